Context: an optimization exercise on an open-source flow, tuned for small area, a short achievable clock period and few clock cycles per item. The choices shown serve that exercise and are no tape-out recipe.
RTL that was checked went through simulation tests only; none was proved equivalent to the original.
Runs are listed by start time; runs that overlapped did not see each other's results, and the first one shown may already differ from the original design.
Not every run is shown, and edits may drop behaviour that the tests do not exercise.
Function not checked in runs 6, 14, 16 to 19, 21 to 24, 28 and 32: the RTL went through the layout flow alone.
Power figures rest on the tool's default switching activity, not on a simulated workload.

File: design/flow/run.sh
#!/bin/bash
# synth_recipe.tcl (not shown) runs the flow's synth.tcl, then flattens the netlist and writes it again
# the make line also repeats each setting of config.mk as NAME=value (left out here)
make -C /OpenROAD-flow-scripts/flow DESIGN_CONFIG=/design/flow/config.mk WORK_HOME=/design/flow/orfs CLKGATE_MAP_FILE= SYNTH_SCRIPT=/design/flow/synth_recipe.tcl finish
File: design/flow/constraint.sdc
create_clock -name core_clock -period 4.5 [get_ports {clk}]
set_input_delay 0.9000 -clock core_clock [delete_from_list [all_inputs] [get_ports {clk}]]
set_output_delay 0.9000 -clock core_clock [all_outputs]
set_load 0.01 [all_outputs]
File: design/flow/config.mk
export PLATFORM = sky130hd
export DESIGN_NAME = multiply
export DESIGN_NICKNAME = multiply
export VERILOG_FILES = /design/flow/design.v
export SDC_FILE = /design/flow/constraint.sdc
export NUM_CORES = 4
export LEC_CHECK = 0
export CAP_MARGIN = 20
export CORE_MARGIN = 2
export CORE_UTILIZATION = 40
export SLEW_MARGIN = 20
File: design/flow/design.v
module multiply (clk, prod, fin, mcand, mplier, reset);
	input clk, reset;
	output [63:0] prod;
	output fin;
	input [31:0] mcand, mplier;
	reg [63:0] prod;
	reg [7:0] working;
	reg fin;
	reg carry;
	always @(posedge clk)
		begin
		if (reset == 1)
			begin
			fin = 0;
			prod = 0;
			working = 1;	 
			end
		else
			begin
			if (working == 1)
				begin
				prod[31:0] = mplier;
				working = working + 1;
				end
			else if (working > 1)
				begin
				carry = 0;
				if (prod[0:0] == 1)
					{carry, prod[63:32]} = {1'b0, prod[63:32]} + {1'b0, mcand};
				prod = {carry, prod[63:1]};
				if (working > 32)
					fin = 1;
				working = working + 1;
				end
			end
		end
endmodule
==> summary.txt, run 1 <==
Outcome -> finished clean
Gp weighted congestion -> 0.917
Crit path arrival time -> 3.61 ns
Final Slew Violations -> 0
Leakage -> 2.69 nW
CTS tree -> done
Worst-margin pin slew -> 0.928 ns
Proportion of layout cells with a drive suffix above 1 -> 0.0519
Placed Area -> 6640 sq um
Power density cells -> 687 nW/um^2
HP Class -> reg -> reg
GRT overflow -> 0
Yosys warnings -> 1
Io pins -> 131
Max_slew headroom -> 0.379
Area added between synthesis and finish -> 32.0%
Post-cts repair resize count -> 0
Most frequent cell after synthesis -> nor2_1
Core area -> 12700 sq um
Via density -> 5.78
Initial Util -> 0.414
FF+latch count, synth -> 73
Seq/Total Area, Yosys -> 0.278
Fin. Hold Viols -> 0
Maximum vdd drop -> 398 uV
Postcts setup bufs -> 0
Crit start category -> input port
Nets -> 909
Max clock buf depth -> 2
Count of cell types in the netlist -> 63
Syn avg cell area -> 7.47 sq um
DR iter-0 viols -> 326
Fin Setup TNS -> 0 ns
Clock latency on the worst-skew pair -> 0.35 ns
Final setup viols -> 0
Fmax -> 0.296 GHz
Top cells by area in the synthesized netlist -> dfxtp_1 28%, ha_1 8.6%, nor2_1 7.4%
Synth top cells by count -> 104 x nor2_1, 74 x nand2_1, 73 x dfxtp_1
CP endpoint kind -> register
Synthesized cell area -> 5260 sq um
Port Buffers -> 130
Avg WL per Cell -> 17.1 um
FFs w/ async S/R, synth -> 0
Post-synth EDFFs -> 0
Clk slew on worst S/H paths -> 0.06 ns
Final ANT Viol Nets -> 0
Unrepaired setup endpoints after global routing -> false
Vias after detailed routing -> 5677
Minimum clock period after layout -> 3.38 ns
Post-synth top area cell -> dfxtp_1
Final WL -> 16800 um
First-pass GRT wire length -> 27500 um
CP required -> 4.73 ns
Clock root buffer -> clkbuf_16
TritonRoute pass-1 iters -> 5
# hold bufs at CTS -> 0
Die Wd -> 119 um
Critical path peak fanout -> 6
Die area -> 14100 sq um
Initial antenna violation count -> 0
Synth Instances -> 705
Setup ws final -> 1.12 ns
Final period util -> 0.752
Max-cap violation count -> 0
Clock Skew -> 0.00850 ns
Chip height -> 119 um
Post-route cell area -> 6950 sq um
DRC errors left -> 0
Largest net degree at the start of global routing -> 55
Critical setup path kind -> in -> reg
Vias in the first global route -> 5514
Share of the synthesized area in the top cell type -> 0.278
DP HPWL -> 11800 um
Core Rows -> 41
ANT cells -> 0
GRT Total Usage -> 0.239
CTS Buf Count -> 9
Dpl ws -> 0.824 ns
H-tree levels -> 3
Clock Sinks -> 73
Synth Flop Type -> dfxtp_1
[layout by cell type, fill, tap and decap left out, types with 9 or more instances in the layout]
cell type,netlist,layout
a211oi_1,44,44
a21o_1,9,9
a21oi_1,54,54
buf_4,1,9
clkbuf_16,0,9
clkdlybuf4s50_1,0,129
dfxtp_1,73,73
ha_1,36,36
inv_1,15,15
mux2i_1,13,13
nand2_1,74,74
nand3_1,15,15
nand4_1,15,15
nor2_1,104,104
nor3_1,19,19
o21a_1,12,11
o21ai_0,50,50
o21bai_1,10,10
xnor2_1,12,12
[worst max-delay path: stages]
cell,delay (ns)
clkdlybuf4s50_1,0.40
ha_1,0.21
fa_1,0.42
a21oi_1,0.30
o211ai_2,0.11
a21oi_2,0.38
o211a_1,0.24
o31a_1,0.28
nor4b_1,0.29
nor3_1,0.07
[path summary, 6_finish.rpt]
kind / start / endpoint / slack (ns) / cells past startpoint
worst max-delay path: mcand[0] / prod[59] / 1.12 / 10
worst min-delay path: prod[27] / prod[26] / 0.51 / 2
worst max register to register: working[2] / prod[59] / 1.69 / 8
worst min register to register: prod[27] / prod[26] / 0.51 / 2
[per-layer routing]
metal  vias to the layer above  GRT usage  wire, um
met5                         -          0         0
li1                       2774          -         -
met1                      2682      0.305      7590
met2                       197      0.385      7600
met3                        24     0.0598      1240
met4                         0     0.0960       382
[cell type report]
type / count / area (sq um)
inverter: 16 / 60.1
clock buffer: 11 / 253
multi-input combinational: 567 / 3540
fill: 1252 / 5770
sequential: 73 / 1460
clock inverter: 4 / 51.3
tap: 172 / 215
timing repair buffer: 139 / 1360
[state kept, by name, indices dropped and copies added, names as in the netlist]
register	cells
prod	64
working	8
fin	1
[cell families after synthesis]
| family | after synthesis | share of synthesized area |
|---|---|---|
| muxes | 14 | 0.0269 |
| xor gates and xnor gates | 19 | 0.0316 |
| buffers and inverters | 65 | 0.0494 |
| adders and majority gates | 37 | 0.0894 |
| and+or+nand+nor | 259 | 0.223 |
| DFF | 73 | 0.278 |
| AOI/OAI and AO/OA | 238 | 0.302 |
[report_power, final]
group          switching (W)  leakage [nW]  internal, W  total, W
Sequential          0.000217         0.603     0.000878   0.00110
Combinational        0.00170          1.94      0.00122   0.00292
Clock               0.000297         0.148     0.000458  0.000755
[stage by stage]
stage | hold WS, ns | instances | utilization | power [W]
floorplan | 0.517 | 705 | - | 0.00303
global placement | 0.499 | 967 | 0.522 | 0.00399
detailed placement | 0.505 | 967 | 0.522 | 0.00401
CTS | 0.521 | 982 | 0.546 | 0.00479
global route | 0.543 | 982 | 0.546 | 0.00516
finish | 0.515 | 982 | 0.546 | 0.00477
Testbench counts, summed over its fixed seeds: cycles 108,800, items 3,200.
==> run 2: changes to the inputs <==
==> design/flow/design.v (replaced) <==
module multiply (clk, prod, fin, mcand, mplier, reset);
	input clk, reset;
	output [63:0] prod;
	output fin;
	input [31:0] mcand, mplier;
	reg first;		 
	reg [2:0] cnt;		 
	reg [34:0] S, C;	 
	reg [5:0] lx, ly;	 
	reg cin;		 
	reg bprev;		 
	reg [29:0] sh;	 
	assign fin = (cnt == 6);
	wire [35:0] mpx = {4'd0, mplier};
	wire [5:0] src = first ? mpx[5:0] : sh[5:0];
	wire bm1 = bprev & ~first;
	wire [34:0] a = S & {35{~first}} | {1'b1, 34'd0} & {35{first}};
	wire [34:0] b = C & {35{~first}};
	wire [33:0] m1 = {2'b00, mcand};
	wire [33:0] m2 = {1'b0, mcand, 1'b0};
	wire [2:0] g0 = {src[1], src[0], bm1};
	wire s1_0 = g0[1] ^ g0[0];
	wire s2_0 = (g0 == 3'b100) | (g0 == 3'b011);
	wire ng0 = g0[2];
	wire [33:0] r0 = (({34{s1_0}} & m1) | ({34{s2_0}} & m2)) ^ {34{ng0}};
	wire [2:0] g1 = {src[3], src[2], src[1]};
	wire s1_1 = g1[1] ^ g1[0];
	wire s2_1 = (g1 == 3'b100) | (g1 == 3'b011);
	wire ng1 = g1[2];
	wire [33:0] r1 = (({34{s1_1}} & m1) | ({34{s2_1}} & m2)) ^ {34{ng1}};
	wire [2:0] g2 = {src[5], src[4], src[3]};
	wire s1_2 = g2[1] ^ g2[0];
	wire s2_2 = (g2 == 3'b100) | (g2 == 3'b011);
	wire ng2 = g2[2];
	wire [33:0] r2 = (({34{s1_2}} & m1) | ({34{s2_2}} & m2)) ^ {34{ng2}};
	wire l0_2_0_s = a[2] ^ b[2];
	wire l0_2_0_c = a[2] & b[2];
	wire l0_3_1_s = a[3] ^ b[3];
	wire l0_3_1_c = a[3] & b[3];
	wire l0_4_2_s = a[4] ^ b[4] ^ r0[4];
	wire l0_4_2_c = (a[4] & b[4]) | (a[4] & r0[4]) | (b[4] & r0[4]);
	wire l0_4_3_s = r1[2] ^ r2[0];
	wire l0_4_3_c = r1[2] & r2[0];
	wire l0_5_4_s = a[5] ^ b[5] ^ r0[5];
	wire l0_5_4_c = (a[5] & b[5]) | (a[5] & r0[5]) | (b[5] & r0[5]);
	wire l0_5_5_s = r1[3] ^ r2[1];
	wire l0_5_5_c = r1[3] & r2[1];
	wire l0_6_6_s = a[6] ^ b[6] ^ r0[6];
	wire l0_6_6_c = (a[6] & b[6]) | (a[6] & r0[6]) | (b[6] & r0[6]);
	wire l0_6_7_s = r1[4] ^ r2[2];
	wire l0_6_7_c = r1[4] & r2[2];
	wire l0_7_8_s = a[7] ^ b[7] ^ r0[7];
	wire l0_7_8_c = (a[7] & b[7]) | (a[7] & r0[7]) | (b[7] & r0[7]);
	wire l0_7_9_s = r1[5] ^ r2[3];
	wire l0_7_9_c = r1[5] & r2[3];
	wire l0_8_10_s = a[8] ^ b[8] ^ r0[8];
	wire l0_8_10_c = (a[8] & b[8]) | (a[8] & r0[8]) | (b[8] & r0[8]);
	wire l0_8_11_s = r1[6] ^ r2[4];
	wire l0_8_11_c = r1[6] & r2[4];
	wire l0_9_12_s = a[9] ^ b[9] ^ r0[9];
	wire l0_9_12_c = (a[9] & b[9]) | (a[9] & r0[9]) | (b[9] & r0[9]);
	wire l0_9_13_s = r1[7] ^ r2[5];
	wire l0_9_13_c = r1[7] & r2[5];
	wire l0_10_14_s = a[10] ^ b[10] ^ r0[10];
	wire l0_10_14_c = (a[10] & b[10]) | (a[10] & r0[10]) | (b[10] & r0[10]);
	wire l0_10_15_s = r1[8] ^ r2[6];
	wire l0_10_15_c = r1[8] & r2[6];
	wire l0_11_16_s = a[11] ^ b[11] ^ r0[11];
	wire l0_11_16_c = (a[11] & b[11]) | (a[11] & r0[11]) | (b[11] & r0[11]);
	wire l0_11_17_s = r1[9] ^ r2[7];
	wire l0_11_17_c = r1[9] & r2[7];
	wire l0_12_18_s = a[12] ^ b[12] ^ r0[12];
	wire l0_12_18_c = (a[12] & b[12]) | (a[12] & r0[12]) | (b[12] & r0[12]);
	wire l0_12_19_s = r1[10] ^ r2[8];
	wire l0_12_19_c = r1[10] & r2[8];
	wire l0_13_20_s = a[13] ^ b[13] ^ r0[13];
	wire l0_13_20_c = (a[13] & b[13]) | (a[13] & r0[13]) | (b[13] & r0[13]);
	wire l0_13_21_s = r1[11] ^ r2[9];
	wire l0_13_21_c = r1[11] & r2[9];
	wire l0_14_22_s = a[14] ^ b[14] ^ r0[14];
	wire l0_14_22_c = (a[14] & b[14]) | (a[14] & r0[14]) | (b[14] & r0[14]);
	wire l0_14_23_s = r1[12] ^ r2[10];
	wire l0_14_23_c = r1[12] & r2[10];
	wire l0_15_24_s = a[15] ^ b[15] ^ r0[15];
	wire l0_15_24_c = (a[15] & b[15]) | (a[15] & r0[15]) | (b[15] & r0[15]);
	wire l0_15_25_s = r1[13] ^ r2[11];
	wire l0_15_25_c = r1[13] & r2[11];
	wire l0_16_26_s = a[16] ^ b[16] ^ r0[16];
	wire l0_16_26_c = (a[16] & b[16]) | (a[16] & r0[16]) | (b[16] & r0[16]);
	wire l0_16_27_s = r1[14] ^ r2[12];
	wire l0_16_27_c = r1[14] & r2[12];
	wire l0_17_28_s = a[17] ^ b[17] ^ r0[17];
	wire l0_17_28_c = (a[17] & b[17]) | (a[17] & r0[17]) | (b[17] & r0[17]);
	wire l0_17_29_s = r1[15] ^ r2[13];
	wire l0_17_29_c = r1[15] & r2[13];
	wire l0_18_30_s = a[18] ^ b[18] ^ r0[18];
	wire l0_18_30_c = (a[18] & b[18]) | (a[18] & r0[18]) | (b[18] & r0[18]);
	wire l0_18_31_s = r1[16] ^ r2[14];
	wire l0_18_31_c = r1[16] & r2[14];
	wire l0_19_32_s = a[19] ^ b[19] ^ r0[19];
	wire l0_19_32_c = (a[19] & b[19]) | (a[19] & r0[19]) | (b[19] & r0[19]);
	wire l0_19_33_s = r1[17] ^ r2[15];
	wire l0_19_33_c = r1[17] & r2[15];
	wire l0_20_34_s = a[20] ^ b[20] ^ r0[20];
	wire l0_20_34_c = (a[20] & b[20]) | (a[20] & r0[20]) | (b[20] & r0[20]);
	wire l0_20_35_s = r1[18] ^ r2[16];
	wire l0_20_35_c = r1[18] & r2[16];
	wire l0_21_36_s = a[21] ^ b[21] ^ r0[21];
	wire l0_21_36_c = (a[21] & b[21]) | (a[21] & r0[21]) | (b[21] & r0[21]);
	wire l0_21_37_s = r1[19] ^ r2[17];
	wire l0_21_37_c = r1[19] & r2[17];
	wire l0_22_38_s = a[22] ^ b[22] ^ r0[22];
	wire l0_22_38_c = (a[22] & b[22]) | (a[22] & r0[22]) | (b[22] & r0[22]);
	wire l0_22_39_s = r1[20] ^ r2[18];
	wire l0_22_39_c = r1[20] & r2[18];
	wire l0_23_40_s = a[23] ^ b[23] ^ r0[23];
	wire l0_23_40_c = (a[23] & b[23]) | (a[23] & r0[23]) | (b[23] & r0[23]);
	wire l0_23_41_s = r1[21] ^ r2[19];
	wire l0_23_41_c = r1[21] & r2[19];
	wire l0_24_42_s = a[24] ^ b[24] ^ r0[24];
	wire l0_24_42_c = (a[24] & b[24]) | (a[24] & r0[24]) | (b[24] & r0[24]);
	wire l0_24_43_s = r1[22] ^ r2[20];
	wire l0_24_43_c = r1[22] & r2[20];
	wire l0_25_44_s = a[25] ^ b[25] ^ r0[25];
	wire l0_25_44_c = (a[25] & b[25]) | (a[25] & r0[25]) | (b[25] & r0[25]);
	wire l0_25_45_s = r1[23] ^ r2[21];
	wire l0_25_45_c = r1[23] & r2[21];
	wire l0_26_46_s = a[26] ^ b[26] ^ r0[26];
	wire l0_26_46_c = (a[26] & b[26]) | (a[26] & r0[26]) | (b[26] & r0[26]);
	wire l0_26_47_s = r1[24] ^ r2[22];
	wire l0_26_47_c = r1[24] & r2[22];
	wire l0_27_48_s = a[27] ^ b[27] ^ r0[27];
	wire l0_27_48_c = (a[27] & b[27]) | (a[27] & r0[27]) | (b[27] & r0[27]);
	wire l0_27_49_s = r1[25] ^ r2[23];
	wire l0_27_49_c = r1[25] & r2[23];
	wire l0_28_50_s = a[28] ^ b[28] ^ r0[28];
	wire l0_28_50_c = (a[28] & b[28]) | (a[28] & r0[28]) | (b[28] & r0[28]);
	wire l0_28_51_s = r1[26] ^ r2[24];
	wire l0_28_51_c = r1[26] & r2[24];
	wire l0_29_52_s = a[29] ^ b[29] ^ r0[29];
	wire l0_29_52_c = (a[29] & b[29]) | (a[29] & r0[29]) | (b[29] & r0[29]);
	wire l0_29_53_s = r1[27] ^ r2[25];
	wire l0_29_53_c = r1[27] & r2[25];
	wire l0_30_54_s = a[30] ^ b[30] ^ r0[30];
	wire l0_30_54_c = (a[30] & b[30]) | (a[30] & r0[30]) | (b[30] & r0[30]);
	wire l0_30_55_s = r1[28] ^ r2[26];
	wire l0_30_55_c = r1[28] & r2[26];
	wire l0_31_56_s = a[31] ^ b[31] ^ r0[31];
	wire l0_31_56_c = (a[31] & b[31]) | (a[31] & r0[31]) | (b[31] & r0[31]);
	wire l0_31_57_s = r1[29] ^ r2[27];
	wire l0_31_57_c = r1[29] & r2[27];
	wire l0_32_58_s = a[32] ^ b[32] ^ r0[32];
	wire l0_32_58_c = (a[32] & b[32]) | (a[32] & r0[32]) | (b[32] & r0[32]);
	wire l0_32_59_s = r1[30] ^ r2[28];
	wire l0_32_59_c = r1[30] & r2[28];
	wire l0_33_60_s = a[33] ^ b[33] ^ ~r0[33];
	wire l0_33_60_c = (a[33] & b[33]) | (a[33] & ~r0[33]) | (b[33] & ~r0[33]);
	wire l0_33_61_s = r1[31] ^ r2[29] ^ 1'b1;
	wire l0_33_61_c = (r1[31] & r2[29]) | (r1[31] & 1'b1) | (r2[29] & 1'b1);
	wire l0_34_62_s = a[34] ^ b[34] ^ r1[32];
	wire l0_34_62_c = (a[34] & b[34]) | (a[34] & r1[32]) | (b[34] & r1[32]);
	wire l1_0_63_s = a[0] ^ b[0];
	wire l1_0_63_c = a[0] & b[0];
	wire l1_1_64_s = a[1] ^ b[1];
	wire l1_1_64_c = a[1] & b[1];
	wire l1_2_65_s = l0_2_0_s ^ r0[2] ^ r1[0];
	wire l1_2_65_c = (l0_2_0_s & r0[2]) | (l0_2_0_s & r1[0]) | (r0[2] & r1[0]);
	wire l1_3_66_s = l0_2_0_c ^ l0_3_1_s ^ r0[3];
	wire l1_3_66_c = (l0_2_0_c & l0_3_1_s) | (l0_2_0_c & r0[3]) | (l0_3_1_s & r0[3]);
	wire l1_4_67_s = l0_3_1_c ^ l0_4_2_s ^ l0_4_3_s;
	wire l1_4_67_c = (l0_3_1_c & l0_4_2_s) | (l0_3_1_c & l0_4_3_s) | (l0_4_2_s & l0_4_3_s);
	wire l1_5_68_s = l0_4_2_c ^ l0_4_3_c ^ l0_5_4_s;
	wire l1_5_68_c = (l0_4_2_c & l0_4_3_c) | (l0_4_2_c & l0_5_4_s) | (l0_4_3_c & l0_5_4_s);
	wire l1_6_69_s = l0_5_4_c ^ l0_5_5_c ^ l0_6_6_s;
	wire l1_6_69_c = (l0_5_4_c & l0_5_5_c) | (l0_5_4_c & l0_6_6_s) | (l0_5_5_c & l0_6_6_s);
	wire l1_7_70_s = l0_6_6_c ^ l0_6_7_c ^ l0_7_8_s;
	wire l1_7_70_c = (l0_6_6_c & l0_6_7_c) | (l0_6_6_c & l0_7_8_s) | (l0_6_7_c & l0_7_8_s);
	wire l1_8_71_s = l0_7_8_c ^ l0_7_9_c ^ l0_8_10_s;
	wire l1_8_71_c = (l0_7_8_c & l0_7_9_c) | (l0_7_8_c & l0_8_10_s) | (l0_7_9_c & l0_8_10_s);
	wire l1_9_72_s = l0_8_10_c ^ l0_8_11_c ^ l0_9_12_s;
	wire l1_9_72_c = (l0_8_10_c & l0_8_11_c) | (l0_8_10_c & l0_9_12_s) | (l0_8_11_c & l0_9_12_s);
	wire l1_10_73_s = l0_9_12_c ^ l0_9_13_c ^ l0_10_14_s;
	wire l1_10_73_c = (l0_9_12_c & l0_9_13_c) | (l0_9_12_c & l0_10_14_s) | (l0_9_13_c & l0_10_14_s);
	wire l1_11_74_s = l0_10_14_c ^ l0_10_15_c ^ l0_11_16_s;
	wire l1_11_74_c = (l0_10_14_c & l0_10_15_c) | (l0_10_14_c & l0_11_16_s) | (l0_10_15_c & l0_11_16_s);
	wire l1_12_75_s = l0_11_16_c ^ l0_11_17_c ^ l0_12_18_s;
	wire l1_12_75_c = (l0_11_16_c & l0_11_17_c) | (l0_11_16_c & l0_12_18_s) | (l0_11_17_c & l0_12_18_s);
	wire l1_13_76_s = l0_12_18_c ^ l0_12_19_c ^ l0_13_20_s;
	wire l1_13_76_c = (l0_12_18_c & l0_12_19_c) | (l0_12_18_c & l0_13_20_s) | (l0_12_19_c & l0_13_20_s);
	wire l1_14_77_s = l0_13_20_c ^ l0_13_21_c ^ l0_14_22_s;
	wire l1_14_77_c = (l0_13_20_c & l0_13_21_c) | (l0_13_20_c & l0_14_22_s) | (l0_13_21_c & l0_14_22_s);
	wire l1_15_78_s = l0_14_22_c ^ l0_14_23_c ^ l0_15_24_s;
	wire l1_15_78_c = (l0_14_22_c & l0_14_23_c) | (l0_14_22_c & l0_15_24_s) | (l0_14_23_c & l0_15_24_s);
	wire l1_16_79_s = l0_15_24_c ^ l0_15_25_c ^ l0_16_26_s;
	wire l1_16_79_c = (l0_15_24_c & l0_15_25_c) | (l0_15_24_c & l0_16_26_s) | (l0_15_25_c & l0_16_26_s);
	wire l1_17_80_s = l0_16_26_c ^ l0_16_27_c ^ l0_17_28_s;
	wire l1_17_80_c = (l0_16_26_c & l0_16_27_c) | (l0_16_26_c & l0_17_28_s) | (l0_16_27_c & l0_17_28_s);
	wire l1_18_81_s = l0_17_28_c ^ l0_17_29_c ^ l0_18_30_s;
	wire l1_18_81_c = (l0_17_28_c & l0_17_29_c) | (l0_17_28_c & l0_18_30_s) | (l0_17_29_c & l0_18_30_s);
	wire l1_19_82_s = l0_18_30_c ^ l0_18_31_c ^ l0_19_32_s;
	wire l1_19_82_c = (l0_18_30_c & l0_18_31_c) | (l0_18_30_c & l0_19_32_s) | (l0_18_31_c & l0_19_32_s);
	wire l1_20_83_s = l0_19_32_c ^ l0_19_33_c ^ l0_20_34_s;
	wire l1_20_83_c = (l0_19_32_c & l0_19_33_c) | (l0_19_32_c & l0_20_34_s) | (l0_19_33_c & l0_20_34_s);
	wire l1_21_84_s = l0_20_34_c ^ l0_20_35_c ^ l0_21_36_s;
	wire l1_21_84_c = (l0_20_34_c & l0_20_35_c) | (l0_20_34_c & l0_21_36_s) | (l0_20_35_c & l0_21_36_s);
	wire l1_22_85_s = l0_21_36_c ^ l0_21_37_c ^ l0_22_38_s;
	wire l1_22_85_c = (l0_21_36_c & l0_21_37_c) | (l0_21_36_c & l0_22_38_s) | (l0_21_37_c & l0_22_38_s);
	wire l1_23_86_s = l0_22_38_c ^ l0_22_39_c ^ l0_23_40_s;
	wire l1_23_86_c = (l0_22_38_c & l0_22_39_c) | (l0_22_38_c & l0_23_40_s) | (l0_22_39_c & l0_23_40_s);
	wire l1_24_87_s = l0_23_40_c ^ l0_23_41_c ^ l0_24_42_s;
	wire l1_24_87_c = (l0_23_40_c & l0_23_41_c) | (l0_23_40_c & l0_24_42_s) | (l0_23_41_c & l0_24_42_s);
	wire l1_25_88_s = l0_24_42_c ^ l0_24_43_c ^ l0_25_44_s;
	wire l1_25_88_c = (l0_24_42_c & l0_24_43_c) | (l0_24_42_c & l0_25_44_s) | (l0_24_43_c & l0_25_44_s);
	wire l1_26_89_s = l0_25_44_c ^ l0_25_45_c ^ l0_26_46_s;
	wire l1_26_89_c = (l0_25_44_c & l0_25_45_c) | (l0_25_44_c & l0_26_46_s) | (l0_25_45_c & l0_26_46_s);
	wire l1_27_90_s = l0_26_46_c ^ l0_26_47_c ^ l0_27_48_s;
	wire l1_27_90_c = (l0_26_46_c & l0_26_47_c) | (l0_26_46_c & l0_27_48_s) | (l0_26_47_c & l0_27_48_s);
	wire l1_28_91_s = l0_27_48_c ^ l0_27_49_c ^ l0_28_50_s;
	wire l1_28_91_c = (l0_27_48_c & l0_27_49_c) | (l0_27_48_c & l0_28_50_s) | (l0_27_49_c & l0_28_50_s);
	wire l1_29_92_s = l0_28_50_c ^ l0_28_51_c ^ l0_29_52_s;
	wire l1_29_92_c = (l0_28_50_c & l0_28_51_c) | (l0_28_50_c & l0_29_52_s) | (l0_28_51_c & l0_29_52_s);
	wire l1_30_93_s = l0_29_52_c ^ l0_29_53_c ^ l0_30_54_s;
	wire l1_30_93_c = (l0_29_52_c & l0_29_53_c) | (l0_29_52_c & l0_30_54_s) | (l0_29_53_c & l0_30_54_s);
	wire l1_31_94_s = l0_30_54_c ^ l0_30_55_c ^ l0_31_56_s;
	wire l1_31_94_c = (l0_30_54_c & l0_30_55_c) | (l0_30_54_c & l0_31_56_s) | (l0_30_55_c & l0_31_56_s);
	wire l1_32_95_s = l0_31_56_c ^ l0_31_57_c ^ l0_32_58_s;
	wire l1_32_95_c = (l0_31_56_c & l0_31_57_c) | (l0_31_56_c & l0_32_58_s) | (l0_31_57_c & l0_32_58_s);
	wire l1_33_96_s = l0_32_58_c ^ l0_32_59_c ^ l0_33_60_s;
	wire l1_33_96_c = (l0_32_58_c & l0_32_59_c) | (l0_32_58_c & l0_33_60_s) | (l0_32_59_c & l0_33_60_s);
	wire l1_34_97_s = l0_33_60_c ^ l0_33_61_c ^ l0_34_62_s;
	wire l1_34_97_c = (l0_33_60_c & l0_33_61_c) | (l0_33_60_c & l0_34_62_s) | (l0_33_61_c & l0_34_62_s);
	wire l1_35_98_s = l0_34_62_c ^ ~r1[33];
	wire l1_35_98_c = l0_34_62_c & ~r1[33];
	wire l2_0_99_s = l1_0_63_s ^ r0[0];
	wire l2_0_99_c = l1_0_63_s & r0[0];
	wire l2_1_100_s = l1_0_63_c ^ l1_1_64_s ^ r0[1];
	wire l2_1_100_c = (l1_0_63_c & l1_1_64_s) | (l1_0_63_c & r0[1]) | (l1_1_64_s & r0[1]);
	wire l2_2_101_s = l1_1_64_c ^ l1_2_65_s ^ ng1;
	wire l2_2_101_c = (l1_1_64_c & l1_2_65_s) | (l1_1_64_c & ng1) | (l1_2_65_s & ng1);
	wire l2_3_102_s = l1_2_65_c ^ l1_3_66_s ^ r1[1];
	wire l2_3_102_c = (l1_2_65_c & l1_3_66_s) | (l1_2_65_c & r1[1]) | (l1_3_66_s & r1[1]);
	wire l2_4_103_s = l1_3_66_c ^ l1_4_67_s ^ ng2;
	wire l2_4_103_c = (l1_3_66_c & l1_4_67_s) | (l1_3_66_c & ng2) | (l1_4_67_s & ng2);
	wire l2_5_104_s = l1_4_67_c ^ l1_5_68_s ^ l0_5_5_s;
	wire l2_5_104_c = (l1_4_67_c & l1_5_68_s) | (l1_4_67_c & l0_5_5_s) | (l1_5_68_s & l0_5_5_s);
	wire l2_6_105_s = l1_5_68_c ^ l1_6_69_s ^ l0_6_7_s;
	wire l2_6_105_c = (l1_5_68_c & l1_6_69_s) | (l1_5_68_c & l0_6_7_s) | (l1_6_69_s & l0_6_7_s);
	wire l2_7_106_s = l1_6_69_c ^ l1_7_70_s ^ l0_7_9_s;
	wire l2_7_106_c = (l1_6_69_c & l1_7_70_s) | (l1_6_69_c & l0_7_9_s) | (l1_7_70_s & l0_7_9_s);
	wire l2_8_107_s = l1_7_70_c ^ l1_8_71_s ^ l0_8_11_s;
	wire l2_8_107_c = (l1_7_70_c & l1_8_71_s) | (l1_7_70_c & l0_8_11_s) | (l1_8_71_s & l0_8_11_s);
	wire l2_9_108_s = l1_8_71_c ^ l1_9_72_s ^ l0_9_13_s;
	wire l2_9_108_c = (l1_8_71_c & l1_9_72_s) | (l1_8_71_c & l0_9_13_s) | (l1_9_72_s & l0_9_13_s);
	wire l2_10_109_s = l1_9_72_c ^ l1_10_73_s ^ l0_10_15_s;
	wire l2_10_109_c = (l1_9_72_c & l1_10_73_s) | (l1_9_72_c & l0_10_15_s) | (l1_10_73_s & l0_10_15_s);
	wire l2_11_110_s = l1_10_73_c ^ l1_11_74_s ^ l0_11_17_s;
	wire l2_11_110_c = (l1_10_73_c & l1_11_74_s) | (l1_10_73_c & l0_11_17_s) | (l1_11_74_s & l0_11_17_s);
	wire l2_12_111_s = l1_11_74_c ^ l1_12_75_s ^ l0_12_19_s;
	wire l2_12_111_c = (l1_11_74_c & l1_12_75_s) | (l1_11_74_c & l0_12_19_s) | (l1_12_75_s & l0_12_19_s);
	wire l2_13_112_s = l1_12_75_c ^ l1_13_76_s ^ l0_13_21_s;
	wire l2_13_112_c = (l1_12_75_c & l1_13_76_s) | (l1_12_75_c & l0_13_21_s) | (l1_13_76_s & l0_13_21_s);
	wire l2_14_113_s = l1_13_76_c ^ l1_14_77_s ^ l0_14_23_s;
	wire l2_14_113_c = (l1_13_76_c & l1_14_77_s) | (l1_13_76_c & l0_14_23_s) | (l1_14_77_s & l0_14_23_s);
	wire l2_15_114_s = l1_14_77_c ^ l1_15_78_s ^ l0_15_25_s;
	wire l2_15_114_c = (l1_14_77_c & l1_15_78_s) | (l1_14_77_c & l0_15_25_s) | (l1_15_78_s & l0_15_25_s);
	wire l2_16_115_s = l1_15_78_c ^ l1_16_79_s ^ l0_16_27_s;
	wire l2_16_115_c = (l1_15_78_c & l1_16_79_s) | (l1_15_78_c & l0_16_27_s) | (l1_16_79_s & l0_16_27_s);
	wire l2_17_116_s = l1_16_79_c ^ l1_17_80_s ^ l0_17_29_s;
	wire l2_17_116_c = (l1_16_79_c & l1_17_80_s) | (l1_16_79_c & l0_17_29_s) | (l1_17_80_s & l0_17_29_s);
	wire l2_18_117_s = l1_17_80_c ^ l1_18_81_s ^ l0_18_31_s;
	wire l2_18_117_c = (l1_17_80_c & l1_18_81_s) | (l1_17_80_c & l0_18_31_s) | (l1_18_81_s & l0_18_31_s);
	wire l2_19_118_s = l1_18_81_c ^ l1_19_82_s ^ l0_19_33_s;
	wire l2_19_118_c = (l1_18_81_c & l1_19_82_s) | (l1_18_81_c & l0_19_33_s) | (l1_19_82_s & l0_19_33_s);
	wire l2_20_119_s = l1_19_82_c ^ l1_20_83_s ^ l0_20_35_s;
	wire l2_20_119_c = (l1_19_82_c & l1_20_83_s) | (l1_19_82_c & l0_20_35_s) | (l1_20_83_s & l0_20_35_s);
	wire l2_21_120_s = l1_20_83_c ^ l1_21_84_s ^ l0_21_37_s;
	wire l2_21_120_c = (l1_20_83_c & l1_21_84_s) | (l1_20_83_c & l0_21_37_s) | (l1_21_84_s & l0_21_37_s);
	wire l2_22_121_s = l1_21_84_c ^ l1_22_85_s ^ l0_22_39_s;
	wire l2_22_121_c = (l1_21_84_c & l1_22_85_s) | (l1_21_84_c & l0_22_39_s) | (l1_22_85_s & l0_22_39_s);
	wire l2_23_122_s = l1_22_85_c ^ l1_23_86_s ^ l0_23_41_s;
	wire l2_23_122_c = (l1_22_85_c & l1_23_86_s) | (l1_22_85_c & l0_23_41_s) | (l1_23_86_s & l0_23_41_s);
	wire l2_24_123_s = l1_23_86_c ^ l1_24_87_s ^ l0_24_43_s;
	wire l2_24_123_c = (l1_23_86_c & l1_24_87_s) | (l1_23_86_c & l0_24_43_s) | (l1_24_87_s & l0_24_43_s);
	wire l2_25_124_s = l1_24_87_c ^ l1_25_88_s ^ l0_25_45_s;
	wire l2_25_124_c = (l1_24_87_c & l1_25_88_s) | (l1_24_87_c & l0_25_45_s) | (l1_25_88_s & l0_25_45_s);
	wire l2_26_125_s = l1_25_88_c ^ l1_26_89_s ^ l0_26_47_s;
	wire l2_26_125_c = (l1_25_88_c & l1_26_89_s) | (l1_25_88_c & l0_26_47_s) | (l1_26_89_s & l0_26_47_s);
	wire l2_27_126_s = l1_26_89_c ^ l1_27_90_s ^ l0_27_49_s;
	wire l2_27_126_c = (l1_26_89_c & l1_27_90_s) | (l1_26_89_c & l0_27_49_s) | (l1_27_90_s & l0_27_49_s);
	wire l2_28_127_s = l1_27_90_c ^ l1_28_91_s ^ l0_28_51_s;
	wire l2_28_127_c = (l1_27_90_c & l1_28_91_s) | (l1_27_90_c & l0_28_51_s) | (l1_28_91_s & l0_28_51_s);
	wire l2_29_128_s = l1_28_91_c ^ l1_29_92_s ^ l0_29_53_s;
	wire l2_29_128_c = (l1_28_91_c & l1_29_92_s) | (l1_28_91_c & l0_29_53_s) | (l1_29_92_s & l0_29_53_s);
	wire l2_30_129_s = l1_29_92_c ^ l1_30_93_s ^ l0_30_55_s;
	wire l2_30_129_c = (l1_29_92_c & l1_30_93_s) | (l1_29_92_c & l0_30_55_s) | (l1_30_93_s & l0_30_55_s);
	wire l2_31_130_s = l1_30_93_c ^ l1_31_94_s ^ l0_31_57_s;
	wire l2_31_130_c = (l1_30_93_c & l1_31_94_s) | (l1_30_93_c & l0_31_57_s) | (l1_31_94_s & l0_31_57_s);
	wire l2_32_131_s = l1_31_94_c ^ l1_32_95_s ^ l0_32_59_s;
	wire l2_32_131_c = (l1_31_94_c & l1_32_95_s) | (l1_31_94_c & l0_32_59_s) | (l1_32_95_s & l0_32_59_s);
	wire l2_33_132_s = l1_32_95_c ^ l1_33_96_s ^ l0_33_61_s;
	wire l2_33_132_c = (l1_32_95_c & l1_33_96_s) | (l1_32_95_c & l0_33_61_s) | (l1_33_96_s & l0_33_61_s);
	wire l2_34_133_s = l1_33_96_c ^ l1_34_97_s ^ r2[30];
	wire l2_34_133_c = (l1_33_96_c & l1_34_97_s) | (l1_33_96_c & r2[30]) | (l1_34_97_s & r2[30]);
	wire l2_35_134_s = l1_34_97_c ^ l1_35_98_s ^ r2[31];
	wire l2_35_134_c = (l1_34_97_c & l1_35_98_s) | (l1_34_97_c & r2[31]) | (l1_35_98_s & r2[31]);
	wire l2_36_135_s = l1_35_98_c ^ r2[32] ^ 1'b1;
	wire l2_36_135_c = (l1_35_98_c & r2[32]) | (l1_35_98_c & 1'b1) | (r2[32] & 1'b1);
	wire [40:0] x = {1'b0, 1'b1, 1'b1, l2_36_135_c, l2_35_134_c, l2_34_133_c, l2_33_132_c, l2_32_131_c, l2_31_130_c, l2_30_129_c, l2_29_128_c, l2_28_127_c, l2_27_126_c, l2_26_125_c, l2_25_124_c, l2_24_123_c, l2_23_122_c, l2_22_121_c, l2_21_120_c, l2_20_119_c, l2_19_118_c, l2_18_117_c, l2_17_116_c, l2_16_115_c, l2_15_114_c, l2_14_113_c, l2_13_112_c, l2_12_111_c, l2_11_110_c, l2_10_109_c, l2_9_108_c, l2_8_107_c, l2_7_106_c, l2_6_105_c, l2_5_104_c, l2_4_103_c, l2_3_102_c, l2_2_101_c, l2_1_100_c, l2_0_99_c, l2_0_99_s};
	wire [40:0] y = {1'b0, 1'b0, 1'b0, ~r2[33], l2_36_135_s, l2_35_134_s, l2_34_133_s, l2_33_132_s, l2_32_131_s, l2_31_130_s, l2_30_129_s, l2_29_128_s, l2_28_127_s, l2_27_126_s, l2_26_125_s, l2_25_124_s, l2_24_123_s, l2_23_122_s, l2_22_121_s, l2_21_120_s, l2_20_119_s, l2_19_118_s, l2_18_117_s, l2_17_116_s, l2_16_115_s, l2_15_114_s, l2_14_113_s, l2_13_112_s, l2_12_111_s, l2_11_110_s, l2_10_109_s, l2_9_108_s, l2_8_107_s, l2_7_106_s, l2_6_105_s, l2_5_104_s, l2_4_103_s, l2_3_102_s, l2_2_101_s, l2_1_100_s, ng0};
	wire [6:0] low = lx + ly + cin;	 
	always @(posedge clk) begin
		first <= reset;
		if (reset)
			cnt <= 0;
		else if (cnt != 6)
			cnt <= cnt + 1'b1;
		S <= x[40:6];
		C <= y[40:6];
		lx <= x[5:0];
		ly <= y[5:0];
		cin <= low[6] & ~first;
		bprev <= src[5];
		sh <= first ? mpx[35:6] : {low[5:0], sh[29:6]};
	end
	wire [33:0] hi = {S, lx} + {C, ly} + cin;
	assign prod = {hi, sh};
endmodule
==> summary.txt, run 2 <==
Outcome -> finished clean (unchanged)
Die area -> 25000 sq um (was 14100 sq um)
Most frequent cell after synthesis -> xnor2_1 (was nor2_1)
Most frequent cells in the layout -> 130 x clkdlybuf4s50_1, 118 x xnor2_1, 111 x dfxtp_1, 98 x fa_1, 93 x a22oi_1 (was 129 x clkdlybuf4s50_1, 104 x nor2_1, 74 x nand2_1, 73 x dfxtp_1, 54 x a21oi_1)
Syn avg cell area -> 10.4 sq um (was 7.47 sq um)
Clock root buffer -> clkbuf_16 (unchanged)
Synthesized cell area -> 9510 sq um (was 5260 sq um)
TritonRoute pass-1 iters -> 5 (unchanged)
Yosys warnings -> 1 (unchanged)
ANT cells -> 0 (unchanged)
Critical setup path kind -> reg -> out (was in -> reg)
H-tree levels -> 3 (unchanged)
Gp weighted congestion -> 0.867 (was 0.917)
Synth top cells by count -> 118 x xnor2_1, 112 x dfxtp_1, 98 x fa_1 (was 104 x nor2_1, 74 x nand2_1, 73 x dfxtp_1)
Avg WL per Cell -> 18.8 um (was 17.1 um)
Worst Reg-to-Reg Cells -> 11 (was 8)
Share of the synthesized area in the top cell type -> 0.236 (was 0.278)
Max_slew headroom -> 0.554 (was 0.379)
Fmax -> 0.228 GHz (was 0.296 GHz)
Crit path buf inv count -> 1 (unchanged)
Largest family of logic cells by synthesized area -> adder cells (was compound AO/OA/AOI/OAI gates)
# hold bufs at CTS -> 0 (unchanged)
Core Rows -> 56 (was 41)
Count of cell types in the netlist -> 61 (was 63)
Crit path capture -> prod[63] (was prod[59])
GRT overflow -> 0 (unchanged)
DP HPWL -> 20300 um (was 11800 um)
Post-synth top area cell -> dfxtp_1 (unchanged)
Clock Skew -> 0.0132 ns (was 0.00850 ns)
HP Class -> reg -> reg (unchanged)
Worst-margin pin slew -> 0.668 ns (was 0.928 ns)
CP endpoint kind -> output pin (was register)
Chip height -> 158 um (was 119 um)
Final Slew Violations -> 0 (unchanged)
Final WL -> 25400 um (was 16800 um)
Via density -> 5.33 (was 5.78)
Top delay family on crit path -> compound AO/OA/AOI/OAI gates (unchanged)
Area added between synthesis and finish -> 20.6% (was 32.0%)
Seq/Total Area, Yosys -> 0.236 (was 0.278)
Clock Sinks -> 112 (was 73)
Max-cap violation count -> 0 (unchanged)
Postcts setup bufs -> 0 (unchanged)
Fin Setup TNS -> 0 ns (unchanged)
CP Cell Sequence -> ha_1, a21oi_1, o21ai_0, a311oi_1, o41ai_2, a31oi_1, xnor2_1, clkdlybuf4s50_1 (was clkdlybuf4s50_1, ha_1, fa_1, a21oi_1, o211ai_2, a21oi_2, o211a_1, o31a_1, nor4b_1, nor3_1)
Core area -> 23400 sq um (was 12700 sq um)
Vias in the first global route -> 7273 (was 5514)
Top cells by area in the synthesized netlist -> dfxtp_1 24%, fa_1 21%, xnor2_1 11% (was dfxtp_1 28%, ha_1 8.6%, nor2_1 7.4%)
Io pins -> 131 (unchanged)
Post-Synth Simple-Gate Area -> 0.0947 (was 0.223)
Adder-Cell Fraction of Synth Area -> 0.309 (was 0.0894)
Unrepaired setup endpoints after global routing -> false (unchanged)
Minimum clock period after layout -> 4.39 ns (was 3.38 ns)
Die Wd -> 158 um (was 119 um)
Final setup viols -> 0 (unchanged)
CP required -> 3.60 ns (was 4.73 ns)
Proportion of layout cells with a drive suffix above 1 -> 0.0861 (was 0.0519)
Clock latency on the worst-skew pair -> 0.37 ns (was 0.35 ns)
Multiplexer share of the synthesized area -> 0.0433 (was 0.0269)
Crit start category -> register (was input port)
FFs w/ async S/R, synth -> 0 (unchanged)
Critical path peak fanout -> 6 (unchanged)
Worst reg2reg endpoint -> C[17] (was prod[59])
Worst Hold Depth -> 1 (was 2)
XOR/XNOR share of the synthesized area -> 0.117 (was 0.0316)
Source of the worst register-to-register timing path -> first (was working[2])
CTS Buf Count -> 9 (unchanged)
Post-synth EDFFs -> 0 (unchanged)
Vias after detailed routing -> 7213 (was 5677)
Largest net degree at the start of global routing -> 50 (was 55)
CP max-delay cell -> clkdlybuf4s50_1 (was fa_1)
GRT Total Usage -> 0.211 (was 0.239)
Clk slew on worst S/H paths -> 0.09 ns (was 0.06 ns)
Leading cell type in the layout, fill and taps excluded -> clkdlybuf4s50_1 (unchanged)
Synth Instances -> 917 (was 705)
Crit. path cell count -> 8 (was 10)
Flop-to-flop setup slack -> 0.78 ns (was 1.69 ns)
Initial Util -> 0.406 (was 0.414)
CTS tree -> done (unchanged)
Max clock buf depth -> 2 (unchanged)
Nets -> 1271 (was 909)
FF+latch count, synth -> 112 (was 73)
Crit path arrival time -> 3.49 ns (was 3.61 ns)
Initial antenna violation count -> 0 (unchanged)
Final ANT Viol Nets -> 0 (unchanged)
Synth Flop Type -> dfxtp_1 (unchanged)
Final period util -> 0.976 (was 0.752)
First-pass GRT wire length -> 40300 um (was 27500 um)
CP max stage delay -> 0.57 ns (was 0.42 ns)
Complex-gate fraction of the synthesized area -> 0.163 (was 0.302)
Worst setup path start -> C[4] (was mcand[0])
Fin. Hold Viols -> 0 (unchanged)
Port Buffers -> 130 (unchanged)
DRC errors left -> 0 (unchanged)
DR iter-0 viols -> 505 (was 326)
## run 2: how the worst min path moves through the flow
stage,endpoint,from,slack (ns)
floorplan,cnt[2],cnt[2],0.48
global route,sh[10],sh[16],0.50
finish,sh[15],sh[21],0.49
CTS,sh[2],sh[8],0.49
detailed placement,sh[2],sh[8],0.47
global placement,sh[17],sh[23],0.47
## run 2: final cells by class
cell class / instances / area (sq um)
Tap cell: 319 / 399
Timing Repair Buffer: 150 / 1450
Inverter: 34 / 128
Fill cell: 2249 / 11900
Clock inverter: 7 / 98.8
Multi-Input combinational cell: 722 / 6920
Clock buffer: 9 / 225
Sequential cell: 112 / 2250
## run 2: per-layer routing
| metal | global-route usage | share of wire | up-vias |
|---|---|---|---|
| met3 | 0.0435 | 0.056 | 29 |
| met5 | 0 | 0 | - |
| met4 | 0.0656 | 0.022 | 0 |
| met1 | 0.296 | 0.47 | 3532 |
| met2 | 0.327 | 0.46 | 206 |
| li1 | - | - | 3446 |
## run 2: worst reg2reg max path, delay by kind of cell (launching register included)
kind,cells,cell delay (ns)
compound gates,1,0.21
xor+xnor,1,0.17
fa+ha+maj,4,1.60
buf+inv,3,0.54
flops,1,0.50
mux,1,0.43
simple gates,1,0.14
## run 2: logic make-up after synthesis
group	after synthesis
AO/OA/AOI/OAI	216
XOR/XNOR	127
adder cells (fa/ha/maj)	176
buffers and inverters	83
flip-flops	112
multiplexers	35
AND/OR/NAND/NOR	168
## run 2: per-stage QoR
step                      hold slack [ns]  std cells  area, sq um   util  setup slack (ns)
after floorplan                     0.481        917         9510      -             0.421
after global placement              0.467       1337        11100  0.476             0.161
after detailed placement            0.468       1337        11100  0.476            0.0847
after CTS                           0.495       1353        11500  0.490            0.0893
after global routing                0.505       1353        11500  0.490            0.0122
final                               0.490       1353        11500  0.490             0.106
## run 2: timing repair
action | in CTS | in global routing
pin swaps | 0 | 0
setup endpoints to repair | 2 | 2
resized for setup | 1 | 2
Testbench counts for the RTL of run 2, summed over its fixed seeds: cycles 22,400, items 3,200.
Power of run 2 is not shown: the default activity estimate is doubtful for this run.
==> run 3: changes to the inputs <==
==> design/flow/flow/run.sh (new file) <==
#!/bin/bash
# Standard layout, but with plain buffers on the ports instead of delay cells.
export BUFFER_PORTS_ARGS="-buffer_cell sky130_fd_sc_hd__buf_2"
bash standard.sh > standard.log 2>&1
==> design/flow/standard.sh (new file) <==
#!/bin/bash
# synth_recipe.tcl (not shown) runs the flow's synth.tcl, then flattens the netlist and writes it again
# the make line also repeats each setting of config.mk as NAME=value (left out here)
make -C /OpenROAD-flow-scripts/flow DESIGN_CONFIG=/design/flow/config.mk WORK_HOME=/design/flow/orfs CLKGATE_MAP_FILE= SYNTH_SCRIPT=/design/flow/synth_recipe.tcl "${@:-finish}"
--- a/design/flow/config.mk
+++ b/design/flow/config.mk
@@ -8,4 +8,5 @@
 export CAP_MARGIN = 20
 export CORE_MARGIN = 2
 export CORE_UTILIZATION = 40
+export SETUP_SLACK_MARGIN = 0.5
 export SLEW_MARGIN = 20
removed: design/flow/run.sh
==> summary.txt, run 3 <==
Clock Sinks -> 112 (unchanged)
Vias after detailed routing -> 7188 (was 7213)
Fin. Hold Viols -> 0 (unchanged)
CTS Buf Count -> 9 (unchanged)
TritonRoute pass-1 iters -> 6 (was 5)
Max clock buf depth -> 2 (unchanged)
Post-synth top area cell -> dfxtp_1 (unchanged)
Postcts setup bufs -> 0 (unchanged)
Outcome -> finished clean (unchanged)
Worst Hold End -> sh[15] (unchanged)
Worst setup path start -> cin (was C[4])
FF+latch count, synth -> 112 (unchanged)
DR iter-0 viols -> 406 (was 505)
Gp weighted congestion -> 0.884 (was 0.867)
Max_slew headroom -> 0.547 (was 0.554)
Unrepaired setup endpoints after global routing -> true (was false)
Synth Flop Type -> dfxtp_1 (unchanged)
Final setup viols -> 0 (unchanged)
CP Cell Sequence -> fa_1, inv_1, fa_1, nand2b_1, a21oi_2, o21ai_2, a21oi_2, a2111oi_0, a311oi_1, buf_2 (was ha_1, a21oi_1, o21ai_0, a311oi_1, o41ai_2, a31oi_1, xnor2_1, clkdlybuf4s50_1)
Chip height -> 158 um (unchanged)
CTS tree -> done (unchanged)
Most frequent cell after synthesis -> xnor2_1 (unchanged)
Via density -> 5.31 (was 5.33)
Count of cell types in the netlist -> 61 (unchanged)
Vias in the first global route -> 7260 (was 7273)
Worst-margin pin slew -> 0.679 ns (was 0.668 ns)
Most frequent cells in the layout -> 130 x buf_2, 118 x xnor2_1, 111 x dfxtp_1, 98 x fa_1, 93 x a22oi_1 (was 130 x clkdlybuf4s50_1, 118 x xnor2_1, 111 x dfxtp_1, 98 x fa_1, 93 x a22oi_1)
Initial antenna violation count -> 2 (was 0)
Top delay family on crit path -> compound AO/OA/AOI/OAI gates (unchanged)
Initial Util -> 0.406 (unchanged)
Final WL -> 24800 um (was 25400 um)
Synthesized cell area -> 9510 sq um (unchanged)
Clk slew on worst S/H paths -> 0.09 ns (about the same)
Leading cell type in the layout, fill and taps excluded -> buf_2 (was clkdlybuf4s50_1)
Critical path peak fanout -> 4 (was 6)
Synth Instances -> 917 (unchanged)
Final std cells w/o fill -> 1353 (unchanged)
Final Slew Violations -> 0 (unchanged)
Die Wd -> 158 um (unchanged)
Clock Skew -> 0.0142 ns (was 0.0132 ns)
CP endpoint kind -> output pin (unchanged)
Fmax -> 0.258 GHz (was 0.228 GHz)
CP max stage delay -> 0.39 ns (was 0.57 ns)
Source of the worst register-to-register timing path -> first (unchanged)
Clock latency on the worst-skew pair -> 0.38 ns (was 0.37 ns)
Post-synth EDFFs -> 0 (unchanged)
Share of the synthesized area in the top cell type -> 0.236 (unchanged)
Clock root buffer -> clkbuf_16 (unchanged)
Core area -> 23400 sq um (unchanged)
Worst Reg-to-Reg Cells -> 11 (unchanged)
Synth top cells by count -> 118 x xnor2_1, 112 x dfxtp_1, 98 x fa_1 (unchanged)
Crit start category -> register (unchanged)
Worst Hold Depth -> 1 (unchanged)
CP max-delay cell -> fa_1 (was clkdlybuf4s50_1)
Seq/Total Area, Yosys -> 0.236 (unchanged)
Flop-to-flop setup slack -> 0.85 ns (was 0.78 ns)
Max-cap violation count -> 0 (unchanged)
Crit path buf inv count -> 2 (was 1)
H-tree levels -> 3 (unchanged)
Port Buffers -> 130 (unchanged)
Hold_sp -> sh[21] (unchanged)
Nets -> 1269 (was 1271)
Yosys warnings -> 1 (unchanged)
First-pass GRT wire length -> 39400 um (was 40300 um)
Placed Instances -> 1335 (was 1337)
FFs w/ async S/R, synth -> 0 (unchanged)
Minimum clock period after layout -> 3.87 ns (was 4.39 ns)
Die area -> 25000 sq um (unchanged)
Top cells by area in the synthesized netlist -> dfxtp_1 24%, fa_1 21%, xnor2_1 11% (unchanged)
Worst reg2reg endpoint -> C[16] (was C[17])
DRC errors left -> 0 (unchanged)
# hold bufs at CTS -> 0 (unchanged)
Largest net degree at the start of global routing -> 65 (was 50)
Final period util -> 0.861 (was 0.976)
Core Rows -> 56 (unchanged)
GRT Total Usage -> 0.205 (was 0.211)
Fin Setup TNS -> 0 ns (unchanged)
GRT overflow -> 0 (unchanged)
Crit path arrival time -> 2.97 ns (was 3.49 ns)
CP required -> 3.60 ns (about the same)
Critical setup path kind -> reg -> out (unchanged)
Final ANT Viol Nets -> 0 (unchanged)
Proportion of layout cells with a drive suffix above 1 -> 0.217 (was 0.0861)
DP HPWL -> 19900 um (was 20300 um)
Area added between synthesis and finish -> 14.2% (was 20.6%)
Io pins -> 131 (unchanged)
Avg WL per Cell -> 18.4 um (was 18.8 um)
HP Class -> reg -> reg (unchanged)
Syn avg cell area -> 10.4 sq um (unchanged)
[run 3: cell count changes in the layout (fill, tap and decap cells not counted), moves of 2 or more]
cell             change
buf_2              +130
clkdlybuf4s50_1    -130
a31oi_2              +2
clkinv_8             -3
a31oi_1              -2
diode_2              +2
inv_12               +2
buf_4                -3
[run 3: cells by family after synthesis]
| family | count (synthesis) | synth area share |
|---|---|---|
| AO/OA/AOI/OAI | 216 | 0.163 |
| adder cells (fa/ha/maj) | 176 | 0.309 |
| AND/OR/NAND/NOR | 168 | 0.0947 |
| XOR/XNOR | 127 | 0.117 |
| flip-flops | 112 | 0.236 |
| buffers and inverters | 83 | 0.0375 |
| multiplexers | 35 | 0.0433 |
[run 3: layout make-up]
cell class,instances,area [sq um]
sequential,112,2250
inverter,34,128
multi-input combinational,722,6970
timing repair buffer,148,798
clock inverter,7,93.8
antenna,2,5.00
tap,319,399
fill,2266,12500
clock buffer,9,225
[run 3: how the worst max path moves through the flow]
stage	to	slack, ns	cells after the start
final	prod[58]	0.63	10
after global routing	prod[63]	0.43	8
after CTS	prod[58]	0.47	10
after detailed placement	ly[4]	0.47	13
after global placement	ly[4]	0.54	13
after floorplan	ly[4]	0.51	13
[run 3: layer usage]
metal	vias up	GRT usage	wire length, um
met5	-	0	0
met4	0	0.0729	561
met3	39	0.0356	1250
met2	208	0.323	11400
met1	3494	0.283	11600
li1	3447	-	-
[run 3: metrics by stage]
step                      area, sq um  hold WS (ns)  worst slack [ns]  utilization
final                           10900         0.488             0.626        0.464
after global routing            10900         0.509             0.431        0.464
after CTS                       10800         0.490             0.468        0.463
after detailed placement        10500         0.466             0.474        0.448
after global placement          10500         0.465             0.541        0.448
after floorplan                  9510         0.481             0.508            -
[run 3: timing repair]
action                     CTS  global route
pin swaps                    0             0
hold endpoints to repair     0             0
setup endpoints to repair    6            10
resized for setup            6             5
Power of run 3 is not shown: the default activity estimate is doubtful for this run.
==> run 4: changes to the inputs <==
--- a/design/flow/config.mk
+++ b/design/flow/config.mk
@@ -5,8 +5,8 @@
 export SDC_FILE = /design/flow/constraint.sdc
 export NUM_CORES = 4
 export LEC_CHECK = 0
+export ABC_CLOCK_PERIOD_IN_PS = 3000
 export CAP_MARGIN = 20
 export CORE_MARGIN = 2
 export CORE_UTILIZATION = 40
-export SETUP_SLACK_MARGIN = 0.5
 export SLEW_MARGIN = 20
==> summary.txt, run 4 <==
Outcome -> finished clean (unchanged)
Worst Reg-to-Reg Cells -> 9 (was 11)
First-pass GRT wire length -> 40000 um (was 39400 um)
Vias after detailed routing -> 7146 (was 7188)
Max_slew headroom -> 0.513 (was 0.547)
Die Wd -> 158 um (unchanged)
CP Cell Sequence -> fa_1, inv_1, fa_1, nand2b_1, a21oi_1, o21ai_0, a21oi_1, a2111oi_0, a311oi_1, buf_2 (was fa_1, inv_1, fa_1, nand2b_1, a21oi_2, o21ai_2, a21oi_2, a2111oi_0, a311oi_1, buf_2)
Proportion of layout cells with a drive suffix above 1 -> 0.206 (was 0.217)
Via density -> 5.30 (was 5.31)
Fin Setup TNS -> 0 ns (unchanged)
Worst reg2reg endpoint -> C[10] (was C[16])
Worst-margin pin slew -> 0.722 ns (was 0.679 ns)
Multi-input logic area -> 6910 sq um (was 6970 sq um)
DP HPWL -> 19700 um (was 19900 um)
Post-synth top area cell -> dfxtp_1 (unchanged)
Worst Hold Depth -> 1 (unchanged)
DRC errors left -> 0 (unchanged)
Routed wl met3 -> 1450 um (was 1250 um)
Core Rows -> 56 (unchanged)
Post-synth EDFFs -> 0 (unchanged)
CTS tree -> done (unchanged)
CP max-delay cell -> o21ai_0 (was fa_1)
Complex-gate fraction of the synthesized area -> 0.163 (unchanged)
Largest family of logic cells by synthesized area -> adder cells (unchanged)
FFs w/ async S/R, synth -> 0 (unchanged)
Final ANT Viol Nets -> 0 (unchanged)
GRT overflow -> 0 (unchanged)
TritonRoute pass-1 iters -> 5 (was 6)
CP endpoint kind -> output pin (unchanged)
Yosys warnings -> 1 (unchanged)
HP Class -> reg -> reg (unchanged)
H-tree levels -> 3 (unchanged)
Chip height -> 158 um (unchanged)
Top cells by area in the synthesized netlist -> dfxtp_1 24%, fa_1 21%, xnor2_1 11% (unchanged)
Post-Synth Simple-Gate Area -> 0.0947 (unchanged)
Vias in the first global route -> 7386 (was 7260)
Critical path peak fanout -> 4 (unchanged)
Final std cells w/o fill -> 1348 (was 1353)
Crit start category -> register (unchanged)
CP required -> 3.60 ns (about the same)
Top sig layer -> met4 (unchanged)
Final Slew Violations -> 0 (unchanged)
Placed Instances -> 1332 (was 1335)
Initial Util -> 0.406 (unchanged)
Post-cts repair resize count -> 0 (was 6)
Synth top cells by count -> 118 x xnor2_1, 112 x dfxtp_1, 98 x fa_1 (unchanged)
Final setup viols -> 0 (unchanged)
# hold bufs at CTS -> 0 (unchanged)
Flop-to-flop setup slack -> 0.57 ns (was 0.85 ns)
Initial antenna violation count -> 0 (was 2)
Clock root buffer -> clkbuf_16 (unchanged)
DR iter-0 viols -> 410 (was 406)
Critical setup path kind -> reg -> out (unchanged)
# fillers -> 2266 (unchanged)
Worst Hold End -> sh[2] (was sh[15])
Fin. Hold Viols -> 0 (unchanged)
Clock latency on the worst-skew pair -> 0.36 ns (was 0.38 ns)
Fmax -> 0.236 GHz (was 0.258 GHz)
Most frequent cells in the layout -> 130 x buf_2, 118 x xnor2_1, 111 x dfxtp_1, 98 x fa_1, 93 x a22oi_1 (unchanged)
Source of the worst register-to-register timing path -> first (unchanged)
Max-cap violation count -> 0 (unchanged)
Register area -> 2250 sq um (unchanged)
Clock Skew -> 0.00937 ns (was 0.0142 ns)
Port Buffers -> 130 (unchanged)
GRT Total Usage -> 0.206 (was 0.205)
WL met2 -> 11100 um (was 11400 um)
Synth Flop Type -> dfxtp_1 (unchanged)
Synthesized cell area -> 9510 sq um (unchanged)
XOR/XNOR share of the synthesized area -> 0.117 (unchanged)
Crit path arrival time -> 3.34 ns (was 2.97 ns)
Io pins -> 131 (unchanged)
Largest net degree at the start of global routing -> 60 (was 65)
Clock Sinks -> 112 (unchanged)
Final WL -> 24700 um (was 24800 um)
FF+latch count, synth -> 112 (unchanged)
Minimum clock period after layout -> 4.24 ns (was 3.87 ns)
Unrepaired setup endpoints after global routing -> false (was true)
CP max stage delay -> 0.62 ns (was 0.39 ns)
Gp weighted congestion -> 0.874 (was 0.884)
Leading cell type in the layout, fill and taps excluded -> buf_2 (unchanged)
Nets -> 1266 (was 1269)
Most frequent cell after synthesis -> xnor2_1 (unchanged)
Syn avg cell area -> 10.4 sq um (unchanged)
M1 wire length -> 11600 um (about the same)
ANT cells -> 0 (was 2)
Area added between synthesis and finish -> 13.1% (was 14.2%)
Count of cell types in the netlist -> 61 (unchanged)
Clk slew on worst S/H paths -> 0.09 ns (about the same)
Avg WL per Cell -> 18.3 um (was 18.4 um)
Core area -> 23400 sq um (unchanged)
Synth Instances -> 917 (unchanged)
Max clock buf depth -> 2 (unchanged)
Share of the synthesized area in the top cell type -> 0.236 (unchanged)
Postcts setup bufs -> 0 (unchanged)
Die area -> 25000 sq um (unchanged)
Adder-Cell Fraction of Synth Area -> 0.309 (unchanged)
CTS Buf Count -> 9 (unchanged)
Multiplexer share of the synthesized area -> 0.0433 (unchanged)
Hold_sp -> sh[8] (was sh[21])
Final period util -> 0.942 (was 0.861)
Seq/Total Area, Yosys -> 0.236 (unchanged)
run 4: cell counts after synthesis:
No cell type changed its count.
run 4: worst max-delay path by stage:
stage	depth (start not counted)	to	slack, ns	start
after CTS	10	prod[58]	0.26	lx[0]
after global routing	10	prod[58]	0.09	lx[0]
after detailed placement	9	C[10]	0.32	mplier[0]
final	10	prod[58]	0.26	lx[0]
after global placement	9	C[7]	0.40	mplier[0]
after floorplan	13	ly[4]	0.42	mplier[1]
run 4: kinds of logic after synthesis:
family / count (synthesis)
flops: 112
compound gates: 216
mux: 35
fa+ha+maj: 176
xor+xnor: 127
buf+inv: 83
simple gates: 168
run 4: stage by stage:
stage | setup WS [ns] | hold WS [ns] | utilization | cell area, sq um
after global routing | 0.0932 | 0.504 | 0.460 | 10800
final | 0.261 | 0.482 | 0.460 | 10800
after CTS | 0.257 | 0.486 | 0.460 | 10800
after detailed placement | 0.320 | 0.466 | 0.447 | 10500
after global placement | 0.397 | 0.464 | 0.447 | 10500
after floorplan | 0.421 | 0.481 | - | 9510
run 4: cell type report:
cell class,instances,area share
multi-input combinational,722,0.643
sequential,112,0.209
timing repair buffer,145,0.0710
tap,319,0.0371
clock buffer,9,0.0209
inverter,34,0.0119
clock inverter,7,0.00756
run 4: per-layer routing:
layer / vias up / GRT usage
li1: 3432 / -
met2: 206 / 0.315
met4: 0 / 0.0661
met3: 34 / 0.0463
met5: - / 0
met1: 3474 / 0.291
run 4: critical path, delay by kind of cell (launching register included):
family | cells | cell delay, ns
AOI/OAI and AO/OA | 5 | 1.57
adders and majority gates | 2 | 0.67
buffers and inverters | 2 | 0.25
DFF | 1 | 0.33
and+or+nand+nor | 1 | 0.14
Power of run 4 is not shown: the default activity estimate is doubtful for this run.
==> run 5: changes to the inputs <==
==> design/flow/flow/run.sh (replaced) <==
#!/bin/bash
# Standard layout (standard.sh, unchanged synthesis), but the ports get
# plain buf_2 buffers instead of the clkdlybuf4s50 delay cells that
# buffer_ports picks by default.  ORFS writes each step's log under orfs/logs.
export BUFFER_PORTS_ARGS="-buffer_cell sky130_fd_sc_hd__buf_2"
bash standard.sh > standard.log 2>&1
--- a/design/flow/config.mk
+++ b/design/flow/config.mk
@@ -5,7 +5,6 @@
 export SDC_FILE = /design/flow/constraint.sdc
 export NUM_CORES = 4
 export LEC_CHECK = 0
-export ABC_CLOCK_PERIOD_IN_PS = 3000
 export CAP_MARGIN = 20
 export CORE_MARGIN = 2
 export CORE_UTILIZATION = 40
==> summary.txt, run 5 <==
Nets -> 1266 (unchanged)
# hold bufs at CTS -> 0 (unchanged)
XOR/XNOR share of the synthesized area -> 0.117 (unchanged)
Fin Setup TNS -> 0 ns (unchanged)
Via density -> 5.30 (unchanged)
FFs w/ async S/R, synth -> 0 (unchanged)
Leading cell type in the layout, fill and taps excluded -> buf_2 (unchanged)
Dpl ws -> 0.320 ns (unchanged)
Share of the synthesized area in the top cell type -> 0.236 (unchanged)
GRT Total Usage -> 0.206 (unchanged)
Clock Sinks -> 112 (unchanged)
Minimum clock period after layout -> 4.24 ns (unchanged)
Crit start category -> register (unchanged)
CP required -> 3.60 ns (about the same)
Clk slew on worst S/H paths -> 0.09 ns (about the same)
DP HPWL -> 19700 um (unchanged)
FF+latch count, synth -> 112 (unchanged)
Post-synth EDFFs -> 0 (unchanged)
Vias after detailed routing -> 7146 (unchanged)
DR iter-0 viols -> 410 (unchanged)
Most frequent cells in the layout -> 130 x buf_2, 118 x xnor2_1, 111 x dfxtp_1, 98 x fa_1, 93 x a22oi_1 (unchanged)
Max_slew headroom -> 0.513 (unchanged)
Largest net degree at the start of global routing -> 60 (unchanged)
Synth Instances -> 917 (unchanged)
Synth Flop Type -> dfxtp_1 (unchanged)
Post-Synth Simple-Gate Area -> 0.0947 (unchanged)
Complex-gate fraction of the synthesized area -> 0.163 (unchanged)
Placed Instances -> 1332 (unchanged)
Post-synth top area cell -> dfxtp_1 (unchanged)
GRT overflow -> 0 (unchanged)
Max-cap violation count -> 0 (unchanged)
HP Class -> reg -> reg (unchanged)
# fillers -> 2266 (unchanged)
Area added between synthesis and finish -> 13.1% (unchanged)
Top cells by area in the synthesized netlist -> dfxtp_1 24%, fa_1 21%, xnor2_1 11% (unchanged)
CP endpoint kind -> output pin (unchanged)
Setup ws final -> 0.261 ns (unchanged)
Critical path peak fanout -> 4 (unchanged)
CP Cell Sequence -> fa_1, inv_1, fa_1, nand2b_1, a21oi_1, o21ai_0, a21oi_1, a2111oi_0, a311oi_1, buf_2 (unchanged)
Fin. Hold Viols -> 0 (unchanged)
Clock root buffer -> clkbuf_16 (unchanged)
Initial antenna violation count -> 0 (unchanged)
Proportion of layout cells with a drive suffix above 1 -> 0.206 (unchanged)
Avg WL per Cell -> 18.3 um (unchanged)
Gp weighted congestion -> 0.874 (unchanged)
Multiplexer share of the synthesized area -> 0.0433 (unchanged)
DRC errors left -> 0 (unchanged)
First-pass GRT wire length -> 40000 um (unchanged)
Max clock buf depth -> 2 (unchanged)
Post-cts repair resize count -> 0 (unchanged)
Vias in the first global route -> 7386 (unchanged)
Worst-margin pin slew -> 0.722 ns (unchanged)
Yosys warnings -> 1 (unchanged)
Largest family of logic cells by synthesized area -> adder cells (unchanged)
Core area -> 23400 sq um (unchanged)
Die Wd -> 158 um (unchanged)
Synth top cells by count -> 118 x xnor2_1, 112 x dfxtp_1, 98 x fa_1 (unchanged)
Synthesized cell area -> 9510 sq um (unchanged)
Io pins -> 131 (unchanged)
Final std cells w/o fill -> 1348 (unchanged)
Crit path buf inv count -> 2 (unchanged)
Adder-Cell Fraction of Synth Area -> 0.309 (unchanged)
Postcts setup bufs -> 0 (unchanged)
Clock latency on the worst-skew pair -> 0.36 ns (about the same)
TritonRoute pass-1 iters -> 5 (unchanged)
Final Slew Violations -> 0 (unchanged)
Fmax -> 0.236 GHz (unchanged)
Most frequent cell after synthesis -> xnor2_1 (unchanged)
CP max stage delay -> 0.62 ns (about the same)
Die area -> 25000 sq um (unchanged)
Post-route cell area -> 10800 sq um (unchanged)
Chip height -> 158 um (unchanged)
Final ANT Viol Nets -> 0 (unchanged)
Critical setup path kind -> reg -> out (unchanged)
Core Rows -> 56 (unchanged)
Initial Util -> 0.406 (unchanged)
Unrepaired setup endpoints after global routing -> false (unchanged)
Final setup viols -> 0 (unchanged)
CTS Buf Count -> 9 (unchanged)
Seq/Total Area, Yosys -> 0.236 (unchanged)
Top delay family on crit path -> compound AO/OA/AOI/OAI gates (unchanged)
CP max-delay cell -> o21ai_0 (unchanged)
CTS tree -> done (unchanged)
Crit path arrival time -> 3.34 ns (about the same)
Placed Area -> 10500 sq um (unchanged)
Clock Skew -> 0.00937 ns (unchanged)
Final period util -> 0.942 (unchanged)
Port Buffers -> 130 (unchanged)
Count of cell types in the netlist -> 61 (unchanged)
Outcome -> finished clean (unchanged)
Syn avg cell area -> 10.4 sq um (unchanged)
ANT cells -> 0 (unchanged)
Final WL -> 24700 um (unchanged)
H-tree levels -> 3 (unchanged)
-- run 5: cell counts after synthesis --
No cell type changed its count.
-- run 5: cells by family (layout without fill, tap and decap cells) --
| kind of cell | count (synthesis) | count (layout) |
|---|---|---|
| buffers and inverters | 83 | 195 |
| muxes | 35 | 35 |
| xor gates and xnor gates | 127 | 127 |
| AOI/OAI and AO/OA | 216 | 216 |
| and+or+nand+nor | 168 | 168 |
| DFF | 112 | 112 |
| adders and majority gates | 176 | 176 |
-- run 5: path summary, 6_finish.rpt --
| path | start | to | slack [ns] | cells after the start |
|---|---|---|---|---|
| setup / recovery | lx[0] | prod[58] | 0.26 | 10 |
| hold reg to reg | sh[8] | sh[2] | 0.48 | 1 |
| hold / removal | sh[8] | sh[2] | 0.48 | 1 |
| setup reg to reg | first | C[10] | 0.57 | 9 |
-- run 5: area by class of cell --
| class | count | area [sq um] | area share |
|---|---|---|---|
| clock buffer | 9 | 225 | 0.0209 |
| clock inverter | 7 | 81.3 | 0.00756 |
| inverter | 34 | 128 | 0.0119 |
| multi-input combinational | 722 | 6910 | 0.643 |
| sequential | 112 | 2250 | 0.209 |
| tap | 319 | 399 | 0.0371 |
| timing repair buffer | 145 | 763 | 0.0710 |
-- run 5: through the flow --
stage / hold WS [ns] / util
global route: 0.504 / 0.460
detailed placement: 0.466 / 0.447
finish: 0.482 / 0.460
floorplan: 0.481 / -
CTS: 0.486 / 0.460
global placement: 0.464 / 0.447
-- run 5: layer usage --
layer | wire length (um) | up-vias | GRT usage
li1 | - | 3432 | -
met1 | 11600 | 3474 | 0.291
met2 | 11100 | 206 | 0.315
met3 | 1450 | 34 | 0.0463
met4 | 531 | 0 | 0.0661
met5 | 0 | - | 0
Power of run 5 is not shown: the default activity estimate is doubtful for this run.
==> run 6: changes to the inputs <==
==> design/flow/design.v (replaced) <==
module multiply (clk, prod, fin, mcand, mplier, reset);
	input clk, reset;
	output [63:0] prod;
	output fin;
	input [31:0] mcand, mplier;
	reg first;		 
	reg [1:0] cnt;		 
	reg [32:0] S, C;	 
	reg [11:0] lx, ly;	 
	reg cin;		 
	reg [5:0] e1, e2, en;	 
	reg [23:0] sh;	 
	assign fin = (cnt == 3);
	wire [35:0] mpx = {4'd0, mplier};
	wire [12:0] nxt = first ? mpx[23:11] : sh[23:11];	 
	wire [32:0] a = S & {33{~first}} | {1'b1, 32'd0} & {33{first}};
	wire [32:0] b = C & {33{~first}};
	wire [33:0] m1 = {2'b00, mcand};
	wire [33:0] m2 = {1'b0, mcand, 1'b0};
	wire [2:0] f0 = {mplier[1], mplier[0], 1'b0};
	wire [2:0] q0 = nxt[2:0];
	wire s1_0 = e1[0] | first & (f0[1] ^ f0[0]);
	wire s2_0 = e2[0] | first & ((f0 == 3'b100) | (f0 == 3'b011));
	wire ng0 = en[0] | first & f0[2];
	wire [33:0] r0 = (({34{s1_0}} & m1) | ({34{s2_0}} & m2)) ^ {34{ng0}};
	wire [2:0] f1 = {mplier[3], mplier[2], mplier[1]};
	wire [2:0] q1 = nxt[4:2];
	wire s1_1 = e1[1] | first & (f1[1] ^ f1[0]);
	wire s2_1 = e2[1] | first & ((f1 == 3'b100) | (f1 == 3'b011));
	wire ng1 = en[1] | first & f1[2];
	wire [33:0] r1 = (({34{s1_1}} & m1) | ({34{s2_1}} & m2)) ^ {34{ng1}};
	wire [2:0] f2 = {mplier[5], mplier[4], mplier[3]};
	wire [2:0] q2 = nxt[6:4];
	wire s1_2 = e1[2] | first & (f2[1] ^ f2[0]);
	wire s2_2 = e2[2] | first & ((f2 == 3'b100) | (f2 == 3'b011));
	wire ng2 = en[2] | first & f2[2];
	wire [33:0] r2 = (({34{s1_2}} & m1) | ({34{s2_2}} & m2)) ^ {34{ng2}};
	wire [2:0] f3 = {mplier[7], mplier[6], mplier[5]};
	wire [2:0] q3 = nxt[8:6];
	wire s1_3 = e1[3] | first & (f3[1] ^ f3[0]);
	wire s2_3 = e2[3] | first & ((f3 == 3'b100) | (f3 == 3'b011));
	wire ng3 = en[3] | first & f3[2];
	wire [33:0] r3 = (({34{s1_3}} & m1) | ({34{s2_3}} & m2)) ^ {34{ng3}};
	wire [2:0] f4 = {mplier[9], mplier[8], mplier[7]};
	wire [2:0] q4 = nxt[10:8];
	wire s1_4 = e1[4] | first & (f4[1] ^ f4[0]);
	wire s2_4 = e2[4] | first & ((f4 == 3'b100) | (f4 == 3'b011));
	wire ng4 = en[4] | first & f4[2];
	wire [33:0] r4 = (({34{s1_4}} & m1) | ({34{s2_4}} & m2)) ^ {34{ng4}};
	wire [2:0] f5 = {mplier[11], mplier[10], mplier[9]};
	wire [2:0] q5 = nxt[12:10];
	wire s1_5 = e1[5] | first & (f5[1] ^ f5[0]);
	wire s2_5 = e2[5] | first & ((f5 == 3'b100) | (f5 == 3'b011));
	wire ng5 = en[5] | first & f5[2];
	wire [33:0] r5 = (({34{s1_5}} & m1) | ({34{s2_5}} & m2)) ^ {34{ng5}};
	wire l0_6_0_s = a[6] ^ b[6];
	wire l0_6_0_c = a[6] & b[6];
	wire l0_7_1_s = a[7] ^ b[7];
	wire l0_7_1_c = a[7] & b[7];
	wire l0_8_2_s = a[8] ^ b[8] ^ r0[8];
	wire l0_8_2_c = (a[8] & b[8]) | (a[8] & r0[8]) | (b[8] & r0[8]);
	wire l0_8_3_s = r1[6] ^ r2[4];
	wire l0_8_3_c = r1[6] & r2[4];
	wire l0_9_4_s = a[9] ^ b[9] ^ r0[9];
	wire l0_9_4_c = (a[9] & b[9]) | (a[9] & r0[9]) | (b[9] & r0[9]);
	wire l0_9_5_s = r1[7] ^ r2[5];
	wire l0_9_5_c = r1[7] & r2[5];
	wire l0_10_6_s = a[10] ^ b[10] ^ r0[10];
	wire l0_10_6_c = (a[10] & b[10]) | (a[10] & r0[10]) | (b[10] & r0[10]);
	wire l0_10_7_s = r1[8] ^ r2[6] ^ r3[4];
	wire l0_10_7_c = (r1[8] & r2[6]) | (r1[8] & r3[4]) | (r2[6] & r3[4]);
	wire l0_10_8_s = r4[2] ^ r5[0];
	wire l0_10_8_c = r4[2] & r5[0];
	wire l0_11_9_s = a[11] ^ b[11] ^ r0[11];
	wire l0_11_9_c = (a[11] & b[11]) | (a[11] & r0[11]) | (b[11] & r0[11]);
	wire l0_11_10_s = r1[9] ^ r2[7] ^ r3[5];
	wire l0_11_10_c = (r1[9] & r2[7]) | (r1[9] & r3[5]) | (r2[7] & r3[5]);
	wire l0_11_11_s = r4[3] ^ r5[1];
	wire l0_11_11_c = r4[3] & r5[1];
	wire l0_12_12_s = a[12] ^ b[12] ^ r0[12];
	wire l0_12_12_c = (a[12] & b[12]) | (a[12] & r0[12]) | (b[12] & r0[12]);
	wire l0_12_13_s = r1[10] ^ r2[8] ^ r3[6];
	wire l0_12_13_c = (r1[10] & r2[8]) | (r1[10] & r3[6]) | (r2[8] & r3[6]);
	wire l0_12_14_s = r4[4] ^ r5[2];
	wire l0_12_14_c = r4[4] & r5[2];
	wire l0_13_15_s = a[13] ^ b[13] ^ r0[13];
	wire l0_13_15_c = (a[13] & b[13]) | (a[13] & r0[13]) | (b[13] & r0[13]);
	wire l0_13_16_s = r1[11] ^ r2[9] ^ r3[7];
	wire l0_13_16_c = (r1[11] & r2[9]) | (r1[11] & r3[7]) | (r2[9] & r3[7]);
	wire l0_13_17_s = r4[5] ^ r5[3];
	wire l0_13_17_c = r4[5] & r5[3];
	wire l0_14_18_s = a[14] ^ b[14] ^ r0[14];
	wire l0_14_18_c = (a[14] & b[14]) | (a[14] & r0[14]) | (b[14] & r0[14]);
	wire l0_14_19_s = r1[12] ^ r2[10] ^ r3[8];
	wire l0_14_19_c = (r1[12] & r2[10]) | (r1[12] & r3[8]) | (r2[10] & r3[8]);
	wire l0_14_20_s = r4[6] ^ r5[4];
	wire l0_14_20_c = r4[6] & r5[4];
	wire l0_15_21_s = a[15] ^ b[15] ^ r0[15];
	wire l0_15_21_c = (a[15] & b[15]) | (a[15] & r0[15]) | (b[15] & r0[15]);
	wire l0_15_22_s = r1[13] ^ r2[11] ^ r3[9];
	wire l0_15_22_c = (r1[13] & r2[11]) | (r1[13] & r3[9]) | (r2[11] & r3[9]);
	wire l0_15_23_s = r4[7] ^ r5[5];
	wire l0_15_23_c = r4[7] & r5[5];
	wire l0_16_24_s = a[16] ^ b[16] ^ r0[16];
	wire l0_16_24_c = (a[16] & b[16]) | (a[16] & r0[16]) | (b[16] & r0[16]);
	wire l0_16_25_s = r1[14] ^ r2[12] ^ r3[10];
	wire l0_16_25_c = (r1[14] & r2[12]) | (r1[14] & r3[10]) | (r2[12] & r3[10]);
	wire l0_16_26_s = r4[8] ^ r5[6];
	wire l0_16_26_c = r4[8] & r5[6];
	wire l0_17_27_s = a[17] ^ b[17] ^ r0[17];
	wire l0_17_27_c = (a[17] & b[17]) | (a[17] & r0[17]) | (b[17] & r0[17]);
	wire l0_17_28_s = r1[15] ^ r2[13] ^ r3[11];
	wire l0_17_28_c = (r1[15] & r2[13]) | (r1[15] & r3[11]) | (r2[13] & r3[11]);
	wire l0_17_29_s = r4[9] ^ r5[7];
	wire l0_17_29_c = r4[9] & r5[7];
	wire l0_18_30_s = a[18] ^ b[18] ^ r0[18];
	wire l0_18_30_c = (a[18] & b[18]) | (a[18] & r0[18]) | (b[18] & r0[18]);
	wire l0_18_31_s = r1[16] ^ r2[14] ^ r3[12];
	wire l0_18_31_c = (r1[16] & r2[14]) | (r1[16] & r3[12]) | (r2[14] & r3[12]);
	wire l0_18_32_s = r4[10] ^ r5[8];
	wire l0_18_32_c = r4[10] & r5[8];
	wire l0_19_33_s = a[19] ^ b[19] ^ r0[19];
	wire l0_19_33_c = (a[19] & b[19]) | (a[19] & r0[19]) | (b[19] & r0[19]);
	wire l0_19_34_s = r1[17] ^ r2[15] ^ r3[13];
	wire l0_19_34_c = (r1[17] & r2[15]) | (r1[17] & r3[13]) | (r2[15] & r3[13]);
	wire l0_19_35_s = r4[11] ^ r5[9];
	wire l0_19_35_c = r4[11] & r5[9];
	wire l0_20_36_s = a[20] ^ b[20] ^ r0[20];
	wire l0_20_36_c = (a[20] & b[20]) | (a[20] & r0[20]) | (b[20] & r0[20]);
	wire l0_20_37_s = r1[18] ^ r2[16] ^ r3[14];
	wire l0_20_37_c = (r1[18] & r2[16]) | (r1[18] & r3[14]) | (r2[16] & r3[14]);
	wire l0_20_38_s = r4[12] ^ r5[10];
	wire l0_20_38_c = r4[12] & r5[10];
	wire l0_21_39_s = a[21] ^ b[21] ^ r0[21];
	wire l0_21_39_c = (a[21] & b[21]) | (a[21] & r0[21]) | (b[21] & r0[21]);
	wire l0_21_40_s = r1[19] ^ r2[17] ^ r3[15];
	wire l0_21_40_c = (r1[19] & r2[17]) | (r1[19] & r3[15]) | (r2[17] & r3[15]);
	wire l0_21_41_s = r4[13] ^ r5[11];
	wire l0_21_41_c = r4[13] & r5[11];
	wire l0_22_42_s = a[22] ^ b[22] ^ r0[22];
	wire l0_22_42_c = (a[22] & b[22]) | (a[22] & r0[22]) | (b[22] & r0[22]);
	wire l0_22_43_s = r1[20] ^ r2[18] ^ r3[16];
	wire l0_22_43_c = (r1[20] & r2[18]) | (r1[20] & r3[16]) | (r2[18] & r3[16]);
	wire l0_22_44_s = r4[14] ^ r5[12];
	wire l0_22_44_c = r4[14] & r5[12];
	wire l0_23_45_s = a[23] ^ b[23] ^ r0[23];
	wire l0_23_45_c = (a[23] & b[23]) | (a[23] & r0[23]) | (b[23] & r0[23]);
	wire l0_23_46_s = r1[21] ^ r2[19] ^ r3[17];
	wire l0_23_46_c = (r1[21] & r2[19]) | (r1[21] & r3[17]) | (r2[19] & r3[17]);
	wire l0_23_47_s = r4[15] ^ r5[13];
	wire l0_23_47_c = r4[15] & r5[13];
	wire l0_24_48_s = a[24] ^ b[24] ^ r0[24];
	wire l0_24_48_c = (a[24] & b[24]) | (a[24] & r0[24]) | (b[24] & r0[24]);
	wire l0_24_49_s = r1[22] ^ r2[20] ^ r3[18];
	wire l0_24_49_c = (r1[22] & r2[20]) | (r1[22] & r3[18]) | (r2[20] & r3[18]);
	wire l0_24_50_s = r4[16] ^ r5[14];
	wire l0_24_50_c = r4[16] & r5[14];
	wire l0_25_51_s = a[25] ^ b[25] ^ r0[25];
	wire l0_25_51_c = (a[25] & b[25]) | (a[25] & r0[25]) | (b[25] & r0[25]);
	wire l0_25_52_s = r1[23] ^ r2[21] ^ r3[19];
	wire l0_25_52_c = (r1[23] & r2[21]) | (r1[23] & r3[19]) | (r2[21] & r3[19]);
	wire l0_25_53_s = r4[17] ^ r5[15];
	wire l0_25_53_c = r4[17] & r5[15];
	wire l0_26_54_s = a[26] ^ b[26] ^ r0[26];
	wire l0_26_54_c = (a[26] & b[26]) | (a[26] & r0[26]) | (b[26] & r0[26]);
	wire l0_26_55_s = r1[24] ^ r2[22] ^ r3[20];
	wire l0_26_55_c = (r1[24] & r2[22]) | (r1[24] & r3[20]) | (r2[22] & r3[20]);
	wire l0_26_56_s = r4[18] ^ r5[16];
	wire l0_26_56_c = r4[18] & r5[16];
	wire l0_27_57_s = a[27] ^ b[27] ^ r0[27];
	wire l0_27_57_c = (a[27] & b[27]) | (a[27] & r0[27]) | (b[27] & r0[27]);
	wire l0_27_58_s = r1[25] ^ r2[23] ^ r3[21];
	wire l0_27_58_c = (r1[25] & r2[23]) | (r1[25] & r3[21]) | (r2[23] & r3[21]);
	wire l0_27_59_s = r4[19] ^ r5[17];
	wire l0_27_59_c = r4[19] & r5[17];
	wire l0_28_60_s = a[28] ^ b[28] ^ r0[28];
	wire l0_28_60_c = (a[28] & b[28]) | (a[28] & r0[28]) | (b[28] & r0[28]);
	wire l0_28_61_s = r1[26] ^ r2[24] ^ r3[22];
	wire l0_28_61_c = (r1[26] & r2[24]) | (r1[26] & r3[22]) | (r2[24] & r3[22]);
	wire l0_28_62_s = r4[20] ^ r5[18];
	wire l0_28_62_c = r4[20] & r5[18];
	wire l0_29_63_s = a[29] ^ b[29] ^ r0[29];
	wire l0_29_63_c = (a[29] & b[29]) | (a[29] & r0[29]) | (b[29] & r0[29]);
	wire l0_29_64_s = r1[27] ^ r2[25] ^ r3[23];
	wire l0_29_64_c = (r1[27] & r2[25]) | (r1[27] & r3[23]) | (r2[25] & r3[23]);
	wire l0_29_65_s = r4[21] ^ r5[19];
	wire l0_29_65_c = r4[21] & r5[19];
	wire l0_30_66_s = a[30] ^ b[30] ^ r0[30];
	wire l0_30_66_c = (a[30] & b[30]) | (a[30] & r0[30]) | (b[30] & r0[30]);
	wire l0_30_67_s = r1[28] ^ r2[26] ^ r3[24];
	wire l0_30_67_c = (r1[28] & r2[26]) | (r1[28] & r3[24]) | (r2[26] & r3[24]);
	wire l0_30_68_s = r4[22] ^ r5[20];
	wire l0_30_68_c = r4[22] & r5[20];
	wire l0_31_69_s = a[31] ^ b[31] ^ r0[31];
	wire l0_31_69_c = (a[31] & b[31]) | (a[31] & r0[31]) | (b[31] & r0[31]);
	wire l0_31_70_s = r1[29] ^ r2[27] ^ r3[25];
	wire l0_31_70_c = (r1[29] & r2[27]) | (r1[29] & r3[25]) | (r2[27] & r3[25]);
	wire l0_31_71_s = r4[23] ^ r5[21];
	wire l0_31_71_c = r4[23] & r5[21];
	wire l0_32_72_s = a[32] ^ b[32] ^ r0[32];
	wire l0_32_72_c = (a[32] & b[32]) | (a[32] & r0[32]) | (b[32] & r0[32]);
	wire l0_32_73_s = r1[30] ^ r2[28] ^ r3[26];
	wire l0_32_73_c = (r1[30] & r2[28]) | (r1[30] & r3[26]) | (r2[28] & r3[26]);
	wire l0_32_74_s = r4[24] ^ r5[22] ^ 1'b1;
	wire l0_32_74_c = (r4[24] & r5[22]) | (r4[24] & 1'b1) | (r5[22] & 1'b1);
	wire l0_33_75_s = ~r0[33] ^ r1[31] ^ r2[29];
	wire l0_33_75_c = (~r0[33] & r1[31]) | (~r0[33] & r2[29]) | (r1[31] & r2[29]);
	wire l0_33_76_s = r3[27] ^ r4[25];
	wire l0_33_76_c = r3[27] & r4[25];
	wire l0_34_77_s = r1[32] ^ r2[30] ^ r3[28];
	wire l0_34_77_c = (r1[32] & r2[30]) | (r1[32] & r3[28]) | (r2[30] & r3[28]);
	wire l1_2_78_s = a[2] ^ b[2];
	wire l1_2_78_c = a[2] & b[2];
	wire l1_3_79_s = a[3] ^ b[3];
	wire l1_3_79_c = a[3] & b[3];
	wire l1_4_80_s = a[4] ^ b[4] ^ r0[4];
	wire l1_4_80_c = (a[4] & b[4]) | (a[4] & r0[4]) | (b[4] & r0[4]);
	wire l1_4_81_s = r1[2] ^ r2[0];
	wire l1_4_81_c = r1[2] & r2[0];
	wire l1_5_82_s = a[5] ^ b[5] ^ r0[5];
	wire l1_5_82_c = (a[5] & b[5]) | (a[5] & r0[5]) | (b[5] & r0[5]);
	wire l1_5_83_s = r1[3] ^ r2[1];
	wire l1_5_83_c = r1[3] & r2[1];
	wire l1_6_84_s = l0_6_0_s ^ r0[6] ^ r1[4];
	wire l1_6_84_c = (l0_6_0_s & r0[6]) | (l0_6_0_s & r1[4]) | (r0[6] & r1[4]);
	wire l1_6_85_s = r2[2] ^ r3[0] ^ ng3;
	wire l1_6_85_c = (r2[2] & r3[0]) | (r2[2] & ng3) | (r3[0] & ng3);
	wire l1_7_86_s = l0_6_0_c ^ l0_7_1_s ^ r0[7];
	wire l1_7_86_c = (l0_6_0_c & l0_7_1_s) | (l0_6_0_c & r0[7]) | (l0_7_1_s & r0[7]);
	wire l1_7_87_s = r1[5] ^ r2[3] ^ r3[1];
	wire l1_7_87_c = (r1[5] & r2[3]) | (r1[5] & r3[1]) | (r2[3] & r3[1]);
	wire l1_8_88_s = l0_7_1_c ^ l0_8_2_s ^ l0_8_3_s;
	wire l1_8_88_c = (l0_7_1_c & l0_8_2_s) | (l0_7_1_c & l0_8_3_s) | (l0_8_2_s & l0_8_3_s);
	wire l1_8_89_s = r3[2] ^ r4[0] ^ ng4;
	wire l1_8_89_c = (r3[2] & r4[0]) | (r3[2] & ng4) | (r4[0] & ng4);
	wire l1_9_90_s = l0_8_2_c ^ l0_8_3_c ^ l0_9_4_s;
	wire l1_9_90_c = (l0_8_2_c & l0_8_3_c) | (l0_8_2_c & l0_9_4_s) | (l0_8_3_c & l0_9_4_s);
	wire l1_9_91_s = l0_9_5_s ^ r3[3] ^ r4[1];
	wire l1_9_91_c = (l0_9_5_s & r3[3]) | (l0_9_5_s & r4[1]) | (r3[3] & r4[1]);
	wire l1_10_92_s = l0_9_4_c ^ l0_9_5_c ^ l0_10_6_s;
	wire l1_10_92_c = (l0_9_4_c & l0_9_5_c) | (l0_9_4_c & l0_10_6_s) | (l0_9_5_c & l0_10_6_s);
	wire l1_10_93_s = l0_10_7_s ^ l0_10_8_s ^ ng5;
	wire l1_10_93_c = (l0_10_7_s & l0_10_8_s) | (l0_10_7_s & ng5) | (l0_10_8_s & ng5);
	wire l1_11_94_s = l0_10_6_c ^ l0_10_7_c ^ l0_10_8_c;
	wire l1_11_94_c = (l0_10_6_c & l0_10_7_c) | (l0_10_6_c & l0_10_8_c) | (l0_10_7_c & l0_10_8_c);
	wire l1_11_95_s = l0_11_9_s ^ l0_11_10_s ^ l0_11_11_s;
	wire l1_11_95_c = (l0_11_9_s & l0_11_10_s) | (l0_11_9_s & l0_11_11_s) | (l0_11_10_s & l0_11_11_s);
	wire l1_12_96_s = l0_11_9_c ^ l0_11_10_c ^ l0_11_11_c;
	wire l1_12_96_c = (l0_11_9_c & l0_11_10_c) | (l0_11_9_c & l0_11_11_c) | (l0_11_10_c & l0_11_11_c);
	wire l1_12_97_s = l0_12_12_s ^ l0_12_13_s ^ l0_12_14_s;
	wire l1_12_97_c = (l0_12_12_s & l0_12_13_s) | (l0_12_12_s & l0_12_14_s) | (l0_12_13_s & l0_12_14_s);
	wire l1_13_98_s = l0_12_12_c ^ l0_12_13_c ^ l0_12_14_c;
	wire l1_13_98_c = (l0_12_12_c & l0_12_13_c) | (l0_12_12_c & l0_12_14_c) | (l0_12_13_c & l0_12_14_c);
	wire l1_13_99_s = l0_13_15_s ^ l0_13_16_s ^ l0_13_17_s;
	wire l1_13_99_c = (l0_13_15_s & l0_13_16_s) | (l0_13_15_s & l0_13_17_s) | (l0_13_16_s & l0_13_17_s);
	wire l1_14_100_s = l0_13_15_c ^ l0_13_16_c ^ l0_13_17_c;
	wire l1_14_100_c = (l0_13_15_c & l0_13_16_c) | (l0_13_15_c & l0_13_17_c) | (l0_13_16_c & l0_13_17_c);
	wire l1_14_101_s = l0_14_18_s ^ l0_14_19_s ^ l0_14_20_s;
	wire l1_14_101_c = (l0_14_18_s & l0_14_19_s) | (l0_14_18_s & l0_14_20_s) | (l0_14_19_s & l0_14_20_s);
	wire l1_15_102_s = l0_14_18_c ^ l0_14_19_c ^ l0_14_20_c;
	wire l1_15_102_c = (l0_14_18_c & l0_14_19_c) | (l0_14_18_c & l0_14_20_c) | (l0_14_19_c & l0_14_20_c);
	wire l1_15_103_s = l0_15_21_s ^ l0_15_22_s ^ l0_15_23_s;
	wire l1_15_103_c = (l0_15_21_s & l0_15_22_s) | (l0_15_21_s & l0_15_23_s) | (l0_15_22_s & l0_15_23_s);
	wire l1_16_104_s = l0_15_21_c ^ l0_15_22_c ^ l0_15_23_c;
	wire l1_16_104_c = (l0_15_21_c & l0_15_22_c) | (l0_15_21_c & l0_15_23_c) | (l0_15_22_c & l0_15_23_c);
	wire l1_16_105_s = l0_16_24_s ^ l0_16_25_s ^ l0_16_26_s;
	wire l1_16_105_c = (l0_16_24_s & l0_16_25_s) | (l0_16_24_s & l0_16_26_s) | (l0_16_25_s & l0_16_26_s);
	wire l1_17_106_s = l0_16_24_c ^ l0_16_25_c ^ l0_16_26_c;
	wire l1_17_106_c = (l0_16_24_c & l0_16_25_c) | (l0_16_24_c & l0_16_26_c) | (l0_16_25_c & l0_16_26_c);
	wire l1_17_107_s = l0_17_27_s ^ l0_17_28_s ^ l0_17_29_s;
	wire l1_17_107_c = (l0_17_27_s & l0_17_28_s) | (l0_17_27_s & l0_17_29_s) | (l0_17_28_s & l0_17_29_s);
	wire l1_18_108_s = l0_17_27_c ^ l0_17_28_c ^ l0_17_29_c;
	wire l1_18_108_c = (l0_17_27_c & l0_17_28_c) | (l0_17_27_c & l0_17_29_c) | (l0_17_28_c & l0_17_29_c);
	wire l1_18_109_s = l0_18_30_s ^ l0_18_31_s ^ l0_18_32_s;
	wire l1_18_109_c = (l0_18_30_s & l0_18_31_s) | (l0_18_30_s & l0_18_32_s) | (l0_18_31_s & l0_18_32_s);
	wire l1_19_110_s = l0_18_30_c ^ l0_18_31_c ^ l0_18_32_c;
	wire l1_19_110_c = (l0_18_30_c & l0_18_31_c) | (l0_18_30_c & l0_18_32_c) | (l0_18_31_c & l0_18_32_c);
	wire l1_19_111_s = l0_19_33_s ^ l0_19_34_s ^ l0_19_35_s;
	wire l1_19_111_c = (l0_19_33_s & l0_19_34_s) | (l0_19_33_s & l0_19_35_s) | (l0_19_34_s & l0_19_35_s);
	wire l1_20_112_s = l0_19_33_c ^ l0_19_34_c ^ l0_19_35_c;
	wire l1_20_112_c = (l0_19_33_c & l0_19_34_c) | (l0_19_33_c & l0_19_35_c) | (l0_19_34_c & l0_19_35_c);
	wire l1_20_113_s = l0_20_36_s ^ l0_20_37_s ^ l0_20_38_s;
	wire l1_20_113_c = (l0_20_36_s & l0_20_37_s) | (l0_20_36_s & l0_20_38_s) | (l0_20_37_s & l0_20_38_s);
	wire l1_21_114_s = l0_20_36_c ^ l0_20_37_c ^ l0_20_38_c;
	wire l1_21_114_c = (l0_20_36_c & l0_20_37_c) | (l0_20_36_c & l0_20_38_c) | (l0_20_37_c & l0_20_38_c);
	wire l1_21_115_s = l0_21_39_s ^ l0_21_40_s ^ l0_21_41_s;
	wire l1_21_115_c = (l0_21_39_s & l0_21_40_s) | (l0_21_39_s & l0_21_41_s) | (l0_21_40_s & l0_21_41_s);
	wire l1_22_116_s = l0_21_39_c ^ l0_21_40_c ^ l0_21_41_c;
	wire l1_22_116_c = (l0_21_39_c & l0_21_40_c) | (l0_21_39_c & l0_21_41_c) | (l0_21_40_c & l0_21_41_c);
	wire l1_22_117_s = l0_22_42_s ^ l0_22_43_s ^ l0_22_44_s;
	wire l1_22_117_c = (l0_22_42_s & l0_22_43_s) | (l0_22_42_s & l0_22_44_s) | (l0_22_43_s & l0_22_44_s);
	wire l1_23_118_s = l0_22_42_c ^ l0_22_43_c ^ l0_22_44_c;
	wire l1_23_118_c = (l0_22_42_c & l0_22_43_c) | (l0_22_42_c & l0_22_44_c) | (l0_22_43_c & l0_22_44_c);
	wire l1_23_119_s = l0_23_45_s ^ l0_23_46_s ^ l0_23_47_s;
	wire l1_23_119_c = (l0_23_45_s & l0_23_46_s) | (l0_23_45_s & l0_23_47_s) | (l0_23_46_s & l0_23_47_s);
	wire l1_24_120_s = l0_23_45_c ^ l0_23_46_c ^ l0_23_47_c;
	wire l1_24_120_c = (l0_23_45_c & l0_23_46_c) | (l0_23_45_c & l0_23_47_c) | (l0_23_46_c & l0_23_47_c);
	wire l1_24_121_s = l0_24_48_s ^ l0_24_49_s ^ l0_24_50_s;
	wire l1_24_121_c = (l0_24_48_s & l0_24_49_s) | (l0_24_48_s & l0_24_50_s) | (l0_24_49_s & l0_24_50_s);
	wire l1_25_122_s = l0_24_48_c ^ l0_24_49_c ^ l0_24_50_c;
	wire l1_25_122_c = (l0_24_48_c & l0_24_49_c) | (l0_24_48_c & l0_24_50_c) | (l0_24_49_c & l0_24_50_c);
	wire l1_25_123_s = l0_25_51_s ^ l0_25_52_s ^ l0_25_53_s;
	wire l1_25_123_c = (l0_25_51_s & l0_25_52_s) | (l0_25_51_s & l0_25_53_s) | (l0_25_52_s & l0_25_53_s);
	wire l1_26_124_s = l0_25_51_c ^ l0_25_52_c ^ l0_25_53_c;
	wire l1_26_124_c = (l0_25_51_c & l0_25_52_c) | (l0_25_51_c & l0_25_53_c) | (l0_25_52_c & l0_25_53_c);
	wire l1_26_125_s = l0_26_54_s ^ l0_26_55_s ^ l0_26_56_s;
	wire l1_26_125_c = (l0_26_54_s & l0_26_55_s) | (l0_26_54_s & l0_26_56_s) | (l0_26_55_s & l0_26_56_s);
	wire l1_27_126_s = l0_26_54_c ^ l0_26_55_c ^ l0_26_56_c;
	wire l1_27_126_c = (l0_26_54_c & l0_26_55_c) | (l0_26_54_c & l0_26_56_c) | (l0_26_55_c & l0_26_56_c);
	wire l1_27_127_s = l0_27_57_s ^ l0_27_58_s ^ l0_27_59_s;
	wire l1_27_127_c = (l0_27_57_s & l0_27_58_s) | (l0_27_57_s & l0_27_59_s) | (l0_27_58_s & l0_27_59_s);
	wire l1_28_128_s = l0_27_57_c ^ l0_27_58_c ^ l0_27_59_c;
	wire l1_28_128_c = (l0_27_57_c & l0_27_58_c) | (l0_27_57_c & l0_27_59_c) | (l0_27_58_c & l0_27_59_c);
	wire l1_28_129_s = l0_28_60_s ^ l0_28_61_s ^ l0_28_62_s;
	wire l1_28_129_c = (l0_28_60_s & l0_28_61_s) | (l0_28_60_s & l0_28_62_s) | (l0_28_61_s & l0_28_62_s);
	wire l1_29_130_s = l0_28_60_c ^ l0_28_61_c ^ l0_28_62_c;
	wire l1_29_130_c = (l0_28_60_c & l0_28_61_c) | (l0_28_60_c & l0_28_62_c) | (l0_28_61_c & l0_28_62_c);
	wire l1_29_131_s = l0_29_63_s ^ l0_29_64_s ^ l0_29_65_s;
	wire l1_29_131_c = (l0_29_63_s & l0_29_64_s) | (l0_29_63_s & l0_29_65_s) | (l0_29_64_s & l0_29_65_s);
	wire l1_30_132_s = l0_29_63_c ^ l0_29_64_c ^ l0_29_65_c;
	wire l1_30_132_c = (l0_29_63_c & l0_29_64_c) | (l0_29_63_c & l0_29_65_c) | (l0_29_64_c & l0_29_65_c);
	wire l1_30_133_s = l0_30_66_s ^ l0_30_67_s ^ l0_30_68_s;
	wire l1_30_133_c = (l0_30_66_s & l0_30_67_s) | (l0_30_66_s & l0_30_68_s) | (l0_30_67_s & l0_30_68_s);
	wire l1_31_134_s = l0_30_66_c ^ l0_30_67_c ^ l0_30_68_c;
	wire l1_31_134_c = (l0_30_66_c & l0_30_67_c) | (l0_30_66_c & l0_30_68_c) | (l0_30_67_c & l0_30_68_c);
	wire l1_31_135_s = l0_31_69_s ^ l0_31_70_s ^ l0_31_71_s;
	wire l1_31_135_c = (l0_31_69_s & l0_31_70_s) | (l0_31_69_s & l0_31_71_s) | (l0_31_70_s & l0_31_71_s);
	wire l1_32_136_s = l0_31_69_c ^ l0_31_70_c ^ l0_31_71_c;
	wire l1_32_136_c = (l0_31_69_c & l0_31_70_c) | (l0_31_69_c & l0_31_71_c) | (l0_31_70_c & l0_31_71_c);
	wire l1_32_137_s = l0_32_72_s ^ l0_32_73_s ^ l0_32_74_s;
	wire l1_32_137_c = (l0_32_72_s & l0_32_73_s) | (l0_32_72_s & l0_32_74_s) | (l0_32_73_s & l0_32_74_s);
	wire l1_33_138_s = l0_32_72_c ^ l0_32_73_c ^ l0_32_74_c;
	wire l1_33_138_c = (l0_32_72_c & l0_32_73_c) | (l0_32_72_c & l0_32_74_c) | (l0_32_73_c & l0_32_74_c);
	wire l1_33_139_s = l0_33_75_s ^ l0_33_76_s ^ r5[23];
	wire l1_33_139_c = (l0_33_75_s & l0_33_76_s) | (l0_33_75_s & r5[23]) | (l0_33_76_s & r5[23]);
	wire l1_34_140_s = l0_33_75_c ^ l0_33_76_c ^ l0_34_77_s;
	wire l1_34_140_c = (l0_33_75_c & l0_33_76_c) | (l0_33_75_c & l0_34_77_s) | (l0_33_76_c & l0_34_77_s);
	wire l1_34_141_s = r4[26] ^ r5[24] ^ 1'b1;
	wire l1_34_141_c = (r4[26] & r5[24]) | (r4[26] & 1'b1) | (r5[24] & 1'b1);
	wire l1_35_142_s = l0_34_77_c ^ ~r1[33] ^ r2[31];
	wire l1_35_142_c = (l0_34_77_c & ~r1[33]) | (l0_34_77_c & r2[31]) | (~r1[33] & r2[31]);
	wire l1_35_143_s = r3[29] ^ r4[27] ^ r5[25];
	wire l1_35_143_c = (r3[29] & r4[27]) | (r3[29] & r5[25]) | (r4[27] & r5[25]);
	wire l1_36_144_s = r2[32] ^ r3[30] ^ r4[28];
	wire l1_36_144_c = (r2[32] & r3[30]) | (r2[32] & r4[28]) | (r3[30] & r4[28]);
	wire l1_36_145_s = r5[26] ^ 1'b1;
	wire l1_36_145_c = r5[26] & 1'b1;
	wire l1_37_146_s = ~r2[33] ^ r3[31] ^ r4[29];
	wire l1_37_146_c = (~r2[33] & r3[31]) | (~r2[33] & r4[29]) | (r3[31] & r4[29]);
	wire l1_38_147_s = r3[32] ^ r4[30];
	wire l1_38_147_c = r3[32] & r4[30];
	wire l2_0_148_s = a[0] ^ b[0];
	wire l2_0_148_c = a[0] & b[0];
	wire l2_1_149_s = a[1] ^ b[1];
	wire l2_1_149_c = a[1] & b[1];
	wire l2_2_150_s = l1_2_78_s ^ r0[2] ^ r1[0];
	wire l2_2_150_c = (l1_2_78_s & r0[2]) | (l1_2_78_s & r1[0]) | (r0[2] & r1[0]);
	wire l2_3_151_s = l1_2_78_c ^ l1_3_79_s ^ r0[3];
	wire l2_3_151_c = (l1_2_78_c & l1_3_79_s) | (l1_2_78_c & r0[3]) | (l1_3_79_s & r0[3]);
	wire l2_4_152_s = l1_3_79_c ^ l1_4_80_s ^ l1_4_81_s;
	wire l2_4_152_c = (l1_3_79_c & l1_4_80_s) | (l1_3_79_c & l1_4_81_s) | (l1_4_80_s & l1_4_81_s);
	wire l2_5_153_s = l1_4_80_c ^ l1_4_81_c ^ l1_5_82_s;
	wire l2_5_153_c = (l1_4_80_c & l1_4_81_c) | (l1_4_80_c & l1_5_82_s) | (l1_4_81_c & l1_5_82_s);
	wire l2_6_154_s = l1_5_82_c ^ l1_5_83_c ^ l1_6_84_s;
	wire l2_6_154_c = (l1_5_82_c & l1_5_83_c) | (l1_5_82_c & l1_6_84_s) | (l1_5_83_c & l1_6_84_s);
	wire l2_7_155_s = l1_6_84_c ^ l1_6_85_c ^ l1_7_86_s;
	wire l2_7_155_c = (l1_6_84_c & l1_6_85_c) | (l1_6_84_c & l1_7_86_s) | (l1_6_85_c & l1_7_86_s);
	wire l2_8_156_s = l1_7_86_c ^ l1_7_87_c ^ l1_8_88_s;
	wire l2_8_156_c = (l1_7_86_c & l1_7_87_c) | (l1_7_86_c & l1_8_88_s) | (l1_7_87_c & l1_8_88_s);
	wire l2_9_157_s = l1_8_88_c ^ l1_8_89_c ^ l1_9_90_s;
	wire l2_9_157_c = (l1_8_88_c & l1_8_89_c) | (l1_8_88_c & l1_9_90_s) | (l1_8_89_c & l1_9_90_s);
	wire l2_10_158_s = l1_9_90_c ^ l1_9_91_c ^ l1_10_92_s;
	wire l2_10_158_c = (l1_9_90_c & l1_9_91_c) | (l1_9_90_c & l1_10_92_s) | (l1_9_91_c & l1_10_92_s);
	wire l2_11_159_s = l1_10_92_c ^ l1_10_93_c ^ l1_11_94_s;
	wire l2_11_159_c = (l1_10_92_c & l1_10_93_c) | (l1_10_92_c & l1_11_94_s) | (l1_10_93_c & l1_11_94_s);
	wire l2_12_160_s = l1_11_94_c ^ l1_11_95_c ^ l1_12_96_s;
	wire l2_12_160_c = (l1_11_94_c & l1_11_95_c) | (l1_11_94_c & l1_12_96_s) | (l1_11_95_c & l1_12_96_s);
	wire l2_13_161_s = l1_12_96_c ^ l1_12_97_c ^ l1_13_98_s;
	wire l2_13_161_c = (l1_12_96_c & l1_12_97_c) | (l1_12_96_c & l1_13_98_s) | (l1_12_97_c & l1_13_98_s);
	wire l2_14_162_s = l1_13_98_c ^ l1_13_99_c ^ l1_14_100_s;
	wire l2_14_162_c = (l1_13_98_c & l1_13_99_c) | (l1_13_98_c & l1_14_100_s) | (l1_13_99_c & l1_14_100_s);
	wire l2_15_163_s = l1_14_100_c ^ l1_14_101_c ^ l1_15_102_s;
	wire l2_15_163_c = (l1_14_100_c & l1_14_101_c) | (l1_14_100_c & l1_15_102_s) | (l1_14_101_c & l1_15_102_s);
	wire l2_16_164_s = l1_15_102_c ^ l1_15_103_c ^ l1_16_104_s;
	wire l2_16_164_c = (l1_15_102_c & l1_15_103_c) | (l1_15_102_c & l1_16_104_s) | (l1_15_103_c & l1_16_104_s);
	wire l2_17_165_s = l1_16_104_c ^ l1_16_105_c ^ l1_17_106_s;
	wire l2_17_165_c = (l1_16_104_c & l1_16_105_c) | (l1_16_104_c & l1_17_106_s) | (l1_16_105_c & l1_17_106_s);
	wire l2_18_166_s = l1_17_106_c ^ l1_17_107_c ^ l1_18_108_s;
	wire l2_18_166_c = (l1_17_106_c & l1_17_107_c) | (l1_17_106_c & l1_18_108_s) | (l1_17_107_c & l1_18_108_s);
	wire l2_19_167_s = l1_18_108_c ^ l1_18_109_c ^ l1_19_110_s;
	wire l2_19_167_c = (l1_18_108_c & l1_18_109_c) | (l1_18_108_c & l1_19_110_s) | (l1_18_109_c & l1_19_110_s);
	wire l2_20_168_s = l1_19_110_c ^ l1_19_111_c ^ l1_20_112_s;
	wire l2_20_168_c = (l1_19_110_c & l1_19_111_c) | (l1_19_110_c & l1_20_112_s) | (l1_19_111_c & l1_20_112_s);
	wire l2_21_169_s = l1_20_112_c ^ l1_20_113_c ^ l1_21_114_s;
	wire l2_21_169_c = (l1_20_112_c & l1_20_113_c) | (l1_20_112_c & l1_21_114_s) | (l1_20_113_c & l1_21_114_s);
	wire l2_22_170_s = l1_21_114_c ^ l1_21_115_c ^ l1_22_116_s;
	wire l2_22_170_c = (l1_21_114_c & l1_21_115_c) | (l1_21_114_c & l1_22_116_s) | (l1_21_115_c & l1_22_116_s);
	wire l2_23_171_s = l1_22_116_c ^ l1_22_117_c ^ l1_23_118_s;
	wire l2_23_171_c = (l1_22_116_c & l1_22_117_c) | (l1_22_116_c & l1_23_118_s) | (l1_22_117_c & l1_23_118_s);
	wire l2_24_172_s = l1_23_118_c ^ l1_23_119_c ^ l1_24_120_s;
	wire l2_24_172_c = (l1_23_118_c & l1_23_119_c) | (l1_23_118_c & l1_24_120_s) | (l1_23_119_c & l1_24_120_s);
	wire l2_25_173_s = l1_24_120_c ^ l1_24_121_c ^ l1_25_122_s;
	wire l2_25_173_c = (l1_24_120_c & l1_24_121_c) | (l1_24_120_c & l1_25_122_s) | (l1_24_121_c & l1_25_122_s);
	wire l2_26_174_s = l1_25_122_c ^ l1_25_123_c ^ l1_26_124_s;
	wire l2_26_174_c = (l1_25_122_c & l1_25_123_c) | (l1_25_122_c & l1_26_124_s) | (l1_25_123_c & l1_26_124_s);
	wire l2_27_175_s = l1_26_124_c ^ l1_26_125_c ^ l1_27_126_s;
	wire l2_27_175_c = (l1_26_124_c & l1_26_125_c) | (l1_26_124_c & l1_27_126_s) | (l1_26_125_c & l1_27_126_s);
	wire l2_28_176_s = l1_27_126_c ^ l1_27_127_c ^ l1_28_128_s;
	wire l2_28_176_c = (l1_27_126_c & l1_27_127_c) | (l1_27_126_c & l1_28_128_s) | (l1_27_127_c & l1_28_128_s);
	wire l2_29_177_s = l1_28_128_c ^ l1_28_129_c ^ l1_29_130_s;
	wire l2_29_177_c = (l1_28_128_c & l1_28_129_c) | (l1_28_128_c & l1_29_130_s) | (l1_28_129_c & l1_29_130_s);
	wire l2_30_178_s = l1_29_130_c ^ l1_29_131_c ^ l1_30_132_s;
	wire l2_30_178_c = (l1_29_130_c & l1_29_131_c) | (l1_29_130_c & l1_30_132_s) | (l1_29_131_c & l1_30_132_s);
	wire l2_31_179_s = l1_30_132_c ^ l1_30_133_c ^ l1_31_134_s;
	wire l2_31_179_c = (l1_30_132_c & l1_30_133_c) | (l1_30_132_c & l1_31_134_s) | (l1_30_133_c & l1_31_134_s);
	wire l2_32_180_s = l1_31_134_c ^ l1_31_135_c ^ l1_32_136_s;
	wire l2_32_180_c = (l1_31_134_c & l1_31_135_c) | (l1_31_134_c & l1_32_136_s) | (l1_31_135_c & l1_32_136_s);
	wire l2_33_181_s = l1_32_136_c ^ l1_32_137_c ^ l1_33_138_s;
	wire l2_33_181_c = (l1_32_136_c & l1_32_137_c) | (l1_32_136_c & l1_33_138_s) | (l1_32_137_c & l1_33_138_s);
	wire l2_34_182_s = l1_33_138_c ^ l1_33_139_c ^ l1_34_140_s;
	wire l2_34_182_c = (l1_33_138_c & l1_33_139_c) | (l1_33_138_c & l1_34_140_s) | (l1_33_139_c & l1_34_140_s);
	wire l2_35_183_s = l1_34_140_c ^ l1_34_141_c ^ l1_35_142_s;
	wire l2_35_183_c = (l1_34_140_c & l1_34_141_c) | (l1_34_140_c & l1_35_142_s) | (l1_34_141_c & l1_35_142_s);
	wire l2_36_184_s = l1_35_142_c ^ l1_35_143_c ^ l1_36_144_s;
	wire l2_36_184_c = (l1_35_142_c & l1_35_143_c) | (l1_35_142_c & l1_36_144_s) | (l1_35_143_c & l1_36_144_s);
	wire l2_37_185_s = l1_36_144_c ^ l1_36_145_c ^ l1_37_146_s;
	wire l2_37_185_c = (l1_36_144_c & l1_36_145_c) | (l1_36_144_c & l1_37_146_s) | (l1_36_145_c & l1_37_146_s);
	wire l2_38_186_s = l1_37_146_c ^ l1_38_147_s ^ r5[28];
	wire l2_38_186_c = (l1_37_146_c & l1_38_147_s) | (l1_37_146_c & r5[28]) | (l1_38_147_s & r5[28]);
	wire l2_39_187_s = l1_38_147_c ^ ~r3[33] ^ r4[31];
	wire l2_39_187_c = (l1_38_147_c & ~r3[33]) | (l1_38_147_c & r4[31]) | (~r3[33] & r4[31]);
	wire l2_40_188_s = r4[32] ^ r5[30];
	wire l2_40_188_c = r4[32] & r5[30];
	wire l3_0_189_s = l2_0_148_s ^ r0[0];
	wire l3_0_189_c = l2_0_148_s & r0[0];
	wire l3_1_190_s = l2_0_148_c ^ l2_1_149_s ^ r0[1];
	wire l3_1_190_c = (l2_0_148_c & l2_1_149_s) | (l2_0_148_c & r0[1]) | (l2_1_149_s & r0[1]);
	wire l3_2_191_s = l2_1_149_c ^ l2_2_150_s ^ ng1;
	wire l3_2_191_c = (l2_1_149_c & l2_2_150_s) | (l2_1_149_c & ng1) | (l2_2_150_s & ng1);
	wire l3_3_192_s = l2_2_150_c ^ l2_3_151_s ^ r1[1];
	wire l3_3_192_c = (l2_2_150_c & l2_3_151_s) | (l2_2_150_c & r1[1]) | (l2_3_151_s & r1[1]);
	wire l3_4_193_s = l2_3_151_c ^ l2_4_152_s ^ ng2;
	wire l3_4_193_c = (l2_3_151_c & l2_4_152_s) | (l2_3_151_c & ng2) | (l2_4_152_s & ng2);
	wire l3_5_194_s = l2_4_152_c ^ l2_5_153_s ^ l1_5_83_s;
	wire l3_5_194_c = (l2_4_152_c & l2_5_153_s) | (l2_4_152_c & l1_5_83_s) | (l2_5_153_s & l1_5_83_s);
	wire l3_6_195_s = l2_5_153_c ^ l2_6_154_s ^ l1_6_85_s;
	wire l3_6_195_c = (l2_5_153_c & l2_6_154_s) | (l2_5_153_c & l1_6_85_s) | (l2_6_154_s & l1_6_85_s);
	wire l3_7_196_s = l2_6_154_c ^ l2_7_155_s ^ l1_7_87_s;
	wire l3_7_196_c = (l2_6_154_c & l2_7_155_s) | (l2_6_154_c & l1_7_87_s) | (l2_7_155_s & l1_7_87_s);
	wire l3_8_197_s = l2_7_155_c ^ l2_8_156_s ^ l1_8_89_s;
	wire l3_8_197_c = (l2_7_155_c & l2_8_156_s) | (l2_7_155_c & l1_8_89_s) | (l2_8_156_s & l1_8_89_s);
	wire l3_9_198_s = l2_8_156_c ^ l2_9_157_s ^ l1_9_91_s;
	wire l3_9_198_c = (l2_8_156_c & l2_9_157_s) | (l2_8_156_c & l1_9_91_s) | (l2_9_157_s & l1_9_91_s);
	wire l3_10_199_s = l2_9_157_c ^ l2_10_158_s ^ l1_10_93_s;
	wire l3_10_199_c = (l2_9_157_c & l2_10_158_s) | (l2_9_157_c & l1_10_93_s) | (l2_10_158_s & l1_10_93_s);
	wire l3_11_200_s = l2_10_158_c ^ l2_11_159_s ^ l1_11_95_s;
	wire l3_11_200_c = (l2_10_158_c & l2_11_159_s) | (l2_10_158_c & l1_11_95_s) | (l2_11_159_s & l1_11_95_s);
	wire l3_12_201_s = l2_11_159_c ^ l2_12_160_s ^ l1_12_97_s;
	wire l3_12_201_c = (l2_11_159_c & l2_12_160_s) | (l2_11_159_c & l1_12_97_s) | (l2_12_160_s & l1_12_97_s);
	wire l3_13_202_s = l2_12_160_c ^ l2_13_161_s ^ l1_13_99_s;
	wire l3_13_202_c = (l2_12_160_c & l2_13_161_s) | (l2_12_160_c & l1_13_99_s) | (l2_13_161_s & l1_13_99_s);
	wire l3_14_203_s = l2_13_161_c ^ l2_14_162_s ^ l1_14_101_s;
	wire l3_14_203_c = (l2_13_161_c & l2_14_162_s) | (l2_13_161_c & l1_14_101_s) | (l2_14_162_s & l1_14_101_s);
	wire l3_15_204_s = l2_14_162_c ^ l2_15_163_s ^ l1_15_103_s;
	wire l3_15_204_c = (l2_14_162_c & l2_15_163_s) | (l2_14_162_c & l1_15_103_s) | (l2_15_163_s & l1_15_103_s);
	wire l3_16_205_s = l2_15_163_c ^ l2_16_164_s ^ l1_16_105_s;
	wire l3_16_205_c = (l2_15_163_c & l2_16_164_s) | (l2_15_163_c & l1_16_105_s) | (l2_16_164_s & l1_16_105_s);
	wire l3_17_206_s = l2_16_164_c ^ l2_17_165_s ^ l1_17_107_s;
	wire l3_17_206_c = (l2_16_164_c & l2_17_165_s) | (l2_16_164_c & l1_17_107_s) | (l2_17_165_s & l1_17_107_s);
	wire l3_18_207_s = l2_17_165_c ^ l2_18_166_s ^ l1_18_109_s;
	wire l3_18_207_c = (l2_17_165_c & l2_18_166_s) | (l2_17_165_c & l1_18_109_s) | (l2_18_166_s & l1_18_109_s);
	wire l3_19_208_s = l2_18_166_c ^ l2_19_167_s ^ l1_19_111_s;
	wire l3_19_208_c = (l2_18_166_c & l2_19_167_s) | (l2_18_166_c & l1_19_111_s) | (l2_19_167_s & l1_19_111_s);
	wire l3_20_209_s = l2_19_167_c ^ l2_20_168_s ^ l1_20_113_s;
	wire l3_20_209_c = (l2_19_167_c & l2_20_168_s) | (l2_19_167_c & l1_20_113_s) | (l2_20_168_s & l1_20_113_s);
	wire l3_21_210_s = l2_20_168_c ^ l2_21_169_s ^ l1_21_115_s;
	wire l3_21_210_c = (l2_20_168_c & l2_21_169_s) | (l2_20_168_c & l1_21_115_s) | (l2_21_169_s & l1_21_115_s);
	wire l3_22_211_s = l2_21_169_c ^ l2_22_170_s ^ l1_22_117_s;
	wire l3_22_211_c = (l2_21_169_c & l2_22_170_s) | (l2_21_169_c & l1_22_117_s) | (l2_22_170_s & l1_22_117_s);
	wire l3_23_212_s = l2_22_170_c ^ l2_23_171_s ^ l1_23_119_s;
	wire l3_23_212_c = (l2_22_170_c & l2_23_171_s) | (l2_22_170_c & l1_23_119_s) | (l2_23_171_s & l1_23_119_s);
	wire l3_24_213_s = l2_23_171_c ^ l2_24_172_s ^ l1_24_121_s;
	wire l3_24_213_c = (l2_23_171_c & l2_24_172_s) | (l2_23_171_c & l1_24_121_s) | (l2_24_172_s & l1_24_121_s);
	wire l3_25_214_s = l2_24_172_c ^ l2_25_173_s ^ l1_25_123_s;
	wire l3_25_214_c = (l2_24_172_c & l2_25_173_s) | (l2_24_172_c & l1_25_123_s) | (l2_25_173_s & l1_25_123_s);
	wire l3_26_215_s = l2_25_173_c ^ l2_26_174_s ^ l1_26_125_s;
	wire l3_26_215_c = (l2_25_173_c & l2_26_174_s) | (l2_25_173_c & l1_26_125_s) | (l2_26_174_s & l1_26_125_s);
	wire l3_27_216_s = l2_26_174_c ^ l2_27_175_s ^ l1_27_127_s;
	wire l3_27_216_c = (l2_26_174_c & l2_27_175_s) | (l2_26_174_c & l1_27_127_s) | (l2_27_175_s & l1_27_127_s);
	wire l3_28_217_s = l2_27_175_c ^ l2_28_176_s ^ l1_28_129_s;
	wire l3_28_217_c = (l2_27_175_c & l2_28_176_s) | (l2_27_175_c & l1_28_129_s) | (l2_28_176_s & l1_28_129_s);
	wire l3_29_218_s = l2_28_176_c ^ l2_29_177_s ^ l1_29_131_s;
	wire l3_29_218_c = (l2_28_176_c & l2_29_177_s) | (l2_28_176_c & l1_29_131_s) | (l2_29_177_s & l1_29_131_s);
	wire l3_30_219_s = l2_29_177_c ^ l2_30_178_s ^ l1_30_133_s;
	wire l3_30_219_c = (l2_29_177_c & l2_30_178_s) | (l2_29_177_c & l1_30_133_s) | (l2_30_178_s & l1_30_133_s);
	wire l3_31_220_s = l2_30_178_c ^ l2_31_179_s ^ l1_31_135_s;
	wire l3_31_220_c = (l2_30_178_c & l2_31_179_s) | (l2_30_178_c & l1_31_135_s) | (l2_31_179_s & l1_31_135_s);
	wire l3_32_221_s = l2_31_179_c ^ l2_32_180_s ^ l1_32_137_s;
	wire l3_32_221_c = (l2_31_179_c & l2_32_180_s) | (l2_31_179_c & l1_32_137_s) | (l2_32_180_s & l1_32_137_s);
	wire l3_33_222_s = l2_32_180_c ^ l2_33_181_s ^ l1_33_139_s;
	wire l3_33_222_c = (l2_32_180_c & l2_33_181_s) | (l2_32_180_c & l1_33_139_s) | (l2_33_181_s & l1_33_139_s);
	wire l3_34_223_s = l2_33_181_c ^ l2_34_182_s ^ l1_34_141_s;
	wire l3_34_223_c = (l2_33_181_c & l2_34_182_s) | (l2_33_181_c & l1_34_141_s) | (l2_34_182_s & l1_34_141_s);
	wire l3_35_224_s = l2_34_182_c ^ l2_35_183_s ^ l1_35_143_s;
	wire l3_35_224_c = (l2_34_182_c & l2_35_183_s) | (l2_34_182_c & l1_35_143_s) | (l2_35_183_s & l1_35_143_s);
	wire l3_36_225_s = l2_35_183_c ^ l2_36_184_s ^ l1_36_145_s;
	wire l3_36_225_c = (l2_35_183_c & l2_36_184_s) | (l2_35_183_c & l1_36_145_s) | (l2_36_184_s & l1_36_145_s);
	wire l3_37_226_s = l2_36_184_c ^ l2_37_185_s ^ r5[27];
	wire l3_37_226_c = (l2_36_184_c & l2_37_185_s) | (l2_36_184_c & r5[27]) | (l2_37_185_s & r5[27]);
	wire l3_38_227_s = l2_37_185_c ^ l2_38_186_s ^ 1'b1;
	wire l3_38_227_c = (l2_37_185_c & l2_38_186_s) | (l2_37_185_c & 1'b1) | (l2_38_186_s & 1'b1);
	wire l3_39_228_s = l2_38_186_c ^ l2_39_187_s ^ r5[29];
	wire l3_39_228_c = (l2_38_186_c & l2_39_187_s) | (l2_38_186_c & r5[29]) | (l2_39_187_s & r5[29]);
	wire l3_40_229_s = l2_39_187_c ^ l2_40_188_s ^ 1'b1;
	wire l3_40_229_c = (l2_39_187_c & l2_40_188_s) | (l2_39_187_c & 1'b1) | (l2_40_188_s & 1'b1);
	wire l3_41_230_s = l2_40_188_c ^ ~r4[33] ^ r5[31];
	wire l3_41_230_c = (l2_40_188_c & ~r4[33]) | (l2_40_188_c & r5[31]) | (~r4[33] & r5[31]);
	wire l3_42_231_s = r5[32] ^ 1'b1;
	wire l3_42_231_c = r5[32] & 1'b1;
	wire [44:0] x = {1'b0, l3_42_231_c, l3_41_230_c, l3_40_229_c, l3_39_228_c, l3_38_227_c, l3_37_226_c, l3_36_225_c, l3_35_224_c, l3_34_223_c, l3_33_222_c, l3_32_221_c, l3_31_220_c, l3_30_219_c, l3_29_218_c, l3_28_217_c, l3_27_216_c, l3_26_215_c, l3_25_214_c, l3_24_213_c, l3_23_212_c, l3_22_211_c, l3_21_210_c, l3_20_209_c, l3_19_208_c, l3_18_207_c, l3_17_206_c, l3_16_205_c, l3_15_204_c, l3_14_203_c, l3_13_202_c, l3_12_201_c, l3_11_200_c, l3_10_199_c, l3_9_198_c, l3_8_197_c, l3_7_196_c, l3_6_195_c, l3_5_194_c, l3_4_193_c, l3_3_192_c, l3_2_191_c, l3_1_190_c, l3_0_189_c, l3_0_189_s};
	wire [44:0] y = {1'b0, ~r5[33], l3_42_231_s, l3_41_230_s, l3_40_229_s, l3_39_228_s, l3_38_227_s, l3_37_226_s, l3_36_225_s, l3_35_224_s, l3_34_223_s, l3_33_222_s, l3_32_221_s, l3_31_220_s, l3_30_219_s, l3_29_218_s, l3_28_217_s, l3_27_216_s, l3_26_215_s, l3_25_214_s, l3_24_213_s, l3_23_212_s, l3_22_211_s, l3_21_210_s, l3_20_209_s, l3_19_208_s, l3_18_207_s, l3_17_206_s, l3_16_205_s, l3_15_204_s, l3_14_203_s, l3_13_202_s, l3_12_201_s, l3_11_200_s, l3_10_199_s, l3_9_198_s, l3_8_197_s, l3_7_196_s, l3_6_195_s, l3_5_194_s, l3_4_193_s, l3_3_192_s, l3_2_191_s, l3_1_190_s, ng0};
	wire [12:0] low = lx + ly + cin;	 
	always @(posedge clk) begin
		first <= reset;
		if (reset)
			cnt <= 0;
		else if (cnt != 3)
			cnt <= cnt + 1'b1;
		S <= x[44:12];
		C <= y[44:12];
		lx <= x[11:0];
		ly <= y[11:0];
		cin <= low[12] & ~first;
		e1 <= reset ? 6'd0 : {q5[1] ^ q5[0], q4[1] ^ q4[0], q3[1] ^ q3[0], q2[1] ^ q2[0], q1[1] ^ q1[0], q0[1] ^ q0[0]};
		e2 <= reset ? 6'd0 : {(q5 == 3'b100) | (q5 == 3'b011), (q4 == 3'b100) | (q4 == 3'b011), (q3 == 3'b100) | (q3 == 3'b011), (q2 == 3'b100) | (q2 == 3'b011), (q1 == 3'b100) | (q1 == 3'b011), (q0 == 3'b100) | (q0 == 3'b011)};
		en <= reset ? 6'd0 : {q5[2], q4[2], q3[2], q2[2], q1[2], q0[2]};
		sh <= first ? mpx[35:12] : {low[11:0], sh[23:12]};
	end
	wire [39:0] hi = {S, lx} + {C, ly} + cin;
	assign prod = {hi, sh};
endmodule
==> design/flow/flow/run.sh (replaced) <==
#!/bin/bash
# Standard layout, but with plain buffers on the ports instead of delay cells.
export BUFFER_PORTS_ARGS="-buffer_cell sky130_fd_sc_hd__buf_2"
bash standard.sh > standard.log 2>&1
--- a/design/flow/config.mk
+++ b/design/flow/config.mk
@@ -8,4 +8,5 @@
 export CAP_MARGIN = 20
 export CORE_MARGIN = 2
 export CORE_UTILIZATION = 40
+export SETUP_SLACK_MARGIN = 1.0
 export SLEW_MARGIN = 20
==> summary.txt, run 6 <==
Outcome -> finished clean (unchanged)
Avg WL per Cell -> 21.6 um (was 18.3 um)
Die area -> 38700 sq um (was 25000 sq um)
Synth top cells by count -> 253 x inv_1, 187 x fa_1, 186 x a22oi_1 (was 118 x xnor2_1, 112 x dfxtp_1, 98 x fa_1)
Minimum clock period after layout -> 4.15 ns (was 4.24 ns)
Register area -> 2690 sq um (was 2250 sq um)
CTS tree -> done (unchanged)
DR iter-0 viols -> 885 (was 410)
Dpl ws -> 0.0845 ns (was 0.320 ns)
Syn avg cell area -> 9.40 sq um (was 10.4 sq um)
WHS -> 0.514 ns (was 0.482 ns)
Share of the synthesized area in the top cell type -> 0.252 (was 0.236)
Max clock buf depth -> 2 (unchanged)
Clock root buffer -> clkbuf_16 (unchanged)
Post-synth EDFFs -> 0 (unchanged)
Worst-margin pin slew -> 0.703 ns (was 0.722 ns)
Unrepaired setup endpoints after global routing -> true (was false)
Nets -> 2081 (was 1266)
Yosys warnings -> 1 (unchanged)
Complex-gate fraction of the synthesized area -> 0.158 (was 0.163)
CP required -> 3.60 ns (about the same)
Final ANT Viol Nets -> 0 (unchanged)
Top cells by area in the synthesized netlist -> fa_1 25%, dfxtp_1 18%, xnor2_1 9.8% (was dfxtp_1 24%, fa_1 21%, xnor2_1 11%)
Seq/Total Area, Yosys -> 0.180 (was 0.236)
Final setup viols -> 0 (unchanged)
Setup ws final -> 0.348 ns (was 0.261 ns)
Final Slew Violations -> 0 (unchanged)
Most frequent cell after synthesis -> inv_1 (was xnor2_1)
Max-cap violation count -> 0 (unchanged)
Proportion of layout cells with a drive suffix above 1 -> 0.374 (was 0.206)
Core Rows -> 70 (was 56)
Largest family of logic cells by synthesized area -> adder cells (unchanged)
Max_slew headroom -> 0.518 (was 0.513)
CTS Buf Count -> 17 (was 9)
Core area -> 36600 sq um (was 23400 sq um)
Fin Setup TNS -> 0 ns (unchanged)
Synthesized cell area -> 14900 sq um (was 9510 sq um)
Vias in the first global route -> 12500 (was 7386)
Port Buffers -> 130 (unchanged)
H-tree levels -> 4 (was 3)
Via density -> 5.43 (was 5.30)
Multi-input logic area -> 12500 sq um (was 6910 sq um)
Largest net degree at the start of global routing -> 42 (was 60)
# fillers -> 3195 (was 2266)
Adder-Cell Fraction of Synth Area -> 0.338 (was 0.309)
TritonRoute pass-1 iters -> 5 (unchanged)
Vias after detailed routing -> 12000 (was 7146)
Initial antenna violation count -> 2 (was 0)
XOR/XNOR share of the synthesized area -> 0.140 (was 0.117)
Final WL -> 47700 um (was 24700 um)
Initial Util -> 0.406 (about the same)
Fmax -> 0.241 GHz (was 0.236 GHz)
Critical path peak fanout -> 4 (unchanged)
Final period util -> 0.923 (was 0.942)
Clock latency on the worst-skew pair -> 0.45 ns (was 0.36 ns)
Die Wd -> 197 um (was 158 um)
HP Class -> reg -> reg (unchanged)
Fin. Hold Viols -> 0 (unchanged)
Chip height -> 197 um (was 158 um)
Synth Flop Type -> dfxtp_1 (unchanged)
Leading cell type in the layout, fill and taps excluded -> inv_1 (was buf_2)
Count of cell types in the netlist -> 55 (was 61)
Clock Sinks -> 134 (was 112)
Clock Skew -> 0.00975 ns (was 0.00937 ns)
Post-synth top area cell -> fa_1 (was dfxtp_1)
Io pins -> 131 (unchanged)
Crit path arrival time -> 3.25 ns (was 3.34 ns)
Gp weighted congestion -> 0.872 (was 0.874)
FF+latch count, synth -> 134 (was 112)
FFs w/ async S/R, synth -> 0 (unchanged)
Most frequent cells in the layout -> 206 x inv_1, 131 x dfxtp_1, 119 x buf_2, 118 x xnor2_1 (was 130 x buf_2, 118 x xnor2_1, 111 x dfxtp_1, 98 x fa_1, 93 x a22oi_1)
Crit start category -> register (unchanged)
First-pass GRT wire length -> 73600 um (was 40000 um)
Multiplexer share of the synthesized area -> 0.0240 (was 0.0433)
Critical setup path kind -> reg -> out (unchanged)
Post-Synth Simple-Gate Area -> 0.0667 (was 0.0947)
Synth Instances -> 1581 (was 917)
DP HPWL -> 33500 um (was 19700 um)
Area added between synthesis and finish -> 31.0% (was 13.1%)
DRC errors left -> 0 (unchanged)
CP endpoint kind -> output pin (unchanged)
Clk slew on worst S/H paths -> 0.06 ns (was 0.09 ns)
GRT Total Usage -> 0.253 (was 0.206)
GRT overflow -> 0 (unchanged)
-- run 6: cell count changes after synthesis, moves of 24 or more --
cell / change
xor2_1: +61
a22oi_1: +93
clkbuf_1: +62
xnor2_1: +49
fa_1: +89
inv_1: +222
ha_1: +24
-- run 6: repair_timing --
item / CTS / global route
pin swaps: 183 / 113
cloned: 9 / 1
hold buffers: 0 / 0
setup buffers: 40 / 21
resized for setup: 200 / 83
endpoints found under the setup margin: 93 / 93
-- run 6: area by class of cell --
type	instances	area share
Sequential cell	134	0.138
Timing Repair Buffer	233	0.109
Clock inverter	12	0.00765
Inverter	257	0.0524
Tap cell	468	0.0301
Clock buffer	20	0.0235
Antenna cell	2	0.000257
Multi-Input combinational cell	1083	0.640
-- run 6: worst paths after layout --
| check | startpoint | to | slack, ns | cells after the start |
|---|---|---|---|---|
| worst max-delay path | cin | prod[60] | 0.35 | 14 |
| worst min-delay path | cnt[1] | cnt[1] | 0.51 | 2 |
| worst max register to register | first | C[22] | 0.87 | 13 |
| worst min register to register | cnt[1] | cnt[1] | 0.51 | 2 |
-- run 6: layer usage --
| metal | global-route usage | vias up | wire length, um |
|---|---|---|---|
| met3 | 0.0464 | 95 | 2800 |
| met2 | 0.416 | 413 | 22900 |
| met5 | 0 | - | 0 |
| met4 | 0.113 | 0 | 2020 |
| li1 | - | 5438 | - |
| met1 | 0.326 | 6050 | 19900 |
-- run 6: worst max-delay path, cell delays in order (launching register included) --
cell,delay [ns]
dfxtp_2,0.32
inv_2,0.06
fa_2,0.23
inv_2,0.04
fa_2,0.34
a21oi_2,0.16
o211ai_1,0.18
a41oi_1,0.22
a21boi_4,0.23
a21o_4,0.20
o21ai_4,0.09
buf_6,0.13
a31o_2,0.20
a311oi_2,0.24
buf_2,0.16
-- run 6: stage by stage --
stage	instances	util	cell area, sq um
after global placement	2104	0.462	16900
after detailed placement	2104	0.462	16900
after CTS	2185	0.518	18900
final	2209	0.532	19500
after floorplan	1581	-	15700
after global routing	2207	0.532	19500
-- run 6: cells by family after synthesis --
logic type,after synthesis
fa+ha+maj,290
xor+xnor,237
flops,134
simple gates,191
compound gates,331
mux,34
buf+inv,364
Power of run 6 is left out: the tool's default activity adds up to more than one toggle a clock period on the data nets, which glitch-free logic cannot reach.
==> run 7: changes to the inputs <==
--- a/design/flow/design.v
+++ b/design/flow/design.v
@@ -519,7 +519,8 @@
 	wire l3_42_231_c = r5[32] & 1'b1;
 	wire [44:0] x = {1'b0, l3_42_231_c, l3_41_230_c, l3_40_229_c, l3_39_228_c, l3_38_227_c, l3_37_226_c, l3_36_225_c, l3_35_224_c, l3_34_223_c, l3_33_222_c, l3_32_221_c, l3_31_220_c, l3_30_219_c, l3_29_218_c, l3_28_217_c, l3_27_216_c, l3_26_215_c, l3_25_214_c, l3_24_213_c, l3_23_212_c, l3_22_211_c, l3_21_210_c, l3_20_209_c, l3_19_208_c, l3_18_207_c, l3_17_206_c, l3_16_205_c, l3_15_204_c, l3_14_203_c, l3_13_202_c, l3_12_201_c, l3_11_200_c, l3_10_199_c, l3_9_198_c, l3_8_197_c, l3_7_196_c, l3_6_195_c, l3_5_194_c, l3_4_193_c, l3_3_192_c, l3_2_191_c, l3_1_190_c, l3_0_189_c, l3_0_189_s};
 	wire [44:0] y = {1'b0, ~r5[33], l3_42_231_s, l3_41_230_s, l3_40_229_s, l3_39_228_s, l3_38_227_s, l3_37_226_s, l3_36_225_s, l3_35_224_s, l3_34_223_s, l3_33_222_s, l3_32_221_s, l3_31_220_s, l3_30_219_s, l3_29_218_s, l3_28_217_s, l3_27_216_s, l3_26_215_s, l3_25_214_s, l3_24_213_s, l3_23_212_s, l3_22_211_s, l3_21_210_s, l3_20_209_s, l3_19_208_s, l3_18_207_s, l3_17_206_s, l3_16_205_s, l3_15_204_s, l3_14_203_s, l3_13_202_s, l3_12_201_s, l3_11_200_s, l3_10_199_s, l3_9_198_s, l3_8_197_s, l3_7_196_s, l3_6_195_s, l3_5_194_s, l3_4_193_s, l3_3_192_s, l3_2_191_s, l3_1_190_s, ng0};
-	wire [12:0] low = lx + ly + cin;	 
+	wire [13:0] lows = {1'b0, lx, cin} + {1'b0, ly, cin};
+	wire [12:0] low = lows[13:1];	 
 	always @(posedge clk) begin
 		first <= reset;
 		if (reset)
@@ -536,6 +537,7 @@
 		en <= reset ? 6'd0 : {q5[2], q4[2], q3[2], q2[2], q1[2], q0[2]};
 		sh <= first ? mpx[35:12] : {low[11:0], sh[23:12]};
 	end
-	wire [39:0] hi = {S, lx} + {C, ly} + cin;
+	wire [40:0] his = {S, lx, cin} + {C, ly, cin};
+	wire [39:0] hi = his[40:1];
 	assign prod = {hi, sh};
 endmodule
--- a/design/flow/config.mk
+++ b/design/flow/config.mk
@@ -8,5 +8,5 @@
 export CAP_MARGIN = 20
 export CORE_MARGIN = 2
 export CORE_UTILIZATION = 40
-export SETUP_SLACK_MARGIN = 1.0
+export SETUP_SLACK_MARGIN = 0.5
 export SLEW_MARGIN = 20
==> summary.txt, run 7 <==
Outcome -> finished clean (unchanged)
Final ANT Viol Nets -> 0 (unchanged)
CP endpoint kind -> output pin (unchanged)
Largest net degree at the start of global routing -> 44 (was 42)
Via density -> 5.45 (was 5.43)
Fmax -> 0.250 GHz (was 0.241 GHz)
HP Class -> reg -> reg (unchanged)
Vias after detailed routing -> 11800 (was 12000)
Clock Sinks -> 134 (unchanged)
CP max-delay cell -> a311o_2 (was fa_2)
Io pins -> 131 (unchanged)
Clock Skew -> 0.0101 ns (was 0.00975 ns)
Final Slew Violations -> 0 (unchanged)
GRT overflow -> 0 (unchanged)
H-tree levels -> 4 (unchanged)
Critical setup path kind -> reg -> out (unchanged)
Fin Setup TNS -> 0 ns (unchanged)
Clock latency on the worst-skew pair -> 0.45 ns (about the same)
GRT busiest layer -> met2 (unchanged)
Top cells by area in the synthesized netlist -> fa_1 25%, dfxtp_1 18%, xnor2_1 9.7% (was fa_1 25%, dfxtp_1 18%, xnor2_1 9.8%)
Worst-margin pin slew -> 0.704 ns (was 0.703 ns)
CP Cell Sequence -> ha_4, a21o_2, o311a_4, a311o_2, a31oi_4, o311ai_4, a31o_1, xor2_1, buf_2 (was inv_2, fa_2, inv_2, fa_2, a21oi_2, o211ai_1, a41oi_1, a21boi_4, a21o_4, o21ai_4, buf_6, a31o_2, a311oi_2, buf_2)
CP required -> 3.60 ns (about the same)
Post-synth EDFFs -> 0 (unchanged)
Clk slew on worst S/H paths -> 0.06 ns (about the same)
Die area -> 39100 sq um (was 38700 sq um)
Synth top cells by count -> 249 x inv_1, 187 x a22oi_1, 186 x fa_1 (was 253 x inv_1, 187 x fa_1, 186 x a22oi_1)
Avg WL per Cell -> 20.7 um (was 21.6 um)
CP max stage delay -> 0.44 ns (was 0.34 ns)
Critical path peak fanout -> 5 (was 4)
CTS Buf Count -> 17 (unchanged)
Post-synth top area cell -> fa_1 (unchanged)
Leading cell type in the layout, fill and taps excluded -> inv_1 (unchanged)
Synth Instances -> 1594 (was 1581)
Gp weighted congestion -> 0.920 (was 0.872)
Share of the synthesized area in the top cell type -> 0.248 (was 0.252)
Synth Flop Type -> dfxtp_1 (unchanged)
Syn avg cell area -> 9.41 sq um (was 9.40 sq um)
Max_slew headroom -> 0.529 (was 0.518)
Unrepaired setup endpoints after global routing -> true (unchanged)
FF+latch count, synth -> 134 (unchanged)
Clock root buffer -> clkbuf_16 (unchanged)
Initial antenna violation count -> 2 (unchanged)
Proportion of layout cells with a drive suffix above 1 -> 0.231 (was 0.374)
ANT cells -> 0 (was 2)
Initial Util -> 0.408 (was 0.406)
Core Rows -> 70 (unchanged)
Die Wd -> 198 um (was 197 um)
Most frequent cells in the layout -> 249 x inv_1, 163 x xnor2_1, 139 x fa_1, 137 x a22oi_1, 130 x buf_2 (was 206 x inv_1, 131 x dfxtp_1, 119 x buf_2, 118 x xnor2_1)
Port Buffers -> 130 (unchanged)
Core area -> 36800 sq um (was 36600 sq um)
First-pass GRT wire length -> 70000 um (was 73600 um)
Crit path arrival time -> 3.10 ns (was 3.25 ns)
Final setup viols -> 0 (unchanged)
DP HPWL -> 34100 um (was 33500 um)
Final period util -> 0.889 (was 0.923)
Fin. Hold Viols -> 0 (unchanged)
Crit path buf inv count -> 1 (was 4)
Crit. path cell count -> 9 (was 14)
Minimum clock period after layout -> 4.00 ns (was 4.15 ns)
Nets -> 2033 (was 2081)
Worst Hold Depth -> 2 (unchanged)
Area added between synthesis and finish -> 17.7% (was 31.0%)
Max-cap violation count -> 0 (unchanged)
Most frequent cell after synthesis -> inv_1 (unchanged)
Seq/Total Area, Yosys -> 0.179 (was 0.180)
FFs w/ async S/R, synth -> 0 (unchanged)
Met2 Track Usage GR -> 0.389 (was 0.416)
Count of cell types in the netlist -> 67 (was 55)
DRC errors left -> 0 (unchanged)
Chip height -> 198 um (was 197 um)
# fillers -> 3449 (was 3195)
Crit start category -> register (unchanged)
Worst Reg-to-Reg Cells -> 11 (was 13)
Top delay family on crit path -> compound AO/OA/AOI/OAI gates (unchanged)
TritonRoute pass-1 iters -> 7 (was 5)
CTS tree -> done (unchanged)
Final WL -> 44800 um (was 47700 um)
DR iter-0 viols -> 1063 (was 885)
Max clock buf depth -> 2 (unchanged)
GRT Total Usage -> 0.238 (was 0.253)
Yosys warnings -> 1 (unchanged)
Vias in the first global route -> 12200 (was 12500)
GRT met3 Usage -> 0.0458 (was 0.0464)
GR Layer Usage met1 -> 0.312 (was 0.326)
Synthesized cell area -> 15000 sq um (was 14900 sq um)
## run 7: per-layer routing
metal,up-vias,share of wire
li1,5371,-
met1,5901,0.43
met2,430,0.48
met3,71,0.063
met4,4,0.032
met5,-,0.00056
## run 7: per-stage QoR
stage / cell area, sq um / util / hold WS [ns] / cells / setup slack [ns]
global route: 17700 / 0.480 / 0.531 / 2159 / 0.401
CTS: 17400 / 0.474 / 0.507 / 2156 / 0.494
detailed placement: 16600 / 0.450 / 0.493 / 2115 / 0.0907
floorplan: 15400 / - / 0.468 / 1594 / 0.460
finish: 17700 / 0.480 / 0.509 / 2159 / 0.499
global placement: 16600 / 0.450 / 0.479 / 2115 / 0.117
## run 7: cell families after synthesis
kind of cell | Yosys count | share of synthesized area
buffers and inverters | 362 | 0.0943
AOI/OAI and AO/OA | 334 | 0.160
adders and majority gates | 290 | 0.335
xor gates and xnor gates | 237 | 0.138
and+or+nand+nor | 206 | 0.0724
DFF | 134 | 0.179
muxes | 31 | 0.0216
## run 7: area by class of cell
| class | instances | area, sq um | area share |
|---|---|---|---|
| multi-input combinational | 1098 | 11700 | 0.660 |
| sequential | 134 | 2700 | 0.153 |
| timing repair buffer | 174 | 1180 | 0.0666 |
| inverter | 253 | 950 | 0.0538 |
| tap | 468 | 586 | 0.0332 |
| clock buffer | 17 | 425 | 0.0241 |
| clock inverter | 15 | 168 | 0.00950 |
## run 7: timing repair
item	4_1_cts	5_1_grt
hold buffers	0	0
resized for setup	32	44
pin swaps	13	18
gates cloned	0	0
setup buffers	9	3
setup endpoints to repair	30	23
## run 7: worst min-delay path: stages, from the launching register on
cell	delay [ns]
dfxtp_1	0.33
mux2i_1	0.07
nor2_1	0.08
## run 7: final timing paths
check               from  slack [ns]        to
hold reg to reg   cnt[1]        0.51    cnt[1]
setup reg to reg   first        0.68      C[4]
setup / recovery   lx[6]        0.50  prod[57]
hold / removal    cnt[1]        0.51    cnt[1]
Testbench counts for the RTL of run 7, summed over its fixed seeds: cycles 12,800, items 3,200.
Power of run 7 is left out for the same reason.
==> run 8: changes to the inputs <==
==> design/flow/flow/run.sh (replaced) <==
#!/bin/bash
# Standard layout (standard.sh, unchanged synthesis), but the ports get
# plain buf_2 buffers instead of the clkdlybuf4s50 delay cells that
# buffer_ports picks by default.  ORFS writes each step's log under orfs/logs.
export BUFFER_PORTS_ARGS="-buffer_cell sky130_fd_sc_hd__buf_2"
bash standard.sh > standard.log 2>&1
==> summary.txt, run 8 <==
CTS tree -> done (unchanged)
CP required -> 3.60 ns (about the same)
Vias in the first global route -> 12200 (unchanged)
Max-cap violation count -> 0 (unchanged)
Avg WL per Cell -> 20.7 um (unchanged)
Clock latency on the worst-skew pair -> 0.45 ns (about the same)
Adder-Cell Fraction of Synth Area -> 0.335 (unchanged)
TritonRoute pass-1 iters -> 7 (unchanged)
Outcome -> finished clean (unchanged)
Initial Util -> 0.408 (unchanged)
Area added between synthesis and finish -> 17.7% (unchanged)
Core Rows -> 70 (unchanged)
Core area -> 36800 sq um (unchanged)
HP Class -> reg -> reg (unchanged)
# fillers -> 3449 (unchanged)
Post-route cell area -> 17700 sq um (unchanged)
Clock Sinks -> 134 (unchanged)
H-tree levels -> 4 (unchanged)
Synth top cells by count -> 249 x inv_1, 187 x a22oi_1, 186 x fa_1 (unchanged)
Dpl ws -> 0.0907 ns (unchanged)
Crit start category -> register (unchanged)
Leading cell type in the layout, fill and taps excluded -> inv_1 (unchanged)
GRT Total Usage -> 0.238 (unchanged)
Final Slew Violations -> 0 (unchanged)
Flop-to-flop setup slack -> 0.68 ns (about the same)
Count of cell types in the netlist -> 67 (unchanged)
Largest net degree at the start of global routing -> 44 (unchanged)
Post-Synth Simple-Gate Area -> 0.0724 (unchanged)
Complex-gate fraction of the synthesized area -> 0.160 (unchanged)
Initial antenna violation count -> 2 (unchanged)
Placed Area -> 16600 sq um (unchanged)
GRT overflow -> 0 (unchanged)
Synthesized cell area -> 15000 sq um (unchanged)
CTS Buf Count -> 17 (unchanged)
Fin. Hold Viols -> 0 (unchanged)
Setup ws final -> 0.499 ns (unchanged)
Final WL -> 44800 um (unchanged)
Post-synth top area cell -> fa_1 (unchanged)
Minimum clock period after layout -> 4.00 ns (unchanged)
Max_slew headroom -> 0.529 (unchanged)
Die area -> 39100 sq um (unchanged)
Top cells by area in the synthesized netlist -> fa_1 25%, dfxtp_1 18%, xnor2_1 9.7% (unchanged)
Io pins -> 131 (unchanged)
Nets -> 2033 (unchanged)
DRC errors left -> 0 (unchanged)
FF+latch count, synth -> 134 (unchanged)
ANT cells -> 0 (unchanged)
Multiplexer share of the synthesized area -> 0.0216 (unchanged)
Clock root buffer -> clkbuf_16 (unchanged)
Largest family of logic cells by synthesized area -> adder cells (unchanged)
Die Wd -> 198 um (unchanged)
Syn avg cell area -> 9.41 sq um (unchanged)
Via density -> 5.45 (unchanged)
Crit path arrival time -> 3.10 ns (about the same)
Final period util -> 0.889 (unchanged)
DP HPWL -> 34100 um (unchanged)
Vias after detailed routing -> 11800 (unchanged)
Chip height -> 198 um (unchanged)
CP endpoint kind -> output pin (unchanged)
FFs w/ async S/R, synth -> 0 (unchanged)
Seq/Total Area, Yosys -> 0.179 (unchanged)
Unrepaired setup endpoints after global routing -> true (unchanged)
# hold bufs at CTS -> 0 (unchanged)
Gp weighted congestion -> 0.920 (unchanged)
XOR/XNOR share of the synthesized area -> 0.138 (unchanged)
First-pass GRT wire length -> 70000 um (unchanged)
Critical path peak fanout -> 5 (unchanged)
Final ANT Viol Nets -> 0 (unchanged)
Proportion of layout cells with a drive suffix above 1 -> 0.231 (unchanged)
Most frequent cells in the layout -> 249 x inv_1, 163 x xnor2_1, 139 x fa_1, 137 x a22oi_1, 130 x buf_2 (unchanged)
DR iter-0 viols -> 1063 (unchanged)
Fin Setup TNS -> 0 ns (unchanged)
Clock Skew -> 0.0101 ns (unchanged)
Share of the synthesized area in the top cell type -> 0.248 (unchanged)
Final setup viols -> 0 (unchanged)
Most frequent cell after synthesis -> inv_1 (unchanged)
Worst-margin pin slew -> 0.704 ns (unchanged)
Port Buffers -> 130 (unchanged)
Yosys warnings -> 1 (unchanged)
Fmax -> 0.250 GHz (unchanged)
Critical setup path kind -> reg -> out (unchanged)
Max clock buf depth -> 2 (unchanged)
Clk slew on worst S/H paths -> 0.06 ns (about the same)
Synth Instances -> 1594 (unchanged)
Synth Flop Type -> dfxtp_1 (unchanged)
Post-synth EDFFs -> 0 (unchanged)
==> run 8: cell counts in the layout (fill, tap and decap cells not counted) <==
No cell type changed its count.
==> run 8: routing by layer <==
metal / vias up / track usage / share of wire
li1: 5371 / - / -
met1: 5901 / 0.312 / 0.43
met2: 430 / 0.389 / 0.48
met3: 71 / 0.0458 / 0.063
met4: 4 / 0.0902 / 0.032
met5: - / 0 / 0.00056
==> run 8: final timing paths <==
path,cells after the start,endpoint,from
worst min register to register,2,cnt[1],cnt[1]
worst max register to register,11,C[4],first
worst min-delay path,2,cnt[1],cnt[1]
worst max-delay path,9,prod[57],lx[6]
==> run 8: area by class of cell <==
| class | count | area (sq um) | area share |
|---|---|---|---|
| Inverter | 253 | 950 | 0.0538 |
| Multi-Input combinational cell | 1098 | 11700 | 0.660 |
| Sequential cell | 134 | 2700 | 0.153 |
| Timing Repair Buffer | 174 | 1180 | 0.0666 |
| Tap cell | 468 | 586 | 0.0332 |
| Clock buffer | 17 | 425 | 0.0241 |
| Clock inverter | 15 | 168 | 0.00950 |
==> run 8: logic make-up (layout without fill, tap and decap cells) <==
group / count (synthesis) / after routing
adders and majority gates: 290 / 290
AOI/OAI and AO/OA: 334 / 334
muxes: 31 / 31
buffers and inverters: 362 / 459
DFF: 134 / 134
xor gates and xnor gates: 237 / 237
and+or+nand+nor: 206 / 206
==> run 8: metrics by stage <==
step / util / hold slack (ns) / instances
floorplan: - / 0.468 / 1594
global placement: 0.450 / 0.479 / 2115
detailed placement: 0.450 / 0.493 / 2115
CTS: 0.474 / 0.507 / 2156
global route: 0.480 / 0.531 / 2159
finish: 0.480 / 0.509 / 2159
==> run 8: worst max-delay path, stage by stage, from the launching register on <==
cell	delay [ns]
dfxtp_2	0.33
ha_4	0.26
a21o_2	0.19
o311a_4	0.39
a311o_2	0.44
a31oi_4	0.29
o311ai_4	0.17
a31o_1	0.28
xor2_1	0.14
buf_2	0.15
==> run 8: timing repair <==
item / 4_1_cts / 5_1_grt
resized for setup: 32 / 44
buffers inserted: 9 / 3
endpoints found under the setup margin: 30 / 23
pin swaps: 13 / 18
Power of run 8 is left out for the same reason.
==> run 9: changes to the inputs <==
==> design/flow/flow/run.sh (replaced) <==
#!/bin/bash
# Standard layout, but with plain buffers on the ports instead of delay cells.
export BUFFER_PORTS_ARGS="-buffer_cell sky130_fd_sc_hd__buf_2"
bash standard.sh > standard.log 2>&1
--- a/design/flow/config.mk
+++ b/design/flow/config.mk
@@ -8,5 +8,7 @@
 export CAP_MARGIN = 20
 export CORE_MARGIN = 2
 export CORE_UTILIZATION = 40
+export CTS_BUF_LIST = sky130_fd_sc_hd__clkbuf_8
+export CTS_CLUSTER_SIZE = 30
 export SETUP_SLACK_MARGIN = 0.5
 export SLEW_MARGIN = 20
==> summary.txt, run 9 <==
Core area -> 36800 sq um (unchanged)
Clock Skew -> 0.0187 ns (was 0.0101 ns)
Largest net degree at the start of global routing -> 44 (unchanged)
Syn avg cell area -> 9.41 sq um (unchanged)
Synth top cells by count -> 249 x inv_1, 187 x a22oi_1, 186 x fa_1 (unchanged)
Max-cap violation count -> 0 (unchanged)
Avg WL per Cell -> 20.6 um (was 20.7 um)
Max clock buf depth -> 2 (unchanged)
Nets -> 2040 (was 2033)
Final Slew Violations -> 0 (unchanged)
FFs w/ async S/R, synth -> 0 (unchanged)
Source of the worst register-to-register timing path -> first (unchanged)
HP Class -> reg -> reg (unchanged)
Post-synth EDFFs -> 0 (unchanged)
Initial Util -> 0.408 (unchanged)
CP max stage delay -> 0.44 ns (about the same)
Fin. Hold Viols -> 0 (unchanged)
Final setup viols -> 0 (unchanged)
Clock latency on the worst-skew pair -> 0.51 ns (was 0.45 ns)
Critical path peak fanout -> 3 (was 5)
Port Buffers -> 130 (unchanged)
Clock Sinks -> 134 (unchanged)
CTS Buf Count -> 17 (unchanged)
Fmax -> 0.249 GHz (was 0.250 GHz)
Share of the synthesized area in the top cell type -> 0.248 (unchanged)
Top delay family on crit path -> compound AO/OA/AOI/OAI gates (unchanged)
Final ANT Viol Nets -> 0 (unchanged)
Unrepaired setup endpoints after global routing -> true (unchanged)
Crit path buf inv count -> 2 (was 1)
CP Cell Sequence -> inv_2, fa_2, nand2b_4, a21oi_4, o311a_4, a311o_2, a31oi_4, o311ai_4, a31o_1, xor2_1, buf_2 (was ha_4, a21o_2, o311a_4, a311o_2, a31oi_4, o311ai_4, a31o_1, xor2_1, buf_2)
Synth Flop Type -> dfxtp_1 (unchanged)
Seq/Total Area, Yosys -> 0.179 (unchanged)
CP endpoint kind -> output pin (unchanged)
CP required -> 3.60 ns (about the same)
CTS tree -> done (unchanged)
Yosys warnings -> 1 (unchanged)
Chip height -> 198 um (unchanged)
FF+latch count, synth -> 134 (unchanged)
Critical setup path kind -> reg -> out (unchanged)
DR iter-0 viols -> 984 (was 1063)
Most frequent cell after synthesis -> inv_1 (unchanged)
Die area -> 39100 sq um (unchanged)
Clk slew on worst S/H paths -> 0.09 ns (was 0.06 ns)
Vias after detailed routing -> 11800 (about the same)
DP HPWL -> 34100 um (unchanged)
Die Wd -> 198 um (unchanged)
Synth Instances -> 1594 (unchanged)
Top cells by area in the synthesized netlist -> fa_1 25%, dfxtp_1 18%, xnor2_1 9.7% (unchanged)
Gp weighted congestion -> 0.920 (unchanged)
Crit. path cell count -> 11 (was 9)
Fin Setup TNS -> 0 ns (unchanged)
Worst-margin pin slew -> 0.761 ns (was 0.704 ns)
ANT cells -> 0 (unchanged)
Worst Reg-to-Reg Cells -> 11 (unchanged)
Final period util -> 0.893 (was 0.889)
Crit path capture -> prod[57] (unchanged)
Vias in the first global route -> 12300 (was 12200)
GRT overflow -> 0 (unchanged)
GRT Total Usage -> 0.237 (was 0.238)
Leading cell type in the layout, fill and taps excluded -> inv_1 (unchanged)
Minimum clock period after layout -> 4.02 ns (was 4.00 ns)
Worst Hold Depth -> 2 (unchanged)
First-pass GRT wire length -> 69900 um (was 70000 um)
Area added between synthesis and finish -> 16.5% (was 17.7%)
Via density -> 5.44 (was 5.45)
Clock root buffer -> clkbuf_8 (was clkbuf_16)
TritonRoute pass-1 iters -> 6 (was 7)
Io pins -> 131 (unchanged)
Initial antenna violation count -> 2 (unchanged)
Flop-to-flop setup slack -> 0.71 ns (was 0.68 ns)
DRC errors left -> 0 (unchanged)
Crit start category -> register (unchanged)
Final WL -> 44700 um (was 44800 um)
Worst setup path start -> cin (was lx[6])
Worst reg2reg endpoint -> S[12] (was C[4])
Max_slew headroom -> 0.491 (was 0.529)
Synthesized cell area -> 15000 sq um (unchanged)
Core Rows -> 70 (unchanged)
H-tree levels -> 4 (unchanged)
Post-synth top area cell -> fa_1 (unchanged)
Count of cell types in the netlist -> 67 (unchanged)
CP max-delay cell -> o311ai_4 (was a311o_2)
Outcome -> finished clean (unchanged)
Proportion of layout cells with a drive suffix above 1 -> 0.231 (about the same)
# hold bufs at CTS -> 0 (unchanged)
Most frequent cells in the layout -> 248 x inv_1, 164 x xnor2_1, 149 x a22oi_1, 140 x fa_1, 130 x buf_2 (was 249 x inv_1, 163 x xnor2_1, 139 x fa_1, 137 x a22oi_1, 130 x buf_2)
Crit path arrival time -> 3.12 ns (was 3.10 ns)
==> run 9: cell count changes in the layout (fill, tap and decap cells not counted), moves of 2 or more <==
cell and delta:
a31oi_4 +2, ha_4 -2, clkbuf_8 +17, clkbuf_16 -17, ha_2 +3, a22oi_2 -12, dfxtp_2 +5, a22oi_1 +12
dfxtp_1 -5, buf_4 +7
==> run 9: cells by family after synthesis <==
| family | count (synthesis) | share of synthesized area |
|---|---|---|
| xor+xnor | 237 | 0.138 |
| compound gates | 334 | 0.160 |
| simple gates | 206 | 0.0724 |
| mux | 31 | 0.0216 |
| flops | 134 | 0.179 |
| fa+ha+maj | 290 | 0.335 |
| buf+inv | 362 | 0.0943 |
==> run 9: through the flow <==
stage | hold WS (ns) | util | instances | area, sq um | worst slack, ns
floorplan | 0.468 | - | 1594 | 15400 | 0.460
CTS | 0.513 | 0.471 | 2163 | 17300 | 0.441
finish | 0.514 | 0.475 | 2166 | 17500 | 0.482
detailed placement | 0.493 | 0.450 | 2115 | 16600 | 0.0907
global route | 0.537 | 0.475 | 2166 | 17500 | 0.343
global placement | 0.479 | 0.450 | 2115 | 16600 | 0.117
==> run 9: worst min-delay path by stage <==
stage	from	end
after floorplan	cnt[1]	cnt[1]
after global routing	cnt[1]	cnt[1]
after detailed placement	cnt[1]	cnt[1]
after global placement	cnt[1]	cnt[1]
after CTS	cnt[1]	cnt[1]
final	cnt[1]	cnt[1]
==> run 9: repair_timing <==
action                                  CTS  global route
setup buffers                            16             3
endpoints found under the setup margin   33            18
pin swaps                                21            21
resized for setup                        47            30
==> run 9: tightest hold or removal path, stage by stage, from the launching register on <==
cell,delay (ns)
dfxtp_1,0.34
mux2i_1,0.07
nor2_1,0.08
==> run 9: cell type report <==
class | instances | area [sq um]
fill | 3466 | 19300
multi-input combinational | 1098 | 11600
sequential | 134 | 2700
timing repair buffer | 181 | 1230
inverter | 253 | 950
tap | 468 | 586
clock buffer | 17 | 234
clock inverter | 15 | 168
==> run 9: per-layer routing <==
metal	track usage	share of wire	vias to the layer above
li1	-	-	5390
met5	0	0.00056	-
met4	0.0964	0.034	4
met2	0.388	0.47	407
met1	0.310	0.43	5913
met3	0.0427	0.057	70
Power of run 9 is left out for the same reason.
==> run 10: changes to the inputs <==
--- a/design/flow/config.mk
+++ b/design/flow/config.mk
@@ -7,7 +7,7 @@
 export LEC_CHECK = 0
 export CAP_MARGIN = 20
 export CORE_MARGIN = 2
-export CORE_UTILIZATION = 40
+export CORE_UTILIZATION = 60
 export CTS_BUF_LIST = sky130_fd_sc_hd__clkbuf_8
 export CTS_CLUSTER_SIZE = 30
 export SETUP_SLACK_MARGIN = 0.5
==> summary.txt, run 10 <==
Io pins -> 131 (unchanged)
DRC errors left -> 0 (unchanged)
Fmax -> 0.246 GHz (was 0.249 GHz)
CP endpoint kind -> output pin (unchanged)
WL met2 -> 20200 um (was 21200 um)
Critical path peak fanout -> 4 (was 3)
Synth Instances -> 1594 (unchanged)
Setup ws final -> 0.439 ns (was 0.482 ns)
Crit path arrival time -> 3.16 ns (was 3.12 ns)
Top sig layer -> met5 (unchanged)
GRT overflow -> 0 (unchanged)
Leading cell type in the layout, fill and taps excluded -> inv_1 (unchanged)
Fin. Hold Viols -> 0 (unchanged)
TritonRoute pass-1 iters -> 5 (was 6)
CTS tree -> done (unchanged)
Proportion of layout cells with a drive suffix above 1 -> 0.227 (was 0.231)
Nets -> 2033 (was 2040)
H-tree levels -> 4 (unchanged)
Syn avg cell area -> 9.41 sq um (unchanged)
Dpl ws -> 0.0936 ns (was 0.0907 ns)
Critical setup path kind -> reg -> out (unchanged)
Post-synth EDFFs -> 0 (unchanged)
Max clock buf depth -> 2 (unchanged)
Initial Util -> 0.613 (was 0.408)
Area added between synthesis and finish -> 14.5% (was 16.5%)
Synth Flop Type -> dfxtp_1 (unchanged)
DR iter-0 viols -> 1032 (was 984)
Top cells by area in the synthesized netlist -> fa_1 25%, dfxtp_1 18%, xnor2_1 9.7% (unchanged)
Port Buffers -> 130 (unchanged)
Fin Setup TNS -> 0 ns (unchanged)
Chip height -> 162 um (was 198 um)
Die area -> 26300 sq um (was 39100 sq um)
M1 wire length -> 18200 um (was 19400 um)
Clk slew on worst S/H paths -> 0.09 ns (about the same)
Post-synth top area cell -> fa_1 (unchanged)
Final period util -> 0.902 (was 0.893)
Seq/Total Area, Yosys -> 0.179 (unchanged)
Most frequent cells in the layout -> 246 x inv_1, 165 x xnor2_1, 141 x a22oi_1, 140 x fa_1, 129 x buf_2 (was 248 x inv_1, 164 x xnor2_1, 149 x a22oi_1, 140 x fa_1, 130 x buf_2)
Avg WL per Cell -> 21.3 um (was 20.6 um)
Clock latency on the worst-skew pair -> 0.48 ns (was 0.51 ns)
Via density -> 5.86 (was 5.44)
Minimum clock period after layout -> 4.06 ns (was 4.02 ns)
Largest net degree at the start of global routing -> 40 (was 44)
Yosys warnings -> 1 (unchanged)
Most frequent cell after synthesis -> inv_1 (unchanged)
Die Wd -> 162 um (was 198 um)
Synth top cells by count -> 249 x inv_1, 187 x a22oi_1, 186 x fa_1 (unchanged)
Unrepaired setup endpoints after global routing -> true (unchanged)
FF+latch count, synth -> 134 (unchanged)
Synthesized cell area -> 15000 sq um (unchanged)
Routed wl met3 -> 3550 um (was 2550 um)
GRT Total Usage -> 0.336 (was 0.237)
# hold bufs at CTS -> 0 (unchanged)
First-pass GRT wire length -> 67100 um (was 69900 um)
Clock Skew -> 0.0239 ns (was 0.0187 ns)
Max_slew headroom -> 0.532 (was 0.491)
CTS Buf Count -> 17 (unchanged)
HP Class -> reg -> reg (unchanged)
Core Rows -> 57 (was 70)
Initial antenna violation count -> 4 (was 2)
Vias in the first global route -> 12000 (was 12300)
Share of the synthesized area in the top cell type -> 0.248 (unchanged)
Core area -> 24500 sq um (was 36800 sq um)
Max-cap violation count -> 0 (unchanged)
Final setup viols -> 0 (unchanged)
FFs w/ async S/R, synth -> 0 (unchanged)
Outcome -> finished clean (unchanged)
Clock root buffer -> clkbuf_8 (unchanged)
Clock Sinks -> 134 (unchanged)
Count of cell types in the netlist -> 67 (unchanged)
Final WL -> 43000 um (was 44700 um)
Worst-margin pin slew -> 0.699 ns (was 0.761 ns)
DP HPWL -> 32100 um (was 34100 um)
Final Slew Violations -> 0 (unchanged)
Gp weighted congestion -> 0.917 (was 0.920)
Final ANT Viol Nets -> 0 (unchanged)
Vias after detailed routing -> 11800 (about the same)
Crit start category -> register (unchanged)
CP required -> 3.60 ns (about the same)
-- run 10: path summary, 6_finish.rpt --
path	depth (start not counted)	slack (ns)	end	from
max	9	0.44	prod[57]	ly[4]
min	2	0.51	cnt[1]	cnt[1]
max reg2reg	11	0.85	ly[9]	first
min reg2reg	2	0.51	cnt[1]	cnt[1]
-- run 10: per-layer routing --
| metal | vias up | track usage |
|---|---|---|
| li1 | 5381 | - |
| met1 | 5868 | 0.461 |
| met2 | 505 | 0.542 |
| met3 | 67 | 0.0730 |
| met4 | 2 | 0.0933 |
| met5 | - | 0 |
-- run 10: logic make-up (layout without fill, tap and decap cells) --
group | Yosys count | after routing | synth area share
xor gates and xnor gates | 237 | 237 | 0.138
adders and majority gates | 290 | 290 | 0.335
DFF | 134 | 134 | 0.179
muxes | 31 | 31 | 0.0216
buffers and inverters | 362 | 459 | 0.0943
other | 0 | 3 | 0
AOI/OAI and AO/OA | 334 | 334 | 0.160
and+or+nand+nor | 206 | 206 | 0.0724
-- run 10: cell type report --
type	instances	area (sq um)
Sequential cell	134	2700
Antenna cell	3	7.51
Fill cell	1970	7290
Tap cell	324	405
Multi-Input combinational cell	1098	11600
Clock inverter	14	134
Clock buffer	18	248
Inverter	253	950
Timing Repair Buffer	174	1170
-- run 10: metrics by stage --
| stage | util | instances | hold slack [ns] | cell area, sq um |
|---|---|---|---|---|
| 3_5_place_dp | 0.668 | 1970 | 0.501 | 16400 |
| 6_report | 0.702 | 2018 | 0.514 | 17200 |
| 3_3_place_gp | 0.668 | 1970 | 0.479 | 16400 |
| 5_1_grt | 0.702 | 2016 | 0.582 | 17200 |
| 4_1_cts | 0.694 | 2010 | 0.525 | 17000 |
| 2_1_floorplan | - | 1594 | 0.468 | 15400 |
-- run 10: critical path: stages (launching register included) --
cell,delay [ns]
dfxtp_2,0.35
ha_4,0.26
a21o_4,0.22
o311a_4,0.36
a311o_2,0.46
a31oi_4,0.31
o311ai_4,0.16
a31o_1,0.28
xor2_1,0.14
buf_2,0.15
-- run 10: timing repair --
action	in CTS	in global routing
gates resized for setup	36	34
endpoints found under the setup margin	17	22
buffers inserted	8	4
cloned	0	1
pin swaps	14	18
Power of run 10 is left out for the same reason.
==> run 11: changes to the inputs <==
==> design/flow/design.v (replaced) <==
module multiply (clk, prod, fin, mcand, mplier, reset);
	input clk, reset;
	output [63:0] prod;
	output fin;
	input [31:0] mcand, mplier;
	reg first;		 
	reg [1:0] cnt;		 
	reg [32:0] S, C;	 
	reg [11:0] lx, ly;	 
	reg cin;		 
	reg [5:0] e1, e2, en;	 
	reg [23:0] sh;	 
	assign fin = (cnt == 3);
	wire [35:0] mpx = {4'd0, mplier};
	wire [12:0] nxt = first ? mpx[23:11] : sh[23:11];	 
	wire [32:0] a = S & {33{~first}} | {1'b1, 32'd0} & {33{first}};
	wire [32:0] b = C & {33{~first}};
	wire [33:0] m1 = {2'b00, mcand};
	wire [33:0] m2 = {1'b0, mcand, 1'b0};
	wire [2:0] f0 = {mplier[1], mplier[0], 1'b0};
	wire [2:0] q0 = nxt[2:0];
	wire s1_0 = e1[0] | first & (f0[1] ^ f0[0]);
	wire s2_0 = e2[0] | first & ((f0 == 3'b100) | (f0 == 3'b011));
	wire ng0 = en[0] | first & f0[2];
	wire [33:0] r0 = (({34{s1_0}} & m1) | ({34{s2_0}} & m2)) ^ {34{ng0}};
	wire [2:0] f1 = {mplier[3], mplier[2], mplier[1]};
	wire [2:0] q1 = nxt[4:2];
	wire s1_1 = e1[1] | first & (f1[1] ^ f1[0]);
	wire s2_1 = e2[1] | first & ((f1 == 3'b100) | (f1 == 3'b011));
	wire ng1 = en[1] | first & f1[2];
	wire [33:0] r1 = (({34{s1_1}} & m1) | ({34{s2_1}} & m2)) ^ {34{ng1}};
	wire [2:0] f2 = {mplier[5], mplier[4], mplier[3]};
	wire [2:0] q2 = nxt[6:4];
	wire s1_2 = e1[2] | first & (f2[1] ^ f2[0]);
	wire s2_2 = e2[2] | first & ((f2 == 3'b100) | (f2 == 3'b011));
	wire ng2 = en[2] | first & f2[2];
	wire [33:0] r2 = (({34{s1_2}} & m1) | ({34{s2_2}} & m2)) ^ {34{ng2}};
	wire [2:0] f3 = {mplier[7], mplier[6], mplier[5]};
	wire [2:0] q3 = nxt[8:6];
	wire s1_3 = e1[3] | first & (f3[1] ^ f3[0]);
	wire s2_3 = e2[3] | first & ((f3 == 3'b100) | (f3 == 3'b011));
	wire ng3 = en[3] | first & f3[2];
	wire [33:0] r3 = (({34{s1_3}} & m1) | ({34{s2_3}} & m2)) ^ {34{ng3}};
	wire [2:0] f4 = {mplier[9], mplier[8], mplier[7]};
	wire [2:0] q4 = nxt[10:8];
	wire s1_4 = e1[4] | first & (f4[1] ^ f4[0]);
	wire s2_4 = e2[4] | first & ((f4 == 3'b100) | (f4 == 3'b011));
	wire ng4 = en[4] | first & f4[2];
	wire [33:0] r4 = (({34{s1_4}} & m1) | ({34{s2_4}} & m2)) ^ {34{ng4}};
	wire [2:0] f5 = {mplier[11], mplier[10], mplier[9]};
	wire [2:0] q5 = nxt[12:10];
	wire s1_5 = e1[5] | first & (f5[1] ^ f5[0]);
	wire s2_5 = e2[5] | first & ((f5 == 3'b100) | (f5 == 3'b011));
	wire ng5 = en[5] | first & f5[2];
	wire [33:0] r5 = (({34{s1_5}} & m1) | ({34{s2_5}} & m2)) ^ {34{ng5}};
	wire l0_6_0_s, l0_6_0_c;
	ha ul0_6_0 (a[6], b[6], l0_6_0_s, l0_6_0_c);
	wire l0_7_1_s, l0_7_1_c;
	ha ul0_7_1 (a[7], b[7], l0_7_1_s, l0_7_1_c);
	wire l0_8_2_s, l0_8_2_c;
	fa ul0_8_2 (a[8], b[8], r0[8], l0_8_2_s, l0_8_2_c);
	wire l0_8_3_s, l0_8_3_c;
	ha ul0_8_3 (r1[6], r2[4], l0_8_3_s, l0_8_3_c);
	wire l0_9_4_s, l0_9_4_c;
	fa ul0_9_4 (a[9], b[9], r0[9], l0_9_4_s, l0_9_4_c);
	wire l0_9_5_s, l0_9_5_c;
	ha ul0_9_5 (r1[7], r2[5], l0_9_5_s, l0_9_5_c);
	wire l0_10_6_s, l0_10_6_c;
	fa ul0_10_6 (a[10], b[10], r0[10], l0_10_6_s, l0_10_6_c);
	wire l0_10_7_s, l0_10_7_c;
	fa ul0_10_7 (r1[8], r2[6], r3[4], l0_10_7_s, l0_10_7_c);
	wire l0_10_8_s, l0_10_8_c;
	ha ul0_10_8 (r4[2], r5[0], l0_10_8_s, l0_10_8_c);
	wire l0_11_9_s, l0_11_9_c;
	fa ul0_11_9 (a[11], b[11], r0[11], l0_11_9_s, l0_11_9_c);
	wire l0_11_10_s, l0_11_10_c;
	fa ul0_11_10 (r1[9], r2[7], r3[5], l0_11_10_s, l0_11_10_c);
	wire l0_11_11_s, l0_11_11_c;
	ha ul0_11_11 (r4[3], r5[1], l0_11_11_s, l0_11_11_c);
	wire l0_12_12_s, l0_12_12_c;
	fa ul0_12_12 (a[12], b[12], r0[12], l0_12_12_s, l0_12_12_c);
	wire l0_12_13_s, l0_12_13_c;
	fa ul0_12_13 (r1[10], r2[8], r3[6], l0_12_13_s, l0_12_13_c);
	wire l0_12_14_s, l0_12_14_c;
	ha ul0_12_14 (r4[4], r5[2], l0_12_14_s, l0_12_14_c);
	wire l0_13_15_s, l0_13_15_c;
	fa ul0_13_15 (a[13], b[13], r0[13], l0_13_15_s, l0_13_15_c);
	wire l0_13_16_s, l0_13_16_c;
	fa ul0_13_16 (r1[11], r2[9], r3[7], l0_13_16_s, l0_13_16_c);
	wire l0_13_17_s, l0_13_17_c;
	ha ul0_13_17 (r4[5], r5[3], l0_13_17_s, l0_13_17_c);
	wire l0_14_18_s, l0_14_18_c;
	fa ul0_14_18 (a[14], b[14], r0[14], l0_14_18_s, l0_14_18_c);
	wire l0_14_19_s, l0_14_19_c;
	fa ul0_14_19 (r1[12], r2[10], r3[8], l0_14_19_s, l0_14_19_c);
	wire l0_14_20_s, l0_14_20_c;
	ha ul0_14_20 (r4[6], r5[4], l0_14_20_s, l0_14_20_c);
	wire l0_15_21_s, l0_15_21_c;
	fa ul0_15_21 (a[15], b[15], r0[15], l0_15_21_s, l0_15_21_c);
	wire l0_15_22_s, l0_15_22_c;
	fa ul0_15_22 (r1[13], r2[11], r3[9], l0_15_22_s, l0_15_22_c);
	wire l0_15_23_s, l0_15_23_c;
	ha ul0_15_23 (r4[7], r5[5], l0_15_23_s, l0_15_23_c);
	wire l0_16_24_s, l0_16_24_c;
	fa ul0_16_24 (a[16], b[16], r0[16], l0_16_24_s, l0_16_24_c);
	wire l0_16_25_s, l0_16_25_c;
	fa ul0_16_25 (r1[14], r2[12], r3[10], l0_16_25_s, l0_16_25_c);
	wire l0_16_26_s, l0_16_26_c;
	ha ul0_16_26 (r4[8], r5[6], l0_16_26_s, l0_16_26_c);
	wire l0_17_27_s, l0_17_27_c;
	fa ul0_17_27 (a[17], b[17], r0[17], l0_17_27_s, l0_17_27_c);
	wire l0_17_28_s, l0_17_28_c;
	fa ul0_17_28 (r1[15], r2[13], r3[11], l0_17_28_s, l0_17_28_c);
	wire l0_17_29_s, l0_17_29_c;
	ha ul0_17_29 (r4[9], r5[7], l0_17_29_s, l0_17_29_c);
	wire l0_18_30_s, l0_18_30_c;
	fa ul0_18_30 (a[18], b[18], r0[18], l0_18_30_s, l0_18_30_c);
	wire l0_18_31_s, l0_18_31_c;
	fa ul0_18_31 (r1[16], r2[14], r3[12], l0_18_31_s, l0_18_31_c);
	wire l0_18_32_s, l0_18_32_c;
	ha ul0_18_32 (r4[10], r5[8], l0_18_32_s, l0_18_32_c);
	wire l0_19_33_s, l0_19_33_c;
	fa ul0_19_33 (a[19], b[19], r0[19], l0_19_33_s, l0_19_33_c);
	wire l0_19_34_s, l0_19_34_c;
	fa ul0_19_34 (r1[17], r2[15], r3[13], l0_19_34_s, l0_19_34_c);
	wire l0_19_35_s, l0_19_35_c;
	ha ul0_19_35 (r4[11], r5[9], l0_19_35_s, l0_19_35_c);
	wire l0_20_36_s, l0_20_36_c;
	fa ul0_20_36 (a[20], b[20], r0[20], l0_20_36_s, l0_20_36_c);
	wire l0_20_37_s, l0_20_37_c;
	fa ul0_20_37 (r1[18], r2[16], r3[14], l0_20_37_s, l0_20_37_c);
	wire l0_20_38_s, l0_20_38_c;
	ha ul0_20_38 (r4[12], r5[10], l0_20_38_s, l0_20_38_c);
	wire l0_21_39_s, l0_21_39_c;
	fa ul0_21_39 (a[21], b[21], r0[21], l0_21_39_s, l0_21_39_c);
	wire l0_21_40_s, l0_21_40_c;
	fa ul0_21_40 (r1[19], r2[17], r3[15], l0_21_40_s, l0_21_40_c);
	wire l0_21_41_s, l0_21_41_c;
	ha ul0_21_41 (r4[13], r5[11], l0_21_41_s, l0_21_41_c);
	wire l0_22_42_s, l0_22_42_c;
	fa ul0_22_42 (a[22], b[22], r0[22], l0_22_42_s, l0_22_42_c);
	wire l0_22_43_s, l0_22_43_c;
	fa ul0_22_43 (r1[20], r2[18], r3[16], l0_22_43_s, l0_22_43_c);
	wire l0_22_44_s, l0_22_44_c;
	ha ul0_22_44 (r4[14], r5[12], l0_22_44_s, l0_22_44_c);
	wire l0_23_45_s, l0_23_45_c;
	fa ul0_23_45 (a[23], b[23], r0[23], l0_23_45_s, l0_23_45_c);
	wire l0_23_46_s, l0_23_46_c;
	fa ul0_23_46 (r1[21], r2[19], r3[17], l0_23_46_s, l0_23_46_c);
	wire l0_23_47_s, l0_23_47_c;
	ha ul0_23_47 (r4[15], r5[13], l0_23_47_s, l0_23_47_c);
	wire l0_24_48_s, l0_24_48_c;
	fa ul0_24_48 (a[24], b[24], r0[24], l0_24_48_s, l0_24_48_c);
	wire l0_24_49_s, l0_24_49_c;
	fa ul0_24_49 (r1[22], r2[20], r3[18], l0_24_49_s, l0_24_49_c);
	wire l0_24_50_s, l0_24_50_c;
	ha ul0_24_50 (r4[16], r5[14], l0_24_50_s, l0_24_50_c);
	wire l0_25_51_s, l0_25_51_c;
	fa ul0_25_51 (a[25], b[25], r0[25], l0_25_51_s, l0_25_51_c);
	wire l0_25_52_s, l0_25_52_c;
	fa ul0_25_52 (r1[23], r2[21], r3[19], l0_25_52_s, l0_25_52_c);
	wire l0_25_53_s, l0_25_53_c;
	ha ul0_25_53 (r4[17], r5[15], l0_25_53_s, l0_25_53_c);
	wire l0_26_54_s, l0_26_54_c;
	fa ul0_26_54 (a[26], b[26], r0[26], l0_26_54_s, l0_26_54_c);
	wire l0_26_55_s, l0_26_55_c;
	fa ul0_26_55 (r1[24], r2[22], r3[20], l0_26_55_s, l0_26_55_c);
	wire l0_26_56_s, l0_26_56_c;
	ha ul0_26_56 (r4[18], r5[16], l0_26_56_s, l0_26_56_c);
	wire l0_27_57_s, l0_27_57_c;
	fa ul0_27_57 (a[27], b[27], r0[27], l0_27_57_s, l0_27_57_c);
	wire l0_27_58_s, l0_27_58_c;
	fa ul0_27_58 (r1[25], r2[23], r3[21], l0_27_58_s, l0_27_58_c);
	wire l0_27_59_s, l0_27_59_c;
	ha ul0_27_59 (r4[19], r5[17], l0_27_59_s, l0_27_59_c);
	wire l0_28_60_s, l0_28_60_c;
	fa ul0_28_60 (a[28], b[28], r0[28], l0_28_60_s, l0_28_60_c);
	wire l0_28_61_s, l0_28_61_c;
	fa ul0_28_61 (r1[26], r2[24], r3[22], l0_28_61_s, l0_28_61_c);
	wire l0_28_62_s, l0_28_62_c;
	ha ul0_28_62 (r4[20], r5[18], l0_28_62_s, l0_28_62_c);
	wire l0_29_63_s, l0_29_63_c;
	fa ul0_29_63 (a[29], b[29], r0[29], l0_29_63_s, l0_29_63_c);
	wire l0_29_64_s, l0_29_64_c;
	fa ul0_29_64 (r1[27], r2[25], r3[23], l0_29_64_s, l0_29_64_c);
	wire l0_29_65_s, l0_29_65_c;
	ha ul0_29_65 (r4[21], r5[19], l0_29_65_s, l0_29_65_c);
	wire l0_30_66_s, l0_30_66_c;
	fa ul0_30_66 (a[30], b[30], r0[30], l0_30_66_s, l0_30_66_c);
	wire l0_30_67_s, l0_30_67_c;
	fa ul0_30_67 (r1[28], r2[26], r3[24], l0_30_67_s, l0_30_67_c);
	wire l0_30_68_s, l0_30_68_c;
	ha ul0_30_68 (r4[22], r5[20], l0_30_68_s, l0_30_68_c);
	wire l0_31_69_s, l0_31_69_c;
	fa ul0_31_69 (a[31], b[31], r0[31], l0_31_69_s, l0_31_69_c);
	wire l0_31_70_s, l0_31_70_c;
	fa ul0_31_70 (r1[29], r2[27], r3[25], l0_31_70_s, l0_31_70_c);
	wire l0_31_71_s, l0_31_71_c;
	ha ul0_31_71 (r4[23], r5[21], l0_31_71_s, l0_31_71_c);
	wire l0_32_72_s, l0_32_72_c;
	fa ul0_32_72 (a[32], b[32], r0[32], l0_32_72_s, l0_32_72_c);
	wire l0_32_73_s, l0_32_73_c;
	fa ul0_32_73 (r1[30], r2[28], r3[26], l0_32_73_s, l0_32_73_c);
	wire l0_32_74_s = r4[24] ^ r5[22] ^ 1'b1;
	wire l0_32_74_c = (r4[24] & r5[22]) | (r4[24] & 1'b1) | (r5[22] & 1'b1);
	wire l0_33_75_s, l0_33_75_c;
	fa ul0_33_75 (~r0[33], r1[31], r2[29], l0_33_75_s, l0_33_75_c);
	wire l0_33_76_s, l0_33_76_c;
	ha ul0_33_76 (r3[27], r4[25], l0_33_76_s, l0_33_76_c);
	wire l0_34_77_s, l0_34_77_c;
	fa ul0_34_77 (r1[32], r2[30], r3[28], l0_34_77_s, l0_34_77_c);
	wire l1_2_78_s, l1_2_78_c;
	ha ul1_2_78 (a[2], b[2], l1_2_78_s, l1_2_78_c);
	wire l1_3_79_s, l1_3_79_c;
	ha ul1_3_79 (a[3], b[3], l1_3_79_s, l1_3_79_c);
	wire l1_4_80_s, l1_4_80_c;
	fa ul1_4_80 (a[4], b[4], r0[4], l1_4_80_s, l1_4_80_c);
	wire l1_4_81_s, l1_4_81_c;
	ha ul1_4_81 (r1[2], r2[0], l1_4_81_s, l1_4_81_c);
	wire l1_5_82_s, l1_5_82_c;
	fa ul1_5_82 (a[5], b[5], r0[5], l1_5_82_s, l1_5_82_c);
	wire l1_5_83_s, l1_5_83_c;
	ha ul1_5_83 (r1[3], r2[1], l1_5_83_s, l1_5_83_c);
	wire l1_6_84_s, l1_6_84_c;
	fa ul1_6_84 (l0_6_0_s, r0[6], r1[4], l1_6_84_s, l1_6_84_c);
	wire l1_6_85_s, l1_6_85_c;
	fa ul1_6_85 (r2[2], r3[0], ng3, l1_6_85_s, l1_6_85_c);
	wire l1_7_86_s, l1_7_86_c;
	fa ul1_7_86 (l0_6_0_c, l0_7_1_s, r0[7], l1_7_86_s, l1_7_86_c);
	wire l1_7_87_s, l1_7_87_c;
	fa ul1_7_87 (r1[5], r2[3], r3[1], l1_7_87_s, l1_7_87_c);
	wire l1_8_88_s, l1_8_88_c;
	fa ul1_8_88 (l0_7_1_c, l0_8_2_s, l0_8_3_s, l1_8_88_s, l1_8_88_c);
	wire l1_8_89_s, l1_8_89_c;
	fa ul1_8_89 (r3[2], r4[0], ng4, l1_8_89_s, l1_8_89_c);
	wire l1_9_90_s, l1_9_90_c;
	fa ul1_9_90 (l0_8_2_c, l0_8_3_c, l0_9_4_s, l1_9_90_s, l1_9_90_c);
	wire l1_9_91_s, l1_9_91_c;
	fa ul1_9_91 (l0_9_5_s, r3[3], r4[1], l1_9_91_s, l1_9_91_c);
	wire l1_10_92_s, l1_10_92_c;
	fa ul1_10_92 (l0_9_4_c, l0_9_5_c, l0_10_6_s, l1_10_92_s, l1_10_92_c);
	wire l1_10_93_s, l1_10_93_c;
	fa ul1_10_93 (l0_10_7_s, l0_10_8_s, ng5, l1_10_93_s, l1_10_93_c);
	wire l1_11_94_s, l1_11_94_c;
	fa ul1_11_94 (l0_10_6_c, l0_10_7_c, l0_10_8_c, l1_11_94_s, l1_11_94_c);
	wire l1_11_95_s, l1_11_95_c;
	fa ul1_11_95 (l0_11_9_s, l0_11_10_s, l0_11_11_s, l1_11_95_s, l1_11_95_c);
	wire l1_12_96_s, l1_12_96_c;
	fa ul1_12_96 (l0_11_9_c, l0_11_10_c, l0_11_11_c, l1_12_96_s, l1_12_96_c);
	wire l1_12_97_s, l1_12_97_c;
	fa ul1_12_97 (l0_12_12_s, l0_12_13_s, l0_12_14_s, l1_12_97_s, l1_12_97_c);
	wire l1_13_98_s, l1_13_98_c;
	fa ul1_13_98 (l0_12_12_c, l0_12_13_c, l0_12_14_c, l1_13_98_s, l1_13_98_c);
	wire l1_13_99_s, l1_13_99_c;
	fa ul1_13_99 (l0_13_15_s, l0_13_16_s, l0_13_17_s, l1_13_99_s, l1_13_99_c);
	wire l1_14_100_s, l1_14_100_c;
	fa ul1_14_100 (l0_13_15_c, l0_13_16_c, l0_13_17_c, l1_14_100_s, l1_14_100_c);
	wire l1_14_101_s, l1_14_101_c;
	fa ul1_14_101 (l0_14_18_s, l0_14_19_s, l0_14_20_s, l1_14_101_s, l1_14_101_c);
	wire l1_15_102_s, l1_15_102_c;
	fa ul1_15_102 (l0_14_18_c, l0_14_19_c, l0_14_20_c, l1_15_102_s, l1_15_102_c);
	wire l1_15_103_s, l1_15_103_c;
	fa ul1_15_103 (l0_15_21_s, l0_15_22_s, l0_15_23_s, l1_15_103_s, l1_15_103_c);
	wire l1_16_104_s, l1_16_104_c;
	fa ul1_16_104 (l0_15_21_c, l0_15_22_c, l0_15_23_c, l1_16_104_s, l1_16_104_c);
	wire l1_16_105_s, l1_16_105_c;
	fa ul1_16_105 (l0_16_24_s, l0_16_25_s, l0_16_26_s, l1_16_105_s, l1_16_105_c);
	wire l1_17_106_s, l1_17_106_c;
	fa ul1_17_106 (l0_16_24_c, l0_16_25_c, l0_16_26_c, l1_17_106_s, l1_17_106_c);
	wire l1_17_107_s, l1_17_107_c;
	fa ul1_17_107 (l0_17_27_s, l0_17_28_s, l0_17_29_s, l1_17_107_s, l1_17_107_c);
	wire l1_18_108_s, l1_18_108_c;
	fa ul1_18_108 (l0_17_27_c, l0_17_28_c, l0_17_29_c, l1_18_108_s, l1_18_108_c);
	wire l1_18_109_s, l1_18_109_c;
	fa ul1_18_109 (l0_18_30_s, l0_18_31_s, l0_18_32_s, l1_18_109_s, l1_18_109_c);
	wire l1_19_110_s, l1_19_110_c;
	fa ul1_19_110 (l0_18_30_c, l0_18_31_c, l0_18_32_c, l1_19_110_s, l1_19_110_c);
	wire l1_19_111_s, l1_19_111_c;
	fa ul1_19_111 (l0_19_33_s, l0_19_34_s, l0_19_35_s, l1_19_111_s, l1_19_111_c);
	wire l1_20_112_s, l1_20_112_c;
	fa ul1_20_112 (l0_19_33_c, l0_19_34_c, l0_19_35_c, l1_20_112_s, l1_20_112_c);
	wire l1_20_113_s, l1_20_113_c;
	fa ul1_20_113 (l0_20_36_s, l0_20_37_s, l0_20_38_s, l1_20_113_s, l1_20_113_c);
	wire l1_21_114_s, l1_21_114_c;
	fa ul1_21_114 (l0_20_36_c, l0_20_37_c, l0_20_38_c, l1_21_114_s, l1_21_114_c);
	wire l1_21_115_s, l1_21_115_c;
	fa ul1_21_115 (l0_21_39_s, l0_21_40_s, l0_21_41_s, l1_21_115_s, l1_21_115_c);
	wire l1_22_116_s, l1_22_116_c;
	fa ul1_22_116 (l0_21_39_c, l0_21_40_c, l0_21_41_c, l1_22_116_s, l1_22_116_c);
	wire l1_22_117_s, l1_22_117_c;
	fa ul1_22_117 (l0_22_42_s, l0_22_43_s, l0_22_44_s, l1_22_117_s, l1_22_117_c);
	wire l1_23_118_s, l1_23_118_c;
	fa ul1_23_118 (l0_22_42_c, l0_22_43_c, l0_22_44_c, l1_23_118_s, l1_23_118_c);
	wire l1_23_119_s, l1_23_119_c;
	fa ul1_23_119 (l0_23_45_s, l0_23_46_s, l0_23_47_s, l1_23_119_s, l1_23_119_c);
	wire l1_24_120_s, l1_24_120_c;
	fa ul1_24_120 (l0_23_45_c, l0_23_46_c, l0_23_47_c, l1_24_120_s, l1_24_120_c);
	wire l1_24_121_s, l1_24_121_c;
	fa ul1_24_121 (l0_24_48_s, l0_24_49_s, l0_24_50_s, l1_24_121_s, l1_24_121_c);
	wire l1_25_122_s, l1_25_122_c;
	fa ul1_25_122 (l0_24_48_c, l0_24_49_c, l0_24_50_c, l1_25_122_s, l1_25_122_c);
	wire l1_25_123_s, l1_25_123_c;
	fa ul1_25_123 (l0_25_51_s, l0_25_52_s, l0_25_53_s, l1_25_123_s, l1_25_123_c);
	wire l1_26_124_s, l1_26_124_c;
	fa ul1_26_124 (l0_25_51_c, l0_25_52_c, l0_25_53_c, l1_26_124_s, l1_26_124_c);
	wire l1_26_125_s, l1_26_125_c;
	fa ul1_26_125 (l0_26_54_s, l0_26_55_s, l0_26_56_s, l1_26_125_s, l1_26_125_c);
	wire l1_27_126_s, l1_27_126_c;
	fa ul1_27_126 (l0_26_54_c, l0_26_55_c, l0_26_56_c, l1_27_126_s, l1_27_126_c);
	wire l1_27_127_s, l1_27_127_c;
	fa ul1_27_127 (l0_27_57_s, l0_27_58_s, l0_27_59_s, l1_27_127_s, l1_27_127_c);
	wire l1_28_128_s, l1_28_128_c;
	fa ul1_28_128 (l0_27_57_c, l0_27_58_c, l0_27_59_c, l1_28_128_s, l1_28_128_c);
	wire l1_28_129_s, l1_28_129_c;
	fa ul1_28_129 (l0_28_60_s, l0_28_61_s, l0_28_62_s, l1_28_129_s, l1_28_129_c);
	wire l1_29_130_s, l1_29_130_c;
	fa ul1_29_130 (l0_28_60_c, l0_28_61_c, l0_28_62_c, l1_29_130_s, l1_29_130_c);
	wire l1_29_131_s, l1_29_131_c;
	fa ul1_29_131 (l0_29_63_s, l0_29_64_s, l0_29_65_s, l1_29_131_s, l1_29_131_c);
	wire l1_30_132_s, l1_30_132_c;
	fa ul1_30_132 (l0_29_63_c, l0_29_64_c, l0_29_65_c, l1_30_132_s, l1_30_132_c);
	wire l1_30_133_s, l1_30_133_c;
	fa ul1_30_133 (l0_30_66_s, l0_30_67_s, l0_30_68_s, l1_30_133_s, l1_30_133_c);
	wire l1_31_134_s, l1_31_134_c;
	fa ul1_31_134 (l0_30_66_c, l0_30_67_c, l0_30_68_c, l1_31_134_s, l1_31_134_c);
	wire l1_31_135_s, l1_31_135_c;
	fa ul1_31_135 (l0_31_69_s, l0_31_70_s, l0_31_71_s, l1_31_135_s, l1_31_135_c);
	wire l1_32_136_s, l1_32_136_c;
	fa ul1_32_136 (l0_31_69_c, l0_31_70_c, l0_31_71_c, l1_32_136_s, l1_32_136_c);
	wire l1_32_137_s, l1_32_137_c;
	fa ul1_32_137 (l0_32_72_s, l0_32_73_s, l0_32_74_s, l1_32_137_s, l1_32_137_c);
	wire l1_33_138_s, l1_33_138_c;
	fa ul1_33_138 (l0_32_72_c, l0_32_73_c, l0_32_74_c, l1_33_138_s, l1_33_138_c);
	wire l1_33_139_s, l1_33_139_c;
	fa ul1_33_139 (l0_33_75_s, l0_33_76_s, r5[23], l1_33_139_s, l1_33_139_c);
	wire l1_34_140_s, l1_34_140_c;
	fa ul1_34_140 (l0_33_75_c, l0_33_76_c, l0_34_77_s, l1_34_140_s, l1_34_140_c);
	wire l1_34_141_s = r4[26] ^ r5[24] ^ 1'b1;
	wire l1_34_141_c = (r4[26] & r5[24]) | (r4[26] & 1'b1) | (r5[24] & 1'b1);
	wire l1_35_142_s, l1_35_142_c;
	fa ul1_35_142 (l0_34_77_c, ~r1[33], r2[31], l1_35_142_s, l1_35_142_c);
	wire l1_35_143_s, l1_35_143_c;
	fa ul1_35_143 (r3[29], r4[27], r5[25], l1_35_143_s, l1_35_143_c);
	wire l1_36_144_s, l1_36_144_c;
	fa ul1_36_144 (r2[32], r3[30], r4[28], l1_36_144_s, l1_36_144_c);
	wire l1_36_145_s = r5[26] ^ 1'b1;
	wire l1_36_145_c = r5[26] & 1'b1;
	wire l1_37_146_s, l1_37_146_c;
	fa ul1_37_146 (~r2[33], r3[31], r4[29], l1_37_146_s, l1_37_146_c);
	wire l1_38_147_s, l1_38_147_c;
	ha ul1_38_147 (r3[32], r4[30], l1_38_147_s, l1_38_147_c);
	wire l2_0_148_s, l2_0_148_c;
	ha ul2_0_148 (a[0], b[0], l2_0_148_s, l2_0_148_c);
	wire l2_1_149_s, l2_1_149_c;
	ha ul2_1_149 (a[1], b[1], l2_1_149_s, l2_1_149_c);
	wire l2_2_150_s, l2_2_150_c;
	fa ul2_2_150 (l1_2_78_s, r0[2], r1[0], l2_2_150_s, l2_2_150_c);
	wire l2_3_151_s, l2_3_151_c;
	fa ul2_3_151 (l1_2_78_c, l1_3_79_s, r0[3], l2_3_151_s, l2_3_151_c);
	wire l2_4_152_s, l2_4_152_c;
	fa ul2_4_152 (l1_3_79_c, l1_4_80_s, l1_4_81_s, l2_4_152_s, l2_4_152_c);
	wire l2_5_153_s, l2_5_153_c;
	fa ul2_5_153 (l1_4_80_c, l1_4_81_c, l1_5_82_s, l2_5_153_s, l2_5_153_c);
	wire l2_6_154_s, l2_6_154_c;
	fa ul2_6_154 (l1_5_82_c, l1_5_83_c, l1_6_84_s, l2_6_154_s, l2_6_154_c);
	wire l2_7_155_s, l2_7_155_c;
	fa ul2_7_155 (l1_6_84_c, l1_6_85_c, l1_7_86_s, l2_7_155_s, l2_7_155_c);
	wire l2_8_156_s, l2_8_156_c;
	fa ul2_8_156 (l1_7_86_c, l1_7_87_c, l1_8_88_s, l2_8_156_s, l2_8_156_c);
	wire l2_9_157_s, l2_9_157_c;
	fa ul2_9_157 (l1_8_88_c, l1_8_89_c, l1_9_90_s, l2_9_157_s, l2_9_157_c);
	wire l2_10_158_s, l2_10_158_c;
	fa ul2_10_158 (l1_9_90_c, l1_9_91_c, l1_10_92_s, l2_10_158_s, l2_10_158_c);
	wire l2_11_159_s, l2_11_159_c;
	fa ul2_11_159 (l1_10_92_c, l1_10_93_c, l1_11_94_s, l2_11_159_s, l2_11_159_c);
	wire l2_12_160_s, l2_12_160_c;
	fa ul2_12_160 (l1_11_94_c, l1_11_95_c, l1_12_96_s, l2_12_160_s, l2_12_160_c);
	wire l2_13_161_s, l2_13_161_c;
	fa ul2_13_161 (l1_12_96_c, l1_12_97_c, l1_13_98_s, l2_13_161_s, l2_13_161_c);
	wire l2_14_162_s, l2_14_162_c;
	fa ul2_14_162 (l1_13_98_c, l1_13_99_c, l1_14_100_s, l2_14_162_s, l2_14_162_c);
	wire l2_15_163_s, l2_15_163_c;
	fa ul2_15_163 (l1_14_100_c, l1_14_101_c, l1_15_102_s, l2_15_163_s, l2_15_163_c);
	wire l2_16_164_s, l2_16_164_c;
	fa ul2_16_164 (l1_15_102_c, l1_15_103_c, l1_16_104_s, l2_16_164_s, l2_16_164_c);
	wire l2_17_165_s, l2_17_165_c;
	fa ul2_17_165 (l1_16_104_c, l1_16_105_c, l1_17_106_s, l2_17_165_s, l2_17_165_c);
	wire l2_18_166_s, l2_18_166_c;
	fa ul2_18_166 (l1_17_106_c, l1_17_107_c, l1_18_108_s, l2_18_166_s, l2_18_166_c);
	wire l2_19_167_s, l2_19_167_c;
	fa ul2_19_167 (l1_18_108_c, l1_18_109_c, l1_19_110_s, l2_19_167_s, l2_19_167_c);
	wire l2_20_168_s, l2_20_168_c;
	fa ul2_20_168 (l1_19_110_c, l1_19_111_c, l1_20_112_s, l2_20_168_s, l2_20_168_c);
	wire l2_21_169_s, l2_21_169_c;
	fa ul2_21_169 (l1_20_112_c, l1_20_113_c, l1_21_114_s, l2_21_169_s, l2_21_169_c);
	wire l2_22_170_s, l2_22_170_c;
	fa ul2_22_170 (l1_21_114_c, l1_21_115_c, l1_22_116_s, l2_22_170_s, l2_22_170_c);
	wire l2_23_171_s, l2_23_171_c;
	fa ul2_23_171 (l1_22_116_c, l1_22_117_c, l1_23_118_s, l2_23_171_s, l2_23_171_c);
	wire l2_24_172_s, l2_24_172_c;
	fa ul2_24_172 (l1_23_118_c, l1_23_119_c, l1_24_120_s, l2_24_172_s, l2_24_172_c);
	wire l2_25_173_s, l2_25_173_c;
	fa ul2_25_173 (l1_24_120_c, l1_24_121_c, l1_25_122_s, l2_25_173_s, l2_25_173_c);
	wire l2_26_174_s, l2_26_174_c;
	fa ul2_26_174 (l1_25_122_c, l1_25_123_c, l1_26_124_s, l2_26_174_s, l2_26_174_c);
	wire l2_27_175_s, l2_27_175_c;
	fa ul2_27_175 (l1_26_124_c, l1_26_125_c, l1_27_126_s, l2_27_175_s, l2_27_175_c);
	wire l2_28_176_s, l2_28_176_c;
	fa ul2_28_176 (l1_27_126_c, l1_27_127_c, l1_28_128_s, l2_28_176_s, l2_28_176_c);
	wire l2_29_177_s, l2_29_177_c;
	fa ul2_29_177 (l1_28_128_c, l1_28_129_c, l1_29_130_s, l2_29_177_s, l2_29_177_c);
	wire l2_30_178_s, l2_30_178_c;
	fa ul2_30_178 (l1_29_130_c, l1_29_131_c, l1_30_132_s, l2_30_178_s, l2_30_178_c);
	wire l2_31_179_s, l2_31_179_c;
	fa ul2_31_179 (l1_30_132_c, l1_30_133_c, l1_31_134_s, l2_31_179_s, l2_31_179_c);
	wire l2_32_180_s, l2_32_180_c;
	fa ul2_32_180 (l1_31_134_c, l1_31_135_c, l1_32_136_s, l2_32_180_s, l2_32_180_c);
	wire l2_33_181_s, l2_33_181_c;
	fa ul2_33_181 (l1_32_136_c, l1_32_137_c, l1_33_138_s, l2_33_181_s, l2_33_181_c);
	wire l2_34_182_s, l2_34_182_c;
	fa ul2_34_182 (l1_33_138_c, l1_33_139_c, l1_34_140_s, l2_34_182_s, l2_34_182_c);
	wire l2_35_183_s, l2_35_183_c;
	fa ul2_35_183 (l1_34_140_c, l1_34_141_c, l1_35_142_s, l2_35_183_s, l2_35_183_c);
	wire l2_36_184_s, l2_36_184_c;
	fa ul2_36_184 (l1_35_142_c, l1_35_143_c, l1_36_144_s, l2_36_184_s, l2_36_184_c);
	wire l2_37_185_s, l2_37_185_c;
	fa ul2_37_185 (l1_36_144_c, l1_36_145_c, l1_37_146_s, l2_37_185_s, l2_37_185_c);
	wire l2_38_186_s, l2_38_186_c;
	fa ul2_38_186 (l1_37_146_c, l1_38_147_s, r5[28], l2_38_186_s, l2_38_186_c);
	wire l2_39_187_s, l2_39_187_c;
	fa ul2_39_187 (l1_38_147_c, ~r3[33], r4[31], l2_39_187_s, l2_39_187_c);
	wire l2_40_188_s, l2_40_188_c;
	ha ul2_40_188 (r4[32], r5[30], l2_40_188_s, l2_40_188_c);
	wire l3_0_189_s, l3_0_189_c;
	ha ul3_0_189 (l2_0_148_s, r0[0], l3_0_189_s, l3_0_189_c);
	wire l3_1_190_s, l3_1_190_c;
	fa ul3_1_190 (l2_0_148_c, l2_1_149_s, r0[1], l3_1_190_s, l3_1_190_c);
	wire l3_2_191_s, l3_2_191_c;
	fa ul3_2_191 (l2_1_149_c, l2_2_150_s, ng1, l3_2_191_s, l3_2_191_c);
	wire l3_3_192_s, l3_3_192_c;
	fa ul3_3_192 (l2_2_150_c, l2_3_151_s, r1[1], l3_3_192_s, l3_3_192_c);
	wire l3_4_193_s, l3_4_193_c;
	fa ul3_4_193 (l2_3_151_c, l2_4_152_s, ng2, l3_4_193_s, l3_4_193_c);
	wire l3_5_194_s, l3_5_194_c;
	fa ul3_5_194 (l2_4_152_c, l2_5_153_s, l1_5_83_s, l3_5_194_s, l3_5_194_c);
	wire l3_6_195_s, l3_6_195_c;
	fa ul3_6_195 (l2_5_153_c, l2_6_154_s, l1_6_85_s, l3_6_195_s, l3_6_195_c);
	wire l3_7_196_s, l3_7_196_c;
	fa ul3_7_196 (l2_6_154_c, l2_7_155_s, l1_7_87_s, l3_7_196_s, l3_7_196_c);
	wire l3_8_197_s, l3_8_197_c;
	fa ul3_8_197 (l2_7_155_c, l2_8_156_s, l1_8_89_s, l3_8_197_s, l3_8_197_c);
	wire l3_9_198_s, l3_9_198_c;
	fa ul3_9_198 (l2_8_156_c, l2_9_157_s, l1_9_91_s, l3_9_198_s, l3_9_198_c);
	wire l3_10_199_s, l3_10_199_c;
	fa ul3_10_199 (l2_9_157_c, l2_10_158_s, l1_10_93_s, l3_10_199_s, l3_10_199_c);
	wire l3_11_200_s, l3_11_200_c;
	fa ul3_11_200 (l2_10_158_c, l2_11_159_s, l1_11_95_s, l3_11_200_s, l3_11_200_c);
	wire l3_12_201_s, l3_12_201_c;
	fa ul3_12_201 (l2_11_159_c, l2_12_160_s, l1_12_97_s, l3_12_201_s, l3_12_201_c);
	wire l3_13_202_s, l3_13_202_c;
	fa ul3_13_202 (l2_12_160_c, l2_13_161_s, l1_13_99_s, l3_13_202_s, l3_13_202_c);
	wire l3_14_203_s, l3_14_203_c;
	fa ul3_14_203 (l2_13_161_c, l2_14_162_s, l1_14_101_s, l3_14_203_s, l3_14_203_c);
	wire l3_15_204_s, l3_15_204_c;
	fa ul3_15_204 (l2_14_162_c, l2_15_163_s, l1_15_103_s, l3_15_204_s, l3_15_204_c);
	wire l3_16_205_s, l3_16_205_c;
	fa ul3_16_205 (l2_15_163_c, l2_16_164_s, l1_16_105_s, l3_16_205_s, l3_16_205_c);
	wire l3_17_206_s, l3_17_206_c;
	fa ul3_17_206 (l2_16_164_c, l2_17_165_s, l1_17_107_s, l3_17_206_s, l3_17_206_c);
	wire l3_18_207_s, l3_18_207_c;
	fa ul3_18_207 (l2_17_165_c, l2_18_166_s, l1_18_109_s, l3_18_207_s, l3_18_207_c);
	wire l3_19_208_s, l3_19_208_c;
	fa ul3_19_208 (l2_18_166_c, l2_19_167_s, l1_19_111_s, l3_19_208_s, l3_19_208_c);
	wire l3_20_209_s, l3_20_209_c;
	fa ul3_20_209 (l2_19_167_c, l2_20_168_s, l1_20_113_s, l3_20_209_s, l3_20_209_c);
	wire l3_21_210_s, l3_21_210_c;
	fa ul3_21_210 (l2_20_168_c, l2_21_169_s, l1_21_115_s, l3_21_210_s, l3_21_210_c);
	wire l3_22_211_s, l3_22_211_c;
	fa ul3_22_211 (l2_21_169_c, l2_22_170_s, l1_22_117_s, l3_22_211_s, l3_22_211_c);
	wire l3_23_212_s, l3_23_212_c;
	fa ul3_23_212 (l2_22_170_c, l2_23_171_s, l1_23_119_s, l3_23_212_s, l3_23_212_c);
	wire l3_24_213_s, l3_24_213_c;
	fa ul3_24_213 (l2_23_171_c, l2_24_172_s, l1_24_121_s, l3_24_213_s, l3_24_213_c);
	wire l3_25_214_s, l3_25_214_c;
	fa ul3_25_214 (l2_24_172_c, l2_25_173_s, l1_25_123_s, l3_25_214_s, l3_25_214_c);
	wire l3_26_215_s, l3_26_215_c;
	fa ul3_26_215 (l2_25_173_c, l2_26_174_s, l1_26_125_s, l3_26_215_s, l3_26_215_c);
	wire l3_27_216_s, l3_27_216_c;
	fa ul3_27_216 (l2_26_174_c, l2_27_175_s, l1_27_127_s, l3_27_216_s, l3_27_216_c);
	wire l3_28_217_s, l3_28_217_c;
	fa ul3_28_217 (l2_27_175_c, l2_28_176_s, l1_28_129_s, l3_28_217_s, l3_28_217_c);
	wire l3_29_218_s, l3_29_218_c;
	fa ul3_29_218 (l2_28_176_c, l2_29_177_s, l1_29_131_s, l3_29_218_s, l3_29_218_c);
	wire l3_30_219_s, l3_30_219_c;
	fa ul3_30_219 (l2_29_177_c, l2_30_178_s, l1_30_133_s, l3_30_219_s, l3_30_219_c);
	wire l3_31_220_s, l3_31_220_c;
	fa ul3_31_220 (l2_30_178_c, l2_31_179_s, l1_31_135_s, l3_31_220_s, l3_31_220_c);
	wire l3_32_221_s, l3_32_221_c;
	fa ul3_32_221 (l2_31_179_c, l2_32_180_s, l1_32_137_s, l3_32_221_s, l3_32_221_c);
	wire l3_33_222_s, l3_33_222_c;
	fa ul3_33_222 (l2_32_180_c, l2_33_181_s, l1_33_139_s, l3_33_222_s, l3_33_222_c);
	wire l3_34_223_s, l3_34_223_c;
	fa ul3_34_223 (l2_33_181_c, l2_34_182_s, l1_34_141_s, l3_34_223_s, l3_34_223_c);
	wire l3_35_224_s, l3_35_224_c;
	fa ul3_35_224 (l2_34_182_c, l2_35_183_s, l1_35_143_s, l3_35_224_s, l3_35_224_c);
	wire l3_36_225_s, l3_36_225_c;
	fa ul3_36_225 (l2_35_183_c, l2_36_184_s, l1_36_145_s, l3_36_225_s, l3_36_225_c);
	wire l3_37_226_s, l3_37_226_c;
	fa ul3_37_226 (l2_36_184_c, l2_37_185_s, r5[27], l3_37_226_s, l3_37_226_c);
	wire l3_38_227_s = l2_37_185_c ^ l2_38_186_s ^ 1'b1;
	wire l3_38_227_c = (l2_37_185_c & l2_38_186_s) | (l2_37_185_c & 1'b1) | (l2_38_186_s & 1'b1);
	wire l3_39_228_s, l3_39_228_c;
	fa ul3_39_228 (l2_38_186_c, l2_39_187_s, r5[29], l3_39_228_s, l3_39_228_c);
	wire l3_40_229_s = l2_39_187_c ^ l2_40_188_s ^ 1'b1;
	wire l3_40_229_c = (l2_39_187_c & l2_40_188_s) | (l2_39_187_c & 1'b1) | (l2_40_188_s & 1'b1);
	wire l3_41_230_s, l3_41_230_c;
	fa ul3_41_230 (l2_40_188_c, ~r4[33], r5[31], l3_41_230_s, l3_41_230_c);
	wire l3_42_231_s = r5[32] ^ 1'b1;
	wire l3_42_231_c = r5[32] & 1'b1;
	wire [44:0] x = {1'b0, l3_42_231_c, l3_41_230_c, l3_40_229_c, l3_39_228_c, l3_38_227_c, l3_37_226_c, l3_36_225_c, l3_35_224_c, l3_34_223_c, l3_33_222_c, l3_32_221_c, l3_31_220_c, l3_30_219_c, l3_29_218_c, l3_28_217_c, l3_27_216_c, l3_26_215_c, l3_25_214_c, l3_24_213_c, l3_23_212_c, l3_22_211_c, l3_21_210_c, l3_20_209_c, l3_19_208_c, l3_18_207_c, l3_17_206_c, l3_16_205_c, l3_15_204_c, l3_14_203_c, l3_13_202_c, l3_12_201_c, l3_11_200_c, l3_10_199_c, l3_9_198_c, l3_8_197_c, l3_7_196_c, l3_6_195_c, l3_5_194_c, l3_4_193_c, l3_3_192_c, l3_2_191_c, l3_1_190_c, l3_0_189_c, l3_0_189_s};
	wire [44:0] y = {1'b0, ~r5[33], l3_42_231_s, l3_41_230_s, l3_40_229_s, l3_39_228_s, l3_38_227_s, l3_37_226_s, l3_36_225_s, l3_35_224_s, l3_34_223_s, l3_33_222_s, l3_32_221_s, l3_31_220_s, l3_30_219_s, l3_29_218_s, l3_28_217_s, l3_27_216_s, l3_26_215_s, l3_25_214_s, l3_24_213_s, l3_23_212_s, l3_22_211_s, l3_21_210_s, l3_20_209_s, l3_19_208_s, l3_18_207_s, l3_17_206_s, l3_16_205_s, l3_15_204_s, l3_14_203_s, l3_13_202_s, l3_12_201_s, l3_11_200_s, l3_10_199_s, l3_9_198_s, l3_8_197_s, l3_7_196_s, l3_6_195_s, l3_5_194_s, l3_4_193_s, l3_3_192_s, l3_2_191_s, l3_1_190_s, ng0};
	wire [13:0] lows = {1'b0, lx, cin} + {1'b0, ly, cin};
	wire [12:0] low = lows[13:1];	 
	always @(posedge clk) begin
		first <= reset;
		if (reset)
			cnt <= 0;
		else if (cnt != 3)
			cnt <= cnt + 1'b1;
		S <= x[44:12];
		C <= y[44:12];
		lx <= x[11:0];
		ly <= y[11:0];
		cin <= low[12] & ~first;
		e1 <= reset ? 6'd0 : {q5[1] ^ q5[0], q4[1] ^ q4[0], q3[1] ^ q3[0], q2[1] ^ q2[0], q1[1] ^ q1[0], q0[1] ^ q0[0]};
		e2 <= reset ? 6'd0 : {(q5 == 3'b100) | (q5 == 3'b011), (q4 == 3'b100) | (q4 == 3'b011), (q3 == 3'b100) | (q3 == 3'b011), (q2 == 3'b100) | (q2 == 3'b011), (q1 == 3'b100) | (q1 == 3'b011), (q0 == 3'b100) | (q0 == 3'b011)};
		en <= reset ? 6'd0 : {q5[2], q4[2], q3[2], q2[2], q1[2], q0[2]};
		sh <= first ? mpx[35:12] : {low[11:0], sh[23:12]};
	end
	wire [40:0] his = {S, lx, cin} + {C, ly, cin};
	wire [39:0] hi = his[40:1];
	assign prod = {hi, sh};
endmodule
module fa (a, b, c, s, co);
	input a, b, c;
	output s, co;
	assign s = a ^ b ^ c;
	assign co = (a & b) | (a & c) | (b & c);
endmodule
module ha (a, b, s, co);
	input a, b;
	output s, co;
	assign s = a ^ b;
	assign co = a & b;
endmodule
--- a/design/flow/config.mk
+++ b/design/flow/config.mk
@@ -7,8 +7,8 @@
 export LEC_CHECK = 0
 export CAP_MARGIN = 20
 export CORE_MARGIN = 2
-export CORE_UTILIZATION = 60
-export CTS_BUF_LIST = sky130_fd_sc_hd__clkbuf_8
-export CTS_CLUSTER_SIZE = 30
+export CORE_UTILIZATION = 40
 export SETUP_SLACK_MARGIN = 0.5
 export SLEW_MARGIN = 20
+export SYNTH_HIERARCHICAL = 1
+export SYNTH_MINIMUM_KEEP_SIZE = 0
==> summary.txt, run 11 <==
Synth Flop Type -> dfxtp_1 (unchanged)
DR iter-0 viols -> 812 (was 1032)
Via density -> 5.69 (was 5.86)
Leading cell type in the layout, fill and taps excluded -> xnor2_1 (was inv_1)
HP Class -> reg -> reg (unchanged)
Largest family of logic cells by synthesized area -> adder cells (unchanged)
Synth top cells by count -> 220 x xnor2_1, 191 x fa_1, 185 x a22oi_1 (was 249 x inv_1, 187 x a22oi_1, 186 x fa_1)
H-tree levels -> 4 (unchanged)
Avg WL per Cell -> 23.0 um (was 21.3 um)
Worst Reg-to-Reg Cells -> 10 (was 11)
DRC errors left -> 0 (unchanged)
First-pass GRT wire length -> 69900 um (was 67100 um)
Worst-margin pin slew -> 0.592 ns (was 0.699 ns)
Postcts setup bufs -> 0 (was 8)
Synthesized cell area -> 14500 sq um (was 15000 sq um)
Core area -> 35700 sq um (was 24500 sq um)
Vias in the first global route -> 11600 (was 12000)
Most frequent cell after synthesis -> xnor2_1 (was inv_1)
Post-synth top area cell -> fa_1 (unchanged)
Fin. Hold Viols -> 0 (unchanged)
TritonRoute pass-1 iters -> 8 (was 5)
Clock latency on the worst-skew pair -> 0.44 ns (was 0.48 ns)
Crit path arrival time -> 4.24 ns (was 3.16 ns)
Source of the worst register-to-register timing path -> first (unchanged)
Clock Skew -> 0.0128 ns (was 0.0239 ns)
Crit start category -> input port (was register)
Final setup viols -> 0 (unchanged)
Flop-to-flop setup slack -> 0.85 ns (about the same)
Gp weighted congestion -> 0.886 (was 0.917)
Worst setup path start -> mplier[1] (was ly[4])
Critical path peak fanout -> 32 (was 4)
Critical setup path kind -> in -> reg (was reg -> out)
# hold bufs at CTS -> 0 (unchanged)
Max_slew headroom -> 0.594 (was 0.532)
Complex-gate fraction of the synthesized area -> 0.174 (was 0.160)
CTS Buf Count -> 17 (unchanged)
Final period util -> 0.874 (was 0.902)
Crit path capture -> C[13] (was prod[57])
Max clock buf depth -> 2 (unchanged)
Fin Setup TNS -> 0 ns (unchanged)
DP HPWL -> 33900 um (was 32100 um)
GRT Total Usage -> 0.243 (was 0.336)
Final WL -> 45300 um (was 43000 um)
Initial antenna violation count -> 1 (was 4)
Multiplexer share of the synthesized area -> 0.0253 (was 0.0216)
CP endpoint kind -> register (was output pin)
Worst reg2reg endpoint -> C[1] (was ly[9])
Final ANT Viol Nets -> 0 (unchanged)
# fillers -> 3318 (was 1970)
Die area -> 37800 sq um (was 26300 sq um)
Core Rows -> 69 (was 57)
FFs w/ async S/R, synth -> 0 (unchanged)
Syn avg cell area -> 10.2 sq um (was 9.41 sq um)
Share of the synthesized area in the top cell type -> 0.263 (was 0.248)
Clock root buffer -> clkbuf_16 (was clkbuf_8)
Seq/Total Area, Yosys -> 0.185 (was 0.179)
Nets -> 1854 (was 2033)
Final Slew Violations -> 0 (unchanged)
Register area -> 2690 sq um (was 2700 sq um)
Yosys warnings -> 7 (was 1)
Vias after detailed routing -> 11200 (was 11800)
Outcome -> finished clean (unchanged)
Max-cap violation count -> 0 (unchanged)
Clock Sinks -> 134 (unchanged)
Count of cell types in the netlist -> 69 (was 67)
Multi-input logic area -> 11700 sq um (was 11600 sq um)
Clk slew on worst S/H paths -> 0.06 ns (was 0.09 ns)
FF+latch count, synth -> 134 (unchanged)
Top cells by area in the synthesized netlist -> fa_1 26%, dfxtp_1 18%, xnor2_1 13% (was fa_1 25%, dfxtp_1 18%, xnor2_1 9.7%)
CTS tree -> done (unchanged)
CP required -> 4.81 ns (was 3.60 ns)
Post-Synth Simple-Gate Area -> 0.0782 (was 0.0724)
Die Wd -> 195 um (was 162 um)
XOR/XNOR share of the synthesized area -> 0.142 (was 0.138)
Unrepaired setup endpoints after global routing -> true (unchanged)
GRT overflow -> 0 (unchanged)
Minimum clock period after layout -> 3.93 ns (was 4.06 ns)
Post-synth EDFFs -> 0 (unchanged)
Io pins -> 131 (unchanged)
Fmax -> 0.254 GHz (was 0.246 GHz)
Chip height -> 195 um (was 162 um)
Synth Instances -> 1429 (was 1594)
Most frequent cells in the layout -> 215 x xnor2_1, 150 x fa_1, 133 x dfxtp_1, 130 x buf_2, 128 x a22oi_1 (was 246 x inv_1, 165 x xnor2_1, 141 x a22oi_1, 140 x fa_1, 129 x buf_2)
Area added between synthesis and finish -> 16.0% (was 14.5%)
WHS -> 0.505 ns (was 0.514 ns)
Largest net degree at the start of global routing -> 53 (was 40)
Initial Util -> 0.407 (was 0.613)
Proportion of layout cells with a drive suffix above 1 -> 0.233 (was 0.227)
Port Buffers -> 130 (unchanged)
Adder-Cell Fraction of Synth Area -> 0.351 (was 0.335)
[run 11: changes by cell type after synthesis, sizes merged, moves of 5 or more]
cell    previous run  this run
o21bai             7        12
inv              253        54
xnor2            166       220
buf               23        36
a21oi             52        61
xor2              71        15
o31ai              8         2
fa               186       191
clkbuf            82        76
[run 11: area by class of cell]
cell class | instances | area share
inverters | 55 | 0.0129
well taps | 461 | 0.0343
clock inverters | 14 | 0.00832
repair buffers | 159 | 0.0642
diodes | 1 | 0.000149
flip-flops and latches | 134 | 0.160
clock buffers | 18 | 0.0261
multi-input cells | 1128 | 0.695
[run 11: cell families (layout without fill, tap and decap cells)]
family                   Yosys count  after routing
AND/OR/NAND/NOR                  217            217
buffers and inverters            167            246
other                              1              2
XOR/XNOR                         235            235
multiplexers                      35             35
flip-flops                       134            134
AO/OA/AOI/OAI                    347            347
adder cells (fa/ha/maj)          293            293
[run 11: Yosys stat by module, one instance, submodules excluded]
| module | flops+latches | copies in the design |
|---|---|---|
| multiply | 134 | 1 |
| ha | 0 | 36 |
| fa | 0 | 190 |
[run 11: timing repair]
item,in CTS,in global routing
resized for setup,2,10
hold endpoints to repair,0,0
pin swaps,0,3
endpoints found under the setup margin,3,10
[run 11: per-layer routing]
metal / GRT usage / vias to the layer above / wire length [um]
met5: 0 / - / 0
met4: 0.0823 / 0 / 1240
met3: 0.0370 / 72 / 2300
met2: 0.410 / 405 / 22200
met1: 0.319 / 5693 / 19600
li1: - / 5046 / -
[run 11: worst min-delay path by stage]
stage	depth (start not counted)	from	endpoint	slack (ns)
CTS	2	cnt[1]	cnt[1]	0.52
global route	2	cnt[1]	cnt[1]	0.54
global placement	2	cnt[1]	cnt[1]	0.48
detailed placement	2	cnt[1]	cnt[1]	0.51
finish	2	cnt[1]	cnt[1]	0.50
floorplan	1	en[5]	C[31]	0.45
[run 11: critical path, cell delays in order]
cell and delay, ns:
buf_2 0.11, inv_1 0.04, ha_1 0.18, mux2_2 0.27, a21o_1 0.21, buf_12 0.17
a22oi_2 0.24, xnor2_1 0.20, fa_2 0.51, fa_2 0.38, fa_1 0.54, fa_1 0.43
[run 11: stage by stage]
stage / std cells / utilization / setup slack (ns) / cell area [sq um]
2_1_floorplan: 1429 / - / 0.492 / 15000
3_3_place_gp: 1937 / 0.454 / 0.162 / 16200
3_5_place_dp: 1937 / 0.454 / 0.0853 / 16200
4_1_cts: 1969 / 0.471 / 0.548 / 16800
5_1_grt: 1970 / 0.472 / 0.420 / 16800
6_report: 1970 / 0.472 / 0.565 / 16800
Testbench counts for the RTL of run 11, summed over its fixed seeds: cycles 12,800, items 3,200.
Power of run 11 is not shown: the default activity estimate is doubtful for this run.
==> run 12: changes to the inputs <==
--- a/design/flow/config.mk
+++ b/design/flow/config.mk
@@ -8,7 +8,7 @@
 export CAP_MARGIN = 20
 export CORE_MARGIN = 2
 export CORE_UTILIZATION = 40
-export SETUP_SLACK_MARGIN = 0.5
+export SETUP_SLACK_MARGIN = 0.8
 export SLEW_MARGIN = 20
 export SYNTH_HIERARCHICAL = 1
 export SYNTH_MINIMUM_KEEP_SIZE = 0
==> summary.txt, run 12 <==
Worst-margin pin slew -> 0.688 ns (was 0.592 ns)
Top delay family on crit path -> adder cells (unchanged)
CTS Buf Count -> 17 (unchanged)
Setup ws final -> 0.647 ns (was 0.565 ns)
H-tree levels -> 4 (unchanged)
Final period util -> 0.856 (was 0.874)
Layout Utilization -> 0.516 (was 0.472)
Initial antenna violation count -> 0 (was 1)
Seq/Total Area, Yosys -> 0.185 (unchanged)
Synth Instances -> 1429 (unchanged)
Top cells by area in the synthesized netlist -> fa_1 26%, dfxtp_1 18%, xnor2_1 13% (unchanged)
Final WL -> 48000 um (was 45300 um)
Initial Util -> 0.407 (unchanged)
GR Layer Usage met1 -> 0.334 (was 0.319)
Critical setup path kind -> in -> reg (unchanged)
Final setup viols -> 0 (unchanged)
Largest net degree at the start of global routing -> 43 (was 53)
Post-synth EDFFs -> 0 (unchanged)
Crit start category -> input port (unchanged)
Core Rows -> 69 (unchanged)
Post-synth top area cell -> fa_1 (unchanged)
# hold bufs at CTS -> 0 (unchanged)
Outcome -> finished clean (unchanged)
Final Slew Violations -> 0 (unchanged)
Synthesized cell area -> 14500 sq um (unchanged)
WHS -> 0.520 ns (was 0.505 ns)
Critical path peak fanout -> 8 (was 32)
Die Wd -> 195 um (unchanged)
Minimum clock period after layout -> 3.85 ns (was 3.93 ns)
CP endpoint kind -> register (unchanged)
Share of the synthesized area in the top cell type -> 0.263 (unchanged)
Clock latency on the worst-skew pair -> 0.44 ns (about the same)
CP Cell Sequence -> buf_12, ha_4, mux2_4, a21o_4, buf_12, a22oi_2, xnor2_1, fa_2, fa_2, fa_1, fa_2 (was buf_2, inv_1, ha_1, mux2_2, a21o_1, buf_12, a22oi_2, xnor2_1, fa_2, fa_2, fa_1, fa_1)
Met2 Track Usage GR -> 0.439 (was 0.410)
Core area -> 35700 sq um (unchanged)
GRT Total Usage -> 0.258 (was 0.243)
Crit path buf inv count -> 2 (was 3)
Gp weighted congestion -> 0.883 (was 0.886)
Syn avg cell area -> 10.2 sq um (unchanged)
Die area -> 37800 sq um (unchanged)
# fillers -> 3161 (was 3318)
Avg WL per Cell -> 24.0 um (was 23.0 um)
Fin. Hold Viols -> 0 (unchanged)
Chip height -> 195 um (unchanged)
Most frequent cell after synthesis -> xnor2_1 (unchanged)
DP HPWL -> 34000 um (was 33900 um)
Vias in the first global route -> 12400 (was 11600)
DR iter-0 viols -> 771 (was 812)
HP Class -> reg -> reg (unchanged)
Nets -> 1886 (was 1854)
First-pass GRT wire length -> 74500 um (was 69900 um)
Most frequent cells in the layout -> 166 x xnor2_1, 130 x dfxtp_1, 124 x buf_2, 105 x a22oi_1, 99 x fa_1 (was 215 x xnor2_1, 150 x fa_1, 133 x dfxtp_1, 130 x buf_2, 128 x a22oi_1)
Most used cell, CP -> fa_2
Max-cap violation count -> 0 (unchanged)
Final ANT Viol Nets -> 0 (unchanged)
Proportion of layout cells with a drive suffix above 1 -> 0.363 (was 0.233)
Fin Setup TNS -> 0 ns (unchanged)
Yosys warnings -> 7 (unchanged)
GRT met3 Usage -> 0.0429 (was 0.0370)
Clock Sinks -> 134 (unchanged)
Unrepaired setup endpoints after global routing -> true (unchanged)
Io pins -> 131 (unchanged)
CTS tree -> done (unchanged)
GRT overflow -> 0 (unchanged)
CP max stage delay -> 0.54 ns (about the same)
DRC errors left -> 0 (unchanged)
Crit path arrival time -> 4.16 ns (was 4.24 ns)
Dpl ws -> 0.128 ns (was 0.0853 ns)
Via density -> 5.73 (was 5.69)
Leading cell type in the layout, fill and taps excluded -> xnor2_1 (unchanged)
Clock root buffer -> clkbuf_16 (unchanged)
CP max-delay cell -> fa_1 (unchanged)
Synth Flop Type -> dfxtp_1 (unchanged)
CP required -> 4.81 ns (about the same)
FF+latch count, synth -> 134 (unchanged)
Fmax -> 0.260 GHz (was 0.254 GHz)
Port Buffers -> 130 (unchanged)
Vias after detailed routing -> 11500 (was 11200)
Area added between synthesis and finish -> 26.8% (was 16.0%)
Clock Skew -> 0.0118 ns (was 0.0128 ns)
Max_slew headroom -> 0.539 (was 0.594)
Count of cell types in the netlist -> 69 (unchanged)
ANT cells -> 0 (was 1)
TritonRoute pass-1 iters -> 5 (was 8)
Max clock buf depth -> 2 (unchanged)
FFs w/ async S/R, synth -> 0 (unchanged)
Clk slew on worst S/H paths -> 0.07 ns (was 0.06 ns)
GRT busiest layer -> met2 (unchanged)
Synth top cells by count -> 220 x xnor2_1, 191 x fa_1, 185 x a22oi_1 (unchanged)
## run 12: area by class of cell
cell class	instances	area (sq um)	area share
Tap cell	461	577	0.0313
Clock inverter	12	143	0.00775
Timing Repair Buffer	191	1550	0.0839
Inverter	55	259	0.0141
Sequential cell	134	2690	0.146
Clock buffer	19	443	0.0241
Multi-Input combinational cell	1128	12800	0.693
## run 12: metal layers
metal / wire length, um / up-vias
met1: 20500 / 5864
met3: 2720 / 69
li1: - / 5132
met5: 0 / -
met4: 1250 / 0
met2: 23500 / 393
## run 12: through the flow
step / area, sq um / std cells
finish: 18400 / 2000
global route: 18400 / 2000
CTS: 17900 / 1990
detailed placement: 16400 / 1938
global placement: 16400 / 1938
floorplan: 15400 / 1429
## run 12: per-module statistics from Yosys, one instance, submodules excluded
module / flip-flops and latches / cells / copies in the design
ha: 0 / 1 / 36
multiply: 134 / 1203 / 1
fa: 0 / 1 / 190
## run 12: what timing repair did
item,CTS,global route
gates cloned,7,2
resized for setup,113,84
pin swaps,88,93
setup endpoints to repair,65,74
buffers inserted,14,8
## run 12: cells by family (layout without fill, tap and decap cells)
kind of cell,Yosys count,after routing,share of synthesized area
compound gates,347,347,0.174
buf+inv,167,277,0.0444
simple gates,217,217,0.0782
flops,134,134,0.185
mux,35,35,0.0253
fa+ha+maj,293,293,0.351
xor+xnor,235,235,0.142
other cells,1,1,0.000258
## run 12: worst paths after layout
path / cells after the start / slack (ns) / to / startpoint
setup / recovery: 11 / 0.65 / C[9] / mplier[3]
hold reg to reg: 2 / 0.52 / cnt[1] / cnt[1]
hold / removal: 2 / 0.52 / cnt[1] / cnt[1]
setup reg to reg: 8 / 0.94 / C[9] / first
## run 12: worst reg2reg max path: stages (launching register included)
cell,delay [ns]
dfxtp_4,0.51
a21oi_2,0.16
inv_2,0.36
buf_12,0.32
xnor2_2,0.19
fa_2,0.51
fa_2,0.39
fa_1,0.54
fa_2,0.46
Power of run 12 is not shown: the default activity estimate is doubtful for this run.
==> run 13: changes to the inputs <==
==> design/flow/flow/run.sh (replaced) <==
#!/bin/bash
# Standard layout (standard.sh, unchanged synthesis), but the ports get
# plain buf_2 buffers instead of the clkdlybuf4s50 delay cells that
# buffer_ports picks by default.  ORFS writes each step's log under orfs/logs.
export BUFFER_PORTS_ARGS="-buffer_cell sky130_fd_sc_hd__buf_2"
bash standard.sh > standard.log 2>&1
--- a/design/flow/config.mk
+++ b/design/flow/config.mk
@@ -8,7 +8,7 @@
 export CAP_MARGIN = 20
 export CORE_MARGIN = 2
 export CORE_UTILIZATION = 40
-export SETUP_SLACK_MARGIN = 0.8
+export SETUP_SLACK_MARGIN = 0.5
 export SLEW_MARGIN = 20
 export SYNTH_HIERARCHICAL = 1
 export SYNTH_MINIMUM_KEEP_SIZE = 0
==> summary.txt, run 13 <==
Post-synth top area cell -> fa_1 (unchanged)
Postcts setup bufs -> 0 (was 14)
Initial antenna violation count -> 1 (was 0)
Max-cap violation count -> 0 (unchanged)
CP max stage delay -> 0.54 ns (about the same)
Crit path buf inv count -> 3 (was 2)
Clock Skew -> 0.0128 ns (was 0.0118 ns)
DP HPWL -> 33900 um (was 34000 um)
Most frequent cells in the layout -> 215 x xnor2_1, 150 x fa_1, 133 x dfxtp_1, 130 x buf_2, 128 x a22oi_1 (was 166 x xnor2_1, 130 x dfxtp_1, 124 x buf_2, 105 x a22oi_1, 99 x fa_1)
Outcome -> finished clean (unchanged)
TritonRoute pass-1 iters -> 8 (was 5)
Final ANT Viol Nets -> 0 (unchanged)
Proportion of layout cells with a drive suffix above 1 -> 0.233 (was 0.363)
Fin Setup TNS -> 0 ns (unchanged)
Crit path arrival time -> 4.24 ns (was 4.16 ns)
Synth top cells by count -> 220 x xnor2_1, 191 x fa_1, 185 x a22oi_1 (unchanged)
Avg WL per Cell -> 23.0 um (was 24.0 um)
Unrepaired setup endpoints after global routing -> true (unchanged)
Initial Util -> 0.407 (unchanged)
FFs w/ async S/R, synth -> 0 (unchanged)
Top delay family on crit path -> adder cells (unchanged)
CP required -> 4.81 ns (about the same)
Leading cell type in the layout, fill and taps excluded -> xnor2_1 (unchanged)
Gp weighted congestion -> 0.886 (was 0.883)
Most frequent cell after synthesis -> xnor2_1 (unchanged)
Fin. Hold Viols -> 0 (unchanged)
HP Class -> reg -> reg (unchanged)
Chip height -> 195 um (unchanged)
Max_slew headroom -> 0.594 (was 0.539)
Syn avg cell area -> 10.2 sq um (unchanged)
Port Buffers -> 130 (unchanged)
Worst-margin pin slew -> 0.592 ns (was 0.688 ns)
Final WL -> 45300 um (was 48000 um)
Critical setup path kind -> in -> reg (unchanged)
Core area -> 35700 sq um (unchanged)
Clock latency on the worst-skew pair -> 0.44 ns (about the same)
Worst Hold Depth -> 2 (unchanged)
Max clock buf depth -> 2 (unchanged)
H-tree levels -> 4 (unchanged)
Nets -> 1854 (was 1886)
Clk slew on worst S/H paths -> 0.06 ns (was 0.07 ns)
DRC errors left -> 0 (unchanged)
GRT overflow -> 0 (unchanged)
Synth Flop Type -> dfxtp_1 (unchanged)
Vias in the first global route -> 11600 (was 12400)
First-pass GRT wire length -> 69900 um (was 74500 um)
Seq/Total Area, Yosys -> 0.185 (unchanged)
CTS tree -> done (unchanged)
GRT Total Usage -> 0.243 (was 0.258)
Final period util -> 0.874 (was 0.856)
Synth Instances -> 1429 (unchanged)
FF+latch count, synth -> 134 (unchanged)
Critical path peak fanout -> 32 (was 8)
Count of cell types in the netlist -> 69 (unchanged)
DR iter-0 viols -> 812 (was 771)
Synthesized cell area -> 14500 sq um (unchanged)
Clock root buffer -> clkbuf_16 (unchanged)
Dpl ws -> 0.0853 ns (was 0.128 ns)
Crit. path cell count -> 12 (was 11)
Yosys warnings -> 7 (unchanged)
Final setup viols -> 0 (unchanged)
Io pins -> 131 (unchanged)
Clock Sinks -> 134 (unchanged)
Top cells by area in the synthesized netlist -> fa_1 26%, dfxtp_1 18%, xnor2_1 13% (unchanged)
Vias after detailed routing -> 11200 (was 11500)
Area added between synthesis and finish -> 16.0% (was 26.8%)
Final Slew Violations -> 0 (unchanged)
Crit start category -> input port (unchanged)
CTS Buf Count -> 17 (unchanged)
Via density -> 5.69 (was 5.73)
Die area -> 37800 sq um (unchanged)
CP Cell Sequence -> buf_2, inv_1, ha_1, mux2_2, a21o_1, buf_12, a22oi_2, xnor2_1, fa_2, fa_2, fa_1, fa_1 (was buf_12, ha_4, mux2_4, a21o_4, buf_12, a22oi_2, xnor2_1, fa_2, fa_2, fa_1, fa_2)
Fmax -> 0.254 GHz (was 0.260 GHz)
WHS -> 0.505 ns (was 0.520 ns)
CP max-delay cell -> fa_1 (unchanged)
Core Rows -> 69 (unchanged)
CP endpoint kind -> register (unchanged)
Post-synth EDFFs -> 0 (unchanged)
Die Wd -> 195 um (unchanged)
Share of the synthesized area in the top cell type -> 0.263 (unchanged)
Minimum clock period after layout -> 3.93 ns (was 3.85 ns)
Flop-to-flop setup slack -> 0.85 ns (was 0.94 ns)
Largest net degree at the start of global routing -> 53 (was 43)
Worst Reg-to-Reg Cells -> 10 (was 8)
Setup ws final -> 0.565 ns (was 0.647 ns)
run 13: cell families (layout without fill, tap and decap cells):
group,after synthesis,count (layout),share of synthesized area
compound gates,347,347,0.174
mux,35,35,0.0253
other cells,1,2,0.000258
simple gates,217,217,0.0782
fa+ha+maj,293,293,0.351
buf+inv,167,246,0.0444
flops,134,134,0.185
xor+xnor,235,235,0.142
run 13: area by class of cell:
| class | count | area, sq um |
|---|---|---|
| multi-input combinational | 1128 | 11700 |
| fill | 3318 | 18800 |
| inverter | 55 | 216 |
| antenna | 1 | 2.50 |
| clock inverter | 14 | 140 |
| sequential | 134 | 2690 |
| clock buffer | 18 | 439 |
| tap | 461 | 577 |
| timing repair buffer | 159 | 1080 |
run 13: metrics by stage:
step                utilization  cells  instance area (sq um)
finish                    0.472   1970                  16800
CTS                       0.471   1969                  16800
global placement          0.454   1937                  16200
global route              0.472   1970                  16800
floorplan                     -   1429                  15000
detailed placement        0.454   1937                  16200
run 13: timing repair:
| action | in CTS | in global routing |
|---|---|---|
| pin swaps | 0 | 3 |
| gates resized for setup | 2 | 10 |
| endpoints found under the hold margin | 0 | 0 |
| hold buffers | 0 | 0 |
| endpoints found under the setup margin | 3 | 10 |
run 13: final timing paths:
| check | start | to |
|---|---|---|
| worst max-delay path | mplier[1] | C[13] |
| worst min-delay path | cnt[1] | cnt[1] |
| worst max register to register | first | C[1] |
| worst min register to register | cnt[1] | cnt[1] |
run 13: per-module statistics from Yosys (local to each module, per instance):
module    copies in the design  cells  flops+latches
multiply                     1   1203            134
ha                          36      1              0
fa                         190      1              0
run 13: metal layers:
metal  vias to the layer above  share of wire  global-route usage
li1                       5046              -                   -
met5                         -              0                   0
met2                       405           0.49               0.410
met4                         0          0.027              0.0823
met1                      5693           0.43               0.319
met3                        72          0.051              0.0370
run 13: worst reg2reg max path, delay by kind of cell, from the launching register on:
family,cells,cell delay (ns)
flip-flops,1,0.46
XOR/XNOR,1,0.16
buffers and inverters,4,1.03
AO/OA/AOI/OAI,1,0.16
adder cells (fa/ha/maj),4,1.72
Power of run 13 is not shown: the default activity estimate is doubtful for this run.
==> run 14: changes to the inputs <==
--- a/design/flow/design.v
+++ b/design/flow/design.v
@@ -8,7 +8,7 @@
 	reg [32:0] S, C;	 
 	reg [11:0] lx, ly;	 
 	reg cin;		 
-	reg [5:0] e1, e2, en;	 
+	reg [5:0] e1, e2;	 
 	reg [23:0] sh;	 
 	assign fin = (cnt == 3);
 	wire [35:0] mpx = {4'd0, mplier};
@@ -21,37 +21,37 @@
 	wire [2:0] q0 = nxt[2:0];
 	wire s1_0 = e1[0] | first & (f0[1] ^ f0[0]);
 	wire s2_0 = e2[0] | first & ((f0 == 3'b100) | (f0 == 3'b011));
-	wire ng0 = en[0] | first & f0[2];
+	wire ng0 = first ? mplier[1] : sh[1];
 	wire [33:0] r0 = (({34{s1_0}} & m1) | ({34{s2_0}} & m2)) ^ {34{ng0}};
 	wire [2:0] f1 = {mplier[3], mplier[2], mplier[1]};
 	wire [2:0] q1 = nxt[4:2];
 	wire s1_1 = e1[1] | first & (f1[1] ^ f1[0]);
 	wire s2_1 = e2[1] | first & ((f1 == 3'b100) | (f1 == 3'b011));
-	wire ng1 = en[1] | first & f1[2];
+	wire ng1 = first ? mplier[3] : sh[3];
 	wire [33:0] r1 = (({34{s1_1}} & m1) | ({34{s2_1}} & m2)) ^ {34{ng1}};
 	wire [2:0] f2 = {mplier[5], mplier[4], mplier[3]};
 	wire [2:0] q2 = nxt[6:4];
 	wire s1_2 = e1[2] | first & (f2[1] ^ f2[0]);
 	wire s2_2 = e2[2] | first & ((f2 == 3'b100) | (f2 == 3'b011));
-	wire ng2 = en[2] | first & f2[2];
+	wire ng2 = first ? mplier[5] : sh[5];
 	wire [33:0] r2 = (({34{s1_2}} & m1) | ({34{s2_2}} & m2)) ^ {34{ng2}};
 	wire [2:0] f3 = {mplier[7], mplier[6], mplier[5]};
 	wire [2:0] q3 = nxt[8:6];
 	wire s1_3 = e1[3] | first & (f3[1] ^ f3[0]);
 	wire s2_3 = e2[3] | first & ((f3 == 3'b100) | (f3 == 3'b011));
-	wire ng3 = en[3] | first & f3[2];
+	wire ng3 = first ? mplier[7] : sh[7];
 	wire [33:0] r3 = (({34{s1_3}} & m1) | ({34{s2_3}} & m2)) ^ {34{ng3}};
 	wire [2:0] f4 = {mplier[9], mplier[8], mplier[7]};
 	wire [2:0] q4 = nxt[10:8];
 	wire s1_4 = e1[4] | first & (f4[1] ^ f4[0]);
 	wire s2_4 = e2[4] | first & ((f4 == 3'b100) | (f4 == 3'b011));
-	wire ng4 = en[4] | first & f4[2];
+	wire ng4 = first ? mplier[9] : sh[9];
 	wire [33:0] r4 = (({34{s1_4}} & m1) | ({34{s2_4}} & m2)) ^ {34{ng4}};
 	wire [2:0] f5 = {mplier[11], mplier[10], mplier[9]};
 	wire [2:0] q5 = nxt[12:10];
 	wire s1_5 = e1[5] | first & (f5[1] ^ f5[0]);
 	wire s2_5 = e2[5] | first & ((f5 == 3'b100) | (f5 == 3'b011));
-	wire ng5 = en[5] | first & f5[2];
+	wire ng5 = first ? mplier[11] : sh[11];
 	wire [33:0] r5 = (({34{s1_5}} & m1) | ({34{s2_5}} & m2)) ^ {34{ng5}};
 	wire l0_6_0_s, l0_6_0_c;
 	ha ul0_6_0 (a[6], b[6], l0_6_0_s, l0_6_0_c);
@@ -534,7 +534,6 @@
 		cin <= low[12] & ~first;
 		e1 <= reset ? 6'd0 : {q5[1] ^ q5[0], q4[1] ^ q4[0], q3[1] ^ q3[0], q2[1] ^ q2[0], q1[1] ^ q1[0], q0[1] ^ q0[0]};
 		e2 <= reset ? 6'd0 : {(q5 == 3'b100) | (q5 == 3'b011), (q4 == 3'b100) | (q4 == 3'b011), (q3 == 3'b100) | (q3 == 3'b011), (q2 == 3'b100) | (q2 == 3'b011), (q1 == 3'b100) | (q1 == 3'b011), (q0 == 3'b100) | (q0 == 3'b011)};
-		en <= reset ? 6'd0 : {q5[2], q4[2], q3[2], q2[2], q1[2], q0[2]};
 		sh <= first ? mpx[35:12] : {low[11:0], sh[23:12]};
 	end
 	wire [40:0] his = {S, lx, cin} + {C, ly, cin};
==> design/flow/flow/run.sh (replaced) <==
#!/bin/bash
# Standard layout, but with plain buffers on the ports instead of delay cells.
export BUFFER_PORTS_ARGS="-buffer_cell sky130_fd_sc_hd__buf_2"
bash standard.sh > standard.log 2>&1
==> summary.txt, run 14 <==
Outcome -> finished clean (unchanged)
Largest net degree at the start of global routing -> 48 (was 53)
Initial Util -> 0.404 (was 0.407)
Seq/Total Area, Yosys -> 0.179 (was 0.185)
Port Buffers -> 130 (unchanged)
GRT Total Usage -> 0.255 (was 0.243)
Minimum clock period after layout -> 3.92 ns (was 3.93 ns)
Placed Instances -> 1926 (was 1937)
CTS tree -> done (unchanged)
Register area -> 2570 sq um (was 2690 sq um)
Syn avg cell area -> 10.1 sq um (was 10.2 sq um)
Io pins -> 131 (unchanged)
Final ANT Viol Nets -> 0 (unchanged)
Unrepaired setup endpoints after global routing -> true (unchanged)
Source of the worst register-to-register timing path -> first (unchanged)
Most frequent cells in the layout -> 221 x xnor2_1, 153 x fa_1, 130 x a22oi_1, 130 x buf_2, 127 x dfxtp_1 (was 215 x xnor2_1, 150 x fa_1, 133 x dfxtp_1, 130 x buf_2, 128 x a22oi_1)
Synthesized cell area -> 14300 sq um (was 14500 sq um)
Synth Flop Type -> dfxtp_1 (unchanged)
CP required -> 4.80 ns (was 4.81 ns)
Most frequent cell after synthesis -> xnor2_1 (unchanged)
Hold_sp -> cnt[1] (unchanged)
H-tree levels -> 4 (unchanged)
Core area -> 35400 sq um (was 35700 sq um)
Fmax -> 0.255 GHz (was 0.254 GHz)
Final period util -> 0.871 (was 0.874)
Max-cap violation count -> 0 (unchanged)
Final setup viols -> 0 (unchanged)
Vias after detailed routing -> 11300 (was 11200)
Final std cells w/o fill -> 1960 (was 1970)
Setup ws final -> 0.579 ns (was 0.565 ns)
Post-route cell area -> 16500 sq um (was 16800 sq um)
Max_slew headroom -> 0.595 (was 0.594)
Initial antenna violation count -> 0 (was 1)
Synth top cells by count -> 221 x xnor2_1, 191 x fa_1, 185 x a22oi_1 (was 220 x xnor2_1, 191 x fa_1, 185 x a22oi_1)
Critical path peak fanout -> 32 (unchanged)
Final Slew Violations -> 0 (unchanged)
Clock latency on the worst-skew pair -> 0.44 ns (about the same)
Placed Area -> 15800 sq um (was 16200 sq um)
HP Class -> reg -> reg (unchanged)
CP Cell Sequence -> buf_2, inv_1, ha_1, mux2_2, a21o_1, buf_12, a22oi_2, xnor2_1, fa_1, fa_2, fa_1, fa_1 (was buf_2, inv_1, ha_1, mux2_2, a21o_1, buf_12, a22oi_2, xnor2_1, fa_2, fa_2, fa_1, fa_1)
Yosys warnings -> 7 (unchanged)
CTS Buf Count -> 17 (unchanged)
Chip height -> 193 um (was 195 um)
Leading cell type in the layout, fill and taps excluded -> xnor2_1 (unchanged)
CP endpoint kind -> register (unchanged)
DP HPWL -> 34200 um (was 33900 um)
Clock Skew -> 0.0107 ns (was 0.0128 ns)
Post-synth EDFFs -> 0 (unchanged)
Flop-to-flop setup slack -> 0.75 ns (was 0.85 ns)
First-pass GRT wire length -> 71100 um (was 69900 um)
Crit start category -> input port (unchanged)
FF+latch count, synth -> 128 (was 134)
ANT cells -> 0 (was 1)
Max clock buf depth -> 2 (unchanged)
DRC errors left -> 0 (unchanged)
Area added between synthesis and finish -> 15.8% (was 16.0%)
CP max stage delay -> 0.52 ns (was 0.54 ns)
Top cells by area in the synthesized netlist -> fa_1 27%, dfxtp_1 18%, xnor2_1 14% (was fa_1 26%, dfxtp_1 18%, xnor2_1 13%)
Die area -> 37200 sq um (was 37800 sq um)
DR iter-0 viols -> 835 (was 812)
Die Wd -> 193 um (was 195 um)
Gp weighted congestion -> 0.909 (was 0.886)
Avg WL per Cell -> 23.6 um (was 23.0 um)
Worst-margin pin slew -> 0.591 ns (was 0.592 ns)
Worst reg2reg endpoint -> C[5] (was C[1])
Clock root buffer -> clkbuf_16 (unchanged)
FFs w/ async S/R, synth -> 0 (unchanged)
Nets -> 1845 (was 1854)
Fin Setup TNS -> 0 ns (unchanged)
Core Rows -> 69 (unchanged)
Share of the synthesized area in the top cell type -> 0.268 (was 0.263)
GRT overflow -> 0 (unchanged)
Post-synth top area cell -> fa_1 (unchanged)
CP max-delay cell -> fa_1 (unchanged)
Proportion of layout cells with a drive suffix above 1 -> 0.223 (was 0.233)
Vias in the first global route -> 11800 (was 11600)
Fin. Hold Viols -> 0 (unchanged)
Final WL -> 46200 um (was 45300 um)
# fillers -> 3378 (was 3318)
Worst Hold End -> cnt[1] (unchanged)
Via density -> 5.76 (was 5.69)
Worst Hold Depth -> 2 (unchanged)
Critical setup path kind -> in -> reg (unchanged)
Worst Reg-to-Reg Cells -> 9 (was 10)
Multi-input logic area -> 11500 sq um (was 11700 sq um)
Clock Sinks -> 128 (was 134)
Most used cell, CP -> fa_1
TritonRoute pass-1 iters -> 6 (was 8)
Synth Instances -> 1416 (was 1429)
Dpl ws -> 0.122 ns (was 0.0853 ns)
Clk slew on worst S/H paths -> 0.07 ns (was 0.06 ns)
Count of cell types in the netlist -> 58 (was 69)
Crit path arrival time -> 4.22 ns (was 4.24 ns)
[run 14: what timing repair did]
action,CTS,global route
setup endpoints to repair,6,17
hold buffers,0,0
gates resized for setup,2,20
gates cloned,0,0
buffers inserted,0,2
pin swaps,0,6
[run 14: final cells by class]
class	instances	area share
multi-input cells	1119	0.696
flip-flops and latches	128	0.155
repair buffers	164	0.0653
well taps	461	0.0349
clock buffers	17	0.0257
inverters	56	0.0127
clock inverters	15	0.0101
[run 14: worst max path at each step]
stage	start	to	slack [ns]	depth (start not counted)
finish	mplier[5]	C[1]	0.58	12
global route	lx[11]	prod[58]	0.46	9
CTS	lx[1]	prod[60]	0.53	9
detailed placement	mplier[5]	C[1]	0.12	12
global placement	mplier[5]	C[1]	0.15	12
floorplan	mplier[5]	C[22]	0.49	11
[run 14: cell families (layout without fill, tap and decap cells)]
family                   count (synthesis)  count (layout)  synth area share
flip-flops                             128             128             0.179
buffers and inverters                  169             252            0.0459
AO/OA/AOI/OAI                          340             340             0.168
other                                    1               1          0.000263
AND/OR/NAND/NOR                        211             211            0.0769
XOR/XNOR                               235             235             0.144
adder cells (fa/ha/maj)                293             293             0.357
multiplexers                            39              39            0.0286
[run 14: critical path: cells and delay by family]
family / cells / cell delay (ns)
adders and majority gates: 5 / 2.06
AOI/OAI and AO/OA: 2 / 0.42
buffers and inverters: 3 / 0.34
muxes: 1 / 0.26
xor gates and xnor gates: 1 / 0.17
[run 14: per-stage QoR]
stage,utilization,hold WS (ns)
2_1_floorplan,-,0.468
3_3_place_gp,0.447,0.480
3_5_place_dp,0.447,0.511
4_1_cts,0.464,0.525
5_1_grt,0.467,0.553
6_report,0.467,0.513
[run 14: Yosys stat by module, one instance, submodules excluded]
module	cells	flip-flops and latches
ha	1	0
fa	1	0
multiply	1190	128
[run 14: per-layer routing]
metal	routed length (um)	up-vias	track usage
met4	1150	0	0.0737
met1	19500	5754	0.332
met5	0	-	0
met3	2860	82	0.0478
li1	-	5025	-
met2	22700	428	0.433
Power of run 14 is not shown: default switching activity piles up to over one toggle a cycle in this logic, so the estimate is an artifact.
==> run 15: changes to the inputs <==
==> design/flow/design.v: back to that of run 11 <==
==> design/flow/flow/run.sh (replaced) <==
#!/bin/bash
# Standard layout, but with plain buffers on the ports instead of delay cells.
export BUFFER_PORTS_ARGS="-buffer_cell sky130_fd_sc_hd__buf_1"
bash standard.sh > standard.log 2>&1
==> summary.txt, run 15 <==
Clock Skew -> 0.0206 ns (was 0.0107 ns)
GRT overflow -> 0 (unchanged)
Initial Util -> 0.407 (was 0.404)
FF+latch count, synth -> 134 (was 128)
DP HPWL -> 35000 um (was 34200 um)
Die area -> 37800 sq um (was 37200 sq um)
Worst setup path start -> mplier[5] (unchanged)
Final period util -> 0.870 (was 0.871)
Worst reg2reg endpoint -> C[16] (was C[5])
Vias after detailed routing -> 11400 (was 11300)
Setup ws final -> 0.585 ns (was 0.579 ns)
H-tree levels -> 4 (unchanged)
Register area -> 2690 sq um (was 2570 sq um)
Multi-input logic area -> 11700 sq um (was 11500 sq um)
Fin. Hold Viols -> 0 (unchanged)
Count of cell types in the netlist -> 69 (was 58)
Seq/Total Area, Yosys -> 0.185 (was 0.179)
Proportion of layout cells with a drive suffix above 1 -> 0.173 (was 0.223)
Final setup viols -> 0 (unchanged)
CP max-delay cell -> fa_1 (unchanged)
Crit path arrival time -> 4.22 ns (about the same)
ANT cells -> 0 (unchanged)
Area added between synthesis and finish -> 17.2% (was 15.8%)
Max clock buf depth -> 2 (unchanged)
Worst Reg-to-Reg Cells -> 10 (was 9)
DR iter-0 viols -> 867 (was 835)
Minimum clock period after layout -> 3.92 ns (about the same)
Io pins -> 131 (unchanged)
Largest net degree at the start of global routing -> 48 (unchanged)
Crit start category -> input port (unchanged)
Clk slew on worst S/H paths -> 0.06 ns (was 0.07 ns)
CP endpoint kind -> register (unchanged)
Critical setup path kind -> in -> reg (unchanged)
DRC errors left -> 0 (unchanged)
CTS Buf Count -> 17 (unchanged)
Outcome -> finished clean (unchanged)
Clock Sinks -> 134 (was 128)
Synth Flop Type -> dfxtp_1 (unchanged)
Clock latency on the worst-skew pair -> 0.45 ns (was 0.44 ns)
Max-cap violation count -> 0 (unchanged)
Avg WL per Cell -> 22.9 um (was 23.6 um)
Dpl ws -> 0.00755 ns (was 0.122 ns)
Worst-margin pin slew -> 0.914 ns (was 0.591 ns)
Syn avg cell area -> 10.2 sq um (was 10.1 sq um)
GRT Total Usage -> 0.247 (was 0.255)
# fillers -> 3344 (was 3378)
HP Class -> reg -> reg (unchanged)
Post-synth top area cell -> fa_1 (unchanged)
CP max stage delay -> 0.53 ns (was 0.52 ns)
CP required -> 4.81 ns (was 4.80 ns)
Core Rows -> 69 (unchanged)
Chip height -> 195 um (was 193 um)
Final Slew Violations -> 0 (unchanged)
Top delay family on crit path -> adder cells (unchanged)
Port Buffers -> 130 (unchanged)
Yosys warnings -> 7 (unchanged)
CP Cell Sequence -> buf_2, inv_4, ha_4, mux2_4, a21o_1, buf_12, a22oi_1, xnor2_1, fa_2, fa_2, fa_1, fa_1 (was buf_2, inv_1, ha_1, mux2_2, a21o_1, buf_12, a22oi_2, xnor2_1, fa_1, fa_2, fa_1, fa_1)
Core area -> 35700 sq um (was 35400 sq um)
Top cells by area in the synthesized netlist -> fa_1 26%, dfxtp_1 18%, xnor2_1 13% (was fa_1 27%, dfxtp_1 18%, xnor2_1 14%)
Most frequent cell after synthesis -> xnor2_1 (unchanged)
Crit. path cell count -> 12 (unchanged)
Crit path buf inv count -> 3 (unchanged)
Share of the synthesized area in the top cell type -> 0.263 (was 0.268)
Post-synth EDFFs -> 0 (unchanged)
Clock root buffer -> clkbuf_16 (unchanged)
TritonRoute pass-1 iters -> 7 (was 6)
Source of the worst register-to-register timing path -> first (unchanged)
Fmax -> 0.255 GHz (about the same)
Final WL -> 46000 um (was 46200 um)
# hold bufs at CTS -> 0 (unchanged)
Final ANT Viol Nets -> 0 (unchanged)
Flop-to-flop setup slack -> 1.01 ns (was 0.75 ns)
Via density -> 5.68 (was 5.76)
Synthesized cell area -> 14500 sq um (was 14300 sq um)
FFs w/ async S/R, synth -> 0 (unchanged)
First-pass GRT wire length -> 70700 um (was 71100 um)
Leading cell type in the layout, fill and taps excluded -> xnor2_1 (unchanged)
Unrepaired setup endpoints after global routing -> true (unchanged)
Crit path capture -> C[11] (was C[1])
Fin Setup TNS -> 0 ns (unchanged)
Nets -> 1893 (was 1845)
Synth Instances -> 1429 (was 1416)
Vias in the first global route -> 12100 (was 11800)
Synth top cells by count -> 220 x xnor2_1, 191 x fa_1, 185 x a22oi_1 (was 221 x xnor2_1, 191 x fa_1, 185 x a22oi_1)
Die Wd -> 195 um (was 193 um)
CTS tree -> done (unchanged)
Most frequent cells in the layout -> 214 x xnor2_1, 150 x fa_1, 133 x dfxtp_1, 131 x a22oi_1, 124 x buf_1 (was 221 x xnor2_1, 153 x fa_1, 130 x a22oi_1, 130 x buf_2, 127 x dfxtp_1)
Max_slew headroom -> 0.391 (was 0.595)
Initial antenna violation count -> 0 (unchanged)
Critical path peak fanout -> 32 (unchanged)
Layout Utilization -> 0.477 (was 0.467)
Gp weighted congestion -> 0.892 (was 0.909)
-- run 15: worst register-to-register path: cells and delay by family (launching register included) --
kind                     cells  cell delay (ns)
AO/OA/AOI/OAI                1             0.15
XOR/XNOR                     1             0.14
adder cells (fa/ha/maj)      4             1.69
buffers and inverters        4             0.94
flip-flops                   1             0.44
-- run 15: final cells by class --
class | count | area share
multi-input combinational | 1128 | 0.689
sequential | 134 | 0.158
timing repair buffer | 198 | 0.0709
tap | 461 | 0.0339
clock buffer | 19 | 0.0267
inverter | 55 | 0.0127
clock inverter | 13 | 0.00846
-- run 15: per-module statistics from Yosys, one instance, submodules excluded --
module | flip-flops and latches | cell area (sq um) | times used | cells inside
multiply | 134 | 10300 | 1 | 1203
fa | 0 | 20.0 | 190 | 1
ha | 0 | 12.5 | 36 | 1
-- run 15: stage by stage --
step / instances / area [sq um] / hold slack (ns)
finish: 2008 / 17000 / 0.514
floorplan: 1429 / 15000 / 0.446
CTS: 2006 / 16900 / 0.526
global placement: 1974 / 16300 / 0.480
detailed placement: 1974 / 16300 / 0.511
global route: 2008 / 17000 / 0.578
-- run 15: worst min path at each step --
stage / from / endpoint / cells after the start
detailed placement: cnt[0] / cnt[0] / 2
CTS: cnt[1] / cnt[1] / 2
global route: cnt[0] / cnt[0] / 2
finish: cnt[1] / cnt[1] / 2
global placement: cnt[1] / cnt[1] / 2
floorplan: en[5] / C[31] / 1
-- run 15: layer usage --
metal / track usage / share of wire / vias up
met2: 0.415 / 0.49 / 382
met4: 0.0906 / 0.030 / 0
met5: 0 / 0 / -
met3: 0.0503 / 0.061 / 77
li1: - / - / 5143
met1: 0.314 / 0.42 / 5809
-- run 15: repair_timing --
action                     CTS  global route
setup endpoints to repair   14            48
gates resized for setup      3            20
pin swaps                    1            11
buffers inserted             0             2
-- run 15: cells by family (layout without fill, tap and decap cells) --
family / Yosys count / in the layout / share of synthesized area
DFF: 134 / 134 / 0.185
AOI/OAI and AO/OA: 347 / 347 / 0.174
and+or+nand+nor: 217 / 217 / 0.0782
buffers and inverters: 167 / 285 / 0.0444
adders and majority gates: 293 / 293 / 0.351
xor gates and xnor gates: 235 / 235 / 0.142
other: 1 / 1 / 0.000258
muxes: 35 / 35 / 0.0253
Testbench counts for the RTL of run 15, summed over its fixed seeds: cycles 12,800, items 3,200.
Power of run 15 is not shown: the default activity estimate is doubtful for this run.
==> run 16: changes to the inputs <==
==> design/flow/design.v: back to that of run 14 <==
==> design/flow/flow/run.sh (replaced) <==
#!/bin/bash
# Standard layout, but with plain buffers on the ports instead of delay cells.
export BUFFER_PORTS_ARGS="-buffer_cell sky130_fd_sc_hd__buf_2"
bash standard.sh > standard.log 2>&1
--- a/design/flow/config.mk
+++ b/design/flow/config.mk
@@ -8,7 +8,7 @@
 export CAP_MARGIN = 20
 export CORE_MARGIN = 2
 export CORE_UTILIZATION = 40
-export SETUP_SLACK_MARGIN = 0.5
+export SETUP_SLACK_MARGIN = 0.35
 export SLEW_MARGIN = 20
 export SYNTH_HIERARCHICAL = 1
 export SYNTH_MINIMUM_KEEP_SIZE = 0
==> summary.txt, run 16 <==
Gp weighted congestion -> 0.931 (was 0.892)
Most frequent cells in the layout -> 220 x xnor2_1, 191 x fa_1, 185 x a22oi_1, 130 x buf_2, 127 x dfxtp_1 (was 214 x xnor2_1, 150 x fa_1, 133 x dfxtp_1, 131 x a22oi_1, 124 x buf_1)
Die Wd -> 193 um (was 195 um)
Largest net degree at the start of global routing -> 46 (was 48)
Most frequent cell after synthesis -> xnor2_1 (unchanged)
Worst Reg-to-Reg Cells -> 9 (was 10)
Max-cap violation count -> 0 (unchanged)
Clock root buffer -> clkbuf_16 (unchanged)
Leading cell type in the layout, fill and taps excluded -> xnor2_1 (unchanged)
Crit path arrival time -> 3.25 ns (was 4.22 ns)
Chip height -> 193 um (was 195 um)
Synthesized cell area -> 14300 sq um (was 14500 sq um)
CTS tree -> done (unchanged)
Die area -> 37200 sq um (was 37800 sq um)
Core Rows -> 69 (unchanged)
Proportion of layout cells with a drive suffix above 1 -> 0.157 (was 0.173)
Worst reg2reg endpoint -> C[8] (was C[16])
Seq/Total Area, Yosys -> 0.179 (was 0.185)
Top cells by area in the synthesized netlist -> fa_1 27%, dfxtp_1 18%, xnor2_1 14% (was fa_1 26%, dfxtp_1 18%, xnor2_1 13%)
Synth Instances -> 1416 (was 1429)
Post-synth EDFFs -> 0 (unchanged)
GRT Total Usage -> 0.253 (was 0.247)
FF+latch count, synth -> 128 (was 134)
Fin Setup TNS -> 0 ns (unchanged)
Crit path capture -> prod[50] (was C[11])
GRT overflow -> 0 (unchanged)
Synth Flop Type -> dfxtp_1 (unchanged)
Core area -> 35400 sq um (was 35700 sq um)
Via density -> 5.71 (was 5.68)
Final ANT Viol Nets -> 0 (unchanged)
Final WL -> 45800 um (was 46000 um)
Register area -> 2570 sq um (was 2690 sq um)
Final setup viols -> 0 (unchanged)
Clock latency on the worst-skew pair -> 0.44 ns (was 0.45 ns)
Yosys warnings -> 7 (unchanged)
DP HPWL -> 34600 um (was 35000 um)
Crit start category -> register (was input port)
Port Buffers -> 130 (unchanged)
Outcome -> finished clean (unchanged)
Worst-margin pin slew -> 0.766 ns (was 0.914 ns)
Unrepaired setup endpoints after global routing -> true (unchanged)
Initial antenna violation count -> 1 (was 0)
Critical path peak fanout -> 6 (was 32)
Count of cell types in the netlist -> 58 (was 69)
Fmax -> 0.241 GHz (was 0.255 GHz)
# fillers -> 3346 (was 3344)
# hold bufs at CTS -> 0 (unchanged)
Nets -> 1849 (was 1893)
Critical setup path kind -> reg -> out (was in -> reg)
Avg WL per Cell -> 23.3 um (was 22.9 um)
Max_slew headroom -> 0.485 (was 0.391)
HP Class -> reg -> reg (unchanged)
Vias after detailed routing -> 11200 (was 11400)
CP endpoint kind -> output pin (was register)
H-tree levels -> 4 (unchanged)
Initial Util -> 0.404 (was 0.407)
Worst setup path start -> C[10] (was mplier[5])
Flop-to-flop setup slack -> 0.69 ns (was 1.01 ns)
DR iter-0 viols -> 1008 (was 867)
CP required -> 3.60 ns (was 4.81 ns)
Clock Sinks -> 128 (was 134)
Post-synth top area cell -> fa_1 (unchanged)
CTS Buf Count -> 17 (unchanged)
FFs w/ async S/R, synth -> 0 (unchanged)
Multi-input logic area -> 11100 sq um (was 11700 sq um)
Syn avg cell area -> 10.1 sq um (was 10.2 sq um)
First-pass GRT wire length -> 69900 um (was 70700 um)
Fin. Hold Viols -> 0 (unchanged)
Clk slew on worst S/H paths -> 0.06 ns (about the same)
DRC errors left -> 0 (unchanged)
Final period util -> 0.923 (was 0.870)
Area added between synthesis and finish -> 13.5% (was 17.2%)
Source of the worst register-to-register timing path -> first (unchanged)
Clock Skew -> 0.0186 ns (was 0.0206 ns)
Minimum clock period after layout -> 4.15 ns (was 3.92 ns)
Max clock buf depth -> 2 (unchanged)
Io pins -> 131 (unchanged)
Share of the synthesized area in the top cell type -> 0.268 (was 0.263)
Vias in the first global route -> 11700 (was 12100)
Final Slew Violations -> 0 (unchanged)
TritonRoute pass-1 iters -> 6 (was 7)
Synth top cells by count -> 221 x xnor2_1, 191 x fa_1, 185 x a22oi_1 (was 220 x xnor2_1, 191 x fa_1, 185 x a22oi_1)
run 16: logic make-up (layout without fill, tap and decap cells):
kind of cell / count (synthesis) / in the layout / synth area share
AOI/OAI and AO/OA: 340 / 340 / 0.168
and+or+nand+nor: 211 / 211 / 0.0769
xor gates and xnor gates: 235 / 235 / 0.144
muxes: 39 / 39 / 0.0286
buffers and inverters: 169 / 255 / 0.0459
DFF: 128 / 128 / 0.179
adders and majority gates: 293 / 293 / 0.357
other: 1 / 2 / 0.000263
run 16: per-module statistics from Yosys (local to each module, per instance):
module | cell area (sq um) | flip-flops and latches | cells
multiply | 10000 | 128 | 1190
fa | 20.0 | 0 | 1
ha | 12.5 | 0 | 1
run 16: per-stage QoR:
stage               utilization  hold slack [ns]  instances  cell area, sq um  setup WS (ns)
finish                    0.458            0.502       1964             16200          0.346
CTS                       0.456            0.511       1962             16200          0.351
floorplan                     -            0.468       1416             14300          0.383
detailed placement        0.437            0.499       1930             15500         0.0644
global placement          0.437            0.481       1930             15500          0.112
global route              0.458            0.549       1964             16200          0.294
run 16: critical path: stages, from the launching register on:
cell and delay [ns]:
dfxtp_1 0.34, ha_1 0.43, inv_1 0.09, nor3_1 0.64
nand4_1 0.17, a21oi_1 0.31, a211oi_2 0.12, buf_4 0.19
xnor2_1 0.32, buf_2 0.21
run 16: layout make-up:
class | instances | area share
clock buffers | 23 | 0.0313
repair buffers | 168 | 0.0662
diodes | 1 | 0.000154
well taps | 461 | 0.0356
multi-input cells | 1119 | 0.686
clock inverters | 8 | 0.00926
inverters | 56 | 0.0130
flip-flops and latches | 128 | 0.158
run 16: worst min path at each step:
stage                 from  cells after the start     end
global route        cnt[1]                      2  cnt[1]
detailed placement  cnt[1]                      2  cnt[1]
floorplan           cnt[1]                      2  cnt[1]
global placement    cnt[1]                      2  cnt[1]
finish              cnt[1]                      2  cnt[1]
CTS                 cnt[1]                      2  cnt[1]
run 16: repair_timing:
item                                    4_1_cts  5_1_grt
pin swaps                                     2        1
endpoints found under the setup margin        1        9
setup buffers                                 1        1
resized for setup                             1        7
run 16: layer usage:
metal | up-vias | global-route usage | part of all wire
li1 | 5029 | - | -
met5 | - | 0 | 0
met2 | 469 | 0.424 | 0.48
met4 | 0 | 0.0883 | 0.028
met1 | 5627 | 0.332 | 0.42
met3 | 80 | 0.0389 | 0.067
Power of run 16 is left out: the tool's default activity adds up to more than one toggle a clock period on the data nets, which glitch-free logic cannot reach.
==> run 17: changes to the inputs <==
--- a/design/flow/config.mk
+++ b/design/flow/config.mk
@@ -8,7 +8,7 @@
 export CAP_MARGIN = 20
 export CORE_MARGIN = 2
 export CORE_UTILIZATION = 40
-export SETUP_SLACK_MARGIN = 0.35
+export SETUP_SLACK_MARGIN = 0.65
 export SLEW_MARGIN = 20
 export SYNTH_HIERARCHICAL = 1
 export SYNTH_MINIMUM_KEEP_SIZE = 0
==> summary.txt, run 17 <==
Fin. Hold Viols -> 0 (unchanged)
CTS tree -> done (unchanged)
Gp weighted congestion -> 0.909 (was 0.931)
Clock Skew -> 0.0124 ns (was 0.0186 ns)
Port Buffers -> 130 (unchanged)
Clk slew on worst S/H paths -> 0.07 ns (was 0.06 ns)
Initial antenna violation count -> 0 (was 1)
Final std cells w/o fill -> 1974 (was 1964)
DRC errors left -> 0 (unchanged)
# hold bufs at CTS -> 0 (unchanged)
GRT overflow -> 0 (unchanged)
First-pass GRT wire length -> 70900 um (was 69900 um)
Synthesized cell area -> 14300 sq um (unchanged)
Core Rows -> 69 (unchanged)
Die Wd -> 193 um (unchanged)
Synth top cells by count -> 221 x xnor2_1, 191 x fa_1, 185 x a22oi_1 (unchanged)
XOR/XNOR share of the synthesized area -> 0.144 (unchanged)
Worst Reg-to-Reg Cells -> 8 (was 9)
Setup ws final -> 0.675 ns (was 0.346 ns)
Top cells by area in the synthesized netlist -> fa_1 27%, dfxtp_1 18%, xnor2_1 14% (unchanged)
H-tree levels -> 4 (unchanged)
Dpl ws -> 0.0943 ns (was 0.0644 ns)
Most frequent cells in the layout -> 194 x xnor2_1, 130 x fa_1, 126 x dfxtp_1, 125 x buf_2, 113 x a22oi_1 (was 220 x xnor2_1, 191 x fa_1, 185 x a22oi_1, 130 x buf_2, 127 x dfxtp_1)
Clock latency on the worst-skew pair -> 0.44 ns (about the same)
Critical path peak fanout -> 4 (was 6)
Avg WL per Cell -> 23.6 um (was 23.3 um)
FFs w/ async S/R, synth -> 0 (unchanged)
Worst reg2reg endpoint -> ly[10] (was C[8])
Crit path arrival time -> 2.93 ns (was 3.25 ns)
Post-synth EDFFs -> 0 (unchanged)
Yosys warnings -> 7 (unchanged)
Fin Setup TNS -> 0 ns (unchanged)
Outcome -> finished clean (unchanged)
Area added between synthesis and finish -> 21.7% (was 13.5%)
Most frequent cell after synthesis -> xnor2_1 (unchanged)
Vias after detailed routing -> 11400 (was 11200)
HP Class -> reg -> reg (unchanged)
DR iter-0 viols -> 858 (was 1008)
Synth Instances -> 1416 (unchanged)
Fmax -> 0.261 GHz (was 0.241 GHz)
CP required -> 3.60 ns (about the same)
DP HPWL -> 34300 um (was 34600 um)
Minimum clock period after layout -> 3.83 ns (was 4.15 ns)
Nets -> 1859 (was 1849)
Vias in the first global route -> 11800 (was 11700)
Complex-gate fraction of the synthesized area -> 0.168 (unchanged)
Syn avg cell area -> 10.1 sq um (unchanged)
FF+latch count, synth -> 128 (unchanged)
Count of cell types in the netlist -> 58 (unchanged)
Final setup viols -> 0 (unchanged)
Share of the synthesized area in the top cell type -> 0.268 (unchanged)
Worst Hold Depth -> 2 (unchanged)
Die area -> 37200 sq um (unchanged)
Adder-Cell Fraction of Synth Area -> 0.357 (unchanged)
Final WL -> 46600 um (was 45800 um)
Chip height -> 193 um (unchanged)
Final ANT Viol Nets -> 0 (unchanged)
Critical setup path kind -> reg -> out (unchanged)
Max_slew headroom -> 0.555 (was 0.485)
Proportion of layout cells with a drive suffix above 1 -> 0.301 (was 0.157)
Synth Flop Type -> dfxtp_1 (unchanged)
Via density -> 5.76 (was 5.71)
CTS Buf Count -> 17 (unchanged)
GRT Total Usage -> 0.255 (was 0.253)
Final Slew Violations -> 0 (unchanged)
ANT cells -> 0 (was 1)
Post-Synth Simple-Gate Area -> 0.0769 (unchanged)
TritonRoute pass-1 iters -> 6 (unchanged)
Unrepaired setup endpoints after global routing -> true (unchanged)
Initial Util -> 0.404 (unchanged)
Post-synth top area cell -> fa_1 (unchanged)
Final period util -> 0.850 (was 0.923)
Hold_sp -> cnt[1] (unchanged)
Flop-to-flop setup slack -> 0.85 ns (was 0.69 ns)
# fillers -> 3266 (was 3346)
Largest net degree at the start of global routing -> 45 (was 46)
Seq/Total Area, Yosys -> 0.179 (unchanged)
Io pins -> 131 (unchanged)
Crit start category -> register (unchanged)
Worst-margin pin slew -> 0.668 ns (was 0.766 ns)
Core area -> 35400 sq um (unchanged)
Leading cell type in the layout, fill and taps excluded -> xnor2_1 (unchanged)
Multiplexer share of the synthesized area -> 0.0286 (unchanged)
Clock root buffer -> clkbuf_16 (unchanged)
CP endpoint kind -> output pin (unchanged)
Source of the worst register-to-register timing path -> first (unchanged)
Placed Instances -> 1927 (was 1930)
Worst Hold End -> cnt[1] (unchanged)
Clock Sinks -> 128 (unchanged)
Largest family of logic cells by synthesized area -> adder cells (unchanged)
Max-cap violation count -> 0 (unchanged)
Max clock buf depth -> 2 (unchanged)
-- run 17: cell type report --
cell class                      count  area, sq um  area share
Multi-Input combinational cell   1119        12100       0.698
Sequential cell                   128         2570       0.148
Timing Repair Buffer              178         1260      0.0727
Tap cell                          461          577      0.0332
Clock buffer                       18          439      0.0253
Inverter                           56          248      0.0142
Clock inverter                     14          148     0.00849
-- run 17: timing repair --
action | in CTS | in global routing
gates resized for setup | 29 | 73
endpoints found under the setup margin | 41 | 42
buffers inserted | 4 | 8
pin swaps | 13 | 39
gates cloned | 0 | 3
-- run 17: worst max-delay path, cell delays in order, from the launching register on --
cell	delay (ns)
dfxtp_2	0.34
ha_1	0.34
a211oi_2	0.27
o21ai_2	0.13
o311ai_2	0.24
buf_4	0.21
a21oi_4	0.08
a211oi_4	0.32
buf_4	0.17
o21bai_1	0.07
xnor2_1	0.16
buf_2	0.15
-- run 17: worst max path at each step --
stage                    from        to  slack (ns)
floorplan           mplier[6]     C[22]        0.53
global placement    mplier[3]      C[5]        0.13
detailed placement  mplier[3]      C[7]        0.09
CTS                 mplier[5]     C[17]        0.65
global route            ly[0]  prod[58]        0.60
finish                  ly[0]  prod[54]        0.67
-- run 17: per-layer routing --
metal | vias up | wire length (um) | GRT usage
met4 | 0 | 1520 | 0.0874
met5 | - | 0 | 0
met3 | 73 | 2510 | 0.0317
met1 | 5828 | 19900 | 0.340
li1 | 5057 | - | -
met2 | 405 | 22600 | 0.430
-- run 17: through the flow --
step	hold slack, ns	utilization	instance area, sq um
4_1_cts	0.515	0.478	16900
3_3_place_gp	0.482	0.457	16200
2_1_floorplan	0.468	-	15100
6_report	0.506	0.491	17400
3_5_place_dp	0.499	0.457	16200
5_1_grt	0.534	0.491	17400
-- run 17: cells by family after synthesis --
logic type               after synthesis
AO/OA/AOI/OAI                        340
XOR/XNOR                             235
adder cells (fa/ha/maj)              293
buffers and inverters                169
flip-flops                           128
multiplexers                          39
other                                  1
AND/OR/NAND/NOR                      211
-- run 17: per-module statistics from Yosys, one instance, submodules excluded --
module	area (sq um)	times used	flip-flops and latches	cells
multiply	10000	1	128	1190
fa	20.0	190	0	1
ha	12.5	36	0	1
Power of run 17 is left out for the same reason.
==> run 18: changes to the inputs <==
--- a/design/flow/design.v
+++ b/design/flow/design.v
@@ -19,38 +19,50 @@
 	wire [33:0] m2 = {1'b0, mcand, 1'b0};
 	wire [2:0] f0 = {mplier[1], mplier[0], 1'b0};
 	wire [2:0] q0 = nxt[2:0];
-	wire s1_0 = e1[0] | first & (f0[1] ^ f0[0]);
-	wire s2_0 = e2[0] | first & ((f0 == 3'b100) | (f0 == 3'b011));
+	wire fs1_0, fs2_0;
+	benc ue0 (f0, fs1_0, fs2_0);
+	wire s1_0 = e1[0] | first & fs1_0;
+	wire s2_0 = e2[0] | first & fs2_0;
 	wire ng0 = first ? mplier[1] : sh[1];
 	wire [33:0] r0 = (({34{s1_0}} & m1) | ({34{s2_0}} & m2)) ^ {34{ng0}};
 	wire [2:0] f1 = {mplier[3], mplier[2], mplier[1]};
 	wire [2:0] q1 = nxt[4:2];
-	wire s1_1 = e1[1] | first & (f1[1] ^ f1[0]);
-	wire s2_1 = e2[1] | first & ((f1 == 3'b100) | (f1 == 3'b011));
+	wire fs1_1, fs2_1;
+	benc ue1 (f1, fs1_1, fs2_1);
+	wire s1_1 = e1[1] | first & fs1_1;
+	wire s2_1 = e2[1] | first & fs2_1;
 	wire ng1 = first ? mplier[3] : sh[3];
 	wire [33:0] r1 = (({34{s1_1}} & m1) | ({34{s2_1}} & m2)) ^ {34{ng1}};
 	wire [2:0] f2 = {mplier[5], mplier[4], mplier[3]};
 	wire [2:0] q2 = nxt[6:4];
-	wire s1_2 = e1[2] | first & (f2[1] ^ f2[0]);
-	wire s2_2 = e2[2] | first & ((f2 == 3'b100) | (f2 == 3'b011));
+	wire fs1_2, fs2_2;
+	benc ue2 (f2, fs1_2, fs2_2);
+	wire s1_2 = e1[2] | first & fs1_2;
+	wire s2_2 = e2[2] | first & fs2_2;
 	wire ng2 = first ? mplier[5] : sh[5];
 	wire [33:0] r2 = (({34{s1_2}} & m1) | ({34{s2_2}} & m2)) ^ {34{ng2}};
 	wire [2:0] f3 = {mplier[7], mplier[6], mplier[5]};
 	wire [2:0] q3 = nxt[8:6];
-	wire s1_3 = e1[3] | first & (f3[1] ^ f3[0]);
-	wire s2_3 = e2[3] | first & ((f3 == 3'b100) | (f3 == 3'b011));
+	wire fs1_3, fs2_3;
+	benc ue3 (f3, fs1_3, fs2_3);
+	wire s1_3 = e1[3] | first & fs1_3;
+	wire s2_3 = e2[3] | first & fs2_3;
 	wire ng3 = first ? mplier[7] : sh[7];
 	wire [33:0] r3 = (({34{s1_3}} & m1) | ({34{s2_3}} & m2)) ^ {34{ng3}};
 	wire [2:0] f4 = {mplier[9], mplier[8], mplier[7]};
 	wire [2:0] q4 = nxt[10:8];
-	wire s1_4 = e1[4] | first & (f4[1] ^ f4[0]);
-	wire s2_4 = e2[4] | first & ((f4 == 3'b100) | (f4 == 3'b011));
+	wire fs1_4, fs2_4;
+	benc ue4 (f4, fs1_4, fs2_4);
+	wire s1_4 = e1[4] | first & fs1_4;
+	wire s2_4 = e2[4] | first & fs2_4;
 	wire ng4 = first ? mplier[9] : sh[9];
 	wire [33:0] r4 = (({34{s1_4}} & m1) | ({34{s2_4}} & m2)) ^ {34{ng4}};
 	wire [2:0] f5 = {mplier[11], mplier[10], mplier[9]};
 	wire [2:0] q5 = nxt[12:10];
-	wire s1_5 = e1[5] | first & (f5[1] ^ f5[0]);
-	wire s2_5 = e2[5] | first & ((f5 == 3'b100) | (f5 == 3'b011));
+	wire fs1_5, fs2_5;
+	benc ue5 (f5, fs1_5, fs2_5);
+	wire s1_5 = e1[5] | first & fs1_5;
+	wire s2_5 = e2[5] | first & fs2_5;
 	wire ng5 = first ? mplier[11] : sh[11];
 	wire [33:0] r5 = (({34{s1_5}} & m1) | ({34{s2_5}} & m2)) ^ {34{ng5}};
 	wire l0_6_0_s, l0_6_0_c;
@@ -540,6 +552,12 @@
 	wire [39:0] hi = his[40:1];
 	assign prod = {hi, sh};
 endmodule
+module benc (g, s1, s2);
+	input [2:0] g;
+	output s1, s2;
+	assign s1 = g[1] ^ g[0];
+	assign s2 = (g == 3'b100) | (g == 3'b011);
+endmodule
 module fa (a, b, c, s, co);
 	input a, b, c;
 	output s, co;
--- a/design/flow/config.mk
+++ b/design/flow/config.mk
@@ -8,7 +8,7 @@
 export CAP_MARGIN = 20
 export CORE_MARGIN = 2
 export CORE_UTILIZATION = 40
-export SETUP_SLACK_MARGIN = 0.65
+export SETUP_SLACK_MARGIN = 0.5
 export SLEW_MARGIN = 20
 export SYNTH_HIERARCHICAL = 1
 export SYNTH_MINIMUM_KEEP_SIZE = 0
==> summary.txt, run 18 <==
Top cells by area in the synthesized netlist -> fa_1 27%, dfxtp_1 18%, xnor2_1 14% (unchanged)
Top delay family on crit path -> compound AO/OA/AOI/OAI gates (unchanged)
Worst-margin pin slew -> 0.865 ns (was 0.668 ns)
CP Cell Sequence -> fa_2, a211oi_2, o21ai_2, o2111ai_4, a21oi_4, o211ai_4, o211ai_2, a41oi_2, o21bai_2, xor2_1, buf_2 (was ha_1, a211oi_2, o21ai_2, o311ai_2, buf_4, a21oi_4, a211oi_4, buf_4, o21bai_1, xnor2_1, buf_2)
Proportion of layout cells with a drive suffix above 1 -> 0.274 (was 0.301)
Chip height -> 191 um (was 193 um)
Core area -> 34500 sq um (was 35400 sq um)
Critical setup path kind -> reg -> out (unchanged)
Outcome -> finished clean (unchanged)
Avg WL per Cell -> 22.8 um (was 23.6 um)
Fin. Hold Viols -> 0 (unchanged)
Minimum clock period after layout -> 3.95 ns (was 3.83 ns)
DR iter-0 viols -> 778 (was 858)
Clock latency on the worst-skew pair -> 0.45 ns (was 0.44 ns)
GRT overflow -> 0 (unchanged)
Vias in the first global route -> 11300 (was 11800)
Die area -> 36500 sq um (was 37200 sq um)
Count of cell types in the netlist -> 57 (was 58)
Most frequent cell after synthesis -> xnor2_1 (unchanged)
Most frequent cells in the layout -> 221 x xnor2_1, 142 x fa_1, 130 x buf_2, 127 x a22oi_1, 126 x dfxtp_1 (was 194 x xnor2_1, 130 x fa_1, 126 x dfxtp_1, 125 x buf_2, 113 x a22oi_1)
Syn avg cell area -> 10.5 sq um (was 10.1 sq um)
Largest net degree at the start of global routing -> 46 (was 45)
Clock Skew -> 0.0116 ns (was 0.0124 ns)
CTS tree -> done (unchanged)
Gp weighted congestion -> 0.854 (was 0.909)
First-pass GRT wire length -> 66800 um (was 70900 um)
HP Class -> reg -> reg (unchanged)
Io pins -> 131 (unchanged)
Fin Setup TNS -> 0 ns (unchanged)
Synth Instances -> 1332 (was 1416)
Port Buffers -> 130 (unchanged)
Share of the synthesized area in the top cell type -> 0.273 (was 0.268)
Die Wd -> 191 um (was 193 um)
Post-synth top area cell -> fa_1 (unchanged)
Clock Sinks -> 128 (unchanged)
CP max-delay cell -> fa_2 (was dfxtp_2)
Core Rows -> 68 (was 69)
Vias after detailed routing -> 10500 (was 11400)
CP endpoint kind -> output pin (unchanged)
Placed Instances -> 1848 (was 1927)
Fmax -> 0.253 GHz (was 0.261 GHz)
Crit start category -> register (unchanged)
TritonRoute pass-1 iters -> 6 (unchanged)
Layout Utilization -> 0.479 (was 0.491)
Yosys warnings -> 7 (unchanged)
Seq/Total Area, Yosys -> 0.183 (was 0.179)
WHS -> 0.520 ns (was 0.506 ns)
Final Slew Violations -> 0 (unchanged)
Initial antenna violation count -> 0 (unchanged)
Max_slew headroom -> 0.423 (was 0.555)
Crit path arrival time -> 3.05 ns (was 2.93 ns)
DRC errors left -> 0 (unchanged)
Final setup viols -> 0 (unchanged)
CP required -> 3.60 ns (about the same)
Final std cells w/o fill -> 1886 (was 1974)
Critical path peak fanout -> 5 (was 4)
CTS Buf Count -> 17 (unchanged)
Max-cap violation count -> 0 (unchanged)
Clk slew on worst S/H paths -> 0.06 ns (was 0.07 ns)
Final ANT Viol Nets -> 0 (unchanged)
Crit path buf inv count -> 1 (was 3)
Nets -> 1778 (was 1859)
Clock root buffer -> clkbuf_16 (unchanged)
Unrepaired setup endpoints after global routing -> true (unchanged)
Flop-to-flop setup slack -> 0.71 ns (was 0.85 ns)
Synth top cells by count -> 223 x xnor2_1, 191 x fa_1, 186 x a22oi_1 (was 221 x xnor2_1, 191 x fa_1, 185 x a22oi_1)
H-tree levels -> 4 (unchanged)
Post-synth EDFFs -> 0 (unchanged)
Max clock buf depth -> 2 (unchanged)
Synthesized cell area -> 14000 sq um (was 14300 sq um)
Area added between synthesis and finish -> 18.1% (was 21.7%)
Final period util -> 0.877 (was 0.850)
FFs w/ async S/R, synth -> 0 (unchanged)
Via density -> 5.59 (was 5.76)
Synth Flop Type -> dfxtp_1 (unchanged)
CP max stage delay -> 0.41 ns (was 0.34 ns)
Initial Util -> 0.405 (was 0.404)
Final WL -> 43000 um (was 46600 um)
DP HPWL -> 31800 um (was 34300 um)
FF+latch count, synth -> 128 (unchanged)
GRT Total Usage -> 0.244 (was 0.255)
Leading cell type in the layout, fill and taps excluded -> xnor2_1 (unchanged)
-- run 18: logic make-up (layout without fill, tap and decap cells) --
kind of cell / Yosys count / count (layout) / synth area share
AOI/OAI and AO/OA: 311 / 311 / 0.167
DFF: 128 / 128 / 0.183
buffers and inverters: 152 / 248 / 0.0412
muxes: 39 / 39 / 0.0308
adders and majority gates: 295 / 295 / 0.366
other: 1 / 4 / 0.000268
and+or+nand+nor: 168 / 168 / 0.0633
xor gates and xnor gates: 238 / 238 / 0.149
-- run 18: routing by layer --
metal | track usage | up-vias | wire (um)
met1 | 0.324 | 5326 | 18200
met3 | 0.0329 | 68 | 2650
met4 | 0.0882 | 0 | 1380
met5 | 0 | - | 0
li1 | - | 4752 | -
met2 | 0.408 | 401 | 20800
-- run 18: area by class of cell --
| type | instances | area [sq um] |
|---|---|---|
| sequential | 128 | 2570 |
| fill | 3288 | 18000 |
| tap | 455 | 569 |
| clock inverter | 12 | 98.8 |
| antenna | 1 | 2.50 |
| timing repair buffer | 166 | 1080 |
| clock buffer | 20 | 468 |
| inverter | 50 | 200 |
| multi-input combinational | 1054 | 11500 |
-- run 18: modules after synthesis, one instance, submodules excluded --
module    flops+latches  cell area, sq um  copies in the design  cells inside
multiply            128              9470                     1          1076
benc                  0              47.5                     6             5
ha                    0              12.5                    36             1
fa                    0              20.0                   190             1
-- run 18: worst paths after layout --
check | cells past startpoint | end | from
max | 11 | prod[57] | ly[0]
min | 2 | cnt[1] | cnt[1]
min reg2reg | 2 | cnt[1] | cnt[1]
max reg2reg | 9 | C[22] | first
-- run 18: worst min-delay path, cell delays in order, from the launching register on --
cell     delay [ns]
dfxtp_1        0.34
mux2i_1        0.07
nor2_1         0.08
-- run 18: repair_timing --
item	4_1_cts	5_1_grt
endpoints found under the setup margin	9	22
pin swaps	13	23
gates resized for setup	12	38
cloned	0	0
setup buffers	2	3
hold buffers	0	0
-- run 18: through the flow --
stage               setup slack, ns  cell area, sq um
finish                        0.552             16500
global route                  0.413             16500
CTS                           0.478             16300
detailed placement            0.105             15700
global placement              0.143             15700
floorplan                     0.502             14500
Power of run 18 is left out for the same reason.
==> run 19: changes to the inputs <==
--- a/design/flow/design.v
+++ b/design/flow/design.v
@@ -12,9 +12,10 @@
 	reg [23:0] sh;	 
 	assign fin = (cnt == 3);
 	wire [35:0] mpx = {4'd0, mplier};
-	wire [12:0] nxt = first ? mpx[23:11] : sh[23:11];	 
-	wire [32:0] a = S & {33{~first}} | {1'b1, 32'd0} & {33{first}};
-	wire [32:0] b = C & {33{~first}};
+	wire ld = (cnt == 0);	 
+	wire [12:0] nxt = ld ? mpx[23:11] : sh[23:11];	 
+	wire [32:0] a = S & {33{~ld}} | {1'b1, 32'd0} & {33{ld}};
+	wire [32:0] b = C & {33{~ld}};
 	wire [33:0] m1 = {2'b00, mcand};
 	wire [33:0] m2 = {1'b0, mcand, 1'b0};
 	wire [2:0] f0 = {mplier[1], mplier[0], 1'b0};
@@ -543,10 +544,10 @@
 		C <= y[44:12];
 		lx <= x[11:0];
 		ly <= y[11:0];
-		cin <= low[12] & ~first;
+		cin <= low[12] & ~ld;
 		e1 <= reset ? 6'd0 : {q5[1] ^ q5[0], q4[1] ^ q4[0], q3[1] ^ q3[0], q2[1] ^ q2[0], q1[1] ^ q1[0], q0[1] ^ q0[0]};
 		e2 <= reset ? 6'd0 : {(q5 == 3'b100) | (q5 == 3'b011), (q4 == 3'b100) | (q4 == 3'b011), (q3 == 3'b100) | (q3 == 3'b011), (q2 == 3'b100) | (q2 == 3'b011), (q1 == 3'b100) | (q1 == 3'b011), (q0 == 3'b100) | (q0 == 3'b011)};
-		sh <= first ? mpx[35:12] : {low[11:0], sh[23:12]};
+		sh <= ld ? mpx[35:12] : {low[11:0], sh[23:12]};
 	end
 	wire [40:0] his = {S, lx, cin} + {C, ly, cin};
 	wire [39:0] hi = his[40:1];
==> summary.txt, run 19 <==
Yosys warnings -> 7 (unchanged)
Chip height -> 193 um (was 191 um)
Register area -> 2570 sq um (about the same)
GRT overflow -> 0 (unchanged)
WHS -> 0.549 ns (was 0.520 ns)
Synth Flop Type -> dfxtp_1 (unchanged)
Final std cells w/o fill -> 1937 (was 1886)
Max-cap violation count -> 0 (unchanged)
DR iter-0 viols -> 834 (was 778)
Post-synth EDFFs -> 0 (unchanged)
Crit start category -> register (unchanged)
Largest net degree at the start of global routing -> 56 (was 46)
Placed Area -> 15700 sq um (about the same)
Final Slew Violations -> 0 (unchanged)
Initial Util -> 0.403 (was 0.405)
Critical path peak fanout -> 4 (was 5)
Synth top cells by count -> 222 x xnor2_1, 191 x fa_1, 186 x a22oi_1 (was 223 x xnor2_1, 191 x fa_1, 186 x a22oi_1)
Worst Hold Depth -> 2 (unchanged)
Final period util -> 0.896 (was 0.877)
Seq/Total Area, Yosys -> 0.180 (was 0.183)
Die area -> 37100 sq um (was 36500 sq um)
Synthesized cell area -> 14200 sq um (was 14000 sq um)
GRT Total Usage -> 0.251 (was 0.244)
Core area -> 35300 sq um (was 34500 sq um)
Unrepaired setup endpoints after global routing -> true (unchanged)
Critical setup path kind -> reg -> out (unchanged)
FF+latch count, synth -> 128 (unchanged)
# hold bufs at CTS -> 0 (unchanged)
Die Wd -> 193 um (was 191 um)
Post-synth top area cell -> fa_1 (unchanged)
Fin. Hold Viols -> 0 (unchanged)
Initial antenna violation count -> 0 (unchanged)
Minimum clock period after layout -> 4.03 ns (was 3.95 ns)
CP Cell Sequence -> fa_2, a21o_1, a221oi_2, o21ai_2, a21o_4, a31oi_4, or2_4, o21ai_2, xnor2_2, buf_2 (was fa_2, a211oi_2, o21ai_2, o2111ai_4, a21oi_4, o211ai_4, o211ai_2, a41oi_2, o21bai_2, xor2_1, buf_2)
Io pins -> 131 (unchanged)
Nets -> 1824 (was 1778)
Most frequent cell after synthesis -> xnor2_1 (unchanged)
Fin Setup TNS -> 0 ns (unchanged)
CP max-delay cell -> fa_2 (unchanged)
Leading cell type in the layout, fill and taps excluded -> xnor2_1 (unchanged)
Clock root buffer -> clkbuf_16 (unchanged)
Top cells by area in the synthesized netlist -> fa_1 27%, dfxtp_1 18%, xnor2_1 14% (unchanged)
Clock Skew -> 0.0160 ns (was 0.0116 ns)
Final ANT Viol Nets -> 0 (unchanged)
Most frequent cells in the layout -> 214 x xnor2_1, 173 x fa_1, 129 x buf_2, 125 x dfxtp_1, 123 x a22oi_1 (was 221 x xnor2_1, 142 x fa_1, 130 x buf_2, 127 x a22oi_1, 126 x dfxtp_1)
Vias after detailed routing -> 11100 (was 10500)
Final WL -> 44900 um (was 43000 um)
Fmax -> 0.248 GHz (was 0.253 GHz)
FFs w/ async S/R, synth -> 0 (unchanged)
Max_slew headroom -> 0.416 (was 0.423)
Vias in the first global route -> 11500 (was 11300)
DRC errors left -> 0 (unchanged)
TritonRoute pass-1 iters -> 5 (was 6)
Most used cell, CP -> o21ai_2
Outcome -> finished clean (unchanged)
H-tree levels -> 4 (unchanged)
Multi-input logic area -> 11700 sq um (was 11500 sq um)
Via density -> 5.72 (was 5.59)
Area added between synthesis and finish -> 17.9% (was 18.1%)
Count of cell types in the netlist -> 59 (was 57)
Gp weighted congestion -> 0.908 (was 0.854)
Synth Instances -> 1390 (was 1332)
CP endpoint kind -> output pin (unchanged)
Core Rows -> 69 (was 68)
Placed Instances -> 1895 (was 1848)
Clock latency on the worst-skew pair -> 0.46 ns (was 0.45 ns)
CTS tree -> done (unchanged)
Avg WL per Cell -> 23.2 um (was 22.8 um)
HP Class -> reg -> reg (unchanged)
DP HPWL -> 33000 um (was 31800 um)
Post-route cell area -> 16800 sq um (was 16500 sq um)
Proportion of layout cells with a drive suffix above 1 -> 0.250 (was 0.274)
Worst-margin pin slew -> 0.875 ns (was 0.865 ns)
Crit path arrival time -> 3.13 ns (was 3.05 ns)
First-pass GRT wire length -> 69300 um (was 66800 um)
# fillers -> 3303 (was 3288)
CP required -> 3.60 ns (about the same)
CTS Buf Count -> 17 (unchanged)
Port Buffers -> 130 (unchanged)
Share of the synthesized area in the top cell type -> 0.269 (was 0.273)
CP max stage delay -> 0.41 ns (about the same)
Syn avg cell area -> 10.2 sq um (was 10.5 sq um)
Clock Sinks -> 128 (unchanged)
Final setup viols -> 0 (unchanged)
Clk slew on worst S/H paths -> 0.07 ns (was 0.06 ns)
Max clock buf depth -> 2 (unchanged)
Worst Reg-to-Reg Cells -> 9 (unchanged)
[run 19: metrics by stage]
step	utilization	setup WS (ns)
finish	0.475	0.467
global route	0.475	0.377
CTS	0.466	0.448
detailed placement	0.444	0.0765
global placement	0.444	0.0670
floorplan	-	0.461
[run 19: modules after synthesis, one instance, submodules excluded]
module / cells / copies in the design / cell area, sq um
benc: 5 / 6 / 47.5
fa: 1 / 190 / 20.0
ha: 1 / 36 / 12.5
multiply: 1134 / 1 / 9700
[run 19: logic make-up (layout without fill, tap and decap cells)]
family	count (synthesis)	count (layout)	synth area share
adders and majority gates	296	296	0.361
muxes	40	40	0.0311
DFF	128	128	0.180
buffers and inverters	171	254	0.0473
xor gates and xnor gates	239	239	0.147
AOI/OAI and AO/OA	329	329	0.165
and+or+nand+nor	186	186	0.0689
other	1	4	0.000263
[run 19: worst max-delay path: cells and delay by family, from the launching register on]
family	cells	cell delay, ns
AO/OA/AOI/OAI	6	1.26
XOR/XNOR	1	0.25
adder cells (fa/ha/maj)	1	0.41
buffers and inverters	1	0.19
flip-flops	1	0.34
AND/OR/NAND/NOR	1	0.21
[run 19: worst paths after layout]
| kind | start | to | slack [ns] |
|---|---|---|---|
| hold reg to reg | cnt[0] | cnt[0] | 0.55 |
| setup reg to reg | first | C[1] | 0.81 |
| hold / removal | cnt[0] | cnt[0] | 0.55 |
| setup / recovery | ly[0] | prod[55] | 0.47 |
[run 19: final cells by class]
cell class | instances | share of cell area
tap | 461 | 0.0344
sequential | 128 | 0.153
inverter | 55 | 0.0133
timing repair buffer | 167 | 0.0648
clock buffer | 17 | 0.0253
antenna | 1 | 0.000149
multi-input combinational | 1093 | 0.699
clock inverter | 15 | 0.00969
[run 19: timing repair]
| item | CTS | global route |
|---|---|---|
| gates resized for setup | 31 | 60 |
| buffers inserted | 2 | 7 |
| pin swaps | 12 | 36 |
| endpoints found under the hold margin | 0 | 0 |
| setup endpoints to repair | 17 | 58 |
[run 19: per-layer routing]
metal	vias to the layer above	GRT usage	wire [um]
met4	0	0.0969	1260
li1	4909	-	-
met5	-	0	0
met3	81	0.0371	3090
met2	472	0.405	21400
met1	5621	0.339	19100
Power of run 19 is left out for the same reason.
==> run 20: changes to the inputs <==
--- a/design/flow/design.v
+++ b/design/flow/design.v
@@ -12,7 +12,7 @@
 	reg [23:0] sh;	 
 	assign fin = (cnt == 3);
 	wire [35:0] mpx = {4'd0, mplier};
-	wire ld = (cnt == 0);	 
+	wire ld = first;	 
 	wire [12:0] nxt = ld ? mpx[23:11] : sh[23:11];	 
 	wire [32:0] a = S & {33{~ld}} | {1'b1, 32'd0} & {33{ld}};
 	wire [32:0] b = C & {33{~ld}};
==> design/flow/flow/run.sh (replaced) <==
#!/bin/bash
# Standard layout (standard.sh, unchanged synthesis), but the ports get
# plain buf_2 buffers instead of the clkdlybuf4s50 delay cells that
# buffer_ports picks by default.  ORFS writes each step's log under orfs/logs.
export BUFFER_PORTS_ARGS="-buffer_cell sky130_fd_sc_hd__buf_2"
bash standard.sh > standard.log 2>&1
==> summary.txt, run 20 <==
Crit start category -> register (unchanged)
# hold bufs at CTS -> 0 (unchanged)
Critical path peak fanout -> 5 (was 4)
H-tree levels -> 4 (unchanged)
DR iter-0 viols -> 778 (was 834)
FFs w/ async S/R, synth -> 0 (unchanged)
Yosys warnings -> 7 (unchanged)
Initial antenna violation count -> 0 (unchanged)
Final ANT Viol Nets -> 0 (unchanged)
Largest net degree at the start of global routing -> 46 (was 56)
Final period util -> 0.877 (was 0.896)
Multiplexer share of the synthesized area -> 0.0308 (was 0.0311)
Fmax -> 0.253 GHz (was 0.248 GHz)
Die Wd -> 191 um (was 193 um)
Worst-margin pin slew -> 0.865 ns (was 0.875 ns)
Avg WL per Cell -> 22.8 um (was 23.2 um)
Synth top cells by count -> 223 x xnor2_1, 191 x fa_1, 186 x a22oi_1 (was 222 x xnor2_1, 191 x fa_1, 186 x a22oi_1)
Adder-Cell Fraction of Synth Area -> 0.366 (was 0.361)
DRC errors left -> 0 (unchanged)
Placed Area -> 15700 sq um (about the same)
Fin Setup TNS -> 0 ns (unchanged)
Proportion of layout cells with a drive suffix above 1 -> 0.274 (was 0.250)
Crit path arrival time -> 3.05 ns (was 3.13 ns)
Post-route cell area -> 16500 sq um (was 16800 sq um)
Leading cell type in the layout, fill and taps excluded -> xnor2_1 (unchanged)
Area added between synthesis and finish -> 18.1% (was 17.9%)
CTS tree -> done (unchanged)
Clk slew on worst S/H paths -> 0.06 ns (was 0.07 ns)
Max-cap violation count -> 0 (unchanged)
Gp weighted congestion -> 0.854 (was 0.908)
First-pass GRT wire length -> 66800 um (was 69300 um)
Final WL -> 43000 um (was 44900 um)
Hold_sp -> cnt[1] (was cnt[0])
Critical setup path kind -> reg -> out (unchanged)
Unrepaired setup endpoints after global routing -> true (unchanged)
Synth Flop Type -> dfxtp_1 (unchanged)
Share of the synthesized area in the top cell type -> 0.273 (was 0.269)
Vias in the first global route -> 11300 (was 11500)
Nets -> 1778 (was 1824)
Port Buffers -> 130 (unchanged)
Clock latency on the worst-skew pair -> 0.45 ns (was 0.46 ns)
TritonRoute pass-1 iters -> 6 (was 5)
Core Rows -> 68 (was 69)
GRT Total Usage -> 0.244 (was 0.251)
XOR/XNOR share of the synthesized area -> 0.149 (was 0.147)
Top cells by area in the synthesized netlist -> fa_1 27%, dfxtp_1 18%, xnor2_1 14% (unchanged)
Vias after detailed routing -> 10500 (was 11100)
Outcome -> finished clean (unchanged)
Post-synth EDFFs -> 0 (unchanged)
Post-Synth Simple-Gate Area -> 0.0633 (was 0.0689)
Initial Util -> 0.405 (was 0.403)
Most frequent cell after synthesis -> xnor2_1 (unchanged)
GRT overflow -> 0 (unchanged)
Minimum clock period after layout -> 3.95 ns (was 4.03 ns)
Synthesized cell area -> 14000 sq um (was 14200 sq um)
Final Slew Violations -> 0 (unchanged)
Synth Instances -> 1332 (was 1390)
Worst setup path start -> ly[0] (unchanged)
Complex-gate fraction of the synthesized area -> 0.167 (was 0.165)
CP endpoint kind -> output pin (unchanged)
Final setup viols -> 0 (unchanged)
Seq/Total Area, Yosys -> 0.183 (was 0.180)
Max clock buf depth -> 2 (unchanged)
FF+latch count, synth -> 128 (unchanged)
Largest family of logic cells by synthesized area -> adder cells (unchanged)
CTS Buf Count -> 17 (unchanged)
Syn avg cell area -> 10.5 sq um (was 10.2 sq um)
Fin. Hold Viols -> 0 (unchanged)
Clock Sinks -> 128 (unchanged)
Chip height -> 191 um (was 193 um)
HP Class -> reg -> reg (unchanged)
Count of cell types in the netlist -> 57 (was 59)
Clock root buffer -> clkbuf_16 (unchanged)
Most frequent cells in the layout -> 221 x xnor2_1, 142 x fa_1, 130 x buf_2, 127 x a22oi_1, 126 x dfxtp_1 (was 214 x xnor2_1, 173 x fa_1, 129 x buf_2, 125 x dfxtp_1, 123 x a22oi_1)
Post-synth top area cell -> fa_1 (unchanged)
Die area -> 36500 sq um (was 37100 sq um)
CP required -> 3.60 ns (about the same)
DP HPWL -> 31800 um (was 33000 um)
Source of the worst register-to-register timing path -> first (unchanged)
Io pins -> 131 (unchanged)
Via density -> 5.59 (was 5.72)
Layout Utilization -> 0.479 (was 0.475)
Max_slew headroom -> 0.423 (was 0.416)
Clock Skew -> 0.0116 ns (was 0.0160 ns)
Core area -> 34500 sq um (was 35300 sq um)
## run 20: cell types whose count changed after synthesis, moves of 4 or more
| cell | delta |
|---|---|
| inv_1 | -5 |
| buf_2 | -11 |
| o21ai_0 | -14 |
| clkbuf_1 | -10 |
| nand4_1 | -8 |
| buf_1 | +9 |
| nor2_1 | -4 |
| a21oi_1 | -16 |
| nand2_1 | -9 |
## run 20: worst paths after layout
kind / to / slack (ns) / depth (start not counted)
max: prod[57] / 0.55 / 11
min: cnt[1] / 0.52 / 2
min reg2reg: cnt[1] / 0.52 / 2
max reg2reg: C[22] / 0.71 / 9
## run 20: repair_timing
item	4_1_cts	5_1_grt
pin swaps	13	23
gates resized for setup	12	38
buffers inserted	2	3
setup endpoints to repair	9	22
## run 20: logic make-up (layout without fill, tap and decap cells)
logic type | count (synthesis) | count (layout)
AO/OA/AOI/OAI | 311 | 311
XOR/XNOR | 238 | 238
adder cells (fa/ha/maj) | 295 | 295
buffers and inverters | 152 | 248
flip-flops | 128 | 128
multiplexers | 39 | 39
other | 1 | 4
AND/OR/NAND/NOR | 168 | 168
## run 20: worst max-delay path, cell delays in order, from the launching register on
cell and delay [ns]:
dfxtp_2 0.33, fa_2 0.41, a211oi_2 0.22, o21ai_2 0.11
o2111ai_4 0.25, a21oi_4 0.12, o211ai_4 0.31, o211ai_2 0.13
a41oi_2 0.31, o21bai_2 0.11, xor2_1 0.14, buf_2 0.15
## run 20: metal layers
metal  routed length, um  global-route usage  part of all wire  vias up
met5                   0                   0                 0        -
met4                1380              0.0882             0.032        0
met3                2650              0.0329             0.062       68
met2               20800               0.408              0.48      401
met1               18200               0.324              0.42     5326
li1                    -                   -                 -     4752
## run 20: per-stage QoR
stage               cells  setup slack, ns  hold slack, ns
detailed placement   1848            0.105           0.515
finish               1886            0.552           0.520
CTS                  1882            0.478           0.532
global placement     1848            0.143           0.481
floorplan            1334            0.502           0.468
global route         1885            0.413           0.540
## run 20: cell type report
class,instances,area (sq um)
flip-flops and latches,128,2570
well taps,455,569
repair buffers,166,1080
clock inverters,12,98.8
clock buffers,20,468
inverters,50,200
diodes,1,2.50
fillers,3288,18000
multi-input cells,1054,11500
## run 20: per-module statistics from Yosys, one instance, submodules excluded
module / flip-flops and latches / copies in the design / cell area, sq um
benc: 0 / 6 / 47.5
fa: 0 / 190 / 20.0
ha: 0 / 36 / 12.5
multiply: 128 / 1 / 9470
Testbench counts for the RTL of run 20, summed over its fixed seeds: cycles 12,800, items 3,200.
Power of run 20 is left out for the same reason.
==> run 21: changes to the inputs <==
--- a/design/flow/design.v
+++ b/design/flow/design.v
@@ -12,10 +12,9 @@
 	reg [23:0] sh;	 
 	assign fin = (cnt == 3);
 	wire [35:0] mpx = {4'd0, mplier};
-	wire ld = first;	 
-	wire [12:0] nxt = ld ? mpx[23:11] : sh[23:11];	 
-	wire [32:0] a = S & {33{~ld}} | {1'b1, 32'd0} & {33{ld}};
-	wire [32:0] b = C & {33{~ld}};
+	wire [12:0] nxt = first ? mpx[23:11] : sh[23:11];	 
+	wire [32:0] a = S & {33{~first}} | {1'b1, 32'd0} & {33{first}};
+	wire [32:0] b = C & {33{~first}};
 	wire [33:0] m1 = {2'b00, mcand};
 	wire [33:0] m2 = {1'b0, mcand, 1'b0};
 	wire [2:0] f0 = {mplier[1], mplier[0], 1'b0};
@@ -544,10 +543,10 @@
 		C <= y[44:12];
 		lx <= x[11:0];
 		ly <= y[11:0];
-		cin <= low[12] & ~ld;
+		cin <= low[12] & ~first;
 		e1 <= reset ? 6'd0 : {q5[1] ^ q5[0], q4[1] ^ q4[0], q3[1] ^ q3[0], q2[1] ^ q2[0], q1[1] ^ q1[0], q0[1] ^ q0[0]};
 		e2 <= reset ? 6'd0 : {(q5 == 3'b100) | (q5 == 3'b011), (q4 == 3'b100) | (q4 == 3'b011), (q3 == 3'b100) | (q3 == 3'b011), (q2 == 3'b100) | (q2 == 3'b011), (q1 == 3'b100) | (q1 == 3'b011), (q0 == 3'b100) | (q0 == 3'b011)};
-		sh <= ld ? mpx[35:12] : {low[11:0], sh[23:12]};
+		sh <= first ? mpx[35:12] : {low[11:0], sh[23:12]};
 	end
 	wire [40:0] his = {S, lx, cin} + {C, ly, cin};
 	wire [39:0] hi = his[40:1];
==> design/flow/flow/run.sh (replaced) <==
#!/bin/bash
# Standard layout, but with plain buffers on the ports instead of delay cells.
export BUFFER_PORTS_ARGS="-buffer_cell sky130_fd_sc_hd__buf_2"
bash standard.sh > standard.log 2>&1
--- a/design/flow/config.mk
+++ b/design/flow/config.mk
@@ -7,7 +7,8 @@
 export LEC_CHECK = 0
 export CAP_MARGIN = 20
 export CORE_MARGIN = 2
-export CORE_UTILIZATION = 40
+export CORE_UTILIZATION = 55
+export PLACE_DENSITY = 0.75
 export SETUP_SLACK_MARGIN = 0.5
 export SLEW_MARGIN = 20
 export SYNTH_HIERARCHICAL = 1
==> summary.txt, run 21 <==
Clock Skew -> 0.0131 ns (was 0.0116 ns)
Post-synth EDFFs -> 0 (unchanged)
Seq/Total Area, Yosys -> 0.183 (unchanged)
Placed Area -> 15500 sq um (was 15700 sq um)
Critical setup path kind -> in -> reg (was reg -> out)
CP Cell Sequence -> buf_2, inv_1, ha_1, mux2_4, a21o_1, buf_12, a22oi_2, xnor2_2, fa_2, fa_2, fa_1, fa_1 (was fa_2, a211oi_2, o21ai_2, o2111ai_4, a21oi_4, o211ai_4, o211ai_2, a41oi_2, o21bai_2, xor2_1, buf_2)
DR iter-0 viols -> 1023 (was 778)
Initial Util -> 0.558 (was 0.405)
Most frequent cells in the layout -> 220 x xnor2_1, 143 x fa_1, 130 x buf_2, 127 x a22oi_1, 124 x dfxtp_1 (was 221 x xnor2_1, 142 x fa_1, 130 x buf_2, 127 x a22oi_1, 126 x dfxtp_1)
Initial antenna violation count -> 2 (was 0)
Fin. Hold Viols -> 0 (unchanged)
Yosys warnings -> 7 (unchanged)
HP Class -> reg -> reg (unchanged)
Crit path arrival time -> 4.23 ns (was 3.05 ns)
Synthesized cell area -> 14000 sq um (unchanged)
Io pins -> 131 (unchanged)
First-pass GRT wire length -> 64700 um (was 66800 um)
Gp weighted congestion -> 0.901 (was 0.854)
Critical path peak fanout -> 32 (was 5)
Final period util -> 0.872 (was 0.877)
Chip height -> 164 um (was 191 um)
Post-synth top area cell -> fa_1 (unchanged)
Post-route cell area -> 16200 sq um (was 16500 sq um)
# fillers -> 2027 (was 3288)
Max clock buf depth -> 2 (unchanged)
Clock Sinks -> 128 (unchanged)
Crit start category -> input port (was register)
Synth Flop Type -> dfxtp_1 (unchanged)
Worst-margin pin slew -> 0.931 ns (was 0.865 ns)
Synth top cells by count -> 223 x xnor2_1, 191 x fa_1, 186 x a22oi_1 (unchanged)
Unrepaired setup endpoints after global routing -> true (unchanged)
Clock root buffer -> clkbuf_16 (unchanged)
TritonRoute pass-1 iters -> 8 (was 6)
FFs w/ async S/R, synth -> 0 (unchanged)
Register area -> 2570 sq um (about the same)
Routed wl met3 -> 3370 um (was 2650 um)
M1 wire length -> 16000 um (was 18200 um)
GRT overflow -> 0 (unchanged)
H-tree levels -> 4 (unchanged)
Top sig layer -> met5 (was met4)
Avg WL per Cell -> 23.5 um (was 22.8 um)
Clock latency on the worst-skew pair -> 0.43 ns (was 0.45 ns)
CTS Buf Count -> 17 (unchanged)
Top cells by area in the synthesized netlist -> fa_1 27%, dfxtp_1 18%, xnor2_1 14% (unchanged)
Final ANT Viol Nets -> 0 (unchanged)
Core Rows -> 58 (was 68)
CP max stage delay -> 0.54 ns (was 0.41 ns)
Nets -> 1776 (was 1778)
# hold bufs at CTS -> 0 (unchanged)
Largest net degree at the start of global routing -> 36 (was 46)
CP endpoint kind -> register (was output pin)
Syn avg cell area -> 10.5 sq um (unchanged)
WL met2 -> 19700 um (was 20800 um)
Final Slew Violations -> 0 (unchanged)
Final WL -> 41300 um (was 43000 um)
Clk slew on worst S/H paths -> 0.06 ns (about the same)
Vias in the first global route -> 11500 (was 11300)
CP required -> 4.80 ns (was 3.60 ns)
CTS tree -> done (unchanged)
Share of the synthesized area in the top cell type -> 0.273 (unchanged)
Top delay family on crit path -> adder cells (was compound AO/OA/AOI/OAI gates)
WHS -> 0.543 ns (was 0.520 ns)
Proportion of layout cells with a drive suffix above 1 -> 0.261 (was 0.274)
Fin Setup TNS -> 0 ns (unchanged)
Setup ws final -> 0.575 ns (was 0.552 ns)
Vias after detailed routing -> 11000 (was 10500)
Minimum clock period after layout -> 3.93 ns (was 3.95 ns)
Dpl ws -> 0.115 ns (was 0.105 ns)
Final setup viols -> 0 (unchanged)
Die Wd -> 164 um (was 191 um)
Multi-input logic area -> 11400 sq um (was 11500 sq um)
FF+latch count, synth -> 128 (unchanged)
GRT Total Usage -> 0.319 (was 0.244)
Fmax -> 0.255 GHz (was 0.253 GHz)
Core area -> 25100 sq um (was 34500 sq um)
Area added between synthesis and finish -> 16.0% (was 18.1%)
Max-cap violation count -> 0 (unchanged)
Crit path buf inv count -> 3 (was 1)
Die area -> 26800 sq um (was 36500 sq um)
Most frequent cell after synthesis -> xnor2_1 (unchanged)
Max_slew headroom -> 0.379 (was 0.423)
Outcome -> finished clean (unchanged)
Count of cell types in the netlist -> 57 (unchanged)
Port Buffers -> 130 (unchanged)
Leading cell type in the layout, fill and taps excluded -> xnor2_1 (unchanged)
DRC errors left -> 0 (unchanged)
CP max-delay cell -> fa_1 (was fa_2)
Synth Instances -> 1332 (unchanged)
Via density -> 6.24 (was 5.59)
DP HPWL -> 29800 um (was 31800 um)
run 21: area by class of cell:
| type | count | area share |
|---|---|---|
| Clock inverter | 14 | 0.00894 |
| Multi-Input combinational cell | 1054 | 0.704 |
| Inverter | 50 | 0.0123 |
| Timing Repair Buffer | 164 | 0.0650 |
| Clock buffer | 18 | 0.0264 |
| Sequential cell | 128 | 0.158 |
| Tap cell | 330 | 0.0254 |
| Antenna cell | 1 | 0.000154 |
run 21: tightest hold or removal path, cell delays in order, from the launching register on:
cell     delay, ns
dfxtp_1       0.35
xor2_1        0.07
nor2_1        0.09
run 21: worst paths after layout:
path | endpoint | cells past startpoint | from | slack [ns]
hold / removal | cnt[0] | 2 | cnt[0] | 0.54
setup / recovery | C[15] | 12 | mplier[1] | 0.57
hold reg to reg | cnt[0] | 2 | cnt[0] | 0.54
setup reg to reg | C[12] | 7 | first | 0.76
run 21: timing repair:
item,CTS,global route
pin swaps,6,12
cloned,0,0
setup endpoints to repair,6,21
gates resized for setup,1,29
buffers inserted,1,3
run 21: per-module statistics from Yosys, one instance, submodules excluded:
module	area, sq um	times used	flops+latches
ha	12.5	36	0
multiply	9470	1	128
benc	47.5	6	0
fa	20.0	190	0
run 21: logic make-up (layout without fill, tap and decap cells):
| logic type | after synthesis | in the layout | share of synthesized area |
|---|---|---|---|
| compound gates | 311 | 311 | 0.167 |
| simple gates | 168 | 168 | 0.0633 |
| buf+inv | 152 | 246 | 0.0412 |
| flops | 128 | 128 | 0.183 |
| other cells | 1 | 4 | 0.000268 |
| fa+ha+maj | 295 | 295 | 0.366 |
| mux | 39 | 39 | 0.0308 |
| xor+xnor | 238 | 238 | 0.149 |
run 21: per-stage QoR:
stage	utilization	std cells
CTS	0.640	1755
global placement	0.617	1722
global route	0.647	1758
floorplan	-	1334
detailed placement	0.617	1722
finish	0.647	1759
run 21: per-layer routing:
layer  up-vias  global-route usage
met3       155              0.0612
met2       614               0.525
met5         -                   0
met4         2               0.166
met1      5465               0.401
li1       4747                   -
Power of run 21 is left out for the same reason.
==> run 22: changes to the inputs <==
--- a/design/flow/config.mk
+++ b/design/flow/config.mk
@@ -7,8 +7,8 @@
 export LEC_CHECK = 0
 export CAP_MARGIN = 20
 export CORE_MARGIN = 2
-export CORE_UTILIZATION = 55
-export PLACE_DENSITY = 0.75
+export CORE_UTILIZATION = 40
+export GPL_ROUTABILITY_DRIVEN = 0
 export SETUP_SLACK_MARGIN = 0.5
 export SLEW_MARGIN = 20
 export SYNTH_HIERARCHICAL = 1
==> summary.txt, run 22 <==
First-pass GRT wire length -> 66800 um (was 64700 um)
Die area -> 36500 sq um (was 26800 sq um)
Leading cell type in the layout, fill and taps excluded -> xnor2_1 (unchanged)
Final setup viols -> 0 (unchanged)
Placed Area -> 15700 sq um (was 15500 sq um)
Syn avg cell area -> 10.5 sq um (unchanged)
GRT Total Usage -> 0.244 (was 0.319)
DRC errors left -> 0 (unchanged)
Worst Hold Depth -> 2 (unchanged)
Top cells by area in the synthesized netlist -> fa_1 27%, dfxtp_1 18%, xnor2_1 14% (unchanged)
FFs w/ async S/R, synth -> 0 (unchanged)
Crit. path cell count -> 11 (was 12)
H-tree levels -> 4 (unchanged)
Final Slew Violations -> 0 (unchanged)
Clock Skew -> 0.0116 ns (was 0.0131 ns)
Final period util -> 0.877 (was 0.872)
CP max-delay cell -> fa_2 (was fa_1)
Post-synth EDFFs -> 0 (unchanged)
Via density -> 5.59 (was 6.24)
Core Rows -> 68 (was 58)
DR iter-0 viols -> 778 (was 1023)
Synthesized cell area -> 14000 sq um (unchanged)
Clock latency on the worst-skew pair -> 0.45 ns (was 0.43 ns)
Synth Flop Type -> dfxtp_1 (unchanged)
Clk slew on worst S/H paths -> 0.06 ns (about the same)
Port Buffers -> 130 (unchanged)
Clock Sinks -> 128 (unchanged)
Synth top cells by count -> 223 x xnor2_1, 191 x fa_1, 186 x a22oi_1 (unchanged)
Max clock buf depth -> 2 (unchanged)
CP Cell Sequence -> fa_2, a211oi_2, o21ai_2, o2111ai_4, a21oi_4, o211ai_4, o211ai_2, a41oi_2, o21bai_2, xor2_1, buf_2 (was buf_2, inv_1, ha_1, mux2_4, a21o_1, buf_12, a22oi_2, xnor2_2, fa_2, fa_2, fa_1, fa_1)
Outcome -> finished clean (unchanged)
Chip height -> 191 um (was 164 um)
Initial Util -> 0.405 (was 0.558)
Minimum clock period after layout -> 3.95 ns (was 3.93 ns)
Post-route cell area -> 16500 sq um (was 16200 sq um)
Seq/Total Area, Yosys -> 0.183 (unchanged)
Share of the synthesized area in the top cell type -> 0.273 (unchanged)
Max_slew headroom -> 0.423 (was 0.379)
Io pins -> 131 (unchanged)
Post-synth top area cell -> fa_1 (unchanged)
Crit path buf inv count -> 1 (was 3)
Nets -> 1778 (was 1776)
Max-cap violation count -> 0 (unchanged)
Die Wd -> 191 um (was 164 um)
Final ANT Viol Nets -> 0 (unchanged)
# hold bufs at CTS -> 0 (unchanged)
Core area -> 34500 sq um (was 25100 sq um)
Fin. Hold Viols -> 0 (unchanged)
Most frequent cell after synthesis -> xnor2_1 (unchanged)
WHS -> 0.520 ns (was 0.543 ns)
TritonRoute pass-1 iters -> 6 (was 8)
Area added between synthesis and finish -> 18.1% (was 16.0%)
HP Class -> reg -> reg (unchanged)
CP required -> 3.60 ns (was 4.80 ns)
Largest net degree at the start of global routing -> 46 (was 36)
Worst-margin pin slew -> 0.865 ns (was 0.931 ns)
Unrepaired setup endpoints after global routing -> true (unchanged)
Vias after detailed routing -> 10500 (was 11000)
CTS Buf Count -> 17 (unchanged)
Top delay family on crit path -> compound AO/OA/AOI/OAI gates (was adder cells)
CP endpoint kind -> output pin (was register)
Vias in the first global route -> 11300 (was 11500)
Count of cell types in the netlist -> 57 (unchanged)
FF+latch count, synth -> 128 (unchanged)
Final std cells w/o fill -> 1886 (was 1759)
Final WL -> 43000 um (was 41300 um)
DP HPWL -> 31800 um (was 29800 um)
# fillers -> 3288 (was 2027)
Fin Setup TNS -> 0 ns (unchanged)
Crit path arrival time -> 3.05 ns (was 4.23 ns)
Critical path peak fanout -> 5 (was 32)
Worst Reg-to-Reg Cells -> 9 (was 7)
Critical setup path kind -> reg -> out (was in -> reg)
CTS tree -> done (unchanged)
CP max stage delay -> 0.41 ns (was 0.54 ns)
Fmax -> 0.253 GHz (was 0.255 GHz)
Clock root buffer -> clkbuf_16 (unchanged)
Yosys warnings -> 7 (unchanged)
Placed Instances -> 1848 (was 1722)
Initial antenna violation count -> 0 (was 2)
Proportion of layout cells with a drive suffix above 1 -> 0.274 (was 0.261)
Most frequent cells in the layout -> 221 x xnor2_1, 142 x fa_1, 130 x buf_2, 127 x a22oi_1, 126 x dfxtp_1 (was 220 x xnor2_1, 143 x fa_1, 130 x buf_2, 127 x a22oi_1, 124 x dfxtp_1)
Synth Instances -> 1332 (unchanged)
GRT overflow -> 0 (unchanged)
Crit start category -> register (was input port)
Avg WL per Cell -> 22.8 um (was 23.5 um)
-- run 22: cell counts after synthesis --
No cell type changed its count.
-- run 22: kinds of logic (layout without fill, tap and decap cells) --
logic type / count (synthesis) / after routing / share of synthesized area
XOR/XNOR: 238 / 238 / 0.149
AND/OR/NAND/NOR: 168 / 168 / 0.0633
flip-flops: 128 / 128 / 0.183
multiplexers: 39 / 39 / 0.0308
buffers and inverters: 152 / 248 / 0.0412
adder cells (fa/ha/maj): 295 / 295 / 0.366
AO/OA/AOI/OAI: 311 / 311 / 0.167
other: 1 / 4 / 0.000268
-- run 22: through the flow --
step	utilization	worst slack, ns
global placement	0.454	0.143
floorplan	-	0.502
global route	0.479	0.413
CTS	0.473	0.478
finish	0.479	0.552
detailed placement	0.454	0.105
-- run 22: tightest hold or removal path: stages, from the launching register on --
cell and delay (ns):
dfxtp_1 0.34, mux2i_1 0.07, nor2_1 0.08
-- run 22: final cells by class --
type | count | area, sq um | area share
Timing Repair Buffer | 166 | 1080 | 0.0655
Antenna cell | 1 | 2.50 | 0.000151
Tap cell | 455 | 569 | 0.0344
Clock inverter | 12 | 98.8 | 0.00598
Clock buffer | 20 | 468 | 0.0283
Inverter | 50 | 200 | 0.0121
Multi-Input combinational cell | 1054 | 11500 | 0.698
Sequential cell | 128 | 2570 | 0.155
-- run 22: path summary, 6_finish.rpt --
check,start,endpoint,slack [ns]
setup / recovery,ly[0],prod[57],0.55
setup reg to reg,first,C[22],0.71
hold / removal,cnt[1],cnt[1],0.52
hold reg to reg,cnt[1],cnt[1],0.52
-- run 22: metal layers --
layer / global-route usage / wire, um / vias to the layer above
met2: 0.408 / 20800 / 401
li1: - / - / 4752
met3: 0.0329 / 2650 / 68
met1: 0.324 / 18200 / 5326
met4: 0.0882 / 1380 / 0
met5: 0 / 0 / -
-- run 22: timing repair --
action                                  4_1_cts  5_1_grt
endpoints found under the setup margin        9       22
endpoints found under the hold margin         0        0
setup buffers                                 2        3
gates resized for setup                      12       38
pin swaps                                    13       23
-- run 22: Yosys stat by module (local to each module, per instance) --
module / cell area [sq um] / cells inside / flops+latches
benc: 47.5 / 5 / 0
multiply: 9470 / 1076 / 128
fa: 20.0 / 1 / 0
ha: 12.5 / 1 / 0
Power of run 22 is left out for the same reason.
==> run 23: changes to the inputs <==
--- a/design/flow/design.v
+++ b/design/flow/design.v
@@ -12,9 +12,10 @@
 	reg [23:0] sh;	 
 	assign fin = (cnt == 3);
 	wire [35:0] mpx = {4'd0, mplier};
-	wire [12:0] nxt = first ? mpx[23:11] : sh[23:11];	 
-	wire [32:0] a = S & {33{~first}} | {1'b1, 32'd0} & {33{first}};
-	wire [32:0] b = C & {33{~first}};
+	wire ld = first;	 
+	wire [12:0] nxt = ld ? mpx[23:11] : sh[23:11];	 
+	wire [32:0] a = S & {33{~ld}} | {1'b1, 32'd0} & {33{ld}};
+	wire [32:0] b = C & {33{~ld}};
 	wire [33:0] m1 = {2'b00, mcand};
 	wire [33:0] m2 = {1'b0, mcand, 1'b0};
 	wire [2:0] f0 = {mplier[1], mplier[0], 1'b0};
@@ -543,10 +544,10 @@
 		C <= y[44:12];
 		lx <= x[11:0];
 		ly <= y[11:0];
-		cin <= low[12] & ~first;
+		cin <= low[12] & ~ld;
 		e1 <= reset ? 6'd0 : {q5[1] ^ q5[0], q4[1] ^ q4[0], q3[1] ^ q3[0], q2[1] ^ q2[0], q1[1] ^ q1[0], q0[1] ^ q0[0]};
-		e2 <= reset ? 6'd0 : {(q5 == 3'b100) | (q5 == 3'b011), (q4 == 3'b100) | (q4 == 3'b011), (q3 == 3'b100) | (q3 == 3'b011), (q2 == 3'b100) | (q2 == 3'b011), (q1 == 3'b100) | (q1 == 3'b011), (q0 == 3'b100) | (q0 == 3'b011)};
-		sh <= first ? mpx[35:12] : {low[11:0], sh[23:12]};
+		e2 <= reset ? 6'd0 : {(q5[2] ^ q5[1]) & ~(q5[1] ^ q5[0]), (q4[2] ^ q4[1]) & ~(q4[1] ^ q4[0]), (q3[2] ^ q3[1]) & ~(q3[1] ^ q3[0]), (q2[2] ^ q2[1]) & ~(q2[1] ^ q2[0]), (q1[2] ^ q1[1]) & ~(q1[1] ^ q1[0]), (q0[2] ^ q0[1]) & ~(q0[1] ^ q0[0])};
+		sh <= ld ? mpx[35:12] : {low[11:0], sh[23:12]};
 	end
 	wire [40:0] his = {S, lx, cin} + {C, ly, cin};
 	wire [39:0] hi = his[40:1];
@@ -556,7 +557,7 @@
 	input [2:0] g;
 	output s1, s2;
 	assign s1 = g[1] ^ g[0];
-	assign s2 = (g == 3'b100) | (g == 3'b011);
+	assign s2 = (g[2] ^ g[1]) & ~(g[1] ^ g[0]);
 endmodule
 module fa (a, b, c, s, co);
 	input a, b, c;
--- a/design/flow/config.mk
+++ b/design/flow/config.mk
@@ -8,7 +8,6 @@
 export CAP_MARGIN = 20
 export CORE_MARGIN = 2
 export CORE_UTILIZATION = 40
-export GPL_ROUTABILITY_DRIVEN = 0
 export SETUP_SLACK_MARGIN = 0.5
 export SLEW_MARGIN = 20
 export SYNTH_HIERARCHICAL = 1
==> summary.txt, run 23 <==
Synth Instances -> 1388 (was 1332)
Io pins -> 131 (unchanged)
Nets -> 1806 (was 1778)
Most frequent cells in the layout -> 223 x xnor2_1, 190 x fa_1, 186 x a22oi_1, 130 x buf_2, 125 x dfxtp_1 (was 221 x xnor2_1, 142 x fa_1, 130 x buf_2, 127 x a22oi_1, 126 x dfxtp_1)
CTS tree -> done (unchanged)
Initial Util -> 0.407 (was 0.405)
FFs w/ async S/R, synth -> 0 (unchanged)
Synth Flop Type -> dfxtp_1 (unchanged)
Final WL -> 44400 um (was 43000 um)
First-pass GRT wire length -> 68200 um (was 66800 um)
Placed Area -> 15200 sq um (was 15700 sq um)
Core Rows -> 68 (unchanged)
Post-synth top area cell -> fa_1 (unchanged)
GRT met3 Usage -> 0.0375 (was 0.0329)
Max-cap violation count -> 0 (unchanged)
Core area -> 34500 sq um (unchanged)
Top cells by area in the synthesized netlist -> fa_1 27%, dfxtp_1 18%, xnor2_1 14% (unchanged)
Crit start category -> register (unchanged)
Port Buffers -> 130 (unchanged)
Syn avg cell area -> 10.1 sq um (was 10.5 sq um)
CTS Buf Count -> 17 (unchanged)
Clk slew on worst S/H paths -> 0.07 ns (was 0.06 ns)
Clock root buffer -> clkbuf_16 (unchanged)
DRC errors left -> 0 (unchanged)
Final ANT Viol Nets -> 0 (unchanged)
Count of cell types in the netlist -> 57 (unchanged)
Synth top cells by count -> 224 x xnor2_1, 191 x fa_1, 187 x a22oi_1 (was 223 x xnor2_1, 191 x fa_1, 186 x a22oi_1)
Unrepaired setup endpoints after global routing -> true (unchanged)
Fin Setup TNS -> 0 ns (unchanged)
Synthesized cell area -> 14000 sq um (about the same)
Max clock buf depth -> 2 (unchanged)
Minimum clock period after layout -> 4.03 ns (was 3.95 ns)
Final setup viols -> 0 (unchanged)
Avg WL per Cell -> 22.9 um (was 22.8 um)
Share of the synthesized area in the top cell type -> 0.272 (was 0.273)
Placed Instances -> 1895 (was 1848)
Post-route cell area -> 16100 sq um (was 16500 sq um)
Vias after detailed routing -> 11100 (was 10500)
Critical path peak fanout -> 4 (was 5)
Final period util -> 0.895 (was 0.877)
GRT overflow -> 0 (unchanged)
Die area -> 36600 sq um (was 36500 sq um)
Leading cell type in the layout, fill and taps excluded -> xnor2_1 (unchanged)
Initial antenna violation count -> 0 (unchanged)
Fmax -> 0.248 GHz (was 0.253 GHz)
DR iter-0 viols -> 1018 (was 778)
Largest net degree at the start of global routing -> 47 (was 46)
Multi-input logic area -> 11100 sq um (was 11500 sq um)
Clock latency on the worst-skew pair -> 0.43 ns (was 0.45 ns)
HP Class -> reg -> reg (unchanged)
Final std cells w/o fill -> 1937 (was 1886)
CP required -> 3.60 ns (about the same)
Post-synth EDFFs -> 0 (unchanged)
Die Wd -> 191 um (about the same)
Seq/Total Area, Yosys -> 0.182 (was 0.183)
Clock Skew -> 0.0107 ns (was 0.0116 ns)
GRT Total Usage -> 0.247 (was 0.244)
Proportion of layout cells with a drive suffix above 1 -> 0.178 (was 0.274)
Max_slew headroom -> 0.356 (was 0.423)
Register area -> 2570 sq um (about the same)
Chip height -> 191 um (about the same)
GR Layer Usage met1 -> 0.333 (was 0.324)
Yosys warnings -> 7 (unchanged)
FF+latch count, synth -> 128 (unchanged)
TritonRoute pass-1 iters -> 6 (unchanged)
Met2 Track Usage GR -> 0.408 (about the same)
Vias in the first global route -> 11500 (was 11300)
Worst-margin pin slew -> 0.966 ns (was 0.865 ns)
Fin. Hold Viols -> 0 (unchanged)
Via density -> 5.75 (was 5.59)
Area added between synthesis and finish -> 14.4% (was 18.1%)
Clock Sinks -> 128 (unchanged)
H-tree levels -> 4 (unchanged)
Most frequent cell after synthesis -> xnor2_1 (unchanged)
WHS -> 0.530 ns (was 0.520 ns)
Critical setup path kind -> reg -> out (unchanged)
DP HPWL -> 33500 um (was 31800 um)
# fillers -> 3295 (was 3288)
Crit path arrival time -> 3.13 ns (was 3.05 ns)
Gp weighted congestion -> 0.954
GRT busiest layer -> met2 (unchanged)
Outcome -> finished clean (unchanged)
Final Slew Violations -> 0 (unchanged)
CP endpoint kind -> output pin (unchanged)
ANT cells -> 0 (was 1)
run 23: cell types whose count changed after synthesis, sizes merged, moves of 5 or more:
cell	before	now
a21o	21	28
a21oi	38	60
clkbuf	68	77
ha	104	80
inv	50	38
mux2i	24	16
nand2	39	50
nand2b	1	6
nand3	5	15
nand3b	0	6
nor2	26	35
nor2b	78	71
o21ai	22	33
xor2	15	23
run 23: area by class of cell:
class	instances	share of cell area
clock buffers	17	0.0265
clock inverters	15	0.00942
inverters	38	0.00888
multi-input cells	1113	0.689
flip-flops and latches	128	0.160
well taps	455	0.0354
repair buffers	171	0.0702
run 23: what timing repair did:
action                     4_1_cts  5_1_grt
gates resized for setup         10       25
pin swaps                        5       19
setup endpoints to repair        9       18
buffers inserted                 3        7
hold endpoints to repair         0        0
hold buffers                     0        0
run 23: path summary, 6_finish.rpt:
kind         slack, ns       end  startpoint  cells after the start
min reg2reg       0.53    cnt[0]      cnt[0]                      2
max reg2reg       0.70      C[1]       first                      9
max               0.47  prod[60]       ly[0]                     10
min               0.53    cnt[0]      cnt[0]                      2
run 23: worst max-delay path, cell delays in order (launching register included):
cell	delay (ns)
dfxtp_4	0.36
ha_4	0.25
a211oi_4	0.27
o21ai_2	0.11
a221o_2	0.45
a221oi_4	0.48
buf_4	0.19
a2111oi_2	0.06
nor3_2	0.21
xnor2_1	0.13
buf_2	0.18
run 23: kinds of logic (layout without fill, tap and decap cells):
family,count (synthesis),after routing,synth area share
DFF,128,128,0.182
other,1,4,0.000267
and+or+nand+nor,217,217,0.0819
muxes,28,28,0.0210
buffers and inverters,150,241,0.0414
AOI/OAI and AO/OA,346,346,0.176
adders and majority gates,271,271,0.343
xor gates and xnor gates,247,247,0.154
run 23: per-module statistics from Yosys (local to each module, per instance):
module | flip-flops and latches | times used | cells | area (sq um)
benc | 0 | 6 | 4 | 31.3
fa | 0 | 190 | 1 | 20.0
ha | 0 | 36 | 1 | 12.5
multiply | 128 | 1 | 1138 | 9610
run 23: per-layer routing:
| metal | vias up | part of all wire |
|---|---|---|
| met2 | 464 | 0.48 |
| met5 | - | 0 |
| met4 | 0 | 0.028 |
| met1 | 5625 | 0.42 |
| li1 | 4958 | - |
| met3 | 83 | 0.067 |
run 23: through the flow:
step / setup WS [ns] / utilization
2_1_floorplan: 0.574 / -
3_3_place_gp: 0.355 / 0.441
3_5_place_dp: 0.327 / 0.441
4_1_cts: 0.462 / 0.460
5_1_grt: 0.389 / 0.465
6_report: 0.474 / 0.465
Power of run 23 is left out for the same reason.
==> run 24: changes to the inputs <==
--- a/design/flow/config.mk
+++ b/design/flow/config.mk
@@ -7,7 +7,8 @@
 export LEC_CHECK = 0
 export CAP_MARGIN = 20
 export CORE_MARGIN = 2
-export CORE_UTILIZATION = 40
+export CORE_UTILIZATION = 55
+export PLACE_DENSITY = 0.75
 export SETUP_SLACK_MARGIN = 0.5
 export SLEW_MARGIN = 20
 export SYNTH_HIERARCHICAL = 1
==> summary.txt, run 24 <==
GRT overflow -> 0 (unchanged)
Clock root buffer -> clkbuf_16 (unchanged)
HP Class -> reg -> reg (unchanged)
Synthesized cell area -> 14000 sq um (unchanged)
Post-synth top area cell -> fa_1 (unchanged)
# fillers -> 2047 (was 3295)
Max-cap violation count -> 0 (unchanged)
Die Wd -> 164 um (was 191 um)
Nets -> 1810 (was 1806)
CP max stage delay -> 0.37 ns (was 0.48 ns)
Minimum clock period after layout -> 4.05 ns (was 4.03 ns)
Die area -> 26800 sq um (was 36600 sq um)
Io pins -> 131 (unchanged)
FFs w/ async S/R, synth -> 0 (unchanged)
Met2 Track Usage GR -> 0.527 (was 0.408)
Synth top cells by count -> 224 x xnor2_1, 191 x fa_1, 187 x a22oi_1 (unchanged)
TritonRoute pass-1 iters -> 7 (was 6)
Synth Flop Type -> dfxtp_1 (unchanged)
CP endpoint kind -> output pin (unchanged)
Critical path peak fanout -> 4 (unchanged)
Chip height -> 164 um (was 191 um)
CTS tree -> done (unchanged)
Largest net degree at the start of global routing -> 44 (was 47)
Critical setup path kind -> reg -> out (unchanged)
Max_slew headroom -> 0.439 (was 0.356)
Area added between synthesis and finish -> 13.7% (was 14.4%)
Final period util -> 0.899 (was 0.895)
Seq/Total Area, Yosys -> 0.182 (unchanged)
Port Buffers -> 130 (unchanged)
Placed Instances -> 1770 (was 1895)
Clk slew on worst S/H paths -> 0.06 ns (was 0.07 ns)
Register area -> 2570 sq um (about the same)
Most frequent cells in the layout -> 223 x xnor2_1, 190 x fa_1, 186 x a22oi_1, 130 x buf_2, 125 x dfxtp_1 (unchanged)
Core Rows -> 58 (was 68)
Clock Sinks -> 128 (unchanged)
First-pass GRT wire length -> 67100 um (was 68200 um)
DR iter-0 viols -> 1395 (was 1018)
Fin. Hold Viols -> 0 (unchanged)
Multi-input logic area -> 11100 sq um (about the same)
GRT Total Usage -> 0.332 (was 0.247)
Final WL -> 43900 um (was 44400 um)
Crit path arrival time -> 3.15 ns (was 3.13 ns)
Clock latency on the worst-skew pair -> 0.44 ns (was 0.43 ns)
CTS Buf Count -> 17 (unchanged)
# hold bufs at CTS -> 0 (unchanged)
Fin Setup TNS -> 0 ns (unchanged)
Final setup viols -> 0 (unchanged)
Initial Util -> 0.559 (was 0.407)
Fmax -> 0.247 GHz (was 0.248 GHz)
Final Slew Violations -> 0 (unchanged)
Syn avg cell area -> 10.1 sq um (unchanged)
Post-synth EDFFs -> 0 (unchanged)
Most used cell, CP -> buf_4
Final ANT Viol Nets -> 0 (unchanged)
Final std cells w/o fill -> 1817 (was 1937)
Top cells by area in the synthesized netlist -> fa_1 27%, dfxtp_1 18%, xnor2_1 14% (unchanged)
Vias in the first global route -> 11800 (was 11500)
H-tree levels -> 4 (unchanged)
Via density -> 6.45 (was 5.75)
Crit start category -> register (unchanged)
Initial antenna violation count -> 0 (unchanged)
Worst-margin pin slew -> 0.841 ns (was 0.966 ns)
Synth Instances -> 1388 (unchanged)
Vias after detailed routing -> 11700 (was 11100)
Unrepaired setup endpoints after global routing -> true (unchanged)
FF+latch count, synth -> 128 (unchanged)
Count of cell types in the netlist -> 57 (unchanged)
Core area -> 25100 sq um (was 34500 sq um)
GRT busiest layer -> met2 (unchanged)
GRT met3 Usage -> 0.0667 (was 0.0375)
Outcome -> finished clean (unchanged)
CP Cell Sequence -> ha_1, nand2_1, o211ai_1, a2111oi_2, buf_4, o31ai_4, a41oi_2, buf_4, a311oi_4, buf_2 (was ha_4, a211oi_4, o21ai_2, a221o_2, a221oi_4, buf_4, a2111oi_2, nor3_2, xnor2_1, buf_2)
CP max-delay cell -> ha_1 (was a221oi_4)
Most frequent cell after synthesis -> xnor2_1 (unchanged)
Share of the synthesized area in the top cell type -> 0.272 (unchanged)
Gp weighted congestion -> 1.03 (was 0.954)
Leading cell type in the layout, fill and taps excluded -> xnor2_1 (unchanged)
DP HPWL -> 32100 um (was 33500 um)
Clock Skew -> 0.0128 ns (was 0.0107 ns)
Max clock buf depth -> 2 (unchanged)
Proportion of layout cells with a drive suffix above 1 -> 0.179 (was 0.178)
Avg WL per Cell -> 24.1 um (was 22.9 um)
DRC errors left -> 0 (unchanged)
CP required -> 3.60 ns (about the same)
GR Layer Usage met1 -> 0.435 (was 0.333)
Yosys warnings -> 7 (unchanged)
==> run 24: final cells by class <==
cell class,count,share of cell area
clock inverter,13,0.0109
timing repair buffer,175,0.0718
tap,330,0.0259
sequential,128,0.161
antenna,1,0.000157
inverter,38,0.00893
multi-input combinational,1113,0.693
clock buffer,19,0.0284
==> run 24: per-stage QoR <==
step | hold slack, ns | utilization | worst slack, ns | instance area, sq um
floorplan | 0.468 | - | 0.574 | 14100
global placement | 0.481 | 0.600 | 0.291 | 15100
detailed placement | 0.516 | 0.600 | 0.246 | 15100
CTS | 0.531 | 0.629 | 0.456 | 15800
global route | 0.561 | 0.636 | 0.380 | 16000
finish | 0.531 | 0.636 | 0.454 | 16000
==> run 24: kinds of logic (layout without fill, tap and decap cells) <==
kind of cell    Yosys count  in the layout  share of synthesized area
buf+inv                 150            245                     0.0414
simple gates            217            217                     0.0819
fa+ha+maj               271            271                      0.343
flops                   128            128                      0.182
mux                      28             28                     0.0210
other cells               1              5                   0.000267
xor+xnor                247            247                      0.154
compound gates          346            346                      0.176
==> run 24: metal layers <==
metal,part of all wire,wire length [um]
met1,0.39,17000
met2,0.47,20500
met3,0.099,4340
met4,0.048,2130
met5,0,0
==> run 24: worst paths after layout <==
| path | endpoint | slack [ns] | from | cells past startpoint |
|---|---|---|---|---|
| setup / recovery | prod[61] | 0.45 | lx[2] | 10 |
| hold / removal | cnt[1] | 0.53 | cnt[1] | 2 |
| setup reg to reg | C[0] | 0.68 | first | 9 |
| hold reg to reg | cnt[1] | 0.53 | cnt[1] | 2 |
==> run 24: Yosys stat by module, one instance, submodules excluded <==
module / cell area (sq um) / cells inside / flip-flops and latches / copies in the design
multiply: 9610 / 1138 / 128 / 1
benc: 31.3 / 4 / 0 / 6
fa: 20.0 / 1 / 0 / 190
ha: 12.5 / 1 / 0 / 36
==> run 24: critical path: cells and delay by family, from the launching register on <==
family                     cells  cell delay (ns)
AOI/OAI and AO/OA              5             1.36
buffers and inverters          3             0.57
adders and majority gates      1             0.37
DFF                            1             0.31
and+or+nand+nor                1             0.10
==> run 24: what timing repair did <==
action / in CTS / in global routing
endpoints found under the setup margin: 9 / 13
pin swaps: 6 / 14
resized for setup: 9 / 24
setup buffers: 5 / 9
Power of run 24 is left out for the same reason.
==> run 25: changes to the inputs <==
--- a/design/flow/design.v
+++ b/design/flow/design.v
@@ -549,8 +549,415 @@
 		e2 <= reset ? 6'd0 : {(q5[2] ^ q5[1]) & ~(q5[1] ^ q5[0]), (q4[2] ^ q4[1]) & ~(q4[1] ^ q4[0]), (q3[2] ^ q3[1]) & ~(q3[1] ^ q3[0]), (q2[2] ^ q2[1]) & ~(q2[1] ^ q2[0]), (q1[2] ^ q1[1]) & ~(q1[1] ^ q1[0]), (q0[2] ^ q0[1]) & ~(q0[1] ^ q0[0])};
 		sh <= ld ? mpx[35:12] : {low[11:0], sh[23:12]};
 	end
-	wire [40:0] his = {S, lx, cin} + {C, ly, cin};
-	wire [39:0] hi = his[40:1];
+	wire hs_p0, hs_g0;
+	ha uhs_0 (lx[0], ly[0], hs_p0, hs_g0);
+	wire hs_p1, hs_g1;
+	ha uhs_1 (lx[1], ly[1], hs_p1, hs_g1);
+	wire hs_p2, hs_g2;
+	ha uhs_2 (lx[2], ly[2], hs_p2, hs_g2);
+	wire hs_p3, hs_g3;
+	ha uhs_3 (lx[3], ly[3], hs_p3, hs_g3);
+	wire hs_p4, hs_g4;
+	ha uhs_4 (lx[4], ly[4], hs_p4, hs_g4);
+	wire hs_p5, hs_g5;
+	ha uhs_5 (lx[5], ly[5], hs_p5, hs_g5);
+	wire hs_p6, hs_g6;
+	ha uhs_6 (lx[6], ly[6], hs_p6, hs_g6);
+	wire hs_p7, hs_g7;
+	ha uhs_7 (lx[7], ly[7], hs_p7, hs_g7);
+	wire hs_p8, hs_g8;
+	ha uhs_8 (lx[8], ly[8], hs_p8, hs_g8);
+	wire hs_p9, hs_g9;
+	ha uhs_9 (lx[9], ly[9], hs_p9, hs_g9);
+	wire hs_p10, hs_g10;
+	ha uhs_10 (lx[10], ly[10], hs_p10, hs_g10);
+	wire hs_p11, hs_g11;
+	ha uhs_11 (lx[11], ly[11], hs_p11, hs_g11);
+	wire hs_p12, hs_g12;
+	ha uhs_12 (S[0], C[0], hs_p12, hs_g12);
+	wire hs_p13, hs_g13;
+	ha uhs_13 (S[1], C[1], hs_p13, hs_g13);
+	wire hs_p14, hs_g14;
+	ha uhs_14 (S[2], C[2], hs_p14, hs_g14);
+	wire hs_p15, hs_g15;
+	ha uhs_15 (S[3], C[3], hs_p15, hs_g15);
+	wire hs_p16, hs_g16;
+	ha uhs_16 (S[4], C[4], hs_p16, hs_g16);
+	wire hs_p17, hs_g17;
+	ha uhs_17 (S[5], C[5], hs_p17, hs_g17);
+	wire hs_p18, hs_g18;
+	ha uhs_18 (S[6], C[6], hs_p18, hs_g18);
+	wire hs_p19, hs_g19;
+	ha uhs_19 (S[7], C[7], hs_p19, hs_g19);
+	wire hs_p20, hs_g20;
+	ha uhs_20 (S[8], C[8], hs_p20, hs_g20);
+	wire hs_p21, hs_g21;
+	ha uhs_21 (S[9], C[9], hs_p21, hs_g21);
+	wire hs_p22, hs_g22;
+	ha uhs_22 (S[10], C[10], hs_p22, hs_g22);
+	wire hs_p23, hs_g23;
+	ha uhs_23 (S[11], C[11], hs_p23, hs_g23);
+	wire hs_p24, hs_g24;
+	ha uhs_24 (S[12], C[12], hs_p24, hs_g24);
+	wire hs_p25, hs_g25;
+	ha uhs_25 (S[13], C[13], hs_p25, hs_g25);
+	wire hs_p26, hs_g26;
+	ha uhs_26 (S[14], C[14], hs_p26, hs_g26);
+	wire hs_p27, hs_g27;
+	ha uhs_27 (S[15], C[15], hs_p27, hs_g27);
+	wire hs_p28, hs_g28;
+	ha uhs_28 (S[16], C[16], hs_p28, hs_g28);
+	wire hs_p29, hs_g29;
+	ha uhs_29 (S[17], C[17], hs_p29, hs_g29);
+	wire hs_p30, hs_g30;
+	ha uhs_30 (S[18], C[18], hs_p30, hs_g30);
+	wire hs_p31, hs_g31;
+	ha uhs_31 (S[19], C[19], hs_p31, hs_g31);
+	wire hs_p32, hs_g32;
+	ha uhs_32 (S[20], C[20], hs_p32, hs_g32);
+	wire hs_p33, hs_g33;
+	ha uhs_33 (S[21], C[21], hs_p33, hs_g33);
+	wire hs_p34, hs_g34;
+	ha uhs_34 (S[22], C[22], hs_p34, hs_g34);
+	wire hs_p35, hs_g35;
+	ha uhs_35 (S[23], C[23], hs_p35, hs_g35);
+	wire hs_p36, hs_g36;
+	ha uhs_36 (S[24], C[24], hs_p36, hs_g36);
+	wire hs_p37, hs_g37;
+	ha uhs_37 (S[25], C[25], hs_p37, hs_g37);
+	wire hs_p38, hs_g38;
+	ha uhs_38 (S[26], C[26], hs_p38, hs_g38);
+	wire hs_p39, hs_g39;
+	ha uhs_39 (S[27], C[27], hs_p39, hs_g39);
+	wire hs_1_1_g;
+	kg000 uhs_1_1_g (hs_g0, hs_p0, cin, hs_1_1_g);
+	wire hs_1_3_g;
+	kg000 uhs_1_3_g (hs_g2, hs_p2, hs_g1, hs_1_3_g);
+	wire hs_1_3_p;
+	kp00 uhs_1_3_p (hs_p2, hs_p1, hs_1_3_p);
+	wire hs_1_5_g;
+	kg000 uhs_1_5_g (hs_g4, hs_p4, hs_g3, hs_1_5_g);
+	wire hs_1_5_p;
+	kp00 uhs_1_5_p (hs_p4, hs_p3, hs_1_5_p);
+	wire hs_1_7_g;
+	kg000 uhs_1_7_g (hs_g6, hs_p6, hs_g5, hs_1_7_g);
+	wire hs_1_7_p;
+	kp00 uhs_1_7_p (hs_p6, hs_p5, hs_1_7_p);
+	wire hs_1_9_g;
+	kg000 uhs_1_9_g (hs_g8, hs_p8, hs_g7, hs_1_9_g);
+	wire hs_1_9_p;
+	kp00 uhs_1_9_p (hs_p8, hs_p7, hs_1_9_p);
+	wire hs_1_11_g;
+	kg000 uhs_1_11_g (hs_g10, hs_p10, hs_g9, hs_1_11_g);
+	wire hs_1_11_p;
+	kp00 uhs_1_11_p (hs_p10, hs_p9, hs_1_11_p);
+	wire hs_1_13_g;
+	kg000 uhs_1_13_g (hs_g12, hs_p12, hs_g11, hs_1_13_g);
+	wire hs_1_13_p;
+	kp00 uhs_1_13_p (hs_p12, hs_p11, hs_1_13_p);
+	wire hs_1_15_g;
+	kg000 uhs_1_15_g (hs_g14, hs_p14, hs_g13, hs_1_15_g);
+	wire hs_1_15_p;
+	kp00 uhs_1_15_p (hs_p14, hs_p13, hs_1_15_p);
+	wire hs_1_17_g;
+	kg000 uhs_1_17_g (hs_g16, hs_p16, hs_g15, hs_1_17_g);
+	wire hs_1_17_p;
+	kp00 uhs_1_17_p (hs_p16, hs_p15, hs_1_17_p);
+	wire hs_1_19_g;
+	kg000 uhs_1_19_g (hs_g18, hs_p18, hs_g17, hs_1_19_g);
+	wire hs_1_19_p;
+	kp00 uhs_1_19_p (hs_p18, hs_p17, hs_1_19_p);
+	wire hs_1_21_g;
+	kg000 uhs_1_21_g (hs_g20, hs_p20, hs_g19, hs_1_21_g);
+	wire hs_1_21_p;
+	kp00 uhs_1_21_p (hs_p20, hs_p19, hs_1_21_p);
+	wire hs_1_23_g;
+	kg000 uhs_1_23_g (hs_g22, hs_p22, hs_g21, hs_1_23_g);
+	wire hs_1_23_p;
+	kp00 uhs_1_23_p (hs_p22, hs_p21, hs_1_23_p);
+	wire hs_1_25_g;
+	kg000 uhs_1_25_g (hs_g24, hs_p24, hs_g23, hs_1_25_g);
+	wire hs_1_25_p;
+	kp00 uhs_1_25_p (hs_p24, hs_p23, hs_1_25_p);
+	wire hs_1_27_g;
+	kg000 uhs_1_27_g (hs_g26, hs_p26, hs_g25, hs_1_27_g);
+	wire hs_1_27_p;
+	kp00 uhs_1_27_p (hs_p26, hs_p25, hs_1_27_p);
+	wire hs_1_29_g;
+	kg000 uhs_1_29_g (hs_g28, hs_p28, hs_g27, hs_1_29_g);
+	wire hs_1_29_p;
+	kp00 uhs_1_29_p (hs_p28, hs_p27, hs_1_29_p);
+	wire hs_1_31_g;
+	kg000 uhs_1_31_g (hs_g30, hs_p30, hs_g29, hs_1_31_g);
+	wire hs_1_31_p;
+	kp00 uhs_1_31_p (hs_p30, hs_p29, hs_1_31_p);
+	wire hs_1_33_g;
+	kg000 uhs_1_33_g (hs_g32, hs_p32, hs_g31, hs_1_33_g);
+	wire hs_1_33_p;
+	kp00 uhs_1_33_p (hs_p32, hs_p31, hs_1_33_p);
+	wire hs_1_35_g;
+	kg000 uhs_1_35_g (hs_g34, hs_p34, hs_g33, hs_1_35_g);
+	wire hs_1_35_p;
+	kp00 uhs_1_35_p (hs_p34, hs_p33, hs_1_35_p);
+	wire hs_1_37_g;
+	kg000 uhs_1_37_g (hs_g36, hs_p36, hs_g35, hs_1_37_g);
+	wire hs_1_37_p;
+	kp00 uhs_1_37_p (hs_p36, hs_p35, hs_1_37_p);
+	wire hs_1_39_g;
+	kg000 uhs_1_39_g (hs_g38, hs_p38, hs_g37, hs_1_39_g);
+	wire hs_1_39_p;
+	kp00 uhs_1_39_p (hs_p38, hs_p37, hs_1_39_p);
+	wire hs_2_2_g;
+	kg001 uhs_2_2_g (hs_g1, hs_p1, hs_1_1_g, hs_2_2_g);
+	wire hs_2_3_g;
+	kg111 uhs_2_3_g (hs_1_3_g, hs_1_3_p, hs_1_1_g, hs_2_3_g);
+	wire hs_2_6_g;
+	kg001 uhs_2_6_g (hs_g5, hs_p5, hs_1_5_g, hs_2_6_g);
+	wire hs_2_6_p;
+	kp01 uhs_2_6_p (hs_p5, hs_1_5_p, hs_2_6_p);
+	wire hs_2_7_g;
+	kg111 uhs_2_7_g (hs_1_7_g, hs_1_7_p, hs_1_5_g, hs_2_7_g);
+	wire hs_2_7_p;
+	kp11 uhs_2_7_p (hs_1_7_p, hs_1_5_p, hs_2_7_p);
+	wire hs_2_10_g;
+	kg001 uhs_2_10_g (hs_g9, hs_p9, hs_1_9_g, hs_2_10_g);
+	wire hs_2_10_p;
+	kp01 uhs_2_10_p (hs_p9, hs_1_9_p, hs_2_10_p);
+	wire hs_2_11_g;
+	kg111 uhs_2_11_g (hs_1_11_g, hs_1_11_p, hs_1_9_g, hs_2_11_g);
+	wire hs_2_11_p;
+	kp11 uhs_2_11_p (hs_1_11_p, hs_1_9_p, hs_2_11_p);
+	wire hs_2_14_g;
+	kg001 uhs_2_14_g (hs_g13, hs_p13, hs_1_13_g, hs_2_14_g);
+	wire hs_2_14_p;
+	kp01 uhs_2_14_p (hs_p13, hs_1_13_p, hs_2_14_p);
+	wire hs_2_15_g;
+	kg111 uhs_2_15_g (hs_1_15_g, hs_1_15_p, hs_1_13_g, hs_2_15_g);
+	wire hs_2_15_p;
+	kp11 uhs_2_15_p (hs_1_15_p, hs_1_13_p, hs_2_15_p);
+	wire hs_2_18_g;
+	kg001 uhs_2_18_g (hs_g17, hs_p17, hs_1_17_g, hs_2_18_g);
+	wire hs_2_18_p;
+	kp01 uhs_2_18_p (hs_p17, hs_1_17_p, hs_2_18_p);
+	wire hs_2_19_g;
+	kg111 uhs_2_19_g (hs_1_19_g, hs_1_19_p, hs_1_17_g, hs_2_19_g);
+	wire hs_2_19_p;
+	kp11 uhs_2_19_p (hs_1_19_p, hs_1_17_p, hs_2_19_p);
+	wire hs_2_22_g;
+	kg001 uhs_2_22_g (hs_g21, hs_p21, hs_1_21_g, hs_2_22_g);
+	wire hs_2_22_p;
+	kp01 uhs_2_22_p (hs_p21, hs_1_21_p, hs_2_22_p);
+	wire hs_2_23_g;
+	kg111 uhs_2_23_g (hs_1_23_g, hs_1_23_p, hs_1_21_g, hs_2_23_g);
+	wire hs_2_23_p;
+	kp11 uhs_2_23_p (hs_1_23_p, hs_1_21_p, hs_2_23_p);
+	wire hs_2_26_g;
+	kg001 uhs_2_26_g (hs_g25, hs_p25, hs_1_25_g, hs_2_26_g);
+	wire hs_2_26_p;
+	kp01 uhs_2_26_p (hs_p25, hs_1_25_p, hs_2_26_p);
+	wire hs_2_27_g;
+	kg111 uhs_2_27_g (hs_1_27_g, hs_1_27_p, hs_1_25_g, hs_2_27_g);
+	wire hs_2_27_p;
+	kp11 uhs_2_27_p (hs_1_27_p, hs_1_25_p, hs_2_27_p);
+	wire hs_2_30_g;
+	kg001 uhs_2_30_g (hs_g29, hs_p29, hs_1_29_g, hs_2_30_g);
+	wire hs_2_30_p;
+	kp01 uhs_2_30_p (hs_p29, hs_1_29_p, hs_2_30_p);
+	wire hs_2_31_g;
+	kg111 uhs_2_31_g (hs_1_31_g, hs_1_31_p, hs_1_29_g, hs_2_31_g);
+	wire hs_2_31_p;
+	kp11 uhs_2_31_p (hs_1_31_p, hs_1_29_p, hs_2_31_p);
+	wire hs_2_34_g;
+	kg001 uhs_2_34_g (hs_g33, hs_p33, hs_1_33_g, hs_2_34_g);
+	wire hs_2_34_p;
+	kp01 uhs_2_34_p (hs_p33, hs_1_33_p, hs_2_34_p);
+	wire hs_2_35_g;
+	kg111 uhs_2_35_g (hs_1_35_g, hs_1_35_p, hs_1_33_g, hs_2_35_g);
+	wire hs_2_35_p;
+	kp11 uhs_2_35_p (hs_1_35_p, hs_1_33_p, hs_2_35_p);
+	wire hs_2_38_g;
+	kg001 uhs_2_38_g (hs_g37, hs_p37, hs_1_37_g, hs_2_38_g);
+	wire hs_2_38_p;
+	kp01 uhs_2_38_p (hs_p37, hs_1_37_p, hs_2_38_p);
+	wire hs_2_39_g;
+	kg111 uhs_2_39_g (hs_1_39_g, hs_1_39_p, hs_1_37_g, hs_2_39_g);
+	wire hs_2_39_p;
+	kp11 uhs_2_39_p (hs_1_39_p, hs_1_37_p, hs_2_39_p);
+	wire hs_3_4_g;
+	kg000 uhs_3_4_g (hs_g3, hs_p3, hs_2_3_g, hs_3_4_g);
+	wire hs_3_5_g;
+	kg110 uhs_3_5_g (hs_1_5_g, hs_1_5_p, hs_2_3_g, hs_3_5_g);
+	wire hs_3_6_g;
+	kg110 uhs_3_6_g (hs_2_6_g, hs_2_6_p, hs_2_3_g, hs_3_6_g);
+	wire hs_3_7_g;
+	kg000 uhs_3_7_g (hs_2_7_g, hs_2_7_p, hs_2_3_g, hs_3_7_g);
+	wire hs_3_12_g;
+	kg000 uhs_3_12_g (hs_g11, hs_p11, hs_2_11_g, hs_3_12_g);
+	wire hs_3_12_p;
+	kp00 uhs_3_12_p (hs_p11, hs_2_11_p, hs_3_12_p);
+	wire hs_3_13_g;
+	kg110 uhs_3_13_g (hs_1_13_g, hs_1_13_p, hs_2_11_g, hs_3_13_g);
+	wire hs_3_13_p;
+	kp10 uhs_3_13_p (hs_1_13_p, hs_2_11_p, hs_3_13_p);
+	wire hs_3_14_g;
+	kg110 uhs_3_14_g (hs_2_14_g, hs_2_14_p, hs_2_11_g, hs_3_14_g);
+	wire hs_3_14_p;
+	kp10 uhs_3_14_p (hs_2_14_p, hs_2_11_p, hs_3_14_p);
+	wire hs_3_15_g;
+	kg000 uhs_3_15_g (hs_2_15_g, hs_2_15_p, hs_2_11_g, hs_3_15_g);
+	wire hs_3_15_p;
+	kp00 uhs_3_15_p (hs_2_15_p, hs_2_11_p, hs_3_15_p);
+	wire hs_3_20_g;
+	kg000 uhs_3_20_g (hs_g19, hs_p19, hs_2_19_g, hs_3_20_g);
+	wire hs_3_20_p;
+	kp00 uhs_3_20_p (hs_p19, hs_2_19_p, hs_3_20_p);
+	wire hs_3_21_g;
+	kg110 uhs_3_21_g (hs_1_21_g, hs_1_21_p, hs_2_19_g, hs_3_21_g);
+	wire hs_3_21_p;
+	kp10 uhs_3_21_p (hs_1_21_p, hs_2_19_p, hs_3_21_p);
+	wire hs_3_22_g;
+	kg110 uhs_3_22_g (hs_2_22_g, hs_2_22_p, hs_2_19_g, hs_3_22_g);
+	wire hs_3_22_p;
+	kp10 uhs_3_22_p (hs_2_22_p, hs_2_19_p, hs_3_22_p);
+	wire hs_3_23_g;
+	kg000 uhs_3_23_g (hs_2_23_g, hs_2_23_p, hs_2_19_g, hs_3_23_g);
+	wire hs_3_23_p;
+	kp00 uhs_3_23_p (hs_2_23_p, hs_2_19_p, hs_3_23_p);
+	wire hs_3_28_g;
+	kg000 uhs_3_28_g (hs_g27, hs_p27, hs_2_27_g, hs_3_28_g);
+	wire hs_3_28_p;
+	kp00 uhs_3_28_p (hs_p27, hs_2_27_p, hs_3_28_p);
+	wire hs_3_29_g;
+	kg110 uhs_3_29_g (hs_1_29_g, hs_1_29_p, hs_2_27_g, hs_3_29_g);
+	wire hs_3_29_p;
+	kp10 uhs_3_29_p (hs_1_29_p, hs_2_27_p, hs_3_29_p);
+	wire hs_3_30_g;
+	kg110 uhs_3_30_g (hs_2_30_g, hs_2_30_p, hs_2_27_g, hs_3_30_g);
+	wire hs_3_30_p;
+	kp10 uhs_3_30_p (hs_2_30_p, hs_2_27_p, hs_3_30_p);
+	wire hs_3_31_g;
+	kg000 uhs_3_31_g (hs_2_31_g, hs_2_31_p, hs_2_27_g, hs_3_31_g);
+	wire hs_3_31_p;
+	kp00 uhs_3_31_p (hs_2_31_p, hs_2_27_p, hs_3_31_p);
+	wire hs_3_36_g;
+	kg000 uhs_3_36_g (hs_g35, hs_p35, hs_2_35_g, hs_3_36_g);
+	wire hs_3_36_p;
+	kp00 uhs_3_36_p (hs_p35, hs_2_35_p, hs_3_36_p);
+	wire hs_3_37_g;
+	kg110 uhs_3_37_g (hs_1_37_g, hs_1_37_p, hs_2_35_g, hs_3_37_g);
+	wire hs_3_37_p;
+	kp10 uhs_3_37_p (hs_1_37_p, hs_2_35_p, hs_3_37_p);
+	wire hs_3_38_g;
+	kg110 uhs_3_38_g (hs_2_38_g, hs_2_38_p, hs_2_35_g, hs_3_38_g);
+	wire hs_3_38_p;
+	kp10 uhs_3_38_p (hs_2_38_p, hs_2_35_p, hs_3_38_p);
+	wire hs_3_39_g;
+	kg000 uhs_3_39_g (hs_2_39_g, hs_2_39_p, hs_2_35_g, hs_3_39_g);
+	wire hs_3_39_p;
+	kp00 uhs_3_39_p (hs_2_39_p, hs_2_35_p, hs_3_39_p);
+	wire hs_4_8_g;
+	kg001 uhs_4_8_g (hs_g7, hs_p7, hs_3_7_g, hs_4_8_g);
+	wire hs_4_9_g;
+	kg111 uhs_4_9_g (hs_1_9_g, hs_1_9_p, hs_3_7_g, hs_4_9_g);
+	wire hs_4_10_g;
+	kg111 uhs_4_10_g (hs_2_10_g, hs_2_10_p, hs_3_7_g, hs_4_10_g);
+	wire hs_4_11_g;
+	kg001 uhs_4_11_g (hs_2_11_g, hs_2_11_p, hs_3_7_g, hs_4_11_g);
+	wire hs_4_12_g;
+	kg111 uhs_4_12_g (hs_3_12_g, hs_3_12_p, hs_3_7_g, hs_4_12_g);
+	wire hs_4_13_g;
+	kg001 uhs_4_13_g (hs_3_13_g, hs_3_13_p, hs_3_7_g, hs_4_13_g);
+	wire hs_4_14_g;
+	kg001 uhs_4_14_g (hs_3_14_g, hs_3_14_p, hs_3_7_g, hs_4_14_g);
+	wire hs_4_15_g;
+	kg111 uhs_4_15_g (hs_3_15_g, hs_3_15_p, hs_3_7_g, hs_4_15_g);
+	wire hs_4_24_g;
+	kg001 uhs_4_24_g (hs_g23, hs_p23, hs_3_23_g, hs_4_24_g);
+	wire hs_4_24_p;
+	kp01 uhs_4_24_p (hs_p23, hs_3_23_p, hs_4_24_p);
+	wire hs_4_25_g;
+	kg111 uhs_4_25_g (hs_1_25_g, hs_1_25_p, hs_3_23_g, hs_4_25_g);
+	wire hs_4_25_p;
+	kp11 uhs_4_25_p (hs_1_25_p, hs_3_23_p, hs_4_25_p);
+	wire hs_4_26_g;
+	kg111 uhs_4_26_g (hs_2_26_g, hs_2_26_p, hs_3_23_g, hs_4_26_g);
+	wire hs_4_26_p;
+	kp11 uhs_4_26_p (hs_2_26_p, hs_3_23_p, hs_4_26_p);
+	wire hs_4_27_g;
+	kg001 uhs_4_27_g (hs_2_27_g, hs_2_27_p, hs_3_23_g, hs_4_27_g);
+	wire hs_4_27_p;
+	kp01 uhs_4_27_p (hs_2_27_p, hs_3_23_p, hs_4_27_p);
+	wire hs_4_28_g;
+	kg111 uhs_4_28_g (hs_3_28_g, hs_3_28_p, hs_3_23_g, hs_4_28_g);
+	wire hs_4_28_p;
+	kp11 uhs_4_28_p (hs_3_28_p, hs_3_23_p, hs_4_28_p);
+	wire hs_4_29_g;
+	kg001 uhs_4_29_g (hs_3_29_g, hs_3_29_p, hs_3_23_g, hs_4_29_g);
+	wire hs_4_29_p;
+	kp01 uhs_4_29_p (hs_3_29_p, hs_3_23_p, hs_4_29_p);
+	wire hs_4_30_g;
+	kg001 uhs_4_30_g (hs_3_30_g, hs_3_30_p, hs_3_23_g, hs_4_30_g);
+	wire hs_4_30_p;
+	kp01 uhs_4_30_p (hs_3_30_p, hs_3_23_p, hs_4_30_p);
+	wire hs_4_31_g;
+	kg111 uhs_4_31_g (hs_3_31_g, hs_3_31_p, hs_3_23_g, hs_4_31_g);
+	wire hs_4_31_p;
+	kp11 uhs_4_31_p (hs_3_31_p, hs_3_23_p, hs_4_31_p);
+	wire hs_4_40_g;
+	kg001 uhs_4_40_g (hs_g39, hs_p39, hs_3_39_g, hs_4_40_g);
+	wire hs_4_40_p;
+	kp01 uhs_4_40_p (hs_p39, hs_3_39_p, hs_4_40_p);
+	wire hs_5_16_g;
+	kg000 uhs_5_16_g (hs_g15, hs_p15, hs_4_15_g, hs_5_16_g);
+	wire hs_5_17_g;
+	kg110 uhs_5_17_g (hs_1_17_g, hs_1_17_p, hs_4_15_g, hs_5_17_g);
+	wire hs_5_18_g;
+	kg110 uhs_5_18_g (hs_2_18_g, hs_2_18_p, hs_4_15_g, hs_5_18_g);
+	wire hs_5_19_g;
+	kg000 uhs_5_19_g (hs_2_19_g, hs_2_19_p, hs_4_15_g, hs_5_19_g);
+	wire hs_5_20_g;
+	kg110 uhs_5_20_g (hs_3_20_g, hs_3_20_p, hs_4_15_g, hs_5_20_g);
+	wire hs_5_21_g;
+	kg000 uhs_5_21_g (hs_3_21_g, hs_3_21_p, hs_4_15_g, hs_5_21_g);
+	wire hs_5_22_g;
+	kg000 uhs_5_22_g (hs_3_22_g, hs_3_22_p, hs_4_15_g, hs_5_22_g);
+	wire hs_5_23_g;
+	kg110 uhs_5_23_g (hs_3_23_g, hs_3_23_p, hs_4_15_g, hs_5_23_g);
+	wire hs_5_24_g;
+	kg110 uhs_5_24_g (hs_4_24_g, hs_4_24_p, hs_4_15_g, hs_5_24_g);
+	wire hs_5_25_g;
+	kg000 uhs_5_25_g (hs_4_25_g, hs_4_25_p, hs_4_15_g, hs_5_25_g);
+	wire hs_5_26_g;
+	kg000 uhs_5_26_g (hs_4_26_g, hs_4_26_p, hs_4_15_g, hs_5_26_g);
+	wire hs_5_27_g;
+	kg110 uhs_5_27_g (hs_4_27_g, hs_4_27_p, hs_4_15_g, hs_5_27_g);
+	wire hs_5_28_g;
+	kg000 uhs_5_28_g (hs_4_28_g, hs_4_28_p, hs_4_15_g, hs_5_28_g);
+	wire hs_5_29_g;
+	kg110 uhs_5_29_g (hs_4_29_g, hs_4_29_p, hs_4_15_g, hs_5_29_g);
+	wire hs_5_30_g;
+	kg110 uhs_5_30_g (hs_4_30_g, hs_4_30_p, hs_4_15_g, hs_5_30_g);
+	wire hs_5_31_g;
+	kg000 uhs_5_31_g (hs_4_31_g, hs_4_31_p, hs_4_15_g, hs_5_31_g);
+	wire hs_6_32_g;
+	kg001 uhs_6_32_g (hs_g31, hs_p31, hs_5_31_g, hs_6_32_g);
+	wire hs_6_33_g;
+	kg111 uhs_6_33_g (hs_1_33_g, hs_1_33_p, hs_5_31_g, hs_6_33_g);
+	wire hs_6_34_g;
+	kg111 uhs_6_34_g (hs_2_34_g, hs_2_34_p, hs_5_31_g, hs_6_34_g);
+	wire hs_6_35_g;
+	kg001 uhs_6_35_g (hs_2_35_g, hs_2_35_p, hs_5_31_g, hs_6_35_g);
+	wire hs_6_36_g;
+	kg111 uhs_6_36_g (hs_3_36_g, hs_3_36_p, hs_5_31_g, hs_6_36_g);
+	wire hs_6_37_g;
+	kg001 uhs_6_37_g (hs_3_37_g, hs_3_37_p, hs_5_31_g, hs_6_37_g);
+	wire hs_6_38_g;
+	kg001 uhs_6_38_g (hs_3_38_g, hs_3_38_p, hs_5_31_g, hs_6_38_g);
+	wire hs_6_39_g;
+	kg111 uhs_6_39_g (hs_3_39_g, hs_3_39_p, hs_5_31_g, hs_6_39_g);
+	wire hs_6_40_g;
+	kg111 uhs_6_40_g (hs_4_40_g, hs_4_40_p, hs_5_31_g, hs_6_40_g);
+	wire [39:0] hi = {(hs_6_39_g ^ hs_p39), (~hs_6_38_g ^ hs_p38), (~hs_6_37_g ^ hs_p37), (hs_6_36_g ^ hs_p36), (~hs_6_35_g ^ hs_p35), (hs_6_34_g ^ hs_p34), (hs_6_33_g ^ hs_p33), (~hs_6_32_g ^ hs_p32), (~hs_5_31_g ^ hs_p31), (hs_5_30_g ^ hs_p30), (hs_5_29_g ^ hs_p29), (~hs_5_28_g ^ hs_p28), (hs_5_27_g ^ hs_p27), (~hs_5_26_g ^ hs_p26), (~hs_5_25_g ^ hs_p25), (hs_5_24_g ^ hs_p24), (hs_5_23_g ^ hs_p23), (~hs_5_22_g ^ hs_p22), (~hs_5_21_g ^ hs_p21), (hs_5_20_g ^ hs_p20), (~hs_5_19_g ^ hs_p19), (hs_5_18_g ^ hs_p18), (hs_5_17_g ^ hs_p17), (~hs_5_16_g ^ hs_p16), (hs_4_15_g ^ hs_p15), (~hs_4_14_g ^ hs_p14), (~hs_4_13_g ^ hs_p13), (hs_4_12_g ^ hs_p12), (~hs_4_11_g ^ hs_p11), (hs_4_10_g ^ hs_p10), (hs_4_9_g ^ hs_p9), (~hs_4_8_g ^ hs_p8), (~hs_3_7_g ^ hs_p7), (hs_3_6_g ^ hs_p6), (hs_3_5_g ^ hs_p5), (~hs_3_4_g ^ hs_p4), (hs_2_3_g ^ hs_p3), (~hs_2_2_g ^ hs_p2), (~hs_1_1_g ^ hs_p1), (cin ^ hs_p0)};
 	assign prod = {hi, sh};
 endmodule
 module benc (g, s1, s2);
@@ -559,6 +966,46 @@
 	assign s1 = g[1] ^ g[0];
 	assign s2 = (g[2] ^ g[1]) & ~(g[1] ^ g[0]);
 endmodule
+module kg000 (g, p, gl, y);
+	input g, p, gl;
+	output y;
+	assign y = ~(g | p & gl);
+endmodule
+module kg001 (g, p, gl, y);
+	input g, p, gl;
+	output y;
+	assign y = ~(g | p & ~gl);
+endmodule
+module kg110 (g, p, gl, y);
+	input g, p, gl;
+	output y;
+	assign y = ~g | ~p & gl;
+endmodule
+module kg111 (g, p, gl, y);
+	input g, p, gl;
+	output y;
+	assign y = ~g | ~p & ~gl;
+endmodule
+module kp00 (p, pl, y);
+	input p, pl;
+	output y;
+	assign y = ~(p & pl);
+endmodule
+module kp01 (p, pl, y);
+	input p, pl;
+	output y;
+	assign y = ~(p & ~pl);
+endmodule
+module kp10 (p, pl, y);
+	input p, pl;
+	output y;
+	assign y = ~p & pl;
+endmodule
+module kp11 (p, pl, y);
+	input p, pl;
+	output y;
+	assign y = ~p & ~pl;
+endmodule
 module fa (a, b, c, s, co);
 	input a, b, c;
 	output s, co;
--- a/design/flow/config.mk
+++ b/design/flow/config.mk
@@ -7,8 +7,7 @@
 export LEC_CHECK = 0
 export CAP_MARGIN = 20
 export CORE_MARGIN = 2
-export CORE_UTILIZATION = 55
-export PLACE_DENSITY = 0.75
+export CORE_UTILIZATION = 40
 export SETUP_SLACK_MARGIN = 0.5
 export SLEW_MARGIN = 20
 export SYNTH_HIERARCHICAL = 1
==> summary.txt, run 25 <==
Outcome -> finished clean (unchanged)
CP max stage delay -> 0.66 ns (was 0.37 ns)
Seq/Total Area, Yosys -> 0.176 (was 0.182)
FFs w/ async S/R, synth -> 0 (unchanged)
CP max-delay cell -> inv_2 (was ha_1)
# fillers -> 3454 (was 2047)
First-pass GRT wire length -> 67300 um (was 67100 um)
Leading cell type in the layout, fill and taps excluded -> xnor2_1 (unchanged)
DR iter-0 viols -> 955 (was 1395)
CP Cell Sequence -> buf_2, mux2i_1, inv_2, xnor2_1, fa_1, fa_1, fa_1, fa_1 (was ha_1, nand2_1, o211ai_1, a2111oi_2, buf_4, o31ai_4, a41oi_2, buf_4, a311oi_4, buf_2)
Vias in the first global route -> 11700 (was 11800)
Proportion of layout cells with a drive suffix above 1 -> 0.208 (was 0.179)
HP Class -> reg -> reg (unchanged)
Crit path arrival time -> 4.08 ns (was 3.15 ns)
Final period util -> 0.839 (was 0.899)
Top cells by area in the synthesized netlist -> fa_1 26%, dfxtp_1 18%, xnor2_1 13% (was fa_1 27%, dfxtp_1 18%, xnor2_1 14%)
Clock root buffer -> clkbuf_16 (unchanged)
Final setup viols -> 0 (unchanged)
Critical setup path kind -> in -> reg (was reg -> out)
Avg WL per Cell -> 21.3 um (was 24.1 um)
CTS Buf Count -> 17 (unchanged)
Crit start category -> input port (was register)
Unrepaired setup endpoints after global routing -> false (was true)
CP required -> 4.80 ns (was 3.60 ns)
Clk slew on worst S/H paths -> 0.07 ns (was 0.06 ns)
CP endpoint kind -> register (was output pin)
Area added between synthesis and finish -> 12.6% (was 13.7%)
Clock Skew -> 0.0158 ns (was 0.0128 ns)
TritonRoute pass-1 iters -> 6 (was 7)
Fin. Hold Viols -> 0 (unchanged)
# hold bufs at CTS -> 0 (unchanged)
H-tree levels -> 4 (unchanged)
Share of the synthesized area in the top cell type -> 0.263 (was 0.272)
XOR/XNOR share of the synthesized area -> 0.154 (about the same)
Clock Sinks -> 128 (unchanged)
Core Rows -> 69 (was 58)
Gp weighted congestion -> 0.862 (was 1.03)
Fin Setup TNS -> 0 ns (unchanged)
Die area -> 37900 sq um (was 26800 sq um)
Max_slew headroom -> 0.419 (was 0.439)
CTS tree -> done (unchanged)
Critical path peak fanout -> 26 (was 4)
Count of cell types in the netlist -> 51 (was 57)
DRC errors left -> 0 (unchanged)
Synth Instances -> 1415 (was 1388)
Complex-gate fraction of the synthesized area -> 0.182 (was 0.176)
Synthesized cell area -> 14600 sq um (was 14000 sq um)
FF+latch count, synth -> 128 (unchanged)
Clock latency on the worst-skew pair -> 0.43 ns (was 0.44 ns)
Most frequent cells in the layout -> 223 x xnor2_1, 191 x fa_1, 186 x a22oi_1, 130 x buf_2, 127 x dfxtp_1 (was 223 x xnor2_1, 190 x fa_1, 186 x a22oi_1, 130 x buf_2, 125 x dfxtp_1)
Multiplexer share of the synthesized area -> 0.0174 (was 0.0210)
GRT Total Usage -> 0.229 (was 0.332)
Die Wd -> 195 um (was 164 um)
Initial antenna violation count -> 2 (was 0)
Largest net degree at the start of global routing -> 52 (was 44)
Initial Util -> 0.407 (was 0.559)
Max-cap violation count -> 0 (unchanged)
Layout Utilization -> 0.459 (was 0.636)
Max clock buf depth -> 2 (unchanged)
Post-synth EDFFs -> 0 (unchanged)
Final ANT Viol Nets -> 0 (unchanged)
Largest family of logic cells by synthesized area -> adder cells (unchanged)
Post-Synth Simple-Gate Area -> 0.0773 (was 0.0818)
Final Slew Violations -> 0 (unchanged)
DP HPWL -> 31100 um (was 32100 um)
Worst-margin pin slew -> 0.870 ns (was 0.841 ns)
GRT overflow -> 0 (unchanged)
Nets -> 1853 (was 1810)
Core area -> 35700 sq um (was 25100 sq um)
Syn avg cell area -> 10.3 sq um (was 10.1 sq um)
Synth top cells by count -> 223 x xnor2_1, 191 x fa_1, 186 x a22oi_1 (was 224 x xnor2_1, 191 x fa_1, 187 x a22oi_1)
Port Buffers -> 130 (unchanged)
Vias after detailed routing -> 11000 (was 11700)
Final WL -> 42200 um (was 43900 um)
Io pins -> 131 (unchanged)
Minimum clock period after layout -> 3.77 ns (was 4.05 ns)
Synth Flop Type -> dfxtp_1 (unchanged)
Chip height -> 195 um (was 164 um)
Adder-Cell Fraction of Synth Area -> 0.343 (about the same)
Yosys warnings -> 7 (unchanged)
Most frequent cell after synthesis -> xnor2_1 (unchanged)
Most used cell, CP -> fa_1 (was buf_4)
Post-synth top area cell -> fa_1 (unchanged)
Via density -> 5.57 (was 6.45)
Fmax -> 0.265 GHz (was 0.247 GHz)
run 25: stage by stage:
step / hold WS, ns / instances / area, sq um / worst slack (ns)
floorplan: 0.468 / 1418 / 14600 / 0.723
global placement: 0.483 / 1944 / 15700 / 0.346
detailed placement: 0.512 / 1944 / 15700 / 0.291
CTS: 0.527 / 1976 / 16300 / 0.529
global route: 0.548 / 1979 / 16400 / 0.505
finish: 0.520 / 1980 / 16400 / 0.725
run 25: what timing repair did:
action                     in CTS  in global routing
setup buffers                   0                  1
resized for setup               2                  6
pin swaps                       0                  1
setup endpoints to repair       9                 22
run 25: per-module statistics from Yosys (local to each module, per instance), excerpt:
module,cells,copies in the design
kg001,2,22
multiply,924,1
benc,4,6
ha,1,76
kp00,1,27
kp11,1,13
kg110,2,18
kg000,1,38
fa,1,190
kg111,1,22
run 25: layout make-up:
cell class,count,area [sq um],share of cell area
clock inverter,15,163,0.00992
inverter,71,269,0.0164
antenna,3,7.51,0.000458
sequential,128,2570,0.157
tap,461,577,0.0352
timing repair buffer,166,1080,0.0661
clock buffer,17,425,0.0260
multi-input combinational,1119,11300,0.689
run 25: cell families (layout without fill, tap and decap cells):
kind of cell / after synthesis / after routing
muxes: 22 / 22
xor gates and xnor gates: 256 / 256
other: 1 / 7
AOI/OAI and AO/OA: 350 / 350
and+or+nand+nor: 203 / 203
buffers and inverters: 171 / 269
DFF: 128 / 128
adders and majority gates: 284 / 284
run 25: worst max-delay path: cells and delay by family:
family	cells	cell delay [ns]
adders and majority gates	4	2.01
muxes	1	0.14
buffers and inverters	2	0.79
xor gates and xnor gates	1	0.22
run 25: final timing paths:
kind / from / to / slack [ns] / depth (start not counted)
hold reg to reg: cnt[1] / cnt[1] / 0.52 / 2
setup / recovery: mplier[3] / C[17] / 0.73 / 8
setup reg to reg: first / C[17] / 0.74 / 7
hold / removal: cnt[1] / cnt[1] / 0.52 / 2
run 25: per-layer routing:
metal / routed length, um / global-route usage / up-vias
li1: - / - / 4980
met1: 18300 / 0.303 / 5579
met2: 20600 / 0.385 / 427
met3: 2430 / 0.0337 / 47
met4: 887 / 0.0738 / 0
met5: 0 / 0 / -
Testbench counts for the RTL of run 25, summed over its fixed seeds: cycles 12,800, items 3,200.
Power of run 25 is not shown: the default activity estimate is doubtful for this run.
==> run 26: changes to the inputs <==
==> design/flow/flow/run.sh (replaced) <==
#!/bin/bash
# Standard layout (standard.sh, unchanged synthesis), but the ports get
# plain buf_2 buffers instead of the clkdlybuf4s50 delay cells that
# buffer_ports picks by default.  ORFS writes each step's log under orfs/logs.
export BUFFER_PORTS_ARGS="-buffer_cell sky130_fd_sc_hd__buf_2"
bash standard.sh > standard.log 2>&1
==> summary.txt, run 26 <==
Outcome -> finished clean (unchanged)
Dpl ws -> 0.291 ns (unchanged)
Final period util -> 0.839 (unchanged)
Initial Util -> 0.407 (unchanged)
CP endpoint kind -> register (unchanged)
Share of the synthesized area in the top cell type -> 0.263 (unchanged)
DP HPWL -> 31100 um (unchanged)
Syn avg cell area -> 10.3 sq um (unchanged)
Proportion of layout cells with a drive suffix above 1 -> 0.208 (unchanged)
Avg WL per Cell -> 21.3 um (unchanged)
Leading cell type in the layout, fill and taps excluded -> xnor2_1 (unchanged)
Seq/Total Area, Yosys -> 0.176 (unchanged)
Port Buffers -> 130 (unchanged)
Critical path peak fanout -> 26 (unchanged)
Vias after detailed routing -> 11000 (unchanged)
Synth top cells by count -> 223 x xnor2_1, 191 x fa_1, 186 x a22oi_1 (unchanged)
TritonRoute pass-1 iters -> 6 (unchanged)
Max clock buf depth -> 2 (unchanged)
FF+latch count, synth -> 128 (unchanged)
Max_slew headroom -> 0.419 (unchanged)
Final setup viols -> 0 (unchanged)
CTS tree -> done (unchanged)
Final Slew Violations -> 0 (unchanged)
Largest net degree at the start of global routing -> 52 (unchanged)
Critical setup path kind -> in -> reg (unchanged)
Nets -> 1853 (unchanged)
First-pass GRT wire length -> 67300 um (unchanged)
Core Rows -> 69 (unchanged)
CTS Buf Count -> 17 (unchanged)
Io pins -> 131 (unchanged)
Yosys warnings -> 7 (unchanged)
Top cells by area in the synthesized netlist -> fa_1 26%, dfxtp_1 18%, xnor2_1 13% (unchanged)
Max-cap violation count -> 0 (unchanged)
Crit start category -> input port (unchanged)
Chip height -> 195 um (unchanged)
Most frequent cells in the layout -> 223 x xnor2_1, 191 x fa_1, 186 x a22oi_1, 130 x buf_2, 127 x dfxtp_1 (unchanged)
Post-synth EDFFs -> 0 (unchanged)
Fin. Hold Viols -> 0 (unchanged)
Final WL -> 42200 um (unchanged)
Most frequent cell after synthesis -> xnor2_1 (unchanged)
Worst-margin pin slew -> 0.870 ns (unchanged)
Die Wd -> 195 um (unchanged)
Setup ws final -> 0.725 ns (unchanged)
Synth Flop Type -> dfxtp_1 (unchanged)
HP Class -> reg -> reg (unchanged)
GRT overflow -> 0 (unchanged)
Clock latency on the worst-skew pair -> 0.43 ns (about the same)
Area added between synthesis and finish -> 12.6% (unchanged)
Synthesized cell area -> 14600 sq um (unchanged)
Clock root buffer -> clkbuf_16 (unchanged)
Fmax -> 0.265 GHz (unchanged)
GRT Total Usage -> 0.229 (unchanged)
Post-route cell area -> 16400 sq um (unchanged)
Post-synth top area cell -> fa_1 (unchanged)
# fillers -> 3454 (unchanged)
DRC errors left -> 0 (unchanged)
Placed Area -> 15700 sq um (unchanged)
Fin Setup TNS -> 0 ns (unchanged)
Core area -> 35700 sq um (unchanged)
CP required -> 4.80 ns (about the same)
Count of cell types in the netlist -> 51 (unchanged)
Vias in the first global route -> 11700 (unchanged)
Via density -> 5.57 (unchanged)
Synth Instances -> 1415 (unchanged)
Unrepaired setup endpoints after global routing -> false (unchanged)
Gp weighted congestion -> 0.862 (unchanged)
Clock Skew -> 0.0158 ns (unchanged)
Crit path arrival time -> 4.08 ns (about the same)
Clock Sinks -> 128 (unchanged)
H-tree levels -> 4 (unchanged)
Die area -> 37900 sq um (unchanged)
DR iter-0 viols -> 955 (unchanged)
FFs w/ async S/R, synth -> 0 (unchanged)
Minimum clock period after layout -> 3.77 ns (unchanged)
Final ANT Viol Nets -> 0 (unchanged)
Clk slew on worst S/H paths -> 0.07 ns (about the same)
Initial antenna violation count -> 2 (unchanged)
==> run 26: cell counts after synthesis <==
Identical to the previous run, type by type.
==> run 26: worst paths after layout <==
path	to	cells after the start	slack (ns)	start
max	C[17]	8	0.73	mplier[3]
min reg2reg	cnt[1]	2	0.52	cnt[1]
max reg2reg	C[17]	7	0.74	first
min	cnt[1]	2	0.52	cnt[1]
==> run 26: cells by family (layout without fill, tap and decap cells) <==
logic type,Yosys count,count (layout),share of synthesized area
AND/OR/NAND/NOR,203,203,0.0773
other,1,7,0.000258
XOR/XNOR,256,256,0.154
adder cells (fa/ha/maj),284,284,0.343
flip-flops,128,128,0.176
buffers and inverters,171,269,0.0509
AO/OA/AOI/OAI,350,350,0.182
multiplexers,22,22,0.0174
==> run 26: metrics by stage <==
step | hold WS, ns | utilization | std cells
2_1_floorplan | 0.468 | - | 1418
3_3_place_gp | 0.483 | 0.441 | 1944
3_5_place_dp | 0.512 | 0.441 | 1944
4_1_cts | 0.527 | 0.457 | 1976
5_1_grt | 0.548 | 0.459 | 1979
6_report | 0.520 | 0.459 | 1980
==> run 26: critical path, stage by stage <==
cell,delay [ns]
buf_2,0.13
mux2i_1,0.14
inv_2,0.66
xnor2_1,0.22
fa_1,0.48
fa_1,0.49
fa_1,0.60
fa_1,0.44
==> run 26: what timing repair did <==
action,in CTS,in global routing
buffers inserted,0,1
pin swaps,0,1
setup endpoints to repair,9,22
gates resized for setup,2,6
hold buffers,0,0
==> run 26: area by class of cell <==
type | instances | area [sq um] | area share
Antenna cell | 3 | 7.51 | 0.000458
Clock buffer | 17 | 425 | 0.0260
Sequential cell | 128 | 2570 | 0.157
Timing Repair Buffer | 166 | 1080 | 0.0661
Multi-Input combinational cell | 1119 | 11300 | 0.689
Tap cell | 461 | 577 | 0.0352
Clock inverter | 15 | 163 | 0.00992
Inverter | 71 | 269 | 0.0164
==> run 26: Yosys stat by module, one instance, submodules excluded, a selection <==
module / copies in the design / cell area [sq um] / flops+latches
benc: 6 / 31.3 / 0
fa: 190 / 20.0 / 0
kg000: 38 / 8.76 / 0
kg001: 22 / 12.5 / 0
kp01: 13 / 6.26 / 0
kp10: 8 / 13.8 / 0
multiply: 1 / 8330 / 128
==> run 26: metal layers <==
metal	routed length, um	up-vias	GRT usage
li1	-	4980	-
met1	18300	5579	0.303
met2	20600	427	0.385
met3	2430	47	0.0337
met4	887	0	0.0738
met5	0	-	0
Power of run 26 is not shown: the default activity estimate is doubtful for this run.
==> run 27: changes to the inputs <==
==> design/flow/flow/run.sh (replaced) <==
#!/bin/bash
# Standard layout, but with plain buffers on the ports instead of delay cells.
export BUFFER_PORTS_ARGS="-buffer_cell sky130_fd_sc_hd__buf_2"
bash standard.sh > standard.log 2>&1
--- a/design/flow/config.mk
+++ b/design/flow/config.mk
@@ -8,7 +8,7 @@
 export CAP_MARGIN = 20
 export CORE_MARGIN = 2
 export CORE_UTILIZATION = 40
-export SETUP_SLACK_MARGIN = 0.5
+export SETUP_SLACK_MARGIN = 0.65
 export SLEW_MARGIN = 20
 export SYNTH_HIERARCHICAL = 1
 export SYNTH_MINIMUM_KEEP_SIZE = 0
==> summary.txt, run 27 <==
Critical path peak fanout -> 32 (was 26)
Max clock buf depth -> 2 (unchanged)
FFs w/ async S/R, synth -> 0 (unchanged)
Final Slew Violations -> 0 (unchanged)
Multiplexer share of the synthesized area -> 0.0174 (unchanged)
Count of cell types in the netlist -> 51 (unchanged)
Port Buffers -> 130 (unchanged)
Fmax -> 0.269 GHz (was 0.265 GHz)
Adder-Cell Fraction of Synth Area -> 0.343 (unchanged)
Fin. Hold Viols -> 0 (unchanged)
Gp weighted congestion -> 0.862 (unchanged)
Post-synth top area cell -> fa_1 (unchanged)
Outcome -> finished clean (unchanged)
Worst Hold End -> cnt[1] (unchanged)
Clock Sinks -> 128 (unchanged)
Top cells by area in the synthesized netlist -> fa_1 26%, dfxtp_1 18%, xnor2_1 13% (unchanged)
Worst reg2reg endpoint -> C[17] (unchanged)
CTS Buf Count -> 17 (unchanged)
Yosys warnings -> 7 (unchanged)
Largest family of logic cells by synthesized area -> adder cells (unchanged)
Synth top cells by count -> 223 x xnor2_1, 191 x fa_1, 186 x a22oi_1 (unchanged)
DP HPWL -> 31100 um (unchanged)
CP required -> 4.81 ns (was 4.80 ns)
Area added between synthesis and finish -> 13.1% (was 12.6%)
# hold bufs at CTS -> 0 (unchanged)
Vias in the first global route -> 11700 (about the same)
CP Cell Sequence -> buf_2, nand2b_1, o21ai_2, a21o_1, buf_12, a22oi_1, xnor2_1, fa_1, fa_1, fa_1, fa_1 (was buf_2, mux2i_1, inv_2, xnor2_1, fa_1, fa_1, fa_1, fa_1)
Max_slew headroom -> 0.482 (was 0.419)
CP max stage delay -> 0.57 ns (was 0.66 ns)
Largest net degree at the start of global routing -> 52 (unchanged)
WHS -> 0.520 ns (about the same)
Crit start category -> input port (unchanged)
Nets -> 1856 (was 1853)
Most frequent cell after synthesis -> xnor2_1 (unchanged)
HP Class -> reg -> reg (unchanged)
Crit path arrival time -> 4.02 ns (was 4.08 ns)
Leading cell type in the layout, fill and taps excluded -> xnor2_1 (unchanged)
Worst Hold Depth -> 2 (unchanged)
CP max-delay cell -> fa_1 (was inv_2)
Max-cap violation count -> 0 (unchanged)
DR iter-0 viols -> 879 (was 955)
Dpl ws -> 0.291 ns (unchanged)
Seq/Total Area, Yosys -> 0.176 (unchanged)
Clock latency on the worst-skew pair -> 0.43 ns (about the same)
Worst Reg-to-Reg Cells -> 7 (unchanged)
Avg WL per Cell -> 21.4 um (was 21.3 um)
CTS tree -> done (unchanged)
Most frequent cells in the layout -> 223 x xnor2_1, 191 x fa_1, 186 x a22oi_1, 130 x buf_2, 127 x dfxtp_1 (unchanged)
Synth Instances -> 1415 (unchanged)
Most used cell, CP -> fa_1 (unchanged)
GRT overflow -> 0 (unchanged)
TritonRoute pass-1 iters -> 5 (was 6)
Unrepaired setup endpoints after global routing -> false (unchanged)
H-tree levels -> 4 (unchanged)
Fin Setup TNS -> 0 ns (unchanged)
Layout Utilization -> 0.461 (was 0.459)
Via density -> 5.56 (was 5.57)
DRC errors left -> 0 (unchanged)
Minimum clock period after layout -> 3.71 ns (was 3.77 ns)
Die area -> 37900 sq um (unchanged)
# fillers -> 3444 (was 3454)
Post-Synth Simple-Gate Area -> 0.0773 (unchanged)
Initial antenna violation count -> 2 (unchanged)
Source of the worst register-to-register timing path -> first (unchanged)
Final WL -> 42300 um (was 42200 um)
Syn avg cell area -> 10.3 sq um (unchanged)
Vias after detailed routing -> 11000 (about the same)
First-pass GRT wire length -> 67300 um (about the same)
Clk slew on worst S/H paths -> 0.07 ns (about the same)
GRT Total Usage -> 0.229 (unchanged)
FF+latch count, synth -> 128 (unchanged)
Synth Flop Type -> dfxtp_1 (unchanged)
Setup ws final -> 0.785 ns (was 0.725 ns)
Post-synth EDFFs -> 0 (unchanged)
Core area -> 35700 sq um (unchanged)
Chip height -> 195 um (unchanged)
Complex-gate fraction of the synthesized area -> 0.182 (unchanged)
Clock Skew -> 0.0152 ns (was 0.0158 ns)
CP endpoint kind -> register (unchanged)
Hold_sp -> cnt[1] (unchanged)
Final ANT Viol Nets -> 0 (unchanged)
XOR/XNOR share of the synthesized area -> 0.154 (unchanged)
Clock root buffer -> clkbuf_16 (unchanged)
Worst-margin pin slew -> 0.775 ns (was 0.870 ns)
Core Rows -> 69 (unchanged)
Share of the synthesized area in the top cell type -> 0.263 (unchanged)
Die Wd -> 195 um (unchanged)
Io pins -> 131 (unchanged)
Proportion of layout cells with a drive suffix above 1 -> 0.215 (was 0.208)
Initial Util -> 0.407 (unchanged)
Final period util -> 0.825 (was 0.839)
Critical setup path kind -> in -> reg (unchanged)
Flop-to-flop setup slack -> 0.86 ns (was 0.74 ns)
Synthesized cell area -> 14600 sq um (unchanged)
Final setup viols -> 0 (unchanged)
[run 27: cell counts after synthesis]
No cell type changed its count.
[run 27: worst max-delay path by stage]
stage | startpoint | to
2_1_floorplan | mplier[1] | ly[11]
3_3_place_gp | mplier[7] | C[1]
3_5_place_dp | mplier[7] | C[17]
4_1_cts | lx[0] | prod[56]
5_1_grt | mplier[3] | C[23]
6_report | mplier[3] | C[23]
[run 27: cells by family after synthesis]
group	count (synthesis)
muxes	22
and+or+nand+nor	203
adders and majority gates	284
xor gates and xnor gates	256
buffers and inverters	171
AOI/OAI and AO/OA	350
DFF	128
other	1
[run 27: Yosys stat by module, one instance, submodules excluded, excerpt]
module,copies in the design,cells inside,cell area (sq um)
kp01,13,1,6.26
kp00,27,1,3.75
kg111,22,1,5.00
kp11,13,1,3.75
kg110,18,2,12.5
fa,190,1,20.0
kg001,22,2,12.5
kp10,8,1,13.8
ha,76,1,12.5
benc,6,4,31.3
[run 27: repair_timing]
item,4_1_cts,5_1_grt
buffers inserted,1,3
gates resized for setup,6,18
setup endpoints to repair,18,70
endpoints found under the hold margin,0,0
gates cloned,0,0
pin swaps,0,3
[run 27: metrics by stage]
stage | cell area, sq um | instances
after floorplan | 14600 | 1418
after global placement | 15700 | 1944
after detailed placement | 15700 | 1944
after CTS | 16400 | 1977
after global routing | 16500 | 1982
final | 16500 | 1983
[run 27: final cells by class]
| cell class | count | area [sq um] | share of cell area |
|---|---|---|---|
| antenna | 3 | 7.51 | 0.000456 |
| clock buffer | 17 | 425 | 0.0258 |
| clock inverter | 15 | 163 | 0.00987 |
| inverter | 71 | 272 | 0.0165 |
| multi-input combinational | 1119 | 11300 | 0.689 |
| sequential | 128 | 2570 | 0.156 |
| tap | 461 | 577 | 0.0350 |
| timing repair buffer | 169 | 1110 | 0.0676 |
[run 27: worst max-delay path: cells and delay by family]
family          cells  cell delay, ns
fa+ha+maj           4            1.89
compound gates      3            0.42
buf+inv             2            0.34
xor+xnor            1            0.28
simple gates        1            0.15
[run 27: per-layer routing]
metal / share of wire / wire length, um / vias up / global-route usage
met4: 0.024 / 1000 / 0 / 0.0738
met5: 0 / 0 / - / 0
met1: 0.43 / 18400 / 5560 / 0.303
met2: 0.49 / 20600 / 416 / 0.384
met3: 0.056 / 2370 / 60 / 0.0337
li1: - / - / 4987 / -
Power of run 27 is not shown: the default activity estimate is doubtful for this run.
==> run 28: changes to the inputs <==
--- a/design/flow/design.v
+++ b/design/flow/design.v
@@ -12,7 +12,7 @@
 	reg [23:0] sh;	 
 	assign fin = (cnt == 3);
 	wire [35:0] mpx = {4'd0, mplier};
-	wire ld = first;	 
+	wire ld = (cnt == 0);	 
 	wire [12:0] nxt = ld ? mpx[23:11] : sh[23:11];	 
 	wire [32:0] a = S & {33{~ld}} | {1'b1, 32'd0} & {33{ld}};
 	wire [32:0] b = C & {33{~ld}};
==> summary.txt, run 28 <==
Count of cell types in the netlist -> 42 (was 51)
Leading cell type in the layout, fill and taps excluded -> xnor2_1 (unchanged)
Nets -> 1859 (was 1856)
WHS -> 0.533 ns (was 0.520 ns)
Post-synth top area cell -> fa_1 (unchanged)
Clock latency on the worst-skew pair -> 0.44 ns (was 0.43 ns)
Flop-to-flop setup slack -> 0.91 ns (was 0.86 ns)
CTS Buf Count -> 17 (unchanged)
FFs w/ async S/R, synth -> 0 (unchanged)
Via density -> 5.61 (was 5.56)
CP endpoint kind -> register (unchanged)
Top cells by area in the synthesized netlist -> fa_1 26%, dfxtp_1 18%, xnor2_1 14% (was fa_1 26%, dfxtp_1 18%, xnor2_1 13%)
Crit path arrival time -> 4.02 ns (about the same)
Vias after detailed routing -> 11100 (was 11000)
Final std cells w/o fill -> 1982 (was 1983)
Final period util -> 0.827 (was 0.825)
TritonRoute pass-1 iters -> 15 (was 5)
Unrepaired setup endpoints after global routing -> false (unchanged)
DRC errors left -> 0 (unchanged)
CTS tree -> done (unchanged)
GRT Total Usage -> 0.235 (was 0.229)
Clock Skew -> 0.0150 ns (was 0.0152 ns)
Crit start category -> input port (unchanged)
Synth Flop Type -> dfxtp_1 (unchanged)
Area added between synthesis and finish -> 13.3% (was 13.1%)
Port Buffers -> 130 (unchanged)
Syn avg cell area -> 10.2 sq um (was 10.3 sq um)
FF+latch count, synth -> 128 (unchanged)
Final ANT Viol Nets -> 0 (unchanged)
Worst Reg-to-Reg Cells -> 9 (was 7)
Synth top cells by count -> 225 x xnor2_1, 191 x fa_1, 186 x a22oi_1 (was 223 x xnor2_1, 191 x fa_1, 186 x a22oi_1)
Initial Util -> 0.407 (about the same)
Crit path capture -> C[1] (was C[23])
Fin. Hold Viols -> 0 (unchanged)
Clock root buffer -> clkbuf_16 (unchanged)
Critical setup path kind -> in -> reg (unchanged)
Max_slew headroom -> 0.435 (was 0.482)
Yosys warnings -> 7 (unchanged)
Fin Setup TNS -> 0 ns (unchanged)
DP HPWL -> 31600 um (was 31100 um)
Final Slew Violations -> 0 (unchanged)
GR Layer Usage met1 -> 0.300 (was 0.303)
Met2 Track Usage GR -> 0.399 (was 0.384)
GRT busiest layer -> met2 (unchanged)
Synth Instances -> 1419 (was 1415)
Core Rows -> 69 (unchanged)
Worst Hold Depth -> 2 (unchanged)
Most frequent cell after synthesis -> xnor2_1 (unchanged)
Max clock buf depth -> 2 (unchanged)
Worst setup path start -> mplier[1] (was mplier[3])
Minimum clock period after layout -> 3.72 ns (was 3.71 ns)
DR iter-0 viols -> 909 (was 879)
Share of the synthesized area in the top cell type -> 0.264 (was 0.263)
Largest net degree at the start of global routing -> 63 (was 52)
Proportion of layout cells with a drive suffix above 1 -> 0.211 (was 0.215)
Io pins -> 131 (unchanged)
Clk slew on worst S/H paths -> 0.07 ns (about the same)
Source of the worst register-to-register timing path -> first (unchanged)
Core area -> 35700 sq um (about the same)
Layout Utilization -> 0.461 (about the same)
Seq/Total Area, Yosys -> 0.177 (was 0.176)
First-pass GRT wire length -> 68500 um (was 67300 um)
Chip height -> 194 um (was 195 um)
Die area -> 37800 sq um (was 37900 sq um)
Post-synth EDFFs -> 0 (unchanged)
ANT cells -> 0 (was 3)
Critical path peak fanout -> 32 (unchanged)
Synthesized cell area -> 14500 sq um (was 14600 sq um)
Gp weighted congestion -> 0.850 (was 0.862)
HP Class -> reg -> reg (unchanged)
Worst-margin pin slew -> 0.846 ns (was 0.775 ns)
Outcome -> finished clean (unchanged)
GRT met3 Usage -> 0.0422 (was 0.0337)
H-tree levels -> 4 (unchanged)
Die Wd -> 194 um (was 195 um)
Max-cap violation count -> 0 (unchanged)
Most frequent cells in the layout -> 224 x xnor2_1, 191 x fa_1, 186 x a22oi_1, 130 x buf_2, 127 x dfxtp_1 (was 223 x xnor2_1, 191 x fa_1, 186 x a22oi_1, 130 x buf_2, 127 x dfxtp_1)
Placed Instances -> 1944 (unchanged)
Fmax -> 0.269 GHz (about the same)
Avg WL per Cell -> 22.0 um (was 21.4 um)
CP required -> 4.80 ns (was 4.81 ns)
Final WL -> 43600 um (was 42300 um)
Vias in the first global route -> 12000 (was 11700)
Final setup viols -> 0 (unchanged)
GRT overflow -> 0 (unchanged)
Initial antenna violation count -> 0 (was 2)
Worst reg2reg endpoint -> C[22] (was C[17])
# hold bufs at CTS -> 0 (unchanged)
Clock Sinks -> 128 (unchanged)
-- run 28: layout make-up --
cell class	instances	area [sq um]
Fill cell	3403	19200
Sequential cell	128	2570
Clock inverter	15	140
Tap cell	461	577
Clock buffer	17	425
Inverter	72	270
Timing Repair Buffer	169	1120
Multi-Input combinational cell	1120	11300
-- run 28: cell families after synthesis --
kind of cell | Yosys count | synth area share
xor gates and xnor gates | 256 | 0.155
AOI/OAI and AO/OA | 349 | 0.181
adders and majority gates | 285 | 0.345
other | 1 | 0.000258
muxes | 22 | 0.0157
buffers and inverters | 174 | 0.0492
and+or+nand+nor | 204 | 0.0779
DFF | 128 | 0.177
-- run 28: routing by layer --
layer  wire length (um)  part of all wire  up-vias
li1                   -                 -     4998
met3               3140             0.072       74
met5                  0                 0        -
met1              17900              0.41     5596
met4               1180             0.027        0
met2              21400              0.49      457
-- run 28: stage by stage --
stage	setup slack, ns	area [sq um]
finish	0.780	16400
CTS	0.640	16400
detailed placement	0.301	15700
global placement	0.373	15700
global route	0.652	16400
floorplan	0.633	14500
-- run 28: worst min path at each step --
stage | to | slack [ns] | from
after floorplan | cnt[1] | 0.49 | cnt[1]
after global placement | cnt[1] | 0.51 | cnt[1]
after detailed placement | cnt[1] | 0.53 | cnt[1]
after CTS | cnt[1] | 0.54 | cnt[1]
after global routing | cnt[0] | 0.59 | cnt[0]
final | cnt[1] | 0.53 | cnt[1]
-- run 28: per-module statistics from Yosys, one instance, submodules excluded --
module    times used  area (sq um)
benc               6          31.3
kg111             22          5.00
kp00              27          3.75
kp10               8          13.8
ha                76          12.5
fa               190          20.0
kg000             38          8.76
kg110             18          12.5
kp01              13          6.26
kg001             22          12.5
kp11              13          3.75
multiply           1          8280
-- run 28: what timing repair did --
item                       in CTS  in global routing
buffers inserted                4                  2
setup endpoints to repair      51                 42
pin swaps                       2                  1
resized for setup               7                 12
-- run 28: worst max-delay path, cell delays in order --
cell      delay, ns
buf_2          0.13
nand2b_1       0.15
o21ai_2        0.11
a21o_1         0.17
buf_12         0.22
a22oi_1        0.13
xnor2_1        0.29
fa_1           0.48
fa_1           0.45
fa_1           0.54
fa_1           0.43
Power of run 28 is left out: the tool's default activity adds up to more than one toggle a clock period on the data nets, which glitch-free logic cannot reach.
==> run 29: changes to the inputs <==
--- a/design/flow/design.v
+++ b/design/flow/design.v
@@ -12,7 +12,7 @@
 	reg [23:0] sh;	 
 	assign fin = (cnt == 3);
 	wire [35:0] mpx = {4'd0, mplier};
-	wire ld = (cnt == 0);	 
+	wire ld = first;	 
 	wire [12:0] nxt = ld ? mpx[23:11] : sh[23:11];	 
 	wire [32:0] a = S & {33{~ld}} | {1'b1, 32'd0} & {33{ld}};
 	wire [32:0] b = C & {33{~ld}};
--- a/design/flow/config.mk
+++ b/design/flow/config.mk
@@ -8,7 +8,7 @@
 export CAP_MARGIN = 20
 export CORE_MARGIN = 2
 export CORE_UTILIZATION = 40
-export SETUP_SLACK_MARGIN = 0.65
+export SETUP_SLACK_MARGIN = 0.8
 export SLEW_MARGIN = 20
 export SYNTH_HIERARCHICAL = 1
 export SYNTH_MINIMUM_KEEP_SIZE = 0
==> summary.txt, run 29 <==
Max-cap violation count -> 0 (unchanged)
FFs w/ async S/R, synth -> 0 (unchanged)
Nets -> 1867 (was 1859)
Outcome -> finished clean (unchanged)
CP max stage delay -> 0.55 ns (was 0.54 ns)
Count of cell types in the netlist -> 51 (was 42)
Seq/Total Area, Yosys -> 0.176 (was 0.177)
Yosys warnings -> 7 (unchanged)
HP Class -> reg -> reg (unchanged)
Top cells by area in the synthesized netlist -> fa_1 26%, dfxtp_1 18%, xnor2_1 13% (was fa_1 26%, dfxtp_1 18%, xnor2_1 14%)
CP max-delay cell -> fa_2 (was fa_1)
Die area -> 37900 sq um (was 37800 sq um)
Fin. Hold Viols -> 0 (unchanged)
GRT Total Usage -> 0.237 (was 0.235)
Hold_sp -> cnt[1] (unchanged)
Share of the synthesized area in the top cell type -> 0.263 (was 0.264)
Max clock buf depth -> 2 (unchanged)
Synth top cells by count -> 223 x xnor2_1, 191 x fa_1, 186 x a22oi_1 (was 225 x xnor2_1, 191 x fa_1, 186 x a22oi_1)
Unrepaired setup endpoints after global routing -> true (was false)
Critical path peak fanout -> 16 (was 32)
Placed Instances -> 1942 (was 1944)
Top delay family on crit path -> adder cells (unchanged)
Worst-margin pin slew -> 0.994 ns (was 0.846 ns)
Crit path buf inv count -> 2 (unchanged)
TritonRoute pass-1 iters -> 7 (was 15)
Most frequent cell after synthesis -> xnor2_1 (unchanged)
CTS tree -> done (unchanged)
Core area -> 35700 sq um (about the same)
Clk slew on worst S/H paths -> 0.07 ns (about the same)
Most used cell, CP -> fa_2 (was fa_1)
Final Slew Violations -> 0 (unchanged)
H-tree levels -> 4 (unchanged)
Vias in the first global route -> 11700 (was 12000)
CP Cell Sequence -> buf_2, nand3b_1, o21ai_2, a21o_4, clkbuf_16, a22oi_1, xnor2_1, fa_2, fa_2, fa_2, fa_1 (was buf_2, nand2b_1, o21ai_2, a21o_1, buf_12, a22oi_1, xnor2_1, fa_1, fa_1, fa_1, fa_1)
Io pins -> 131 (unchanged)
Via density -> 5.64 (was 5.61)
Final period util -> 0.813 (was 0.827)
Synth Flop Type -> dfxtp_1 (unchanged)
# hold bufs at CTS -> 0 (unchanged)
Fin Setup TNS -> 0 ns (unchanged)
Port Buffers -> 130 (unchanged)
Area added between synthesis and finish -> 17.9% (was 13.3%)
Clock latency on the worst-skew pair -> 0.43 ns (was 0.44 ns)
DR iter-0 viols -> 886 (was 909)
Final std cells w/o fill -> 1991 (was 1982)
Gp weighted congestion -> 0.889 (was 0.850)
Worst Hold End -> cnt[1] (unchanged)
DP HPWL -> 32100 um (was 31600 um)
Minimum clock period after layout -> 3.66 ns (was 3.72 ns)
Core Rows -> 69 (unchanged)
Dpl ws -> 0.247 ns (was 0.301 ns)
GRT overflow -> 0 (unchanged)
Critical setup path kind -> in -> reg (unchanged)
First-pass GRT wire length -> 69400 um (was 68500 um)
Syn avg cell area -> 10.3 sq um (was 10.2 sq um)
Vias after detailed routing -> 11200 (was 11100)
Final setup viols -> 0 (unchanged)
CP endpoint kind -> register (unchanged)
Final WL -> 45000 um (was 43600 um)
Final ANT Viol Nets -> 0 (unchanged)
Fmax -> 0.273 GHz (was 0.269 GHz)
CTS Buf Count -> 17 (unchanged)
Crit start category -> input port (unchanged)
Clock Skew -> 0.0118 ns (was 0.0150 ns)
Avg WL per Cell -> 22.6 um (was 22.0 um)
ANT cells -> 0 (unchanged)
Post-synth top area cell -> fa_1 (unchanged)
Die Wd -> 195 um (was 194 um)
Clock root buffer -> clkbuf_16 (unchanged)
Proportion of layout cells with a drive suffix above 1 -> 0.287 (was 0.211)
Most frequent cells in the layout -> 211 x xnor2_1, 151 x fa_1, 150 x a22oi_1, 130 x buf_2, 125 x dfxtp_1 (was 224 x xnor2_1, 191 x fa_1, 186 x a22oi_1, 130 x buf_2, 127 x dfxtp_1)
Worst Hold Depth -> 2 (unchanged)
Largest net degree at the start of global routing -> 57 (was 63)
Leading cell type in the layout, fill and taps excluded -> xnor2_1 (unchanged)
Synthesized cell area -> 14600 sq um (was 14500 sq um)
Initial Util -> 0.407 (about the same)
Synth Instances -> 1415 (was 1419)
Worst reg2reg endpoint -> C[7] (was C[22])
Initial antenna violation count -> 1 (was 0)
Setup ws final -> 0.841 ns (was 0.780 ns)
Crit path arrival time -> 3.96 ns (was 4.02 ns)
Chip height -> 195 um (was 194 um)
Worst Reg-to-Reg Cells -> 8 (was 9)
Flop-to-flop setup slack -> 0.89 ns (was 0.91 ns)
Source of the worst register-to-register timing path -> first (unchanged)
DRC errors left -> 0 (unchanged)
Clock Sinks -> 128 (unchanged)
FF+latch count, synth -> 128 (unchanged)
CP required -> 4.80 ns (about the same)
Post-synth EDFFs -> 0 (unchanged)
Max_slew headroom -> 0.337 (was 0.435)
run 29: cell types whose count changed in the layout (fill, tap and decap cells not counted), moves of 11 or more:
| cell | before | now |
|---|---|---|
| a22oi_2 | 0 | 36 |
| xnor2_1 | 224 | 211 |
| fa_2 | 0 | 40 |
| fa_1 | 191 | 151 |
| xnor2_2 | 1 | 12 |
| a22oi_1 | 186 | 150 |
run 29: final cells by class:
type / count / area [sq um]
fillers: 3328 / 18600
multi-input cells: 1120 / 11900
flip-flops and latches: 128 / 2570
repair buffers: 179 / 1330
well taps: 461 / 577
clock buffers: 17 / 425
inverters: 71 / 269
clock inverters: 15 / 141
run 29: cells by family (layout without fill, tap and decap cells):
| kind of cell | after synthesis | in the layout | share of synthesized area |
|---|---|---|---|
| flip-flops | 128 | 128 | 0.176 |
| AO/OA/AOI/OAI | 350 | 351 | 0.182 |
| AND/OR/NAND/NOR | 203 | 203 | 0.0773 |
| buffers and inverters | 171 | 282 | 0.0509 |
| multiplexers | 22 | 22 | 0.0174 |
| XOR/XNOR | 256 | 256 | 0.154 |
| other | 1 | 4 | 0.000258 |
| adder cells (fa/ha/maj) | 284 | 284 | 0.343 |
run 29: repair_timing:
action	CTS	global route
pin swaps	5	58
setup buffers	3	8
cloned	1	5
gates resized for setup	30	75
setup endpoints to repair	82	67
run 29: through the flow:
step                       util  instance area (sq um)  hold slack, ns
after floorplan               -                  14700           0.468
after global placement    0.444                  15900           0.480
after detailed placement  0.444                  15900           0.511
after CTS                 0.465                  16600           0.526
after global routing      0.480                  17200           0.582
final                     0.480                  17200           0.517
run 29: worst max path at each step:
stage                         start        to  slack (ns)  cells past startpoint
final                     mplier[3]      C[4]        0.84                     11
after global routing      mplier[1]      C[0]        0.76                     11
after CTS                     lx[0]  prod[56]        0.77                     10
after detailed placement  mplier[3]      C[3]        0.25                      9
after global placement    mplier[3]     S[21]        0.27                      9
after floorplan           mplier[1]      C[0]        0.76                     10
run 29: modules after synthesis (local to each module, per instance):
module | flip-flops and latches | area, sq um | copies in the design
kp01 | 0 | 6.26 | 13
kp00 | 0 | 3.75 | 27
benc | 0 | 31.3 | 6
kp10 | 0 | 13.8 | 8
fa | 0 | 20.0 | 190
kg111 | 0 | 5.00 | 22
kg000 | 0 | 8.76 | 38
kg001 | 0 | 12.5 | 22
kg110 | 0 | 12.5 | 18
multiply | 128 | 8330 | 1
ha | 0 | 12.5 | 76
kp11 | 0 | 3.75 | 13
run 29: tightest hold or removal path, stage by stage (launching register included):
cell,delay [ns]
dfxtp_1,0.33
mux2i_1,0.07
nor2_1,0.08
run 29: layer usage:
layer	up-vias	track usage	share of wire
met5	-	0	0.00029
met4	2	0.0775	0.033
met3	98	0.0462	0.073
met2	464	0.387	0.47
met1	5653	0.318	0.42
li1	5015	-	-
Testbench counts for the RTL of run 29, summed over its fixed seeds: cycles 12,800, items 3,200.
Power of run 29 is not shown: the default activity estimate is doubtful for this run.
==> run 30: changes to the inputs <==
==> design/flow/flow/run.sh (replaced) <==
#!/bin/bash
# Standard layout (standard.sh, unchanged synthesis), but the ports get
# plain buf_2 buffers instead of the clkdlybuf4s50 delay cells that
# buffer_ports picks by default.  ORFS writes each step's log under orfs/logs.
export BUFFER_PORTS_ARGS="-buffer_cell sky130_fd_sc_hd__buf_2"
bash standard.sh > standard.log 2>&1
--- a/design/flow/config.mk
+++ b/design/flow/config.mk
@@ -8,7 +8,7 @@
 export CAP_MARGIN = 20
 export CORE_MARGIN = 2
 export CORE_UTILIZATION = 40
-export SETUP_SLACK_MARGIN = 0.8
+export SETUP_SLACK_MARGIN = 0.65
 export SLEW_MARGIN = 20
 export SYNTH_HIERARCHICAL = 1
 export SYNTH_MINIMUM_KEEP_SIZE = 0
==> summary.txt, run 30 <==
GRT busiest layer -> met2 (unchanged)
Register area -> 2570 sq um (about the same)
DR iter-0 viols -> 879 (was 886)
CP Cell Sequence -> buf_2, nand2b_1, o21ai_2, a21o_1, buf_12, a22oi_1, xnor2_1, fa_1, fa_1, fa_1, fa_1 (was buf_2, nand3b_1, o21ai_2, a21o_4, clkbuf_16, a22oi_1, xnor2_1, fa_2, fa_2, fa_2, fa_1)
CP max stage delay -> 0.57 ns (was 0.55 ns)
Most frequent cells in the layout -> 223 x xnor2_1, 191 x fa_1, 186 x a22oi_1, 130 x buf_2, 127 x dfxtp_1 (was 211 x xnor2_1, 151 x fa_1, 150 x a22oi_1, 130 x buf_2, 125 x dfxtp_1)
Minimum clock period after layout -> 3.71 ns (was 3.66 ns)
Clock Skew -> 0.0152 ns (was 0.0118 ns)
Core Rows -> 69 (unchanged)
Clk slew on worst S/H paths -> 0.07 ns (about the same)
Vias in the first global route -> 11700 (about the same)
Top cells by area in the synthesized netlist -> fa_1 26%, dfxtp_1 18%, xnor2_1 13% (unchanged)
Most used cell, CP -> fa_1 (was fa_2)
Max clock buf depth -> 2 (unchanged)
Synth top cells by count -> 223 x xnor2_1, 191 x fa_1, 186 x a22oi_1 (unchanged)
Core area -> 35700 sq um (unchanged)
Clock latency on the worst-skew pair -> 0.43 ns (about the same)
GRT met3 Usage -> 0.0337 (was 0.0462)
Largest net degree at the start of global routing -> 52 (was 57)
Die area -> 37900 sq um (unchanged)
Unrepaired setup endpoints after global routing -> false (was true)
HP Class -> reg -> reg (unchanged)
Critical path peak fanout -> 32 (was 16)
Max_slew headroom -> 0.482 (was 0.337)
Final period util -> 0.825 (was 0.813)
Clock Sinks -> 128 (unchanged)
FFs w/ async S/R, synth -> 0 (unchanged)
Crit start category -> input port (unchanged)
Nets -> 1856 (was 1867)
Final WL -> 42300 um (was 45000 um)
Gp weighted congestion -> 0.862 (was 0.889)
GRT Total Usage -> 0.229 (was 0.237)
Initial Util -> 0.407 (unchanged)
Worst Hold End -> cnt[1] (unchanged)
Hold_sp -> cnt[1] (unchanged)
# fillers -> 3444 (was 3328)
Flop-to-flop setup slack -> 0.86 ns (was 0.89 ns)
DRC errors left -> 0 (unchanged)
Fin. Hold Viols -> 0 (unchanged)
Leading cell type in the layout, fill and taps excluded -> xnor2_1 (unchanged)
FF+latch count, synth -> 128 (unchanged)
Synth Flop Type -> dfxtp_1 (unchanged)
Top delay family on crit path -> adder cells (unchanged)
Share of the synthesized area in the top cell type -> 0.263 (unchanged)
Initial antenna violation count -> 2 (was 1)
Syn avg cell area -> 10.3 sq um (unchanged)
Clock root buffer -> clkbuf_16 (unchanged)
Final setup viols -> 0 (unchanged)
Proportion of layout cells with a drive suffix above 1 -> 0.215 (was 0.287)
Count of cell types in the netlist -> 51 (unchanged)
CP max-delay cell -> fa_1 (was fa_2)
Chip height -> 195 um (unchanged)
Crit path arrival time -> 4.02 ns (was 3.96 ns)
Io pins -> 131 (unchanged)
Worst-margin pin slew -> 0.775 ns (was 0.994 ns)
TritonRoute pass-1 iters -> 5 (was 7)
Synth Instances -> 1415 (unchanged)
Worst Hold Depth -> 2 (unchanged)
Avg WL per Cell -> 21.4 um (was 22.6 um)
Post-synth EDFFs -> 0 (unchanged)
GR Layer Usage met1 -> 0.303 (was 0.318)
Worst Reg-to-Reg Cells -> 7 (was 8)
First-pass GRT wire length -> 67300 um (was 69400 um)
Final ANT Viol Nets -> 0 (unchanged)
CP endpoint kind -> register (unchanged)
Met2 Track Usage GR -> 0.384 (was 0.387)
Outcome -> finished clean (unchanged)
Fmax -> 0.269 GHz (was 0.273 GHz)
Max-cap violation count -> 0 (unchanged)
Worst reg2reg endpoint -> C[17] (was C[7])
Multi-input logic area -> 11300 sq um (was 11900 sq um)
Area added between synthesis and finish -> 13.1% (was 17.9%)
Crit path buf inv count -> 2 (unchanged)
Die Wd -> 195 um (unchanged)
Worst setup path start -> mplier[3] (unchanged)
Seq/Total Area, Yosys -> 0.176 (unchanged)
CTS Buf Count -> 17 (unchanged)
Fin Setup TNS -> 0 ns (unchanged)
Most frequent cell after synthesis -> xnor2_1 (unchanged)
Via density -> 5.56 (was 5.64)
Synthesized cell area -> 14600 sq um (unchanged)
GRT overflow -> 0 (unchanged)
CP required -> 4.81 ns (was 4.80 ns)
H-tree levels -> 4 (unchanged)
Post-synth top area cell -> fa_1 (unchanged)
DP HPWL -> 31100 um (was 32100 um)
Source of the worst register-to-register timing path -> first (unchanged)
Vias after detailed routing -> 11000 (was 11200)
Yosys warnings -> 7 (unchanged)
Critical setup path kind -> in -> reg (unchanged)
Final Slew Violations -> 0 (unchanged)
Port Buffers -> 130 (unchanged)
# hold bufs at CTS -> 0 (unchanged)
CTS tree -> done (unchanged)
==> run 30: how the worst max path moves through the flow <==
stage,to,depth (start not counted)
after global placement,C[1],8
after detailed placement,C[17],8
final,C[23],11
after global routing,C[23],11
after floorplan,ly[11],10
after CTS,prod[56],10
==> run 30: stage by stage <==
stage / worst slack [ns] / util / cells / area [sq um] / hold WS [ns]
3_3_place_gp: 0.346 / 0.441 / 1944 / 15700 / 0.483
3_5_place_dp: 0.291 / 0.441 / 1944 / 15700 / 0.512
2_1_floorplan: 0.723 / - / 1418 / 14600 / 0.468
5_1_grt: 0.652 / 0.461 / 1982 / 16500 / 0.548
6_report: 0.785 / 0.461 / 1983 / 16500 / 0.520
4_1_cts: 0.630 / 0.458 / 1977 / 16400 / 0.527
==> run 30: kinds of logic after synthesis <==
family | share of synthesized area
compound gates | 0.182
xor+xnor | 0.154
fa+ha+maj | 0.343
buf+inv | 0.0509
flops | 0.176
mux | 0.0174
other cells | 0.000258
simple gates | 0.0773
==> run 30: routing by layer <==
layer,vias to the layer above,wire [um]
met5,-,0
met4,0,1000
met3,60,2370
met2,416,20600
met1,5560,18400
li1,4987,-
==> run 30: final cells by class <==
type / count / area share
Multi-Input combinational cell: 1119 / 0.689
Clock buffer: 17 / 0.0258
Clock inverter: 15 / 0.00987
Sequential cell: 128 / 0.156
Inverter: 71 / 0.0165
Antenna cell: 3 / 0.000456
Timing Repair Buffer: 169 / 0.0676
Tap cell: 461 / 0.0350
==> run 30: repair_timing <==
item                                    4_1_cts  5_1_grt
setup buffers                                 1        3
gates resized for setup                       6       18
endpoints found under the setup margin       18       70
pin swaps                                     0        3
==> run 30: per-module statistics from Yosys (local to each module, per instance), a selection <==
module    area (sq um)  times used  flops+latches
kg110             12.5          18              0
kp00              3.75          27              0
ha                12.5          76              0
fa                20.0         190              0
multiply          8330           1            128
kg000             8.76          38              0
kg111             5.00          22              0
==> run 30: worst min-delay path, cell delays in order (launching register included) <==
cell     delay (ns)
dfxtp_1        0.34
mux2i_1        0.07
nor2_1         0.07
Power of run 30 is not shown: the default activity estimate is doubtful for this run.
==> run 31: changes to the inputs <==
==> design/flow/flow/run.sh (replaced) <==
#!/bin/bash
# Standard layout, but with plain buffers on the ports instead of delay cells.
export BUFFER_PORTS_ARGS="-buffer_cell sky130_fd_sc_hd__buf_2"
bash standard.sh > standard.log 2>&1
--- a/design/flow/config.mk
+++ b/design/flow/config.mk
@@ -7,7 +7,8 @@
 export LEC_CHECK = 0
 export CAP_MARGIN = 20
 export CORE_MARGIN = 2
-export CORE_UTILIZATION = 40
+export CORE_UTILIZATION = 55
+export PLACE_DENSITY = 0.75
 export SETUP_SLACK_MARGIN = 0.65
 export SLEW_MARGIN = 20
 export SYNTH_HIERARCHICAL = 1
==> summary.txt, run 31 <==
Clock root buffer -> clkbuf_16 (unchanged)
Most frequent cell after synthesis -> xnor2_1 (unchanged)
Avg WL per Cell -> 21.6 um (was 21.4 um)
CTS tree -> done (unchanged)
Worst reg2reg endpoint -> C[5] (was C[17])
Crit path buf inv count -> 4 (was 2)
CP max stage delay -> 0.44 ns (was 0.57 ns)
Fin Setup TNS -> 0 ns (unchanged)
First-pass GRT wire length -> 63800 um (was 67300 um)
Die Wd -> 167 um (was 195 um)
Post-synth EDFFs -> 0 (unchanged)
Max clock buf depth -> 2 (unchanged)
Final ANT Viol Nets -> 0 (unchanged)
Io pins -> 131 (unchanged)
Clk slew on worst S/H paths -> 0.06 ns (was 0.07 ns)
FFs w/ async S/R, synth -> 0 (unchanged)
Final Slew Violations -> 0 (unchanged)
Fin. Hold Viols -> 0 (unchanged)
Source of the worst register-to-register timing path -> first (unchanged)
Synth top cells by count -> 223 x xnor2_1, 191 x fa_1, 186 x a22oi_1 (unchanged)
Vias after detailed routing -> 11400 (was 11000)
Fmax -> 0.270 GHz (was 0.269 GHz)
Die area -> 27800 sq um (was 37900 sq um)
GRT Total Usage -> 0.290 (was 0.229)
ANT cells -> 0 (was 3)
Synth Instances -> 1415 (unchanged)
Initial Util -> 0.559 (was 0.407)
Gp weighted congestion -> 0.917 (was 0.862)
Port Buffers -> 130 (unchanged)
Clock Skew -> 0.0118 ns (was 0.0152 ns)
Leading cell type in the layout, fill and taps excluded -> xnor2_1 (unchanged)
Most frequent cells in the layout -> 223 x xnor2_1, 191 x fa_1, 186 x a22oi_1, 130 x buf_2, 126 x dfxtp_1 (was 223 x xnor2_1, 191 x fa_1, 186 x a22oi_1, 130 x buf_2, 127 x dfxtp_1)
Worst-margin pin slew -> 0.782 ns (was 0.775 ns)
Top delay family on crit path -> compound AO/OA/AOI/OAI gates (was adder cells)
GRT overflow -> 0 (unchanged)
CP Cell Sequence -> ha_4, a21oi_4, o21ai_2, a21oi_2, buf_6, o21ai_4, buf_12, a21oi_4, inv_1, a21oi_2, xnor2_1, buf_2 (was buf_2, nand2b_1, o21ai_2, a21o_1, buf_12, a22oi_1, xnor2_1, fa_1, fa_1, fa_1, fa_1)
Synthesized cell area -> 14600 sq um (unchanged)
CP max-delay cell -> dfxtp_1 (was fa_1)
Yosys warnings -> 7 (unchanged)
Proportion of layout cells with a drive suffix above 1 -> 0.214 (was 0.215)
CP required -> 3.60 ns (was 4.81 ns)
Synth Flop Type -> dfxtp_1 (unchanged)
Crit path capture -> prod[56] (was C[23])
Core Rows -> 59 (was 69)
Via density -> 6.13 (was 5.56)
Top cells by area in the synthesized netlist -> fa_1 26%, dfxtp_1 18%, xnor2_1 13% (unchanged)
HP Class -> reg -> reg (unchanged)
Count of cell types in the netlist -> 51 (unchanged)
Dpl ws -> 0.277 ns (was 0.291 ns)
Final period util -> 0.824 (was 0.825)
Worst setup path start -> ly[0] (was mplier[3])
Initial antenna violation count -> 0 (was 2)
Largest net degree at the start of global routing -> 45 (was 52)
Share of the synthesized area in the top cell type -> 0.263 (unchanged)
Chip height -> 167 um (was 195 um)
FF+latch count, synth -> 128 (unchanged)
GRT met3 Usage -> 0.0589 (was 0.0337)
Crit path arrival time -> 2.81 ns (was 4.02 ns)
Unrepaired setup endpoints after global routing -> true (was false)
Worst Reg-to-Reg Cells -> 8 (was 7)
Max_slew headroom -> 0.478 (was 0.482)
Nets -> 1855 (was 1856)
Crit start category -> register (was input port)
Area added between synthesis and finish -> 11.7% (was 13.1%)
H-tree levels -> 4 (unchanged)
Final WL -> 40000 um (was 42300 um)
Syn avg cell area -> 10.3 sq um (unchanged)
Met2 Track Usage GR -> 0.481 (was 0.384)
Clock Sinks -> 128 (unchanged)
Hold_sp -> cnt[0] (was cnt[1])
Max-cap violation count -> 0 (unchanged)
Layout Utilization -> 0.624 (was 0.461)
TritonRoute pass-1 iters -> 8 (was 5)
Clock latency on the worst-skew pair -> 0.42 ns (was 0.43 ns)
Final setup viols -> 0 (unchanged)
GRT busiest layer -> met2 (unchanged)
Critical path peak fanout -> 9 (was 32)
Outcome -> finished clean (unchanged)
Core area -> 26100 sq um (was 35700 sq um)
Flop-to-flop setup slack -> 0.80 ns (was 0.86 ns)
Critical setup path kind -> reg -> out (was in -> reg)
Minimum clock period after layout -> 3.71 ns (about the same)
Post-synth top area cell -> fa_1 (unchanged)
CP endpoint kind -> output pin (was register)
DR iter-0 viols -> 1167 (was 879)
Setup ws final -> 0.793 ns (was 0.785 ns)
Seq/Total Area, Yosys -> 0.176 (unchanged)
CTS Buf Count -> 17 (unchanged)
Vias in the first global route -> 12000 (was 11700)
DRC errors left -> 0 (unchanged)
Crit. path cell count -> 12 (was 11)
GR Layer Usage met1 -> 0.373 (was 0.303)
DP HPWL -> 29100 um (was 31100 um)
==> run 31: cell counts after synthesis <==
Identical to the previous run, type by type.
==> run 31: metrics by stage <==
step | hold WS [ns] | instances | cell area (sq um)
global route | 0.578 | 1853 | 16300
CTS | 0.525 | 1851 | 16200
detailed placement | 0.506 | 1819 | 15600
floorplan | 0.468 | 1418 | 14600
finish | 0.525 | 1853 | 16300
global placement | 0.481 | 1819 | 15600
==> run 31: routing by layer <==
layer	part of all wire	up-vias
met4	0.033	0
met3	0.098	109
met1	0.39	5593
met5	0	-
li1	-	4994
met2	0.48	659
==> run 31: final cells by class <==
type,instances,area (sq um)
multi-input combinational,1120,11400
sequential,128,2570
tap,335,419
clock buffer,20,478
inverter,71,272
fill,2133,9790
clock inverter,12,95.1
timing repair buffer,167,1080
==> run 31: kinds of logic (layout without fill, tap and decap cells) <==
family,Yosys count,count (layout),share of synthesized area
AO/OA/AOI/OAI,350,351,0.182
multiplexers,22,22,0.0174
AND/OR/NAND/NOR,203,203,0.0773
buffers and inverters,171,270,0.0509
other,1,4,0.000258
flip-flops,128,128,0.176
XOR/XNOR,256,256,0.154
adder cells (fa/ha/maj),284,284,0.343
==> run 31: worst reg2reg max path, stage by stage (launching register included) <==
cell,delay [ns]
dfxtp_4,0.47
buf_4,0.39
mux2i_2,0.31
inv_2,0.34
xnor2_1,0.39
ha_1,0.30
fa_1,0.40
fa_1,0.54
fa_1,0.43
==> run 31: Yosys stat by module (local to each module, per instance) <==
module,cells inside,area [sq um],copies in the design
multiply,924,8330,1
kp01,1,6.26,13
kg111,1,5.00,22
ha,1,12.5,76
kg000,1,8.76,38
kg001,2,12.5,22
kp10,1,13.8,8
kg110,2,12.5,18
benc,4,31.3,6
kp00,1,3.75,27
fa,1,20.0,190
kp11,1,3.75,13
==> run 31: worst min-delay path by stage <==
stage               endpoint  slack, ns  cells after the start
detailed placement    cnt[0]       0.51                      2
CTS                   cnt[0]       0.52                      2
global placement      cnt[1]       0.48                      2
floorplan             cnt[1]       0.47                      2
global route          sh[11]       0.58                      1
finish                cnt[0]       0.52                      2
==> run 31: what timing repair did <==
item                       in CTS  in global routing
pin swaps                       0                  3
cloned                          0                  1
gates resized for setup         4                 20
setup endpoints to repair      21                 53
hold buffers                    0                  0
setup buffers                   0                  1
Power of run 31 is not shown: default switching activity piles up to over one toggle a cycle in this logic, so the estimate is an artifact.
==> run 32: changes to the inputs <==
--- a/design/flow/design.v
+++ b/design/flow/design.v
@@ -8,7 +8,7 @@
 	reg [32:0] S, C;	 
 	reg [11:0] lx, ly;	 
 	reg cin;		 
-	reg [5:0] e1, e2;	 
+	reg [5:0] e1, e2, en;	 
 	reg [23:0] sh;	 
 	assign fin = (cnt == 3);
 	wire [35:0] mpx = {4'd0, mplier};
@@ -24,7 +24,7 @@
 	benc ue0 (f0, fs1_0, fs2_0);
 	wire s1_0 = e1[0] | first & fs1_0;
 	wire s2_0 = e2[0] | first & fs2_0;
-	wire ng0 = first ? mplier[1] : sh[1];
+	wire ng0 = en[0] | first & f0[2];
 	wire [33:0] r0 = (({34{s1_0}} & m1) | ({34{s2_0}} & m2)) ^ {34{ng0}};
 	wire [2:0] f1 = {mplier[3], mplier[2], mplier[1]};
 	wire [2:0] q1 = nxt[4:2];
@@ -32,7 +32,7 @@
 	benc ue1 (f1, fs1_1, fs2_1);
 	wire s1_1 = e1[1] | first & fs1_1;
 	wire s2_1 = e2[1] | first & fs2_1;
-	wire ng1 = first ? mplier[3] : sh[3];
+	wire ng1 = en[1] | first & f1[2];
 	wire [33:0] r1 = (({34{s1_1}} & m1) | ({34{s2_1}} & m2)) ^ {34{ng1}};
 	wire [2:0] f2 = {mplier[5], mplier[4], mplier[3]};
 	wire [2:0] q2 = nxt[6:4];
@@ -40,7 +40,7 @@
 	benc ue2 (f2, fs1_2, fs2_2);
 	wire s1_2 = e1[2] | first & fs1_2;
 	wire s2_2 = e2[2] | first & fs2_2;
-	wire ng2 = first ? mplier[5] : sh[5];
+	wire ng2 = en[2] | first & f2[2];
 	wire [33:0] r2 = (({34{s1_2}} & m1) | ({34{s2_2}} & m2)) ^ {34{ng2}};
 	wire [2:0] f3 = {mplier[7], mplier[6], mplier[5]};
 	wire [2:0] q3 = nxt[8:6];
@@ -48,7 +48,7 @@
 	benc ue3 (f3, fs1_3, fs2_3);
 	wire s1_3 = e1[3] | first & fs1_3;
 	wire s2_3 = e2[3] | first & fs2_3;
-	wire ng3 = first ? mplier[7] : sh[7];
+	wire ng3 = en[3] | first & f3[2];
 	wire [33:0] r3 = (({34{s1_3}} & m1) | ({34{s2_3}} & m2)) ^ {34{ng3}};
 	wire [2:0] f4 = {mplier[9], mplier[8], mplier[7]};
 	wire [2:0] q4 = nxt[10:8];
@@ -56,7 +56,7 @@
 	benc ue4 (f4, fs1_4, fs2_4);
 	wire s1_4 = e1[4] | first & fs1_4;
 	wire s2_4 = e2[4] | first & fs2_4;
-	wire ng4 = first ? mplier[9] : sh[9];
+	wire ng4 = en[4] | first & f4[2];
 	wire [33:0] r4 = (({34{s1_4}} & m1) | ({34{s2_4}} & m2)) ^ {34{ng4}};
 	wire [2:0] f5 = {mplier[11], mplier[10], mplier[9]};
 	wire [2:0] q5 = nxt[12:10];
@@ -64,7 +64,7 @@
 	benc ue5 (f5, fs1_5, fs2_5);
 	wire s1_5 = e1[5] | first & fs1_5;
 	wire s2_5 = e2[5] | first & fs2_5;
-	wire ng5 = first ? mplier[11] : sh[11];
+	wire ng5 = en[5] | first & f5[2];
 	wire [33:0] r5 = (({34{s1_5}} & m1) | ({34{s2_5}} & m2)) ^ {34{ng5}};
 	wire l0_6_0_s, l0_6_0_c;
 	ha ul0_6_0 (a[6], b[6], l0_6_0_s, l0_6_0_c);
@@ -547,6 +547,7 @@
 		cin <= low[12] & ~ld;
 		e1 <= reset ? 6'd0 : {q5[1] ^ q5[0], q4[1] ^ q4[0], q3[1] ^ q3[0], q2[1] ^ q2[0], q1[1] ^ q1[0], q0[1] ^ q0[0]};
 		e2 <= reset ? 6'd0 : {(q5[2] ^ q5[1]) & ~(q5[1] ^ q5[0]), (q4[2] ^ q4[1]) & ~(q4[1] ^ q4[0]), (q3[2] ^ q3[1]) & ~(q3[1] ^ q3[0]), (q2[2] ^ q2[1]) & ~(q2[1] ^ q2[0]), (q1[2] ^ q1[1]) & ~(q1[1] ^ q1[0]), (q0[2] ^ q0[1]) & ~(q0[1] ^ q0[0])};
+		en <= reset ? 6'd0 : {q5[2], q4[2], q3[2], q2[2], q1[2], q0[2]};
 		sh <= ld ? mpx[35:12] : {low[11:0], sh[23:12]};
 	end
 	wire hs_p0, hs_g0;
--- a/design/flow/config.mk
+++ b/design/flow/config.mk
@@ -7,8 +7,7 @@
 export LEC_CHECK = 0
 export CAP_MARGIN = 20
 export CORE_MARGIN = 2
-export CORE_UTILIZATION = 55
-export PLACE_DENSITY = 0.75
+export CORE_UTILIZATION = 40
 export SETUP_SLACK_MARGIN = 0.65
 export SLEW_MARGIN = 20
 export SYNTH_HIERARCHICAL = 1
==> summary.txt, run 32 <==
Outcome -> finished clean (unchanged)
DR iter-0 viols -> 927 (was 1167)
Minimum clock period after layout -> 3.71 ns (about the same)
H-tree levels -> 4 (unchanged)
Seq/Total Area, Yosys -> 0.183 (was 0.176)
Nets -> 1876 (was 1855)
Final period util -> 0.824 (about the same)
Fmax -> 0.270 GHz (about the same)
Core area -> 36300 sq um (was 26100 sq um)
Top delay family on crit path -> compound AO/OA/AOI/OAI gates (unchanged)
Largest net degree at the start of global routing -> 35 (was 45)
Io pins -> 131 (unchanged)
Crit path buf inv count -> 3 (was 4)
Final setup viols -> 0 (unchanged)
# hold bufs at CTS -> 0 (unchanged)
Clock Sinks -> 134 (was 128)
Crit path arrival time -> 2.81 ns (about the same)
Gp weighted congestion -> 0.854 (was 0.917)
Final WL -> 43600 um (was 40000 um)
Final ANT Viol Nets -> 0 (unchanged)
CP required -> 3.60 ns (about the same)
GRT busiest layer -> met2 (unchanged)
Unrepaired setup endpoints after global routing -> true (unchanged)
Chip height -> 196 um (was 167 um)
CTS Buf Count -> 17 (unchanged)
GR Layer Usage met1 -> 0.300 (was 0.373)
Most frequent cells in the layout -> 220 x xnor2_1, 191 x fa_1, 186 x a22oi_1, 133 x dfxtp_1, 130 x buf_2 (was 223 x xnor2_1, 191 x fa_1, 186 x a22oi_1, 130 x buf_2, 126 x dfxtp_1)
Fin. Hold Viols -> 0 (unchanged)
Crit. path cell count -> 11 (was 12)
Initial antenna violation count -> 3 (was 0)
GRT Total Usage -> 0.234 (was 0.290)
Worst reg2reg endpoint -> C[19] (was C[5])
Final Slew Violations -> 0 (unchanged)
Worst-margin pin slew -> 0.895 ns (was 0.782 ns)
GRT met3 Usage -> 0.0385 (was 0.0589)
DRC errors left -> 0 (unchanged)
Share of the synthesized area in the top cell type -> 0.260 (was 0.263)
Crit start category -> register (unchanged)
Source of the worst register-to-register timing path -> first (unchanged)
Crit path capture -> prod[58] (was prod[56])
Synth top cells by count -> 220 x xnor2_1, 191 x fa_1, 186 x a22oi_1 (was 223 x xnor2_1, 191 x fa_1, 186 x a22oi_1)
Core Rows -> 70 (was 59)
Proportion of layout cells with a drive suffix above 1 -> 0.206 (was 0.214)
Die area -> 38300 sq um (was 27800 sq um)
Register area -> 2690 sq um (was 2570 sq um)
Met2 Track Usage GR -> 0.399 (was 0.481)
Via density -> 5.57 (was 6.13)
Clock root buffer -> clkbuf_16 (unchanged)
Critical path peak fanout -> 9 (unchanged)
CP max-delay cell -> ha_1 (was dfxtp_1)
Fin Setup TNS -> 0 ns (unchanged)
Leading cell type in the layout, fill and taps excluded -> xnor2_1 (unchanged)
FF+latch count, synth -> 134 (was 128)
# fillers -> 3461 (was 2133)
Max_slew headroom -> 0.402 (was 0.478)
Syn avg cell area -> 10.2 sq um (was 10.3 sq um)
Vias in the first global route -> 11900 (was 12000)
Yosys warnings -> 7 (unchanged)
Area added between synthesis and finish -> 13.0% (was 11.7%)
CTS tree -> done (unchanged)
FFs w/ async S/R, synth -> 0 (unchanged)
Top cells by area in the synthesized netlist -> fa_1 26%, dfxtp_1 18%, xnor2_1 13% (unchanged)
TritonRoute pass-1 iters -> 6 (was 8)
Critical setup path kind -> reg -> out (unchanged)
Count of cell types in the netlist -> 50 (was 51)
Worst setup path start -> ly[0] (unchanged)
Avg WL per Cell -> 21.7 um (was 21.6 um)
HP Class -> reg -> reg (unchanged)
Synthesized cell area -> 14700 sq um (was 14600 sq um)
Most frequent cell after synthesis -> xnor2_1 (unchanged)
Port Buffers -> 130 (unchanged)
Flop-to-flop setup slack -> 0.87 ns (was 0.80 ns)
DP HPWL -> 31900 um (was 29100 um)
Post-synth EDFFs -> 0 (unchanged)
Vias after detailed routing -> 11200 (was 11400)
Post-synth top area cell -> fa_1 (unchanged)
GRT overflow -> 0 (unchanged)
Max clock buf depth -> 2 (unchanged)
Clock Skew -> 0.0174 ns (was 0.0118 ns)
CP Cell Sequence -> ha_1, a21oi_4, o21ai_4, a21oi_2, buf_4, o21ai_4, a21oi_4, buf_12, o21ai_1, xor2_1, buf_2 (was ha_4, a21oi_4, o21ai_2, a21oi_2, buf_6, o21ai_4, buf_12, a21oi_4, inv_1, a21oi_2, xnor2_1, buf_2)
Die Wd -> 196 um (was 167 um)
CP endpoint kind -> output pin (unchanged)
Synth Flop Type -> dfxtp_1 (unchanged)
Clk slew on worst S/H paths -> 0.07 ns (was 0.06 ns)
Initial Util -> 0.404 (was 0.559)
CP max stage delay -> 0.37 ns (was 0.44 ns)
Multi-input logic area -> 11300 sq um (was 11400 sq um)
Max-cap violation count -> 0 (unchanged)
Clock latency on the worst-skew pair -> 0.44 ns (was 0.42 ns)
First-pass GRT wire length -> 68900 um (was 63800 um)
Worst Reg-to-Reg Cells -> 9 (was 8)
Synth Instances -> 1436 (was 1415)
-- run 32: routing by layer --
| metal | up-vias | part of all wire |
|---|---|---|
| met5 | - | 0.00030 |
| met4 | 2 | 0.028 |
| met3 | 80 | 0.056 |
| met2 | 412 | 0.50 |
| met1 | 5643 | 0.42 |
| li1 | 5063 | - |
-- run 32: kinds of logic after synthesis --
kind of cell / after synthesis / share of synthesized area
fa+ha+maj: 284 / 0.340
compound gates: 359 / 0.184
buf+inv: 176 / 0.0510
simple gates: 212 / 0.0786
mux: 17 / 0.0127
flops: 134 / 0.183
other cells: 1 / 0.000255
xor+xnor: 253 / 0.151
-- run 32: worst reg2reg max path: cells and delay by family, from the launching register on --
kind	cells	cell delay [ns]
compound gates	2	0.34
xor+xnor	1	0.21
fa+ha+maj	4	1.92
buf+inv	2	0.53
flops	1	0.51
-- run 32: worst min-delay path by stage --
| stage | cells after the start | startpoint | end | slack (ns) |
|---|---|---|---|---|
| 3_3_place_gp | 1 | en[5] | C[31] | 0.47 |
| 4_1_cts | 1 | en[5] | C[31] | 0.48 |
| 2_1_floorplan | 1 | en[5] | C[31] | 0.44 |
| 5_1_grt | 1 | en[5] | C[31] | 0.50 |
| 3_5_place_dp | 1 | en[5] | C[31] | 0.47 |
| 6_report | 1 | en[5] | C[31] | 0.48 |
-- run 32: area by class of cell --
type                            instances  share of cell area
Inverter                               75              0.0170
Sequential cell                       134               0.162
Multi-Input combinational cell       1129               0.682
Tap cell                              468              0.0353
Timing Repair Buffer                  169              0.0683
Clock buffer                           17              0.0256
Antenna cell                            2            0.000301
Clock inverter                         15             0.00957
-- run 32: what timing repair did --
| item | in CTS | in global routing |
|---|---|---|
| endpoints found under the setup margin | 30 | 38 |
| pin swaps | 2 | 2 |
| buffers inserted | 1 | 4 |
| resized for setup | 8 | 5 |
-- run 32: Yosys stat by module, one instance, submodules excluded, excerpt --
module,area [sq um],flops+latches,copies in the design,cells
kg000,8.76,0,38,1
ha,12.5,0,76,1
kg001,12.5,0,22,2
kg110,12.5,0,18,2
kg111,5.00,0,22,1
kp00,3.75,0,27,1
multiply,8460,134,1,945
kp11,3.75,0,13,1
kp10,13.8,0,8,1
fa,20.0,0,190,1
kp01,6.26,0,13,1
-- run 32: stage by stage --
step,instance area (sq um),std cells,utilization,setup WS (ns),hold WS (ns)
finish,16600,2009,0.457,0.790,0.476
global route,16600,2009,0.457,0.590,0.496
CTS,16500,2003,0.455,0.632,0.479
detailed placement,15900,1970,0.437,0.365,0.468
global placement,15900,1970,0.437,0.412,0.467
floorplan,14700,1439,-,0.723,0.439
Power of run 32 is not shown: the default activity estimate is doubtful for this run.
==> run 33: changes to the inputs <==
==> design/flow/design.v: back to that of run 25 <==
--- a/design/flow/config.mk
+++ b/design/flow/config.mk
@@ -8,6 +8,7 @@
 export CAP_MARGIN = 20
 export CORE_MARGIN = 2
 export CORE_UTILIZATION = 40
+export CTS_BUF_LIST = sky130_fd_sc_hd__clkbuf_8
 export SETUP_SLACK_MARGIN = 0.65
 export SLEW_MARGIN = 20
 export SYNTH_HIERARCHICAL = 1
==> summary.txt, run 33 <==
Outcome -> finished clean (unchanged)
Gp weighted congestion -> 0.862 (was 0.854)
CTS tree -> done (unchanged)
GRT busiest layer -> met2 (unchanged)
CP max-delay cell -> fa_1 (was ha_1)
Proportion of layout cells with a drive suffix above 1 -> 0.219 (was 0.206)
H-tree levels -> 4 (unchanged)
Final period util -> 0.815 (was 0.824)
Fin Setup TNS -> 0 ns (unchanged)
Port Buffers -> 130 (unchanged)
Met2 Track Usage GR -> 0.376 (was 0.399)
Flop-to-flop setup slack -> 0.85 ns (was 0.87 ns)
Nets -> 1861 (was 1876)
Worst-margin pin slew -> 0.789 ns (was 0.895 ns)
Clock Skew -> 0.0248 ns (was 0.0174 ns)
TritonRoute pass-1 iters -> 6 (unchanged)
Register area -> 2570 sq um (was 2690 sq um)
Leading cell type in the layout, fill and taps excluded -> xnor2_1 (unchanged)
Fmax -> 0.273 GHz (was 0.270 GHz)
Synth Flop Type -> dfxtp_1 (unchanged)
Io pins -> 131 (unchanged)
CP endpoint kind -> register (was output pin)
Die Wd -> 195 um (was 196 um)
HP Class -> reg -> reg (unchanged)
GRT Total Usage -> 0.229 (was 0.234)
Crit start category -> input port (was register)
XOR/XNOR share of the synthesized area -> 0.154 (was 0.151)
Top delay family on crit path -> adder cells (was compound AO/OA/AOI/OAI gates)
Yosys warnings -> 7 (unchanged)
Final WL -> 42600 um (was 43600 um)
Most frequent cell after synthesis -> xnor2_1 (unchanged)
Share of the synthesized area in the top cell type -> 0.263 (was 0.260)
Initial Util -> 0.407 (was 0.404)
Source of the worst register-to-register timing path -> first (unchanged)
DRC errors left -> 0 (unchanged)
# fillers -> 3451 (was 3461)
Seq/Total Area, Yosys -> 0.176 (was 0.183)
Post-synth EDFFs -> 0 (unchanged)
CTS Buf Count -> 17 (unchanged)
WHS -> 0.525 ns (was 0.476 ns)
Synth Instances -> 1415 (was 1436)
Post-synth top area cell -> fa_1 (unchanged)
Setup ws final -> 0.831 ns (was 0.790 ns)
Adder-Cell Fraction of Synth Area -> 0.343 (was 0.340)
CP required -> 4.84 ns (was 3.60 ns)
Final std cells w/o fill -> 1988 (was 2009)
Minimum clock period after layout -> 3.67 ns (was 3.71 ns)
CP Cell Sequence -> buf_2, nand2b_1, o21ai_2, a21o_1, buf_12, a22oi_1, xnor2_1, fa_1, fa_1, fa_1, fa_1 (was ha_1, a21oi_4, o21ai_4, a21oi_2, buf_4, o21ai_4, a21oi_4, buf_12, o21ai_1, xor2_1, buf_2)
Multiplexer share of the synthesized area -> 0.0174 (was 0.0127)
DR iter-0 viols -> 956 (was 927)
Most used cell, CP -> fa_1
Avg WL per Cell -> 21.4 um (was 21.7 um)
Vias in the first global route -> 11600 (was 11900)
Max_slew headroom -> 0.474 (was 0.402)
Count of cell types in the netlist -> 51 (was 50)
Core area -> 35700 sq um (was 36300 sq um)
Clock latency on the worst-skew pair -> 0.47 ns (was 0.44 ns)
Final setup viols -> 0 (unchanged)
Clock Sinks -> 128 (was 134)
Worst setup path start -> mplier[3] (was ly[0])
Initial antenna violation count -> 3 (unchanged)
GR Layer Usage met1 -> 0.299 (was 0.300)
Complex-gate fraction of the synthesized area -> 0.182 (was 0.184)
Most frequent cells in the layout -> 223 x xnor2_1, 191 x fa_1, 186 x a22oi_1, 130 x buf_2, 126 x dfxtp_1 (was 220 x xnor2_1, 191 x fa_1, 186 x a22oi_1, 133 x dfxtp_1, 130 x buf_2)
Syn avg cell area -> 10.3 sq um (was 10.2 sq um)
Multi-input logic area -> 11400 sq um (was 11300 sq um)
Clk slew on worst S/H paths -> 0.09 ns (was 0.07 ns)
Largest family of logic cells by synthesized area -> adder cells (unchanged)
Largest net degree at the start of global routing -> 52 (was 35)
Hold_sp -> cnt[1] (was en[5])
Die area -> 37900 sq um (was 38300 sq um)
Critical setup path kind -> in -> reg (was reg -> out)
Area added between synthesis and finish -> 12.6% (was 13.0%)
Unrepaired setup endpoints after global routing -> false (was true)
FFs w/ async S/R, synth -> 0 (unchanged)
Synthesized cell area -> 14600 sq um (was 14700 sq um)
Final ANT Viol Nets -> 0 (unchanged)
Vias after detailed routing -> 11100 (was 11200)
Crit path arrival time -> 4.01 ns (was 2.81 ns)
Clock root buffer -> clkbuf_8 (was clkbuf_16)
Critical path peak fanout -> 32 (was 9)
Placed Instances -> 1944 (was 1970)
Via density -> 5.59 (was 5.57)
CP max stage delay -> 0.57 ns (was 0.37 ns)
First-pass GRT wire length -> 66900 um (was 68900 um)
Post-Synth Simple-Gate Area -> 0.0773 (was 0.0786)
DP HPWL -> 31100 um (was 31900 um)
Dpl ws -> 0.291 ns (was 0.365 ns)
Fin. Hold Viols -> 0 (unchanged)
Chip height -> 195 um (was 196 um)
FF+latch count, synth -> 128 (was 134)
GRT overflow -> 0 (unchanged)
Max-cap violation count -> 0 (unchanged)
Crit path buf inv count -> 2 (was 3)
Top cells by area in the synthesized netlist -> fa_1 26%, dfxtp_1 18%, xnor2_1 13% (unchanged)
Final Slew Violations -> 0 (unchanged)
Max clock buf depth -> 2 (unchanged)
Synth top cells by count -> 223 x xnor2_1, 191 x fa_1, 186 x a22oi_1 (was 220 x xnor2_1, 191 x fa_1, 186 x a22oi_1)
GRT met3 Usage -> 0.0510 (was 0.0385)
Core Rows -> 69 (was 70)
==> run 33: changes by cell type after synthesis, sizes merged, moves of 3 or more <==
cell   previous run  this run
mux2              3         7
nor2             29        25
or3               1         4
nand3            16        13
nand2            60        54
dfxtp           134       128
a21oi            83        74
xnor2           220       223
inv              75        71
==> run 33: timing repair <==
action                     CTS  global route
setup buffers                2             6
pin swaps                    1             7
resized for setup           14            18
hold buffers                 0             0
cloned                       1             0
setup endpoints to repair   23            69
==> run 33: final cells by class <==
type	count	share of cell area
antenna	3	0.000458
clock buffer	17	0.0143
timing repair buffer	173	0.0713
multi-input combinational	1120	0.696
inverter	71	0.0166
sequential	128	0.157
clock inverter	15	0.00992
tap	461	0.0352
==> run 33: routing by layer <==
metal | vias to the layer above | share of wire | routed length (um)
li1 | 4997 | - | -
met1 | 5617 | 0.43 | 18100
met2 | 414 | 0.48 | 20500
met3 | 74 | 0.067 | 2860
met4 | 2 | 0.026 | 1110
met5 | - | 0.00016 | 7
==> run 33: per-module statistics from Yosys (local to each module, per instance) <==
module	flip-flops and latches	area, sq um	times used	cells
multiply	128	8330	1	924
benc	0	31.3	6	4
fa	0	20.0	190	1
kp10	0	13.8	8	1
ha	0	12.5	76	1
kg001	0	12.5	22	2
kg110	0	12.5	18	2
kg000	0	8.76	38	1
kp01	0	6.26	13	1
kg111	0	5.00	22	1
kp00	0	3.75	27	1
kp11	0	3.75	13	1
==> run 33: metrics by stage <==
step                      utilization  cell area [sq um]
after floorplan                     -              14600
after global placement          0.441              15700
after detailed placement        0.441              15700
after CTS                       0.454              16200
after global routing            0.459              16400
final                           0.459              16400
==> run 33: kinds of logic after synthesis <==
family                   after synthesis
AO/OA/AOI/OAI                        350
adder cells (fa/ha/maj)              284
flip-flops                           128
buffers and inverters                171
XOR/XNOR                             256
multiplexers                          22
AND/OR/NAND/NOR                      203
other                                  1
==> run 33: path summary, 6_finish.rpt <==
| path | to | cells after the start |
|---|---|---|
| hold / removal | cnt[1] | 2 |
| hold reg to reg | cnt[1] | 2 |
| setup / recovery | C[23] | 11 |
| setup reg to reg | C[17] | 7 |
==> run 33: worst min-delay path, cell delays in order, from the launching register on <==
cell and delay [ns]:
dfxtp_1 0.34, mux2i_1 0.07, nor2_1 0.07
Testbench counts for the RTL of run 33, summed over its fixed seeds: cycles 12,800, items 3,200.
Power of run 33 is not shown: the default activity estimate is doubtful for this run.
==> run 34: changes to the inputs <==
==> design/flow/flow/run.sh (replaced) <==
#!/bin/bash
# Standard layout (standard.sh, unchanged synthesis), but the ports get
# plain buf_2 buffers instead of the clkdlybuf4s50 delay cells that
# buffer_ports picks by default.  ORFS writes each step's log under orfs/logs.
export BUFFER_PORTS_ARGS="-buffer_cell sky130_fd_sc_hd__buf_2"
bash standard.sh > standard.log 2>&1
==> summary.txt, run 34 <==
Port Buffers -> 130 (unchanged)
Worst-margin pin slew -> 0.789 ns (unchanged)
Top cells by area in the synthesized netlist -> fa_1 26%, dfxtp_1 18%, xnor2_1 13% (unchanged)
M1 wire length -> 18100 um (unchanged)
Max-cap violation count -> 0 (unchanged)
DR iter-0 viols -> 956 (unchanged)
Top sig layer -> met5 (unchanged)
Io pins -> 131 (unchanged)
Via density -> 5.59 (unchanged)
CTS tree -> done (unchanged)
TritonRoute pass-1 iters -> 6 (unchanged)
Synth Instances -> 1415 (unchanged)
Final ANT Viol Nets -> 0 (unchanged)
HP Class -> reg -> reg (unchanged)
Area added between synthesis and finish -> 12.6% (unchanged)
Final period util -> 0.815 (unchanged)
CTS Buf Count -> 17 (unchanged)
FF+latch count, synth -> 128 (unchanged)
Final Slew Violations -> 0 (unchanged)
Fmax -> 0.273 GHz (unchanged)
Share of the synthesized area in the top cell type -> 0.263 (unchanged)
Post-synth top area cell -> fa_1 (unchanged)
Source of the worst register-to-register timing path -> first (unchanged)
Initial antenna violation count -> 3 (unchanged)
Most frequent cell after synthesis -> xnor2_1 (unchanged)
Setup ws final -> 0.831 ns (unchanged)
Hold_sp -> cnt[1] (unchanged)
H-tree levels -> 4 (unchanged)
Synthesized cell area -> 14600 sq um (unchanged)
GRT overflow -> 0 (unchanged)
Clock Skew -> 0.0248 ns (unchanged)
CP required -> 4.84 ns (about the same)
GRT Total Usage -> 0.229 (unchanged)
Avg WL per Cell -> 21.4 um (unchanged)
Fin Setup TNS -> 0 ns (unchanged)
Leading cell type in the layout, fill and taps excluded -> xnor2_1 (unchanged)
Gp weighted congestion -> 0.862 (unchanged)
Yosys warnings -> 7 (unchanged)
Crit path arrival time -> 4.01 ns (about the same)
Core Rows -> 69 (unchanged)
Post-synth EDFFs -> 0 (unchanged)
FFs w/ async S/R, synth -> 0 (unchanged)
Dpl ws -> 0.291 ns (unchanged)
Clock latency on the worst-skew pair -> 0.47 ns (about the same)
Fin. Hold Viols -> 0 (unchanged)
Final std cells w/o fill -> 1988 (unchanged)
Final WL -> 42600 um (unchanged)
Routed wl met3 -> 2860 um (unchanged)
Max_slew headroom -> 0.474 (unchanged)
Die area -> 37900 sq um (unchanged)
Critical setup path kind -> in -> reg (unchanged)
Proportion of layout cells with a drive suffix above 1 -> 0.219 (unchanged)
Seq/Total Area, Yosys -> 0.176 (unchanged)
Die Wd -> 195 um (unchanged)
CP endpoint kind -> register (unchanged)
Minimum clock period after layout -> 3.67 ns (unchanged)
WL met2 -> 20500 um (unchanged)
Clock root buffer -> clkbuf_8 (unchanged)
Largest net degree at the start of global routing -> 52 (unchanged)
Core area -> 35700 sq um (unchanged)
Synth Flop Type -> dfxtp_1 (unchanged)
Multi-input logic area -> 11400 sq um (unchanged)
DP HPWL -> 31100 um (unchanged)
Outcome -> finished clean (unchanged)
Final setup viols -> 0 (unchanged)
Most frequent cells in the layout -> 223 x xnor2_1, 191 x fa_1, 186 x a22oi_1, 130 x buf_2, 126 x dfxtp_1 (unchanged)
Initial Util -> 0.407 (unchanged)
First-pass GRT wire length -> 66900 um (unchanged)
Worst setup path start -> mplier[3] (unchanged)
Placed Area -> 15700 sq um (unchanged)
Nets -> 1861 (unchanged)
Crit start category -> input port (unchanged)
Syn avg cell area -> 10.3 sq um (unchanged)
Vias after detailed routing -> 11100 (unchanged)
Vias in the first global route -> 11600 (unchanged)
Register area -> 2570 sq um (unchanged)
Clk slew on worst S/H paths -> 0.09 ns (about the same)
Post-route cell area -> 16400 sq um (unchanged)
Placed Instances -> 1944 (unchanged)
Unrepaired setup endpoints after global routing -> false (unchanged)
Clock Sinks -> 128 (unchanged)
Synth top cells by count -> 223 x xnor2_1, 191 x fa_1, 186 x a22oi_1 (unchanged)
Max clock buf depth -> 2 (unchanged)
Count of cell types in the netlist -> 51 (unchanged)
Critical path peak fanout -> 32 (unchanged)
DRC errors left -> 0 (unchanged)
# fillers -> 3451 (unchanged)
Chip height -> 195 um (unchanged)
[run 34: cell counts after synthesis]
No cell type changed its count.
[run 34: per-layer routing]
metal | vias to the layer above | global-route usage
li1 | 4997 | -
met1 | 5617 | 0.299
met2 | 414 | 0.376
met3 | 74 | 0.0510
met4 | 2 | 0.0761
met5 | - | 0
[run 34: critical path, cell delays in order]
cell,delay [ns]
buf_2,0.13
nand2b_1,0.15
o21ai_2,0.11
a21o_1,0.17
buf_12,0.21
a22oi_1,0.14
xnor2_1,0.27
fa_1,0.48
fa_1,0.41
fa_1,0.57
fa_1,0.43
[run 34: cell type report]
| class | count | area share |
|---|---|---|
| multi-input combinational | 1120 | 0.696 |
| sequential | 128 | 0.157 |
| timing repair buffer | 173 | 0.0713 |
| tap | 461 | 0.0352 |
| inverter | 71 | 0.0166 |
| clock buffer | 17 | 0.0143 |
| clock inverter | 15 | 0.00992 |
| antenna | 3 | 0.000458 |
[run 34: final timing paths]
kind	end	slack, ns	cells past startpoint
max	C[23]	0.83	11
min	cnt[1]	0.52	2
max reg2reg	C[17]	0.85	7
min reg2reg	cnt[1]	0.52	2
[run 34: timing repair]
item / CTS / global route
setup buffers: 2 / 6
gates cloned: 1 / 0
hold buffers: 0 / 0
setup endpoints to repair: 23 / 69
pin swaps: 1 / 7
gates resized for setup: 14 / 18
[run 34: cell families after synthesis]
group | synth area share
AO/OA/AOI/OAI | 0.182
AND/OR/NAND/NOR | 0.0773
multiplexers | 0.0174
XOR/XNOR | 0.154
adder cells (fa/ha/maj) | 0.343
other | 0.000258
buffers and inverters | 0.0509
flip-flops | 0.176
[run 34: per-stage QoR]
step,utilization,hold WS [ns]
after detailed placement,0.441,0.512
after CTS,0.454,0.532
final,0.459,0.525
after floorplan,-,0.468
after global routing,0.459,0.554
after global placement,0.441,0.483
[run 34: modules after synthesis, one instance, submodules excluded, excerpt]
module | cells inside | flops+latches
benc | 4 | 0
fa | 1 | 0
kg001 | 2 | 0
kg110 | 2 | 0
kp00 | 1 | 0
kp01 | 1 | 0
multiply | 924 | 128
Power of run 34 is not shown: the default activity estimate is doubtful for this run.

[static timing again, ports no longer ideal]
In the flow no input, the clock included, has a driving cell. The finished layouts below were timed again as built, in two steps. Step 1: set_driving_cell puts a clkbuf_16 on clk and a buf_2 on each other input, an assumption about the parent block. Step 2 also shifts input and output timing later by t, the mid clock arrival at the registers, as if the neighbouring blocks saw the same clock. a / b / c = no drivers / after step 1 / after step 2; a / b = the first two.
run	shift t [ns]	setup WS [ns]	hold slack, ns	worst slew at a driven data input, ns
run 1	0.384	1.117 / 1.135 / 0.751	0.515 / 0.515 / 0.515	0.05
run 2	0.413	0.106 / 0.059 / 0.088	0.490 / 0.490 / 0.490	0.04
run 3	0.416	0.626 / 0.581 / 0.476	0.488 / 0.488 / 0.488	0.07
run 4	0.402	0.261 / 0.219 / 0.359	0.482 / 0.482 / 0.482	0.07
run 5	0.402	0.261 / 0.219 / 0.359	0.482 / 0.482 / 0.482	0.07
run 6	0.496	0.348 / 0.295 / 0.066	0.514 / 0.514 / 0.514	0.08
run 7	0.499	0.499 / 0.449 / 0.072	0.509 / 0.509 / 0.509	0.09
run 8	0.499	0.499 / 0.449 / 0.072	0.509 / 0.509 / 0.509	0.09
run 9	0.548	0.482 / 0.435 / 0.094	0.514 / 0.514 / 0.514	0.08
run 10	0.516	0.439 / 0.393 / 0.105	0.514 / 0.514 / 0.514	0.08
run 11	0.482	0.565 / 0.555 / 0.104	0.505 / 0.505 / 0.505	0.04
run 12	0.488	0.647 / 0.629 / 0.141	0.520 / 0.520 / 0.520	0.08
run 13	0.482	0.565 / 0.555 / 0.104	0.505 / 0.505 / 0.505	0.04
run 14	0.483	0.579 / 0.554 / 0.124	0.513 / 0.513 / 0.513	0.06
run 15	0.485	0.585 / 0.560 / 0.113	0.514 / 0.514 / 0.514	0.05
run 16	0.487	0.346 / 0.295 / 0.011	0.502 / 0.502 / 0.502	0.09
run 17	0.484	0.675 / 0.620 / 0.224	0.506 / 0.506 / 0.506	0.05
run 18	0.494	0.552 / 0.498 / 0.121	0.520 / 0.520 / 0.520	0.06
run 19	0.503	0.467 / 0.411 / 0.091	0.549 / 0.549 / 0.549	0.07
run 20	0.494	0.552 / 0.498 / 0.121	0.520 / 0.520 / 0.520	0.06
run 21	0.473	0.575 / 0.545 / 0.128	0.543 / 0.543 / 0.543	0.08
run 22	0.494	0.552 / 0.498 / 0.121	0.520 / 0.520 / 0.520	0.06
run 23	0.480	0.474 / 0.421 / 0.246	0.530 / 0.530 / 0.530	0.07
run 24	0.479	0.454 / 0.404 / 0.213	0.531 / 0.531 / 0.531	0.08
run 25	0.477	0.725 / 0.702 / 0.265	0.520 / 0.520 / 0.520	0.06
run 26	0.477	0.725 / 0.702 / 0.265	0.520 / 0.520 / 0.520	0.06
run 27	0.478	0.785 / 0.752 / 0.328	0.520 / 0.520 / 0.520	0.06
run 28	0.482	0.780 / 0.768 / 0.314	0.533 / 0.533 / 0.533	0.06
run 29	0.477	0.841 / 0.822 / 0.364	0.517 / 0.517 / 0.517	0.06
run 30	0.478	0.785 / 0.752 / 0.328	0.520 / 0.520 / 0.520	0.06
run 31	0.467	0.793 / 0.743 / 0.348	0.525 / 0.525 / 0.525	0.06
run 32	0.485	0.790 / 0.736 / 0.328	0.476 / 0.476 / 0.476	0.06
run 33	0.505	0.831 / 0.802 / 0.343	0.525 / 0.525 / 0.525	0.06
run 34	0.505	0.831 / 0.802 / 0.343	0.525 / 0.525 / 0.525	0.06
After both steps setup and hold are still met in every run listed. For run 12, which loses most, drivers alone change the setup slack by -0.018 ns; drivers and shift together by -0.506 ns.
